This is an optimization exercise on Yosys and OpenROAD, whose aim is small area, not a production implementation. In this exercise RTL edits were held to simulation tests only and were not proved equivalent to the original. The runs stand in the order in which they began. Some may have run side by side, so a run need not build on the results above it, and the first need not be the original design. Some runs may be left out. An edit can pass the tests and still lose a function that they never use.

**design/flow/config.mk**
```make
export PLATFORM = sky130hd
export DESIGN_NAME = comparator_latch
export DESIGN_NICKNAME = comparator_latch
export VERILOG_FILES = /design/flow/design.v
export SDC_FILE = /design/flow/constraint.sdc
export NUM_CORES = 4
export LEC_CHECK = 0
export CAP_MARGIN = 20
export CORE_MARGIN = 2
export CORE_UTILIZATION = 40
export SLEW_MARGIN = 20
```
**design/flow/constraint.sdc**
```tcl
create_clock -name core_clock -period 26.0 [get_ports {clk}]
set_input_delay 5.2000 -clock core_clock [delete_from_list [all_inputs] [get_ports {clk}]]
set_output_delay 5.2000 -clock core_clock [all_outputs]
set_load 0.01 [all_outputs]
```
**design/flow/design.v**
```verilog
module comparator_latch #
(
  parameter n_to_response_time = -1038,
  parameter p_to_response_time = -1020,
  parameter const_response_time = 1285,
  parameter n_to_tau = -1248,
  parameter p_to_tau = 1037,
  parameter const_tau = 1042,
  parameter n_to_response_time_lh = -1752,
  parameter p_to_response_time_lh = -1006,
  parameter const_response_time_lh = 1185,
  parameter n_to_tau_lh = 1131,
  parameter p_to_tau_lh = -1115,
  parameter const_tau_lh = 1529
)
(
  input clk,
  input reset,
  input sys_clk,
  input [15-1:0] n,
  input [15-1:0] p,
  output [35-1:0] out
);
  reg [17-1:0] state_cycle_counter;
  reg [1-1:0] prev_sys_clk;
  reg [35-1:0] o;
  wire [32-1:0] wait_time;
  wire [51-1:0] tau;
  wire [36-1:0] dvdt;
  wire [32-1:0] wait_time_lh;
  wire [59-1:0] tau_lh;
  wire [37-1:0] dodt;
  reg [32-1:0] fsm;
  localparam fsm_init = 0;
  wire [35-1:0] padr_0;
  wire [23-1:0] padr_bits_1;
  assign padr_bits_1 = 0;
  wire [29-1:0] truncR_2;
  wire [29-1:0] padl_3;
  wire [28-1:0] padl_bits_4;
  wire [1-1:0] toSInt_5;
  assign toSInt_5 = 0;
  wire [28-1:0] toSInt_imm_6;
  wire [27-1:0] const_7;
  assign const_7 = 27'd55364812;
  assign toSInt_imm_6 = { toSInt_5, const_7 };
  assign padl_bits_4 = toSInt_imm_6;
  assign padl_3 = { { 1{ padl_bits_4[27] } }, padl_bits_4 };
  assign truncR_2 = padl_3;
  wire [12-1:0] truncR_shift_8;
  assign truncR_shift_8 = truncR_2 >>> 17;
  wire [12-1:0] truncR_imm_9;
  assign truncR_imm_9 = (truncR_2[28])? truncR_shift_8[11:0] : truncR_2[28:17];
  assign padr_0 = { truncR_imm_9, padr_bits_1 };
  wire [32-1:0] padl_10;
  wire [18-1:0] padl_bits_11;
  wire [32-1:0] truncR_12;
  wire [32-1:0] padl_13;
  wire [17-1:0] padl_bits_14;
  wire [96-1:0] truncR_15;
  wire [163-1:0] truncval_16;
  wire [163-1:0] padl_17;
  wire [85-1:0] padl_bits_18;
  wire [85-1:0] padl_19;
  wire [52-1:0] padl_bits_20;
  wire [98-1:0] truncR_21;
  wire [107-1:0] truncval_22;
  wire [107-1:0] padl_23;
  wire [53-1:0] padl_bits_24;
  wire [53-1:0] padr_25;
  wire [38-1:0] padr_bits_26;
  assign padr_bits_26 = 0;
  assign padr_25 = { n, padr_bits_26 };
  assign padl_bits_24 = padr_25;
  assign padl_23 = { { 54{ padl_bits_24[52] } }, padl_bits_24 };
  wire [107-1:0] padl_27;
  wire [53-1:0] padl_bits_28;
  wire [53-1:0] padl_29;
  wire [50-1:0] padl_bits_30;
  wire [50-1:0] param_31;
  assign param_31 = n_to_response_time;
  assign padl_bits_30 = param_31;
  assign padl_29 = { { 3{ padl_bits_30[49] } }, padl_bits_30 };
  assign padl_bits_28 = padl_29;
  assign padl_27 = { { 54{ padl_bits_28[52] } }, padl_bits_28 };
  assign truncval_22 = padl_23 * padl_27;
  wire [98-1:0] truncval_imm_32;
  assign truncval_imm_32 = { truncval_22[106], truncval_22[96:0] };
  assign truncR_21 = truncval_imm_32;
  wire [52-1:0] truncR_shift_33;
  assign truncR_shift_33 = truncR_21 >>> 46;
  wire [52-1:0] truncR_imm_34;
  assign truncR_imm_34 = (truncR_21[97])? truncR_shift_33[51:0] : truncR_21[97:46];
  wire [52-1:0] padr_35;
  wire [2-1:0] padr_bits_36;
  assign padr_bits_36 = 0;
  wire [94-1:0] truncR_37;
  wire [103-1:0] truncval_38;
  wire [103-1:0] padl_39;
  wire [51-1:0] padl_bits_40;
  wire [51-1:0] padr_41;
  wire [36-1:0] padr_bits_42;
  assign padr_bits_42 = 0;
  assign padr_41 = { p, padr_bits_42 };
  assign padl_bits_40 = padr_41;
  assign padl_39 = { { 52{ padl_bits_40[50] } }, padl_bits_40 };
  wire [103-1:0] padl_43;
  wire [51-1:0] padl_bits_44;
  wire [51-1:0] padl_45;
  wire [48-1:0] padl_bits_46;
  wire [48-1:0] param_47;
  assign param_47 = p_to_response_time;
  assign padl_bits_46 = param_47;
  assign padl_45 = { { 3{ padl_bits_46[47] } }, padl_bits_46 };
  assign padl_bits_44 = padl_45;
  assign padl_43 = { { 52{ padl_bits_44[50] } }, padl_bits_44 };
  assign truncval_38 = padl_39 * padl_43;
  wire [94-1:0] truncval_imm_48;
  assign truncval_imm_48 = { truncval_38[102], truncval_38[92:0] };
  assign truncR_37 = truncval_imm_48;
  wire [50-1:0] truncR_shift_49;
  assign truncR_shift_49 = truncR_37 >>> 44;
  wire [50-1:0] truncR_imm_50;
  assign truncR_imm_50 = (truncR_37[93])? truncR_shift_49[49:0] : truncR_37[93:44];
  assign padr_35 = { truncR_imm_50, padr_bits_36 };
  wire [52-1:0] padr_51;
  wire [8-1:0] padr_bits_52;
  assign padr_bits_52 = 0;
  wire [44-1:0] padl_53;
  wire [43-1:0] padl_bits_54;
  wire [1-1:0] toSInt_55;
  assign toSInt_55 = 0;
  wire [43-1:0] toSInt_imm_56;
  wire [42-1:0] param_57;
  assign param_57 = const_response_time;
  assign toSInt_imm_56 = { toSInt_55, param_57 };
  assign padl_bits_54 = toSInt_imm_56;
  assign padl_53 = { { 1{ padl_bits_54[42] } }, padl_bits_54 };
  assign padr_51 = { padl_53, padr_bits_52 };
  assign padl_bits_20 = truncR_imm_34 + padr_35 + padr_51;
  assign padl_19 = { { 33{ padl_bits_20[51] } }, padl_bits_20 };
  assign padl_bits_18 = padl_19;
  assign padl_17 = { { 78{ padl_bits_18[84] } }, padl_bits_18 };
  wire [163-1:0] padl_58;
  wire [85-1:0] padl_bits_59;
  wire [85-1:0] padr_60;
  wire [50-1:0] padr_bits_61;
  assign padr_bits_61 = 0;
  wire [1-1:0] toSInt_62;
  assign toSInt_62 = 0;
  wire [35-1:0] toSInt_imm_63;
  wire [34-1:0] const_64;
  assign const_64 = 34'd78125000;
  assign toSInt_imm_63 = { toSInt_62, const_64 };
  assign padr_60 = { toSInt_imm_63, padr_bits_61 };
  assign padl_bits_59 = padr_60;
  assign padl_58 = { { 78{ padl_bits_59[84] } }, padl_bits_59 };
  assign truncval_16 = padl_17 * padl_58;
  assign truncR_15 = truncval_16[95:0];
  assign padl_bits_14 = truncR_15[95:79];
  wire [15-1:0] padl_bits_zero_65;
  assign padl_bits_zero_65 = 0;
  assign padl_13 = { padl_bits_zero_65, padl_bits_14 };
  assign truncR_12 = padl_13;
  assign padl_bits_11 = truncR_12[31:14];
  wire [14-1:0] padl_bits_zero_66;
  assign padl_bits_zero_66 = 0;
  assign padl_10 = { padl_bits_zero_66, padl_bits_11 };
  assign wait_time = padl_10;
  wire [35-1:0] padr_67;
  wire [23-1:0] padr_bits_68;
  assign padr_bits_68 = 0;
  wire [29-1:0] truncR_69;
  wire [29-1:0] padl_70;
  wire [28-1:0] padl_bits_71;
  wire [1-1:0] toSInt_72;
  assign toSInt_72 = 0;
  wire [28-1:0] toSInt_imm_73;
  wire [27-1:0] const_74;
  assign const_74 = 27'd55364812;
  assign toSInt_imm_73 = { toSInt_72, const_74 };
  assign padl_bits_71 = toSInt_imm_73;
  assign padl_70 = { { 1{ padl_bits_71[27] } }, padl_bits_71 };
  assign truncR_69 = padl_70;
  wire [12-1:0] truncR_shift_75;
  assign truncR_shift_75 = truncR_69 >>> 17;
  wire [12-1:0] truncR_imm_76;
  assign truncR_imm_76 = (truncR_69[28])? truncR_shift_75[11:0] : truncR_69[28:17];
  assign padr_67 = { truncR_imm_76, padr_bits_68 };
  wire [51-1:0] padr_77;
  wire [6-1:0] padr_bits_78;
  assign padr_bits_78 = 0;
  wire [46-1:0] truncval_79;
  wire [47-1:0] toUsInt_80;
  wire [47-1:0] padr_81;
  wire [1-1:0] padr_bits_82;
  assign padr_bits_82 = 0;
  wire [88-1:0] truncR_83;
  wire [97-1:0] truncval_84;
  wire [97-1:0] padl_85;
  wire [48-1:0] padl_bits_86;
  wire [48-1:0] padr_87;
  wire [33-1:0] padr_bits_88;
  assign padr_bits_88 = 0;
  assign padr_87 = { n, padr_bits_88 };
  assign padl_bits_86 = padr_87;
  assign padl_85 = { { 49{ padl_bits_86[47] } }, padl_bits_86 };
  wire [97-1:0] padl_89;
  wire [48-1:0] padl_bits_90;
  wire [48-1:0] padl_91;
  wire [45-1:0] padl_bits_92;
  wire [45-1:0] param_93;
  assign param_93 = n_to_tau;
  assign padl_bits_92 = param_93;
  assign padl_91 = { { 3{ padl_bits_92[44] } }, padl_bits_92 };
  assign padl_bits_90 = padl_91;
  assign padl_89 = { { 49{ padl_bits_90[47] } }, padl_bits_90 };
  assign truncval_84 = padl_85 * padl_89;
  wire [88-1:0] truncval_imm_94;
  assign truncval_imm_94 = { truncval_84[96], truncval_84[86:0] };
  assign truncR_83 = truncval_imm_94;
  wire [46-1:0] truncR_shift_95;
  assign truncR_shift_95 = truncR_83 >>> 42;
  wire [46-1:0] truncR_imm_96;
  assign truncR_imm_96 = (truncR_83[87])? truncR_shift_95[45:0] : truncR_83[87:42];
  assign padr_81 = { truncR_imm_96, padr_bits_82 };
  wire [88-1:0] truncR_97;
  wire [97-1:0] truncval_98;
  wire [97-1:0] padl_99;
  wire [48-1:0] padl_bits_100;
  wire [48-1:0] padr_101;
  wire [33-1:0] padr_bits_102;
  assign padr_bits_102 = 0;
  assign padr_101 = { p, padr_bits_102 };
  assign padl_bits_100 = padr_101;
  assign padl_99 = { { 49{ padl_bits_100[47] } }, padl_bits_100 };
  wire [97-1:0] padl_103;
  wire [48-1:0] padl_bits_104;
  wire [48-1:0] padl_105;
  wire [44-1:0] padl_bits_106;
  wire [1-1:0] toSInt_107;
  assign toSInt_107 = 0;
  wire [44-1:0] toSInt_imm_108;
  wire [43-1:0] param_109;
  assign param_109 = p_to_tau;
  assign toSInt_imm_108 = { toSInt_107, param_109 };
  assign padl_bits_106 = toSInt_imm_108;
  assign padl_105 = { { 4{ padl_bits_106[43] } }, padl_bits_106 };
  assign padl_bits_104 = padl_105;
  assign padl_103 = { { 49{ padl_bits_104[47] } }, padl_bits_104 };
  assign truncval_98 = padl_99 * padl_103;
  wire [88-1:0] truncval_imm_110;
  assign truncval_imm_110 = { truncval_98[96], truncval_98[86:0] };
  assign truncR_97 = truncval_imm_110;
  wire [47-1:0] truncR_shift_111;
  assign truncR_shift_111 = truncR_97 >>> 41;
  wire [47-1:0] truncR_imm_112;
  assign truncR_imm_112 = (truncR_97[87])? truncR_shift_111[46:0] : truncR_97[87:41];
  wire [47-1:0] padr_113;
  wire [4-1:0] padr_bits_114;
  assign padr_bits_114 = 0;
  wire [43-1:0] padl_115;
  wire [42-1:0] padl_bits_116;
  wire [1-1:0] toSInt_117;
  assign toSInt_117 = 0;
  wire [42-1:0] toSInt_imm_118;
  wire [41-1:0] param_119;
  assign param_119 = const_tau;
  assign toSInt_imm_118 = { toSInt_117, param_119 };
  assign padl_bits_116 = toSInt_imm_118;
  assign padl_115 = { { 1{ padl_bits_116[41] } }, padl_bits_116 };
  assign padr_113 = { padl_115, padr_bits_114 };
  assign toUsInt_80 = padr_81 + truncR_imm_112 + padr_113;
  assign truncval_79 = toUsInt_80[43:0];
  assign padr_77 = { truncval_79[44:0], padr_bits_78 };
  assign tau = padr_77;
  wire [36-1:0] padl_120;
  wire [13-1:0] padl_bits_121;
  wire [36-1:0] truncR_122;
  wire [60-1:0] truncR_123;
  wire [93-1:0] truncval_124;
  wire [93-1:0] padl_125;
  wire [46-1:0] padl_bits_126;
  wire [46-1:0] padl_127;
  wire [16-1:0] padl_bits_128;
  wire [16-1:0] neg_imm_129;
  wire [16-1:0] padr_130;
  wire [5-1:0] padr_bits_131;
  assign padr_bits_131 = 0;
  wire [12-1:0] truncval_132;
  wire [35-1:0] truncR_133;
  assign truncR_133 = o;
  wire [12-1:0] truncR_shift_134;
  assign truncR_shift_134 = truncR_133 >>> 23;
  wire [12-1:0] truncR_imm_135;
  assign truncR_imm_135 = (truncR_133[34])? truncR_shift_134[11:0] : truncR_133[34:23];
  assign truncval_132 = truncR_imm_135;
  wire [11-1:0] truncval_imm_136;
  assign truncval_imm_136 = { truncval_132[11], truncval_132[9:0] };
  assign padr_130 = { truncval_imm_136, padr_bits_131 };
  assign neg_imm_129 = -padr_130;
  assign padl_bits_128 = neg_imm_129;
  assign padl_127 = { { 30{ padl_bits_128[15] } }, padl_bits_128 };
  assign padl_bits_126 = padl_127;
  assign padl_125 = { { 47{ padl_bits_126[45] } }, padl_bits_126 };
  wire [93-1:0] padl_137;
  wire [46-1:0] padl_bits_138;
  wire [46-1:0] padr_139;
  wire [12-1:0] padr_bits_140;
  assign padr_bits_140 = 0;
  wire [1-1:0] toSInt_141;
  assign toSInt_141 = 0;
  wire [34-1:0] toSInt_imm_142;
  wire [51-1:0] truncval_143;
  assign truncval_143 = 52'd2251799813685248 / tau;
  assign toSInt_imm_142 = { toSInt_141, truncval_143[32:0] };
  assign padr_139 = { toSInt_imm_142, padr_bits_140 };
  assign padl_bits_138 = padr_139;
  assign padl_137 = { { 47{ padl_bits_138[45] } }, padl_bits_138 };
  assign truncval_124 = padl_125 * padl_137;
  wire [60-1:0] truncval_imm_144;
  assign truncval_imm_144 = { truncval_124[92], truncval_124[58:0] };
  assign truncR_123 = truncval_imm_144;
  wire [36-1:0] truncR_shift_145;
  assign truncR_shift_145 = truncR_123 >>> 24;
  wire [36-1:0] truncR_imm_146;
  assign truncR_imm_146 = (truncR_123[59])? truncR_shift_145[35:0] : truncR_123[59:24];
  assign truncR_122 = truncR_imm_146;
  wire [13-1:0] truncR_shift_147;
  assign truncR_shift_147 = truncR_122 >>> 23;
  wire [13-1:0] truncR_imm_148;
  assign truncR_imm_148 = (truncR_122[35])? truncR_shift_147[12:0] : truncR_122[35:23];
  assign padl_bits_121 = truncR_imm_148;
  assign padl_120 = { { 23{ padl_bits_121[12] } }, padl_bits_121 };
  assign dvdt = padl_120;
  wire [35-1:0] padr_149;
  wire [23-1:0] padr_bits_150;
  assign padr_bits_150 = 0;
  wire [19-1:0] truncR_151;
  wire [19-1:0] padl_152;
  wire [16-1:0] padl_bits_153;
  wire [31-1:0] truncR_154;
  wire [102-1:0] truncval_155;
  wire [102-1:0] padl_156;
  wire [62-1:0] padl_bits_157;
  wire [62-1:0] padl_158;
  wire [28-1:0] padl_bits_159;
  wire [28-1:0] const_160;
  assign const_160 = 28'd0;
  assign padl_bits_159 = const_160;
  assign padl_158 = { { 34{ padl_bits_159[27] } }, padl_bits_159 };
  assign padl_bits_157 = padl_158;
  assign padl_156 = { { 40{ padl_bits_157[61] } }, padl_bits_157 };
  wire [102-1:0] padl_161;
  wire [62-1:0] padl_bits_162;
  wire [62-1:0] padr_163;
  wire [26-1:0] padr_bits_164;
  assign padr_bits_164 = 0;
  assign padr_163 = { dvdt, padr_bits_164 };
  assign padl_bits_162 = padr_163;
  assign padl_161 = { { 40{ padl_bits_162[61] } }, padl_bits_162 };
  assign truncval_155 = 0;
  wire [31-1:0] truncval_imm_165;
  assign truncval_imm_165 = { truncval_155[101], truncval_155[29:0] };
  assign truncR_154 = truncval_imm_165;
  wire [16-1:0] truncR_shift_166;
  assign truncR_shift_166 = truncR_154 >>> 15;
  wire [16-1:0] truncR_imm_167;
  assign truncR_imm_167 = (truncR_154[30])? truncR_shift_166[15:0] : truncR_154[30:15];
  assign padl_bits_153 = truncR_imm_167;
  assign padl_152 = { { 3{ padl_bits_153[15] } }, padl_bits_153 };
  assign truncR_151 = padl_152;
  wire [12-1:0] truncR_shift_168;
  assign truncR_shift_168 = truncR_151 >>> 7;
  wire [12-1:0] truncR_imm_169;
  assign truncR_imm_169 = (truncR_151[18])? truncR_shift_168[11:0] : truncR_151[18:7];
  assign padr_149 = { truncR_imm_169, padr_bits_150 };
  wire [32-1:0] padl_170;
  wire [2-1:0] padl_bits_171;
  wire [13-1:0] truncR_172;
  wire [16-1:0] truncR_173;
  wire [93-1:0] truncR_174;
  wire [161-1:0] truncval_175;
  wire [161-1:0] padl_176;
  wire [84-1:0] padl_bits_177;
  wire [84-1:0] padl_178;
  wire [51-1:0] padl_bits_179;
  wire [98-1:0] truncR_180;
  wire [107-1:0] truncval_181;
  wire [107-1:0] padl_182;
  wire [53-1:0] padl_bits_183;
  wire [53-1:0] padr_184;
  wire [41-1:0] padr_bits_185;
  assign padr_bits_185 = 0;
  wire [15-1:0] truncR_186;
  assign truncR_186 = n;
  wire [12-1:0] truncR_shift_187;
  assign truncR_shift_187 = truncR_186 >>> 3;
  wire [12-1:0] truncR_imm_188;
  assign truncR_imm_188 = (truncR_186[14])? truncR_shift_187[11:0] : truncR_186[14:3];
  assign padr_184 = { truncR_imm_188, padr_bits_185 };
  assign padl_bits_183 = padr_184;
  assign padl_182 = { { 54{ padl_bits_183[52] } }, padl_bits_183 };
  wire [107-1:0] padl_189;
  wire [53-1:0] padl_bits_190;
  wire [53-1:0] padl_191;
  wire [50-1:0] padl_bits_192;
  wire [50-1:0] param_193;
  assign param_193 = n_to_response_time_lh;
  assign padl_bits_192 = param_193;
  assign padl_191 = { { 3{ padl_bits_192[49] } }, padl_bits_192 };
  assign padl_bits_190 = padl_191;
  assign padl_189 = { { 54{ padl_bits_190[52] } }, padl_bits_190 };
  assign truncval_181 = padl_182 * padl_189;
  wire [98-1:0] truncval_imm_194;
  assign truncval_imm_194 = { truncval_181[106], truncval_181[96:0] };
  assign truncR_180 = truncval_imm_194;
  wire [51-1:0] truncR_shift_195;
  assign truncR_shift_195 = truncR_180 >>> 47;
  wire [51-1:0] truncR_imm_196;
  assign truncR_imm_196 = (truncR_180[97])? truncR_shift_195[50:0] : truncR_180[97:47];
  wire [51-1:0] padr_197;
  wire [1-1:0] padr_bits_198;
  assign padr_bits_198 = 0;
  wire [94-1:0] truncR_199;
  wire [103-1:0] truncval_200;
  wire [103-1:0] padl_201;
  wire [51-1:0] padl_bits_202;
  wire [51-1:0] padr_203;
  wire [39-1:0] padr_bits_204;
  assign padr_bits_204 = 0;
  assign padr_203 = { p, padr_bits_204 };
  assign padl_bits_202 = padr_203;
  assign padl_201 = { { 52{ padl_bits_202[50] } }, padl_bits_202 };
  wire [103-1:0] padl_205;
  wire [51-1:0] padl_bits_206;
  wire [51-1:0] padl_207;
  wire [48-1:0] padl_bits_208;
  wire [48-1:0] param_209;
  assign param_209 = p_to_response_time_lh;
  assign padl_bits_208 = param_209;
  assign padl_207 = { { 3{ padl_bits_208[47] } }, padl_bits_208 };
  assign padl_bits_206 = padl_207;
  assign padl_205 = { { 52{ padl_bits_206[50] } }, padl_bits_206 };
  assign truncval_200 = padl_201 * padl_205;
  wire [94-1:0] truncval_imm_210;
  assign truncval_imm_210 = { truncval_200[102], truncval_200[92:0] };
  assign truncR_199 = truncval_imm_210;
  wire [50-1:0] truncR_shift_211;
  assign truncR_shift_211 = truncR_199 >>> 44;
  wire [50-1:0] truncR_imm_212;
  assign truncR_imm_212 = (truncR_199[93])? truncR_shift_211[49:0] : truncR_199[93:44];
  assign padr_197 = { truncR_imm_212, padr_bits_198 };
  wire [51-1:0] padr_213;
  wire [6-1:0] padr_bits_214;
  assign padr_bits_214 = 0;
  wire [45-1:0] padl_215;
  wire [44-1:0] padl_bits_216;
  wire [1-1:0] toSInt_217;
  assign toSInt_217 = 0;
  wire [44-1:0] toSInt_imm_218;
  wire [43-1:0] param_219;
  assign param_219 = const_response_time_lh;
  assign toSInt_imm_218 = { toSInt_217, param_219 };
  assign padl_bits_216 = toSInt_imm_218;
  assign padl_215 = { { 1{ padl_bits_216[43] } }, padl_bits_216 };
  assign padr_213 = { padl_215, padr_bits_214 };
  assign padl_bits_179 = truncR_imm_196 + padr_197 + padr_213;
  assign padl_178 = { { 33{ padl_bits_179[50] } }, padl_bits_179 };
  assign padl_bits_177 = padl_178;
  assign padl_176 = { { 77{ padl_bits_177[83] } }, padl_bits_177 };
  wire [161-1:0] padl_220;
  wire [84-1:0] padl_bits_221;
  wire [84-1:0] padr_222;
  wire [49-1:0] padr_bits_223;
  assign padr_bits_223 = 0;
  wire [1-1:0] toSInt_224;
  assign toSInt_224 = 0;
  wire [35-1:0] toSInt_imm_225;
  wire [34-1:0] const_226;
  assign const_226 = 34'd78125000;
  assign toSInt_imm_225 = { toSInt_224, const_226 };
  assign padr_222 = { toSInt_imm_225, padr_bits_223 };
  assign padl_bits_221 = padr_222;
  assign padl_220 = { { 77{ padl_bits_221[83] } }, padl_bits_221 };
  assign truncval_175 = padl_176 * padl_220;
  assign truncR_174 = truncval_175[92:0];
  assign truncR_173 = truncR_174[92:77];
  assign truncR_172 = truncR_173[15:3];
  assign padl_bits_171 = truncR_172[12:11];
  wire [30-1:0] padl_bits_zero_227;
  assign padl_bits_zero_227 = 0;
  assign padl_170 = { padl_bits_zero_227, padl_bits_171 };
  assign wait_time_lh = padl_170;
  wire [35-1:0] padr_228;
  wire [26-1:0] padr_bits_229;
  assign padr_bits_229 = 0;
  wire [31-1:0] truncR_230;
  wire [31-1:0] padl_231;
  wire [27-1:0] padl_bits_232;
  wire [1-1:0] toSInt_233;
  assign toSInt_233 = 0;
  wire [27-1:0] toSInt_imm_234;
  wire [26-1:0] const_235;
  assign const_235 = 26'd67108;
  assign toSInt_imm_234 = { toSInt_233, const_235 };
  assign padl_bits_232 = toSInt_imm_234;
  assign padl_231 = { { 4{ padl_bits_232[26] } }, padl_bits_232 };
  assign truncR_230 = padl_231;
  wire [9-1:0] truncR_shift_236;
  assign truncR_shift_236 = truncR_230 >>> 22;
  wire [9-1:0] truncR_imm_237;
  assign truncR_imm_237 = (truncR_230[30])? truncR_shift_236[8:0] : truncR_230[30:22];
  assign padr_228 = { truncR_imm_237, padr_bits_229 };
  wire [59-1:0] padr_238;
  wire [10-1:0] padr_bits_239;
  assign padr_bits_239 = 0;
  wire [50-1:0] truncval_240;
  wire [51-1:0] toUsInt_241;
  wire [51-1:0] padr_242;
  wire [3-1:0] padr_bits_243;
  assign padr_bits_243 = 0;
  wire [90-1:0] truncR_244;
  wire [99-1:0] truncval_245;
  wire [99-1:0] padl_246;
  wire [49-1:0] padl_bits_247;
  wire [49-1:0] padr_248;
  wire [37-1:0] padr_bits_249;
  assign padr_bits_249 = 0;
  wire [15-1:0] truncR_250;
  assign truncR_250 = n;
  wire [12-1:0] truncR_shift_251;
  assign truncR_shift_251 = truncR_250 >>> 3;
  wire [12-1:0] truncR_imm_252;
  assign truncR_imm_252 = (truncR_250[14])? truncR_shift_251[11:0] : truncR_250[14:3];
  assign padr_248 = { truncR_imm_252, padr_bits_249 };
  assign padl_bits_247 = padr_248;
  assign padl_246 = { { 50{ padl_bits_247[48] } }, padl_bits_247 };
  wire [99-1:0] padl_253;
  wire [49-1:0] padl_bits_254;
  wire [49-1:0] padl_255;
  wire [45-1:0] padl_bits_256;
  wire [1-1:0] toSInt_257;
  assign toSInt_257 = 0;
  wire [45-1:0] toSInt_imm_258;
  wire [44-1:0] param_259;
  assign param_259 = n_to_tau_lh;
  assign toSInt_imm_258 = { toSInt_257, param_259 };
  assign padl_bits_256 = toSInt_imm_258;
  assign padl_255 = { { 4{ padl_bits_256[44] } }, padl_bits_256 };
  assign padl_bits_254 = padl_255;
  assign padl_253 = { { 50{ padl_bits_254[48] } }, padl_bits_254 };
  assign truncval_245 = padl_246 * padl_253;
  wire [90-1:0] truncval_imm_260;
  assign truncval_imm_260 = { truncval_245[98], truncval_245[88:0] };
  assign truncR_244 = truncval_imm_260;
  wire [48-1:0] truncR_shift_261;
  assign truncR_shift_261 = truncR_244 >>> 42;
  wire [48-1:0] truncR_imm_262;
  assign truncR_imm_262 = (truncR_244[89])? truncR_shift_261[47:0] : truncR_244[89:42];
  assign padr_242 = { truncR_imm_262, padr_bits_243 };
  wire [96-1:0] truncR_263;
  wire [105-1:0] truncval_264;
  wire [105-1:0] padl_265;
  wire [52-1:0] padl_bits_266;
  wire [52-1:0] padr_267;
  wire [40-1:0] padr_bits_268;
  assign padr_bits_268 = 0;
  assign padr_267 = { p, padr_bits_268 };
  assign padl_bits_266 = padr_267;
  assign padl_265 = { { 53{ padl_bits_266[51] } }, padl_bits_266 };
  wire [105-1:0] padl_269;
  wire [52-1:0] padl_bits_270;
  wire [52-1:0] padl_271;
  wire [49-1:0] padl_bits_272;
  wire [49-1:0] param_273;
  assign param_273 = p_to_tau_lh;
  assign padl_bits_272 = param_273;
  assign padl_271 = { { 3{ padl_bits_272[48] } }, padl_bits_272 };
  assign padl_bits_270 = padl_271;
  assign padl_269 = { { 53{ padl_bits_270[51] } }, padl_bits_270 };
  assign truncval_264 = padl_265 * padl_269;
  wire [96-1:0] truncval_imm_274;
  assign truncval_imm_274 = { truncval_264[104], truncval_264[94:0] };
  assign truncR_263 = truncval_imm_274;
  wire [51-1:0] truncR_shift_275;
  assign truncR_shift_275 = truncR_263 >>> 45;
  wire [51-1:0] truncR_imm_276;
  assign truncR_imm_276 = (truncR_263[95])? truncR_shift_275[50:0] : truncR_263[95:45];
  wire [51-1:0] padr_277;
  wire [6-1:0] padr_bits_278;
  assign padr_bits_278 = 0;
  wire [45-1:0] padl_279;
  wire [44-1:0] padl_bits_280;
  wire [1-1:0] toSInt_281;
  assign toSInt_281 = 0;
  wire [44-1:0] toSInt_imm_282;
  wire [43-1:0] param_283;
  assign param_283 = const_tau_lh;
  assign toSInt_imm_282 = { toSInt_281, param_283 };
  assign padl_bits_280 = toSInt_imm_282;
  assign padl_279 = { { 1{ padl_bits_280[43] } }, padl_bits_280 };
  assign padr_277 = { padl_279, padr_bits_278 };
  assign toUsInt_241 = padr_242 + truncR_imm_276 + padr_277;
  assign truncval_240 = toUsInt_241[47:0];
  assign padr_238 = { truncval_240[48:0], padr_bits_239 };
  assign tau_lh = padr_238;
  wire [37-1:0] padl_284;
  wire [13-1:0] padl_bits_285;
  wire [37-1:0] truncR_286;
  wire [38-1:0] truncval_287;
  wire [98-1:0] truncR_288;
  wire [129-1:0] truncval_289;
  wire [129-1:0] padl_290;
  wire [64-1:0] padl_bits_291;
  wire [64-1:0] padl_292;
  wire [35-1:0] padl_bits_293;
  wire [35-1:0] padr_294;
  wire [6-1:0] padr_bits_295;
  assign padr_bits_295 = 0;
  wire [29-1:0] padl_296;
  wire [28-1:0] padl_bits_297;
  wire [1-1:0] toSInt_298;
  assign toSInt_298 = 0;
  wire [28-1:0] toSInt_imm_299;
  wire [27-1:0] const_300;
  assign const_300 = 27'd55364812;
  assign toSInt_imm_299 = { toSInt_298, const_300 };
  assign padl_bits_297 = toSInt_imm_299;
  assign padl_296 = { { 1{ padl_bits_297[27] } }, padl_bits_297 };
  assign padr_294 = { padl_296, padr_bits_295 };
  assign padl_bits_293 = padr_294 - o;
  assign padl_292 = { { 29{ padl_bits_293[34] } }, padl_bits_293 };
  assign padl_bits_291 = padl_292;
  assign padl_290 = { { 65{ padl_bits_291[63] } }, padl_bits_291 };
  wire [129-1:0] padl_301;
  wire [64-1:0] padl_bits_302;
  wire [64-1:0] padr_303;
  wire [30-1:0] padr_bits_304;
  assign padr_bits_304 = 0;
  wire [1-1:0] toSInt_305;
  assign toSInt_305 = 0;
  wire [34-1:0] toSInt_imm_306;
  wire [59-1:0] truncval_307;
  assign truncval_307 = 60'd576460752303423488 / tau_lh;
  assign toSInt_imm_306 = { toSInt_305, truncval_307[32:0] };
  assign padr_303 = { toSInt_imm_306, padr_bits_304 };
  assign padl_bits_302 = padr_303;
  assign padl_301 = { { 65{ padl_bits_302[63] } }, padl_bits_302 };
  assign truncval_289 = padl_290 * padl_301;
  wire [98-1:0] truncval_imm_308;
  assign truncval_imm_308 = { truncval_289[128], truncval_289[96:0] };
  assign truncR_288 = truncval_imm_308;
  wire [38-1:0] truncR_shift_309;
  assign truncR_shift_309 = truncR_288 >>> 60;
  wire [38-1:0] truncR_imm_310;
  assign truncR_imm_310 = (truncR_288[97])? truncR_shift_309[37:0] : truncR_288[97:60];
  assign truncval_287 = truncR_imm_310;
  wire [37-1:0] truncval_imm_311;
  assign truncval_imm_311 = { truncval_287[37], truncval_287[35:0] };
  assign truncR_286 = truncval_imm_311;
  wire [13-1:0] truncR_shift_312;
  assign truncR_shift_312 = truncR_286 >>> 24;
  wire [13-1:0] truncR_imm_313;
  assign truncR_imm_313 = (truncR_286[36])? truncR_shift_312[12:0] : truncR_286[36:24];
  assign padl_bits_285 = truncR_imm_313;
  assign padl_284 = { { 24{ padl_bits_285[12] } }, padl_bits_285 };
  assign dodt = padl_284;
  wire [35-1:0] padr_314;
  wire [17-1:0] padr_bits_315;
  assign padr_bits_315 = 0;
  wire [18-1:0] padl_316;
  wire [17-1:0] padl_bits_317;
  wire [32-1:0] truncR_318;
  wire [103-1:0] truncval_319;
  wire [103-1:0] padl_320;
  wire [63-1:0] padl_bits_321;
  wire [63-1:0] padl_322;
  wire [28-1:0] padl_bits_323;
  wire [28-1:0] const_324;
  assign const_324 = 28'd0;
  assign padl_bits_323 = const_324;
  assign padl_322 = { { 35{ padl_bits_323[27] } }, padl_bits_323 };
  assign padl_bits_321 = padl_322;
  assign padl_320 = { { 40{ padl_bits_321[62] } }, padl_bits_321 };
  wire [103-1:0] padl_325;
  wire [63-1:0] padl_bits_326;
  wire [63-1:0] padr_327;
  wire [26-1:0] padr_bits_328;
  assign padr_bits_328 = 0;
  assign padr_327 = { dodt, padr_bits_328 };
  assign padl_bits_326 = padr_327;
  assign padl_325 = { { 40{ padl_bits_326[62] } }, padl_bits_326 };
  assign truncval_319 = 0;
  wire [32-1:0] truncval_imm_329;
  assign truncval_imm_329 = { truncval_319[102], truncval_319[30:0] };
  assign truncR_318 = truncval_imm_329;
  wire [17-1:0] truncR_shift_330;
  assign truncR_shift_330 = truncR_318 >>> 15;
  wire [17-1:0] truncR_imm_331;
  assign truncR_imm_331 = (truncR_318[31])? truncR_shift_330[16:0] : truncR_318[31:15];
  assign padl_bits_317 = truncR_imm_331;
  assign padl_316 = { { 1{ padl_bits_317[16] } }, padl_bits_317 };
  assign padr_314 = { padl_316, padr_bits_315 };
  assign out = (fsm == 0)? o : o;
  always @(posedge clk) begin
    prev_sys_clk <= sys_clk;
  end
  localparam fsm_1 = 1;
  localparam fsm_2 = 2;
  localparam fsm_3 = 3;
  localparam fsm_4 = 4;
  always @(posedge clk) begin
    if(reset) begin
      fsm <= fsm_init;
      o <= 35'd3543348019;
      state_cycle_counter <= 0;
    end else begin
      case(fsm)
        fsm_init: begin
          if(reset) begin
            o <= 35'd3543348019;
          end else begin
            o <= padr_0;
          end
          if(~prev_sys_clk & sys_clk & ((n > p) & (n <= 15'd16384))) begin
            fsm <= fsm_1;
          end 
        end
        fsm_1: begin
          if(reset) begin
            o <= 35'd3543348019;
          end else begin
            o <= padr_67;
          end
          if(state_cycle_counter > wait_time) begin
            state_cycle_counter <= 0;
          end else begin
            state_cycle_counter <= state_cycle_counter + 1;
          end
          if(state_cycle_counter > wait_time) begin
            fsm <= fsm_2;
          end 
        end
        fsm_2: begin
          if(reset) begin
            o <= 35'd3543348019;
          end else begin
            o <= o + padr_149;
          end
          if(prev_sys_clk & ~sys_clk) begin
            fsm <= fsm_3;
          end 
        end
        fsm_3: begin
          if(reset) begin
            o <= 35'd3543348019;
          end else begin
            o <= padr_228;
          end
          if(state_cycle_counter > wait_time_lh) begin
            state_cycle_counter <= 0;
          end else begin
            state_cycle_counter <= state_cycle_counter + 1;
          end
          if(state_cycle_counter > wait_time_lh) begin
            fsm <= fsm_4;
          end 
        end
        fsm_4: begin
          if(reset) begin
            o <= 35'd3543348019;
          end else begin
            o <= o + padr_314;
          end
          if((o > 35'd3532610600) & (o <= 35'd17179869184)) begin
            fsm <= fsm_init;
          end 
        end
      endcase
    end
  end
endmodule
```
**design/flow/run.sh**
```bash
#!/bin/bash
# synth_recipe.tcl (not shown) runs the flow's synth.tcl, then flattens the netlist and writes it again
# the make line also repeats each setting of config.mk as NAME=value (left out here)
make -C /OpenROAD-flow-scripts/flow DESIGN_CONFIG=/design/flow/config.mk WORK_HOME=/design/flow/orfs CLKGATE_MAP_FILE= SYNTH_SCRIPT=/design/flow/synth_recipe.tcl finish
```
==> results of run 1 <==
-- layout make-up --
type	instances	area share
timing repair buffer	142	0.0204
sequential	23	0.00799
antenna	1	0.0000434
inverter	1900	0.124
clock buffer	4	0.00137
multi-input combinational	3851	0.808
tap	1781	0.0387
-- through the flow --
stage	util	worst slack [ps]	cell area, um2
after floorplan	-	2630	54400
after global placement	0.426	654	57500
after detailed placement	0.426	504	57500
after CTS	0.426	725	57600
after global routing	0.427	78.0	57600
final	0.427	1300	57600
-- path summary, 6_finish.rpt --
| check | start | endpoint | slack (ps) | cells after the start |
|---|---|---|---|---|
| hold reg to reg | state_cycle_counter[12] | state_cycle_counter[12] | 470 | 2 |
| setup reg to reg | fsm[0] | state_cycle_counter[6] | 23950 | 6 |
| setup / recovery | n[2] | fsm[1] | 1300 | 69 |
| hold / removal | state_cycle_counter[12] | state_cycle_counter[12] | 470 | 2 |
-- metal layers --
layer / GRT usage / vias up
met5: 0 / -
met4: 0.0160 / 6
met3: 0.00968 / 55
met2: 0.285 / 464
met1: 0.275 / 18300
li1: - / 18200
-- placed cells by master, fill, tap and decap left out, types with 13 or more instances in the layout --
| master | n |
|---|---|
| sky130_fd_sc_hd__and3_1 | 15 |
| sky130_fd_sc_hd__a21oi_1 | 194 |
| sky130_fd_sc_hd__xor2_1 | 84 |
| sky130_fd_sc_hd__fa_1 | 979 |
| sky130_fd_sc_hd__a21o_1 | 148 |
| sky130_fd_sc_hd__a31oi_1 | 25 |
| sky130_fd_sc_hd__o21ai_1 | 19 |
| sky130_fd_sc_hd__clkdlybuf4s50_1 | 47 |
| sky130_fd_sc_hd__nand2_1 | 105 |
| sky130_fd_sc_hd__o21ai_0 | 93 |
| sky130_fd_sc_hd__dfxtp_1 | 23 |
| sky130_fd_sc_hd__nor2_1 | 146 |
| sky130_fd_sc_hd__or2_2 | 14 |
| sky130_fd_sc_hd__nand2b_1 | 36 |
| sky130_fd_sc_hd__xnor2_1 | 196 |
| sky130_fd_sc_hd__nand4_1 | 39 |
| sky130_fd_sc_hd__inv_1 | 1897 |
| sky130_fd_sc_hd__nor4_1 | 13 |
| sky130_fd_sc_hd__o21bai_1 | 38 |
| sky130_fd_sc_hd__nor2b_1 | 37 |
| sky130_fd_sc_hd__ha_1 | 1373 |
| sky130_fd_sc_hd__nor3_1 | 30 |
| sky130_fd_sc_hd__o21a_1 | 37 |
| sky130_fd_sc_hd__conb_1 | 18 |
| sky130_fd_sc_hd__nand3_1 | 44 |
| sky130_fd_sc_hd__buf_4 | 93 |
| sky130_fd_sc_hd__a211oi_1 | 13 |
-- kinds of logic (layout without fill, tap and decap cells) --
kind of cell | after synthesis | after routing | share of synthesized area
AO/OA/AOI/OAI | 661 | 661 | 0.0793
XOR/XNOR | 293 | 293 | 0.0496
adder cells (fa/ha/maj) | 2353 | 2353 | 0.677
buffers and inverters | 1953 | 2046 | 0.137
flip-flops | 23 | 23 | 0.00847
multiplexers | 2 | 2 | 0.000391
other | 1 | 19 | 0.0000690
AND/OR/NAND/NOR | 524 | 524 | 0.0480
-- sequential cells by signal (all words and copies together), names as in the netlist --
name,cells
fsm,3
o,2
prev_sys_clk,1
state_cycle_counter,17
-- worst max-delay path, delay by kind of cell --
| kind | cells | cell delay (ps) |
|---|---|---|
| xor+xnor | 9 | 2150 |
| simple gates | 10 | 1950 |
| buf+inv | 13 | 2030 |
| fa+ha+maj | 21 | 10100 |
| compound gates | 16 | 3400 |
==> results by group, run 1 <==
Status
  • Run status: complete, no violations

Layout
  • Proportion of layout cells with a drive suffix above 1: 0.0236
  • Final std cells w/o fill: 7702
  • Sequential cell area: 460 um2
  • Combined area of the multi-input logic cells: 0.0466 mm2
  • Layout net count: 8307
  • Filler instances: 13300
  • P&R area growth vs syn: 6.05%

Timing
  • Highest achievable clock rate: 0.0405 GHz
  • Post-layout min period: 24700 ps
  • Total count of hold-check failures in the final report: 0
  • Max_slew headroom: 0.294
  • Worst-Margin Slew: 1050 ps
  • Setup Viol. Count Final: 0
  • Clock Skew: 1.75 ps
  • Setup TNS after final layout: 0 ps
  • Hold Worst Slack: 473 ps
  • Unrepaired setup endpoints after global routing: no
  • Final period util: 0.950
  • Count of final max-slew check failures: 0

Clock tree
  • Hold_buf cts: 0
  • CTS tree: done
  • Post-CTS clock slew at the launch and capture registers of the worst setup and hold paths: 60 ps
  • H-tree Lvls: 1
  • Total setup buffers inserted after CTS: 0
  • Largest buffer count on any clock path: 2
  • Number of buffers created by CTS: 3
  • Clock Root Buffer: sky130_fd_sc_hd__clkbuf_16
  • Clock latency (worst-skew pair): 260 ps
  • Total of cells resized after clock tree synthesis: 0
  • TritonCTS Sinks: 23

Run
  • Max-Cap Viols: 0

Drt
  • Antenna-violating nets left: 0
  • Via-to-Cell Ratio: 4.81
  • Highest routed metal layer: met5
  • Routed wire length on met2: 53.7 mm
  • Post-Route WL: 119 mm
  • Number of remaining DRC errors: 0
  • Via count: 37000
  • Wire length on met3: 4.13 mm
  • Number of design-rule violations left by the first detailed-router iteration: 1651
  • Drt wl/cell: 15.5 um
  • Detailed-routing iteration count for the pre-antenna-repair pass: 6
  • DRT met1 WL: 60.3 mm

Logic synthesis
  • Most instantiated flip-flop cell in the synthesis netlist: sky130_fd_sc_hd__dfxtp_1
  • Portion of the post-synthesis area used by sequential elements: 0.00847
  • Mean area per synthesized cell: 9.36 um2
  • Library cells used by synthesis: 77
  • Cell type with the highest aggregate area in the netlist: sky130_fd_sc_hd__fa_1
  • Dominant cells by area after synthesis: sky130_fd_sc_hd__fa_1 36%, sky130_fd_sc_hd__ha_1 32%, sky130_fd_sc_hd__inv_1 13%
  • Ranking of synthesized cells by instance count: 1898 x sky130_fd_sc_hd__inv_1, 1373 x sky130_fd_sc_hd__ha_1, 980 x sky130_fd_sc_hd__fa_1, 199 x sky130_fd_sc_hd__xnor2_1, 195 x sky130_fd_sc_hd__a21oi_1
  • Most frequently used cell type in the post-synthesis netlist: sky130_fd_sc_hd__inv_1
  • YS warnings: 1
  • Number of synthesized flops with an enable pin: 0
  • Netlist area before placement: 0.0544 mm2
  • Number of standard cells after synthesis: 5810
  • Async set-reset flop share out of synthesis: 0
  • Fraction of synthesized cell area taken by the top area cell type: 0.361
  • Yosys reg bits: 23

Worst setup path
  • Startpoint type of the worst setup path: input pin
  • Highest net fanout along the worst path: 9
  • Classification of the worst setup path: in2reg
  • Data arrival time of the critical path: 24900 ps
  • Critical Path Max Stage Delay: 660 ps
  • Endpoint type of the worst setup path: flop
  • Dominant cell type by count on the critical path: sky130_fd_sc_hd__fa_1
  • Data required, critical path: 26190 ps
  • Cell with the largest stage delay on the worst path: sky130_fd_sc_hd__fa_1

Global route
  • Number of global-route vias before repair: 38700
  • Overall overflow remaining after global route: 0
  • Global Route Usage Sum: 0.179
  • Pin count of the biggest net entering global routing: 32
  • First-pass GRT wire length: 202 mm
  • Number of antenna violations at the first check in global routing: 5

Placement
  • Half-perimeter wire length after placement: 110 mm
  • Final RePlAce weighted congestion: 0.882
  • Cell count after placement: 7697
  • Count of input and output buffers: 49

Die
  • Core Box Area: 0.135 mm2
  • Placement Rows: 135
  • Count of boundary I/O pins: 68
  • Initial cell density of the core: 0.402
  • Die boundary height: 373 um
  • Die boundary width: 373 um
  • Die area: 0.139 mm2

Min path
  • Type of the most critical hold path: reg2reg
Power of run 1 is not shown: default switching activity piles up to over one toggle a cycle in this logic, so the estimate is an artifact.
==> run 2, diff against run 1 <==
==> design/flow/design.v (replaced) <==
module comparator_latch #
(
  parameter n_to_response_time = -1038,
  parameter p_to_response_time = -1020,
  parameter const_response_time = 1285,
  parameter n_to_tau = -1248,
  parameter p_to_tau = 1037,
  parameter const_tau = 1042,
  parameter n_to_response_time_lh = -1752,
  parameter p_to_response_time_lh = -1006,
  parameter const_response_time_lh = 1185,
  parameter n_to_tau_lh = 1131,
  parameter p_to_tau_lh = -1115,
  parameter const_tau_lh = 1529
)
(
  input clk,
  input reset,
  input sys_clk,
  input [15-1:0] n,
  input [15-1:0] p,
  output [35-1:0] out
);
  wire g0 = 8'd42 >> cnt;
  wire g1 = 8'd217 >> cnt;
  wire g2 = 8'd56 >> cnt;
  wire g3 = 8'd18 >> cnt;
  wire g4 = 8'd28 >> cnt;
  wire g5 = 8'd10 >> cnt;
  wire g6 = 8'd249 >> cnt;
  wire g7 = 8'd249 >> cnt;
  wire g8 = 8'd199 >> cnt;
  wire g9 = 8'd193 >> cnt;
  wire g10 = 8'd42 >> cnt;
  wire g11 = 8'd217 >> cnt;
  wire g12 = 8'd199 >> cnt;
  wire g13 = 8'd213 >> cnt;
  wire g14 = 8'd243 >> cnt;
  wire g15 = 8'd14 >> cnt;
  wire g16 = 8'd235 >> cnt;
  wire g17 = 8'd50 >> cnt;
  wire g18 = 8'd60 >> cnt;
  wire g19 = 8'd63 >> cnt;
  wire g20 = n[0] & ~n[3];
  wire g21 = (n[1] & ~n[4]) | (n[1] & g20) | (~n[4] & g20);
  wire g22 = (n[2] & ~n[5]) | (n[2] & g21) | (~n[5] & g21);
  wire g23 = (n[3] & ~n[6]) | (n[3] & g22) | (~n[6] & g22);
  wire g24 = (n[4] & ~n[7]) | (n[4] & g23) | (~n[7] & g23);
  wire g25 = n[5] ^ g0 ^ g24;
  wire g26 = (n[5] & g0) | (n[5] & g24) | (g0 & g24);
  wire g27 = ~n[8] & g25;
  wire g28 = n[0] ^ n[6] ^ g1;
  wire g29 = (n[0] & n[6]) | (n[0] & g1) | (n[6] & g1);
  wire g30 = g26 ^ g27 ^ g28;
  wire g31 = (g26 & g27) | (g26 & g28) | (g27 & g28);
  wire g32 = (~n[9] & ~p[6]) | (~n[9] & g30) | (~p[6] & g30);
  wire g33 = n[1] ^ n[7] ^ g2;
  wire g34 = (n[1] & n[7]) | (n[1] & g2) | (n[7] & g2);
  wire g35 = g29 ^ g31 ^ g32;
  wire g36 = (g29 & g31) | (g29 & g32) | (g31 & g32);
  wire g37 = ~g33;
  wire g38 = n[10] ^ p[7] ^ g37;
  wire g39 = (n[10] & p[7]) | (n[10] & g37) | (p[7] & g37);
  wire g40 = g35 & ~g38;
  wire g41 = n[11] ^ p[8] ^ g39;
  wire g42 = (n[11] & p[8]) | (n[11] & g39) | (p[8] & g39);
  wire g43 = n[2] ^ n[8] ^ p[0];
  wire g44 = (n[2] & n[8]) | (n[2] & p[0]) | (n[8] & p[0]);
  wire g45 = g3 ^ g34 ^ g36;
  wire g46 = (g3 & g34) | (g3 & g36) | (g34 & g36);
  wire g47 = g40 ^ g43 ^ g45;
  wire g48 = (g40 & g43) | (g40 & g45) | (g43 & g45);
  wire g49 = ~g41 & g47;
  wire g50 = n[12] ^ p[9] ^ g42;
  wire g51 = (n[12] & p[9]) | (n[12] & g42) | (p[9] & g42);
  wire g52 = n[3] ^ n[9] ^ p[1];
  wire g53 = (n[3] & n[9]) | (n[3] & p[1]) | (n[9] & p[1]);
  wire g54 = g4 ^ g44 ^ g46;
  wire g55 = (g4 & g44) | (g4 & g46) | (g44 & g46);
  wire g56 = g48 ^ g49 ^ g52;
  wire g57 = (g48 & g49) | (g48 & g52) | (g49 & g52);
  wire g58 = (~g50 & g54) | (~g50 & g56) | (g54 & g56);
  wire g59 = n[13] ^ p[10] ^ g51;
  wire g60 = (n[13] & p[10]) | (n[13] & g51) | (p[10] & g51);
  wire g61 = n[4] ^ n[10] ^ p[2];
  wire g62 = (n[4] & n[10]) | (n[4] & p[2]) | (n[10] & p[2]);
  wire g63 = g5 ^ g53 ^ g55;
  wire g64 = (g5 & g53) | (g5 & g55) | (g53 & g55);
  wire g65 = g57 ^ g58 ^ g61;
  wire g66 = (g57 & g58) | (g57 & g61) | (g58 & g61);
  wire g67 = (~g59 & g63) | (~g59 & g65) | (g63 & g65);
  wire g68 = n[5] ^ n[11] ^ n[14];
  wire g69 = (n[5] & n[11]) | (n[5] & n[14]) | (n[11] & n[14]);
  wire g70 = p[3] ^ g6 ^ g62;
  wire g71 = (p[3] & g6) | (p[3] & g62) | (g6 & g62);
  wire g72 = g64 ^ g66 ^ g67;
  wire g73 = (g64 & g66) | (g64 & g67) | (g66 & g67);
  wire g74 = g68 ^ g70 ^ g72;
  wire g75 = (g68 & g70) | (g68 & g72) | (g70 & g72);
  wire g76 = (~p[11] & ~g60) | (~p[11] & g74) | (~g60 & g74);
  wire g77 = n[6] ^ n[12] ^ p[4];
  wire g78 = (n[6] & n[12]) | (n[6] & p[4]) | (n[12] & p[4]);
  wire g79 = g7 ^ g69 ^ g71;
  wire g80 = (g7 & g69) | (g7 & g71) | (g69 & g71);
  wire g81 = g73 ^ g75 ^ g76;
  wire g82 = (g73 & g75) | (g73 & g76) | (g75 & g76);
  wire g83 = g77 ^ g79 ^ g81;
  wire g84 = (g77 & g79) | (g77 & g81) | (g79 & g81);
  wire g85 = ~p[12] & g83;
  wire g86 = n[7] ^ n[13] ^ p[5];
  wire g87 = (n[7] & n[13]) | (n[7] & p[5]) | (n[13] & p[5]);
  wire g88 = g8 ^ g78 ^ g80;
  wire g89 = (g8 & g78) | (g8 & g80) | (g78 & g80);
  wire g90 = g82 ^ g84 ^ g85;
  wire g91 = (g82 & g84) | (g82 & g85) | (g84 & g85);
  wire g92 = g86 ^ g88 ^ g90;
  wire g93 = (g86 & g88) | (g86 & g90) | (g88 & g90);
  wire g94 = ~p[13] & g92;
  wire g95 = n[8] ^ p[6] ^ p[14];
  wire g96 = (n[8] & p[6]) | (n[8] & p[14]) | (p[6] & p[14]);
  wire g97 = g9 ^ g87 ^ g89;
  wire g98 = (g9 & g87) | (g9 & g89) | (g87 & g89);
  wire g99 = g91 ^ g93 ^ g94;
  wire g100 = (g91 & g93) | (g91 & g94) | (g93 & g94);
  wire g101 = g95 ^ g97 ^ g99;
  wire g102 = (g95 & g97) | (g95 & g99) | (g97 & g99);
  wire g103 = ~n[14] & g101;
  wire g104 = n[9] ^ p[7] ^ g10;
  wire g105 = (n[9] & p[7]) | (n[9] & g10) | (p[7] & g10);
  wire g106 = g96 ^ g98 ^ g100;
  wire g107 = (g96 & g98) | (g96 & g100) | (g98 & g100);
  wire g108 = g102 ^ g103 ^ g104;
  wire g109 = (g102 & g103) | (g102 & g104) | (g103 & g104);
  wire g110 = g106 & g108;
  wire g111 = n[10] ^ p[8] ^ g11;
  wire g112 = (n[10] & p[8]) | (n[10] & g11) | (p[8] & g11);
  wire g113 = g105 ^ g107 ^ g109;
  wire g114 = (g105 & g107) | (g105 & g109) | (g107 & g109);
  wire g115 = (g110 & g111) | (g110 & g113) | (g111 & g113);
  wire g116 = n[11] ^ p[9] ^ g12;
  wire g117 = (n[11] & p[9]) | (n[11] & g12) | (p[9] & g12);
  wire g118 = g112 ^ g114 ^ g115;
  wire g119 = (g112 & g114) | (g112 & g115) | (g114 & g115);
  wire g120 = g116 & g118;
  wire g121 = n[12] ^ p[10] ^ g13;
  wire g122 = (n[12] & p[10]) | (n[12] & g13) | (p[10] & g13);
  wire g123 = g117 ^ g119 ^ g120;
  wire g124 = (g117 & g119) | (g117 & g120) | (g119 & g120);
  wire g125 = g121 & g123;
  wire g126 = n[13] ^ p[11] ^ g14;
  wire g127 = (n[13] & p[11]) | (n[13] & g14) | (p[11] & g14);
  wire g128 = g122 ^ g124 ^ g125;
  wire g129 = (g122 & g124) | (g122 & g125) | (g124 & g125);
  wire g130 = g126 & g128;
  wire g131 = p[12] ^ g15 ^ g127;
  wire g132 = (p[12] & g15) | (p[12] & g127) | (g15 & g127);
  wire g133 = g129 ^ g130 ^ g131;
  wire g134 = (g129 & g130) | (g129 & g131) | (g130 & g131);
  wire g135 = ~n[14] & g133;
  wire g136 = p[13] ^ g16 ^ g132;
  wire g137 = (p[13] & g16) | (p[13] & g132) | (g16 & g132);
  wire g138 = (g134 & g135) | (g134 & g136) | (g135 & g136);
  wire g139 = g17 ^ g137 ^ g138;
  wire g140 = (g17 & g137) | (g17 & g138) | (g137 & g138);
  wire g141 = ~p[14] & g139;
  wire g142 = (g18 & g140) | (g18 & g141) | (g140 & g141);
  wire g143 = g19 ^ g142;
  wire g144 = ~g143;
  wire g145 = p[3] ^ p[0];
  wire g146 = ~p[0];
  wire g147 = n[3] ^ p[0] ^ g146;
  wire g148 = (n[3] & p[0]) | (n[3] & g146) | (p[0] & g146);
  wire g149 = n[4] ^ p[1] ^ g148;
  wire g150 = (n[4] & p[1]) | (n[4] & g148) | (p[1] & g148);
  wire g151 = ~g149;
  wire g152 = p[1] ^ g151 ^ 1'b1;
  wire g153 = (p[1] & g151) | (p[1] & 1'b1) | (g151 & 1'b1);
  wire g154 = n[3] ^ n[5] ^ p[2];
  wire g155 = (n[3] & n[5]) | (n[3] & p[2]) | (n[5] & p[2]);
  wire g156 = ~g150;
  wire g157 = p[2] ^ g156 ^ g153;
  wire g158 = (p[2] & g156) | (p[2] & g153) | (g156 & g153);
  wire g159 = ~g154;
  wire g160 = g159 ^ g157 ^ 1'b1;
  wire g161 = (g159 & g157) | (g159 & 1'b1) | (g157 & 1'b1);
  wire g162 = n[4] ^ n[6] ^ p[0];
  wire g163 = (n[4] & n[6]) | (n[4] & p[0]) | (n[6] & p[0]);
  wire g164 = p[3] ^ g155 ^ g162;
  wire g165 = (p[3] & g155) | (p[3] & g162) | (g155 & g162);
  wire g166 = g145 ^ g158 ^ g161;
  wire g167 = (g145 & g158) | (g145 & g161) | (g158 & g161);
  wire g168 = ~g164;
  wire g169 = g168 ^ g166 ^ 1'b1;
  wire g170 = (g168 & g166) | (g168 & 1'b1) | (g166 & 1'b1);
  wire g171 = n[5] ^ n[7] ^ p[1];
  wire g172 = (n[5] & n[7]) | (n[5] & p[1]) | (n[7] & p[1]);
  wire g173 = p[4] ^ g163 ^ g165;
  wire g174 = (p[4] & g163) | (p[4] & g165) | (g163 & g165);
  wire g175 = ~g171;
  wire g176 = g167 ^ g170 ^ g175;
  wire g177 = (g167 & g170) | (g167 & g175) | (g170 & g175);
  wire g178 = ~g173 ^ g176;
  wire g179 = ~g173 & g176;
  wire g180 = n[3] ^ n[6] ^ n[8];
  wire g181 = (n[3] & n[6]) | (n[3] & n[8]) | (n[6] & n[8]);
  wire g182 = p[2] ^ p[5] ^ g172;
  wire g183 = (p[2] & p[5]) | (p[2] & g172) | (p[5] & g172);
  wire g184 = g174 ^ g180 ^ g182;
  wire g185 = (g174 & g180) | (g174 & g182) | (g180 & g182);
  wire g186 = ~g184;
  wire g187 = g177 ^ g179 ^ g186;
  wire g188 = (g177 & g179) | (g177 & g186) | (g179 & g186);
  wire g189 = g187 ^ 1'b1;
  wire g190 = g187 & 1'b1;
  wire g191 = n[4] ^ n[7] ^ n[9];
  wire g192 = (n[4] & n[7]) | (n[4] & n[9]) | (n[7] & n[9]);
  wire g193 = p[3] ^ p[6] ^ g181;
  wire g194 = (p[3] & p[6]) | (p[3] & g181) | (p[6] & g181);
  wire g195 = g183 ^ g185 ^ g191;
  wire g196 = (g183 & g185) | (g183 & g191) | (g185 & g191);
  wire g197 = ~g193;
  wire g198 = g188 ^ g190 ^ g197;
  wire g199 = (g188 & g190) | (g188 & g197) | (g190 & g197);
  wire g200 = ~g195 ^ g198;
  wire g201 = ~g195 & g198;
  wire g202 = n[5] ^ n[8] ^ n[10];
  wire g203 = (n[5] & n[8]) | (n[5] & n[10]) | (n[8] & n[10]);
  wire g204 = p[4] ^ p[7] ^ g192;
  wire g205 = (p[4] & p[7]) | (p[4] & g192) | (p[7] & g192);
  wire g206 = g194 ^ g196 ^ g202;
  wire g207 = (g194 & g196) | (g194 & g202) | (g196 & g202);
  wire g208 = ~g204;
  wire g209 = g199 ^ g201 ^ g208;
  wire g210 = (g199 & g201) | (g199 & g208) | (g201 & g208);
  wire g211 = ~g206 ^ g209;
  wire g212 = ~g206 & g209;
  wire g213 = n[6] ^ n[9] ^ n[11];
  wire g214 = (n[6] & n[9]) | (n[6] & n[11]) | (n[9] & n[11]);
  wire g215 = p[5] ^ p[8] ^ g203;
  wire g216 = (p[5] & p[8]) | (p[5] & g203) | (p[8] & g203);
  wire g217 = g205 ^ g207 ^ g213;
  wire g218 = (g205 & g207) | (g205 & g213) | (g207 & g213);
  wire g219 = n[3] ^ g210 ^ g212;
  wire g220 = (n[3] & g210) | (n[3] & g212) | (g210 & g212);
  wire g221 = ~g219;
  wire g222 = g215 ^ g217 ^ g221;
  wire g223 = (g215 & g217) | (g215 & g221) | (g217 & g221);
  wire g224 = n[7] ^ n[10] ^ n[12];
  wire g225 = (n[7] & n[10]) | (n[7] & n[12]) | (n[10] & n[12]);
  wire g226 = p[6] ^ p[9] ^ g214;
  wire g227 = (p[6] & p[9]) | (p[6] & g214) | (p[9] & g214);
  wire g228 = g216 ^ g218 ^ g223;
  wire g229 = (g216 & g218) | (g216 & g223) | (g218 & g223);
  wire g230 = g224 ^ g226 ^ g228;
  wire g231 = (g224 & g226) | (g224 & g228) | (g226 & g228);
  wire g232 = n[4] ^ p[0] ^ g220;
  wire g233 = (n[4] & p[0]) | (n[4] & g220) | (p[0] & g220);
  wire g234 = ~g230 ^ g232;
  wire g235 = ~g230 & g232;
  wire g236 = n[8] ^ n[11] ^ n[13];
  wire g237 = (n[8] & n[11]) | (n[8] & n[13]) | (n[11] & n[13]);
  wire g238 = p[7] ^ p[10] ^ g225;
  wire g239 = (p[7] & p[10]) | (p[7] & g225) | (p[10] & g225);
  wire g240 = g227 ^ g229 ^ g231;
  wire g241 = (g227 & g229) | (g227 & g231) | (g229 & g231);
  wire g242 = g236 ^ g238 ^ g240;
  wire g243 = (g236 & g238) | (g236 & g240) | (g238 & g240);
  wire g244 = n[5] ^ p[1] ^ g233;
  wire g245 = (n[5] & p[1]) | (n[5] & g233) | (p[1] & g233);
  wire g246 = ~g242;
  wire g247 = g235 ^ g246 ^ g244;
  wire g248 = (g235 & g246) | (g235 & g244) | (g246 & g244);
  wire g249 = n[9] ^ n[12] ^ p[8];
  wire g250 = (n[9] & n[12]) | (n[9] & p[8]) | (n[12] & p[8]);
  wire g251 = g237 ^ g239 ^ g241;
  wire g252 = (g237 & g239) | (g237 & g241) | (g239 & g241);
  wire g253 = g243 ^ g249 ^ g251;
  wire g254 = (g243 & g249) | (g243 & g251) | (g249 & g251);
  wire g255 = n[6] ^ n[14] ^ p[2];
  wire g256 = (n[6] & n[14]) | (n[6] & p[2]) | (n[14] & p[2]);
  wire g257 = p[11] ^ g245 ^ g248;
  wire g258 = (p[11] & g245) | (p[11] & g248) | (g245 & g248);
  wire g259 = ~g253;
  wire g260 = g259 ^ g255 ^ g257;
  wire g261 = (g259 & g255) | (g259 & g257) | (g255 & g257);
  wire g262 = n[10] ^ n[13] ^ p[9];
  wire g263 = (n[10] & n[13]) | (n[10] & p[9]) | (n[13] & p[9]);
  wire g264 = g250 ^ g252 ^ g254;
  wire g265 = (g250 & g252) | (g250 & g254) | (g252 & g254);
  wire g266 = n[7] ^ p[3] ^ g256;
  wire g267 = (n[7] & p[3]) | (n[7] & g256) | (p[3] & g256);
  wire g268 = g258 ^ g261 ^ g266;
  wire g269 = (g258 & g261) | (g258 & g266) | (g261 & g266);
  wire g270 = ~g268;
  wire g271 = g262 ^ g264 ^ g270;
  wire g272 = (g262 & g264) | (g262 & g270) | (g264 & g270);
  wire g273 = ~g271 ^ 1'b1;
  wire g274 = ~g271 & 1'b1;
  wire g275 = n[11] ^ p[10] ^ g263;
  wire g276 = (n[11] & p[10]) | (n[11] & g263) | (p[10] & g263);
  wire g277 = g265 ^ g272 ^ g275;
  wire g278 = (g265 & g272) | (g265 & g275) | (g272 & g275);
  wire g279 = n[8] ^ n[14] ^ p[4];
  wire g280 = (n[8] & n[14]) | (n[8] & p[4]) | (n[14] & p[4]);
  wire g281 = g267 ^ g269 ^ g274;
  wire g282 = (g267 & g269) | (g267 & g274) | (g269 & g274);
  wire g283 = ~g277;
  wire g284 = g283 ^ g279 ^ g281;
  wire g285 = (g283 & g279) | (g283 & g281) | (g279 & g281);
  wire g286 = n[12] ^ g276 ^ g278;
  wire g287 = (n[12] & g276) | (n[12] & g278) | (g276 & g278);
  wire g288 = n[9] ^ p[5] ^ p[11];
  wire g289 = (n[9] & p[5]) | (n[9] & p[11]) | (p[5] & p[11]);
  wire g290 = g280 ^ g282 ^ g285;
  wire g291 = (g280 & g282) | (g280 & g285) | (g282 & g285);
  wire g292 = ~g286;
  wire g293 = g292 ^ g288 ^ g290;
  wire g294 = (g292 & g288) | (g292 & g290) | (g288 & g290);
  wire g295 = n[10] ^ p[6] ^ g289;
  wire g296 = (n[10] & p[6]) | (n[10] & g289) | (p[6] & g289);
  wire g297 = g291 ^ g294 ^ g295;
  wire g298 = (g291 & g294) | (g291 & g295) | (g294 & g295);
  wire g299 = ~g297;
  wire g300 = n[13] ^ g287 ^ g299;
  wire g301 = (n[13] & g287) | (n[13] & g299) | (g287 & g299);
  wire g302 = ~g300 ^ 1'b1;
  wire g303 = ~g300 & 1'b1;
  wire g304 = n[11] ^ n[14] ^ p[7];
  wire g305 = (n[11] & n[14]) | (n[11] & p[7]) | (n[14] & p[7]);
  wire g306 = g296 ^ g298 ^ g303;
  wire g307 = (g296 & g298) | (g296 & g303) | (g298 & g303);
  wire g308 = ~g301;
  wire g309 = g308 ^ g304 ^ g306;
  wire g310 = (g308 & g304) | (g308 & g306) | (g304 & g306);
  wire g311 = n[12] ^ p[8] ^ g305;
  wire g312 = (n[12] & p[8]) | (n[12] & g305) | (p[8] & g305);
  wire g313 = g307 ^ g310 ^ g311;
  wire g314 = (g307 & g310) | (g307 & g311) | (g310 & g311);
  wire g315 = g313 ^ 1'b1;
  wire g316 = g313 & 1'b1;
  wire g317 = n[13] ^ p[9] ^ g312;
  wire g318 = (n[13] & p[9]) | (n[13] & g312) | (p[9] & g312);
  wire g319 = g314 ^ g316 ^ g317;
  wire g320 = (g314 & g316) | (g314 & g317) | (g316 & g317);
  wire g321 = g319 ^ 1'b1;
  wire g322 = g319 & 1'b1;
  wire g323 = p[10] ^ g318 ^ g320;
  wire g324 = (p[10] & g318) | (p[10] & g320) | (g318 & g320);
  wire g325 = ~n[14];
  wire g326 = g325 ^ g322 ^ g323;
  wire g327 = (g325 & g322) | (g325 & g323) | (g322 & g323);
  wire g328 = ~p[11];
  wire g329 = g328 ^ g324 ^ g327;
  wire g330 = (g328 & g324) | (g328 & g327) | (g324 & g327);
  wire g331 = g330 ^ 1'b1;
  wire g332 = ~~g147 & 1'b1;
  wire g333 = ~g152 & g332;
  wire g334 = ~g160 & g333;
  wire g335 = ~g169 & g334;
  wire g336 = ~g178 & g335;
  wire g337 = ~g189 & g336;
  wire g338 = ~g200 & g337;
  wire g339 = ~g211 & g338;
  wire g340 = ~~g222 & g339;
  wire g341 = ~g234 | g340;
  wire g342 = ~g247 & g341;
  wire g343 = ~g260 & g342;
  wire g344 = ~g273 & g343;
  wire g345 = ~g284 & g344;
  wire g346 = ~g293 | g345;
  wire g347 = ~g302 & g346;
  wire g348 = ~g309 | g347;
  wire g349 = ~g315 & g348;
  wire g350 = ~g321 & g349;
  wire g351 = ~g326 | g350;
  wire g352 = ~g329 & g351;
  wire g353 = ~~g331 | g352;
  wire g354 = ~~g147 & 1'b1;
  wire g355 = ~g152 & g354;
  wire g356 = ~g160 & g355;
  wire g357 = ~g169 | g356;
  wire g358 = ~g178 & g357;
  wire g359 = ~g189 & g358;
  wire g360 = ~g200 | g359;
  wire g361 = ~g211 | g360;
  wire g362 = ~~g222 & g361;
  wire g363 = ~g234 | g362;
  wire g364 = ~g247 & g363;
  wire g365 = ~g260 & g364;
  wire g366 = ~g273 & g365;
  wire g367 = ~g284 | g366;
  wire g368 = ~g293 | g367;
  wire g369 = ~g302 & g368;
  wire g370 = ~g309 & g369;
  wire g371 = ~g315 | g370;
  wire g372 = ~g321 & g371;
  wire g373 = ~g326 & g372;
  wire g374 = ~g329 & g373;
  wire g375 = ~~g331 | g374;
  wire g376 = ~~g147 & 1'b1;
  wire g377 = ~g152 & g376;
  wire g378 = ~g160 & g377;
  wire g379 = ~g169 & g378;
  wire g380 = ~g178 | g379;
  wire g381 = ~g189 & g380;
  wire g382 = ~g200 & g381;
  wire g383 = ~g211 | g382;
  wire g384 = ~~g222 | g383;
  wire g385 = ~g234 | g384;
  wire g386 = ~g247 & g385;
  wire g387 = ~g260 & g386;
  wire g388 = ~g273 & g387;
  wire g389 = ~g284 & g388;
  wire g390 = ~g293 & g389;
  wire g391 = ~g302 | g390;
  wire g392 = ~g309 | g391;
  wire g393 = ~g315 | g392;
  wire g394 = ~g321 & g393;
  wire g395 = ~g326 | g394;
  wire g396 = ~g329 | g395;
  wire g397 = ~~g331 & g396;
  wire g398 = ~~g147 & 1'b1;
  wire g399 = ~g152 & g398;
  wire g400 = ~g160 & g399;
  wire g401 = ~g169 | g400;
  wire g402 = ~g178 | g401;
  wire g403 = ~g189 & g402;
  wire g404 = ~g200 | g403;
  wire g405 = ~g211 & g404;
  wire g406 = ~~g222 & g405;
  wire g407 = ~g234 & g406;
  wire g408 = ~g247 | g407;
  wire g409 = ~g260 & g408;
  wire g410 = ~g273 & g409;
  wire g411 = ~g284 | g410;
  wire g412 = ~g293 & g411;
  wire g413 = ~g302 | g412;
  wire g414 = ~g309 & g413;
  wire g415 = ~g315 & g414;
  wire g416 = ~g321 | g415;
  wire g417 = ~g326 & g416;
  wire g418 = ~g329 | g417;
  wire g419 = ~~g331 & g418;
  wire g420 = ~~g147 & 1'b1;
  wire g421 = ~g152 & g420;
  wire g422 = ~g160 & g421;
  wire g423 = ~g169 & g422;
  wire g424 = ~g178 & g423;
  wire g425 = ~g189 | g424;
  wire g426 = ~g200 & g425;
  wire g427 = ~g211 & g426;
  wire g428 = ~~g222 | g427;
  wire g429 = ~g234 & g428;
  wire g430 = ~g247 | g429;
  wire g431 = ~g260 & g430;
  wire g432 = ~g273 & g431;
  wire g433 = ~g284 & g432;
  wire g434 = ~g293 | g433;
  wire g435 = ~g302 | g434;
  wire g436 = ~g309 | g435;
  wire g437 = ~g315 & g436;
  wire g438 = ~g321 | g437;
  wire g439 = ~g326 | g438;
  wire g440 = ~g329 & g439;
  wire g441 = ~~g331 & g440;
  wire g442 = ~~g147 & 1'b1;
  wire g443 = ~g152 & g442;
  wire g444 = ~g160 & g443;
  wire g445 = ~g169 & g444;
  wire g446 = ~g178 | g445;
  wire g447 = ~g189 | g446;
  wire g448 = ~g200 & g447;
  wire g449 = ~g211 & g448;
  wire g450 = ~~g222 | g449;
  wire g451 = ~g234 & g450;
  wire g452 = ~g247 & g451;
  wire g453 = ~g260 & g452;
  wire g454 = ~g273 & g453;
  wire g455 = ~g284 | g454;
  wire g456 = ~g293 & g455;
  wire g457 = ~g302 & g456;
  wire g458 = ~g309 & g457;
  wire g459 = ~g315 & g458;
  wire g460 = ~g321 & g459;
  wire g461 = ~g326 & g460;
  wire g462 = ~g329 | g461;
  wire g463 = ~~g331 | g462;
  wire g464 = (cnt == 3'd1) ? ((g353 & ~g375) | g441) : (cnt == 3'd2) ? ((g353 & ~g397) | g441) : (cnt == 3'd3) ? (~g463 | (g353 & ~g419) | g441) : (cnt != 3'd0);
  wire done1 = g144;
  wire done2 = g464;
  reg [2:0] fsm;
  reg [2:0] cnt;
  reg prev_sys_clk;
  reg is_r;
  wire start = ~prev_sys_clk & sys_clk & (n > p) & (n <= 15'd16384);
  always @(posedge clk) prev_sys_clk <= sys_clk;
  always @(posedge clk) begin
    if (reset) begin
      fsm <= 3'd0;
      cnt <= 3'd0;
      is_r <= 1'b1;
    end else begin
      is_r <= 1'b0;
      case (fsm)
        3'd0: if (start) fsm <= 3'd1;
        3'd1: begin
          cnt <= done1 ? 3'd0 : cnt + 3'd1;
          if (done1) fsm <= 3'd2;
        end
        3'd2: if (prev_sys_clk & ~sys_clk) fsm <= 3'd3;
        3'd3: begin
          cnt <= done2 ? 3'd0 : cnt + 3'd1;
          if (done2) fsm <= 3'd4;
        end
        default: ;
      endcase
    end
  end
  wire nz = ~((fsm == 3'd4) | ((fsm == 3'd3) & (cnt != 3'd0)));
  assign out = {1'b0, 1'b0, 1'b0, nz, nz, 1'b0, nz, 1'b0, 1'b0, nz, nz, 1'b0, 1'b0, is_r, is_r, 1'b0, 1'b0, is_r, is_r, 1'b0, 1'b0, is_r, is_r, 1'b0, 1'b0, is_r, is_r, 1'b0, 1'b0, is_r, is_r, 1'b0, 1'b0, is_r, is_r};
endmodule
==> results by group, run 2 <==
Logic synthesis
  • Most instantiated flip-flop cell in the synthesis netlist: sky130_fd_sc_hd__dfxtp_1 (unchanged)
  • Portion of the post-synthesis area used by sequential elements: 0.0332 (was 0.00847)
  • Netlist area before placement: 0.00482 mm2 (was 0.0544 mm2)
  • Number of synthesized flops with an enable pin: 0 (unchanged)
  • YS warnings: 1 (unchanged)
  • Mean area per synthesized cell: 9.36 um2 (about the same)
  • Fraction of synthesized cell area taken by the top area cell type: 0.494 (was 0.361)
  • Async set-reset flop share out of synthesis: 0 (unchanged)
  • Yosys reg bits: 8 (was 23)
  • Dominant cells by area after synthesis: sky130_fd_sc_hd__fa_1 49%, sky130_fd_sc_hd__inv_1 10%, sky130_fd_sc_hd__ha_1 8.6% (was sky130_fd_sc_hd__fa_1 36%, sky130_fd_sc_hd__ha_1 32%, sky130_fd_sc_hd__inv_1 13%)
  • Ranking of synthesized cells by instance count: 133 x sky130_fd_sc_hd__inv_1, 119 x sky130_fd_sc_hd__fa_1, 35 x sky130_fd_sc_hd__buf_4, 33 x sky130_fd_sc_hd__ha_1 (was 1898 x sky130_fd_sc_hd__inv_1, 1373 x sky130_fd_sc_hd__ha_1, 980 x sky130_fd_sc_hd__fa_1, 199 x sky130_fd_sc_hd__xnor2_1, 195 x sky130_fd_sc_hd__a21oi_1)
  • Most frequently used cell type in the post-synthesis netlist: sky130_fd_sc_hd__inv_1 (unchanged)
  • Number of standard cells after synthesis: 515 (was 5810)
  • Cell type with the highest aggregate area in the netlist: sky130_fd_sc_hd__fa_1 (unchanged)
  • Library cells used by synthesis: 51 (was 77)

Drt
  • Via-to-Cell Ratio: 5.01 (was 4.81)
  • Antenna-violating nets left: 0 (unchanged)
  • Via count: 3470 (was 37000)
  • Detailed-routing iteration count for the pre-antenna-repair pass: 4 (was 6)
  • Post-Route WL: 11.8 mm (was 119 mm)
  • Drt wl/cell: 17.0 um (was 15.5 um)
  • Number of remaining DRC errors: 0 (unchanged)
  • Number of design-rule violations left by the first detailed-router iteration: 175 (was 1651)

Global route
  • Pin count of the biggest net entering global routing: 13 (was 32)
  • Number of antenna violations at the first check in global routing: 0 (was 5)
  • First-pass GRT wire length: 19.6 mm (was 202 mm)
  • Global Route Usage Sum: 0.194 (was 0.179)
  • Number of global-route vias before repair: 3802 (was 38700)
  • Overall overflow remaining after global route: 0 (unchanged)

Worst setup path
  • Flop2flop setup slack: 10120 ps (was 23950 ps)
  • Capture point of the worst reg-to-reg path: fsm[0] (was state_cycle_counter[6])
  • Worst reg2reg path startpoint: cnt[1] (was fsm[0])
  • FF-to-FF path depth: 54 (was 6)
  • Data arrival time of the critical path: 23800 ps (was 24900 ps)
  • Critical Path Max Stage Delay: 710 ps (was 660 ps)
  • Classification of the worst setup path: in2reg (unchanged)
  • Kind of cell with the highest combined delay on the critical path: adder cells (unchanged)
  • Dominant cell type by count on the critical path: sky130_fd_sc_hd__fa_1 (unchanged)
  • Highest net fanout along the worst path: 10 (was 9)
  • WP buf/inv: 23 (was 13)
  • Startpoint type of the worst setup path: input pin (unchanged)
  • Endpoint type of the worst setup path: flop (unchanged)
  • Data required, critical path: 26120 ps (was 26190 ps)
  • Cell with the largest stage delay on the worst path: sky130_fd_sc_hd__clkdlybuf4s50_1 (was sky130_fd_sc_hd__fa_1)

Timing
  • Max_slew headroom: 0.515 (was 0.294)
  • Total count of hold-check failures in the final report: 0 (unchanged)
  • Highest achievable clock rate: 0.0422 GHz (was 0.0405 GHz)
  • Setup TNS after final layout: 0 ps (unchanged)
  • Worst-Margin Slew: 725 ps (was 1050 ps)
  • Post-layout min period: 23680 ps (was 24700 ps)
  • Setup Viol. Count Final: 0 (unchanged)
  • Count of final max-slew check failures: 0 (unchanged)
  • Unrepaired setup endpoints after global routing: no (unchanged)
  • Final period util: 0.911 (was 0.950)
  • Clock Skew: 5.01 ps (was 1.75 ps)

Layout
  • Diodes inserted: 0 (was 1)
  • Largest registers: cnt x3, fsm x3 (was state_cycle_counter x17, fsm x3, o x2)
  • Most common cell after layout, fill and taps aside: sky130_fd_sc_hd__inv_1 (unchanged)
  • Leading cell types in the layout, fill and taps excluded: 133 x sky130_fd_sc_hd__inv_1, 119 x sky130_fd_sc_hd__fa_1, 49 x sky130_fd_sc_hd__clkdlybuf4s50_1 (was 1897 x sky130_fd_sc_hd__inv_1, 1373 x sky130_fd_sc_hd__ha_1, 979 x sky130_fd_sc_hd__fa_1)
  • Proportion of layout cells with a drive suffix above 1: 0.0183 (was 0.0236)
  • P&R area growth vs syn: 11.1% (was 6.05%)
  • Filler instances: 1127 (was 13300)
  • Layout net count: 732 (was 8307)

Clock tree
  • Total of cells resized after clock tree synthesis: 0 (unchanged)
  • H-tree Lvls: 1 (unchanged)
  • Total setup buffers inserted after CTS: 0 (unchanged)
  • Largest buffer count on any clock path: 2 (unchanged)
  • Clock Root Buffer: sky130_fd_sc_hd__clkbuf_16 (unchanged)
  • TritonCTS Sinks: 8 (was 23)
  • Clock latency (worst-skew pair): 230 ps (was 260 ps)
  • Number of buffers created by CTS: 3 (unchanged)
  • CTS tree: done (unchanged)
  • Post-CTS clock slew at the launch and capture registers of the worst setup and hold paths: 40 ps (was 60 ps)
  • Hold_buf cts: 0 (unchanged)

Min path
  • Min-Delay Path Depth: 1 (was 2)
  • Endpoint of the worst hold path: fsm[2] (was state_cycle_counter[12])
  • Type of the most critical hold path: reg2reg (unchanged)
  • Worst Min Path Start: fsm[2] (was state_cycle_counter[12])

Die
  • Initial cell density of the core: 0.406 (was 0.402)
  • Placement Rows: 40 (was 135)
  • Die boundary width: 114 um (was 373 um)
  • Core Box Area: 0.0119 mm2 (was 0.135 mm2)
  • Die boundary height: 114 um (was 373 um)
  • Die area: 0.0129 mm2 (was 0.139 mm2)
  • Count of boundary I/O pins: 68 (unchanged)

Placement
  • Final RePlAce weighted congestion: 0.885 (was 0.882)
  • Count of input and output buffers: 49 (unchanged)
  • Half-perimeter wire length after placement: 10.4 mm (was 110 mm)

Run
  • Max-Cap Viols: 0 (unchanged)

Status
  • Run status: complete, no violations (unchanged)
## run 2: final cells by class
cell class,instances,area (um2),area share
flip-flops and latches,8,160,0.0299
clock buffers,3,75.1,0.0140
multi-input cells,348,3930,0.734
well taps,147,184,0.0343
repair buffers,49,490,0.0916
inverters,137,514,0.0960
## run 2: metal layers
layer / GRT usage / wire length [um] / up-vias
met5: 0 / 0 / -
met1: 0.270 / 5240 / 1744
met3: 0.0165 / 476 / 18
met2: 0.335 / 5820 / 90
met4: 0.0431 / 251 / 0
li1: - / - / 1618
## run 2: how the worst max path moves through the flow
| stage | endpoint | startpoint | slack [ps] | cells after the start |
|---|---|---|---|---|
| 4_1_cts | cnt[2] | n[3] | 2300 | 67 |
| 6_report | cnt[2] | n[3] | 2320 | 69 |
| 2_1_floorplan | cnt[0] | p[0] | 3840 | 67 |
| 3_5_place_dp | cnt[2] | n[3] | 2110 | 67 |
| 5_1_grt | cnt[2] | n[3] | 1250 | 69 |
| 3_3_place_gp | fsm[0] | n[3] | 2430 | 68 |
## run 2: worst register-to-register path, delay by kind of cell, from the launching register on
family                     cells  cell delay, ps
AOI/OAI and AO/OA             12            1970
xor gates and xnor gates       1             220
adders and majority gates     25           11300
buffers and inverters          5             330
DFF                            1             480
and+or+nand+nor               11            1460
## run 2: cell families after synthesis
logic type	after synthesis	synth area share
buffers and inverters	176	0.164
adder cells (fa/ha/maj)	156	0.588
AND/OR/NAND/NOR	103	0.114
AO/OA/AOI/OAI	68	0.0935
flip-flops	8	0.0332
XOR/XNOR	3	0.00545
other	1	0.000778
## run 2: metrics by stage
| stage | utilization | worst slack, ps | hold WS (ps) | cell area, um2 | cells |
|---|---|---|---|---|---|
| final | 0.451 | 2320 | 595 | 5360 | 692 |
| after global routing | 0.451 | 1250 | 648 | 5360 | 692 |
| after detailed placement | 0.445 | 2110 | 576 | 5280 | 689 |
| after global placement | 0.445 | 2430 | 578 | 5280 | 689 |
| after CTS | 0.451 | 2300 | 591 | 5360 | 692 |
| after floorplan | - | 3840 | 521 | 4880 | 532 |
Power of run 2 is left out for the same reason.
==> run 3, diff against run 2 <==
==> design/flow/design.v (replaced) <==
module comparator_latch #
(
  parameter n_to_response_time = -1038,
  parameter p_to_response_time = -1020,
  parameter const_response_time = 1285,
  parameter n_to_tau = -1248,
  parameter p_to_tau = 1037,
  parameter const_tau = 1042,
  parameter n_to_response_time_lh = -1752,
  parameter p_to_response_time_lh = -1006,
  parameter const_response_time_lh = 1185,
  parameter n_to_tau_lh = 1131,
  parameter p_to_tau_lh = -1115,
  parameter const_tau_lh = 1529
)
(
  input clk,
  input reset,
  input sys_clk,
  input [15-1:0] n,
  input [15-1:0] p,
  output [35-1:0] out
);
  wire g0 = 8'd42 >> cnt;
  wire g1 = 8'd217 >> cnt;
  wire g2 = 8'd56 >> cnt;
  wire g3 = 8'd18 >> cnt;
  wire g4 = 8'd28 >> cnt;
  wire g5 = 8'd10 >> cnt;
  wire g6 = 8'd249 >> cnt;
  wire g7 = 8'd249 >> cnt;
  wire g8 = 8'd199 >> cnt;
  wire g9 = 8'd193 >> cnt;
  wire g10 = 8'd42 >> cnt;
  wire g11 = 8'd217 >> cnt;
  wire g12 = 8'd199 >> cnt;
  wire g13 = 8'd213 >> cnt;
  wire g14 = 8'd243 >> cnt;
  wire g15 = 8'd14 >> cnt;
  wire g16 = 8'd235 >> cnt;
  wire g17 = 8'd50 >> cnt;
  wire g18 = 8'd60 >> cnt;
  wire g19 = 8'd63 >> cnt;
  wire g20 = n[0] & ~n[3];
  wire g21 = (n[1] & ~n[4]) | (n[1] & g20) | (~n[4] & g20);
  wire g22 = (n[2] & ~n[5]) | (n[2] & g21) | (~n[5] & g21);
  wire g23 = (n[3] & ~n[6]) | (n[3] & g22) | (~n[6] & g22);
  wire g24 = (n[4] & ~n[7]) | (n[4] & g23) | (~n[7] & g23);
  wire g25, g26;
  cl_fa u_g25 (.a(n[5]), .b(g0), .c(g24), .s(g25), .co(g26));
  wire g27 = ~n[8] & g25;
  wire g28, g29;
  cl_fa u_g28 (.a(n[0]), .b(n[6]), .c(g1), .s(g28), .co(g29));
  wire g30, g31;
  cl_fa u_g30 (.a(g26), .b(g27), .c(g28), .s(g30), .co(g31));
  wire g32 = (~n[9] & ~p[6]) | (~n[9] & g30) | (~p[6] & g30);
  wire g33, g34;
  cl_fa u_g33 (.a(n[1]), .b(n[7]), .c(g2), .s(g33), .co(g34));
  wire g35, g36;
  cl_fa u_g35 (.a(g29), .b(g31), .c(g32), .s(g35), .co(g36));
  wire g37 = ~g33;
  wire g38, g39;
  cl_fa u_g38 (.a(n[10]), .b(p[7]), .c(g37), .s(g38), .co(g39));
  wire g40 = g35 & ~g38;
  wire g41, g42;
  cl_fa u_g41 (.a(n[11]), .b(p[8]), .c(g39), .s(g41), .co(g42));
  wire g43, g44;
  cl_fa u_g43 (.a(n[2]), .b(n[8]), .c(p[0]), .s(g43), .co(g44));
  wire g45, g46;
  cl_fa u_g45 (.a(g3), .b(g34), .c(g36), .s(g45), .co(g46));
  wire g47, g48;
  cl_fa u_g47 (.a(g40), .b(g43), .c(g45), .s(g47), .co(g48));
  wire g49 = ~g41 & g47;
  wire g50, g51;
  cl_fa u_g50 (.a(n[12]), .b(p[9]), .c(g42), .s(g50), .co(g51));
  wire g52, g53;
  cl_fa u_g52 (.a(n[3]), .b(n[9]), .c(p[1]), .s(g52), .co(g53));
  wire g54, g55;
  cl_fa u_g54 (.a(g4), .b(g44), .c(g46), .s(g54), .co(g55));
  wire g56, g57;
  cl_fa u_g56 (.a(g48), .b(g49), .c(g52), .s(g56), .co(g57));
  wire g58 = (~g50 & g54) | (~g50 & g56) | (g54 & g56);
  wire g59, g60;
  cl_fa u_g59 (.a(n[13]), .b(p[10]), .c(g51), .s(g59), .co(g60));
  wire g61, g62;
  cl_fa u_g61 (.a(n[4]), .b(n[10]), .c(p[2]), .s(g61), .co(g62));
  wire g63, g64;
  cl_fa u_g63 (.a(g5), .b(g53), .c(g55), .s(g63), .co(g64));
  wire g65, g66;
  cl_fa u_g65 (.a(g57), .b(g58), .c(g61), .s(g65), .co(g66));
  wire g67 = (~g59 & g63) | (~g59 & g65) | (g63 & g65);
  wire g68, g69;
  cl_fa u_g68 (.a(n[5]), .b(n[11]), .c(n[14]), .s(g68), .co(g69));
  wire g70, g71;
  cl_fa u_g70 (.a(p[3]), .b(g6), .c(g62), .s(g70), .co(g71));
  wire g72, g73;
  cl_fa u_g72 (.a(g64), .b(g66), .c(g67), .s(g72), .co(g73));
  wire g74, g75;
  cl_fa u_g74 (.a(g68), .b(g70), .c(g72), .s(g74), .co(g75));
  wire g76 = (~p[11] & ~g60) | (~p[11] & g74) | (~g60 & g74);
  wire g77, g78;
  cl_fa u_g77 (.a(n[6]), .b(n[12]), .c(p[4]), .s(g77), .co(g78));
  wire g79, g80;
  cl_fa u_g79 (.a(g7), .b(g69), .c(g71), .s(g79), .co(g80));
  wire g81, g82;
  cl_fa u_g81 (.a(g73), .b(g75), .c(g76), .s(g81), .co(g82));
  wire g83, g84;
  cl_fa u_g83 (.a(g77), .b(g79), .c(g81), .s(g83), .co(g84));
  wire g85 = ~p[12] & g83;
  wire g86, g87;
  cl_fa u_g86 (.a(n[7]), .b(n[13]), .c(p[5]), .s(g86), .co(g87));
  wire g88, g89;
  cl_fa u_g88 (.a(g8), .b(g78), .c(g80), .s(g88), .co(g89));
  wire g90, g91;
  cl_fa u_g90 (.a(g82), .b(g84), .c(g85), .s(g90), .co(g91));
  wire g92, g93;
  cl_fa u_g92 (.a(g86), .b(g88), .c(g90), .s(g92), .co(g93));
  wire g94 = ~p[13] & g92;
  wire g95, g96;
  cl_fa u_g95 (.a(n[8]), .b(p[6]), .c(p[14]), .s(g95), .co(g96));
  wire g97, g98;
  cl_fa u_g97 (.a(g9), .b(g87), .c(g89), .s(g97), .co(g98));
  wire g99, g100;
  cl_fa u_g99 (.a(g91), .b(g93), .c(g94), .s(g99), .co(g100));
  wire g101, g102;
  cl_fa u_g101 (.a(g95), .b(g97), .c(g99), .s(g101), .co(g102));
  wire g103 = ~n[14] & g101;
  wire g104, g105;
  cl_fa u_g104 (.a(n[9]), .b(p[7]), .c(g10), .s(g104), .co(g105));
  wire g106, g107;
  cl_fa u_g106 (.a(g96), .b(g98), .c(g100), .s(g106), .co(g107));
  wire g108, g109;
  cl_fa u_g108 (.a(g102), .b(g103), .c(g104), .s(g108), .co(g109));
  wire g110 = g106 & g108;
  wire g111, g112;
  cl_fa u_g111 (.a(n[10]), .b(p[8]), .c(g11), .s(g111), .co(g112));
  wire g113, g114;
  cl_fa u_g113 (.a(g105), .b(g107), .c(g109), .s(g113), .co(g114));
  wire g115 = (g110 & g111) | (g110 & g113) | (g111 & g113);
  wire g116, g117;
  cl_fa u_g116 (.a(n[11]), .b(p[9]), .c(g12), .s(g116), .co(g117));
  wire g118, g119;
  cl_fa u_g118 (.a(g112), .b(g114), .c(g115), .s(g118), .co(g119));
  wire g120 = g116 & g118;
  wire g121, g122;
  cl_fa u_g121 (.a(n[12]), .b(p[10]), .c(g13), .s(g121), .co(g122));
  wire g123, g124;
  cl_fa u_g123 (.a(g117), .b(g119), .c(g120), .s(g123), .co(g124));
  wire g125 = g121 & g123;
  wire g126, g127;
  cl_fa u_g126 (.a(n[13]), .b(p[11]), .c(g14), .s(g126), .co(g127));
  wire g128, g129;
  cl_fa u_g128 (.a(g122), .b(g124), .c(g125), .s(g128), .co(g129));
  wire g130 = g126 & g128;
  wire g131, g132;
  cl_fa u_g131 (.a(p[12]), .b(g15), .c(g127), .s(g131), .co(g132));
  wire g133, g134;
  cl_fa u_g133 (.a(g129), .b(g130), .c(g131), .s(g133), .co(g134));
  wire g135 = ~n[14] & g133;
  wire g136, g137;
  cl_fa u_g136 (.a(p[13]), .b(g16), .c(g132), .s(g136), .co(g137));
  wire g138 = (g134 & g135) | (g134 & g136) | (g135 & g136);
  wire g139, g140;
  cl_fa u_g139 (.a(g17), .b(g137), .c(g138), .s(g139), .co(g140));
  wire g141 = ~p[14] & g139;
  wire g142 = (g18 & g140) | (g18 & g141) | (g140 & g141);
  wire g143 = g19 ^ g142;
  wire g144 = ~g143;
  wire g145 = n[3] & n[5];
  wire g146, g147;
  cl_fa u_g146 (.a(n[4]), .b(n[6]), .c(g145), .s(g146), .co(g147));
  wire g148, g149;
  cl_fa u_g148 (.a(n[5]), .b(n[7]), .c(g147), .s(g148), .co(g149));
  wire g150, g151;
  cl_fa u_g150 (.a(n[6]), .b(n[8]), .c(g149), .s(g150), .co(g151));
  wire g152, g153;
  cl_fa u_g152 (.a(n[7]), .b(n[9]), .c(g151), .s(g152), .co(g153));
  wire g154, g155;
  cl_fa u_g154 (.a(n[8]), .b(n[10]), .c(g153), .s(g154), .co(g155));
  wire g156, g157;
  cl_fa u_g156 (.a(n[9]), .b(n[11]), .c(g155), .s(g156), .co(g157));
  wire g158, g159;
  cl_fa u_g158 (.a(n[10]), .b(n[12]), .c(g157), .s(g158), .co(g159));
  wire g160, g161;
  cl_fa u_g160 (.a(n[11]), .b(n[13]), .c(g159), .s(g160), .co(g161));
  wire g162 = ~n[14];
  wire g163, g164;
  cl_fa u_g163 (.a(n[12]), .b(g162), .c(g161), .s(g163), .co(g164));
  wire g165 = g163 ^ 1'b1;
  wire g166 = g163 & 1'b1;
  wire g167, g168;
  cl_fa u_g167 (.a(n[13]), .b(g164), .c(g166), .s(g167), .co(g168));
  wire g169 = g167 ^ 1'b1;
  wire g170 = g167 & 1'b1;
  wire g171, g172;
  cl_fa u_g171 (.a(g162), .b(g168), .c(g170), .s(g171), .co(g172));
  wire g173 = g172 ^ 1'b1;
  wire g174 = p[0] & p[3];
  wire g175, g176;
  cl_fa u_g175 (.a(p[1]), .b(p[4]), .c(g174), .s(g175), .co(g176));
  wire g177, g178;
  cl_fa u_g177 (.a(p[2]), .b(p[5]), .c(g176), .s(g177), .co(g178));
  wire g179, g180;
  cl_fa u_g179 (.a(p[3]), .b(p[6]), .c(g178), .s(g179), .co(g180));
  wire g181, g182;
  cl_fa u_g181 (.a(p[4]), .b(p[7]), .c(g180), .s(g181), .co(g182));
  wire g183, g184;
  cl_fa u_g183 (.a(p[5]), .b(p[8]), .c(g182), .s(g183), .co(g184));
  wire g185, g186;
  cl_fa u_g185 (.a(p[6]), .b(p[9]), .c(g184), .s(g185), .co(g186));
  wire g187, g188;
  cl_fa u_g187 (.a(p[7]), .b(p[10]), .c(g186), .s(g187), .co(g188));
  wire g189 = ~p[11];
  wire g190, g191;
  cl_fa u_g190 (.a(p[8]), .b(g189), .c(g188), .s(g190), .co(g191));
  wire g192 = g190 ^ 1'b1;
  wire g193 = g190 & 1'b1;
  wire g194, g195;
  cl_fa u_g194 (.a(p[9]), .b(g191), .c(g193), .s(g194), .co(g195));
  wire g196 = g194 ^ 1'b1;
  wire g197 = g194 & 1'b1;
  wire g198, g199;
  cl_fa u_g198 (.a(p[10]), .b(g195), .c(g197), .s(g198), .co(g199));
  wire g200 = g198 ^ 1'b1;
  wire g201 = g198 & 1'b1;
  wire g202, g203;
  cl_fa u_g202 (.a(g189), .b(g199), .c(g201), .s(g202), .co(g203));
  wire g204 = g203 ^ 1'b1;
  wire g205 = g148 ^ g175;
  wire g206 = g148 & g175;
  wire g207, g208;
  cl_fa u_g207 (.a(n[3]), .b(g150), .c(g177), .s(g207), .co(g208));
  wire g209 = g206 ^ g207;
  wire g210 = g206 & g207;
  wire g211, g212;
  cl_fa u_g211 (.a(n[4]), .b(g152), .c(g179), .s(g211), .co(g212));
  wire g213, g214;
  cl_fa u_g213 (.a(g208), .b(g210), .c(g211), .s(g213), .co(g214));
  wire g215, g216;
  cl_fa u_g215 (.a(n[5]), .b(g154), .c(g181), .s(g215), .co(g216));
  wire g217, g218;
  cl_fa u_g217 (.a(g212), .b(g214), .c(g215), .s(g217), .co(g218));
  wire g219, g220;
  cl_fa u_g219 (.a(n[6]), .b(g156), .c(g183), .s(g219), .co(g220));
  wire g221, g222;
  cl_fa u_g221 (.a(g216), .b(g218), .c(g219), .s(g221), .co(g222));
  wire g223 = ~(~n[3] ^ g221);
  wire g224 = ~n[3] | g221;
  wire g225, g226;
  cl_fa u_g225 (.a(n[7]), .b(g158), .c(g185), .s(g225), .co(g226));
  wire g227, g228;
  cl_fa u_g227 (.a(g220), .b(g222), .c(g224), .s(g227), .co(g228));
  wire g229 = ~g225;
  wire g230, g231;
  cl_fa u_g230 (.a(n[4]), .b(p[0]), .c(g229), .s(g230), .co(g231));
  wire g232 = g227 ^ ~g230;
  wire g233 = g227 & ~g230;
  wire g234, g235;
  cl_fa u_g234 (.a(n[5]), .b(p[1]), .c(g231), .s(g234), .co(g235));
  wire g236, g237;
  cl_fa u_g236 (.a(n[8]), .b(g160), .c(g187), .s(g236), .co(g237));
  wire g238, g239;
  cl_fa u_g238 (.a(g226), .b(g228), .c(g233), .s(g238), .co(g239));
  wire g240 = ~g234;
  wire g241, g242;
  cl_fa u_g241 (.a(g240), .b(g236), .c(g238), .s(g241), .co(g242));
  wire g243 = g241 ^ 1'b1;
  wire g244 = g241 & 1'b1;
  wire g245, g246;
  cl_fa u_g245 (.a(n[6]), .b(p[2]), .c(g235), .s(g245), .co(g246));
  wire g247, g248;
  cl_fa u_g247 (.a(n[9]), .b(g165), .c(g192), .s(g247), .co(g248));
  wire g249, g250;
  cl_fa u_g249 (.a(g237), .b(g239), .c(g242), .s(g249), .co(g250));
  wire g251, g252;
  cl_fa u_g251 (.a(g244), .b(g247), .c(g249), .s(g251), .co(g252));
  wire g253 = ~g245 ^ g251;
  wire g254 = ~g245 & g251;
  wire g255, g256;
  cl_fa u_g255 (.a(n[7]), .b(p[3]), .c(g246), .s(g255), .co(g256));
  wire g257, g258;
  cl_fa u_g257 (.a(n[10]), .b(g169), .c(g196), .s(g257), .co(g258));
  wire g259, g260;
  cl_fa u_g259 (.a(g248), .b(g250), .c(g252), .s(g259), .co(g260));
  wire g261, g262;
  cl_fa u_g261 (.a(g254), .b(g257), .c(g259), .s(g261), .co(g262));
  wire g263 = ~g255 ^ g261;
  wire g264 = ~g255 & g261;
  wire g265, g266;
  cl_fa u_g265 (.a(n[8]), .b(p[4]), .c(g256), .s(g265), .co(g266));
  wire g267, g268;
  cl_fa u_g267 (.a(n[11]), .b(g171), .c(g200), .s(g267), .co(g268));
  wire g269, g270;
  cl_fa u_g269 (.a(g258), .b(g260), .c(g262), .s(g269), .co(g270));
  wire g271, g272;
  cl_fa u_g271 (.a(g264), .b(g267), .c(g269), .s(g271), .co(g272));
  wire g273 = ~g265 ^ g271;
  wire g274 = ~g265 & g271;
  wire g275, g276;
  cl_fa u_g275 (.a(n[9]), .b(g173), .c(p[5]), .s(g275), .co(g276));
  wire g277, g278;
  cl_fa u_g277 (.a(n[12]), .b(g202), .c(g268), .s(g277), .co(g278));
  wire g279, g280;
  cl_fa u_g279 (.a(g270), .b(g272), .c(g274), .s(g279), .co(g280));
  wire g281 = ~g277;
  wire g282, g283;
  cl_fa u_g282 (.a(g266), .b(g275), .c(g281), .s(g282), .co(g283));
  wire g284 = g279 ^ ~g282;
  wire g285 = g279 & ~g282;
  wire g286, g287;
  cl_fa u_g286 (.a(n[10]), .b(p[6]), .c(g204), .s(g286), .co(g287));
  wire g288, g289;
  cl_fa u_g288 (.a(g276), .b(g283), .c(g286), .s(g288), .co(g289));
  wire g290, g291;
  cl_fa u_g290 (.a(n[13]), .b(g278), .c(g280), .s(g290), .co(g291));
  wire g292 = ~g288;
  wire g293, g294;
  cl_fa u_g293 (.a(g285), .b(g292), .c(g290), .s(g293), .co(g294));
  wire g295 = g293 ^ 1'b1;
  wire g296 = g293 & 1'b1;
  wire g297, g298;
  cl_fa u_g297 (.a(n[11]), .b(n[14]), .c(p[7]), .s(g297), .co(g298));
  wire g299, g300;
  cl_fa u_g299 (.a(g287), .b(g289), .c(g297), .s(g299), .co(g300));
  wire g301, g302;
  cl_fa u_g301 (.a(g291), .b(g294), .c(g296), .s(g301), .co(g302));
  wire g303 = ~(~g299 ^ g301);
  wire g304 = ~g299 | g301;
  wire g305, g306;
  cl_fa u_g305 (.a(n[12]), .b(p[8]), .c(g298), .s(g305), .co(g306));
  wire g307 = ~g300;
  wire g308, g309;
  cl_fa u_g308 (.a(g307), .b(g302), .c(g304), .s(g308), .co(g309));
  wire g310 = ~(~g305 ^ g308);
  wire g311 = ~g305 | g308;
  wire g312, g313;
  cl_fa u_g312 (.a(n[13]), .b(p[9]), .c(g306), .s(g312), .co(g313));
  wire g314 = ~g312;
  wire g315, g316;
  cl_fa u_g315 (.a(g309), .b(g311), .c(g314), .s(g315), .co(g316));
  wire g317 = g315 ^ 1'b1;
  wire g318 = g315 & 1'b1;
  wire g319, g320;
  cl_fa u_g319 (.a(n[14]), .b(g316), .c(g318), .s(g319), .co(g320));
  wire g321 = ~g319;
  wire g322, g323;
  cl_fa u_g322 (.a(p[10]), .b(g313), .c(g321), .s(g322), .co(g323));
  wire g324 = ~g322 ^ 1'b1;
  wire g325 = ~g322 & 1'b1;
  wire g326, g327;
  cl_fa u_g326 (.a(p[11]), .b(g320), .c(g325), .s(g326), .co(g327));
  wire g328 = ~g323 ^ g326;
  wire g329 = ~g323 & g326;
  wire g330 = ~(g327 ^ g329);
  wire g331 = g327 | g329;
  wire g332 = g331 ^ 1'b1;
  wire g333 = ~g146 | 1'b1;
  wire g334 = ~g205 | g333;
  wire g335 = ~g209 | g334;
  wire g336 = ~g213 | g335;
  wire g337 = ~g217 | g336;
  wire g338 = ~g223 | g337;
  wire g339 = ~g232 | g338;
  wire g340 = ~g243 | g339;
  wire g341 = ~g253 | g340;
  wire g342 = ~g263 | g341;
  wire g343 = ~g273 | g342;
  wire g344 = ~g284 | g343;
  wire g345 = ~g295 | g344;
  wire g346 = ~g303 | g345;
  wire g347 = ~g310 | g346;
  wire g348 = ~g317 | g347;
  wire g349 = ~g324 | g348;
  wire g350 = ~g328 | g349;
  wire g351 = ~g330 | g350;
  wire g352 = ~~g332 & g351;
  wire g353 = ~g352;
  wire g354 = ~g146 & 1'b1;
  wire g355 = ~g205 | g354;
  wire g356 = ~g209 | g355;
  wire g357 = ~g213 & g356;
  wire g358 = ~g217 & g357;
  wire g359 = ~g223 | g358;
  wire g360 = ~g232 | g359;
  wire g361 = ~g243 | g360;
  wire g362 = ~g253 | g361;
  wire g363 = ~g263 | g362;
  wire g364 = ~g273 & g363;
  wire g365 = ~g284 | g364;
  wire g366 = ~g295 | g365;
  wire g367 = ~g303 & g366;
  wire g368 = ~g310 | g367;
  wire g369 = ~g317 | g368;
  wire g370 = ~g324 & g369;
  wire g371 = ~g328 & g370;
  wire g372 = ~g330 & g371;
  wire g373 = ~~g332 | g372;
  wire g374 = ~g373;
  wire g375 = ~g146 | 1'b1;
  wire g376 = ~g205 & g375;
  wire g377 = ~g209 | g376;
  wire g378 = ~g213 | g377;
  wire g379 = ~g217 & g378;
  wire g380 = ~g223 & g379;
  wire g381 = ~g232 | g380;
  wire g382 = ~g243 | g381;
  wire g383 = ~g253 | g382;
  wire g384 = ~g263 | g383;
  wire g385 = ~g273 | g384;
  wire g386 = ~g284 & g385;
  wire g387 = ~g295 | g386;
  wire g388 = ~g303 | g387;
  wire g389 = ~g310 & g388;
  wire g390 = ~g317 | g389;
  wire g391 = ~g324 | g390;
  wire g392 = ~g328 & g391;
  wire g393 = ~g330 & g392;
  wire g394 = ~~g332 | g393;
  wire g395 = ~g394;
  wire g396 = ~g146 & 1'b1;
  wire g397 = ~g205 & g396;
  wire g398 = ~g209 | g397;
  wire g399 = ~g213 & g398;
  wire g400 = ~g217 | g399;
  wire g401 = ~g223 | g400;
  wire g402 = ~g232 & g401;
  wire g403 = ~g243 | g402;
  wire g404 = ~g253 | g403;
  wire g405 = ~g263 | g404;
  wire g406 = ~g273 & g405;
  wire g407 = ~g284 & g406;
  wire g408 = ~g295 | g407;
  wire g409 = ~g303 & g408;
  wire g410 = ~g310 & g409;
  wire g411 = ~g317 | g410;
  wire g412 = ~g324 & g411;
  wire g413 = ~g328 | g412;
  wire g414 = ~g330 & g413;
  wire g415 = ~~g332 | g414;
  wire g416 = ~g415;
  wire g417 = ~g146 | 1'b1;
  wire g418 = ~g205 | g417;
  wire g419 = ~g209 & g418;
  wire g420 = ~g213 | g419;
  wire g421 = ~g217 | g420;
  wire g422 = ~g223 & g421;
  wire g423 = ~g232 & g422;
  wire g424 = ~g243 | g423;
  wire g425 = ~g253 | g424;
  wire g426 = ~g263 | g425;
  wire g427 = ~g273 | g426;
  wire g428 = ~g284 | g427;
  wire g429 = ~g295 & g428;
  wire g430 = ~g303 | g429;
  wire g431 = ~g310 | g430;
  wire g432 = ~g317 & g431;
  wire g433 = ~g324 | g432;
  wire g434 = ~g328 | g433;
  wire g435 = ~g330 & g434;
  wire g436 = ~~g332 | g435;
  wire g437 = ~g436;
  wire g438 = ~g146 | 1'b1;
  wire g439 = ~g205 & g438;
  wire g440 = ~g209 & g439;
  wire g441 = ~g213 | g440;
  wire g442 = ~g217 | g441;
  wire g443 = ~g223 & g442;
  wire g444 = ~g232 & g443;
  wire g445 = ~g243 & g444;
  wire g446 = ~g253 & g445;
  wire g447 = ~g263 & g446;
  wire g448 = ~g273 | g447;
  wire g449 = ~g284 & g448;
  wire g450 = ~g295 & g449;
  wire g451 = ~g303 | g450;
  wire g452 = ~g310 & g451;
  wire g453 = ~g317 & g452;
  wire g454 = ~g324 | g453;
  wire g455 = ~g328 | g454;
  wire g456 = ~g330 | g455;
  wire g457 = ~~g332 & g456;
  wire g458 = ~g457;
  wire g459 = (cnt == 3'd1) ? ((g353 & ~g374) | g437) : (cnt == 3'd2) ? ((g353 & ~g395) | g437) : (cnt == 3'd3) ? (~g458 | (g353 & ~g416) | g437) : (cnt != 3'd0);
  wire g460 = (n[0] & ~p[0]) | (~(n[0] ^ p[0]) & 1'b0);
  wire g461 = (n[1] & ~p[1]) | (~(n[1] ^ p[1]) & g460);
  wire g462 = (n[2] & ~p[2]) | (~(n[2] ^ p[2]) & g461);
  wire g463 = (n[3] & ~p[3]) | (~(n[3] ^ p[3]) & g462);
  wire g464 = (n[4] & ~p[4]) | (~(n[4] ^ p[4]) & g463);
  wire g465 = (n[5] & ~p[5]) | (~(n[5] ^ p[5]) & g464);
  wire g466 = (n[6] & ~p[6]) | (~(n[6] ^ p[6]) & g465);
  wire g467 = (n[7] & ~p[7]) | (~(n[7] ^ p[7]) & g466);
  wire g468 = (n[8] & ~p[8]) | (~(n[8] ^ p[8]) & g467);
  wire g469 = (n[9] & ~p[9]) | (~(n[9] ^ p[9]) & g468);
  wire g470 = (n[10] & ~p[10]) | (~(n[10] ^ p[10]) & g469);
  wire g471 = (n[11] & ~p[11]) | (~(n[11] ^ p[11]) & g470);
  wire g472 = (n[12] & ~p[12]) | (~(n[12] ^ p[12]) & g471);
  wire g473 = (n[13] & ~p[13]) | (~(n[13] ^ p[13]) & g472);
  wire g474 = (n[14] & ~p[14]) | (~(n[14] ^ p[14]) & g473);
  wire done1 = g144;
  wire done2 = g459;
  wire n_gt_p = g474;
  reg [2:0] fsm;
  reg [2:0] cnt;
  reg prev_sys_clk;
  reg is_r;
  wire start = ~prev_sys_clk & sys_clk & n_gt_p & (~n[14] | (n[13:0] == 14'd0));
  always @(posedge clk) prev_sys_clk <= sys_clk;
  always @(posedge clk) begin
    if (reset) begin
      fsm <= 3'd0;
      cnt <= 3'd0;
      is_r <= 1'b1;
    end else begin
      is_r <= 1'b0;
      case (fsm)
        3'd0: if (start) fsm <= 3'd1;
        3'd1: begin
          cnt <= done1 ? 3'd0 : cnt + 3'd1;
          if (done1) fsm <= 3'd2;
        end
        3'd2: if (prev_sys_clk & ~sys_clk) fsm <= 3'd3;
        3'd3: begin
          cnt <= done2 ? 3'd0 : cnt + 3'd1;
          if (done2) fsm <= 3'd4;
        end
        default: ;
      endcase
    end
  end
  wire nz = ~((fsm == 3'd4) | ((fsm == 3'd3) & (cnt != 3'd0)));
  assign out = {1'b0, 1'b0, 1'b0, nz, nz, 1'b0, nz, 1'b0, 1'b0, nz, nz, 1'b0, 1'b0, is_r, is_r, 1'b0, 1'b0, is_r, is_r, 1'b0, 1'b0, is_r, is_r, 1'b0, 1'b0, is_r, is_r, 1'b0, 1'b0, is_r, is_r, 1'b0, 1'b0, is_r, is_r};
endmodule
module cl_fa(input a, input b, input c, output s, output co);
  assign s = a ^ b ^ c;
  assign co = (a & b) | (a & c) | (b & c);
endmodule
--- a/design/flow/config.mk
+++ b/design/flow/config.mk
@@ -8,4 +8,7 @@
 export CAP_MARGIN = 20
 export CORE_MARGIN = 2
 export CORE_UTILIZATION = 40
+export CTS_BUF_LIST = sky130_fd_sc_hd__clkbuf_2
 export SLEW_MARGIN = 20
+export SYNTH_HIERARCHICAL = 1
+export SYNTH_MINIMUM_KEEP_SIZE = 0
==> results by group, run 3 <==
Status
  • Run status: complete, no violations (unchanged)

Clock tree
  • Largest buffer count on any clock path: 2 (unchanged)
  • Hold_buf cts: 0 (unchanged)
  • Number of buffers created by CTS: 3 (unchanged)
  • H-tree Lvls: 1 (unchanged)
  • Total of cells resized after clock tree synthesis: 0 (unchanged)
  • Clock Root Buffer: sky130_fd_sc_hd__clkbuf_2 (was sky130_fd_sc_hd__clkbuf_16)
  • Total setup buffers inserted after CTS: 0 (unchanged)
  • CTS tree: done (unchanged)
  • Clock latency (worst-skew pair): 250 ps (was 230 ps)
  • TritonCTS Sinks: 8 (unchanged)
  • Post-CTS clock slew at the launch and capture registers of the worst setup and hold paths: 90 ps (was 40 ps)

Layout
  • Layout net count: 638 (was 732)
  • Final std cells w/o fill: 592 (was 692)
  • Filler instances: 1046 (was 1127)
  • Most common cell after layout, fill and taps aside: sky130_fd_sc_hd__fa_1 (was sky130_fd_sc_hd__inv_1)
  • Combined area of the multi-input logic cells: 0.00380 mm2 (was 0.00393 mm2)
  • Sequential cell area: 160 um2 (unchanged)
  • Leading cell types in the layout, fill and taps excluded: 115 x sky130_fd_sc_hd__fa_1, 69 x sky130_fd_sc_hd__inv_1, 49 x sky130_fd_sc_hd__clkdlybuf4s50_1 (was 133 x sky130_fd_sc_hd__inv_1, 119 x sky130_fd_sc_hd__fa_1, 49 x sky130_fd_sc_hd__clkdlybuf4s50_1)
  • Summed area of non-filler cells in the final layout: 0.00491 mm2 (was 0.00536 mm2)
  • P&R area growth vs syn: 10.7% (was 11.1%)
  • Diodes inserted: 0 (unchanged)
  • Proportion of layout cells with a drive suffix above 1: 0.0177 (was 0.0183)
  • Largest registers: cnt x3, fsm x3 (unchanged)

Logic synthesis
  • Async set-reset flop share out of synthesis: 0 (unchanged)
  • Ranking of synthesized cells by instance count: 115 x sky130_fd_sc_hd__fa_1, 69 x sky130_fd_sc_hd__inv_1, 36 x sky130_fd_sc_hd__ha_1, 35 x sky130_fd_sc_hd__buf_4, 17 x sky130_fd_sc_hd__nand2_1 (was 133 x sky130_fd_sc_hd__inv_1, 119 x sky130_fd_sc_hd__fa_1, 35 x sky130_fd_sc_hd__buf_4, 33 x sky130_fd_sc_hd__ha_1)
  • Mean area per synthesized cell: 10.5 um2 (was 9.36 um2)
  • Fraction of synthesized cell area taken by the top area cell type: 0.519 (was 0.494)
  • Library cells used by synthesis: 51 (unchanged)
  • Most frequently used cell type in the post-synthesis netlist: sky130_fd_sc_hd__fa_1 (was sky130_fd_sc_hd__inv_1)
  • Most instantiated flip-flop cell in the synthesis netlist: sky130_fd_sc_hd__dfxtp_1 (unchanged)
  • Yosys reg bits: 8 (unchanged)
  • Number of standard cells after synthesis: 421 (was 515)
  • Dominant cells by area after synthesis: sky130_fd_sc_hd__fa_1 52%, sky130_fd_sc_hd__ha_1 10%, sky130_fd_sc_hd__buf_4 5.9% (was sky130_fd_sc_hd__fa_1 49%, sky130_fd_sc_hd__inv_1 10%, sky130_fd_sc_hd__ha_1 8.6%)
  • Cell type with the highest aggregate area in the netlist: sky130_fd_sc_hd__fa_1 (unchanged)
  • Number of synthesized flops with an enable pin: 0 (unchanged)
  • Portion of the post-synthesis area used by sequential elements: 0.0361 (was 0.0332)
  • Netlist area before placement: 0.00444 mm2 (was 0.00482 mm2)
  • YS warnings: 7 (was 1)

Timing
  • Clock Skew: 13.1 ps (was 5.01 ps)
  • Post-layout min period: 22230 ps (was 23680 ps)
  • Final period util: 0.855 (was 0.911)
  • Setup TNS after final layout: 0 ps (unchanged)
  • Max_slew headroom: 0.494 (was 0.515)
  • Total count of hold-check failures in the final report: 0 (unchanged)
  • Final worst slack: 3770 ps (was 2320 ps)
  • Setup Viol. Count Final: 0 (unchanged)
  • Unrepaired setup endpoints after global routing: no (unchanged)
  • Worst-Margin Slew: 756 ps (was 725 ps)
  • Highest achievable clock rate: 0.0450 GHz (was 0.0422 GHz)
  • Count of final max-slew check failures: 0 (unchanged)

Die
  • Die area: 0.0120 mm2 (was 0.0129 mm2)
  • Count of boundary I/O pins: 68 (unchanged)
  • Initial cell density of the core: 0.409 (was 0.406)
  • Die boundary height: 109 um (was 114 um)
  • Core Box Area: 0.0108 mm2 (was 0.0119 mm2)
  • Die boundary width: 109 um (was 114 um)
  • Placement Rows: 38 (was 40)

Worst setup path
  • Highest net fanout along the worst path: 8 (was 10)
  • Startpoint type of the worst setup path: input pin (unchanged)
  • Data arrival time of the critical path: 22420 ps (was 23800 ps)
  • FF-to-FF path depth: 47 (was 54)
  • Cell with the largest stage delay on the worst path: sky130_fd_sc_hd__clkdlybuf4s50_1 (unchanged)
  • CP startpoint: n[4] (was n[3])
  • Data required, critical path: 26200 ps (was 26120 ps)
  • Worst reg2reg path startpoint: cnt[0] (was cnt[1])
  • Endpoint type of the worst setup path: flop (unchanged)
  • Dominant cell type by count on the critical path: sky130_fd_sc_hd__fa_1 (unchanged)
  • Capture point of the worst reg-to-reg path: cnt[2] (was fsm[0])
  • Classification of the worst setup path: in2reg (unchanged)
  • Critical Path Max Stage Delay: 760 ps (was 710 ps)
  • Flop2flop setup slack: 9250 ps (was 10120 ps)

Drt
  • Via count: 3078 (was 3470)
  • Number of design-rule violations left by the first detailed-router iteration: 143 (was 175)
  • Number of remaining DRC errors: 0 (unchanged)
  • Detailed-routing iteration count for the pre-antenna-repair pass: 4 (unchanged)
  • Via-to-Cell Ratio: 5.20 (was 5.01)
  • Drt wl/cell: 16.9 um (was 17.0 um)
  • Antenna-violating nets left: 0 (unchanged)
  • Post-Route WL: 10.0 mm (was 11.8 mm)

Global route
  • Global Route Usage Sum: 0.187 (was 0.194)
  • Pin count of the biggest net entering global routing: 16 (was 13)
  • Overall overflow remaining after global route: 0 (unchanged)
  • First-pass GRT wire length: 16.9 mm (was 19.6 mm)
  • Number of antenna violations at the first check in global routing: 0 (unchanged)
  • Number of global-route vias before repair: 3262 (was 3802)

Placement
  • Half-perimeter wire length after placement: 8.63 mm (was 10.4 mm)
  • Count of input and output buffers: 49 (unchanged)
  • Minimum setup slack after placement: 3430 ps (was 2110 ps)
  • Placement-stage cell area: 0.00490 mm2 (was 0.00528 mm2)
  • Cell count after placement: 589 (was 689)
  • Final RePlAce weighted congestion: 0.858 (was 0.885)

Min path
  • Endpoint of the worst hold path: fsm[0] (was fsm[2])
  • Worst Min Path Start: fsm[0] (was fsm[2])
  • Type of the most critical hold path: reg2reg (unchanged)
  • Min-Delay Path Depth: 2 (was 1)

Run
  • Max-Cap Viols: 0 (unchanged)
run 3: changes by cell type in the layout (fill, tap and decap cells not counted), sizes merged, moves of 4 or more:
cell,change
a21oi,-12
a311oi,+4
fa,-4
inv,-67
maj3,+5
nand2,-4
nand2b,-5
nor2,-6
nor2b,+4
o21a,-4
run 3: logic make-up after synthesis:
kind of cell               share of synthesized area
xor gates and xnor gates                     0.00197
other                                       0.000845
adders and majority gates                      0.641
AOI/OAI and AO/OA                             0.0965
and+or+nand+nor                                0.102
DFF                                           0.0361
buffers and inverters                          0.122
run 3: worst max path at each step:
stage | end | cells past startpoint
after CTS | cnt[1] | 51
after floorplan | cnt[2] | 50
after global placement | cnt[2] | 51
final | cnt[2] | 51
after global routing | cnt[2] | 51
after detailed placement | cnt[1] | 51
run 3: final cells by class:
type                    instances  share of cell area
clock buffers                   3             0.00306
inverters                      70              0.0535
multi-input cells             321               0.774
flip-flops and latches          8              0.0326
well taps                     140              0.0357
repair buffers                 50               0.101
run 3: Yosys stat by module, one instance, submodules excluded:
module,flops+latches,times used
comparator_latch,8,1
cl_fa,0,115
run 3: stage by stage:
stage | hold slack (ps) | util
global route | 674 | 0.453
detailed placement | 617 | 0.452
CTS | 628 | 0.453
finish | 617 | 0.453
global placement | 612 | 0.452
floorplan | 596 | -
run 3: routing by layer:
metal | global-route usage | up-vias | share of wire | wire, um
li1 | - | 1397 | - | -
met1 | 0.267 | 1559 | 0.42 | 4230
met2 | 0.325 | 117 | 0.49 | 4940
met3 | 0.0154 | 5 | 0.080 | 802
met4 | 0.0163 | 0 | 0.0042 | 42
met5 | 0 | - | 0 | 0
run 3: critical path: cells and delay by family:
kind            cells  cell delay [ps]
fa+ha+maj          31            13330
simple gates       12             2030
buf+inv             2              860
compound gates      5              690
xor+xnor            1              310
Power of run 3 is left out for the same reason.
==> run 4, diff against run 3 <==
==> design/flow/flow/run.sh (new file) <==
#!/bin/bash
set -euo pipefail
bash standard.sh "BUFFER_PORTS_ARGS=-buffer_cell sky130_fd_sc_hd__buf_1" finish > make_finish.log 2>&1
==> design/flow/standard.sh (new file) <==
#!/bin/bash
# synth_recipe.tcl (not shown) runs the flow's synth.tcl, then flattens the netlist and writes it again
# the make line also repeats each setting of config.mk as NAME=value (left out here)
make -C /OpenROAD-flow-scripts/flow DESIGN_CONFIG=/design/flow/config.mk WORK_HOME=/design/flow/orfs CLKGATE_MAP_FILE= SYNTH_SCRIPT=/design/flow/synth_recipe.tcl "${@:-finish}"
removed: design/flow/run.sh
==> results by group, run 4 <==
Status
  • Run status: complete, no violations (unchanged)

Drt
  • Number of design-rule violations left by the first detailed-router iteration: 110 (was 143)
  • Antenna-violating nets left: 0 (unchanged)
  • Number of remaining DRC errors: 0 (unchanged)
  • Via count: 3118 (was 3078)
  • Via-to-Cell Ratio: 5.24 (was 5.20)
  • Detailed-routing iteration count for the pre-antenna-repair pass: 4 (unchanged)
  • Post-Route WL: 9.94 mm (was 10.0 mm)
  • Drt wl/cell: 16.7 um (was 16.9 um)

Clock tree
  • Hold_buf cts: 0 (unchanged)
  • TritonCTS Sinks: 8 (unchanged)
  • Total setup buffers inserted after CTS: 0 (unchanged)
  • Largest buffer count on any clock path: 2 (unchanged)
  • CTS tree: done (unchanged)
  • Total of cells resized after clock tree synthesis: 0 (unchanged)
  • H-tree Lvls: 1 (unchanged)
  • Clock Root Buffer: sky130_fd_sc_hd__clkbuf_2 (unchanged)
  • Number of buffers created by CTS: 3 (unchanged)
  • Post-CTS clock slew at the launch and capture registers of the worst setup and hold paths: 80 ps (was 90 ps)
  • Clock latency (worst-skew pair): 250 ps (about the same)

Layout
  • Most common cell after layout, fill and taps aside: sky130_fd_sc_hd__fa_1 (unchanged)
  • Proportion of layout cells with a drive suffix above 1: 0.0242 (was 0.0177)
  • Layout net count: 641 (was 638)
  • P&R area growth vs syn: 4.29% (was 10.7%)
  • Largest registers: cnt x3, fsm x3 (unchanged)
  • Filler instances: 1069 (was 1046)
  • Diodes inserted: 0 (unchanged)
  • Leading cell types in the layout, fill and taps excluded: 115 x sky130_fd_sc_hd__fa_1, 69 x sky130_fd_sc_hd__inv_1, 49 x sky130_fd_sc_hd__buf_1 (was 115 x sky130_fd_sc_hd__fa_1, 69 x sky130_fd_sc_hd__inv_1, 49 x sky130_fd_sc_hd__clkdlybuf4s50_1)
  • Final std cells w/o fill: 595 (was 592)

Timing
  • Post-layout min period: 21860 ps (was 22230 ps)
  • Clock Skew: 13.1 ps (about the same)
  • Unrepaired setup endpoints after global routing: no (unchanged)
  • Count of final max-slew check failures: 0 (unchanged)
  • Max_slew headroom: 0.437 (was 0.494)
  • Total count of hold-check failures in the final report: 0 (unchanged)
  • Worst-Margin Slew: 844 ps (was 756 ps)
  • Hold Worst Slack: 655 ps (was 617 ps)
  • Setup Viol. Count Final: 0 (unchanged)
  • Highest achievable clock rate: 0.0457 GHz (was 0.0450 GHz)
  • Final worst slack: 4140 ps (was 3770 ps)
  • Final period util: 0.841 (was 0.855)
  • Setup TNS after final layout: 0 ps (unchanged)

Logic synthesis
  • Mean area per synthesized cell: 10.5 um2 (unchanged)
  • Yosys reg bits: 8 (unchanged)
  • Async set-reset flop share out of synthesis: 0 (unchanged)
  • Netlist area before placement: 0.00444 mm2 (unchanged)
  • Library cells used by synthesis: 51 (unchanged)
  • Most instantiated flip-flop cell in the synthesis netlist: sky130_fd_sc_hd__dfxtp_1 (unchanged)
  • Fraction of synthesized cell area taken by the top area cell type: 0.519 (unchanged)
  • Cell type with the highest aggregate area in the netlist: sky130_fd_sc_hd__fa_1 (unchanged)
  • Number of standard cells after synthesis: 421 (unchanged)
  • Number of synthesized flops with an enable pin: 0 (unchanged)
  • Dominant cells by area after synthesis: sky130_fd_sc_hd__fa_1 52%, sky130_fd_sc_hd__ha_1 10%, sky130_fd_sc_hd__buf_4 5.9% (unchanged)
  • Ranking of synthesized cells by instance count: 115 x sky130_fd_sc_hd__fa_1, 69 x sky130_fd_sc_hd__inv_1, 36 x sky130_fd_sc_hd__ha_1, 35 x sky130_fd_sc_hd__buf_4, 17 x sky130_fd_sc_hd__nand2_1 (unchanged)
  • YS warnings: 7 (unchanged)
  • Most frequently used cell type in the post-synthesis netlist: sky130_fd_sc_hd__fa_1 (unchanged)
  • Portion of the post-synthesis area used by sequential elements: 0.0361 (unchanged)

Global route
  • Pin count of the biggest net entering global routing: 16 (unchanged)
  • Overall overflow remaining after global route: 0 (unchanged)
  • Global Route Usage Sum: 0.188 (was 0.187)
  • First-pass GRT wire length: 17.2 mm (was 16.9 mm)
  • Number of antenna violations at the first check in global routing: 0 (unchanged)
  • Number of global-route vias before repair: 3324 (was 3262)

Die
  • Core Box Area: 0.0108 mm2 (unchanged)
  • Die boundary height: 109 um (unchanged)
  • Placement Rows: 38 (unchanged)
  • Count of boundary I/O pins: 68 (unchanged)
  • Initial cell density of the core: 0.409 (unchanged)
  • Die boundary width: 109 um (unchanged)
  • Die area: 0.0120 mm2 (unchanged)

Placement
  • Count of input and output buffers: 49 (unchanged)
  • Final RePlAce weighted congestion: 0.854 (was 0.858)
  • Half-perimeter wire length after placement: 8.53 mm (was 8.63 mm)
  • Cell count after placement: 592 (was 589)
  • Minimum setup slack after placement: 3790 ps (was 3430 ps)

Worst setup path
  • Startpoint type of the worst setup path: input pin (unchanged)
  • Data required, critical path: 26190 ps (was 26200 ps)
  • Dominant cell type by count on the critical path: sky130_fd_sc_hd__fa_1 (unchanged)
  • Endpoint type of the worst setup path: flop (unchanged)
  • Classification of the worst setup path: in2reg (unchanged)
  • Critical Path Max Stage Delay: 510 ps (was 760 ps)
  • Highest net fanout along the worst path: 8 (unchanged)
  • Cell with the largest stage delay on the worst path: sky130_fd_sc_hd__fa_1 (was sky130_fd_sc_hd__clkdlybuf4s50_1)
  • Data arrival time of the critical path: 22050 ps (was 22420 ps)

Min path
  • Type of the most critical hold path: reg2reg (unchanged)

Run
  • Max-Cap Viols: 0 (unchanged)
-- run 4: cell counts after synthesis --
No cell type changed its count.
-- run 4: cells by family after synthesis --
logic type / share of synthesized area
buffers and inverters: 0.122
other: 0.000845
adders and majority gates: 0.641
DFF: 0.0361
xor gates and xnor gates: 0.00197
and+or+nand+nor: 0.102
AOI/OAI and AO/OA: 0.0965
-- run 4: worst paths after layout --
path / from / end / slack, ps / cells after the start
min reg2reg: fsm[0] / fsm[0] / 660 / 2
max reg2reg: cnt[0] / cnt[2] / 9260 / 47
min: fsm[0] / fsm[0] / 660 / 2
max: n[4] / cnt[2] / 4140 / 51
-- run 4: through the flow --
stage               utilization  cell area, um2
global placement          0.425            4610
detailed placement        0.425            4610
finish                    0.427            4630
floorplan                     -            4500
CTS                       0.427            4630
global route              0.427            4630
-- run 4: area by class of cell --
type / count / area (um2) / share of cell area
clock buffers: 3 / 15.0 / 0.00324
well taps: 140 / 175 / 0.0379
inverters: 70 / 263 / 0.0568
repair buffers: 53 / 214 / 0.0462
flip-flops and latches: 8 / 160 / 0.0346
multi-input cells: 321 / 3800 / 0.821
-- run 4: modules after synthesis, one instance, submodules excluded --
module	cell area, um2	flip-flops and latches
cl_fa	20.0	0
comparator_latch	2130	8
-- run 4: layer usage --
layer	track usage	share of wire	up-vias
met5	0	0	-
met4	0.0199	0.0050	0
met3	0.0119	0.047	4
met2	0.321	0.49	92
met1	0.273	0.45	1622
li1	-	-	1400
-- run 4: critical path: cells and delay by family --
family	cells	cell delay (ps)
fa+ha+maj	31	13290
simple gates	12	2000
compound gates	5	700
buf+inv	2	540
xor+xnor	1	300
Power of run 4 is left out for the same reason.
==> run 5, diff against run 4 <==
==> design/flow/design.v (replaced) <==
module comparator_latch #
(
  parameter n_to_response_time = -1038,
  parameter p_to_response_time = -1020,
  parameter const_response_time = 1285,
  parameter n_to_tau = -1248,
  parameter p_to_tau = 1037,
  parameter const_tau = 1042,
  parameter n_to_response_time_lh = -1752,
  parameter p_to_response_time_lh = -1006,
  parameter const_response_time_lh = 1185,
  parameter n_to_tau_lh = 1131,
  parameter p_to_tau_lh = -1115,
  parameter const_tau_lh = 1529
)
(
  input clk,
  input reset,
  input sys_clk,
  input [15-1:0] n,
  input [15-1:0] p,
  output [35-1:0] out
);
  wire p3x = p[3] ^ p[0];
  wire g0 = n[0] | st[3];
  wire g1 = n[1] | st[3];
  wire g2 = n[2] | st[3];
  wire g3 = n[0] & ~st[3];
  wire g4 = n[3] | st[3];
  wire g5 = st[3] ? n[3] : n[1];
  wire g6 = st[3] ? p[0] : ~n[4];
  wire g7 = p[0] | ~st[3];
  wire g8 = st[3] ? n[4] : n[2];
  wire g9 = st[3] ? p[1] : ~n[5];
  wire g10 = p[1] | ~st[3];
  wire g11 = st[3] ? n[5] : ~n[6];
  wire g12 = p[2] & st[3];
  wire g13 = p[2] | ~st[3];
  wire g14 = st[3] ? n[6] : ~n[7];
  wire g15 = p[0] & st[3];
  wire g16 = p[3] & st[3];
  wire g17 = p3x | ~st[3];
  wire g18 = st[3] ? n[7] : ~n[8];
  wire g19 = p[1] & st[3];
  wire g20 = p[4] & st[3];
  wire g21 = st[3] ? n[3] : n[0];
  wire g22 = st[3] ? n[8] : ~n[9];
  wire g23 = st[3] ? p[2] : ~p[6];
  wire g24 = p[5] & st[3];
  wire g25 = st[3] ? n[4] : n[1];
  wire g26 = st[3] ? n[9] : ~n[10];
  wire g27 = st[3] ? p[3] : ~p[7];
  wire g28 = p[6] & st[3];
  wire g29 = st[3] ? n[5] : n[2];
  wire g30 = st[3] ? n[10] : p[0];
  wire g31 = st[3] ? p[4] : ~n[11];
  wire g32 = st[3] ? p[7] : ~p[8];
  wire g33 = n[3] ^ st[3];
  wire g34 = st[3] ? n[6] : p[1];
  wire g35 = st[3] ? n[11] : ~n[12];
  wire g36 = st[3] ? p[5] : ~p[9];
  wire g37 = p[8] & st[3];
  wire g38 = n[4] ^ st[3];
  wire g39 = st[3] ? n[7] : p[2];
  wire g40 = st[3] ? n[12] : ~n[13];
  wire g41 = st[3] ? p[6] : ~p[10];
  wire g42 = p[9] & st[3];
  wire g43 = p[0] | ~st[3];
  wire g44 = n[5] ^ st[3];
  wire g45 = st[3] ? n[8] : n[14];
  wire g46 = st[3] ? n[13] : p[3];
  wire g47 = st[3] ? p[7] : ~p[11];
  wire g48 = p[10] & st[3];
  wire g49 = p[1] | ~st[3];
  wire g50 = n[6] ^ st[3];
  wire g51 = st[3] ? n[9] : p[4];
  wire g52 = st[3] ? p[8] : ~p[12];
  wire g53 = n[14] | ~st[3];
  wire g54 = p[2] | ~st[3];
  wire g55 = p[11] | ~st[3];
  wire g56 = n[7] ^ st[3];
  wire g57 = st[3] ? n[10] : p[5];
  wire g58 = st[3] ? p[9] : ~p[13];
  wire g59 = p[3] | ~st[3];
  wire g60 = n[8] ^ st[3];
  wire g61 = st[3] ? n[11] : p[6];
  wire g62 = st[3] ? p[10] : p[14];
  wire g63 = p[4] | ~st[3];
  wire g64 = n[9] ^ st[3];
  wire g65 = st[3] ? n[12] : p[7];
  wire g66 = p[5] | ~st[3];
  wire g67 = p[11] | ~st[3];
  wire g68 = n[10] ^ st[3];
  wire g69 = st[3] ? n[13] : p[8];
  wire g70 = p[6] | ~st[3];
  wire g71 = n[11] ^ st[3];
  wire g72 = st[3] ? ~n[14] : p[9];
  wire g73 = p[7] | ~st[3];
  wire g74 = n[12] ^ st[3];
  wire g75 = st[3] ? ~p[8] : p[10];
  wire g76 = n[13] ^ st[3];
  wire g77 = st[3] ? ~p[9] : p[11];
  wire g78 = n[14] ^ st[3];
  wire g79 = st[3] ? ~p[10] : p[12];
  wire g80 = st[3] ? p[11] : p[13];
  wire g81 = p[14] | st[3];
  wire g82 = 16'd65280 >> {st[3], st[2:0]};
  wire g83 = 16'd65322 >> {st[3], st[2:0]};
  wire g84 = 16'd65497 >> {st[3], st[2:0]};
  wire g85 = 16'd65336 >> {st[3], st[2:0]};
  wire g86 = 16'd65298 >> {st[3], st[2:0]};
  wire g87 = 16'd28 >> {st[3], st[2:0]};
  wire g88 = 16'd65290 >> {st[3], st[2:0]};
  wire g89 = 16'd249 >> {st[3], st[2:0]};
  wire g90 = 16'd249 >> {st[3], st[2:0]};
  wire g91 = 16'd65479 >> {st[3], st[2:0]};
  wire g92 = 16'd193 >> {st[3], st[2:0]};
  wire g93 = 16'd42 >> {st[3], st[2:0]};
  wire g94 = 16'd65497 >> {st[3], st[2:0]};
  wire g95 = 16'd199 >> {st[3], st[2:0]};
  wire g96 = 16'd65493 >> {st[3], st[2:0]};
  wire g97 = 16'd65523 >> {st[3], st[2:0]};
  wire g98 = 16'd14 >> {st[3], st[2:0]};
  wire g99 = 16'd235 >> {st[3], st[2:0]};
  wire g100 = 16'd65330 >> {st[3], st[2:0]};
  wire g101 = 16'd65340 >> {st[3], st[2:0]};
  wire g102 = 16'd65343 >> {st[3], st[2:0]};
  wire g103 = g3 ^ ~g4;
  wire g104 = g3 & ~g4;
  wire g105, g106;
  cl_fa u_g105 (.a(g5), .b(g6), .c(g82), .s(g105), .co(g106));
  wire g107 = ~g7;
  wire g108, g109;
  cl_fa u_g108 (.a(g107), .b(g104), .c(g105), .s(g108), .co(g109));
  wire g110, g111;
  cl_fa u_g110 (.a(g8), .b(g9), .c(g106), .s(g110), .co(g111));
  wire g112 = ~g10;
  wire g113, g114;
  cl_fa u_g113 (.a(g112), .b(g109), .c(g110), .s(g113), .co(g114));
  wire g115, g116;
  cl_fa u_g115 (.a(n[3]), .b(g11), .c(g12), .s(g115), .co(g116));
  wire g117, g118;
  cl_fa u_g117 (.a(g111), .b(g114), .c(g115), .s(g117), .co(g118));
  wire g119 = ~g13 ^ g117;
  wire g120 = ~g13 & g117;
  wire g121, g122;
  cl_fa u_g121 (.a(n[4]), .b(g14), .c(g15), .s(g121), .co(g122));
  wire g123, g124;
  cl_fa u_g123 (.a(g16), .b(g116), .c(g118), .s(g123), .co(g124));
  wire g125, g126;
  cl_fa u_g125 (.a(g120), .b(g121), .c(g123), .s(g125), .co(g126));
  wire g127 = ~g17 ^ g125;
  wire g128 = ~g17 & g125;
  wire g129, g130;
  cl_fa u_g129 (.a(n[5]), .b(g18), .c(g19), .s(g129), .co(g130));
  wire g131, g132;
  cl_fa u_g131 (.a(g20), .b(g83), .c(g122), .s(g131), .co(g132));
  wire g133, g134;
  cl_fa u_g133 (.a(g124), .b(g126), .c(g128), .s(g133), .co(g134));
  wire g135, g136;
  cl_fa u_g135 (.a(g129), .b(g131), .c(g133), .s(g135), .co(g136));
  wire g137, g138;
  cl_fa u_g137 (.a(n[6]), .b(g21), .c(g22), .s(g137), .co(g138));
  wire g139, g140;
  cl_fa u_g139 (.a(g23), .b(g24), .c(g84), .s(g139), .co(g140));
  wire g141, g142;
  cl_fa u_g141 (.a(g130), .b(g132), .c(g134), .s(g141), .co(g142));
  wire g143, g144;
  cl_fa u_g143 (.a(g136), .b(g137), .c(g139), .s(g143), .co(g144));
  wire g145 = g141 ^ g143;
  wire g146 = g141 & g143;
  wire g147, g148;
  cl_fa u_g147 (.a(n[7]), .b(g25), .c(g26), .s(g147), .co(g148));
  wire g149, g150;
  cl_fa u_g149 (.a(g27), .b(g28), .c(g85), .s(g149), .co(g150));
  wire g151, g152;
  cl_fa u_g151 (.a(g138), .b(g140), .c(g142), .s(g151), .co(g152));
  wire g153, g154;
  cl_fa u_g153 (.a(g144), .b(g146), .c(g147), .s(g153), .co(g154));
  wire g155, g156;
  cl_fa u_g155 (.a(g149), .b(g151), .c(g153), .s(g155), .co(g156));
  wire g157, g158;
  cl_fa u_g157 (.a(n[8]), .b(g29), .c(g30), .s(g157), .co(g158));
  wire g159, g160;
  cl_fa u_g159 (.a(g31), .b(g32), .c(g86), .s(g159), .co(g160));
  wire g161, g162;
  cl_fa u_g161 (.a(g148), .b(g150), .c(g152), .s(g161), .co(g162));
  wire g163, g164;
  cl_fa u_g163 (.a(g154), .b(g156), .c(g157), .s(g163), .co(g164));
  wire g165, g166;
  cl_fa u_g165 (.a(g159), .b(g161), .c(g163), .s(g165), .co(g166));
  wire g167, g168;
  cl_fa u_g167 (.a(n[9]), .b(g33), .c(g34), .s(g167), .co(g168));
  wire g169, g170;
  cl_fa u_g169 (.a(g35), .b(g36), .c(g37), .s(g169), .co(g170));
  wire g171, g172;
  cl_fa u_g171 (.a(g87), .b(g158), .c(g160), .s(g171), .co(g172));
  wire g173, g174;
  cl_fa u_g173 (.a(g162), .b(g164), .c(g166), .s(g173), .co(g174));
  wire g175, g176;
  cl_fa u_g175 (.a(g167), .b(g169), .c(g171), .s(g175), .co(g176));
  wire g177 = g173 ^ g175;
  wire g178 = g173 & g175;
  wire g179, g180;
  cl_fa u_g179 (.a(n[10]), .b(g38), .c(g39), .s(g179), .co(g180));
  wire g181, g182;
  cl_fa u_g181 (.a(g40), .b(g41), .c(g42), .s(g181), .co(g182));
  wire g183, g184;
  cl_fa u_g183 (.a(g88), .b(g168), .c(g170), .s(g183), .co(g184));
  wire g185, g186;
  cl_fa u_g185 (.a(g172), .b(g174), .c(g176), .s(g185), .co(g186));
  wire g187, g188;
  cl_fa u_g187 (.a(g178), .b(g179), .c(g181), .s(g187), .co(g188));
  wire g189, g190;
  cl_fa u_g189 (.a(g183), .b(g185), .c(g187), .s(g189), .co(g190));
  wire g191 = ~g43 ^ g189;
  wire g192 = ~g43 & g189;
  wire g193, g194;
  cl_fa u_g193 (.a(n[11]), .b(g44), .c(g45), .s(g193), .co(g194));
  wire g195, g196;
  cl_fa u_g195 (.a(g46), .b(g47), .c(g48), .s(g195), .co(g196));
  wire g197, g198;
  cl_fa u_g197 (.a(g89), .b(g180), .c(g182), .s(g197), .co(g198));
  wire g199, g200;
  cl_fa u_g199 (.a(g184), .b(g186), .c(g188), .s(g199), .co(g200));
  wire g201, g202;
  cl_fa u_g201 (.a(g190), .b(g192), .c(g193), .s(g201), .co(g202));
  wire g203, g204;
  cl_fa u_g203 (.a(g195), .b(g197), .c(g199), .s(g203), .co(g204));
  wire g205 = ~g49;
  wire g206, g207;
  cl_fa u_g206 (.a(g205), .b(g201), .c(g203), .s(g206), .co(g207));
  wire g208, g209;
  cl_fa u_g208 (.a(g53), .b(g54), .c(g55), .s(g208), .co(g209));
  wire g210, g211;
  cl_fa u_g210 (.a(n[12]), .b(g50), .c(g51), .s(g210), .co(g211));
  wire g212, g213;
  cl_fa u_g212 (.a(g52), .b(g90), .c(g194), .s(g212), .co(g213));
  wire g214, g215;
  cl_fa u_g214 (.a(g196), .b(g198), .c(g200), .s(g214), .co(g215));
  wire g216, g217;
  cl_fa u_g216 (.a(g202), .b(g204), .c(g207), .s(g216), .co(g217));
  wire g218, g219;
  cl_fa u_g218 (.a(g210), .b(g212), .c(g214), .s(g218), .co(g219));
  wire g220 = ~g208;
  wire g221, g222;
  cl_fa u_g221 (.a(g220), .b(g216), .c(g218), .s(g221), .co(g222));
  wire g223, g224;
  cl_fa u_g223 (.a(n[13]), .b(g56), .c(g57), .s(g223), .co(g224));
  wire g225, g226;
  cl_fa u_g225 (.a(g58), .b(g91), .c(g211), .s(g225), .co(g226));
  wire g227, g228;
  cl_fa u_g227 (.a(g213), .b(g215), .c(g217), .s(g227), .co(g228));
  wire g229, g230;
  cl_fa u_g229 (.a(g219), .b(g222), .c(g223), .s(g229), .co(g230));
  wire g231, g232;
  cl_fa u_g231 (.a(g225), .b(g227), .c(g229), .s(g231), .co(g232));
  wire g233 = ~g231;
  wire g234, g235;
  cl_fa u_g234 (.a(g59), .b(g209), .c(g233), .s(g234), .co(g235));
  wire g236, g237;
  cl_fa u_g236 (.a(n[14]), .b(g63), .c(g235), .s(g236), .co(g237));
  wire g238, g239;
  cl_fa u_g238 (.a(g60), .b(g61), .c(g62), .s(g238), .co(g239));
  wire g240, g241;
  cl_fa u_g240 (.a(g92), .b(g224), .c(g226), .s(g240), .co(g241));
  wire g242, g243;
  cl_fa u_g242 (.a(g228), .b(g230), .c(g232), .s(g242), .co(g243));
  wire g244, g245;
  cl_fa u_g244 (.a(g238), .b(g240), .c(g242), .s(g244), .co(g245));
  wire g246 = ~g236 ^ g244;
  wire g247 = ~g236 & g244;
  wire g248, g249;
  cl_fa u_g248 (.a(g66), .b(g67), .c(g237), .s(g248), .co(g249));
  wire g250, g251;
  cl_fa u_g250 (.a(g64), .b(g65), .c(g93), .s(g250), .co(g251));
  wire g252, g253;
  cl_fa u_g252 (.a(g239), .b(g241), .c(g243), .s(g252), .co(g253));
  wire g254, g255;
  cl_fa u_g254 (.a(g245), .b(g247), .c(g250), .s(g254), .co(g255));
  wire g256 = ~g248;
  wire g257, g258;
  cl_fa u_g257 (.a(g256), .b(g252), .c(g254), .s(g257), .co(g258));
  wire g259, g260;
  cl_fa u_g259 (.a(g68), .b(g69), .c(g94), .s(g259), .co(g260));
  wire g261, g262;
  cl_fa u_g261 (.a(g251), .b(g253), .c(g255), .s(g261), .co(g262));
  wire g263, g264;
  cl_fa u_g263 (.a(g258), .b(g259), .c(g261), .s(g263), .co(g264));
  wire g265 = ~g263;
  wire g266, g267;
  cl_fa u_g266 (.a(g70), .b(g249), .c(g265), .s(g266), .co(g267));
  wire g268, g269;
  cl_fa u_g268 (.a(g71), .b(g72), .c(g95), .s(g268), .co(g269));
  wire g270, g271;
  cl_fa u_g270 (.a(g260), .b(g262), .c(g264), .s(g270), .co(g271));
  wire g272 = ~g268;
  wire g273, g274;
  cl_fa u_g273 (.a(g73), .b(g267), .c(g272), .s(g273), .co(g274));
  wire g275 = g270 ^ ~g273;
  wire g276 = g270 & ~g273;
  wire g277, g278;
  cl_fa u_g277 (.a(g74), .b(g75), .c(g96), .s(g277), .co(g278));
  wire g279, g280;
  cl_fa u_g279 (.a(g269), .b(g271), .c(g276), .s(g279), .co(g280));
  wire g281 = ~g274;
  wire g282, g283;
  cl_fa u_g282 (.a(g281), .b(g277), .c(g279), .s(g282), .co(g283));
  wire g284, g285;
  cl_fa u_g284 (.a(g76), .b(g77), .c(g97), .s(g284), .co(g285));
  wire g286, g287;
  cl_fa u_g286 (.a(g278), .b(g280), .c(g283), .s(g286), .co(g287));
  wire g288 = g284 ^ g286;
  wire g289 = g284 & g286;
  wire g290, g291;
  cl_fa u_g290 (.a(g79), .b(g98), .c(g285), .s(g290), .co(g291));
  wire g292, g293;
  cl_fa u_g292 (.a(g287), .b(g289), .c(g290), .s(g292), .co(g293));
  wire g294 = ~g78 ^ g292;
  wire g295 = ~g78 & g292;
  wire g296, g297;
  cl_fa u_g296 (.a(g80), .b(g99), .c(g291), .s(g296), .co(g297));
  wire g298, g299;
  cl_fa u_g298 (.a(g293), .b(g295), .c(g296), .s(g298), .co(g299));
  wire g300, g301;
  cl_fa u_g300 (.a(g100), .b(g297), .c(g299), .s(g300), .co(g301));
  wire g302 = ~g81 ^ g300;
  wire g303 = ~g81 & g300;
  wire g304, g305;
  cl_fa u_g304 (.a(g101), .b(g301), .c(g303), .s(g304), .co(g305));
  wire g306 = g102 ^ g305;
  wire g307 = ~g306;
  wire g308 = ~g108 | 1'b1;
  wire g309 = ~g113 | g308;
  wire g310 = ~g119 | g309;
  wire g311 = ~g127 | g310;
  wire g312 = ~g135 | g311;
  wire g313 = ~g145 | g312;
  wire g314 = ~g155 | g313;
  wire g315 = ~g165 | g314;
  wire g316 = ~g177 | g315;
  wire g317 = ~g191 & g316;
  wire g318 = ~g206 | g317;
  wire g319 = ~g221 | g318;
  wire g320 = ~~g234 | g319;
  wire g321 = ~g246 | g320;
  wire g322 = ~g257 & g321;
  wire g323 = ~~g266 | g322;
  wire g324 = ~g275 & g323;
  wire g325 = ~g282 | g324;
  wire g326 = ~g288 | g325;
  wire g327 = ~g294 & g326;
  wire g328 = ~g298 | g327;
  wire g329 = ~g302 | g328;
  wire g330 = ~g304 | g329;
  wire g331 = ~~g306 & g330;
  wire g332 = ~g331;
  wire g333 = ~g108 | 1'b1;
  wire g334 = ~g113 | g333;
  wire g335 = ~g119 | g334;
  wire g336 = ~g127 & g335;
  wire g337 = ~g135 | g336;
  wire g338 = ~g145 | g337;
  wire g339 = ~g155 & g338;
  wire g340 = ~g165 & g339;
  wire g341 = ~g177 | g340;
  wire g342 = ~g191 & g341;
  wire g343 = ~g206 | g342;
  wire g344 = ~g221 | g343;
  wire g345 = ~~g234 | g344;
  wire g346 = ~g246 & g345;
  wire g347 = ~g257 & g346;
  wire g348 = ~~g266 | g347;
  wire g349 = ~g275 | g348;
  wire g350 = ~g282 & g349;
  wire g351 = ~g288 | g350;
  wire g352 = ~g294 | g351;
  wire g353 = ~g298 | g352;
  wire g354 = ~g302 | g353;
  wire g355 = ~g304 | g354;
  wire g356 = ~~g306 & g355;
  wire g357 = ~g356;
  wire g358 = ~g108 | 1'b1;
  wire g359 = ~g113 | g358;
  wire g360 = ~g119 | g359;
  wire g361 = ~g127 | g360;
  wire g362 = ~g135 & g361;
  wire g363 = ~g145 | g362;
  wire g364 = ~g155 | g363;
  wire g365 = ~g165 & g364;
  wire g366 = ~g177 & g365;
  wire g367 = ~g191 & g366;
  wire g368 = ~g206 | g367;
  wire g369 = ~g221 | g368;
  wire g370 = ~~g234 | g369;
  wire g371 = ~g246 | g370;
  wire g372 = ~g257 | g371;
  wire g373 = ~~g266 & g372;
  wire g374 = ~g275 & g373;
  wire g375 = ~g282 & g374;
  wire g376 = ~g288 | g375;
  wire g377 = ~g294 & g376;
  wire g378 = ~g298 & g377;
  wire g379 = ~g302 & g378;
  wire g380 = ~g304 & g379;
  wire g381 = ~~g306 | g380;
  wire g382 = ~g381;
  wire g383 = ~g108 | 1'b1;
  wire g384 = ~g113 | g383;
  wire g385 = ~g119 | g384;
  wire g386 = ~g127 & g385;
  wire g387 = ~g135 & g386;
  wire g388 = ~g145 | g387;
  wire g389 = ~g155 & g388;
  wire g390 = ~g165 | g389;
  wire g391 = ~g177 | g390;
  wire g392 = ~g191 | g391;
  wire g393 = ~g206 & g392;
  wire g394 = ~g221 | g393;
  wire g395 = ~~g234 | g394;
  wire g396 = ~g246 & g395;
  wire g397 = ~g257 | g396;
  wire g398 = ~~g266 & g397;
  wire g399 = ~g275 | g398;
  wire g400 = ~g282 | g399;
  wire g401 = ~g288 & g400;
  wire g402 = ~g294 | g401;
  wire g403 = ~g298 & g402;
  wire g404 = ~g302 & g403;
  wire g405 = ~g304 & g404;
  wire g406 = ~~g306 | g405;
  wire g407 = ~g406;
  wire g408 = ~g108 | 1'b1;
  wire g409 = ~g113 | g408;
  wire g410 = ~g119 | g409;
  wire g411 = ~g127 | g410;
  wire g412 = ~g135 | g411;
  wire g413 = ~g145 & g412;
  wire g414 = ~g155 | g413;
  wire g415 = ~g165 | g414;
  wire g416 = ~g177 & g415;
  wire g417 = ~g191 | g416;
  wire g418 = ~g206 & g417;
  wire g419 = ~g221 | g418;
  wire g420 = ~~g234 | g419;
  wire g421 = ~g246 | g420;
  wire g422 = ~g257 & g421;
  wire g423 = ~~g266 & g422;
  wire g424 = ~g275 & g423;
  wire g425 = ~g282 | g424;
  wire g426 = ~g288 & g425;
  wire g427 = ~g294 & g426;
  wire g428 = ~g298 | g427;
  wire g429 = ~g302 & g428;
  wire g430 = ~g304 & g429;
  wire g431 = ~~g306 | g430;
  wire g432 = ~g431;
  wire g433 = ~g108 | 1'b1;
  wire g434 = ~g113 | g433;
  wire g435 = ~g119 | g434;
  wire g436 = ~g127 | g435;
  wire g437 = ~g135 & g436;
  wire g438 = ~g145 & g437;
  wire g439 = ~g155 | g438;
  wire g440 = ~g165 | g439;
  wire g441 = ~g177 & g440;
  wire g442 = ~g191 | g441;
  wire g443 = ~g206 | g442;
  wire g444 = ~g221 | g443;
  wire g445 = ~~g234 | g444;
  wire g446 = ~g246 & g445;
  wire g447 = ~g257 | g446;
  wire g448 = ~~g266 | g447;
  wire g449 = ~g275 | g448;
  wire g450 = ~g282 | g449;
  wire g451 = ~g288 | g450;
  wire g452 = ~g294 | g451;
  wire g453 = ~g298 & g452;
  wire g454 = ~g302 | g453;
  wire g455 = ~g304 | g454;
  wire g456 = ~~g306 & g455;
  wire g457 = ~g456;
  wire g458 = (st[2:0] == 3'd1) ? ((g332 & ~g357) | g432) : (st[2:0] == 3'd2) ? ((g332 & ~g382) | g432) : (st[2:0] == 3'd3) ? (~g457 | (g332 & ~g407) | g432) : (st[2:0] != 3'd0);
  wire g459 = (n[0] & ~p[0]) | (~(n[0] ^ p[0]) & 1'b0);
  wire g460 = (n[1] & ~p[1]) | (~(n[1] ^ p[1]) & g459);
  wire g461 = (n[2] & ~p[2]) | (~(n[2] ^ p[2]) & g460);
  wire g462 = (n[3] & ~p[3]) | (~(n[3] ^ p[3]) & g461);
  wire g463 = (n[4] & ~p[4]) | (~(n[4] ^ p[4]) & g462);
  wire g464 = (n[5] & ~p[5]) | (~(n[5] ^ p[5]) & g463);
  wire g465 = (n[6] & ~p[6]) | (~(n[6] ^ p[6]) & g464);
  wire g466 = (n[7] & ~p[7]) | (~(n[7] ^ p[7]) & g465);
  wire g467 = (n[8] & ~p[8]) | (~(n[8] ^ p[8]) & g466);
  wire g468 = (n[9] & ~p[9]) | (~(n[9] ^ p[9]) & g467);
  wire g469 = (n[10] & ~p[10]) | (~(n[10] ^ p[10]) & g468);
  wire g470 = (n[11] & ~p[11]) | (~(n[11] ^ p[11]) & g469);
  wire g471 = (n[12] & ~p[12]) | (~(n[12] ^ p[12]) & g470);
  wire g472 = (n[13] & ~p[13]) | (~(n[13] ^ p[13]) & g471);
  wire g473 = (n[14] & ~p[14]) | (~(n[14] ^ p[14]) & g472);
  wire done1 = g307;
  wire done2 = g458;
  wire n_gt_p = g473;
  reg [3:0] st;
  reg prev_sys_clk;
  wire [2:0] cnt = st[2:0];
  wire start = ~prev_sys_clk & sys_clk & n_gt_p & (~n[14] | (n[13:0] == 14'd0));
  always @(posedge clk) prev_sys_clk <= sys_clk;
  always @(posedge clk) begin
    if (reset) st <= 4'd7;
    else if (st == 4'd7 || st == 4'd13) st <= start ? 4'd0 : 4'd13;
    else if (st == 4'd14) st <= (prev_sys_clk & ~sys_clk) ? 4'd8 : 4'd14;
    else if (st == 4'd15) st <= 4'd15;
    else if (~st[3]) st <= done1 ? 4'd14 : st + 4'd1;
    else st <= done2 ? 4'd15 : st + 4'd1;
  end
  wire is_r = (st == 4'd7);
  wire nz = ~((st == 4'd15) | (st[3] & (st[2:0] != 3'd0) & (st[2:0] < 3'd5)));
  assign out = {1'b0, 1'b0, 1'b0, nz, nz, 1'b0, nz, 1'b0, 1'b0, nz, nz, 1'b0, 1'b0, is_r, is_r, 1'b0, 1'b0, is_r, is_r, 1'b0, 1'b0, is_r, is_r, 1'b0, 1'b0, is_r, is_r, 1'b0, 1'b0, is_r, is_r, 1'b0, 1'b0, is_r, is_r};
endmodule
module cl_fa(input a, input b, input c, output s, output co);
  assign s = a ^ b ^ c;
  assign co = (a & b) | (a & c) | (b & c);
endmodule
--- a/design/flow/config.mk
+++ b/design/flow/config.mk
@@ -5,6 +5,7 @@
 export SDC_FILE = /design/flow/constraint.sdc
 export NUM_CORES = 4
 export LEC_CHECK = 0
+export ABC_AREA = 1
 export CAP_MARGIN = 20
 export CORE_MARGIN = 2
 export CORE_UTILIZATION = 40
==> results by group, run 5 <==
Status
  • Run status: complete, no violations (unchanged)

Placement
  • Half-perimeter wire length after placement: 9.03 mm (was 8.53 mm)
  • Count of input and output buffers: 49 (unchanged)
  • Final RePlAce weighted congestion: 0.859 (was 0.854)

Die
  • Die area: 0.0109 mm2 (was 0.0120 mm2)
  • Die boundary height: 104 um (was 109 um)
  • Count of boundary I/O pins: 68 (unchanged)
  • Core Box Area: 0.00977 mm2 (was 0.0108 mm2)
  • Die boundary width: 104 um (was 109 um)
  • Placement Rows: 36 (was 38)
  • Initial cell density of the core: 0.411 (was 0.409)

Logic synthesis
  • YS warnings: 7 (unchanged)
  • Multiplexer share of the synthesized area: 0 (unchanged)
  • Netlist area before placement: 0.00402 mm2 (was 0.00444 mm2)
  • Most instantiated flip-flop cell in the synthesis netlist: sky130_fd_sc_hd__dfxtp_1 (unchanged)
  • Cell type with the highest aggregate area in the netlist: sky130_fd_sc_hd__fa_1 (unchanged)
  • Async set-reset flop share out of synthesis: 0 (unchanged)
  • Mean area per synthesized cell: 8.17 um2 (was 10.5 um2)
  • Adder-Cell Fraction of Synth Area: 0.538 (was 0.641)
  • Compound-cell area share of the yosys netlist: 0.105 (was 0.0964)
  • Number of synthesized flops with an enable pin: 0 (unchanged)
  • Number of standard cells after synthesis: 492 (was 421)
  • Fraction of synthesized cell area taken by the top area cell type: 0.429 (was 0.519)
  • Yosys reg bits: 5 (was 8)
  • Dominant cells by area after synthesis: sky130_fd_sc_hd__fa_1 43%, sky130_fd_sc_hd__ha_1 11%, sky130_fd_sc_hd__nand2_1 7.9% (was sky130_fd_sc_hd__fa_1 52%, sky130_fd_sc_hd__ha_1 10%, sky130_fd_sc_hd__buf_4 5.9%)
  • Area share of and/or/nand/nor cells after synthesis: 0.160 (was 0.102)
  • Combinational family with the most area after synthesis: adder cells (unchanged)
  • Ranking of synthesized cells by instance count: 86 x sky130_fd_sc_hd__fa_1, 85 x sky130_fd_sc_hd__nand2_1, 78 x sky130_fd_sc_hd__inv_1, 38 x sky130_fd_sc_hd__a21oi_1 (was 115 x sky130_fd_sc_hd__fa_1, 69 x sky130_fd_sc_hd__inv_1, 36 x sky130_fd_sc_hd__ha_1, 35 x sky130_fd_sc_hd__buf_4, 17 x sky130_fd_sc_hd__nand2_1)
  • Portion of the post-synthesis area used by sequential elements: 0.0249 (was 0.0361)
  • Xor and xnor area share after synthesis: 0.0196 (was 0.00197)
  • Library cells used by synthesis: 32 (was 51)
  • Most frequently used cell type in the post-synthesis netlist: sky130_fd_sc_hd__fa_1 (unchanged)

Worst setup path
  • Data required, critical path: 26100 ps (was 26190 ps)
  • Startpoint type of the worst setup path: input pin (unchanged)
  • Classification of the worst setup path: in2reg (unchanged)
  • Cell with the largest stage delay on the worst path: sky130_fd_sc_hd__fa_1 (unchanged)
  • Endpoint type of the worst setup path: flop (unchanged)
  • Data arrival time of the critical path: 25210 ps (was 22050 ps)
  • Highest net fanout along the worst path: 5 (was 8)
  • Critical Path Max Stage Delay: 550 ps (was 510 ps)
  • Dominant cell type by count on the critical path: sky130_fd_sc_hd__fa_1 (unchanged)

Layout
  • P&R area growth vs syn: 4.14% (was 4.29%)
  • Leading cell types in the layout, fill and taps excluded: 86 x sky130_fd_sc_hd__fa_1, 84 x sky130_fd_sc_hd__nand2_1, 78 x sky130_fd_sc_hd__inv_1 (was 115 x sky130_fd_sc_hd__fa_1, 69 x sky130_fd_sc_hd__inv_1, 49 x sky130_fd_sc_hd__buf_1)
  • Filler instances: 1029 (was 1069)
  • Largest register FFs: 4
  • Diodes inserted: 0 (unchanged)
  • Largest registers: st x4, prev_sys_clk x1 (was cnt x3, fsm x3)
  • Layout net count: 672 (was 641)
  • Proportion of layout cells with a drive suffix above 1: 0.0445 (was 0.0242)
  • Most common cell after layout, fill and taps aside: sky130_fd_sc_hd__fa_1 (unchanged)
  • Register with the most flip-flops: st

Clock tree
  • Clock latency (worst-skew pair): 210 ps (was 250 ps)
  • TritonCTS Sinks: 5 (was 8)
  • Number of buffers created by CTS: 3 (unchanged)
  • H-tree Lvls: 1 (unchanged)
  • Largest buffer count on any clock path: 2 (unchanged)
  • Post-CTS clock slew at the launch and capture registers of the worst setup and hold paths: 50 ps (was 80 ps)
  • CTS tree: done (unchanged)
  • Total of cells resized after clock tree synthesis: 0 (unchanged)
  • Clock Root Buffer: sky130_fd_sc_hd__clkbuf_2 (unchanged)
  • Total setup buffers inserted after CTS: 0 (unchanged)
  • Hold_buf cts: 0 (unchanged)

Timing
  • Setup TNS after final layout: 0 ps (unchanged)
  • Max_slew headroom: 0.553 (was 0.437)
  • Hold Worst Slack: 690 ps (was 655 ps)
  • Count of final max-slew check failures: 0 (unchanged)
  • Setup Viol. Count Final: 0 (unchanged)
  • Clock Skew: 3.98 ps (was 13.1 ps)
  • Final period util: 0.966 (was 0.841)
  • Highest achievable clock rate: 0.0398 GHz (was 0.0457 GHz)
  • Worst-Margin Slew: 671 ps (was 844 ps)
  • Post-layout min period: 25110 ps (was 21860 ps)
  • Total count of hold-check failures in the final report: 0 (unchanged)
  • Unrepaired setup endpoints after global routing: no (unchanged)

Run
  • Max-Cap Viols: 0 (unchanged)

Drt
  • Antenna-violating nets left: 0 (unchanged)
  • Via-to-Cell Ratio: 4.88 (was 5.24)
  • Drt wl/cell: 15.8 um (was 16.7 um)
  • Detailed-routing iteration count for the pre-antenna-repair pass: 4 (unchanged)
  • Via count: 3174 (was 3118)
  • Number of remaining DRC errors: 0 (unchanged)
  • Post-Route WL: 10.3 mm (was 9.94 mm)
  • Number of design-rule violations left by the first detailed-router iteration: 131 (was 110)

Global route
  • Pin count of the biggest net entering global routing: 61 (was 16)
  • Number of global-route vias before repair: 3357 (was 3324)
  • Number of antenna violations at the first check in global routing: 0 (unchanged)
  • Global Route Usage Sum: 0.200 (was 0.188)
  • First-pass GRT wire length: 17.2 mm (about the same)
  • Overall overflow remaining after global route: 0 (unchanged)

Min path
  • Type of the most critical hold path: reg2reg (unchanged)
[run 5: routing by layer]
metal / share of wire / vias to the layer above / GRT usage
met1: 0.45 / 1534 / 0.280
met3: 0.046 / 8 / 0.0163
met2: 0.49 / 79 / 0.345
li1: - / 1553 / -
met5: 0 / - / 0
met4: 0.011 / 0 / 0.0328
[run 5: final timing paths]
check | startpoint | slack (ps) | cells past startpoint | end
max | n[3] | 890 | 65 | st[3]
min | prev_sys_clk | 690 | 6 | st[2]
max reg2reg | st[3] | 4750 | 67 | st[3]
min reg2reg | prev_sys_clk | 690 | 6 | st[2]
[run 5: final cells by class]
class                      count  area [um2]  share of cell area
clock buffer                   4        20.0             0.00478
multi-input combinational    377        3390               0.811
tap                          133         166              0.0398
timing repair buffer          51         203              0.0484
sequential                     5         101              0.0242
inverter                      80         300              0.0718
[run 5: critical path, delay by kind of cell]
kind | cells | cell delay (ps)
AOI/OAI and AO/OA | 5 | 620
adders and majority gates | 45 | 18280
buffers and inverters | 6 | 380
and+or+nand+nor | 9 | 750
[run 5: kinds of logic (layout without fill, tap and decap cells)]
logic type	count (synthesis)	after routing
AND/OR/NAND/NOR	153	153
buffers and inverters	127	135
adder cells (fa/ha/maj)	121	121
AO/OA/AOI/OAI	76	76
XOR/XNOR	9	9
flip-flops	5	5
other	1	18
[run 5: per-module statistics from Yosys (local to each module, per instance)]
module | flip-flops and latches | copies in the design
comparator_latch | 5 | 1
cl_fa | 0 | 86
[run 5: per-stage QoR]
step | instances | setup WS [ps] | utilization | cell area, um2
floorplan | 509 | 1400 | - | 4080
global placement | 646 | 529 | 0.424 | 4140
detailed placement | 646 | 359 | 0.424 | 4140
CTS | 650 | 575 | 0.426 | 4160
global route | 650 | 15.1 | 0.428 | 4180
finish | 650 | 890 | 0.428 | 4180
Power of run 5 is left out for the same reason.
==> run 6, diff against run 5 <==
==> design/flow/design.v (replaced) <==
module comparator_latch #
(
  parameter n_to_response_time = -1038,
  parameter p_to_response_time = -1020,
  parameter const_response_time = 1285,
  parameter n_to_tau = -1248,
  parameter p_to_tau = 1037,
  parameter const_tau = 1042,
  parameter n_to_response_time_lh = -1752,
  parameter p_to_response_time_lh = -1006,
  parameter const_response_time_lh = 1185,
  parameter n_to_tau_lh = 1131,
  parameter p_to_tau_lh = -1115,
  parameter const_tau_lh = 1529
)
(
  input clk,
  input reset,
  input sys_clk,
  input [15-1:0] n,
  input [15-1:0] p,
  output [35-1:0] out
);
  wire g0 = p[0] & p[3];
  wire g1, g2;
  cl_fa u_g1 (.a(p[1]), .b(p[4]), .c(g0), .s(g1), .co(g2));
  wire g3, g4;
  cl_fa u_g3 (.a(p[2]), .b(p[5]), .c(g2), .s(g3), .co(g4));
  wire g5, g6;
  cl_fa u_g5 (.a(p[3]), .b(p[6]), .c(g4), .s(g5), .co(g6));
  wire g7, g8;
  cl_fa u_g7 (.a(p[4]), .b(p[7]), .c(g6), .s(g7), .co(g8));
  wire g9, g10;
  cl_fa u_g9 (.a(p[5]), .b(p[8]), .c(g8), .s(g9), .co(g10));
  wire g11, g12;
  cl_fa u_g11 (.a(p[6]), .b(p[9]), .c(g10), .s(g11), .co(g12));
  wire g13, g14;
  cl_fa u_g13 (.a(p[7]), .b(p[10]), .c(g12), .s(g13), .co(g14));
  wire g15 = ~p[11];
  wire g16, g17;
  cl_fa u_g16 (.a(p[8]), .b(g15), .c(g14), .s(g16), .co(g17));
  wire g18 = g16 ^ 1'b1;
  wire g19 = g16 & 1'b1;
  wire g20, g21;
  cl_fa u_g20 (.a(p[9]), .b(g17), .c(g19), .s(g20), .co(g21));
  wire g22 = g20 ^ 1'b1;
  wire g23 = g20 & 1'b1;
  wire g24, g25;
  cl_fa u_g24 (.a(p[10]), .b(g21), .c(g23), .s(g24), .co(g25));
  wire g26 = g24 ^ 1'b1;
  wire g27 = g24 & 1'b1;
  wire g28, g29;
  cl_fa u_g28 (.a(g15), .b(g25), .c(g27), .s(g28), .co(g29));
  wire g30 = g29 ^ 1'b1;
  wire g31 = n[0] | st[3];
  wire g32 = n[1] | st[3];
  wire g33 = n[2] | st[3];
  wire g34 = n[0] & ~st[3];
  wire g35 = n[3] | st[3];
  wire g36 = st[3] ? n[3] : n[1];
  wire g37 = n[4] | st[3];
  wire g38 = st[3] ? n[4] : n[2];
  wire g39 = n[5] | st[3];
  wire g40 = st[3] ? n[5] : ~n[6];
  wire g41 = st[3] ? n[6] : ~n[7];
  wire g42 = st[3] ? n[7] : ~n[8];
  wire g43 = g1 & st[3];
  wire g44 = st[3] ? n[3] : n[0];
  wire g45 = st[3] ? n[8] : ~n[9];
  wire g46 = st[3] ? g3 : ~p[6];
  wire g47 = st[3] ? n[4] : n[1];
  wire g48 = st[3] ? n[9] : ~n[10];
  wire g49 = st[3] ? g5 : ~p[7];
  wire g50 = st[3] ? n[5] : n[2];
  wire g51 = st[3] ? n[10] : p[0];
  wire g52 = st[3] ? g7 : ~n[11];
  wire g53 = p[8] | st[3];
  wire g54 = n[3] ^ st[3];
  wire g55 = st[3] ? n[6] : p[1];
  wire g56 = st[3] ? n[11] : ~n[12];
  wire g57 = st[3] ? g9 : ~p[9];
  wire g58 = n[4] ^ st[3];
  wire g59 = st[3] ? n[7] : p[2];
  wire g60 = st[3] ? n[12] : ~n[13];
  wire g61 = st[3] ? g11 : ~p[10];
  wire g62 = p[0] | ~st[3];
  wire g63 = n[5] ^ st[3];
  wire g64 = st[3] ? n[8] : n[14];
  wire g65 = st[3] ? n[13] : p[3];
  wire g66 = st[3] ? g13 : ~p[11];
  wire g67 = p[1] | ~st[3];
  wire g68 = n[6] ^ st[3];
  wire g69 = st[3] ? n[9] : p[4];
  wire g70 = st[3] ? g18 : ~p[12];
  wire g71 = n[14] | ~st[3];
  wire g72 = p[2] | ~st[3];
  wire g73 = n[7] ^ st[3];
  wire g74 = st[3] ? n[10] : p[5];
  wire g75 = st[3] ? g22 : ~p[13];
  wire g76 = p[3] | ~st[3];
  wire g77 = n[8] ^ st[3];
  wire g78 = st[3] ? n[11] : p[6];
  wire g79 = st[3] ? g26 : p[14];
  wire g80 = p[4] | ~st[3];
  wire g81 = n[9] ^ st[3];
  wire g82 = st[3] ? n[12] : p[7];
  wire g83 = g28 & st[3];
  wire g84 = p[5] | ~st[3];
  wire g85 = n[10] ^ st[3];
  wire g86 = st[3] ? n[13] : p[8];
  wire g87 = p[6] | ~st[3];
  wire g88 = g30 | ~st[3];
  wire g89 = n[11] ^ st[3];
  wire g90 = st[3] ? ~n[14] : p[9];
  wire g91 = p[7] | ~st[3];
  wire g92 = n[12] ^ st[3];
  wire g93 = st[3] ? ~p[8] : p[10];
  wire g94 = n[13] ^ st[3];
  wire g95 = st[3] ? ~p[9] : p[11];
  wire g96 = n[14] ^ st[3];
  wire g97 = st[3] ? ~p[10] : p[12];
  wire g98 = st[3] ? p[11] : p[13];
  wire g99 = p[14] | st[3];
  wire g100 = g34 ^ ~g35;
  wire g101 = g34 & ~g35;
  wire g102 = ~g37;
  wire g103, g104;
  cl_fa u_g103 (.a(g36), .b(g102), .c(g101), .s(g103), .co(g104));
  wire g105 = ~g39;
  wire g106, g107;
  cl_fa u_g106 (.a(g38), .b(g105), .c(g104), .s(g106), .co(g107));
  wire g108, g109;
  cl_fa u_g108 (.a(n[3]), .b(g40), .c(g107), .s(g108), .co(g109));
  wire g110, g111;
  cl_fa u_g110 (.a(n[4]), .b(g41), .c(g109), .s(g110), .co(g111));
  wire g112, g113;
  cl_fa u_g112 (.a(n[5]), .b(g42), .c(g43), .s(g112), .co(g113));
  wire g114 = g111 ^ g112;
  wire g115 = g111 & g112;
  wire g116, g117;
  cl_fa u_g116 (.a(n[6]), .b(g44), .c(g45), .s(g116), .co(g117));
  wire g118, g119;
  cl_fa u_g118 (.a(g46), .b(g113), .c(g115), .s(g118), .co(g119));
  wire g120 = ~(g116 ^ g118);
  wire g121 = g116 | g118;
  wire g122, g123;
  cl_fa u_g122 (.a(n[7]), .b(g47), .c(g48), .s(g122), .co(g123));
  wire g124, g125;
  cl_fa u_g124 (.a(g49), .b(g117), .c(g119), .s(g124), .co(g125));
  wire g126, g127;
  cl_fa u_g126 (.a(g121), .b(g122), .c(g124), .s(g126), .co(g127));
  wire g128, g129;
  cl_fa u_g128 (.a(n[8]), .b(g50), .c(g51), .s(g128), .co(g129));
  wire g130, g131;
  cl_fa u_g130 (.a(g52), .b(g123), .c(g125), .s(g130), .co(g131));
  wire g132, g133;
  cl_fa u_g132 (.a(g127), .b(g128), .c(g130), .s(g132), .co(g133));
  wire g134 = ~g53 ^ g132;
  wire g135 = ~g53 & g132;
  wire g136, g137;
  cl_fa u_g136 (.a(n[9]), .b(g54), .c(g55), .s(g136), .co(g137));
  wire g138, g139;
  cl_fa u_g138 (.a(g56), .b(g57), .c(g129), .s(g138), .co(g139));
  wire g140, g141;
  cl_fa u_g140 (.a(g131), .b(g133), .c(g135), .s(g140), .co(g141));
  wire g142, g143;
  cl_fa u_g142 (.a(g136), .b(g138), .c(g140), .s(g142), .co(g143));
  wire g144, g145;
  cl_fa u_g144 (.a(n[10]), .b(g58), .c(g59), .s(g144), .co(g145));
  wire g146, g147;
  cl_fa u_g146 (.a(g60), .b(g61), .c(g137), .s(g146), .co(g147));
  wire g148, g149;
  cl_fa u_g148 (.a(g139), .b(g141), .c(g143), .s(g148), .co(g149));
  wire g150, g151;
  cl_fa u_g150 (.a(g144), .b(g146), .c(g148), .s(g150), .co(g151));
  wire g152 = ~g62 ^ g150;
  wire g153 = ~g62 & g150;
  wire g154, g155;
  cl_fa u_g154 (.a(n[11]), .b(g63), .c(g64), .s(g154), .co(g155));
  wire g156, g157;
  cl_fa u_g156 (.a(g65), .b(g66), .c(g145), .s(g156), .co(g157));
  wire g158, g159;
  cl_fa u_g158 (.a(g147), .b(g149), .c(g151), .s(g158), .co(g159));
  wire g160, g161;
  cl_fa u_g160 (.a(g153), .b(g154), .c(g156), .s(g160), .co(g161));
  wire g162 = ~g67;
  wire g163, g164;
  cl_fa u_g163 (.a(g162), .b(g158), .c(g160), .s(g163), .co(g164));
  wire g165 = g163 ^ 1'b1;
  wire g166 = g163 & 1'b1;
  wire g167, g168;
  cl_fa u_g167 (.a(n[12]), .b(g68), .c(g69), .s(g167), .co(g168));
  wire g169, g170;
  cl_fa u_g169 (.a(g70), .b(g155), .c(g157), .s(g169), .co(g170));
  wire g171, g172;
  cl_fa u_g171 (.a(g159), .b(g161), .c(g164), .s(g171), .co(g172));
  wire g173, g174;
  cl_fa u_g173 (.a(g166), .b(g167), .c(g169), .s(g173), .co(g174));
  wire g175 = ~g171;
  wire g176, g177;
  cl_fa u_g176 (.a(g71), .b(g72), .c(g175), .s(g176), .co(g177));
  wire g178 = ~(g173 ^ ~g176);
  wire g179 = g173 | ~g176;
  wire g180, g181;
  cl_fa u_g180 (.a(n[13]), .b(g73), .c(g74), .s(g180), .co(g181));
  wire g182, g183;
  cl_fa u_g182 (.a(g75), .b(g168), .c(g170), .s(g182), .co(g183));
  wire g184, g185;
  cl_fa u_g184 (.a(g172), .b(g174), .c(g179), .s(g184), .co(g185));
  wire g186, g187;
  cl_fa u_g186 (.a(g180), .b(g182), .c(g184), .s(g186), .co(g187));
  wire g188 = ~g186;
  wire g189, g190;
  cl_fa u_g189 (.a(g76), .b(g177), .c(g188), .s(g189), .co(g190));
  wire g191 = ~g189 ^ 1'b1;
  wire g192 = ~g189 & 1'b1;
  wire g193, g194;
  cl_fa u_g193 (.a(n[14]), .b(g80), .c(g190), .s(g193), .co(g194));
  wire g195, g196;
  cl_fa u_g195 (.a(g77), .b(g78), .c(g79), .s(g195), .co(g196));
  wire g197, g198;
  cl_fa u_g197 (.a(g181), .b(g183), .c(g185), .s(g197), .co(g198));
  wire g199, g200;
  cl_fa u_g199 (.a(g187), .b(g192), .c(g195), .s(g199), .co(g200));
  wire g201 = ~g193;
  wire g202, g203;
  cl_fa u_g202 (.a(g201), .b(g197), .c(g199), .s(g202), .co(g203));
  wire g204 = g202 ^ 1'b1;
  wire g205 = g202 & 1'b1;
  wire g206, g207;
  cl_fa u_g206 (.a(g81), .b(g82), .c(g83), .s(g206), .co(g207));
  wire g208, g209;
  cl_fa u_g208 (.a(g196), .b(g198), .c(g200), .s(g208), .co(g209));
  wire g210, g211;
  cl_fa u_g210 (.a(g203), .b(g205), .c(g206), .s(g210), .co(g211));
  wire g212 = ~g208;
  wire g213, g214;
  cl_fa u_g213 (.a(g84), .b(g194), .c(g212), .s(g213), .co(g214));
  wire g215 = g210 ^ ~g213;
  wire g216 = g210 & ~g213;
  wire g217, g218;
  cl_fa u_g217 (.a(g87), .b(g88), .c(g214), .s(g217), .co(g218));
  wire g219, g220;
  cl_fa u_g219 (.a(g85), .b(g86), .c(g207), .s(g219), .co(g220));
  wire g221, g222;
  cl_fa u_g221 (.a(g209), .b(g211), .c(g216), .s(g221), .co(g222));
  wire g223 = ~g217;
  wire g224, g225;
  cl_fa u_g224 (.a(g223), .b(g219), .c(g221), .s(g224), .co(g225));
  wire g226 = g224 ^ 1'b1;
  wire g227 = g224 & 1'b1;
  wire g228, g229;
  cl_fa u_g228 (.a(g89), .b(g90), .c(g220), .s(g228), .co(g229));
  wire g230, g231;
  cl_fa u_g230 (.a(g222), .b(g225), .c(g227), .s(g230), .co(g231));
  wire g232 = ~g228;
  wire g233, g234;
  cl_fa u_g233 (.a(g91), .b(g218), .c(g232), .s(g233), .co(g234));
  wire g235 = ~(g230 ^ ~g233);
  wire g236 = g230 | ~g233;
  wire g237, g238;
  cl_fa u_g237 (.a(g92), .b(g93), .c(g229), .s(g237), .co(g238));
  wire g239, g240;
  cl_fa u_g239 (.a(g231), .b(g236), .c(g237), .s(g239), .co(g240));
  wire g241 = ~(~g234 ^ g239);
  wire g242 = ~g234 | g239;
  wire g243, g244;
  cl_fa u_g243 (.a(g94), .b(g95), .c(g238), .s(g243), .co(g244));
  wire g245, g246;
  cl_fa u_g245 (.a(g240), .b(g242), .c(g243), .s(g245), .co(g246));
  wire g247 = g245 ^ 1'b1;
  wire g248 = g245 & 1'b1;
  wire g249, g250;
  cl_fa u_g249 (.a(g97), .b(g244), .c(g246), .s(g249), .co(g250));
  wire g251 = ~g96;
  wire g252, g253;
  cl_fa u_g252 (.a(g251), .b(g248), .c(g249), .s(g252), .co(g253));
  wire g254, g255;
  cl_fa u_g254 (.a(g98), .b(g250), .c(g253), .s(g254), .co(g255));
  wire g256 = g254 ^ 1'b1;
  wire g257 = g254 & 1'b1;
  wire g258 = ~g99;
  wire g259, g260;
  cl_fa u_g259 (.a(g258), .b(g255), .c(g257), .s(g259), .co(g260));
  wire g261 = g260 ^ 1'b1;
  wire g262 = g260 & 1'b1;
  wire g263 = g262 ^ 1'b1;
  wire g264 = 8'd63 >> st[2:0];
  wire g265 = (~g31 & ~g264) | ((~g31 | ~g264) & 1'b0);
  wire g266 = 8'd63 >> st[2:0];
  wire g267 = (~g32 & ~g266) | ((~g32 | ~g266) & g265);
  wire g268 = 8'd63 >> st[2:0];
  wire g269 = (~g33 & ~g268) | ((~g33 | ~g268) & g267);
  wire g270 = 8'd63 >> st[2:0];
  wire g271 = (g100 & ~g270) | ((g100 | ~g270) & g269);
  wire g272 = 8'd63 >> st[2:0];
  wire g273 = (g103 & ~g272) | ((g103 | ~g272) & g271);
  wire g274 = 8'd63 >> st[2:0];
  wire g275 = (g106 & ~g274) | ((g106 | ~g274) & g273);
  wire g276 = 8'd63 >> st[2:0];
  wire g277 = (g108 & ~g276) | ((g108 | ~g276) & g275);
  wire g278 = 8'd63 >> st[2:0];
  wire g279 = (g110 & ~g278) | ((g110 | ~g278) & g277);
  wire g280 = 8'd21 >> st[2:0];
  wire g281 = (g114 & ~g280) | ((g114 | ~g280) & g279);
  wire g282 = 8'd25 >> st[2:0];
  wire g283 = (g120 & ~g282) | ((g120 | ~g282) & g281);
  wire g284 = 8'd33 >> st[2:0];
  wire g285 = (g126 & ~g284) | ((g126 | ~g284) & g283);
  wire g286 = 8'd43 >> st[2:0];
  wire g287 = (g134 & ~g286) | ((g134 | ~g286) & g285);
  wire g288 = 8'd39 >> st[2:0];
  wire g289 = (g142 & ~g288) | ((g142 | ~g288) & g287);
  wire g290 = 8'd53 >> st[2:0];
  wire g291 = (g152 & ~g290) | ((g152 | ~g290) & g289);
  wire g292 = 8'd57 >> st[2:0];
  wire g293 = (g165 & ~g292) | ((g165 | ~g292) & g291);
  wire g294 = 8'd63 >> st[2:0];
  wire g295 = (g178 & ~g294) | ((g178 | ~g294) & g293);
  wire g296 = 8'd1 >> st[2:0];
  wire g297 = (g191 & ~g296) | ((g191 | ~g296) & g295);
  wire g298 = 8'd63 >> st[2:0];
  wire g299 = (g204 & ~g298) | ((g204 | ~g298) & g297);
  wire g300 = 8'd43 >> st[2:0];
  wire g301 = (g215 & ~g300) | ((g215 | ~g300) & g299);
  wire g302 = 8'd13 >> st[2:0];
  wire g303 = (g226 & ~g302) | ((g226 | ~g302) & g301);
  wire g304 = 8'd49 >> st[2:0];
  wire g305 = (g235 & ~g304) | ((g235 | ~g304) & g303);
  wire g306 = 8'd43 >> st[2:0];
  wire g307 = (g241 & ~g306) | ((g241 | ~g306) & g305);
  wire g308 = 8'd13 >> st[2:0];
  wire g309 = (g247 & ~g308) | ((g247 | ~g308) & g307);
  wire g310 = 8'd15 >> st[2:0];
  wire g311 = (g252 & ~g310) | ((g252 | ~g310) & g309);
  wire g312 = 8'd27 >> st[2:0];
  wire g313 = (g256 & ~g312) | ((g256 | ~g312) & g311);
  wire g314 = 8'd57 >> st[2:0];
  wire g315 = (g259 & ~g314) | ((g259 | ~g314) & g313);
  wire g316 = 8'd57 >> st[2:0];
  wire g317 = (g261 & ~g316) | ((g261 | ~g316) & g315);
  wire g318 = 8'd7 >> st[2:0];
  wire g319 = (~g263 & ~g318) | ((~g263 | ~g318) & g317);
  wire g320 = ~~g31 | 1'b1;
  wire g321 = ~~g32 | g320;
  wire g322 = ~~g33 | g321;
  wire g323 = ~g100 | g322;
  wire g324 = ~g103 | g323;
  wire g325 = ~g106 | g324;
  wire g326 = ~g108 | g325;
  wire g327 = ~g110 | g326;
  wire g328 = ~g114 | g327;
  wire g329 = ~g120 & g328;
  wire g330 = ~g126 & g329;
  wire g331 = ~g134 & g330;
  wire g332 = ~g142 | g331;
  wire g333 = ~g152 | g332;
  wire g334 = ~g165 | g333;
  wire g335 = ~g178 | g334;
  wire g336 = ~g191 | g335;
  wire g337 = ~g204 & g336;
  wire g338 = ~g215 & g337;
  wire g339 = ~g226 & g338;
  wire g340 = ~g235 & g339;
  wire g341 = ~g241 & g340;
  wire g342 = ~g247 & g341;
  wire g343 = ~g252 | g342;
  wire g344 = ~g256 & g343;
  wire g345 = ~g259 | g344;
  wire g346 = ~g261 | g345;
  wire g347 = ~~g263 & g346;
  wire g348 = ~g347;
  wire g349 = ~~g31 | 1'b1;
  wire g350 = ~~g32 | g349;
  wire g351 = ~~g33 | g350;
  wire g352 = ~g100 | g351;
  wire g353 = ~g103 | g352;
  wire g354 = ~g106 | g353;
  wire g355 = ~g108 | g354;
  wire g356 = ~g110 & g355;
  wire g357 = ~g114 | g356;
  wire g358 = ~g120 & g357;
  wire g359 = ~g126 | g358;
  wire g360 = ~g134 & g359;
  wire g361 = ~g142 & g360;
  wire g362 = ~g152 | g361;
  wire g363 = ~g165 | g362;
  wire g364 = ~g178 | g363;
  wire g365 = ~g191 | g364;
  wire g366 = ~g204 | g365;
  wire g367 = ~g215 | g366;
  wire g368 = ~g226 | g367;
  wire g369 = ~g235 & g368;
  wire g370 = ~g241 | g369;
  wire g371 = ~g247 | g370;
  wire g372 = ~g252 | g371;
  wire g373 = ~g256 & g372;
  wire g374 = ~g259 | g373;
  wire g375 = ~g261 | g374;
  wire g376 = ~~g263 & g375;
  wire g377 = ~g376;
  wire g378 = ~~g31 | 1'b1;
  wire g379 = ~~g32 | g378;
  wire g380 = ~~g33 | g379;
  wire g381 = ~g100 | g380;
  wire g382 = ~g103 | g381;
  wire g383 = ~g106 | g382;
  wire g384 = ~g108 | g383;
  wire g385 = ~g110 | g384;
  wire g386 = ~g114 & g385;
  wire g387 = ~g120 & g386;
  wire g388 = ~g126 & g387;
  wire g389 = ~g134 | g388;
  wire g390 = ~g142 | g389;
  wire g391 = ~g152 & g390;
  wire g392 = ~g165 | g391;
  wire g393 = ~g178 | g392;
  wire g394 = ~g191 | g393;
  wire g395 = ~g204 & g394;
  wire g396 = ~g215 | g395;
  wire g397 = ~g226 | g396;
  wire g398 = ~g235 | g397;
  wire g399 = ~g241 & g398;
  wire g400 = ~g247 | g399;
  wire g401 = ~g252 & g400;
  wire g402 = ~g256 | g401;
  wire g403 = ~g259 | g402;
  wire g404 = ~g261 | g403;
  wire g405 = ~~g263 & g404;
  wire g406 = ~g405;
  wire g407 = ~~g31 | 1'b1;
  wire g408 = ~~g32 | g407;
  wire g409 = ~~g33 | g408;
  wire g410 = ~g100 | g409;
  wire g411 = ~g103 | g410;
  wire g412 = ~g106 | g411;
  wire g413 = ~g108 | g412;
  wire g414 = ~g110 & g413;
  wire g415 = ~g114 & g414;
  wire g416 = ~g120 & g415;
  wire g417 = ~g126 | g416;
  wire g418 = ~g134 | g417;
  wire g419 = ~g142 & g418;
  wire g420 = ~g152 & g419;
  wire g421 = ~g165 | g420;
  wire g422 = ~g178 | g421;
  wire g423 = ~g191 | g422;
  wire g424 = ~g204 | g423;
  wire g425 = ~g215 & g424;
  wire g426 = ~g226 | g425;
  wire g427 = ~g235 & g426;
  wire g428 = ~g241 & g427;
  wire g429 = ~g247 | g428;
  wire g430 = ~g252 | g429;
  wire g431 = ~g256 | g430;
  wire g432 = ~g259 | g431;
  wire g433 = ~g261 | g432;
  wire g434 = ~~g263 & g433;
  wire g435 = ~g434;
  wire g436 = ~~g31 | 1'b1;
  wire g437 = ~~g32 | g436;
  wire g438 = ~~g33 | g437;
  wire g439 = ~g100 | g438;
  wire g440 = ~g103 | g439;
  wire g441 = ~g106 | g440;
  wire g442 = ~g108 | g441;
  wire g443 = ~g110 | g442;
  wire g444 = ~g114 | g443;
  wire g445 = ~g120 | g444;
  wire g446 = ~g126 | g445;
  wire g447 = ~g134 | g446;
  wire g448 = ~g142 | g447;
  wire g449 = ~g152 | g448;
  wire g450 = ~g165 & g449;
  wire g451 = ~g178 | g450;
  wire g452 = ~g191 | g451;
  wire g453 = ~g204 & g452;
  wire g454 = ~g215 & g453;
  wire g455 = ~g226 | g454;
  wire g456 = ~g235 | g455;
  wire g457 = ~g241 | g456;
  wire g458 = ~g247 & g457;
  wire g459 = ~g252 & g458;
  wire g460 = ~g256 & g459;
  wire g461 = ~g259 & g460;
  wire g462 = ~g261 & g461;
  wire g463 = ~~g263 | g462;
  wire g464 = ~g463;
  wire g465 = ~~g31 | 1'b1;
  wire g466 = ~~g32 | g465;
  wire g467 = ~~g33 | g466;
  wire g468 = ~g100 | g467;
  wire g469 = ~g103 | g468;
  wire g470 = ~g106 | g469;
  wire g471 = ~g108 | g470;
  wire g472 = ~g110 | g471;
  wire g473 = ~g114 & g472;
  wire g474 = ~g120 | g473;
  wire g475 = ~g126 | g474;
  wire g476 = ~g134 | g475;
  wire g477 = ~g142 | g476;
  wire g478 = ~g152 | g477;
  wire g479 = ~g165 | g478;
  wire g480 = ~g178 | g479;
  wire g481 = ~g191 | g480;
  wire g482 = ~g204 | g481;
  wire g483 = ~g215 & g482;
  wire g484 = ~g226 & g483;
  wire g485 = ~g235 | g484;
  wire g486 = ~g241 & g485;
  wire g487 = ~g247 & g486;
  wire g488 = ~g252 & g487;
  wire g489 = ~g256 & g488;
  wire g490 = ~g259 | g489;
  wire g491 = ~g261 | g490;
  wire g492 = ~~g263 & g491;
  wire g493 = ~g492;
  wire g494 = (st[2:0] == 3'd1) ? ((g348 & ~g377) | g464) : (st[2:0] == 3'd2) ? ((g348 & ~g406) | g464) : (st[2:0] == 3'd3) ? (~g493 | (g348 & ~g435) | g464) : (st[2:0] != 3'd0);
  wire g495 = (n[0] & ~p[0]) | ((n[0] | ~p[0]) & 1'b0);
  wire g496 = (n[1] & ~p[1]) | ((n[1] | ~p[1]) & g495);
  wire g497 = (n[2] & ~p[2]) | ((n[2] | ~p[2]) & g496);
  wire g498 = (n[3] & ~p[3]) | ((n[3] | ~p[3]) & g497);
  wire g499 = (n[4] & ~p[4]) | ((n[4] | ~p[4]) & g498);
  wire g500 = (n[5] & ~p[5]) | ((n[5] | ~p[5]) & g499);
  wire g501 = (n[6] & ~p[6]) | ((n[6] | ~p[6]) & g500);
  wire g502 = (n[7] & ~p[7]) | ((n[7] | ~p[7]) & g501);
  wire g503 = (n[8] & ~p[8]) | ((n[8] | ~p[8]) & g502);
  wire g504 = (n[9] & ~p[9]) | ((n[9] | ~p[9]) & g503);
  wire g505 = (n[10] & ~p[10]) | ((n[10] | ~p[10]) & g504);
  wire g506 = (n[11] & ~p[11]) | ((n[11] | ~p[11]) & g505);
  wire g507 = (n[12] & ~p[12]) | ((n[12] | ~p[12]) & g506);
  wire g508 = (n[13] & ~p[13]) | ((n[13] | ~p[13]) & g507);
  wire g509 = (n[14] & ~p[14]) | ((n[14] | ~p[14]) & g508);
  wire done1 = g319;
  wire done2 = g494;
  wire n_gt_p = g509;
  reg [3:0] st;
  reg prev_sys_clk;
  wire [2:0] cnt = st[2:0];
  wire start = ~prev_sys_clk & sys_clk & n_gt_p & (~n[14] | (n[13:0] == 14'd0));
  always @(posedge clk) prev_sys_clk <= sys_clk;
  always @(posedge clk) begin
    if (reset) st <= 4'd7;
    else if (st == 4'd7 || st == 4'd13) st <= start ? 4'd0 : 4'd13;
    else if (st == 4'd14) st <= (prev_sys_clk & ~sys_clk) ? 4'd8 : 4'd14;
    else if (st == 4'd15) st <= 4'd15;
    else if (~st[3]) st <= done1 ? 4'd14 : st + 4'd1;
    else st <= done2 ? 4'd15 : st + 4'd1;
  end
  wire is_r = (st == 4'd7);
  wire nz = ~((st == 4'd15) | (st[3] & (st[2:0] != 3'd0) & (st[2:0] < 3'd5)));
  assign out = {1'b0, 1'b0, 1'b0, nz, nz, 1'b0, nz, 1'b0, 1'b0, nz, nz, 1'b0, 1'b0, is_r, is_r, 1'b0, 1'b0, is_r, is_r, 1'b0, 1'b0, is_r, is_r, 1'b0, 1'b0, is_r, is_r, 1'b0, 1'b0, is_r, is_r, 1'b0, 1'b0, is_r, is_r};
endmodule
module cl_fa(input a, input b, input c, output s, output co);
  assign s = a ^ b ^ c;
  assign co = (a & b) | (a & c) | (b & c);
endmodule
==> results by group, run 6 <==
Logic synthesis
  • Cell type with the highest aggregate area in the netlist: sky130_fd_sc_hd__fa_1 (unchanged)
  • Netlist area before placement: 0.00384 mm2 (was 0.00402 mm2)
  • Number of standard cells after synthesis: 509 (was 492)
  • Most frequently used cell type in the post-synthesis netlist: sky130_fd_sc_hd__nand2_1 (was sky130_fd_sc_hd__fa_1)
  • Library cells used by synthesis: 43 (was 32)
  • Portion of the post-synthesis area used by sequential elements: 0.0261 (was 0.0249)
  • Yosys reg bits: 5 (unchanged)
  • Fraction of synthesized cell area taken by the top area cell type: 0.371 (was 0.429)
  • Dominant cells by area after synthesis: sky130_fd_sc_hd__fa_1 37%, sky130_fd_sc_hd__nand2_1 9.5%, sky130_fd_sc_hd__inv_1 7.8% (was sky130_fd_sc_hd__fa_1 43%, sky130_fd_sc_hd__ha_1 11%, sky130_fd_sc_hd__nand2_1 7.9%)
  • YS warnings: 7 (unchanged)
  • Ranking of synthesized cells by instance count: 97 x sky130_fd_sc_hd__nand2_1, 80 x sky130_fd_sc_hd__inv_1, 71 x sky130_fd_sc_hd__fa_1, 36 x sky130_fd_sc_hd__nor2_1, 35 x sky130_fd_sc_hd__buf_4 (was 86 x sky130_fd_sc_hd__fa_1, 85 x sky130_fd_sc_hd__nand2_1, 78 x sky130_fd_sc_hd__inv_1, 38 x sky130_fd_sc_hd__a21oi_1)
  • Most instantiated flip-flop cell in the synthesis netlist: sky130_fd_sc_hd__dfxtp_1 (unchanged)
  • Mean area per synthesized cell: 7.54 um2 (was 8.17 um2)
  • Number of synthesized flops with an enable pin: 0 (unchanged)
  • Async set-reset flop share out of synthesis: 0 (unchanged)

Clock tree
  • H-tree Lvls: 1 (unchanged)
  • Largest buffer count on any clock path: 2 (unchanged)
  • Total setup buffers inserted after CTS: 0 (unchanged)
  • Post-CTS clock slew at the launch and capture registers of the worst setup and hold paths: 50 ps (about the same)
  • Clock Root Buffer: sky130_fd_sc_hd__clkbuf_2 (unchanged)
  • Clock latency (worst-skew pair): 210 ps (about the same)
  • CTS tree: done (unchanged)
  • Total of cells resized after clock tree synthesis: 0 (unchanged)
  • Hold_buf cts: 0 (unchanged)
  • Number of buffers created by CTS: 3 (unchanged)
  • TritonCTS Sinks: 5 (unchanged)

Timing
  • Setup TNS after final layout: 0 ps (unchanged)
  • Clock Skew: 1.94 ps (was 3.98 ps)
  • Setup Viol. Count Final: 0 (unchanged)
  • Total count of hold-check failures in the final report: 0 (unchanged)
  • Highest achievable clock rate: 0.0434 GHz (was 0.0398 GHz)
  • Post-layout min period: 23040 ps (was 25110 ps)
  • Unrepaired setup endpoints after global routing: no (unchanged)
  • Count of final max-slew check failures: 0 (unchanged)
  • Max_slew headroom: 0.594 (was 0.553)
  • Worst-Margin Slew: 601 ps (was 671 ps)
  • Final period util: 0.886 (was 0.966)

Layout
  • Leading cell types in the layout, fill and taps excluded: 97 x sky130_fd_sc_hd__nand2_1, 80 x sky130_fd_sc_hd__inv_1, 71 x sky130_fd_sc_hd__fa_1 (was 86 x sky130_fd_sc_hd__fa_1, 84 x sky130_fd_sc_hd__nand2_1, 78 x sky130_fd_sc_hd__inv_1)
  • Final std cells w/o fill: 661 (was 650)
  • Most common cell after layout, fill and taps aside: sky130_fd_sc_hd__nand2_1 (was sky130_fd_sc_hd__fa_1)
  • Filler instances: 999 (was 1029)
  • Largest register FFs: 4 (unchanged)
  • P&R area growth vs syn: 3.00% (was 4.14%)
  • Largest registers: st x4, prev_sys_clk x1 (unchanged)
  • Register with the most flip-flops: st (unchanged)
  • Share of the core filled with cells in the final layout: 0.426 (was 0.428)
  • Proportion of layout cells with a drive suffix above 1: 0.0658 (was 0.0445)
  • Diodes inserted: 0 (unchanged)
  • Summed area of non-filler cells in the final layout: 0.00395 mm2 (was 0.00418 mm2)
  • Layout net count: 656 (was 672)

Global route
  • Pin count of the biggest net entering global routing: 54 (was 61)
  • Overall overflow remaining after global route: 0 (unchanged)
  • Number of global-route vias before repair: 3278 (was 3357)
  • Global Route Usage Sum: 0.197 (was 0.200)
  • First-pass GRT wire length: 16.3 mm (was 17.2 mm)
  • Number of antenna violations at the first check in global routing: 0 (unchanged)

Min path
  • Endpoint of the worst hold path: st[2] (unchanged)
  • Worst Min Path Start: prev_sys_clk (unchanged)
  • Min-Delay Path Depth: 6 (unchanged)
  • Type of the most critical hold path: reg2reg (unchanged)

Drt
  • Drt wl/cell: 14.6 um (was 15.8 um)
  • Via count: 3367 (was 3174)
  • Number of design-rule violations left by the first detailed-router iteration: 205 (was 131)
  • Number of remaining DRC errors: 0 (unchanged)
  • Via-to-Cell Ratio: 5.09 (was 4.88)
  • Detailed-routing iteration count for the pre-antenna-repair pass: 5 (was 4)
  • Post-Route WL: 9.62 mm (was 10.3 mm)
  • Antenna-violating nets left: 0 (unchanged)

Worst setup path
  • Classification of the worst setup path: in2reg (unchanged)
  • Critical Path Max Stage Delay: 640 ps (was 550 ps)
  • Highest net fanout along the worst path: 6 (was 5)
  • Endpoint type of the worst setup path: flop (unchanged)
  • Worst reg2reg path startpoint: st[3] (unchanged)
  • Dominant cell type by count on the critical path: sky130_fd_sc_hd__fa_1 (unchanged)
  • Data required, critical path: 26100 ps (about the same)
  • FF-to-FF path depth: 59 (was 67)
  • Data arrival time of the critical path: 23150 ps (was 25210 ps)
  • Flop2flop setup slack: 6930 ps (was 4750 ps)
  • Cell with the largest stage delay on the worst path: sky130_fd_sc_hd__fa_1 (unchanged)
  • Startpoint type of the worst setup path: input pin (unchanged)
  • Capture point of the worst reg-to-reg path: st[0] (was st[3])

Die
  • Core Box Area: 0.00928 mm2 (was 0.00977 mm2)
  • Count of boundary I/O pins: 68 (unchanged)
  • Initial cell density of the core: 0.413 (was 0.411)
  • Die boundary width: 102 um (was 104 um)
  • Die area: 0.0104 mm2 (was 0.0109 mm2)
  • Die boundary height: 102 um (was 104 um)
  • Placement Rows: 35 (was 36)

Placement
  • Count of input and output buffers: 49 (unchanged)
  • Cell count after placement: 657 (was 646)
  • Placement-stage cell area: 0.00393 mm2 (was 0.00414 mm2)
  • Final RePlAce weighted congestion: 0.884 (was 0.859)
  • Half-perimeter wire length after placement: 8.37 mm (was 9.03 mm)

Run
  • Max-Cap Viols: 0 (unchanged)

Status
  • Run status: complete, no violations (unchanged)
## run 6: per-stage QoR
stage | setup WS (ps) | hold WS [ps]
2_1_floorplan | 3810 | 599
3_3_place_gp | 2980 | 681
3_5_place_dp | 2680 | 693
4_1_cts | 2890 | 703
5_1_grt | 2070 | 793
6_report | 2960 | 693
## run 6: worst max-delay path by stage
| stage | cells after the start | to | slack, ps | startpoint |
|---|---|---|---|---|
| after global routing | 58 | st[2] | 2070 | n[3] |
| after CTS | 60 | st[0] | 2890 | n[3] |
| final | 59 | st[0] | 2960 | n[3] |
| after global placement | 59 | st[0] | 2980 | n[3] |
| after detailed placement | 60 | st[0] | 2680 | n[3] |
| after floorplan | 59 | st[0] | 3810 | n[3] |
## run 6: cells by family (layout without fill, tap and decap cells)
kind of cell    Yosys count  count (layout)  share of synthesized area
simple gates            188             188                      0.223
other cells               1              18                   0.000978
compound gates           87              87                      0.133
flops                     5               5                     0.0261
xor+xnor                  7               7                     0.0160
fa+ha+maj                90              90                      0.432
buf+inv                 131             137                      0.168
## run 6: critical path: cells and delay by family
family                     cells  cell delay [ps]
adders and majority gates     40            15990
and+or+nand+nor                7              900
buffers and inverters         10              760
AOI/OAI and AO/OA              2              290
## run 6: per-layer routing
| layer | routed length (um) | part of all wire | GRT usage | up-vias |
|---|---|---|---|---|
| li1 | - | - | - | 1622 |
| met1 | 4430 | 0.46 | 0.294 | 1634 |
| met2 | 4710 | 0.49 | 0.336 | 107 |
| met3 | 450 | 0.047 | 0.00958 | 4 |
| met4 | 32 | 0.0033 | 0.00923 | 0 |
| met5 | 0 | 0 | 0 | - |
## run 6: cell type report
type	count	area, um2	share of cell area
Sequential cell	5	101	0.0256
Tap cell	129	161	0.0408
Inverter	83	317	0.0801
Timing Repair Buffer	50	191	0.0484
Clock buffer	4	20.0	0.00507
Multi-Input combinational cell	390	3160	0.800
## run 6: modules after synthesis, one instance, submodules excluded
module | cells inside | area (um2)
comparator_latch | 438 | 2410
cl_fa | 1 | 20.0
Power of run 6 is left out for the same reason.
==> run 7, diff against run 6 <==
==> design/flow/flow/run.sh (replaced) <==
#!/bin/bash
# The standard layout, with two changes:
#  - ABC maps the logic for area only (map -a, no buffering or upsizing), from a copy of
#    ORFS's scripts whose abc_area.script is replaced (ABC_AREA is 1 in config.mk);
#  - the port buffers are made from the smallest buffer cell.
set -euo pipefail
rm -rf scripts_area
cp -r "$FLOW_HOME/scripts" scripts_area
printf 'strash\ndch\nmap -a\ntopo\nstime -c\ndnsize -c\n' > scripts_area/abc_area.script
bash standard.sh "SCRIPTS_DIR=$PWD/scripts_area" \
  "BUFFER_PORTS_ARGS=-buffer_cell sky130_fd_sc_hd__buf_1" finish > make_finish.log 2>&1
==> results by group, run 7 <==
Status
  • Run status: complete, no violations (unchanged)

Run
  • Max-Cap Viols: 0 (unchanged)

Layout
  • Diodes inserted: 0 (unchanged)
  • Largest register FFs: 4 (unchanged)
  • Most common cell after layout, fill and taps aside: sky130_fd_sc_hd__clkinv_1 (was sky130_fd_sc_hd__nand2_1)
  • Final std cells w/o fill: 585 (was 661)
  • Leading cell types in the layout, fill and taps excluded: 72 x sky130_fd_sc_hd__clkinv_1, 71 x sky130_fd_sc_hd__fa_1, 51 x sky130_fd_sc_hd__nor2_1 (was 97 x sky130_fd_sc_hd__nand2_1, 80 x sky130_fd_sc_hd__inv_1, 71 x sky130_fd_sc_hd__fa_1)
  • P&R area growth vs syn: 4.41% (was 3.00%)
  • Filler instances: 955 (was 999)
  • Layout net count: 601 (was 656)
  • Proportion of layout cells with a drive suffix above 1: 0.0168 (was 0.0658)
  • Largest registers: st x4, prev_sys_clk x1 (unchanged)
  • Register with the most flip-flops: st (unchanged)

Timing
  • Setup Viol. Count Final: 0 (unchanged)
  • Post-layout min period: 23700 ps (was 23040 ps)
  • Final period util: 0.912 (was 0.886)
  • Max_slew headroom: 0.584 (was 0.594)
  • Total count of hold-check failures in the final report: 0 (unchanged)
  • Clock Skew: 5.16 ps (was 1.94 ps)
  • Highest achievable clock rate: 0.0422 GHz (was 0.0434 GHz)
  • Final worst slack: 2300 ps (was 2960 ps)
  • Unrepaired setup endpoints after global routing: no (unchanged)
  • Setup TNS after final layout: 0 ps (unchanged)
  • Count of final max-slew check failures: 0 (unchanged)
  • Worst-Margin Slew: 621 ps (was 601 ps)

Drt
  • Antenna-violating nets left: 0 (unchanged)
  • Detailed-routing iteration count for the pre-antenna-repair pass: 4 (was 5)
  • Number of remaining DRC errors: 0 (unchanged)
  • Drt wl/cell: 15.7 um (was 14.6 um)
  • Post-Route WL: 9.19 mm (was 9.62 mm)
  • Number of design-rule violations left by the first detailed-router iteration: 166 (was 205)
  • Via count: 3116 (was 3367)
  • Via-to-Cell Ratio: 5.33 (was 5.09)

Worst setup path
  • Startpoint type of the worst setup path: input pin (unchanged)
  • Endpoint type of the worst setup path: flop (unchanged)
  • Critical Path Max Stage Delay: 610 ps (was 640 ps)
  • Data arrival time of the critical path: 23810 ps (was 23150 ps)
  • Dominant cell type by count on the critical path: sky130_fd_sc_hd__fa_1 (unchanged)
  • Cell with the largest stage delay on the worst path: sky130_fd_sc_hd__fa_1 (unchanged)
  • Classification of the worst setup path: in2reg (unchanged)
  • Data required, critical path: 26110 ps (was 26100 ps)
  • Highest net fanout along the worst path: 5 (was 6)

Logic synthesis
  • Portion of the post-synthesis area used by sequential elements: 0.0282 (was 0.0261)
  • Fraction of synthesized cell area taken by the top area cell type: 0.401 (was 0.371)
  • Most instantiated flip-flop cell in the synthesis netlist: sky130_fd_sc_hd__dfxtp_1 (unchanged)
  • Mean area per synthesized cell: 8.06 um2 (was 7.54 um2)
  • Cell type with the highest aggregate area in the netlist: sky130_fd_sc_hd__fa_1 (unchanged)
  • Number of standard cells after synthesis: 440 (was 509)
  • Async set-reset flop share out of synthesis: 0 (unchanged)
  • Yosys reg bits: 5 (unchanged)
  • Library cells used by synthesis: 33 (was 43)
  • Ranking of synthesized cells by instance count: 72 x sky130_fd_sc_hd__clkinv_1, 71 x sky130_fd_sc_hd__fa_1, 51 x sky130_fd_sc_hd__nor2_1, 36 x sky130_fd_sc_hd__nand2_1, 35 x sky130_fd_sc_hd__buf_4 (was 97 x sky130_fd_sc_hd__nand2_1, 80 x sky130_fd_sc_hd__inv_1, 71 x sky130_fd_sc_hd__fa_1, 36 x sky130_fd_sc_hd__nor2_1, 35 x sky130_fd_sc_hd__buf_4)
  • Netlist area before placement: 0.00355 mm2 (was 0.00384 mm2)
  • YS warnings: 7 (unchanged)
  • Dominant cells by area after synthesis: sky130_fd_sc_hd__fa_1 40%, sky130_fd_sc_hd__clkinv_1 7.6%, sky130_fd_sc_hd__buf_4 7.4% (was sky130_fd_sc_hd__fa_1 37%, sky130_fd_sc_hd__nand2_1 9.5%, sky130_fd_sc_hd__inv_1 7.8%)
  • Most frequently used cell type in the post-synthesis netlist: sky130_fd_sc_hd__clkinv_1 (was sky130_fd_sc_hd__nand2_1)
  • Number of synthesized flops with an enable pin: 0 (unchanged)

Global route
  • GR Util met2: 0.342 (was 0.336)
  • Met3 track demand over resource: 0.00787 (was 0.00958)
  • Pin count of the biggest net entering global routing: 54 (unchanged)
  • Number of global-route vias before repair: 3141 (was 3278)
  • Global Route Usage Sum: 0.202 (was 0.197)
  • Met1 layer usage reported by global route: 0.293 (was 0.294)
  • First-pass GRT wire length: 15.8 mm (was 16.3 mm)
  • Number of antenna violations at the first check in global routing: 0 (unchanged)
  • Overall overflow remaining after global route: 0 (unchanged)
  • Most Crowded Layer GR: met2 (unchanged)

Placement
  • Half-perimeter wire length after placement: 8.02 mm (was 8.37 mm)
  • Cell count after placement: 581 (was 657)
  • Final RePlAce weighted congestion: 0.959 (was 0.884)
  • Count of input and output buffers: 49 (unchanged)
  • Minimum setup slack after placement: 2040 ps (was 2680 ps)

Clock tree
  • Clock Root Buffer: sky130_fd_sc_hd__clkbuf_2 (unchanged)
  • Largest buffer count on any clock path: 2 (unchanged)
  • Hold_buf cts: 0 (unchanged)
  • Post-CTS clock slew at the launch and capture registers of the worst setup and hold paths: 60 ps (was 50 ps)
  • TritonCTS Sinks: 5 (unchanged)
  • H-tree Lvls: 1 (unchanged)
  • CTS tree: done (unchanged)
  • Clock latency (worst-skew pair): 220 ps (was 210 ps)
  • Total setup buffers inserted after CTS: 0 (unchanged)
  • Total of cells resized after clock tree synthesis: 0 (unchanged)
  • Number of buffers created by CTS: 3 (unchanged)

Die
  • Die boundary width: 98.2 um (was 102 um)
  • Core Box Area: 0.00868 mm2 (was 0.00928 mm2)
  • Die boundary height: 98.2 um (was 102 um)
  • Count of boundary I/O pins: 68 (unchanged)
  • Initial cell density of the core: 0.409 (was 0.413)
  • Die area: 0.00964 mm2 (was 0.0104 mm2)
  • Placement Rows: 34 (was 35)

Min path
  • Type of the most critical hold path: reg2reg (unchanged)
## run 7: worst paths after layout
kind | start | to | slack (ps) | cells after the start
hold / removal | prev_sys_clk | st[2] | 600 | 2
setup / recovery | n[3] | st[0] | 2300 | 60
setup reg to reg | st[3] | st[0] | 6880 | 60
hold reg to reg | prev_sys_clk | st[2] | 600 | 2
## run 7: cells by family after synthesis
group | Yosys count | synth area share
AOI/OAI and AO/OA | 95 | 0.154
buffers and inverters | 107 | 0.150
DFF | 5 | 0.0282
adders and majority gates | 102 | 0.501
other | 1 | 0.00106
and+or+nand+nor | 123 | 0.147
xor gates and xnor gates | 7 | 0.0173
## run 7: layout make-up
| class | instances | area [um2] | area share |
|---|---|---|---|
| clock buffers | 4 | 20.0 | 0.00540 |
| inverters | 72 | 270 | 0.0729 |
| multi-input cells | 345 | 2980 | 0.804 |
| flip-flops and latches | 5 | 101 | 0.0274 |
| well taps | 108 | 135 | 0.0365 |
| repair buffers | 51 | 199 | 0.0537 |
## run 7: metal layers
metal	up-vias	wire length, um
met5	-	0
met4	0	119
met3	11	457
met2	120	4330
met1	1489	4280
li1	1496	-
## run 7: metrics by stage
step | area, um2 | util | hold slack (ps)
2_1_floorplan | 3610 | - | 505
3_3_place_gp | 3680 | 0.425 | 571
3_5_place_dp | 3680 | 0.425 | 570
4_1_cts | 3700 | 0.427 | 595
5_1_grt | 3700 | 0.427 | 631
6_report | 3700 | 0.427 | 598
## run 7: critical path: cells and delay by family
family                     cells  cell delay, ps
adders and majority gates     40           16020
AOI/OAI and AO/OA              5            1040
and+or+nand+nor                4             400
buffers and inverters         11            1120
## run 7: modules after synthesis, one instance, submodules excluded
module / area, um2 / cells inside / flops+latches
comparator_latch: 2130 / 369 / 5
cl_fa: 20.0 / 1 / 0
Power of run 7 is left out for the same reason.
==> run 8, diff against run 7 <==
==> design/flow/design.v (replaced) <==
module comparator_latch #
(
  parameter n_to_response_time = -1038,
  parameter p_to_response_time = -1020,
  parameter const_response_time = 1285,
  parameter n_to_tau = -1248,
  parameter p_to_tau = 1037,
  parameter const_tau = 1042,
  parameter n_to_response_time_lh = -1752,
  parameter p_to_response_time_lh = -1006,
  parameter const_response_time_lh = 1185,
  parameter n_to_tau_lh = 1131,
  parameter p_to_tau_lh = -1115,
  parameter const_tau_lh = 1529
)
(
  input clk,
  input reset,
  input sys_clk,
  input [15-1:0] n,
  input [15-1:0] p,
  output [35-1:0] out
);
  wire g0 = p[0] & p[3];
  wire g1, g2;
  cl_fa u_g1 (.a(p[1]), .b(p[4]), .c(g0), .s(g1), .co(g2));
  wire g3, g4;
  cl_fa u_g3 (.a(p[2]), .b(p[5]), .c(g2), .s(g3), .co(g4));
  wire g5, g6;
  cl_fa u_g5 (.a(p[3]), .b(p[6]), .c(g4), .s(g5), .co(g6));
  wire g7, g8;
  cl_fa u_g7 (.a(p[4]), .b(p[7]), .c(g6), .s(g7), .co(g8));
  wire g9, g10;
  cl_fa u_g9 (.a(p[5]), .b(p[8]), .c(g8), .s(g9), .co(g10));
  wire g11, g12;
  cl_fa u_g11 (.a(p[6]), .b(p[9]), .c(g10), .s(g11), .co(g12));
  wire g13, g14;
  cl_fa u_g13 (.a(p[7]), .b(p[10]), .c(g12), .s(g13), .co(g14));
  wire g15 = ~p[11];
  wire g16, g17;
  cl_fa u_g16 (.a(p[8]), .b(g15), .c(g14), .s(g16), .co(g17));
  wire g18 = g16 ^ 1'b1;
  wire g19 = g16 & 1'b1;
  wire g20, g21;
  cl_fa u_g20 (.a(p[9]), .b(g17), .c(g19), .s(g20), .co(g21));
  wire g22 = g20 ^ 1'b1;
  wire g23 = g20 & 1'b1;
  wire g24, g25;
  cl_fa u_g24 (.a(p[10]), .b(g21), .c(g23), .s(g24), .co(g25));
  wire g26 = g24 ^ 1'b1;
  wire g27 = g24 & 1'b1;
  wire g28, g29;
  cl_fa u_g28 (.a(g15), .b(g25), .c(g27), .s(g28), .co(g29));
  wire g30 = g29 ^ 1'b1;
  wire g31 = n[0] | st[3];
  wire g32 = n[1] | st[3];
  wire g33 = n[2] | st[3];
  wire g34 = n[0] & ~st[3];
  wire g35 = n[3] | st[3];
  wire g36 = st[3] ? n[3] : n[1];
  wire g37 = n[4] | st[3];
  wire g38 = st[3] ? n[4] : n[2];
  wire g39 = n[5] | st[3];
  wire g40 = st[3] ? n[5] : ~n[6];
  wire g41 = st[3] ? n[6] : ~n[7];
  wire g42 = st[3] ? n[7] : ~n[8];
  wire g43 = g1 & st[3];
  wire g44 = st[3] ? n[3] : n[0];
  wire g45 = st[3] ? n[8] : ~n[9];
  wire g46 = st[3] ? g3 : ~p[6];
  wire g47 = st[3] ? n[4] : n[1];
  wire g48 = st[3] ? n[9] : ~n[10];
  wire g49 = st[3] ? g5 : ~p[7];
  wire g50 = st[3] ? n[5] : n[2];
  wire g51 = st[3] ? n[10] : p[0];
  wire g52 = st[3] ? g7 : ~n[11];
  wire g53 = p[8] | st[3];
  wire g54 = n[3] ^ st[3];
  wire g55 = st[3] ? n[6] : p[1];
  wire g56 = st[3] ? n[11] : ~n[12];
  wire g57 = st[3] ? g9 : ~p[9];
  wire g58 = n[4] ^ st[3];
  wire g59 = st[3] ? n[7] : p[2];
  wire g60 = st[3] ? n[12] : ~n[13];
  wire g61 = st[3] ? g11 : ~p[10];
  wire g62 = p[0] | ~st[3];
  wire g63 = n[5] ^ st[3];
  wire g64 = st[3] ? n[8] : n[14];
  wire g65 = st[3] ? n[13] : p[3];
  wire g66 = st[3] ? g13 : ~p[11];
  wire g67 = p[1] | ~st[3];
  wire g68 = n[6] ^ st[3];
  wire g69 = st[3] ? n[9] : p[4];
  wire g70 = st[3] ? g18 : ~p[12];
  wire g71 = n[14] | ~st[3];
  wire g72 = p[2] | ~st[3];
  wire g73 = n[7] ^ st[3];
  wire g74 = st[3] ? n[10] : p[5];
  wire g75 = st[3] ? g22 : ~p[13];
  wire g76 = p[3] | ~st[3];
  wire g77 = n[8] ^ st[3];
  wire g78 = st[3] ? n[11] : p[6];
  wire g79 = st[3] ? g26 : p[14];
  wire g80 = p[4] | ~st[3];
  wire g81 = n[9] ^ st[3];
  wire g82 = st[3] ? n[12] : p[7];
  wire g83 = g28 & st[3];
  wire g84 = p[5] | ~st[3];
  wire g85 = n[10] ^ st[3];
  wire g86 = st[3] ? n[13] : p[8];
  wire g87 = p[6] | ~st[3];
  wire g88 = g30 | ~st[3];
  wire g89 = n[11] ^ st[3];
  wire g90 = st[3] ? ~n[14] : p[9];
  wire g91 = p[7] | ~st[3];
  wire g92 = n[12] ^ st[3];
  wire g93 = st[3] ? ~p[8] : p[10];
  wire g94 = n[13] ^ st[3];
  wire g95 = st[3] ? ~p[9] : p[11];
  wire g96 = n[14] ^ st[3];
  wire g97 = st[3] ? ~p[10] : p[12];
  wire g98 = st[3] ? p[11] : p[13];
  wire g99 = p[14] | st[3];
  wire g100 = g34 ^ ~g35;
  wire g101 = g34 & ~g35;
  wire g102 = ~g37;
  wire g103, g104;
  cl_fa u_g103 (.a(g36), .b(g102), .c(g101), .s(g103), .co(g104));
  wire g105 = ~g39;
  wire g106, g107;
  cl_fa u_g106 (.a(g38), .b(g105), .c(g104), .s(g106), .co(g107));
  wire g108, g109;
  cl_fa u_g108 (.a(n[3]), .b(g40), .c(g107), .s(g108), .co(g109));
  wire g110, g111;
  cl_fa u_g110 (.a(n[4]), .b(g41), .c(g109), .s(g110), .co(g111));
  wire g112, g113;
  cl_fa u_g112 (.a(n[5]), .b(g42), .c(g43), .s(g112), .co(g113));
  wire g114 = g111 ^ g112;
  wire g115 = g111 & g112;
  wire g116, g117;
  cl_fa u_g116 (.a(n[6]), .b(g44), .c(g45), .s(g116), .co(g117));
  wire g118, g119;
  cl_fa u_g118 (.a(g46), .b(g113), .c(g115), .s(g118), .co(g119));
  wire g120 = ~(g116 ^ g118);
  wire g121 = g116 | g118;
  wire g122, g123;
  cl_fa u_g122 (.a(n[7]), .b(g47), .c(g48), .s(g122), .co(g123));
  wire g124, g125;
  cl_fa u_g124 (.a(g49), .b(g117), .c(g119), .s(g124), .co(g125));
  wire g126, g127;
  cl_fa u_g126 (.a(g121), .b(g122), .c(g124), .s(g126), .co(g127));
  wire g128, g129;
  cl_fa u_g128 (.a(n[8]), .b(g50), .c(g51), .s(g128), .co(g129));
  wire g130, g131;
  cl_fa u_g130 (.a(g52), .b(g123), .c(g125), .s(g130), .co(g131));
  wire g132, g133;
  cl_fa u_g132 (.a(g127), .b(g128), .c(g130), .s(g132), .co(g133));
  wire g134 = ~g53 ^ g132;
  wire g135 = ~g53 & g132;
  wire g136, g137;
  cl_fa u_g136 (.a(n[9]), .b(g54), .c(g55), .s(g136), .co(g137));
  wire g138, g139;
  cl_fa u_g138 (.a(g56), .b(g57), .c(g129), .s(g138), .co(g139));
  wire g140, g141;
  cl_fa u_g140 (.a(g131), .b(g133), .c(g135), .s(g140), .co(g141));
  wire g142, g143;
  cl_fa u_g142 (.a(g136), .b(g138), .c(g140), .s(g142), .co(g143));
  wire g144, g145;
  cl_fa u_g144 (.a(n[10]), .b(g58), .c(g59), .s(g144), .co(g145));
  wire g146, g147;
  cl_fa u_g146 (.a(g60), .b(g61), .c(g137), .s(g146), .co(g147));
  wire g148, g149;
  cl_fa u_g148 (.a(g139), .b(g141), .c(g143), .s(g148), .co(g149));
  wire g150, g151;
  cl_fa u_g150 (.a(g144), .b(g146), .c(g148), .s(g150), .co(g151));
  wire g152 = ~g62 ^ g150;
  wire g153 = ~g62 & g150;
  wire g154, g155;
  cl_fa u_g154 (.a(n[11]), .b(g63), .c(g64), .s(g154), .co(g155));
  wire g156, g157;
  cl_fa u_g156 (.a(g65), .b(g66), .c(g145), .s(g156), .co(g157));
  wire g158, g159;
  cl_fa u_g158 (.a(g147), .b(g149), .c(g151), .s(g158), .co(g159));
  wire g160, g161;
  cl_fa u_g160 (.a(g153), .b(g154), .c(g156), .s(g160), .co(g161));
  wire g162 = ~g67;
  wire g163, g164;
  cl_fa u_g163 (.a(g162), .b(g158), .c(g160), .s(g163), .co(g164));
  wire g165, g166;
  cl_fa u_g165 (.a(n[12]), .b(g68), .c(g69), .s(g165), .co(g166));
  wire g167, g168;
  cl_fa u_g167 (.a(g70), .b(g155), .c(g157), .s(g167), .co(g168));
  wire g169, g170;
  cl_fa u_g169 (.a(g159), .b(g161), .c(g164), .s(g169), .co(g170));
  wire g171, g172;
  cl_fa u_g171 (.a(g165), .b(g167), .c(g169), .s(g171), .co(g172));
  wire g173 = ~g171;
  wire g174, g175;
  cl_fa u_g174 (.a(g71), .b(g72), .c(g173), .s(g174), .co(g175));
  wire g176, g177;
  cl_fa u_g176 (.a(n[13]), .b(g73), .c(g74), .s(g176), .co(g177));
  wire g178, g179;
  cl_fa u_g178 (.a(g75), .b(g166), .c(g168), .s(g178), .co(g179));
  wire g180, g181;
  cl_fa u_g180 (.a(g170), .b(g172), .c(g176), .s(g180), .co(g181));
  wire g182 = ~g178;
  wire g183, g184;
  cl_fa u_g183 (.a(g76), .b(g175), .c(g182), .s(g183), .co(g184));
  wire g185 = g180 ^ ~g183;
  wire g186 = g180 & ~g183;
  wire g187, g188;
  cl_fa u_g187 (.a(n[14]), .b(g80), .c(g184), .s(g187), .co(g188));
  wire g189, g190;
  cl_fa u_g189 (.a(g77), .b(g78), .c(g79), .s(g189), .co(g190));
  wire g191, g192;
  cl_fa u_g191 (.a(g177), .b(g179), .c(g181), .s(g191), .co(g192));
  wire g193, g194;
  cl_fa u_g193 (.a(g186), .b(g189), .c(g191), .s(g193), .co(g194));
  wire g195 = ~(~g187 ^ g193);
  wire g196 = ~g187 | g193;
  wire g197, g198;
  cl_fa u_g197 (.a(g81), .b(g82), .c(g83), .s(g197), .co(g198));
  wire g199, g200;
  cl_fa u_g199 (.a(g190), .b(g192), .c(g194), .s(g199), .co(g200));
  wire g201, g202;
  cl_fa u_g201 (.a(g196), .b(g197), .c(g199), .s(g201), .co(g202));
  wire g203 = ~g201;
  wire g204, g205;
  cl_fa u_g204 (.a(g84), .b(g188), .c(g203), .s(g204), .co(g205));
  wire g206, g207;
  cl_fa u_g206 (.a(g87), .b(g88), .c(g205), .s(g206), .co(g207));
  wire g208, g209;
  cl_fa u_g208 (.a(g85), .b(g86), .c(g198), .s(g208), .co(g209));
  wire g210, g211;
  cl_fa u_g210 (.a(g200), .b(g202), .c(g208), .s(g210), .co(g211));
  wire g212 = ~g206 ^ g210;
  wire g213 = ~g206 & g210;
  wire g214, g215;
  cl_fa u_g214 (.a(g89), .b(g90), .c(g209), .s(g214), .co(g215));
  wire g216, g217;
  cl_fa u_g216 (.a(g211), .b(g213), .c(g214), .s(g216), .co(g217));
  wire g218 = ~g216;
  wire g219, g220;
  cl_fa u_g219 (.a(g91), .b(g207), .c(g218), .s(g219), .co(g220));
  wire g221, g222;
  cl_fa u_g221 (.a(g92), .b(g93), .c(g215), .s(g221), .co(g222));
  wire g223 = ~g220;
  wire g224, g225;
  cl_fa u_g224 (.a(g217), .b(g223), .c(g221), .s(g224), .co(g225));
  wire g226, g227;
  cl_fa u_g226 (.a(g94), .b(g95), .c(g222), .s(g226), .co(g227));
  wire g228 = ~(g225 ^ g226);
  wire g229 = g225 | g226;
  wire g230, g231;
  cl_fa u_g230 (.a(g97), .b(g227), .c(g229), .s(g230), .co(g231));
  wire g232 = ~g96 ^ g230;
  wire g233 = ~g96 & g230;
  wire g234, g235;
  cl_fa u_g234 (.a(g98), .b(g231), .c(g233), .s(g234), .co(g235));
  wire g236 = g234 ^ 1'b1;
  wire g237 = g234 & 1'b1;
  wire g238 = ~g99;
  wire g239, g240;
  cl_fa u_g239 (.a(g238), .b(g235), .c(g237), .s(g239), .co(g240));
  wire g241 = g240 ^ 1'b1;
  wire g242 = g240 & 1'b1;
  wire g243 = g242 ^ 1'b1;
  wire g244 = ~g31 & 1'b0;
  wire g245 = ~g32 & g244;
  wire g246 = ~g33 & g245;
  wire g247 = g100 & g246;
  wire g248 = g103 & g247;
  wire g249 = g106 & g248;
  wire g250 = g108 & g249;
  wire g251 = g110 & g250;
  wire g252 = 8'd20 >> st[2:0];
  wire g253 = (g114 & ~g252) | ((g114 | ~g252) & g251);
  wire g254 = 8'd24 >> st[2:0];
  wire g255 = (g120 & ~g254) | ((g120 | ~g254) & g253);
  wire g256 = 8'd32 >> st[2:0];
  wire g257 = (g126 & ~g256) | ((g126 | ~g256) & g255);
  wire g258 = 8'd235 >> st[2:0];
  wire g259 = (g134 & ~g258) | ((g134 | ~g258) & g257);
  wire g260 = 8'd231 >> st[2:0];
  wire g261 = (g142 & ~g260) | ((g142 | ~g260) & g259);
  wire g262 = 8'd52 >> st[2:0];
  wire g263 = (g152 & ~g262) | ((g152 | ~g262) & g261);
  wire g264 = 8'd199 >> st[2:0];
  wire g265 = (g163 & ~g264) | ((g163 | ~g264) & g263);
  wire g266 = 8'd199 >> st[2:0];
  wire g267 = (~g174 & ~g266) | ((~g174 | ~g266) & g265);
  wire g268 = 8'd56 >> st[2:0];
  wire g269 = (g185 & ~g268) | ((g185 | ~g268) & g267);
  wire g270 = g195 | g269;
  wire g271 = 8'd235 >> st[2:0];
  wire g272 = (~g204 & ~g271) | ((~g204 | ~g271) & g270);
  wire g273 = 8'd243 >> st[2:0];
  wire g274 = (g212 & ~g273) | ((g212 | ~g273) & g272);
  wire g275 = 8'd60 >> st[2:0];
  wire g276 = (~g219 & ~g275) | ((~g219 | ~g275) & g274);
  wire g277 = 8'd235 >> st[2:0];
  wire g278 = (g224 & ~g277) | ((g224 | ~g277) & g276);
  wire g279 = 8'd243 >> st[2:0];
  wire g280 = (g228 & ~g279) | ((g228 | ~g279) & g278);
  wire g281 = 8'd60 >> st[2:0];
  wire g282 = (g232 & ~g281) | ((g232 | ~g281) & g280);
  wire g283 = 8'd235 >> st[2:0];
  wire g284 = (g236 & ~g283) | ((g236 | ~g283) & g282);
  wire g285 = 8'd24 >> st[2:0];
  wire g286 = (g239 & ~g285) | ((g239 | ~g285) & g284);
  wire g287 = 8'd56 >> st[2:0];
  wire g288 = (g241 & ~g287) | ((g241 | ~g287) & g286);
  wire g289 = 8'd199 >> st[2:0];
  wire g290 = (~g243 & ~g289) | ((~g243 | ~g289) & g288);
  wire g291 = ((st[2:0] == 3'd0) | (st[2:0] >= 3'd6)) ? (st[2:0] >= 3'd6) : g290;
  wire g292 = ~~g31 | 1'b1;
  wire g293 = ~~g32 | g292;
  wire g294 = ~~g33 | g293;
  wire g295 = ~g100 | g294;
  wire g296 = ~g103 | g295;
  wire g297 = ~g106 | g296;
  wire g298 = ~g108 | g297;
  wire g299 = ~g110 | g298;
  wire g300 = ~g114 | g299;
  wire g301 = ~g120 & g300;
  wire g302 = ~g126 & g301;
  wire g303 = ~g134 & g302;
  wire g304 = ~g142 | g303;
  wire g305 = ~g152 | g304;
  wire g306 = ~g163 & g305;
  wire g307 = ~~g174 & g306;
  wire g308 = ~g185 & g307;
  wire g309 = ~g195 & g308;
  wire g310 = ~~g204 & g309;
  wire g311 = ~g212 | g310;
  wire g312 = ~~g219 & g311;
  wire g313 = ~g224 & g312;
  wire g314 = ~g228 | g313;
  wire g315 = ~g232 & g314;
  wire g316 = ~g236 & g315;
  wire g317 = ~g239 | g316;
  wire g318 = ~g241 | g317;
  wire g319 = ~~g243 & g318;
  wire g320 = ~g319;
  wire g321 = ~~g31 | 1'b1;
  wire g322 = ~~g32 | g321;
  wire g323 = ~~g33 | g322;
  wire g324 = ~g100 | g323;
  wire g325 = ~g103 | g324;
  wire g326 = ~g106 | g325;
  wire g327 = ~g108 | g326;
  wire g328 = ~g110 & g327;
  wire g329 = ~g114 | g328;
  wire g330 = ~g120 & g329;
  wire g331 = ~g126 | g330;
  wire g332 = ~g134 & g331;
  wire g333 = ~g142 & g332;
  wire g334 = ~g152 | g333;
  wire g335 = ~g163 & g334;
  wire g336 = ~~g174 & g335;
  wire g337 = ~g185 & g336;
  wire g338 = ~g195 | g337;
  wire g339 = ~~g204 | g338;
  wire g340 = ~g212 & g339;
  wire g341 = ~~g219 | g340;
  wire g342 = ~g224 | g341;
  wire g343 = ~g228 & g342;
  wire g344 = ~g232 | g343;
  wire g345 = ~g236 & g344;
  wire g346 = ~g239 | g345;
  wire g347 = ~g241 | g346;
  wire g348 = ~~g243 & g347;
  wire g349 = ~g348;
  wire g350 = ~~g31 | 1'b1;
  wire g351 = ~~g32 | g350;
  wire g352 = ~~g33 | g351;
  wire g353 = ~g100 | g352;
  wire g354 = ~g103 | g353;
  wire g355 = ~g106 | g354;
  wire g356 = ~g108 | g355;
  wire g357 = ~g110 | g356;
  wire g358 = ~g114 & g357;
  wire g359 = ~g120 & g358;
  wire g360 = ~g126 & g359;
  wire g361 = ~g134 | g360;
  wire g362 = ~g142 | g361;
  wire g363 = ~g152 & g362;
  wire g364 = ~g163 & g363;
  wire g365 = ~~g174 & g364;
  wire g366 = ~g185 & g365;
  wire g367 = ~g195 & g366;
  wire g368 = ~~g204 | g367;
  wire g369 = ~g212 & g368;
  wire g370 = ~~g219 & g369;
  wire g371 = ~g224 | g370;
  wire g372 = ~g228 & g371;
  wire g373 = ~g232 & g372;
  wire g374 = ~g236 | g373;
  wire g375 = ~g239 | g374;
  wire g376 = ~g241 | g375;
  wire g377 = ~~g243 & g376;
  wire g378 = ~g377;
  wire g379 = ~~g31 | 1'b1;
  wire g380 = ~~g32 | g379;
  wire g381 = ~~g33 | g380;
  wire g382 = ~g100 | g381;
  wire g383 = ~g103 | g382;
  wire g384 = ~g106 | g383;
  wire g385 = ~g108 | g384;
  wire g386 = ~g110 & g385;
  wire g387 = ~g114 & g386;
  wire g388 = ~g120 & g387;
  wire g389 = ~g126 | g388;
  wire g390 = ~g134 | g389;
  wire g391 = ~g142 & g390;
  wire g392 = ~g152 & g391;
  wire g393 = ~g163 & g392;
  wire g394 = ~~g174 & g393;
  wire g395 = ~g185 & g394;
  wire g396 = ~g195 | g395;
  wire g397 = ~~g204 & g396;
  wire g398 = ~g212 & g397;
  wire g399 = ~~g219 | g398;
  wire g400 = ~g224 & g399;
  wire g401 = ~g228 & g400;
  wire g402 = ~g232 | g401;
  wire g403 = ~g236 | g402;
  wire g404 = ~g239 | g403;
  wire g405 = ~g241 | g404;
  wire g406 = ~~g243 & g405;
  wire g407 = ~g406;
  wire g408 = ~g243;
  wire g409 = ~~g31 | 1'b1;
  wire g410 = ~~g32 | g409;
  wire g411 = ~~g33 | g410;
  wire g412 = ~g100 | g411;
  wire g413 = ~g103 | g412;
  wire g414 = ~g106 | g413;
  wire g415 = ~g108 | g414;
  wire g416 = ~g110 | g415;
  wire g417 = ~g114 & g416;
  wire g418 = ~g120 | g417;
  wire g419 = ~g126 | g418;
  wire g420 = ~g134 | g419;
  wire g421 = ~g142 | g420;
  wire g422 = ~g152 | g421;
  wire g423 = ~g163 & g422;
  wire g424 = ~~g174 & g423;
  wire g425 = ~g185 & g424;
  wire g426 = ~g195 | g425;
  wire g427 = ~~g204 & g426;
  wire g428 = ~g212 | g427;
  wire g429 = ~~g219 | g428;
  wire g430 = ~g224 & g429;
  wire g431 = ~g228 | g430;
  wire g432 = ~g232 | g431;
  wire g433 = ~g236 | g432;
  wire g434 = ~g239 & g433;
  wire g435 = ~g241 | g434;
  wire g436 = ~~g243 & g435;
  wire g437 = ~g436;
  wire g438 = (st[2:0] == 3'd1) ? ((g320 & ~g349) | g408) : (st[2:0] == 3'd2) ? ((g320 & ~g378) | g408) : (st[2:0] == 3'd3) ? (~g437 | (g320 & ~g407) | g408) : (st[2:0] != 3'd0);
  wire g439 = (n[0] & ~p[0]) | ((n[0] | ~p[0]) & 1'b0);
  wire g440 = (n[1] & ~p[1]) | ((n[1] | ~p[1]) & g439);
  wire g441 = (n[2] & ~p[2]) | ((n[2] | ~p[2]) & g440);
  wire g442 = (n[3] & ~p[3]) | ((n[3] | ~p[3]) & g441);
  wire g443 = (n[4] & ~p[4]) | ((n[4] | ~p[4]) & g442);
  wire g444 = (n[5] & ~p[5]) | ((n[5] | ~p[5]) & g443);
  wire g445 = (n[6] & ~p[6]) | ((n[6] | ~p[6]) & g444);
  wire g446 = (n[7] & ~p[7]) | ((n[7] | ~p[7]) & g445);
  wire g447 = (n[8] & ~p[8]) | ((n[8] | ~p[8]) & g446);
  wire g448 = (n[9] & ~p[9]) | ((n[9] | ~p[9]) & g447);
  wire g449 = (n[10] & ~p[10]) | ((n[10] | ~p[10]) & g448);
  wire g450 = (n[11] & ~p[11]) | ((n[11] | ~p[11]) & g449);
  wire g451 = (n[12] & ~p[12]) | ((n[12] | ~p[12]) & g450);
  wire g452 = (n[13] & ~p[13]) | ((n[13] | ~p[13]) & g451);
  wire g453 = (n[14] & ~p[14]) | ((n[14] | ~p[14]) & g452);
  wire done1 = g291;
  wire done2 = g438;
  wire n_gt_p = g453;
  reg [3:0] st;
  reg prev_sys_clk;
  wire [2:0] cnt = st[2:0];
  wire start = ~prev_sys_clk & sys_clk & n_gt_p & (~n[14] | (n[13:0] == 14'd0));
  always @(posedge clk) prev_sys_clk <= sys_clk;
  always @(posedge clk) begin
    if (reset) st <= 4'd7;
    else if (st == 4'd7 || st == 4'd13) st <= start ? 4'd0 : 4'd13;
    else if (st == 4'd14) st <= (prev_sys_clk & ~sys_clk) ? 4'd8 : 4'd14;
    else if (st == 4'd15) st <= 4'd15;
    else if (~st[3]) st <= done1 ? 4'd14 : st + 4'd1;
    else st <= done2 ? 4'd15 : st + 4'd1;
  end
  wire is_r = (st == 4'd7);
  wire nz = ~((st == 4'd15) | (st[3] & (st[2:0] != 3'd0) & (st[2:0] < 3'd5)));
  assign out = {1'b0, 1'b0, 1'b0, nz, nz, 1'b0, nz, 1'b0, 1'b0, nz, nz, 1'b0, 1'b0, is_r, is_r, 1'b0, 1'b0, is_r, is_r, 1'b0, 1'b0, is_r, is_r, 1'b0, 1'b0, is_r, is_r, 1'b0, 1'b0, is_r, is_r, 1'b0, 1'b0, is_r, is_r};
endmodule
module cl_fa(input a, input b, input c, output s, output co);
  assign s = a ^ b ^ c;
  assign co = (a & b) | (a & c) | (b & c);
endmodule
==> results by group, run 8 <==
Die
  • Count of boundary I/O pins: 68 (unchanged)
  • Die boundary height: 96.4 um (was 98.2 um)
  • Die boundary width: 96.4 um (was 98.2 um)
  • Placement Rows: 33 (was 34)
  • Initial cell density of the core: 0.413 (was 0.409)
  • Die area: 0.00929 mm2 (was 0.00964 mm2)
  • Core Box Area: 0.00826 mm2 (was 0.00868 mm2)

Clock tree
  • Clock Root Buffer: sky130_fd_sc_hd__clkbuf_2 (unchanged)
  • Total of cells resized after clock tree synthesis: 0 (unchanged)
  • Hold_buf cts: 0 (unchanged)
  • CTS tree: done (unchanged)
  • Total setup buffers inserted after CTS: 0 (unchanged)
  • Number of buffers created by CTS: 3 (unchanged)
  • H-tree Lvls: 1 (unchanged)
  • Largest buffer count on any clock path: 2 (unchanged)
  • Post-CTS clock slew at the launch and capture registers of the worst setup and hold paths: 60 ps (about the same)
  • TritonCTS Sinks: 5 (unchanged)
  • Clock latency (worst-skew pair): 220 ps (about the same)

Drt
  • Via count: 2978 (was 3116)
  • Via-to-Cell Ratio: 5.23 (was 5.33)
  • Drt wl/cell: 14.9 um (was 15.7 um)
  • Number of remaining DRC errors: 0 (unchanged)
  • Post-Route WL: 8.49 mm (was 9.19 mm)
  • Detailed-routing iteration count for the pre-antenna-repair pass: 4 (unchanged)
  • Antenna-violating nets left: 0 (unchanged)
  • Number of design-rule violations left by the first detailed-router iteration: 157 (was 166)

Worst setup path
  • Critical Path Max Stage Delay: 560 ps (was 610 ps)
  • Classification of the worst setup path: in2reg (unchanged)
  • Critical path depth in cells: 58 (was 60)
  • Capturing instance or port of the critical path: st[1] (was st[0])
  • WP buf/inv: 11 (unchanged)
  • Data required, critical path: 26110 ps (about the same)
  • Worst reg2reg path startpoint: st[3] (unchanged)
  • Cell with the largest stage delay on the worst path: sky130_fd_sc_hd__fa_1 (unchanged)
  • Startpoint type of the worst setup path: input pin (unchanged)
  • Endpoint type of the worst setup path: flop (unchanged)
  • Dominant cell type by count on the critical path: sky130_fd_sc_hd__fa_1 (unchanged)
  • Capture point of the worst reg-to-reg path: st[1] (was st[0])
  • Flop2flop setup slack: 8020 ps (was 6880 ps)
  • Kind of cell with the highest combined delay on the critical path: adder cells (unchanged)
  • FF-to-FF path depth: 61 (was 60)
  • Highest net fanout along the worst path: 4 (was 5)
  • CP startpoint: n[4] (was n[3])
  • Data arrival time of the critical path: 21970 ps (was 23810 ps)

Timing
  • Setup Viol. Count Final: 0 (unchanged)
  • Setup TNS after final layout: 0 ps (unchanged)
  • Count of final max-slew check failures: 0 (unchanged)
  • Clock Skew: 7.14 ps (was 5.16 ps)
  • Unrepaired setup endpoints after global routing: no (unchanged)
  • Hold Worst Slack: 575 ps (was 598 ps)
  • Final period util: 0.841 (was 0.912)
  • Max_slew headroom: 0.598 (was 0.584)
  • Post-layout min period: 21860 ps (was 23700 ps)
  • Worst-Margin Slew: 601 ps (was 621 ps)
  • Highest achievable clock rate: 0.0457 GHz (was 0.0422 GHz)
  • Total count of hold-check failures in the final report: 0 (unchanged)

Logic synthesis
  • Most instantiated flip-flop cell in the synthesis netlist: sky130_fd_sc_hd__dfxtp_1 (unchanged)
  • Most frequently used cell type in the post-synthesis netlist: sky130_fd_sc_hd__clkinv_1 (unchanged)
  • Ranking of synthesized cells by instance count: 77 x sky130_fd_sc_hd__clkinv_1, 66 x sky130_fd_sc_hd__fa_1, 51 x sky130_fd_sc_hd__nor2_1, 41 x sky130_fd_sc_hd__a21oi_1, 36 x sky130_fd_sc_hd__nand2_1 (was 72 x sky130_fd_sc_hd__clkinv_1, 71 x sky130_fd_sc_hd__fa_1, 51 x sky130_fd_sc_hd__nor2_1, 36 x sky130_fd_sc_hd__nand2_1, 35 x sky130_fd_sc_hd__buf_4)
  • Portion of the post-synthesis area used by sequential elements: 0.0293 (was 0.0282)
  • Dominant cells by area after synthesis: sky130_fd_sc_hd__fa_1 39%, sky130_fd_sc_hd__clkinv_1 8.5%, sky130_fd_sc_hd__ha_1 8.4% (was sky130_fd_sc_hd__fa_1 40%, sky130_fd_sc_hd__clkinv_1 7.6%, sky130_fd_sc_hd__buf_4 7.4%)
  • Library cells used by synthesis: 31 (was 33)
  • Number of synthesized flops with an enable pin: 0 (unchanged)
  • Fraction of synthesized cell area taken by the top area cell type: 0.387 (was 0.401)
  • Netlist area before placement: 0.00341 mm2 (was 0.00355 mm2)
  • Async set-reset flop share out of synthesis: 0 (unchanged)
  • Number of standard cells after synthesis: 427 (was 440)
  • Mean area per synthesized cell: 7.99 um2 (was 8.06 um2)
  • Cell type with the highest aggregate area in the netlist: sky130_fd_sc_hd__fa_1 (unchanged)
  • Yosys reg bits: 5 (unchanged)
  • YS warnings: 7 (unchanged)

Placement
  • Half-perimeter wire length after placement: 7.57 mm (was 8.02 mm)
  • Final RePlAce weighted congestion: 0.942 (was 0.959)
  • Count of input and output buffers: 49 (unchanged)

Layout
  • Register with the most flip-flops: st (unchanged)
  • Largest registers: st x4, prev_sys_clk x1 (unchanged)
  • P&R area growth vs syn: 4.47% (was 4.41%)
  • Layout net count: 587 (was 601)
  • Leading cell types in the layout, fill and taps excluded: 77 x sky130_fd_sc_hd__clkinv_1, 66 x sky130_fd_sc_hd__fa_1, 51 x sky130_fd_sc_hd__nor2_1 (was 72 x sky130_fd_sc_hd__clkinv_1, 71 x sky130_fd_sc_hd__fa_1, 51 x sky130_fd_sc_hd__nor2_1)
  • Diodes inserted: 0 (unchanged)
  • Proportion of layout cells with a drive suffix above 1: 0.0194 (was 0.0168)
  • Largest register FFs: 4 (unchanged)
  • Most common cell after layout, fill and taps aside: sky130_fd_sc_hd__clkinv_1 (unchanged)

Global route
  • Global Route Usage Sum: 0.198 (was 0.202)
  • First-pass GRT wire length: 14.1 mm (was 15.8 mm)
  • Number of antenna violations at the first check in global routing: 0 (unchanged)
  • Overall overflow remaining after global route: 0 (unchanged)
  • Pin count of the biggest net entering global routing: 54 (unchanged)
  • Number of global-route vias before repair: 2978 (was 3141)

Run
  • Max-Cap Viols: 0 (unchanged)

Status
  • Run status: complete, no violations (unchanged)

Min path
  • Type of the most critical hold path: reg2reg (unchanged)
==> run 8: final cells by class <==
| type | count | area (um2) |
|---|---|---|
| clock buffer | 4 | 20.0 |
| tap | 105 | 131 |
| fill | 855 | 4690 |
| sequential | 5 | 101 |
| inverter | 77 | 289 |
| timing repair buffer | 51 | 199 |
| multi-input combinational | 327 | 2830 |
==> run 8: worst min-delay path by stage <==
stage                      start  endpoint  slack [ps]  depth (start not counted)
floorplan           prev_sys_clk     st[2]         520                          3
global placement    prev_sys_clk     st[2]         580                          3
detailed placement  prev_sys_clk     st[2]         580                          3
CTS                 prev_sys_clk     st[2]         580                          3
global route        prev_sys_clk     st[2]         610                          3
finish              prev_sys_clk     st[2]         580                          3
==> run 8: logic make-up after synthesis <==
kind of cell | count (synthesis) | synth area share
AOI/OAI and AO/OA | 112 | 0.201
buffers and inverters | 112 | 0.162
and+or+nand+nor | 101 | 0.118
adders and majority gates | 89 | 0.471
xor gates and xnor gates | 7 | 0.0180
DFF | 5 | 0.0293
other | 1 | 0.00110
==> run 8: layer usage <==
layer	part of all wire	up-vias	track usage
li1	-	1452	-
met1	0.45	1419	0.272
met2	0.47	103	0.343
met3	0.067	4	0.0264
met4	0.0049	0	0.0270
met5	0	-	0
==> run 8: per-module statistics from Yosys, one instance, submodules excluded <==
| module | cells | flops+latches | times used | area, um2 |
|---|---|---|---|---|
| comparator_latch | 361 | 5 | 1 | 2090 |
| cl_fa | 1 | 0 | 66 | 20.0 |
==> run 8: worst reg2reg max path, delay by kind of cell (launching register included) <==
kind | cells | cell delay (ps)
fa+ha+maj | 37 | 14250
buf+inv | 12 | 1820
compound gates | 7 | 1010
simple gates | 5 | 530
flops | 1 | 310
==> run 8: stage by stage <==
step / instance area, um2 / worst slack [ps] / cells / utilization
2_1_floorplan: 3480 / 4880 / 444 / -
3_3_place_gp: 3550 / 4160 / 565 / 0.429
3_5_place_dp: 3550 / 3880 / 565 / 0.429
4_1_cts: 3570 / 4120 / 569 / 0.432
5_1_grt: 3570 / 3360 / 569 / 0.432
6_report: 3570 / 4140 / 569 / 0.432
Power of run 8 is left out for the same reason.
==> run 9, diff against run 8 <==
==> design/flow/design.v (replaced) <==
module comparator_latch #
(
  parameter n_to_response_time = -1038,
  parameter p_to_response_time = -1020,
  parameter const_response_time = 1285,
  parameter n_to_tau = -1248,
  parameter p_to_tau = 1037,
  parameter const_tau = 1042,
  parameter n_to_response_time_lh = -1752,
  parameter p_to_response_time_lh = -1006,
  parameter const_response_time_lh = 1185,
  parameter n_to_tau_lh = 1131,
  parameter p_to_tau_lh = -1115,
  parameter const_tau_lh = 1529
)
(
  input clk,
  input reset,
  input sys_clk,
  input [15-1:0] n,
  input [15-1:0] p,
  output [35-1:0] out
);
  wire g0 = p[0] & p[3];
  wire g1, g2;
  cl_fa u_g1 (.a(p[1]), .b(p[4]), .c(g0), .s(g1), .co(g2));
  wire g3, g4;
  cl_fa u_g3 (.a(p[2]), .b(p[5]), .c(g2), .s(g3), .co(g4));
  wire g5, g6;
  cl_fa u_g5 (.a(p[3]), .b(p[6]), .c(g4), .s(g5), .co(g6));
  wire g7, g8;
  cl_fa u_g7 (.a(p[4]), .b(p[7]), .c(g6), .s(g7), .co(g8));
  wire g9, g10;
  cl_fa u_g9 (.a(p[5]), .b(p[8]), .c(g8), .s(g9), .co(g10));
  wire g11, g12;
  cl_fa u_g11 (.a(p[6]), .b(p[9]), .c(g10), .s(g11), .co(g12));
  wire g13, g14;
  cl_fa u_g13 (.a(p[7]), .b(p[10]), .c(g12), .s(g13), .co(g14));
  wire g15 = ~p[11];
  wire g16, g17;
  cl_fa u_g16 (.a(p[8]), .b(g15), .c(g14), .s(g16), .co(g17));
  wire g18 = g16 ^ 1'b1;
  wire g19 = g16 & 1'b1;
  wire g20, g21;
  cl_fa u_g20 (.a(p[9]), .b(g17), .c(g19), .s(g20), .co(g21));
  wire g22 = g20 ^ 1'b1;
  wire g23 = g20 & 1'b1;
  wire g24, g25;
  cl_fa u_g24 (.a(p[10]), .b(g21), .c(g23), .s(g24), .co(g25));
  wire g26 = g24 ^ 1'b1;
  wire g27 = g24 & 1'b1;
  wire g28, g29;
  cl_fa u_g28 (.a(g15), .b(g25), .c(g27), .s(g28), .co(g29));
  wire g30 = g29 ^ 1'b1;
  wire g31 = n[0] | st[3];
  wire g32 = n[1] | st[3];
  wire g33 = n[2] | st[3];
  wire g34 = n[0] & ~st[3];
  wire g35 = n[3] | st[3];
  wire g36 = st[3] ? n[3] : n[1];
  wire g37 = n[4] | st[3];
  wire g38 = st[3] ? n[4] : n[2];
  wire g39 = n[5] | st[3];
  wire g40 = st[3] ? n[5] : ~n[6];
  wire g41 = st[3] ? n[6] : ~n[7];
  wire g42 = st[3] ? n[7] : ~n[8];
  wire g43 = g1 & st[3];
  wire g44 = st[3] ? n[3] : n[0];
  wire g45 = st[3] ? n[8] : ~n[9];
  wire g46 = st[3] ? g3 : ~p[6];
  wire g47 = st[3] ? n[4] : n[1];
  wire g48 = st[3] ? n[9] : ~n[10];
  wire g49 = st[3] ? g5 : ~p[7];
  wire g50 = st[3] ? n[5] : n[2];
  wire g51 = st[3] ? n[10] : p[0];
  wire g52 = st[3] ? g7 : ~n[11];
  wire g53 = p[8] | st[3];
  wire g54 = n[3] ^ st[3];
  wire g55 = st[3] ? n[6] : p[1];
  wire g56 = st[3] ? n[11] : ~n[12];
  wire g57 = st[3] ? g9 : ~p[9];
  wire g58 = n[4] ^ st[3];
  wire g59 = st[3] ? n[7] : p[2];
  wire g60 = st[3] ? n[12] : ~n[13];
  wire g61 = st[3] ? g11 : ~p[10];
  wire g62 = p[0] | ~st[3];
  wire g63 = n[5] ^ st[3];
  wire g64 = st[3] ? n[8] : n[14];
  wire g65 = st[3] ? n[13] : p[3];
  wire g66 = st[3] ? g13 : ~p[11];
  wire g67 = p[1] | ~st[3];
  wire g68 = n[6] ^ st[3];
  wire g69 = st[3] ? n[9] : p[4];
  wire g70 = st[3] ? g18 : ~p[12];
  wire g71 = n[14] | ~st[3];
  wire g72 = p[2] | ~st[3];
  wire g73 = n[7] ^ st[3];
  wire g74 = st[3] ? n[10] : p[5];
  wire g75 = st[3] ? g22 : ~p[13];
  wire g76 = p[3] | ~st[3];
  wire g77 = n[8] ^ st[3];
  wire g78 = st[3] ? n[11] : p[6];
  wire g79 = st[3] ? g26 : p[14];
  wire g80 = p[4] | ~st[3];
  wire g81 = n[9] ^ st[3];
  wire g82 = st[3] ? n[12] : p[7];
  wire g83 = g28 & st[3];
  wire g84 = p[5] | ~st[3];
  wire g85 = n[10] ^ st[3];
  wire g86 = st[3] ? n[13] : p[8];
  wire g87 = p[6] | ~st[3];
  wire g88 = g30 | ~st[3];
  wire g89 = n[11] ^ st[3];
  wire g90 = st[3] ? ~n[14] : p[9];
  wire g91 = p[7] | ~st[3];
  wire g92 = n[12] ^ st[3];
  wire g93 = st[3] ? ~p[8] : p[10];
  wire g94 = n[13] ^ st[3];
  wire g95 = st[3] ? ~p[9] : p[11];
  wire g96 = n[14] ^ st[3];
  wire g97 = st[3] ? ~p[10] : p[12];
  wire g98 = st[3] ? p[11] : p[13];
  wire g99 = p[14] | st[3];
  wire g100 = g34 & ~g35;
  wire g101 = (g36 & ~g37) | (g36 & g100) | (~g37 & g100);
  wire g102 = (g38 & ~g39) | (g38 & g101) | (~g39 & g101);
  wire g103 = (n[3] & g40) | (n[3] & g102) | (g40 & g102);
  wire g104, g105;
  cl_fa u_g104 (.a(n[4]), .b(g41), .c(g103), .s(g104), .co(g105));
  wire g106, g107;
  cl_fa u_g106 (.a(n[5]), .b(g42), .c(g43), .s(g106), .co(g107));
  wire g108 = g105 ^ g106;
  wire g109 = g105 & g106;
  wire g110, g111;
  cl_fa u_g110 (.a(n[6]), .b(g44), .c(g45), .s(g110), .co(g111));
  wire g112, g113;
  cl_fa u_g112 (.a(g46), .b(g107), .c(g109), .s(g112), .co(g113));
  wire g114 = ~(g110 ^ g112);
  wire g115 = g110 | g112;
  wire g116, g117;
  cl_fa u_g116 (.a(n[7]), .b(g47), .c(g48), .s(g116), .co(g117));
  wire g118, g119;
  cl_fa u_g118 (.a(g49), .b(g111), .c(g113), .s(g118), .co(g119));
  wire g120, g121;
  cl_fa u_g120 (.a(g115), .b(g116), .c(g118), .s(g120), .co(g121));
  wire g122, g123;
  cl_fa u_g122 (.a(n[8]), .b(g50), .c(g51), .s(g122), .co(g123));
  wire g124, g125;
  cl_fa u_g124 (.a(g52), .b(g117), .c(g119), .s(g124), .co(g125));
  wire g126, g127;
  cl_fa u_g126 (.a(g121), .b(g122), .c(g124), .s(g126), .co(g127));
  wire g128 = g53 ^ g126;
  wire g129 = ~g53 & g126;
  wire g130, g131;
  cl_fa u_g130 (.a(n[9]), .b(g54), .c(g55), .s(g130), .co(g131));
  wire g132, g133;
  cl_fa u_g132 (.a(g56), .b(g57), .c(g123), .s(g132), .co(g133));
  wire g134, g135;
  cl_fa u_g134 (.a(g125), .b(g127), .c(g129), .s(g134), .co(g135));
  wire g136, g137;
  cl_fa u_g136 (.a(g130), .b(g132), .c(g134), .s(g136), .co(g137));
  wire g138, g139;
  cl_fa u_g138 (.a(n[10]), .b(g58), .c(g59), .s(g138), .co(g139));
  wire g140, g141;
  cl_fa u_g140 (.a(g60), .b(g61), .c(g131), .s(g140), .co(g141));
  wire g142, g143;
  cl_fa u_g142 (.a(g133), .b(g135), .c(g137), .s(g142), .co(g143));
  wire g144, g145;
  cl_fa u_g144 (.a(g138), .b(g140), .c(g142), .s(g144), .co(g145));
  wire g146 = g62 ^ g144;
  wire g147 = ~g62 & g144;
  wire g148, g149;
  cl_fa u_g148 (.a(n[11]), .b(g63), .c(g64), .s(g148), .co(g149));
  wire g150, g151;
  cl_fa u_g150 (.a(g65), .b(g66), .c(g139), .s(g150), .co(g151));
  wire g152, g153;
  cl_fa u_g152 (.a(g141), .b(g143), .c(g145), .s(g152), .co(g153));
  wire g154, g155;
  cl_fa u_g154 (.a(g147), .b(g148), .c(g150), .s(g154), .co(g155));
  wire g156 = ~g67;
  wire g157, g158;
  cl_fa u_g157 (.a(g156), .b(g152), .c(g154), .s(g157), .co(g158));
  wire g159, g160;
  cl_fa u_g159 (.a(n[12]), .b(g68), .c(g69), .s(g159), .co(g160));
  wire g161, g162;
  cl_fa u_g161 (.a(g70), .b(g149), .c(g151), .s(g161), .co(g162));
  wire g163, g164;
  cl_fa u_g163 (.a(g153), .b(g155), .c(g158), .s(g163), .co(g164));
  wire g165, g166;
  cl_fa u_g165 (.a(g159), .b(g161), .c(g163), .s(g165), .co(g166));
  wire g167 = ~g165;
  wire g168, g169;
  cl_fa u_g168 (.a(g71), .b(g72), .c(g167), .s(g168), .co(g169));
  wire g170, g171;
  cl_fa u_g170 (.a(n[13]), .b(g73), .c(g74), .s(g170), .co(g171));
  wire g172, g173;
  cl_fa u_g172 (.a(g75), .b(g160), .c(g162), .s(g172), .co(g173));
  wire g174, g175;
  cl_fa u_g174 (.a(g164), .b(g166), .c(g170), .s(g174), .co(g175));
  wire g176 = ~g172;
  wire g177, g178;
  cl_fa u_g177 (.a(g76), .b(g169), .c(g176), .s(g177), .co(g178));
  wire g179 = g174 ^ g177;
  wire g180 = g174 & ~g177;
  wire g181, g182;
  cl_fa u_g181 (.a(n[14]), .b(g80), .c(g178), .s(g181), .co(g182));
  wire g183, g184;
  cl_fa u_g183 (.a(g77), .b(g78), .c(g79), .s(g183), .co(g184));
  wire g185, g186;
  cl_fa u_g185 (.a(g171), .b(g173), .c(g175), .s(g185), .co(g186));
  wire g187, g188;
  cl_fa u_g187 (.a(g180), .b(g183), .c(g185), .s(g187), .co(g188));
  wire g189 = ~(~g181 ^ g187);
  wire g190 = ~g181 | g187;
  wire g191, g192;
  cl_fa u_g191 (.a(g81), .b(g82), .c(g83), .s(g191), .co(g192));
  wire g193, g194;
  cl_fa u_g193 (.a(g184), .b(g186), .c(g188), .s(g193), .co(g194));
  wire g195, g196;
  cl_fa u_g195 (.a(g190), .b(g191), .c(g193), .s(g195), .co(g196));
  wire g197 = ~g195;
  wire g198, g199;
  cl_fa u_g198 (.a(g84), .b(g182), .c(g197), .s(g198), .co(g199));
  wire g200, g201;
  cl_fa u_g200 (.a(g87), .b(g88), .c(g199), .s(g200), .co(g201));
  wire g202, g203;
  cl_fa u_g202 (.a(g85), .b(g86), .c(g192), .s(g202), .co(g203));
  wire g204, g205;
  cl_fa u_g204 (.a(g194), .b(g196), .c(g202), .s(g204), .co(g205));
  wire g206 = g200 ^ g204;
  wire g207 = ~g200 & g204;
  wire g208, g209;
  cl_fa u_g208 (.a(g89), .b(g90), .c(g203), .s(g208), .co(g209));
  wire g210, g211;
  cl_fa u_g210 (.a(g205), .b(g207), .c(g208), .s(g210), .co(g211));
  wire g212 = ~g210;
  wire g213, g214;
  cl_fa u_g213 (.a(g91), .b(g201), .c(g212), .s(g213), .co(g214));
  wire g215, g216;
  cl_fa u_g215 (.a(g92), .b(g93), .c(g209), .s(g215), .co(g216));
  wire g217 = ~g214;
  wire g218, g219;
  cl_fa u_g218 (.a(g211), .b(g217), .c(g215), .s(g218), .co(g219));
  wire g220, g221;
  cl_fa u_g220 (.a(g94), .b(g95), .c(g216), .s(g220), .co(g221));
  wire g222 = ~(g219 ^ g220);
  wire g223 = g219 | g220;
  wire g224, g225;
  cl_fa u_g224 (.a(g97), .b(g221), .c(g223), .s(g224), .co(g225));
  wire g226 = g96 ^ g224;
  wire g227 = ~g96 & g224;
  wire g228, g229;
  cl_fa u_g228 (.a(g98), .b(g225), .c(g227), .s(g228), .co(g229));
  wire g230 = g228 ^ 1'b1;
  wire g231 = g228 & 1'b1;
  wire g232 = ~g99;
  wire g233, g234;
  cl_fa u_g233 (.a(g232), .b(g229), .c(g231), .s(g233), .co(g234));
  wire g235 = g234 ^ 1'b1;
  wire g236 = g234 & 1'b1;
  wire g237 = g236 ^ 1'b1;
  wire g238 = 16'd1279 >> {st[3], st[2:0]};
  wire g239 = (g104 & ~g238) | ((g104 | ~g238) & 1'b0);
  wire g240 = 16'd62228 >> {st[3], st[2:0]};
  wire g241 = (g108 & ~g240) | ((g108 | ~g240) & g239);
  wire g242 = 16'd24 >> {st[3], st[2:0]};
  wire g243 = (g114 & ~g242) | ((g114 | ~g242) & g241);
  wire g244 = 16'd64288 >> {st[3], st[2:0]};
  wire g245 = (g120 & ~g244) | ((g120 | ~g244) & g243);
  wire g246 = 16'd3307 >> {st[3], st[2:0]};
  wire g247 = (~g128 & ~g246) | ((~g128 | ~g246) & g245);
  wire g248 = 16'd1255 >> {st[3], st[2:0]};
  wire g249 = (g136 & ~g248) | ((g136 | ~g248) & g247);
  wire g250 = 16'd62260 >> {st[3], st[2:0]};
  wire g251 = (~g146 & ~g250) | ((~g146 | ~g250) & g249);
  wire g252 = 16'd199 >> {st[3], st[2:0]};
  wire g253 = (g157 & ~g252) | ((g157 | ~g252) & g251);
  wire g254 = 16'd199 >> {st[3], st[2:0]};
  wire g255 = (~g168 & ~g254) | ((~g168 | ~g254) & g253);
  wire g256 = 16'd56 >> {st[3], st[2:0]};
  wire g257 = (~g179 & ~g256) | ((~g179 | ~g256) & g255);
  wire g258 = 16'd64256 >> {st[3], st[2:0]};
  wire g259 = (g189 & ~g258) | ((g189 | ~g258) & g257);
  wire g260 = 16'd63467 >> {st[3], st[2:0]};
  wire g261 = (~g198 & ~g260) | ((~g198 | ~g260) & g259);
  wire g262 = 16'd243 >> {st[3], st[2:0]};
  wire g263 = (~g206 & ~g262) | ((~g206 | ~g262) & g261);
  wire g264 = 16'd64316 >> {st[3], st[2:0]};
  wire g265 = (~g213 & ~g264) | ((~g213 | ~g264) & g263);
  wire g266 = 16'd63467 >> {st[3], st[2:0]};
  wire g267 = (g218 & ~g266) | ((g218 | ~g266) & g265);
  wire g268 = 16'd243 >> {st[3], st[2:0]};
  wire g269 = (g222 & ~g268) | ((g222 | ~g268) & g267);
  wire g270 = 16'd64316 >> {st[3], st[2:0]};
  wire g271 = (~g226 & ~g270) | ((~g226 | ~g270) & g269);
  wire g272 = 16'd3307 >> {st[3], st[2:0]};
  wire g273 = (g230 & ~g272) | ((g230 | ~g272) & g271);
  wire g274 = 16'd65304 >> {st[3], st[2:0]};
  wire g275 = (g233 & ~g274) | ((g233 | ~g274) & g273);
  wire g276 = 16'd65336 >> {st[3], st[2:0]};
  wire g277 = (g235 & ~g276) | ((g235 | ~g276) & g275);
  wire g278 = 16'd199 >> {st[3], st[2:0]};
  wire g279 = (~g237 & ~g278) | ((~g237 | ~g278) & g277);
  wire g280 = ((st[2:0] == 3'd0) | (st[2:0] >= 3'd6)) ? (st[2:0] >= 3'd6) : g279;
  wire g281 = ~g104 | 1'b1;
  wire g282 = ~g108 | g281;
  wire g283 = ~g114 & g282;
  wire g284 = ~g120 & g283;
  wire g285 = ~~g128 & g284;
  wire g286 = ~g136 | g285;
  wire g287 = ~~g146 | g286;
  wire g288 = ~g157 & g287;
  wire g289 = ~~g168 & g288;
  wire g290 = ~~g179 & g289;
  wire g291 = ~g189 & g290;
  wire g292 = ~~g198 & g291;
  wire g293 = ~~g206 | g292;
  wire g294 = ~~g213 & g293;
  wire g295 = ~g218 & g294;
  wire g296 = ~g222 | g295;
  wire g297 = ~~g226 & g296;
  wire g298 = ~g230 & g297;
  wire g299 = ~g233 | g298;
  wire g300 = ~g235 | g299;
  wire g301 = ~~g237 & g300;
  wire g302 = ~g301;
  wire g303 = ~g237;
  wire g304 = ~g104 | 1'b1;
  wire g305 = ~g108 & g304;
  wire g306 = ~g114 | g305;
  wire g307 = ~g120 | g306;
  wire g308 = ~~g128 | g307;
  wire g309 = ~g136 | g308;
  wire g310 = ~~g146 | g309;
  wire g311 = ~g157 & g310;
  wire g312 = ~~g168 & g311;
  wire g313 = ~~g179 & g312;
  wire g314 = ~g189 | g313;
  wire g315 = ~~g198 & g314;
  wire g316 = ~~g206 | g315;
  wire g317 = ~~g213 | g316;
  wire g318 = ~g218 & g317;
  wire g319 = ~g222 | g318;
  wire g320 = ~~g226 | g319;
  wire g321 = ~g230 | g320;
  wire g322 = ~g233 & g321;
  wire g323 = ~g235 | g322;
  wire g324 = ~~g237 & g323;
  wire g325 = ~g324;
  wire g326 = (st[2:0] == 3'd1 || st[2:0] == 3'd2) ? ((g302 & ~g279) | g303) : (st[2:0] == 3'd3) ? (~g325 | (g302 & ~g279) | g303) : (st[2:0] != 3'd0);
  wire g327 = (n[0] & ~p[0]) | ((n[0] | ~p[0]) & 1'b0);
  wire g328 = (n[1] & ~p[1]) | ((n[1] | ~p[1]) & g327);
  wire g329 = (n[2] & ~p[2]) | ((n[2] | ~p[2]) & g328);
  wire g330 = (n[3] & ~p[3]) | ((n[3] | ~p[3]) & g329);
  wire g331 = (n[4] & ~p[4]) | ((n[4] | ~p[4]) & g330);
  wire g332 = (n[5] & ~p[5]) | ((n[5] | ~p[5]) & g331);
  wire g333 = (n[6] & ~p[6]) | ((n[6] | ~p[6]) & g332);
  wire g334 = (n[7] & ~p[7]) | ((n[7] | ~p[7]) & g333);
  wire g335 = (n[8] & ~p[8]) | ((n[8] | ~p[8]) & g334);
  wire g336 = (n[9] & ~p[9]) | ((n[9] | ~p[9]) & g335);
  wire g337 = (n[10] & ~p[10]) | ((n[10] | ~p[10]) & g336);
  wire g338 = (n[11] & ~p[11]) | ((n[11] | ~p[11]) & g337);
  wire g339 = (n[12] & ~p[12]) | ((n[12] | ~p[12]) & g338);
  wire g340 = (n[13] & ~p[13]) | ((n[13] | ~p[13]) & g339);
  wire g341 = (n[14] & ~p[14]) | ((n[14] | ~p[14]) & g340);
  wire done1 = g280;
  wire done2 = g326;
  wire n_gt_p = g341;
  reg [3:0] st;
  reg prev_sys_clk;
  wire [2:0] cnt = st[2:0];
  wire start = ~prev_sys_clk & sys_clk & n_gt_p & (~n[14] | (n[13:0] == 14'd0));
  always @(posedge clk) prev_sys_clk <= sys_clk;
  always @(posedge clk) begin
    if (reset) st <= 4'd7;
    else if (st == 4'd7 || st == 4'd13) st <= start ? 4'd0 : 4'd13;
    else if (st == 4'd14) st <= (prev_sys_clk & ~sys_clk) ? 4'd8 : 4'd14;
    else if (st == 4'd15) st <= 4'd15;
    else if (~st[3]) st <= done1 ? 4'd14 : st + 4'd1;
    else st <= done2 ? 4'd15 : st + 4'd1;
  end
  wire is_r = (st == 4'd7);
  wire nz = ~((st == 4'd15) | (st[3] & (st[2:0] != 3'd0) & (st[2:0] < 3'd5)));
  assign out = {1'b0, 1'b0, 1'b0, nz, nz, 1'b0, nz, 1'b0, 1'b0, nz, nz, 1'b0, 1'b0, is_r, is_r, 1'b0, 1'b0, is_r, is_r, 1'b0, 1'b0, is_r, is_r, 1'b0, 1'b0, is_r, is_r, 1'b0, 1'b0, is_r, is_r, 1'b0, 1'b0, is_r, is_r};
endmodule
module cl_fa(input a, input b, input c, output s, output co);
  assign s = a ^ b ^ c;
  assign co = (a & b) | (a & c) | (b & c);
endmodule
==> results by group, run 9 <==
Worst setup path
  • Endpoint type of the worst setup path: flop (unchanged)
  • Data required, critical path: 26070 ps (was 26110 ps)
  • Critical path depth in cells: 57 (was 58)
  • Capture point of the worst reg-to-reg path: st[3] (was st[1])
  • Highest net fanout along the worst path: 5 (was 4)
  • Critical Path Max Stage Delay: 590 ps (was 560 ps)
  • FF-to-FF path depth: 58 (was 61)
  • Worst reg2reg path startpoint: st[3] (unchanged)
  • Classification of the worst setup path: in2reg (unchanged)
  • Cell with the largest stage delay on the worst path: sky130_fd_sc_hd__fa_1 (unchanged)
  • Startpoint type of the worst setup path: input pin (unchanged)
  • CP startpoint: n[3] (was n[4])
  • Dominant cell type by count on the critical path: sky130_fd_sc_hd__fa_1 (unchanged)
  • WP buf/inv: 10 (was 11)
  • Kind of cell with the highest combined delay on the critical path: adder cells (unchanged)
  • Data arrival time of the critical path: 21680 ps (was 21970 ps)
  • Flop2flop setup slack: 7870 ps (was 8020 ps)
  • Capturing instance or port of the critical path: st[3] (was st[1])

Clock tree
  • Clock latency (worst-skew pair): 210 ps (was 220 ps)
  • CTS tree: done (unchanged)
  • H-tree Lvls: 1 (unchanged)
  • Post-CTS clock slew at the launch and capture registers of the worst setup and hold paths: 60 ps (about the same)
  • Number of buffers created by CTS: 3 (unchanged)
  • TritonCTS Sinks: 5 (unchanged)
  • Clock Root Buffer: sky130_fd_sc_hd__clkbuf_2 (unchanged)
  • Largest buffer count on any clock path: 2 (unchanged)
  • Hold_buf cts: 0 (unchanged)
  • Total of cells resized after clock tree synthesis: 0 (unchanged)
  • Total setup buffers inserted after CTS: 0 (unchanged)

Logic synthesis
  • Async set-reset flop share out of synthesis: 0 (unchanged)
  • Multiplexer share of the synthesized area: 0 (unchanged)
  • Library cells used by synthesis: 31 (unchanged)
  • Mean area per synthesized cell: 7.90 um2 (was 7.99 um2)
  • Most frequently used cell type in the post-synthesis netlist: sky130_fd_sc_hd__clkinv_1 (unchanged)
  • Netlist area before placement: 0.00336 mm2 (was 0.00341 mm2)
  • Xor and xnor area share after synthesis: 0.0182 (was 0.0180)
  • Fraction of synthesized cell area taken by the top area cell type: 0.375 (was 0.387)
  • Combinational family with the most area after synthesis: adder cells (unchanged)
  • Number of standard cells after synthesis: 425 (was 427)
  • Adder-Cell Fraction of Synth Area: 0.482 (was 0.471)
  • Yosys reg bits: 5 (unchanged)
  • Dominant cells by area after synthesis: sky130_fd_sc_hd__fa_1 38%, sky130_fd_sc_hd__ha_1 8.6%, sky130_fd_sc_hd__clkinv_1 8.3% (was sky130_fd_sc_hd__fa_1 39%, sky130_fd_sc_hd__clkinv_1 8.5%, sky130_fd_sc_hd__ha_1 8.4%)
  • Area share of and/or/nand/nor cells after synthesis: 0.125 (was 0.118)
  • YS warnings: 7 (unchanged)
  • Compound-cell area share of the yosys netlist: 0.183 (was 0.201)
  • Most instantiated flip-flop cell in the synthesis netlist: sky130_fd_sc_hd__dfxtp_1 (unchanged)
  • Number of synthesized flops with an enable pin: 0 (unchanged)
  • Cell type with the highest aggregate area in the netlist: sky130_fd_sc_hd__fa_1 (unchanged)
  • Ranking of synthesized cells by instance count: 74 x sky130_fd_sc_hd__clkinv_1, 63 x sky130_fd_sc_hd__fa_1, 50 x sky130_fd_sc_hd__nor2_1, 41 x sky130_fd_sc_hd__a21oi_1, 38 x sky130_fd_sc_hd__nand2_1 (was 77 x sky130_fd_sc_hd__clkinv_1, 66 x sky130_fd_sc_hd__fa_1, 51 x sky130_fd_sc_hd__nor2_1, 41 x sky130_fd_sc_hd__a21oi_1, 36 x sky130_fd_sc_hd__nand2_1)
  • Portion of the post-synthesis area used by sequential elements: 0.0298 (was 0.0293)

Placement
  • Final RePlAce weighted congestion: 0.899 (was 0.942)
  • Half-perimeter wire length after placement: 7.22 mm (was 7.57 mm)
  • Count of input and output buffers: 49 (unchanged)

Die
  • Die boundary height: 95.6 um (was 96.4 um)
  • Die area: 0.00915 mm2 (was 0.00929 mm2)
  • Core Box Area: 0.00818 mm2 (was 0.00826 mm2)
  • Count of boundary I/O pins: 68 (unchanged)
  • Initial cell density of the core: 0.411 (was 0.413)
  • Placement Rows: 33 (unchanged)
  • Die boundary width: 95.6 um (was 96.4 um)

Timing
  • Worst-Margin Slew: 629 ps (was 601 ps)
  • Post-layout min period: 21610 ps (was 21860 ps)
  • Total count of hold-check failures in the final report: 0 (unchanged)
  • Unrepaired setup endpoints after global routing: no (unchanged)
  • Setup Viol. Count Final: 0 (unchanged)
  • Max_slew headroom: 0.581 (was 0.598)
  • Final period util: 0.831 (was 0.841)
  • Count of final max-slew check failures: 0 (unchanged)
  • Highest achievable clock rate: 0.0463 GHz (was 0.0457 GHz)
  • Clock Skew: 9.84 ps (was 7.14 ps)
  • Setup TNS after final layout: 0 ps (unchanged)

Global route
  • Number of antenna violations at the first check in global routing: 0 (unchanged)
  • Pin count of the biggest net entering global routing: 62 (was 54)
  • First-pass GRT wire length: 13.9 mm (was 14.1 mm)
  • Number of global-route vias before repair: 2970 (was 2978)
  • Overall overflow remaining after global route: 0 (unchanged)
  • Global Route Usage Sum: 0.194 (was 0.198)

Drt
  • Via count: 2985 (was 2978)
  • Antenna-violating nets left: 0 (unchanged)
  • Number of remaining DRC errors: 0 (unchanged)
  • Number of design-rule violations left by the first detailed-router iteration: 143 (was 157)
  • Via-to-Cell Ratio: 5.26 (was 5.23)
  • Post-Route WL: 8.16 mm (was 8.49 mm)
  • Drt wl/cell: 14.4 um (was 14.9 um)
  • Detailed-routing iteration count for the pre-antenna-repair pass: 5 (was 4)

Layout
  • Register with the most flip-flops: st (unchanged)
  • Largest registers: st x4, prev_sys_clk x1 (unchanged)
  • Proportion of layout cells with a drive suffix above 1: 0.0195 (was 0.0194)
  • P&R area growth vs syn: 4.54% (was 4.47%)
  • Largest register FFs: 4 (unchanged)
  • Diodes inserted: 0 (unchanged)
  • Leading cell types in the layout, fill and taps excluded: 74 x sky130_fd_sc_hd__clkinv_1, 63 x sky130_fd_sc_hd__fa_1, 50 x sky130_fd_sc_hd__nor2_1 (was 77 x sky130_fd_sc_hd__clkinv_1, 66 x sky130_fd_sc_hd__fa_1, 51 x sky130_fd_sc_hd__nor2_1)
  • Most common cell after layout, fill and taps aside: sky130_fd_sc_hd__clkinv_1 (unchanged)
  • Layout net count: 582 (was 587)

Run
  • Max-Cap Viols: 0 (unchanged)

Min path
  • Type of the most critical hold path: reg2reg (unchanged)

Status
  • Run status: complete, no violations (unchanged)
-- run 9: changes by cell type after synthesis, moves of 2 or more --
cell,change
sky130_fd_sc_hd__o41ai_1,-2
sky130_fd_sc_hd__a31oi_1,-4
sky130_fd_sc_hd__nand2_1,+2
sky130_fd_sc_hd__nand3_1,+2
sky130_fd_sc_hd__o21ai_0,+9
sky130_fd_sc_hd__o211ai_1,-2
sky130_fd_sc_hd__a221oi_1,-2
sky130_fd_sc_hd__clkinv_1,-3
sky130_fd_sc_hd__o221ai_1,-2
sky130_fd_sc_hd__o22ai_1,-2
sky130_fd_sc_hd__fa_1,-3
sky130_fd_sc_hd__maj3_1,+7
-- run 9: how the worst min path moves through the flow --
stage / start / end / slack [ps] / cells after the start
3_3_place_gp: prev_sys_clk / st[1] / 700 / 5
4_1_cts: prev_sys_clk / st[1] / 700 / 5
2_1_floorplan: prev_sys_clk / st[1] / 640 / 5
5_1_grt: prev_sys_clk / st[1] / 760 / 5
6_report: prev_sys_clk / st[1] / 710 / 5
3_5_place_dp: prev_sys_clk / st[1] / 690 / 5
-- run 9: routing by layer --
| metal | GRT usage | part of all wire |
|---|---|---|
| met1 | 0.271 | 0.45 |
| met4 | 0.0190 | 0.0075 |
| met2 | 0.344 | 0.49 |
| met5 | 0 | 0 |
| met3 | 0.0119 | 0.055 |
-- run 9: per-module statistics from Yosys (local to each module, per instance) --
module            flip-flops and latches  copies in the design  cell area [um2]
cl_fa                                  0                    63             20.0
comparator_latch                       5                     1             2100
-- run 9: cell families after synthesis --
kind of cell,after synthesis
DFF,5
AOI/OAI and AO/OA,106
buffers and inverters,109
xor gates and xnor gates,7
and+or+nand+nor,104
other,1
adders and majority gates,93
-- run 9: final cells by class --
class	count	area, um2
Fill cell	859	4660
Tap cell	105	131
Timing Repair Buffer	51	199
Multi-Input combinational cell	328	2780
Inverter	74	278
Sequential cell	5	101
Clock buffer	4	20.0
-- run 9: stage by stage --
step	instance area [um2]	utilization	setup slack [ps]	hold WS (ps)	std cells
3_5_place_dp	3490	0.427	4190	691	563
3_3_place_gp	3490	0.427	4300	699	563
5_1_grt	3510	0.430	3690	762	567
6_report	3510	0.430	4390	706	567
2_1_floorplan	3420	-	5120	639	442
4_1_cts	3510	0.430	4390	704	567
-- run 9: worst min-delay path, stage by stage, from the launching register on --
cell and delay [ps]:
sky130_fd_sc_hd__dfxtp_1 310, sky130_fd_sc_hd__clkinv_1 70, sky130_fd_sc_hd__nor2_1 100, sky130_fd_sc_hd__a21oi_1 90
sky130_fd_sc_hd__nand2_1 60, sky130_fd_sc_hd__nand2_1 40
Power of run 9 is left out for the same reason.
==> run 10, diff against run 9 <==
--- a/design/flow/design.v
+++ b/design/flow/design.v
@@ -259,49 +259,49 @@
   wire g235 = g234 ^ 1'b1;
   wire g236 = g234 & 1'b1;
   wire g237 = g236 ^ 1'b1;
-  wire g238 = 16'd1279 >> {st[3], st[2:0]};
+  wire g238 = 16'd8447 >> {st[3], st[2:0]};
   wire g239 = (g104 & ~g238) | ((g104 | ~g238) & 1'b0);
-  wire g240 = 16'd62228 >> {st[3], st[2:0]};
+  wire g240 = 16'd55200 >> {st[3], st[2:0]};
   wire g241 = (g108 & ~g240) | ((g108 | ~g240) & g239);
-  wire g242 = 16'd24 >> {st[3], st[2:0]};
+  wire g242 = 16'd136 >> {st[3], st[2:0]};
   wire g243 = (g114 & ~g242) | ((g114 | ~g242) & g241);
-  wire g244 = 16'd64288 >> {st[3], st[2:0]};
+  wire g244 = 16'd57152 >> {st[3], st[2:0]};
   wire g245 = (g120 & ~g244) | ((g120 | ~g244) & g243);
-  wire g246 = 16'd3307 >> {st[3], st[2:0]};
+  wire g246 = 16'd10335 >> {st[3], st[2:0]};
   wire g247 = (~g128 & ~g246) | ((~g128 | ~g246) & g245);
-  wire g248 = 16'd1255 >> {st[3], st[2:0]};
+  wire g248 = 16'd8311 >> {st[3], st[2:0]};
   wire g249 = (g136 & ~g248) | ((g136 | ~g248) & g247);
-  wire g250 = 16'd62260 >> {st[3], st[2:0]};
+  wire g250 = 16'd55264 >> {st[3], st[2:0]};
   wire g251 = (~g146 & ~g250) | ((~g146 | ~g250) & g249);
-  wire g252 = 16'd199 >> {st[3], st[2:0]};
+  wire g252 = 16'd55 >> {st[3], st[2:0]};
   wire g253 = (g157 & ~g252) | ((g157 | ~g252) & g251);
-  wire g254 = 16'd199 >> {st[3], st[2:0]};
+  wire g254 = 16'd55 >> {st[3], st[2:0]};
   wire g255 = (~g168 & ~g254) | ((~g168 | ~g254) & g253);
-  wire g256 = 16'd56 >> {st[3], st[2:0]};
+  wire g256 = 16'd200 >> {st[3], st[2:0]};
   wire g257 = (~g179 & ~g256) | ((~g179 | ~g256) & g255);
-  wire g258 = 16'd64256 >> {st[3], st[2:0]};
+  wire g258 = 16'd57088 >> {st[3], st[2:0]};
   wire g259 = (g189 & ~g258) | ((g189 | ~g258) & g257);
-  wire g260 = 16'd63467 >> {st[3], st[2:0]};
+  wire g260 = 16'd63327 >> {st[3], st[2:0]};
   wire g261 = (~g198 & ~g260) | ((~g198 | ~g260) & g259);
-  wire g262 = 16'd243 >> {st[3], st[2:0]};
+  wire g262 = 16'd215 >> {st[3], st[2:0]};
   wire g263 = (~g206 & ~g262) | ((~g206 | ~g262) & g261);
-  wire g264 = 16'd64316 >> {st[3], st[2:0]};
+  wire g264 = 16'd57320 >> {st[3], st[2:0]};
   wire g265 = (~g213 & ~g264) | ((~g213 | ~g264) & g263);
-  wire g266 = 16'd63467 >> {st[3], st[2:0]};
+  wire g266 = 16'd63327 >> {st[3], st[2:0]};
   wire g267 = (g218 & ~g266) | ((g218 | ~g266) & g265);
-  wire g268 = 16'd243 >> {st[3], st[2:0]};
+  wire g268 = 16'd215 >> {st[3], st[2:0]};
   wire g269 = (g222 & ~g268) | ((g222 | ~g268) & g267);
-  wire g270 = 16'd64316 >> {st[3], st[2:0]};
+  wire g270 = 16'd57320 >> {st[3], st[2:0]};
   wire g271 = (~g226 & ~g270) | ((~g226 | ~g270) & g269);
-  wire g272 = 16'd3307 >> {st[3], st[2:0]};
+  wire g272 = 16'd10335 >> {st[3], st[2:0]};
   wire g273 = (g230 & ~g272) | ((g230 | ~g272) & g271);
-  wire g274 = 16'd65304 >> {st[3], st[2:0]};
+  wire g274 = 16'd65416 >> {st[3], st[2:0]};
   wire g275 = (g233 & ~g274) | ((g233 | ~g274) & g273);
-  wire g276 = 16'd65336 >> {st[3], st[2:0]};
+  wire g276 = 16'd65480 >> {st[3], st[2:0]};
   wire g277 = (g235 & ~g276) | ((g235 | ~g276) & g275);
-  wire g278 = 16'd199 >> {st[3], st[2:0]};
+  wire g278 = 16'd55 >> {st[3], st[2:0]};
   wire g279 = (~g237 & ~g278) | ((~g237 | ~g278) & g277);
-  wire g280 = ((st[2:0] == 3'd0) | (st[2:0] >= 3'd6)) ? (st[2:0] >= 3'd6) : g279;
+  wire g280 = ((st[2:0] == 3'd1)) ? 1'b0 : ((st[2:0] == 3'd4)) ? 1'b1 : g279;
   wire g281 = ~g104 | 1'b1;
   wire g282 = ~g108 | g281;
   wire g283 = ~g114 & g282;
@@ -347,7 +347,7 @@
   wire g323 = ~g235 | g322;
   wire g324 = ~~g237 & g323;
   wire g325 = ~g324;
-  wire g326 = (st[2:0] == 3'd1 || st[2:0] == 3'd2) ? ((g302 & ~g279) | g303) : (st[2:0] == 3'd3) ? (~g325 | (g302 & ~g279) | g303) : (st[2:0] != 3'd0);
+  wire g326 = ((st[2:0] == 3'd2) | (st[2:0] == 3'd5)) ? ((g302 & ~g279) | g303) : ((st[2:0] == 3'd3)) ? (~g325 | (g302 & ~g279) | g303) : ((st[2:0] == 3'd1)) ? 1'b0 : 1'b1;
   wire g327 = (n[0] & ~p[0]) | ((n[0] | ~p[0]) & 1'b0);
   wire g328 = (n[1] & ~p[1]) | ((n[1] | ~p[1]) & g327);
   wire g329 = (n[2] & ~p[2]) | ((n[2] | ~p[2]) & g328);
@@ -368,19 +368,21 @@
   wire n_gt_p = g341;
   reg [3:0] st;
   reg prev_sys_clk;
-  wire [2:0] cnt = st[2:0];
+  wire [2:0] lf = {st[1:0], st[2] ^ st[1]};
   wire start = ~prev_sys_clk & sys_clk & n_gt_p & (~n[14] | (n[13:0] == 14'd0));
   always @(posedge clk) prev_sys_clk <= sys_clk;
   always @(posedge clk) begin
-    if (reset) st <= 4'd7;
-    else if (st == 4'd7 || st == 4'd13) st <= start ? 4'd0 : 4'd13;
-    else if (st == 4'd14) st <= (prev_sys_clk & ~sys_clk) ? 4'd8 : 4'd14;
-    else if (st == 4'd15) st <= 4'd15;
-    else if (~st[3]) st <= done1 ? 4'd14 : st + 4'd1;
-    else st <= done2 ? 4'd15 : st + 4'd1;
+    if (reset) st <= 4'd0;
+    else case (st)
+      4'd0, 4'd8: st <= start ? 4'd1 : 4'd8;
+      4'd12: st <= (prev_sys_clk & ~sys_clk) ? 4'd9 : 4'd12;
+      4'd14: st <= 4'd14;
+      4'd9, 4'd10, 4'd13, 4'd11, 4'd15: st <= done2 ? 4'd14 : {1'b1, lf};
+      default: st <= done1 ? 4'd12 : {1'b0, lf};
+    endcase
   end
-  wire is_r = (st == 4'd7);
-  wire nz = ~((st == 4'd15) | (st[3] & (st[2:0] != 3'd0) & (st[2:0] < 3'd5)));
+  wire is_r = (st == 4'd0);
+  wire nz = ~((st == 4'd14) | (st == 4'd10) | (st == 4'd13) | (st == 4'd11) | (st == 4'd15));
   assign out = {1'b0, 1'b0, 1'b0, nz, nz, 1'b0, nz, 1'b0, 1'b0, nz, nz, 1'b0, 1'b0, is_r, is_r, 1'b0, 1'b0, is_r, is_r, 1'b0, 1'b0, is_r, is_r, 1'b0, 1'b0, is_r, is_r, 1'b0, 1'b0, is_r, is_r, 1'b0, 1'b0, is_r, is_r};
 endmodule
 module cl_fa(input a, input b, input c, output s, output co);
==> results by group, run 10 <==
Global route
  • First-pass GRT wire length: 13.6 mm (was 13.9 mm)
  • Overall overflow remaining after global route: 0 (unchanged)
  • Number of global-route vias before repair: 2816 (was 2970)
  • Number of antenna violations at the first check in global routing: 0 (unchanged)
  • Global Route Usage Sum: 0.196 (was 0.194)
  • Pin count of the biggest net entering global routing: 56 (was 62)

Clock tree
  • Total setup buffers inserted after CTS: 0 (unchanged)
  • CTS tree: done (unchanged)
  • H-tree Lvls: 1 (unchanged)
  • Number of buffers created by CTS: 3 (unchanged)
  • Hold_buf cts: 0 (unchanged)
  • Total of cells resized after clock tree synthesis: 0 (unchanged)
  • Clock Root Buffer: sky130_fd_sc_hd__clkbuf_2 (unchanged)
  • Largest buffer count on any clock path: 2 (unchanged)
  • Post-CTS clock slew at the launch and capture registers of the worst setup and hold paths: 60 ps (about the same)
  • Clock latency (worst-skew pair): 220 ps (was 210 ps)
  • TritonCTS Sinks: 5 (unchanged)

Layout
  • Most common cell after layout, fill and taps aside: sky130_fd_sc_hd__fa_1 (was sky130_fd_sc_hd__clkinv_1)
  • Summed area of non-filler cells in the final layout: 0.00330 mm2 (was 0.00351 mm2)
  • Proportion of layout cells with a drive suffix above 1: 0.0183 (was 0.0195)
  • P&R area growth vs syn: 4.73% (was 4.54%)
  • Register with the most flip-flops: st (unchanged)
  • Largest registers: st x4, prev_sys_clk x1 (unchanged)
  • Layout net count: 546 (was 582)
  • Diodes inserted: 0 (unchanged)
  • Leading cell types in the layout, fill and taps excluded: 63 x sky130_fd_sc_hd__fa_1, 62 x sky130_fd_sc_hd__clkinv_1, 51 x sky130_fd_sc_hd__nor2_1 (was 74 x sky130_fd_sc_hd__clkinv_1, 63 x sky130_fd_sc_hd__fa_1, 50 x sky130_fd_sc_hd__nor2_1)
  • Largest register FFs: 4 (unchanged)
  • Share of the core filled with cells in the final layout: 0.429 (was 0.430)

Timing
  • Unrepaired setup endpoints after global routing: no (unchanged)
  • Clock Skew: 0.647 ps (was 9.84 ps)
  • Setup TNS after final layout: 0 ps (unchanged)
  • Final period util: 0.802 (was 0.831)
  • Setup Viol. Count Final: 0 (unchanged)
  • Worst-Margin Slew: 627 ps (was 629 ps)
  • Count of final max-slew check failures: 0 (unchanged)
  • Post-layout min period: 20850 ps (was 21610 ps)
  • Total count of hold-check failures in the final report: 0 (unchanged)
  • Max_slew headroom: 0.577 (was 0.581)
  • Highest achievable clock rate: 0.0480 GHz (was 0.0463 GHz)

Logic synthesis
  • Dominant cells by area after synthesis: sky130_fd_sc_hd__fa_1 40%, sky130_fd_sc_hd__buf_4 8.3%, sky130_fd_sc_hd__clkinv_1 7.4% (was sky130_fd_sc_hd__fa_1 38%, sky130_fd_sc_hd__ha_1 8.6%, sky130_fd_sc_hd__clkinv_1 8.3%)
  • Portion of the post-synthesis area used by sequential elements: 0.0318 (was 0.0298)
  • Fraction of synthesized cell area taken by the top area cell type: 0.400 (was 0.375)
  • Number of standard cells after synthesis: 399 (was 425)
  • Library cells used by synthesis: 30 (was 31)
  • Netlist area before placement: 0.00315 mm2 (was 0.00336 mm2)
  • YS warnings: 7 (unchanged)
  • Async set-reset flop share out of synthesis: 0 (unchanged)
  • Yosys reg bits: 5 (unchanged)
  • Number of synthesized flops with an enable pin: 0 (unchanged)
  • Most instantiated flip-flop cell in the synthesis netlist: sky130_fd_sc_hd__dfxtp_1 (unchanged)
  • Most frequently used cell type in the post-synthesis netlist: sky130_fd_sc_hd__fa_1 (was sky130_fd_sc_hd__clkinv_1)
  • Cell type with the highest aggregate area in the netlist: sky130_fd_sc_hd__fa_1 (unchanged)
  • Mean area per synthesized cell: 7.89 um2 (was 7.90 um2)
  • Ranking of synthesized cells by instance count: 63 x sky130_fd_sc_hd__fa_1, 62 x sky130_fd_sc_hd__clkinv_1, 51 x sky130_fd_sc_hd__nor2_1, 43 x sky130_fd_sc_hd__nand2_1, 35 x sky130_fd_sc_hd__buf_4 (was 74 x sky130_fd_sc_hd__clkinv_1, 63 x sky130_fd_sc_hd__fa_1, 50 x sky130_fd_sc_hd__nor2_1, 41 x sky130_fd_sc_hd__a21oi_1, 38 x sky130_fd_sc_hd__nand2_1)

Worst setup path
  • Data arrival time of the critical path: 20950 ps (was 21680 ps)
  • Critical Path Max Stage Delay: 580 ps (was 590 ps)
  • Data required, critical path: 26100 ps (was 26070 ps)
  • Capture point of the worst reg-to-reg path: st[2] (was st[3])
  • Dominant cell type by count on the critical path: sky130_fd_sc_hd__fa_1 (unchanged)
  • Cell with the largest stage delay on the worst path: sky130_fd_sc_hd__fa_1 (unchanged)
  • Endpoint type of the worst setup path: flop (unchanged)
  • Highest net fanout along the worst path: 4 (was 5)
  • Classification of the worst setup path: in2reg (unchanged)
  • Flop2flop setup slack: 9440 ps (was 7870 ps)
  • FF-to-FF path depth: 56 (was 58)
  • Startpoint type of the worst setup path: input pin (unchanged)
  • Worst reg2reg path startpoint: st[3] (unchanged)

Drt
  • Via count: 2779 (was 2985)
  • Detailed-routing iteration count for the pre-antenna-repair pass: 4 (was 5)
  • Number of design-rule violations left by the first detailed-router iteration: 208 (was 143)
  • Antenna-violating nets left: 0 (unchanged)
  • Drt wl/cell: 14.5 um (was 14.4 um)
  • Post-Route WL: 7.80 mm (was 8.16 mm)
  • Number of remaining DRC errors: 0 (unchanged)
  • Via-to-Cell Ratio: 5.17 (was 5.26)

Status
  • Run status: complete, no violations (unchanged)

Die
  • Placement Rows: 32 (was 33)
  • Count of boundary I/O pins: 68 (unchanged)
  • Die boundary width: 92.7 um (was 95.6 um)
  • Core Box Area: 0.00769 mm2 (was 0.00818 mm2)
  • Die area: 0.00860 mm2 (was 0.00915 mm2)
  • Die boundary height: 92.7 um (was 95.6 um)
  • Initial cell density of the core: 0.410 (was 0.411)

Min path
  • Min-Delay Path Depth: 2 (was 5)
  • Worst Min Path Start: prev_sys_clk (unchanged)
  • Endpoint of the worst hold path: st[0] (was st[1])
  • Type of the most critical hold path: reg2reg (unchanged)

Placement
  • Count of input and output buffers: 49 (unchanged)
  • Placement-stage cell area: 0.00328 mm2 (was 0.00349 mm2)
  • Final RePlAce weighted congestion: 0.897 (was 0.899)
  • Half-perimeter wire length after placement: 6.87 mm (was 7.22 mm)

Run
  • Max-Cap Viols: 0 (unchanged)
## run 10: cell count changes after synthesis, moves of 2 or more
| cell | before | now |
|---|---|---|
| sky130_fd_sc_hd__maj3_1 | 7 | 2 |
| sky130_fd_sc_hd__ha_1 | 23 | 13 |
| sky130_fd_sc_hd__nand2_1 | 38 | 43 |
| sky130_fd_sc_hd__a22oi_1 | 2 | 5 |
| sky130_fd_sc_hd__a21oi_1 | 41 | 33 |
| sky130_fd_sc_hd__nand3_1 | 4 | 6 |
| sky130_fd_sc_hd__clkinv_1 | 74 | 62 |
| sky130_fd_sc_hd__o41ai_1 | 3 | 1 |
| sky130_fd_sc_hd__a221oi_1 | 2 | 6 |
| sky130_fd_sc_hd__o21ai_0 | 31 | 28 |
## run 10: final cells by class
class,instances,area (um2)
clock buffer,4,20.0
fill,810,4390
inverter,62,233
multi-input combinational,314,2620
sequential,5,101
tap,102,128
timing repair buffer,51,199
## run 10: critical path, delay by kind of cell
kind	cells	cell delay [ps]
adder cells (fa/ha/maj)	34	13420
AO/OA/AOI/OAI	5	1020
buffers and inverters	11	930
AND/OR/NAND/NOR	4	350
## run 10: metal layers
| metal | routed length (um) | part of all wire | vias to the layer above | global-route usage |
|---|---|---|---|---|
| li1 | - | - | 1368 | - |
| met1 | 3530 | 0.45 | 1320 | 0.279 |
| met2 | 3760 | 0.48 | 87 | 0.341 |
| met3 | 447 | 0.057 | 4 | 0.0171 |
| met4 | 55 | 0.0071 | 0 | 0.0123 |
| met5 | 0 | 0 | - | 0 |
## run 10: metrics by stage
stage               cells  hold slack, ps  worst slack, ps
finish                538             533             5150
detailed placement    534             529             4870
floorplan             416             489             5820
CTS                   538             529             5110
global route          538             572             4400
global placement      534             522             5200
## run 10: cell families (layout without fill, tap and decap cells)
kind of cell,after synthesis,after routing,synth area share
and+or+nand+nor,111,111,0.141
AOI/OAI and AO/OA,100,100,0.190
adders and majority gates,78,78,0.458
DFF,5,5,0.0318
xor gates and xnor gates,7,7,0.0195
other,1,18,0.00119
buffers and inverters,97,117,0.157
## run 10: worst max-delay path by stage
stage,cells past startpoint,slack [ps],to,start
after global routing,54,4400,st[2],p[3]
after CTS,54,5110,st[2],p[3]
final,54,5150,st[2],p[3]
after floorplan,53,5820,st[2],p[3]
after global placement,54,5200,st[2],p[3]
after detailed placement,54,4870,st[2],p[3]
## run 10: per-module statistics from Yosys (local to each module, per instance)
module | cell area [um2] | flip-flops and latches
cl_fa | 20.0 | 0
comparator_latch | 1890 | 5
Power of run 10 is left out for the same reason.
==> run 11, diff against run 10 <==
==> design/flow/flow/run.sh (replaced) <==
#!/bin/bash
# The standard layout, with three changes:
#  - ABC maps the logic for area only (map -a, no buffering or upsizing), from a copy of
#    ORFS's scripts whose abc_area.script is replaced (ABC_AREA is 1 in config.mk);
#  - the port buffers are made from the smallest buffer cell;
#  - the constant outputs share one tie cell instead of one tie cell each.
set -euo pipefail
rm -rf scripts_area
cp -r "$FLOW_HOME/scripts" scripts_area
printf 'strash\ndch\nmap -a\ntopo\nstime -c\ndnsize -c\n' > scripts_area/abc_area.script
bash standard.sh "SCRIPTS_DIR=$PWD/scripts_area" \
  "BUFFER_PORTS_ARGS=-buffer_cell sky130_fd_sc_hd__buf_1" \
  SKIP_REPAIR_TIE_FANOUT=1 finish > make_finish.log 2>&1
--- a/design/flow/config.mk
+++ b/design/flow/config.mk
@@ -9,7 +9,7 @@
 export CAP_MARGIN = 20
 export CORE_MARGIN = 2
 export CORE_UTILIZATION = 40
-export CTS_BUF_LIST = sky130_fd_sc_hd__clkbuf_2
+export CTS_BUF_LIST = sky130_fd_sc_hd__clkbuf_1
 export SLEW_MARGIN = 20
 export SYNTH_HIERARCHICAL = 1
 export SYNTH_MINIMUM_KEEP_SIZE = 0
==> results by group, run 11 <==
Status
  • Run status: complete, no violations (unchanged)

Min path
  • Min-Delay Path Depth: 2 (unchanged)
  • Type of the most critical hold path: reg2reg (unchanged)

Logic synthesis
  • Mean area per synthesized cell: 7.89 um2 (unchanged)
  • Cell type with the highest aggregate area in the netlist: sky130_fd_sc_hd__fa_1 (unchanged)
  • Async set-reset flop share out of synthesis: 0 (unchanged)
  • Dominant cells by area after synthesis: sky130_fd_sc_hd__fa_1 40%, sky130_fd_sc_hd__buf_4 8.3%, sky130_fd_sc_hd__clkinv_1 7.4% (unchanged)
  • Yosys reg bits: 5 (unchanged)
  • Portion of the post-synthesis area used by sequential elements: 0.0318 (unchanged)
  • Ranking of synthesized cells by instance count: 63 x sky130_fd_sc_hd__fa_1, 62 x sky130_fd_sc_hd__clkinv_1, 51 x sky130_fd_sc_hd__nor2_1, 43 x sky130_fd_sc_hd__nand2_1, 35 x sky130_fd_sc_hd__buf_4 (unchanged)
  • Netlist area before placement: 0.00315 mm2 (unchanged)
  • Library cells used by synthesis: 30 (unchanged)
  • YS warnings: 7 (unchanged)
  • Most frequently used cell type in the post-synthesis netlist: sky130_fd_sc_hd__fa_1 (unchanged)
  • Fraction of synthesized cell area taken by the top area cell type: 0.400 (unchanged)
  • Number of standard cells after synthesis: 399 (unchanged)
  • Most instantiated flip-flop cell in the synthesis netlist: sky130_fd_sc_hd__dfxtp_1 (unchanged)
  • Number of synthesized flops with an enable pin: 0 (unchanged)

Drt
  • Antenna-violating nets left: 0 (unchanged)
  • Drt wl/cell: 14.8 um (was 14.5 um)
  • Via-to-Cell Ratio: 5.24 (was 5.17)
  • Number of design-rule violations left by the first detailed-router iteration: 177 (was 208)
  • Detailed-routing iteration count for the pre-antenna-repair pass: 5 (was 4)
  • Post-Route WL: 7.70 mm (was 7.80 mm)
  • Number of remaining DRC errors: 0 (unchanged)
  • Via count: 2730 (was 2779)

Timing
  • Setup Viol. Count Final: 0 (unchanged)
  • Clock Skew: 10.6 ps (was 0.647 ps)
  • Setup TNS after final layout: 0 ps (unchanged)
  • Post-layout min period: 20770 ps (was 20850 ps)
  • Total count of hold-check failures in the final report: 0 (unchanged)
  • Count of final max-slew check failures: 0 (unchanged)
  • Final period util: 0.799 (was 0.802)
  • Max_slew headroom: 0.589 (was 0.577)
  • Worst-Margin Slew: 614 ps (was 627 ps)
  • Unrepaired setup endpoints after global routing: no (unchanged)
  • Highest achievable clock rate: 0.0481 GHz (was 0.0480 GHz)

Clock tree
  • Total setup buffers inserted after CTS: 0 (unchanged)
  • Clock Root Buffer: sky130_fd_sc_hd__clkbuf_1 (was sky130_fd_sc_hd__clkbuf_2)
  • Hold_buf cts: 0 (unchanged)
  • Total of cells resized after clock tree synthesis: 0 (unchanged)
  • Number of buffers created by CTS: 3 (unchanged)
  • Largest buffer count on any clock path: 2 (unchanged)
  • CTS tree: done (unchanged)
  • Clock latency (worst-skew pair): 250 ps (was 220 ps)
  • TritonCTS Sinks: 5 (unchanged)
  • Post-CTS clock slew at the launch and capture registers of the worst setup and hold paths: 110 ps (was 60 ps)
  • H-tree Lvls: 1 (unchanged)

Worst setup path
  • Dominant cell type by count on the critical path: sky130_fd_sc_hd__fa_1 (unchanged)
  • Highest net fanout along the worst path: 4 (unchanged)
  • Cell with the largest stage delay on the worst path: sky130_fd_sc_hd__fa_1 (unchanged)
  • Startpoint type of the worst setup path: input pin (unchanged)
  • Endpoint type of the worst setup path: flop (unchanged)
  • FF-to-FF path depth: 56 (unchanged)
  • Data required, critical path: 26140 ps (was 26100 ps)
  • Data arrival time of the critical path: 20910 ps (was 20950 ps)
  • Classification of the worst setup path: in2reg (unchanged)
  • Critical Path Max Stage Delay: 590 ps (was 580 ps)

Global route
  • Global Route Usage Sum: 0.195 (was 0.196)
  • Pin count of the biggest net entering global routing: 56 (unchanged)
  • Number of global-route vias before repair: 2830 (was 2816)
  • First-pass GRT wire length: 13.5 mm (was 13.6 mm)
  • Overall overflow remaining after global route: 0 (unchanged)
  • Number of antenna violations at the first check in global routing: 0 (unchanged)

Die
  • Core Box Area: 0.00769 mm2 (unchanged)
  • Count of boundary I/O pins: 68 (unchanged)
  • Die boundary height: 92.7 um (unchanged)
  • Initial cell density of the core: 0.410 (unchanged)
  • Die area: 0.00860 mm2 (unchanged)
  • Die boundary width: 92.7 um (unchanged)
  • Placement Rows: 32 (unchanged)

Layout
  • Register with the most flip-flops: st (unchanged)
  • Largest registers: st x4, prev_sys_clk x1 (unchanged)
  • Proportion of layout cells with a drive suffix above 1: 0.00955 (was 0.0183)
  • Largest register FFs: 4 (unchanged)
  • Leading cell types in the layout, fill and taps excluded: 63 x sky130_fd_sc_hd__fa_1, 62 x sky130_fd_sc_hd__clkinv_1, 51 x sky130_fd_sc_hd__nor2_1 (unchanged)
  • Summed area of non-filler cells in the final layout: 0.00323 mm2 (was 0.00330 mm2)
  • Diodes inserted: 0 (unchanged)
  • Most common cell after layout, fill and taps aside: sky130_fd_sc_hd__fa_1 (unchanged)
  • P&R area growth vs syn: 2.54% (was 4.73%)
  • Layout net count: 529 (was 546)

Run
  • Max-Cap Viols: 0 (unchanged)

Placement
  • Count of input and output buffers: 49 (unchanged)
  • Half-perimeter wire length after placement: 6.68 mm (was 6.87 mm)
  • Final RePlAce weighted congestion: 0.891 (was 0.897)
  • Placement-stage cell area: 0.00321 mm2 (was 0.00328 mm2)
==> run 11: cell counts after synthesis <==
Identical to the previous run, type by type.
==> run 11: stage by stage <==
step | cells | setup WS, ps | util | hold slack (ps)
floorplan | 399 | 5820 | - | 489
global placement | 517 | 5160 | 0.418 | 525
detailed placement | 517 | 4910 | 0.418 | 533
CTS | 521 | 5190 | 0.420 | 543
global route | 521 | 4380 | 0.420 | 571
finish | 521 | 5230 | 0.420 | 539
==> run 11: cell type report <==
cell class | count | area (um2)
repair buffers | 51 | 199
inverters | 62 | 233
multi-input cells | 297 | 2550
clock buffers | 4 | 15.0
flip-flops and latches | 5 | 101
fillers | 824 | 4460
well taps | 102 | 128
==> run 11: cell families (layout without fill, tap and decap cells) <==
| family | Yosys count | count (layout) | share of synthesized area |
|---|---|---|---|
| AND/OR/NAND/NOR | 111 | 111 | 0.141 |
| buffers and inverters | 97 | 117 | 0.157 |
| flip-flops | 5 | 5 | 0.0318 |
| adder cells (fa/ha/maj) | 78 | 78 | 0.458 |
| XOR/XNOR | 7 | 7 | 0.0195 |
| other | 1 | 1 | 0.00119 |
| AO/OA/AOI/OAI | 100 | 100 | 0.190 |
==> run 11: final timing paths <==
| check | start | slack, ps | to |
|---|---|---|---|
| hold reg to reg | prev_sys_clk | 540 | st[0] |
| setup / recovery | p[3] | 5230 | st[2] |
| hold / removal | prev_sys_clk | 540 | st[0] |
| setup reg to reg | st[3] | 9380 | st[2] |
==> run 11: critical path, delay by kind of cell <==
family | cells | cell delay (ps)
simple gates | 4 | 340
buf+inv | 11 | 870
compound gates | 5 | 990
fa+ha+maj | 34 | 13480
==> run 11: modules after synthesis (local to each module, per instance) <==
module            times used  cell area, um2
comparator_latch           1            1890
cl_fa                     63            20.0
==> run 11: layer usage <==
metal	up-vias	wire length, um	global-route usage
li1	1349	-	-
met1	1283	3540	0.273
met2	89	3660	0.330
met3	9	416	0.0260
met4	0	86	0.0306
met5	-	0	0
Power of run 11 is left out for the same reason.
==> run 12, diff against run 11 <==
--- a/design/flow/config.mk
+++ b/design/flow/config.mk
@@ -10,6 +10,7 @@
 export CORE_MARGIN = 2
 export CORE_UTILIZATION = 40
 export CTS_BUF_LIST = sky130_fd_sc_hd__clkbuf_1
+export GPL_TIMING_DRIVEN = 0
 export SLEW_MARGIN = 20
 export SYNTH_HIERARCHICAL = 1
 export SYNTH_MINIMUM_KEEP_SIZE = 0
==> results by group, run 12 <==
Status
  • Run status: complete, no violations (unchanged)

Die
  • Count of boundary I/O pins: 68 (unchanged)
  • Placement Rows: 32 (unchanged)
  • Core Box Area: 0.00769 mm2 (unchanged)
  • Initial cell density of the core: 0.410 (unchanged)
  • Die boundary width: 92.7 um (unchanged)
  • Die area: 0.00860 mm2 (unchanged)
  • Die boundary height: 92.7 um (unchanged)

Layout
  • P&R area growth vs syn: 11.1% (was 2.54%)
  • Filler instances: 822 (was 824)
  • Most common cell after layout, fill and taps aside: sky130_fd_sc_hd__fa_1 (unchanged)
  • Proportion of layout cells with a drive suffix above 1: 0.0861 (was 0.00955)
  • Largest registers: st x4, prev_sys_clk x1 (unchanged)
  • Register with the most flip-flops: st (unchanged)
  • Share of the core filled with cells in the final layout: 0.455 (was 0.420)
  • Layout net count: 563 (was 529)
  • Diodes inserted: 0 (unchanged)
  • Largest register FFs: 4 (unchanged)
  • Leading cell types in the layout, fill and taps excluded: 63 x sky130_fd_sc_hd__fa_1, 61 x sky130_fd_sc_hd__clkinv_1, 51 x sky130_fd_sc_hd__nor2_1 (was 63 x sky130_fd_sc_hd__fa_1, 62 x sky130_fd_sc_hd__clkinv_1, 51 x sky130_fd_sc_hd__nor2_1)

Clock tree
  • Clock Root Buffer: sky130_fd_sc_hd__clkbuf_1 (unchanged)
  • Post-CTS clock slew at the launch and capture registers of the worst setup and hold paths: 110 ps (about the same)
  • Total setup buffers inserted after CTS: 0 (unchanged)
  • TritonCTS Sinks: 5 (unchanged)
  • Number of buffers created by CTS: 3 (unchanged)
  • Largest buffer count on any clock path: 2 (unchanged)
  • CTS tree: done (unchanged)
  • H-tree Lvls: 1 (unchanged)
  • Total of cells resized after clock tree synthesis: 0 (unchanged)
  • Hold_buf cts: 0 (unchanged)
  • Clock latency (worst-skew pair): 270 ps (was 250 ps)

Timing
  • Post-layout min period: 20860 ps (was 20770 ps)
  • Total count of hold-check failures in the final report: 0 (unchanged)
  • Hold Worst Slack: 546 ps (was 539 ps)
  • Setup Viol. Count Final: 0 (unchanged)
  • Max_slew headroom: 0.558 (was 0.589)
  • Setup TNS after final layout: 0 ps (unchanged)
  • Final period util: 0.802 (was 0.799)
  • Highest achievable clock rate: 0.0479 GHz (was 0.0481 GHz)
  • Count of final max-slew check failures: 0 (unchanged)
  • Worst-Margin Slew: 661 ps (was 614 ps)
  • Clock Skew: 2.10 ps (was 10.6 ps)
  • Unrepaired setup endpoints after global routing: no (unchanged)

Global route
  • Pin count of the biggest net entering global routing: 46 (was 56)
  • Number of global-route vias before repair: 2908 (was 2830)
  • Global Route Usage Sum: 0.198 (was 0.195)
  • Number of antenna violations at the first check in global routing: 0 (unchanged)
  • First-pass GRT wire length: 13.7 mm (was 13.5 mm)
  • Overall overflow remaining after global route: 0 (unchanged)

Logic synthesis
  • Number of synthesized flops with an enable pin: 0 (unchanged)
  • Number of standard cells after synthesis: 399 (unchanged)
  • Async set-reset flop share out of synthesis: 0 (unchanged)
  • Netlist area before placement: 0.00315 mm2 (unchanged)
  • Most instantiated flip-flop cell in the synthesis netlist: sky130_fd_sc_hd__dfxtp_1 (unchanged)
  • Most frequently used cell type in the post-synthesis netlist: sky130_fd_sc_hd__fa_1 (unchanged)
  • Yosys reg bits: 5 (unchanged)
  • Dominant cells by area after synthesis: sky130_fd_sc_hd__fa_1 40%, sky130_fd_sc_hd__buf_4 8.3%, sky130_fd_sc_hd__clkinv_1 7.4% (unchanged)
  • YS warnings: 7 (unchanged)
  • Cell type with the highest aggregate area in the netlist: sky130_fd_sc_hd__fa_1 (unchanged)
  • Fraction of synthesized cell area taken by the top area cell type: 0.400 (unchanged)
  • Ranking of synthesized cells by instance count: 63 x sky130_fd_sc_hd__fa_1, 62 x sky130_fd_sc_hd__clkinv_1, 51 x sky130_fd_sc_hd__nor2_1, 43 x sky130_fd_sc_hd__nand2_1, 35 x sky130_fd_sc_hd__buf_4 (unchanged)
  • Portion of the post-synthesis area used by sequential elements: 0.0318 (unchanged)
  • Library cells used by synthesis: 30 (unchanged)
  • Mean area per synthesized cell: 7.89 um2 (unchanged)

Drt
  • Routed wire length on met2: 3.85 mm (was 3.66 mm)
  • DRT met1 WL: 3.73 mm (was 3.54 mm)
  • Number of remaining DRC errors: 0 (unchanged)
  • Antenna-violating nets left: 0 (unchanged)
  • Post-Route WL: 8.06 mm (was 7.70 mm)
  • Via-to-Cell Ratio: 5.12 (was 5.24)
  • Via count: 2844 (was 2730)
  • Drt wl/cell: 14.5 um (was 14.8 um)
  • Highest routed metal layer: met4 (unchanged)
  • Wire length on met3: 460 um (was 416 um)
  • Number of design-rule violations left by the first detailed-router iteration: 141 (was 177)
  • Detailed-routing iteration count for the pre-antenna-repair pass: 4 (was 5)

Worst setup path
  • CP startpoint: p[3] (unchanged)
  • Data arrival time of the critical path: 21020 ps (was 20910 ps)
  • Startpoint type of the worst setup path: input pin (unchanged)
  • Critical Path Max Stage Delay: 580 ps (was 590 ps)
  • Endpoint type of the worst setup path: flop (unchanged)
  • Capture point of the worst reg-to-reg path: st[2] (unchanged)
  • Dominant cell type by count on the critical path: sky130_fd_sc_hd__fa_1 (unchanged)
  • Flop2flop setup slack: 9210 ps (was 9380 ps)
  • Highest net fanout along the worst path: 4 (unchanged)
  • Worst reg2reg path startpoint: st[3] (unchanged)
  • Cell with the largest stage delay on the worst path: sky130_fd_sc_hd__fa_1 (unchanged)
  • FF-to-FF path depth: 54 (was 56)
  • Data required, critical path: 26160 ps (was 26140 ps)
  • Classification of the worst setup path: in2reg (unchanged)

Placement
  • Half-perimeter wire length after placement: 7.01 mm (was 6.68 mm)
  • Final RePlAce weighted congestion: 0.893 (was 0.891)
  • Count of input and output buffers: 49 (unchanged)

Min path
  • Worst Min Path Start: prev_sys_clk (unchanged)
  • Type of the most critical hold path: reg2reg (unchanged)
  • Min-Delay Path Depth: 2 (unchanged)
  • Endpoint of the worst hold path: st[0] (unchanged)

Run
  • Max-Cap Viols: 0 (unchanged)
-- run 12: cell counts after synthesis --
No cell type changed its count.
-- run 12: worst max-delay path by stage --
| stage | to |
|---|---|
| 2_1_floorplan | st[2] |
| 3_3_place_gp | st[2] |
| 4_1_cts | st[2] |
| 6_report | st[2] |
| 3_5_place_dp | st[2] |
| 5_1_grt | st[2] |
-- run 12: final cells by class --
type,count,area [um2],area share
multi-input cells,297,2550,0.730
plain buffers,35,263,0.0751
inverters,62,234,0.0669
repair buffers,50,204,0.0583
well taps,102,128,0.0365
flip-flops and latches,5,101,0.0290
clock buffers,4,15.0,0.00429
-- run 12: logic make-up (layout without fill, tap and decap cells) --
kind of cell / Yosys count / after routing / synth area share
other cells: 1 / 1 / 0.00119
xor+xnor: 7 / 7 / 0.0195
flops: 5 / 5 / 0.0318
compound gates: 100 / 100 / 0.190
simple gates: 111 / 111 / 0.141
buf+inv: 97 / 151 / 0.157
fa+ha+maj: 78 / 78 / 0.458
-- run 12: per-module statistics from Yosys, one instance, submodules excluded --
module | flops+latches | times used | cells
comparator_latch | 5 | 1 | 336
cl_fa | 0 | 63 | 1
-- run 12: routing by layer --
layer	GRT usage	vias up
met5	0	-
met4	0.0123	0
met3	0.0244	2
met2	0.342	87
met1	0.281	1351
li1	-	1404
-- run 12: worst max-delay path: cells and delay by family --
| family | cells | cell delay (ps) |
|---|---|---|
| compound gates | 5 | 1030 |
| fa+ha+maj | 34 | 13500 |
| buf+inv | 11 | 930 |
| simple gates | 4 | 350 |
-- run 12: per-stage QoR --
| stage | instance area (um2) | setup slack, ps | instances |
|---|---|---|---|
| after CTS | 3500 | 5150 | 555 |
| after global routing | 3500 | 4460 | 555 |
| final | 3500 | 5140 | 555 |
| after floorplan | 3150 | 5820 | 399 |
| after detailed placement | 3480 | 4830 | 551 |
| after global placement | 3460 | 5000 | 550 |
Power of run 12 is left out for the same reason.
==> run 13, diff against run 12 <==
--- a/design/flow/config.mk
+++ b/design/flow/config.mk
@@ -9,8 +9,7 @@
 export CAP_MARGIN = 20
 export CORE_MARGIN = 2
 export CORE_UTILIZATION = 40
-export CTS_BUF_LIST = sky130_fd_sc_hd__clkbuf_1
-export GPL_TIMING_DRIVEN = 0
+export CTS_BUF_LIST = sky130_fd_sc_hd__clkbuf_2
 export SLEW_MARGIN = 20
 export SYNTH_HIERARCHICAL = 1
 export SYNTH_MINIMUM_KEEP_SIZE = 0
==> results by group, run 13 <==
Status
  • Run status: complete, no violations (unchanged)

Die
  • Placement Rows: 32 (unchanged)
  • Core Box Area: 0.00769 mm2 (unchanged)
  • Die area: 0.00860 mm2 (unchanged)
  • Count of boundary I/O pins: 68 (unchanged)
  • Die boundary height: 92.7 um (unchanged)
  • Initial cell density of the core: 0.410 (unchanged)
  • Die boundary width: 92.7 um (unchanged)

Global route
  • Global Route Usage Sum: 0.196 (was 0.198)
  • Number of global-route vias before repair: 2836 (was 2908)
  • Pin count of the biggest net entering global routing: 56 (was 46)
  • First-pass GRT wire length: 13.5 mm (was 13.7 mm)
  • Overall overflow remaining after global route: 0 (unchanged)
  • Number of antenna violations at the first check in global routing: 0 (unchanged)

Layout
  • Largest register FFs: 4 (unchanged)
  • P&R area growth vs syn: 2.70% (was 11.1%)
  • Filler instances: 823 (was 822)
  • Share of the core filled with cells in the final layout: 0.421 (was 0.455)
  • Diodes inserted: 0 (unchanged)
  • Proportion of layout cells with a drive suffix above 1: 0.0191 (was 0.0861)
  • Leading cell types in the layout, fill and taps excluded: 63 x sky130_fd_sc_hd__fa_1, 62 x sky130_fd_sc_hd__clkinv_1, 51 x sky130_fd_sc_hd__nor2_1 (was 63 x sky130_fd_sc_hd__fa_1, 61 x sky130_fd_sc_hd__clkinv_1, 51 x sky130_fd_sc_hd__nor2_1)
  • Combined area of the multi-input logic cells: 0.00255 mm2 (unchanged)
  • Register with the most flip-flops: st (unchanged)
  • Most common cell after layout, fill and taps aside: sky130_fd_sc_hd__fa_1 (unchanged)
  • Sequential cell area: 101 um2 (unchanged)
  • Largest registers: st x4, prev_sys_clk x1 (unchanged)
  • Layout net count: 529 (was 563)

Timing
  • Post-layout min period: 20800 ps (was 20860 ps)
  • Unrepaired setup endpoints after global routing: no (unchanged)
  • Total count of hold-check failures in the final report: 0 (unchanged)
  • Highest achievable clock rate: 0.0481 GHz (was 0.0479 GHz)
  • Setup TNS after final layout: 0 ps (unchanged)
  • Clock Skew: 5.16 ps (was 2.10 ps)
  • Count of final max-slew check failures: 0 (unchanged)
  • Final period util: 0.800 (was 0.802)
  • Setup Viol. Count Final: 0 (unchanged)
  • Worst-Margin Slew: 615 ps (was 661 ps)
  • Max_slew headroom: 0.589 (was 0.558)

Clock tree
  • CTS tree: done (unchanged)
  • Total setup buffers inserted after CTS: 0 (unchanged)
  • H-tree Lvls: 1 (unchanged)
  • Post-CTS clock slew at the launch and capture registers of the worst setup and hold paths: 60 ps (was 110 ps)
  • Hold_buf cts: 0 (unchanged)
  • Number of buffers created by CTS: 3 (unchanged)
  • Largest buffer count on any clock path: 2 (unchanged)
  • Total of cells resized after clock tree synthesis: 0 (unchanged)
  • TritonCTS Sinks: 5 (unchanged)
  • Clock Root Buffer: sky130_fd_sc_hd__clkbuf_2 (was sky130_fd_sc_hd__clkbuf_1)
  • Clock latency (worst-skew pair): 220 ps (was 270 ps)

Logic synthesis
  • Fraction of synthesized cell area taken by the top area cell type: 0.400 (unchanged)
  • Async set-reset flop share out of synthesis: 0 (unchanged)
  • Netlist area before placement: 0.00315 mm2 (unchanged)
  • Most frequently used cell type in the post-synthesis netlist: sky130_fd_sc_hd__fa_1 (unchanged)
  • Dominant cells by area after synthesis: sky130_fd_sc_hd__fa_1 40%, sky130_fd_sc_hd__buf_4 8.3%, sky130_fd_sc_hd__clkinv_1 7.4% (unchanged)
  • Library cells used by synthesis: 30 (unchanged)
  • Mean area per synthesized cell: 7.89 um2 (unchanged)
  • Number of synthesized flops with an enable pin: 0 (unchanged)
  • Ranking of synthesized cells by instance count: 63 x sky130_fd_sc_hd__fa_1, 62 x sky130_fd_sc_hd__clkinv_1, 51 x sky130_fd_sc_hd__nor2_1, 43 x sky130_fd_sc_hd__nand2_1, 35 x sky130_fd_sc_hd__buf_4 (unchanged)
  • Portion of the post-synthesis area used by sequential elements: 0.0318 (unchanged)
  • Yosys reg bits: 5 (unchanged)
  • Most instantiated flip-flop cell in the synthesis netlist: sky130_fd_sc_hd__dfxtp_1 (unchanged)
  • Number of standard cells after synthesis: 399 (unchanged)
  • Cell type with the highest aggregate area in the netlist: sky130_fd_sc_hd__fa_1 (unchanged)
  • YS warnings: 7 (unchanged)

Drt
  • Detailed-routing iteration count for the pre-antenna-repair pass: 5 (was 4)
  • Post-Route WL: 7.72 mm (was 8.06 mm)
  • Drt wl/cell: 14.8 um (was 14.5 um)
  • Via count: 2725 (was 2844)
  • Number of remaining DRC errors: 0 (unchanged)
  • Antenna-violating nets left: 0 (unchanged)
  • Number of design-rule violations left by the first detailed-router iteration: 178 (was 141)
  • Via-to-Cell Ratio: 5.23 (was 5.12)

Worst setup path
  • Cell with the largest stage delay on the worst path: sky130_fd_sc_hd__fa_1 (unchanged)
  • Data required, critical path: 26100 ps (was 26160 ps)
  • Critical path depth in cells: 54 (unchanged)
  • Kind of cell with the highest combined delay on the critical path: adder cells (unchanged)
  • WP buf/inv: 11 (unchanged)
  • Highest net fanout along the worst path: 4 (unchanged)
  • FF-to-FF path depth: 56 (was 54)
  • Endpoint type of the worst setup path: flop (unchanged)
  • Data arrival time of the critical path: 20900 ps (was 21020 ps)
  • Dominant cell type by count on the critical path: sky130_fd_sc_hd__fa_1 (unchanged)
  • Critical Path Max Stage Delay: 590 ps (was 580 ps)
  • Classification of the worst setup path: in2reg (unchanged)
  • Startpoint type of the worst setup path: input pin (unchanged)

Placement
  • Count of input and output buffers: 49 (unchanged)
  • Half-perimeter wire length after placement: 6.68 mm (was 7.01 mm)
  • Final RePlAce weighted congestion: 0.891 (was 0.893)

Run
  • Max-Cap Viols: 0 (unchanged)

Min path
  • Min-Delay Path Depth: 2 (unchanged)
  • Type of the most critical hold path: reg2reg (unchanged)
run 13: metal layers:
metal | GRT usage | part of all wire | up-vias
met5 | 0 | 0 | -
met2 | 0.330 | 0.48 | 90
met3 | 0.0260 | 0.059 | 9
met4 | 0.0343 | 0.011 | 0
li1 | - | - | 1347
met1 | 0.273 | 0.45 | 1279
run 13: area by class of cell:
cell class | count | area share
clock buffer | 4 | 0.00619
inverter | 62 | 0.0720
multi-input combinational | 297 | 0.790
sequential | 5 | 0.0313
tap | 102 | 0.0395
timing repair buffer | 51 | 0.0615
run 13: modules after synthesis, one instance, submodules excluded:
| module | area, um2 | flops+latches | cells | times used |
|---|---|---|---|---|
| comparator_latch | 1890 | 5 | 336 | 1 |
| cl_fa | 20.0 | 0 | 1 | 63 |
run 13: path summary, 6_finish.rpt:
check	startpoint	end	slack, ps
max	p[3]	st[2]	5200
min	prev_sys_clk	st[0]	530
max reg2reg	st[3]	st[2]	9390
min reg2reg	prev_sys_clk	st[0]	530
run 13: per-stage QoR:
step | hold WS [ps] | area, um2 | std cells | setup WS (ps)
2_1_floorplan | 489 | 3150 | 399 | 5820
3_3_place_gp | 525 | 3210 | 517 | 5160
3_5_place_dp | 533 | 3210 | 517 | 4910
4_1_cts | 538 | 3230 | 521 | 5130
5_1_grt | 561 | 3230 | 521 | 4300
6_report | 534 | 3230 | 521 | 5200
run 13: cells by family after synthesis:
kind of cell	after synthesis	synth area share
simple gates	111	0.141
compound gates	100	0.190
buf+inv	97	0.157
fa+ha+maj	78	0.458
xor+xnor	7	0.0195
flops	5	0.0318
other cells	1	0.00119
run 13: worst reg2reg max path, delay by kind of cell (launching register included):
kind / cells / cell delay, ps
fa+ha+maj: 34 / 13310
buf+inv: 11 / 1380
compound gates: 8 / 1250
flops: 1 / 310
simple gates: 3 / 230
Power of run 13 is left out for the same reason.
==> run 14, diff against run 13 <==
--- a/design/flow/config.mk
+++ b/design/flow/config.mk
@@ -8,7 +8,7 @@
 export ABC_AREA = 1
 export CAP_MARGIN = 20
 export CORE_MARGIN = 2
-export CORE_UTILIZATION = 40
+export CORE_UTILIZATION = 60
 export CTS_BUF_LIST = sky130_fd_sc_hd__clkbuf_2
 export SLEW_MARGIN = 20
 export SYNTH_HIERARCHICAL = 1
==> results by group, run 14 <==
Status
  • Run status: complete, no violations (unchanged)

Logic synthesis
  • Yosys reg bits: 5 (unchanged)
  • Ranking of synthesized cells by instance count: 63 x sky130_fd_sc_hd__fa_1, 62 x sky130_fd_sc_hd__clkinv_1, 51 x sky130_fd_sc_hd__nor2_1, 43 x sky130_fd_sc_hd__nand2_1, 35 x sky130_fd_sc_hd__buf_4 (unchanged)
  • Fraction of synthesized cell area taken by the top area cell type: 0.400 (unchanged)
  • Library cells used by synthesis: 30 (unchanged)
  • Cell type with the highest aggregate area in the netlist: sky130_fd_sc_hd__fa_1 (unchanged)
  • Async set-reset flop share out of synthesis: 0 (unchanged)
  • Dominant cells by area after synthesis: sky130_fd_sc_hd__fa_1 40%, sky130_fd_sc_hd__buf_4 8.3%, sky130_fd_sc_hd__clkinv_1 7.4% (unchanged)
  • Most frequently used cell type in the post-synthesis netlist: sky130_fd_sc_hd__fa_1 (unchanged)
  • YS warnings: 7 (unchanged)
  • Most instantiated flip-flop cell in the synthesis netlist: sky130_fd_sc_hd__dfxtp_1 (unchanged)
  • Number of synthesized flops with an enable pin: 0 (unchanged)
  • Netlist area before placement: 0.00315 mm2 (unchanged)
  • Portion of the post-synthesis area used by sequential elements: 0.0318 (unchanged)
  • Number of standard cells after synthesis: 399 (unchanged)
  • Mean area per synthesized cell: 7.89 um2 (unchanged)

Layout
  • Largest register FFs: 4 (unchanged)
  • Register with the most flip-flops: st (unchanged)
  • Largest registers: st x4, prev_sys_clk x1 (unchanged)
  • Most common cell after layout, fill and taps aside: sky130_fd_sc_hd__fa_1 (unchanged)
  • Summed area of non-filler cells in the final layout: 0.00319 mm2 (was 0.00323 mm2)
  • Layout net count: 529 (unchanged)
  • Proportion of layout cells with a drive suffix above 1: 0.0191 (unchanged)
  • P&R area growth vs syn: 1.43% (was 2.70%)
  • Filler instances: 510 (was 823)
  • Leading cell types in the layout, fill and taps excluded: 63 x sky130_fd_sc_hd__fa_1, 62 x sky130_fd_sc_hd__clkinv_1, 51 x sky130_fd_sc_hd__nor2_1 (unchanged)
  • Diodes inserted: 0 (unchanged)

Global route
  • Global Route Usage Sum: 0.280 (was 0.196)
  • First-pass GRT wire length: 13.2 mm (was 13.5 mm)
  • Number of antenna violations at the first check in global routing: 0 (unchanged)
  • Number of global-route vias before repair: 2817 (was 2836)
  • Overall overflow remaining after global route: 0 (unchanged)
  • Pin count of the biggest net entering global routing: 56 (unchanged)

Drt
  • Number of design-rule violations left by the first detailed-router iteration: 170 (was 178)
  • Detailed-routing iteration count for the pre-antenna-repair pass: 4 (was 5)
  • Post-Route WL: 7.44 mm (was 7.72 mm)
  • Via count: 2726 (was 2725)
  • Number of remaining DRC errors: 0 (unchanged)
  • Drt wl/cell: 15.2 um (was 14.8 um)
  • Antenna-violating nets left: 0 (unchanged)
  • Via-to-Cell Ratio: 5.57 (was 5.23)

Clock tree
  • Clock Root Buffer: sky130_fd_sc_hd__clkbuf_2 (unchanged)
  • Total of cells resized after clock tree synthesis: 0 (unchanged)
  • Total setup buffers inserted after CTS: 0 (unchanged)
  • Clock latency (worst-skew pair): 210 ps (was 220 ps)
  • Number of buffers created by CTS: 3 (unchanged)
  • Post-CTS clock slew at the launch and capture registers of the worst setup and hold paths: 70 ps (was 60 ps)
  • H-tree Lvls: 1 (unchanged)
  • Largest buffer count on any clock path: 2 (unchanged)
  • TritonCTS Sinks: 5 (unchanged)
  • Hold_buf cts: 0 (unchanged)
  • CTS tree: done (unchanged)

Timing
  • Final worst slack: 5300 ps (was 5200 ps)
  • Highest achievable clock rate: 0.0483 GHz (was 0.0481 GHz)
  • Count of final max-slew check failures: 0 (unchanged)
  • Unrepaired setup endpoints after global routing: no (unchanged)
  • Worst-Margin Slew: 553 ps (was 615 ps)
  • Post-layout min period: 20700 ps (was 20800 ps)
  • Max_slew headroom: 0.630 (was 0.589)
  • Setup Viol. Count Final: 0 (unchanged)
  • Total count of hold-check failures in the final report: 0 (unchanged)
  • Clock Skew: 5.81 ps (was 5.16 ps)
  • Final period util: 0.796 (was 0.800)
  • Setup TNS after final layout: 0 ps (unchanged)

Die
  • Core Box Area: 0.00507 mm2 (was 0.00769 mm2)
  • Die area: 0.00584 mm2 (was 0.00860 mm2)
  • Count of boundary I/O pins: 68 (unchanged)
  • Initial cell density of the core: 0.621 (was 0.410)
  • Die boundary width: 76.5 um (was 92.7 um)
  • Placement Rows: 26 (was 32)
  • Die boundary height: 76.5 um (was 92.7 um)

Worst setup path
  • Dominant cell type by count on the critical path: sky130_fd_sc_hd__fa_1 (unchanged)
  • Cell with the largest stage delay on the worst path: sky130_fd_sc_hd__fa_1 (unchanged)
  • Highest net fanout along the worst path: 4 (unchanged)
  • Startpoint type of the worst setup path: input pin (unchanged)
  • FF-to-FF path depth: 56 (unchanged)
  • Endpoint type of the worst setup path: flop (unchanged)
  • Data arrival time of the critical path: 20790 ps (was 20900 ps)
  • Data required, critical path: 26090 ps (was 26100 ps)
  • Critical Path Max Stage Delay: 570 ps (was 590 ps)
  • Classification of the worst setup path: in2reg (unchanged)

Placement
  • Count of input and output buffers: 49 (unchanged)
  • Minimum setup slack after placement: 5070 ps (was 4910 ps)
  • Half-perimeter wire length after placement: 6.49 mm (was 6.68 mm)
  • Final RePlAce weighted congestion: 0.938 (was 0.891)
  • Placement-stage cell area: 0.00317 mm2 (was 0.00321 mm2)

Min path
  • Type of the most critical hold path: reg2reg (unchanged)
  • Min-Delay Path Depth: 2 (unchanged)

Run
  • Max-Cap Viols: 0 (unchanged)
-- run 14: final timing paths --
path	to	startpoint	slack, ps
max	st[2]	p[3]	5300
min	st[0]	prev_sys_clk	550
max reg2reg	st[2]	st[3]	9490
min reg2reg	st[0]	prev_sys_clk	550
-- run 14: cells by family after synthesis --
| family | count (synthesis) | share of synthesized area |
|---|---|---|
| DFF | 5 | 0.0318 |
| buffers and inverters | 97 | 0.157 |
| AOI/OAI and AO/OA | 100 | 0.190 |
| and+or+nand+nor | 111 | 0.141 |
| other | 1 | 0.00119 |
| xor gates and xnor gates | 7 | 0.0195 |
| adders and majority gates | 78 | 0.458 |
-- run 14: critical path, delay by kind of cell --
kind	cells	cell delay [ps]
AO/OA/AOI/OAI	5	1020
adder cells (fa/ha/maj)	34	13340
buffers and inverters	11	880
AND/OR/NAND/NOR	4	330
-- run 14: per-stage QoR --
step | utilization | hold WS, ps | std cells
after CTS | 0.629 | 557 | 489
after global placement | 0.625 | 527 | 485
final | 0.629 | 550 | 489
after global routing | 0.629 | 595 | 489
after detailed placement | 0.625 | 552 | 485
after floorplan | - | 489 | 399
-- run 14: cell type report --
| type | count | area, um2 | area share |
|---|---|---|---|
| Multi-Input combinational cell | 297 | 2550 | 0.799 |
| Inverter | 62 | 233 | 0.0729 |
| Timing Repair Buffer | 51 | 199 | 0.0623 |
| Sequential cell | 5 | 101 | 0.0317 |
| Tap cell | 70 | 87.6 | 0.0274 |
| Clock buffer | 4 | 20.0 | 0.00627 |
-- run 14: modules after synthesis, one instance, submodules excluded --
module / times used / cells inside / area [um2] / flip-flops and latches
comparator_latch: 1 / 336 / 1890 / 5
cl_fa: 63 / 1 / 20.0 / 0
-- run 14: routing by layer --
metal,share of wire,up-vias,global-route usage
li1,-,1345,-
met1,0.44,1282,0.398
met2,0.48,93,0.486
met3,0.062,6,0.0142
met4,0.012,0,0.0436
met5,0,-,0
Power of run 14 is left out for the same reason.
==> run 15, diff against run 14 <==
--- a/design/flow/config.mk
+++ b/design/flow/config.mk
@@ -8,7 +8,7 @@
 export ABC_AREA = 1
 export CAP_MARGIN = 20
 export CORE_MARGIN = 2
-export CORE_UTILIZATION = 60
+export CORE_UTILIZATION = 25
 export CTS_BUF_LIST = sky130_fd_sc_hd__clkbuf_2
 export SLEW_MARGIN = 20
 export SYNTH_HIERARCHICAL = 1
==> results by group, run 15 <==
Status
  • Run status: complete, no violations (unchanged)

Clock tree
  • CTS tree: done (unchanged)
  • Clock latency (worst-skew pair): 220 ps (was 210 ps)
  • Largest buffer count on any clock path: 2 (unchanged)
  • Total of cells resized after clock tree synthesis: 0 (unchanged)
  • Clock Root Buffer: sky130_fd_sc_hd__clkbuf_2 (unchanged)
  • Number of buffers created by CTS: 3 (unchanged)
  • Hold_buf cts: 0 (unchanged)
  • Post-CTS clock slew at the launch and capture registers of the worst setup and hold paths: 60 ps (was 70 ps)
  • Total setup buffers inserted after CTS: 0 (unchanged)
  • TritonCTS Sinks: 5 (unchanged)
  • H-tree Lvls: 1 (unchanged)

Timing
  • Post-layout min period: 20860 ps (was 20700 ps)
  • Setup Viol. Count Final: 0 (unchanged)
  • Max_slew headroom: 0.609 (was 0.630)
  • Total count of hold-check failures in the final report: 0 (unchanged)
  • Setup TNS after final layout: 0 ps (unchanged)
  • Worst-Margin Slew: 585 ps (was 553 ps)
  • Count of final max-slew check failures: 0 (unchanged)
  • Final period util: 0.802 (was 0.796)
  • Clock Skew: 3.47 ps (was 5.81 ps)
  • Highest achievable clock rate: 0.0479 GHz (was 0.0483 GHz)
  • Hold Worst Slack: 534 ps (was 550 ps)
  • Unrepaired setup endpoints after global routing: no (unchanged)

Die
  • Placement Rows: 40 (was 26)
  • Count of boundary I/O pins: 68 (unchanged)
  • Die boundary width: 116 um (was 76.5 um)
  • Die area: 0.0135 mm2 (was 0.00584 mm2)
  • Die boundary height: 116 um (was 76.5 um)
  • Initial cell density of the core: 0.259 (was 0.621)
  • Core Box Area: 0.0122 mm2 (was 0.00507 mm2)

Logic synthesis
  • Number of standard cells after synthesis: 399 (unchanged)
  • Yosys reg bits: 5 (unchanged)
  • Netlist area before placement: 0.00315 mm2 (unchanged)
  • Ranking of synthesized cells by instance count: 63 x sky130_fd_sc_hd__fa_1, 62 x sky130_fd_sc_hd__clkinv_1, 51 x sky130_fd_sc_hd__nor2_1, 43 x sky130_fd_sc_hd__nand2_1, 35 x sky130_fd_sc_hd__buf_4 (unchanged)
  • Mean area per synthesized cell: 7.89 um2 (unchanged)
  • Library cells used by synthesis: 30 (unchanged)
  • Portion of the post-synthesis area used by sequential elements: 0.0318 (unchanged)
  • Fraction of synthesized cell area taken by the top area cell type: 0.400 (unchanged)
  • Most frequently used cell type in the post-synthesis netlist: sky130_fd_sc_hd__fa_1 (unchanged)
  • Async set-reset flop share out of synthesis: 0 (unchanged)
  • Dominant cells by area after synthesis: sky130_fd_sc_hd__fa_1 40%, sky130_fd_sc_hd__buf_4 8.3%, sky130_fd_sc_hd__clkinv_1 7.4% (unchanged)
  • Most instantiated flip-flop cell in the synthesis netlist: sky130_fd_sc_hd__dfxtp_1 (unchanged)
  • YS warnings: 7 (unchanged)
  • Number of synthesized flops with an enable pin: 0 (unchanged)
  • Cell type with the highest aggregate area in the netlist: sky130_fd_sc_hd__fa_1 (unchanged)

Global route
  • First-pass GRT wire length: 13.9 mm (was 13.2 mm)
  • Pin count of the biggest net entering global routing: 56 (unchanged)
  • Number of antenna violations at the first check in global routing: 0 (unchanged)
  • Global Route Usage Sum: 0.127 (was 0.280)
  • Overall overflow remaining after global route: 0 (unchanged)
  • Number of global-route vias before repair: 2884 (was 2817)

Worst setup path
  • Highest net fanout along the worst path: 4 (unchanged)
  • Cell with the largest stage delay on the worst path: sky130_fd_sc_hd__fa_1 (unchanged)
  • Data required, critical path: 26090 ps (about the same)
  • Critical Path Max Stage Delay: 590 ps (was 570 ps)
  • Classification of the worst setup path: in2reg (unchanged)
  • Dominant cell type by count on the critical path: sky130_fd_sc_hd__fa_1 (unchanged)
  • Startpoint type of the worst setup path: input pin (unchanged)
  • Data arrival time of the critical path: 20940 ps (was 20790 ps)
  • Endpoint type of the worst setup path: flop (unchanged)

Min path
  • Type of the most critical hold path: reg2reg (unchanged)

Layout
  • Filler instances: 1339 (was 510)
  • Summed area of non-filler cells in the final layout: 0.00332 mm2 (was 0.00319 mm2)
  • Most common cell after layout, fill and taps aside: sky130_fd_sc_hd__fa_1 (unchanged)
  • Largest register FFs: 4 (unchanged)
  • Layout net count: 529 (unchanged)
  • Leading cell types in the layout, fill and taps excluded: 63 x sky130_fd_sc_hd__fa_1, 62 x sky130_fd_sc_hd__clkinv_1, 51 x sky130_fd_sc_hd__nor2_1 (unchanged)
  • Diodes inserted: 0 (unchanged)
  • Proportion of layout cells with a drive suffix above 1: 0.0191 (unchanged)
  • P&R area growth vs syn: 5.32% (was 1.43%)
  • Largest registers: st x4, prev_sys_clk x1 (unchanged)
  • Register with the most flip-flops: st (unchanged)

Drt
  • Number of design-rule violations left by the first detailed-router iteration: 132 (was 170)
  • Antenna-violating nets left: 0 (unchanged)
  • Number of remaining DRC errors: 0 (unchanged)
  • Detailed-routing iteration count for the pre-antenna-repair pass: 4 (unchanged)
  • Via count: 2770 (was 2726)
  • Post-Route WL: 8.04 mm (was 7.44 mm)
  • Via-to-Cell Ratio: 4.72 (was 5.57)
  • Drt wl/cell: 13.7 um (was 15.2 um)

Run
  • Max-Cap Viols: 0 (unchanged)

Placement
  • Half-perimeter wire length after placement: 7.09 mm (was 6.49 mm)
  • Count of input and output buffers: 49 (unchanged)
  • Placement-stage cell area: 0.00330 mm2 (was 0.00317 mm2)
  • Final RePlAce weighted congestion: 0.874 (was 0.938)
## run 15: cell counts after synthesis
No cell type changed its count.
## run 15: path summary, 6_finish.rpt
| kind | from | endpoint | slack, ps | cells past startpoint |
|---|---|---|---|---|
| setup / recovery | p[3] | st[2] | 5140 | 54 |
| hold / removal | prev_sys_clk | st[0] | 530 | 2 |
| setup reg to reg | st[3] | st[2] | 9400 | 54 |
| hold reg to reg | prev_sys_clk | st[0] | 530 | 2 |
## run 15: kinds of logic (layout without fill, tap and decap cells)
family,Yosys count,after routing,synth area share
AOI/OAI and AO/OA,100,100,0.190
xor gates and xnor gates,7,7,0.0195
adders and majority gates,78,78,0.458
buffers and inverters,97,117,0.157
DFF,5,5,0.0318
other,1,1,0.00119
and+or+nand+nor,111,111,0.141
## run 15: layout make-up
type                       instances  area (um2)  share of cell area
sequential                         5         101              0.0306
tap                              168         210              0.0634
clock buffer                       4        20.0             0.00604
inverter                          62         233              0.0702
multi-input combinational        297        2550               0.770
timing repair buffer              51         199              0.0600
## run 15: worst max-delay path, delay by kind of cell
family / cells / cell delay, ps
and+or+nand+nor: 4 / 330
buffers and inverters: 11 / 900
adders and majority gates: 34 / 13420
AOI/OAI and AO/OA: 5 / 1050
## run 15: per-module statistics from Yosys (local to each module, per instance)
module            flip-flops and latches  times used
cl_fa                                  0          63
comparator_latch                       5           1
## run 15: routing by layer
metal / vias to the layer above / global-route usage / routed length [um]
met3: 10 / 0.0104 / 360
met4: 0 / 0.0254 / 117
li1: 1342 / - / -
met2: 72 / 0.232 / 4110
met1: 1346 / 0.165 / 3450
met5: - / 0 / 0
## run 15: per-stage QoR
stage                      util  std cells  worst slack [ps]
after floorplan               -        399              5820
final                     0.273        587              5140
after detailed placement  0.271        583              4870
after CTS                 0.273        587              5080
after global routing      0.273        587              4290
after global placement    0.271        583              5150
Power of run 15 is left out for the same reason.

==> static timing again, ports no longer ideal <==
In the flow no input, the clock included, has a driving cell. The finished layouts below were timed again as built, in two steps.
Step 1 assumes that a clkbuf_16 drives the clock port and a buf_2 every other input.
Step 2 adds t to the input delays and takes it off the output delays; t is the mean of the earliest and latest rising clock arrival at the registers after step 1. Input paths then give back, and output paths get back, about the clock's delay inside the block.
Slacks: no drivers / after step 1 / after step 2; pairs: no drivers / after step 1.
run | t, ns | setup slack, ns | hold WS [ns] | worst setup path at the end
run 1 | 0.307 | 1.296 / 1.260 / 0.953 | 0.473 / 0.473 / 0.473 | input to register
run 2 | 0.249 | 2.317 / 2.317 / 2.067 | 0.595 / 0.595 / 0.595 | input to register
run 3 | 0.262 | 3.774 / 3.762 / 3.501 | 0.617 / 0.617 / 0.617 | input to register
run 4 | 0.258 | 4.142 / 4.132 / 3.874 | 0.655 / 0.655 / 0.655 | input to register
run 5 | 0.224 | 0.890 / 0.884 / 0.660 | 0.690 / 0.690 / 0.690 | input to register
run 6 | 0.228 | 2.957 / 2.951 / 2.723 | 0.693 / 0.693 / 0.693 | input to register
run 7 | 0.236 | 2.298 / 2.291 / 2.055 | 0.598 / 0.598 / 0.598 | input to register
run 8 | 0.228 | 4.139 / 4.131 / 3.903 | 0.575 / 0.575 / 0.575 | input to register
run 9 | 0.224 | 4.386 / 4.383 / 4.159 | 0.706 / 0.706 / 0.706 | input to register
run 10 | 0.235 | 5.148 / 5.142 / 4.906 | 0.533 / 0.533 / 0.533 | input to register
run 11 | 0.260 | 5.230 / 5.223 / 4.963 | 0.539 / 0.539 / 0.539 | input to register
run 12 | 0.285 | 5.143 / 5.137 / 4.852 | 0.546 / 0.546 / 0.546 | input to register
run 13 | 0.233 | 5.195 / 5.188 / 4.955 | 0.534 / 0.534 / 0.534 | input to register
run 14 | 0.225 | 5.300 / 5.288 / 5.063 | 0.550 / 0.550 / 0.550 | input to register
run 15 | 0.233 | 5.145 / 5.143 / 4.910 | 0.534 / 0.534 / 0.534 | input to register
After both steps every run listed still meets setup and hold. For run 1, which loses most, drivers alone change the setup slack by -0.036 ns; drivers and shift together by -0.343 ns.
